This design comes from an exercise in tuning for small area on the open sky130 flow, not from production work. Where RTL was checked, it was by simulation tests only, not by an equivalence proof against the original. Runs are listed by start time; runs that overlapped did not see each other's results, and the first one shown may already differ from the original design. Some runs may be left out. An edit can pass the tests and still lose a function that they never use. Function not checked in runs 2, 3, 6 to 8, 18 to 20, 22, 25 and 30: the RTL went through the layout flow alone. The clock cells of runs 15 to 30 come from the design's own scripts or RTL, not from TritonCTS. The clock input has no modelled driver; a real chip could not lean on it and would need a root buffer or a full tree. Power is estimated from default activity; no workload was simulated.

<file path="flow/design.v">
`timescale 1ns/1ps
module mtm_Alu_deserializer(
	input wire clk,
	input wire rst,	
	input wire sin,				
	output reg [9:0] packet,		
	output reg data_valid	
);
    reg state, next_state, data_valid_next;
    reg [3:0] bit_counter, next_bit_counter;
    reg [9:0] buffer, buffer_next, packet_next;
	parameter IDLE = 1'b0, ACQUIRE = 1'b1;
    always @ (posedge clk) begin
		if (!rst) begin
		state <= IDLE;
		data_valid <= 0;
		buffer <= 0;		
		bit_counter <= 0; 
        end	else begin
            state <= next_state;            
            bit_counter <= next_bit_counter;
            buffer <= buffer_next;
            packet <= packet_next;
            data_valid <= data_valid_next;
        end			
	end
    always @* begin
        next_bit_counter = 0;
        buffer_next = 0;
        packet_next = 10'b0000000000;
        data_valid_next = 1'b0;
        case (next_state)
            IDLE: begin
                buffer_next = 0;
                next_bit_counter = 0;
                packet_next = 10'b0000000000;
                data_valid_next = 1'b0;
                if (bit_counter == 10) begin
                    if (sin == 0) begin
                        packet_next = 10'b0000000000;
                        data_valid_next = 1'b0;
                    end else begin
                        packet_next = buffer;
                        data_valid_next = 1'b1;
                    end
                end else begin
                    packet_next = 10'b0000000000;
                    data_valid_next = 1'b0;
                end
            end
            ACQUIRE:
                begin
                    next_bit_counter = bit_counter + 1;  
                    buffer_next = {buffer[8:0], sin};                  
                end
        endcase
    end
	always @* begin
		case (state)
			IDLE: begin
		            if (sin == 0) begin
		                next_state = ACQUIRE;
		            end else begin
		                next_state = IDLE;
                    		end
                	end
            		ACQUIRE: begin
		            if (bit_counter < 10) begin
		                next_state = ACQUIRE;
		            end else begin
		                next_state = IDLE;
                    		end                    
                	end
			    default:
				next_state = IDLE;
		endcase
	end
endmodule  
`timescale 1ns/1ps
module mtm_Alu_core(
	input wire clk,
	input wire rst_n,
	input wire [9:0] frame,
	input wire input_ready,
	output reg [54:0] ALU_out,
	output reg data_ready
	);
	reg [2:0] OP;
	reg [2:0] OP_nxt;
	reg [31:0] A;
	reg [31:0] A_nxt;
	reg [31:0] B;
	reg [31:0] B_nxt;
	localparam 
	AND 	= 3'b000,
	OR 		= 3'b001,
	ADD 	= 3'b100,
	SUB 	= 3'b101;
	reg [2:0] state;
	reg [2:0] state_nxt;
	localparam
	IDLE			= 3'b000,
	CHECK_DATA		= 3'b001,
	BUFFER			= 3'b010,
	CHECK_OP_CRC	= 3'b011,
	CALCULATE		= 3'b100,
	SEND			= 3'b101,
	ERROR			= 3'b111;
	reg [3:0] packet_counter;
	reg [3:0] packet_counter_nxt;
	reg error;
	reg error_nxt;
	reg [9:0] frame_buff;
	reg [9:0] frame_buff_nxt;
	reg [54:0] ALU_out_nxt;
	reg data_ready_nxt;
	reg [31:0] C_buff;
	reg [31:0] C_buff_nxt;
	reg [7:0] CTL;
	reg [7:0] CTL_nxt;
	reg [3:0] CRC4;
	reg [2:0] CRC3;
	reg f_carry, f_overflow, f_zero, f_negative;
	always @(posedge clk) begin
		if (!rst_n) begin
			CTL			<= 0;
			C_buff			<= 0;
			data_ready		<= 0;
			OP			<= 0;
			error			<= 0;
			frame_buff		<= 0;
			A			<= 32'hFFFFFFFF;
			B			<= 32'hFFFFFFFF;
			ALU_out			<= 55'hFFFFFFFFFFFFFF;
			state			<= IDLE;
			packet_counter		<= 0;
		end
		else begin
			CTL		 		<= CTL_nxt;
			data_ready		<= data_ready_nxt;
			frame_buff		<= frame_buff_nxt;
			packet_counter	<= packet_counter_nxt;
			error			<= error_nxt;
			C_buff			<= C_buff_nxt;
			ALU_out 		<= ALU_out_nxt;
			A				<= A_nxt;
			B				<= B_nxt;
			OP				<= OP_nxt;
			state			<= state_nxt;
		end
	end
	always @* begin
		state_nxt = state;
		case(state) 
			IDLE: begin
				if(input_ready == 1) state_nxt = CHECK_DATA;
			end
			CHECK_DATA: begin
				if(error == 1) state_nxt = ERROR; 
				else state_nxt = BUFFER;
			end
			BUFFER: begin
				if(packet_counter == 9) state_nxt = CHECK_OP_CRC;
				else state_nxt = IDLE;
			end
			CHECK_OP_CRC: begin
				if(error == 1) state_nxt = ERROR;
				else state_nxt = CALCULATE;
			end
			CALCULATE: begin
				state_nxt = SEND;
			end
			SEND: begin
				state_nxt = IDLE;
			end
			ERROR: begin
				state_nxt = SEND;
			end
		endcase
	end
	always @* begin
		ALU_out_nxt = 0;
		A_nxt = 0;
		B_nxt = 0;
		CTL_nxt = 0;
		C_buff_nxt = 0;
		OP_nxt = 0;
		error_nxt = 0;
		data_ready_nxt = 0;
		frame_buff_nxt = 0;
		packet_counter_nxt = 0;
		f_carry = 0;
		f_overflow = 0;
		f_zero = 0;
		f_negative = 0;
		CRC4 = 0;
		CRC3 = 0;
		case(state_nxt) 
			IDLE: begin
				OP_nxt = 0;
				ALU_out_nxt = 55'hFFFFFFFFFFFFFF;
				error_nxt = 0;
				A_nxt = A;
				B_nxt = B;
				CTL_nxt = 8'hFF;
				C_buff_nxt = 0;
				data_ready_nxt = 0;
				packet_counter_nxt = packet_counter;
			end
			CHECK_DATA: begin
				OP_nxt = 0;
				ALU_out_nxt = ALU_out;
				error_nxt = 0;
				A_nxt = A;
				B_nxt = B;
				CTL_nxt = CTL;
				C_buff_nxt = C_buff;
				data_ready_nxt = 0;
				frame_buff_nxt = frame;
				packet_counter_nxt = packet_counter;
				if(packet_counter < 8) begin
					if(frame[8] == 1) begin
						error_nxt = 1;		 
						CTL_nxt = 8'b11001001;
					end
				end
				else if(packet_counter == 8) begin
					if(frame[8] == 0) begin
						error_nxt = 1;		 
						CTL_nxt = 8'b11001001;
					end
				end
				else if(frame[9] == 1) begin
					error_nxt = 1;			 
					CTL_nxt = 8'b11001001;
				end
			end
			BUFFER: begin
				OP_nxt = 0;
				ALU_out_nxt = ALU_out;
				error_nxt = 0;
				A_nxt = A;
				B_nxt = B;
				CTL_nxt = CTL;
				C_buff_nxt = C_buff;
				data_ready_nxt = 0;
				frame_buff_nxt = 0;
				packet_counter_nxt = packet_counter + 1;
				if(packet_counter < 4) B_nxt = {B, frame_buff[7:0]};		 
				else if(packet_counter < 8) A_nxt = {A, frame_buff[7:0]};		 
				else if(packet_counter == 8) CTL_nxt = {CTL, frame_buff[7:0]};	 
			end
			CHECK_OP_CRC: begin
				OP_nxt = CTL[6:4];
				ALU_out_nxt = ALU_out;
				error_nxt = 0;
				A_nxt = A;
				B_nxt = B;
				CTL_nxt = CTL;
				C_buff_nxt = C_buff;
				data_ready_nxt = 0;
				frame_buff_nxt = frame_buff;
				packet_counter_nxt = 0;
				CRC4_68({B, A, 1'b1, OP_nxt}, CRC4);
				if((OP_nxt != ADD) && (OP_nxt != OR) && (OP_nxt != SUB) && (OP_nxt != AND)) begin
					error_nxt = 1;				 
					CTL_nxt = 8'b10010011;
				end
				else if(CTL[3:0] != CRC4) begin															 
					error_nxt = 1;				 
					CTL_nxt = 8'b10100101;
				end
				else begin
					error_nxt = 0;				 
					CTL_nxt = 0;
				end
			end
			CALCULATE: begin
				OP_nxt = OP;
				ALU_out_nxt = ALU_out;
				error_nxt = 0;
				A_nxt = A;
				B_nxt = B;
				CTL_nxt = CTL;
				C_buff_nxt = C_buff;
				data_ready_nxt = 0;
				frame_buff_nxt = frame_buff;
				packet_counter_nxt = 0;
				f_carry 	= 0; 
				f_overflow 	= 0; 
				f_zero 		= 0; 
				f_negative 	= 0;
				case(OP)
					AND: begin
						C_buff_nxt = A & B;
					end
					OR: begin
						C_buff_nxt = A | B;
					end
					ADD: begin
						{f_carry, C_buff_nxt} = {1'b0, A} + {1'b0, B};
						f_overflow = ((B[31] ^ C_buff_nxt[31]) ^ A[31]) ^ f_carry;
					end
					SUB: begin
						{f_carry, C_buff_nxt} = {1'b0, A} - {1'b0, B};
						f_overflow = ((B[31] ^ C_buff_nxt[31]) ^ A[31]) ^ f_carry;
					end
				endcase
				if(C_buff_nxt[31] == 1) f_negative = 1;
				if(C_buff_nxt == 0) f_zero = 1;
				CRC3_37({C_buff_nxt, 1'b0, f_carry, f_overflow, f_zero, f_negative}, CRC3);
				CTL_nxt = {1'b0, f_carry, f_overflow, f_zero, f_negative, CRC3};
			end
			SEND: begin
				OP_nxt = OP;
				C_buff_nxt = C_buff;			
				error_nxt = 0;
				A_nxt = 32'hFFFFFFFF;
				B_nxt = 32'hFFFFFFFF;
				CTL_nxt = CTL;
				data_ready_nxt = 1;
				frame_buff_nxt = frame_buff;
				packet_counter_nxt = 0;
				ALU_out_nxt[54:44] = {2'b00, C_buff[31:24], 1'b1};
				ALU_out_nxt[43:33] = {2'b00, C_buff[23:16], 1'b1};
				ALU_out_nxt[32:22] = {2'b00, C_buff[15:8], 1'b1};
				ALU_out_nxt[21:11] = {2'b00, C_buff[7:0], 1'b1};
				ALU_out_nxt[10:0] = {2'b01, CTL, 1'b1};
			end
			ERROR: begin
				OP_nxt = OP;
				C_buff_nxt = 0;
				CTL_nxt = CTL;
				error_nxt = 0;
				A_nxt = 0;
				B_nxt = 0;
				data_ready_nxt = 0;
				frame_buff_nxt = frame_buff;
				packet_counter_nxt = 0;
			end
		endcase
	end
	task CRC3_37;
	  input reg [36:0] data;
	  output reg [2:0] CRC3_result;
	  reg [36:0] data_copy;
	  reg [2:0] Result;
	  begin
		 data_copy = data;
		 Result[0] = data_copy[35] ^ data_copy[32] ^ data_copy[31] ^ data_copy[30] ^ data_copy[28] ^ data_copy[25] ^ data_copy[24] ^ data_copy[23] ^ data_copy[21] ^ data_copy[18] ^ data_copy[17] ^ data_copy[16] ^ data_copy[14] ^ data_copy[11] ^ data_copy[10] ^ data_copy[9] ^ data_copy[7] ^ data_copy[4] ^ data_copy[3] ^ data_copy[2] ^ data_copy[0];
		 Result[1] = data_copy[36] ^ data_copy[35] ^ data_copy[33] ^ data_copy[30] ^ data_copy[29] ^ data_copy[28] ^ data_copy[26] ^ data_copy[23] ^ data_copy[22] ^ data_copy[21] ^ data_copy[19] ^ data_copy[16] ^ data_copy[15] ^ data_copy[14] ^ data_copy[12] ^ data_copy[9] ^ data_copy[8] ^ data_copy[7] ^ data_copy[5] ^ data_copy[2] ^ data_copy[1] ^ data_copy[0];
		 Result[2] = data_copy[36] ^ data_copy[34] ^ data_copy[31] ^ data_copy[30] ^ data_copy[29] ^ data_copy[27] ^ data_copy[24] ^ data_copy[23] ^ data_copy[22] ^ data_copy[20] ^ data_copy[17] ^ data_copy[16] ^ data_copy[15] ^ data_copy[13] ^ data_copy[10] ^ data_copy[9] ^ data_copy[8] ^ data_copy[6] ^ data_copy[3] ^ data_copy[2] ^ data_copy[1];
		 CRC3_result = Result;
	  end
	endtask
	task CRC4_68;
      input reg [67:0] data;
      output reg [3:0] CRC4_result;
      reg [67:0] data_copy;
      reg [3:0] Result;
      begin
         data_copy = data;
         Result[0] = data_copy[66] ^ data_copy[64] ^ data_copy[63] ^ data_copy[60] ^ data_copy[56] ^ data_copy[55] ^ data_copy[54] ^ data_copy[53] ^ data_copy[51] ^ data_copy[49] ^ data_copy[48] ^ data_copy[45] ^ data_copy[41] ^ data_copy[40] ^ data_copy[39] ^ data_copy[38] ^ data_copy[36] ^ data_copy[34] ^ data_copy[33] ^ data_copy[30] ^ data_copy[26] ^ data_copy[25] ^ data_copy[24] ^ data_copy[23] ^ data_copy[21] ^ data_copy[19] ^ data_copy[18] ^ data_copy[15] ^ data_copy[11] ^ data_copy[10] ^ data_copy[9] ^ data_copy[8] ^ data_copy[6] ^ data_copy[4] ^ data_copy[3] ^ data_copy[0];
         Result[1] = data_copy[67] ^ data_copy[66] ^ data_copy[65] ^ data_copy[63] ^ data_copy[61] ^ data_copy[60] ^ data_copy[57] ^ data_copy[53] ^ data_copy[52] ^ data_copy[51] ^ data_copy[50] ^ data_copy[48] ^ data_copy[46] ^ data_copy[45] ^ data_copy[42] ^ data_copy[38] ^ data_copy[37] ^ data_copy[36] ^ data_copy[35] ^ data_copy[33] ^ data_copy[31] ^ data_copy[30] ^ data_copy[27] ^ data_copy[23] ^ data_copy[22] ^ data_copy[21] ^ data_copy[20] ^ data_copy[18] ^ data_copy[16] ^ data_copy[15] ^ data_copy[12] ^ data_copy[8] ^ data_copy[7] ^ data_copy[6] ^ data_copy[5] ^ data_copy[3] ^ data_copy[1] ^ data_copy[0];
         Result[2] = data_copy[67] ^ data_copy[66] ^ data_copy[64] ^ data_copy[62] ^ data_copy[61] ^ data_copy[58] ^ data_copy[54] ^ data_copy[53] ^ data_copy[52] ^ data_copy[51] ^ data_copy[49] ^ data_copy[47] ^ data_copy[46] ^ data_copy[43] ^ data_copy[39] ^ data_copy[38] ^ data_copy[37] ^ data_copy[36] ^ data_copy[34] ^ data_copy[32] ^ data_copy[31] ^ data_copy[28] ^ data_copy[24] ^ data_copy[23] ^ data_copy[22] ^ data_copy[21] ^ data_copy[19] ^ data_copy[17] ^ data_copy[16] ^ data_copy[13] ^ data_copy[9] ^ data_copy[8] ^ data_copy[7] ^ data_copy[6] ^ data_copy[4] ^ data_copy[2] ^ data_copy[1];
         Result[3] = data_copy[67] ^ data_copy[65] ^ data_copy[63] ^ data_copy[62] ^ data_copy[59] ^ data_copy[55] ^ data_copy[54] ^ data_copy[53] ^ data_copy[52] ^ data_copy[50] ^ data_copy[48] ^ data_copy[47] ^ data_copy[44] ^ data_copy[40] ^ data_copy[39] ^ data_copy[38] ^ data_copy[37] ^ data_copy[35] ^ data_copy[33] ^ data_copy[32] ^ data_copy[29] ^ data_copy[25] ^ data_copy[24] ^ data_copy[23] ^ data_copy[22] ^ data_copy[20] ^ data_copy[18] ^ data_copy[17] ^ data_copy[14] ^ data_copy[10] ^ data_copy[9] ^ data_copy[8] ^ data_copy[7] ^ data_copy[5] ^ data_copy[3] ^ data_copy[2];
         CRC4_result = Result;
      end
   endtask
endmodule
`timescale 1ns/1ps
module mtm_Alu_serializer(
	input wire clk,
	input wire rst,	
	input wire [54:0] aluin,
	input wire dataready,				
	output reg sout
);
    reg [1:0] state, next_state;
	reg [54:0] buffer, buffer_next;
	reg[5:0] bit_counter, bit_counter_next;
	reg sout_next;
	parameter IDLE = 2'b00, SET_TYPE = 2'b01, FRAME = 2'b10;
    always @ (posedge clk) begin
		if (!rst) begin
			state <= IDLE;
            		sout <= 1'b1;
			buffer <= 0;
			bit_counter <= 0;
		end	else begin
            		state <= next_state;   
			buffer <= buffer_next;        
			sout <= sout_next;  
			bit_counter <= bit_counter_next;
			end			
		end
    always @* begin        
	sout_next = sout;
	bit_counter_next = bit_counter;
	buffer_next = buffer;
        case (next_state)
            IDLE: begin      
			sout_next = 1;
			bit_counter_next = 0;
			buffer_next = 0;
            end
            SET_TYPE: begin
			buffer_next = aluin;
			sout_next = 1'b1;
			if (aluin[8] == 1) begin
				bit_counter_next = 11;
			end else begin
				bit_counter_next = 55;
			end
        	end
	FRAME: begin
		sout_next = buffer[bit_counter - 1];
		bit_counter_next = bit_counter - 1;			
        	end
        endcase
    end
	always @* begin
		case (state)
			IDLE: begin              
				if (dataready == 1) begin
					next_state = SET_TYPE;
				end else begin
					next_state = IDLE;
				end
            end
            SET_TYPE: begin
				next_state = FRAME;
        	end
			FRAME: begin
				if (bit_counter == 0) begin
					next_state = IDLE;					
				end else begin
					next_state = FRAME;
				end				              
        	end
            default:
                next_state = IDLE;
		endcase
	end
endmodule  
`timescale 1ns/1ps
module mtm_Alu (
    input  wire clk,    
    input  wire rst_n,  
    input  wire sin,    
    output wire sout    
);
wire [31:0] A;
wire [31:0] B;
wire [31:0] C;
wire [7:0] CTL;
wire [7:0] CTL_out;
wire data_valid;
wire [9:0] packet;
wire [54:0] ALU_out;
wire data_ready;
mtm_Alu_deserializer u_mtm_Alu_deserializer(
  .clk(clk),
  .rst(rst_n),
  .sin(sin),
  .packet(packet),
  .data_valid(data_valid)
);
mtm_Alu_core u_mtm_Alu_core(
  .clk(clk),
  .rst_n(rst_n),
  .frame(packet),
  .input_ready(data_valid),
  .ALU_out(ALU_out),
  .data_ready(data_ready)
);
mtm_Alu_serializer u_mtm_Alu_serializer(
  .clk(clk),
  .rst(rst_n),
  .aluin(ALU_out),
  .dataready(data_ready),
  .sout(sout)
);
endmodule
</file>
<file path="flow/run.sh">
#!/bin/bash
# synth_recipe.tcl (not shown) runs the flow's synth.tcl, then flattens the netlist and writes it again
# the make line also repeats each setting of config.mk as NAME=value (left out here)
make -C /OpenROAD-flow-scripts/flow DESIGN_CONFIG=/design/flow/config.mk WORK_HOME=/design/flow/orfs CLKGATE_MAP_FILE= SYNTH_SCRIPT=/design/flow/synth_recipe.tcl finish
</file>
<file path="flow/config.mk">
export PLATFORM = sky130hd
export DESIGN_NAME = mtm_Alu
export DESIGN_NICKNAME = mtm_Alu
export VERILOG_FILES = /design/flow/design.v
export SDC_FILE = /design/flow/constraint.sdc
export NUM_CORES = 4
export LEC_CHECK = 0
export CAP_MARGIN = 20
export CORE_MARGIN = 2
export CORE_UTILIZATION = 40
export SLEW_MARGIN = 20
</file>
<file path="flow/constraint.sdc">
create_clock -name core_clock -period 8.0 [get_ports {clk}]
set_input_delay 1.6000 -clock core_clock [delete_from_list [all_inputs] [get_ports {clk}]]
set_output_delay 1.6000 -clock core_clock [all_outputs]
set_load 0.01 [all_outputs]
</file>
==> impl_metrics.sql, run 1 <==
INSERT INTO impl_metrics (metric_group, metric, value, unit) VALUES
('critical_path', 'worst_ep_arrival_time', '5.98', 'ns'),
('run_status', 'outcome', 'no timing/DRC/antenna violations', ''),
('hold_path', 'worst_case_hold_path_end_point', 'u_mtm_Alu_deserializer.buffer[6]', ''),
('detailed_routing', 'vias', '15300', ''),
('synthesis', 'synth_warn', '5', ''),
('timing', 'post_route_minimum_period', '5.54', 'ns'),
('cells_and_area', 'finalCoreUtilization', '44.1', '%'),
('cells_and_area', 'final.fill_count', '4118', ''),
('job', 'cap_viol_max_count', '0', ''),
('detailed_routing', 'drt_iter0_markers', '1516', ''),
('critical_path', 'type_of_element_launching_the_critical_path', 'flip-flop', ''),
('detailed_routing', 'drt_drc_violations_left', '0', ''),
('clocking', 'cts.repair.resized', '0', ''),
('detailed_routing', 'met3_wirelength', '2.94', 'mm'),
('clocking', 'cts_buffers', '29', ''),
('synthesis', 'yosysMostFrequentCell', 'sky130_fd_sc_hd__a21oi_1', ''),
('critical_path', 'r2r-end', 'u_mtm_Alu_core.CTL[2]', ''),
('die', 'die_area', '0.0434', 'mm^2'),
('timing', 'setup-tns-final', '0', 'ns'),
('cells_and_area', 'areaGrowthSynthToFinish', '8.20', '%'),
('grt', 'grt_pass1_wl', '87.9', 'mm'),
('timing', 'highest_clock_frequency_the_design_can_meet', '181', 'MHz'),
('clocking', 'tritoncts_num_sinks', '243', ''),
('critical_path', 'worstRegToRegCells', '21', ''),
('synthesis', 'netlist-cell-type-count', '96', ''),
('die', 'placementRows', '74', ''),
('synthesis', 'avg_cell_area_syn', '7.99', 'um^2'),
('clocking', 'ctsHtreeMaxLevel', '1', ''),
('timing', 'final-max-slew-violation-count', '0', ''),
('detailed_routing', 'highest-signal-layer', 'met4', ''),
('detailed_routing', 'drt_wl_total', '57.5', 'mm'),
('grt', 'maximum_number_of_pins_on_one_net_before_global_route_repair', '89', ''),
('detailed_routing', 'met2WireLength', '25.4', 'mm'),
('synthesis', 'synth_area_leader_cell', 'sky130_fd_sc_hd__dfxtp_1', ''),
('critical_path', 'worstSetupPathType', 'reg2reg', ''),
('timing', 'finClkSkew', '0.0123', 'ns'),
('synthesis', 'synth-seq-cells', '243', ''),
('hold_path', 'min-delay-start', 'u_mtm_Alu_deserializer.buffer[5]', ''),
('clocking', 'clk_root_buffer_cell', 'sky130_fd_sc_hd__clkbuf_16', ''),
('critical_path', 'timing.critical_path.required', '8.44', 'ns'),
('detailed_routing', 'route.antenna.remaining_nets', '0', ''),
('clocking', 'clk_path_buf_depth', '3', ''),
('synthesis', 'mappedNetlistNets', '2203', ''),
('timing', 'finalWorstSetupSlack', '2.46', 'ns'),
('synthesis', 'synthesis.instances', '2090', ''),
('placement', 'count_of_buffers_inserted_at_the_top_level_ports', '3', ''),
('detailed_routing', 'wire_per_inst', '22.5', 'um'),
('placement', 'gp_routability_congestion', '0.963', ''),
('critical_path', 'critPathCaptureType', 'flip-flop', ''),
('timing', 'layout_worst_path_cycle_share', '69.2', '%'),
('critical_path', 'reg_to_reg_critical_path_startpoint', 'u_mtm_Alu_core.B[12]', ''),
('critical_path', 'highest_net_fanout_along_the_worst_path', '13', ''),
('die', 'core-area', '0.0410', 'mm^2'),
('timing', 'setup_violations', '0', ''),
('clocking', 'post_cts_buffers', '0', ''),
('die', 'initial_utilization', '40.7', '%'),
('detailed_routing', 'wirelength_met1', '27.3', 'mm'),
('clocking', 'postCtsHoldBufs', '0', ''),
('die', 'die_h', '208', 'um'),
('timing', 'setup_repair_after_global_routing_missed_its_margin', 'false', ''),
('grt', 'groute.usage.overall', '25.9', '%'),
('synthesis', 'synthFlopType', 'sky130_fd_sc_hd__dfxtp_1', ''),
('synthesis', 'syn-cell-area', '0.0167', 'mm^2'),
('clocking', 'cts_tree', 'built', ''),
('die', 'chipWidth', '208', 'um'),
('timing', 'final_hold_viol_count', '0', ''),
('grt', 'antenna_violations_before_repair', '0', ''),
('placement', 'dp_worst_setup_slack', '2.74', 'ns'),
('detailed_routing', 'vias_per_cell', '5.99', ''),
('grt', 'vias_in_the_first_global_route', '14200', ''),
('synthesis', 'synth_edf_count', '10', '');
## cell families (layout without fill, tap and decap cells)
kind of cell / after synthesis / after routing / share of synthesized area, %
adders and majority gates: 110 / 110 / 8.33
muxes: 33 / 33 / 2.91
xor gates and xnor gates: 141 / 141 / 7.95
buffers and inverters: 272 / 205 / 6.30
AOI/OAI and AO/OA: 651 / 651 / 26.0
DFF: 243 / 243 / 29.7
and+or+nand+nor: 640 / 640 / 18.8
## sequential cells by signal, indices dropped and copies added, names as in the netlist, 3 cells and up
signal and flops:
u_mtm_Alu_core.ALU_out 42, u_mtm_Alu_serializer.buffer 42, u_mtm_Alu_core.A 32, u_mtm_Alu_core.B 32, u_mtm_Alu_core.C_buff 32, u_mtm_Alu_deserializer.buffer 10
u_mtm_Alu_deserializer.packet 10, u_mtm_Alu_core.CTL 8, u_mtm_Alu_core.frame_buff 8, u_mtm_Alu_serializer.bit_counter 6, u_mtm_Alu_core.packet_counter 4, u_mtm_Alu_deserializer.bit_counter 4
u_mtm_Alu_core.OP 3, u_mtm_Alu_core.state 3
## layout by cell type (no fill, tap or decap), types with 11 or more instances in the layout
cell type / count
sky130_fd_sc_hd__nand2b_1: 17
sky130_fd_sc_hd__nand2_1: 199
sky130_fd_sc_hd__a21o_1: 19
sky130_fd_sc_hd__nor2b_1: 52
sky130_fd_sc_hd__o21bai_1: 13
sky130_fd_sc_hd__or3_1: 12
sky130_fd_sc_hd__mux2i_1: 15
sky130_fd_sc_hd__xor2_1: 20
sky130_fd_sc_hd__o21ai_0: 61
sky130_fd_sc_hd__o21ai_1: 15
sky130_fd_sc_hd__nor2_1: 164
sky130_fd_sc_hd__nor3_1: 30
sky130_fd_sc_hd__a22oi_1: 33
sky130_fd_sc_hd__nor3b_1: 46
sky130_fd_sc_hd__buf_4: 27
sky130_fd_sc_hd__a21oi_1: 240
sky130_fd_sc_hd__and2_1: 27
sky130_fd_sc_hd__nand3_1: 28
sky130_fd_sc_hd__o211ai_1: 86
sky130_fd_sc_hd__clkbuf_16: 29
sky130_fd_sc_hd__nor4_1: 11
sky130_fd_sc_hd__inv_1: 122
sky130_fd_sc_hd__dfxtp_1: 233
sky130_fd_sc_hd__ha_1: 107
sky130_fd_sc_hd__mux4_2: 12
sky130_fd_sc_hd__xnor2_1: 113
sky130_fd_sc_hd__a211oi_1: 19
sky130_fd_sc_hd__o221ai_1: 50
## stage by stage
stage / area [um^2] / hold WS, ns / std cells
6_report: 18100 / 0.442 / 2555
5_1_grt: 18100 / 0.462 / 2555
4_1_cts: 18100 / 0.449 / 2555
3_5_place_dp: 17100 / 0.432 / 2503
3_3_place_gp: 17100 / 0.433 / 2503
2_1_floorplan: 16700 / 0.421 / 2090
## area by class of cell
type                            count  area, um^2  share of cell area [%]
Clock buffer                       34         774                    4.29
Sequential cell                   243        4960                    27.5
Timing Repair Buffer               29         223                    1.23
Clock inverter                     18         231                    1.28
Tap cell                          532         666                    3.68
Inverter                          124         465                    2.58
Multi-Input combinational cell   1575       10700                    59.5
## worst max-delay path: stages (launching register included)
cell and delay [ns]:
sky130_fd_sc_hd__dfxtp_1 0.46, sky130_fd_sc_hd__inv_1 0.10, sky130_fd_sc_hd__ha_1 0.62, sky130_fd_sc_hd__nand4_1 0.31
sky130_fd_sc_hd__a211oi_1 0.44, sky130_fd_sc_hd__nand2_1 0.22, sky130_fd_sc_hd__a21oi_1 0.35, sky130_fd_sc_hd__o2111ai_1 0.25
sky130_fd_sc_hd__o21a_1 0.22, sky130_fd_sc_hd__o311ai_1 0.37, sky130_fd_sc_hd__nor2_1 0.08, sky130_fd_sc_hd__o22a_1 0.30
sky130_fd_sc_hd__inv_1 0.09, sky130_fd_sc_hd__ha_1 0.19, sky130_fd_sc_hd__nand4_1 0.10, sky130_fd_sc_hd__nor3_1 0.16
sky130_fd_sc_hd__nand4_1 0.12, sky130_fd_sc_hd__nor4_1 0.31, sky130_fd_sc_hd__nand4_1 0.18, sky130_fd_sc_hd__o21ai_1 0.20
sky130_fd_sc_hd__xor2_1 0.25, sky130_fd_sc_hd__o22ai_1 0.10
## worst max-delay path by stage
stage	to	startpoint	cells past startpoint	slack, ns
floorplan	u_mtm_Alu_core.CTL[1]	u_mtm_Alu_core.B[0]	19	3.49
global placement	u_mtm_Alu_core.CTL[1]	u_mtm_Alu_core.B[0]	19	2.75
detailed placement	u_mtm_Alu_core.CTL[4]	u_mtm_Alu_core.B[12]	21	2.74
CTS	u_mtm_Alu_core.CTL[4]	u_mtm_Alu_core.B[12]	21	2.70
global route	u_mtm_Alu_core.CTL[2]	u_mtm_Alu_core.B[12]	21	1.98
finish	u_mtm_Alu_core.CTL[2]	u_mtm_Alu_core.B[12]	21	2.46
## routing by layer
metal,up-vias,global-route usage (%)
met2,486,40.9
met5,-,0
met1,7431,37.6
met4,0,7.84
met3,94,2.10
li1,7286,-
Power of run 1 is not shown: the default activity estimate is doubtful for this run.
==> run 2, diff against run 1 <==
==> flow/design.v (replaced) <==
`timescale 1ns/1ps
module mtm_Alu (
    input  wire clk,    
    input  wire rst_n,  
    input  wire sin,    
    output reg  sout    
);
localparam [1:0] RX = 2'd0, CP = 2'd1, TX = 2'd2;
reg  [1:0]  ph;      
reg  [3:0]  bc;      
reg  [3:0]  fc;      
reg  [64:0] r;       
reg         up;      
reg         sd;      
reg         dly;     
reg         t;       
reg  [3:0]  crc;     
reg         op2, op1, op0;
reg  [1:0]  kind;    
reg         cf;      
reg         ov, z, n;
wire rx = (ph == RX);
wire cp = (ph == CP);
wire tx = (ph == TX);
wire pay    = (bc >= 4'd2) && (bc <= 4'd9);    
wire push   = rx && !t && (((bc == 4'd2) && !up) || ((bc >= 4'd3) && (bc <= 4'd9)) ||
                           ((bc == 4'd10) && dly));
wire step   = cp && !up;
wire txsh   = tx && pay && (fc != 4'd4);
wire a   = r[0];
wire b   = r[32];
wire c   = op2 ? (a ^ b ^ cf) : (op0 ? (a | b) : (a & b));
wire cfn = op2 & (((a ^ op0) & b) | (((a ^ op0) | b) & cf));
wire [2:0] j = bc[2:0] - 3'd2;
reg  ebit, fbit;
always @* begin
    case (kind)
        2'd1:    ebit = 8'b11001001 >> (3'd7 - j);
        2'd2:    ebit = 8'b10010011 >> (3'd7 - j);
        default: ebit = 8'b10100101 >> (3'd7 - j);
    endcase
    case (j)
        3'd0:    fbit = 1'b0;
        3'd1:    fbit = cf;
        3'd2:    fbit = ov;
        3'd3:    fbit = z;
        3'd4:    fbit = n;
        default: fbit = crc[2];
    endcase
end
wire tbit = (fc != 4'd4) ? r[31] : ((kind == 2'd0) ? fbit : ebit);
wire cd  = tx ? tbit : ((t && bc == 4'd2) ? 1'b1 : sin);
wire cfb = cd ^ (tx ? crc[2] : crc[3]);
always @(posedge clk) begin
    sd <= sin;
    if (push || txsh || (!step && !up)) begin
        r  <= {r[63:0], dly ? sd : sin};
        up <= !(push || txsh);
    end else begin
        r  <= {1'b1, r[64:33], step ? c : r[32], r[31:1]};
        up <= 1'b0;
    end
    if (rx && pay) crc <= {crc[2:0], 1'b0} ^ {2'b00, cfb, cfb};
    if (tx && pay) crc <= {crc[2:0], 1'b0} ^ {2'b00, cfb, cfb};
    case (ph)
    RX: begin
        sout <= 1'b1;
        cf   <= 1'b0;
        z    <= 1'b1;
        dly  <= (bc == 4'd2) ? up : (dly && bc >= 4'd3);
        if (bc == 4'd1) t <= sin;
        if (t && bc == 4'd3) op2 <= sin;
        if (t && bc == 4'd4) op1 <= sin;
        if (t && bc == 4'd5) op0 <= sin;
        if (bc == 4'd0) begin
            if (!sin) bc <= 4'd1;
        end else if (bc != 4'd10) begin
            bc <= bc + 4'd1;
        end else begin
            bc <= 4'd0;
            if (!t && fc != 4'd8) begin
                fc <= fc + 4'd1;
            end else if (t && fc == 4'd8 && !op1 && crc == 4'd0) begin
                ph   <= CP;
                fc   <= 4'd0;
                kind <= 2'd0;
            end else begin
                ph   <= TX;
                fc   <= 4'd4;
                kind <= (!t || fc != 4'd8) ? 2'd1 : op1 ? 2'd2 : 2'd3;
            end
        end
    end
    CP: begin
        sout <= 1'b1;
        if (step) begin
            cf <= cfn;
            ov <= cf ^ cfn;
            z  <= z & !c;
            n  <= c;
            {fc[0], bc} <= {fc[0], bc} + 5'd1;
            if (fc[0] && bc == 4'd15) begin
                ph <= TX;
                fc <= 4'd0;
                bc <= 4'd0;
            end
        end
    end
    default: begin
        sout <= (bc == 4'd0) ? 1'b0 : (bc == 4'd1) ? (fc == 4'd4) : pay ? tbit : 1'b1;
        if (fc == 4'd4 && bc == 4'd10) begin
            ph  <= RX;
            bc  <= 4'd0;
            fc  <= 4'd0;
            crc <= 4'd0;
        end else if (bc == 4'd11) begin
            bc <= 4'd0;
            fc <= fc + 4'd1;
        end else begin
            bc <= bc + 4'd1;
        end
    end
    endcase
    if (!rst_n) begin
        ph   <= RX;
        bc   <= 4'd0;
        fc   <= 4'd0;
        up   <= 1'b0;
        crc  <= 4'd0;
        sout <= 1'b1;
    end
end
endmodule
==> impl_metrics.sql, run 2 <==
INSERT INTO impl_metrics (metric_group, metric, value, unit) VALUES
('clocking', 'cts_buffers', '9', ''),
('clocking', 'postCtsHoldBufs', '0', ''),
('placement', 'count_of_buffers_inserted_at_the_top_level_ports', '3', ''),
('detailed_routing', 'drt_wl_total', '7.27', 'mm'),
('grt', 'groute.usage.overall', '14.0', '%'),
('synthesis', 'netlist-cell-type-count', '56', ''),
('die', 'ports', '4', ''),
('die', 'die_area', '0.0110', 'mm^2'),
('detailed_routing', 'met3_wirelength', '333', 'um'),
('cells_and_area', 'largest-register', 'r', ''),
('timing', 'setup_violations', '0', ''),
('cells_and_area', 'mostFrequentLayoutCells', 'sky130_fd_sc_hd__dfxtp_1, sky130_fd_sc_hd__mux2_1, sky130_fd_sc_hd__nor2_1, sky130_fd_sc_hd__a21oi_1', ''),
('synthesis', 'synth.area.top_cells', 'sky130_fd_sc_hd__dfxtp_1, sky130_fd_sc_hd__mux2_1, sky130_fd_sc_hd__edfxtp_1, sky130_fd_sc_hd__ha_1, sky130_fd_sc_hd__mux2_2', ''),
('critical_path', 'reg_to_reg_critical_path_startpoint', 'bc[1]', ''),
('timing', 'highest_clock_frequency_the_design_can_meet', '319', 'MHz'),
('critical_path', 'setup.worst_path.start', 'bc[1]', ''),
('critical_path', 'type_of_element_launching_the_critical_path', 'flip-flop', ''),
('detailed_routing', 'route.antenna.remaining_nets', '0', ''),
('detailed_routing', 'vias', '2659', ''),
('cells_and_area', 'multi_input_comb_area', '0.00195', 'mm^2'),
('timing', 'hold_ws', '0.456', 'ns'),
('synthesis', 'syn-cell-area', '0.00407', 'mm^2'),
('cells_and_area', 'antenna_cells_inserted', '0', ''),
('placement', 'gp_routability_congestion', '0.822', ''),
('synthesis', 'yosysMostFrequentCell', 'sky130_fd_sc_hd__dfxtp_1', ''),
('synthesis', 'synth-seq-cells', '93', ''),
('die', 'core-area', '0.00982', 'mm^2'),
('synthesis', 'avg_cell_area_syn', '11.1', 'um^2'),
('synthesis', 'synthFlopType', 'sky130_fd_sc_hd__dfxtp_1', ''),
('synthesis', 'synth_simple_gate_area_share', '12.2', '%'),
('clocking', 'clk_root_buffer_cell', 'sky130_fd_sc_hd__clkbuf_8', ''),
('job', 'cap_viol_max_count', '0', ''),
('detailed_routing', 'wire_per_inst', '14.4', 'um'),
('clocking', 'clk_path_buf_depth', '2', ''),
('timing', 'final_hold_viol_count', '0', ''),
('detailed_routing', 'drt_iter0_markers', '171', ''),
('hold_path', 'min-delay-start', 'r[63]', ''),
('timing', 'setup-tns-final', '0', 'ns'),
('power_and_ir_drop', 'power.static_leakage', '1.81', 'nW'),
('clocking', 'insertion_delay', '0.37', 'ns'),
('timing', 'finClkSkew', '0.0186', 'ns'),
('critical_path', 'worstSetupPathType', 'reg2reg', ''),
('clocking', 'clkTransAtPathRegs', '0.11', 'ns'),
('synthesis', 'synth_xor_xnor_area_share', '1.51', '%'),
('synthesis', 'mappedNetlistNets', '385', ''),
('die', 'die_h', '105', 'um'),
('synthesis', 'synth_commonest_cells', 'sky130_fd_sc_hd__dfxtp_1, sky130_fd_sc_hd__mux2_1, sky130_fd_sc_hd__nor2_1', ''),
('timing', 'post_route_minimum_period', '3.13', 'ns'),
('timing', 'final-max-slew-violation-count', '0', ''),
('synthesis', 'post-synth-top-area-fraction', '40.4', '%'),
('detailed_routing', 'drt_first_pass_iters', '4', ''),
('timing', 'worst_slew_pin_slew', '0.776', 'ns'),
('placement', 'hpwlAfterDp', '5.01', 'mm'),
('synthesis', 'synthesis.instances', '367', ''),
('synthesis', 'synth-seq-area-share', '48.5', '%'),
('critical_path', 'r2r-end', 'r[44]', ''),
('detailed_routing', 'wirelength_met1', '3.56', 'mm'),
('critical_path', 'worstRegToRegCells', '9', ''),
('grt', 'maximum_number_of_pins_on_one_net_before_global_route_repair', '66', ''),
('hold_path', 'timing.hold.worst.class', 'reg2reg', ''),
('grt', 'grt_pass1_wl', '12.2', 'mm'),
('grt', 'gr-total-overflow', '0', ''),
('clocking', 'tritoncts_num_sinks', '93', ''),
('critical_path', 'highest_net_fanout_along_the_worst_path', '65', ''),
('synthesis', 'synth_area_leader_cell', 'sky130_fd_sc_hd__dfxtp_1', ''),
('timing', 'setup_repair_after_global_routing_missed_its_margin', 'false', ''),
('synthesis', 'synth_compound_gate_area_share', '10.0', '%'),
('cells_and_area', 'layout.cells.most_common', 'sky130_fd_sc_hd__dfxtp_1', ''),
('power_and_ir_drop', 'power.density', '249', 'mW/mm^2'),
('synthesis', 'synth_warn', '1', ''),
('critical_path', 'timing.critical_path.required', '8.25', 'ns'),
('power_and_ir_drop', 'ir_drop', '0.161', 'mV'),
('critical_path', 'worst_ep_arrival_time', '3.39', 'ns'),
('cells_and_area', 'final.fill_count', '968', ''),
('timing', 'layout_worst_path_cycle_share', '39.1', '%'),
('cells_and_area', 'ratio_of_cells_with_drive_above_1_in_the_final_layout', '9.14', '%'),
('clocking', 'cts.repair.resized', '0', ''),
('detailed_routing', 'vias_per_cell', '5.27', ''),
('die', 'initial_utilization', '41.4', '%'),
('clocking', 'cts_tree', 'built', ''),
('synthesis', 'combinational_family_with_the_most_area_after_synthesis', 'multiplexers', ''),
('timing', 'slew-limit-headroom', '48.3', '%'),
('grt', 'antenna_violations_before_repair', '0', ''),
('cells_and_area', 'final_nets', '385', ''),
('clocking', 'post_cts_buffers', '0', ''),
('detailed_routing', 'drt_drc_violations_left', '0', ''),
('clocking', 'ctsHtreeMaxLevel', '3', ''),
('synthesis', 'synth_edf_count', '11', ''),
('critical_path', 'crit_end', 'r[44]', ''),
('synthesis', 'synthMuxAreaShare', '19.2', '%'),
('detailed_routing', 'met2WireLength', '3.22', 'mm'),
('synthesis', 'synth-async-reset-ratio', '0', '%'),
('grt', 'vias_in_the_first_global_route', '2518', ''),
('critical_path', 'r2r_setup_slack', '4.87', 'ns'),
('synthesis', 'post_synth_fa_ha_maj_area_fraction', '4.86', '%'),
('cells_and_area', 'areaGrowthSynthToFinish', '7.69', '%'),
('die', 'chipWidth', '105', 'um'),
('detailed_routing', 'highest-signal-layer', 'met4', ''),
('cells_and_area', 'largest_register_ffs', '65', ''),
('die', 'placementRows', '36', ''),
('cells_and_area', 'seqCellArea', '0.00197', 'mm^2'),
('run_status', 'outcome', 'no timing/DRC/antenna violations', ''),
('critical_path', 'critPathCaptureType', 'flip-flop', '');
## run 2: cell types whose count changed in the layout (fill, tap and decap cells not counted), sizes merged, moves of 93 or more
| cell | previous run | this run |
|---|---|---|
| a21oi | 243 | 21 |
| nand2 | 199 | 16 |
| dfxtp | 233 | 82 |
| nor2 | 167 | 23 |
| xnor2 | 116 | 3 |
| inv | 125 | 18 |
| ha | 108 | 15 |
## run 2: layout make-up
cell class / count / share of cell area (%)
Inverter: 16 / 1.37
Tap cell: 133 / 3.80
Timing Repair Buffer: 4 / 0.857
Sequential cell: 93 / 45.0
Clock inverter: 7 / 1.60
Clock buffer: 9 / 2.83
Multi-Input combinational cell: 243 / 44.5
## run 2: worst min path at each step
stage	to	slack [ns]	depth (start not counted)
floorplan	r[64]	0.41	1
detailed placement	r[63]	0.43	1
finish	r[64]	0.46	1
global route	r[37]	0.48	1
CTS	r[64]	0.46	1
global placement	r[64]	0.42	1
## run 2: cell families (layout without fill, tap and decap cells)
logic type | count (synthesis) | in the layout
mux | 70 | 70
xor+xnor | 7 | 7
simple gates | 89 | 89
buf+inv | 31 | 36
compound gates | 61 | 61
fa+ha+maj | 16 | 16
flops | 93 | 93
## run 2: report_power, final
part           total [W]  internal, W  switching (W)
clock           0.000303     0.000120       0.000182
combinational   0.000179    0.0000934      0.0000857
sequential      0.000610     0.000561      0.0000484
## run 2: stage by stage
step	util [%]	instance area, um^2	total power [W]	worst slack, ns	std cells
final	44.6	4380	0.00109	4.87	505
after global routing	44.6	4380	0.00115	4.58	505
after CTS	44.6	4380	0.00111	4.84	505
after detailed placement	42.6	4190	0.000802	4.73	489
after global placement	42.6	4190	0.000791	4.78	489
after floorplan	-	4070	0.000758	5.40	367
## run 2: critical path: stages, from the launching register on
cell	delay, ns
sky130_fd_sc_hd__dfxtp_1	0.53
sky130_fd_sc_hd__inv_1	0.17
sky130_fd_sc_hd__ha_1	0.32
sky130_fd_sc_hd__o21bai_1	0.35
sky130_fd_sc_hd__a22oi_1	0.15
sky130_fd_sc_hd__o21ai_1	0.15
sky130_fd_sc_hd__a21oi_1	0.15
sky130_fd_sc_hd__nor2_4	0.14
sky130_fd_sc_hd__buf_4	0.61
sky130_fd_sc_hd__mux2_2	0.41
## run 2: routing by layer
metal / vias up / track usage [%]
li1: 1319 / -
met1: 1268 / 19.2
met2: 59 / 20.8
met3: 13 / 2.81
met4: 0 / 7.24
met5: - / 0
==> run 3, diff against run 2 <==
==> flow/design.v (replaced) <==
`timescale 1ns/1ps
module mtm_Alu (
    input  wire clk,    
    input  wire rst_n,  
    input  wire sin,    
    output reg  sout    
);
localparam [1:0] RX = 2'd0, CP = 2'd1, TX = 2'd2;
reg  [1:0]  ph;
reg  [3:0]  bc;
reg  [3:0]  fc;
reg  [64:0] q;       
reg         p;       
reg         ls, rs;  
reg         up;      
reg         sd;      
reg         dly;     
reg         t;       
reg  [3:0]  crc;     
reg         op2, op0;
reg         cf;      
reg         ov, z, n;
wire rx = (ph == RX);
wire cp = (ph == CP);
wire tx = !rx && !cp;
wire a   = q[0] ^ p;
wire b   = q[32] ^ p;
wire c   = op2 ? (a ^ b ^ cf) : (op0 ? (a | b) : (a & b));
wire cfn = op2 & (((a ^ op0) & b) | (((a ^ op0) | b) & cf));
reg  tbit;
always @* begin
    case (fc[1:0])
        2'd0:    case (bc[2:0])
                     3'd0:    tbit = 1'b0;
                     3'd1:    tbit = cf;
                     3'd2:    tbit = ov;
                     3'd3:    tbit = z;
                     3'd4:    tbit = n;
                     default: tbit = crc[2];
                 endcase
        2'd1:    tbit = 8'b10010011 >> bc[2:0];    
        2'd2:    tbit = 8'b11001001 >> bc[2:0];    
        default: tbit = 8'b10100101 >> bc[2:0];    
    endcase
    if (!fc[2]) tbit = q[31] ^ p;
end
wire cd  = tx ? tbit : ((t && bc == 4'd8) ? 1'b1 : sin);
wire cfb = cd ^ (tx ? crc[2] : crc[3]);
wire crc_ok = (crc[2:0] == 3'd0) && !cfb;
wire push = rx && !t && (((bc == 4'd8) && !up) || (bc[3] && bc != 4'd8) ||
                         ((bc == 4'd6) && dly));
wire txsh = tx && bc[3] && !fc[2];
wire step = cp && !up;
wire hold = !push && !txsh && !step;
reg  [1:0] ph_n;
reg  [3:0] bc_n, fc_n;
reg        t_n, dly_n, up_n;
always @* begin
    ph_n  = ph;
    bc_n  = bc;
    fc_n  = fc;
    t_n   = t;
    dly_n = dly;
    up_n  = hold && !up;
    case (ph)
    RX: begin
        if (bc == 4'd7) t_n = sin;
        if (bc == 4'd6) dly_n = 1'b0;
        if (bc == 4'd8 && !t) dly_n = up;
        if (bc == 4'd10 && t) dly_n = sin;
        if (bc == 4'd6) begin
            if (!sin) bc_n = 4'd7;
        end else if (bc != 4'd15) begin
            bc_n = bc + 4'd1;
        end else begin
            bc_n = 4'd6;
            if (!t && !fc[3]) begin
                fc_n = fc + 4'd1;
            end else if (t && fc[3] && !dly && crc_ok) begin
                ph_n = CP;
                fc_n = 4'd0;
                bc_n = 4'd0;
            end else begin
                ph_n = TX;
                fc_n = (!t || !fc[3]) ? 4'd5 : dly ? 4'd6 : 4'd7;
            end
        end
    end
    CP: begin
        if (step) begin
            {fc_n[0], bc_n} = {fc[0], bc} + 5'd1;
            if (fc[0] && bc == 4'd15) begin
                ph_n = TX;
                fc_n = 4'd0;
                bc_n = 4'd6;
            end
        end
    end
    default: begin
        if (bc == 4'd4 && fc[2]) begin
            ph_n = RX;
            bc_n = 4'd6;
            fc_n = 4'd0;
        end else begin
            bc_n = (bc == 4'd15) ? 4'd4 : bc + 4'd1;
            if (bc == 4'd5) fc_n = fc + 4'd1;
        end
    end
    endcase
    if (!rst_n) begin
        ph_n = RX;
        bc_n = 4'd6;
        fc_n = 4'd0;
        up_n = 1'b0;
    end
end
wire rx_n   = (ph_n == RX);
wire cp_n   = (ph_n == CP);
wire tx_n   = !rx_n && !cp_n;
wire push_n = rx_n && !t_n && (((bc_n == 4'd8) && !up_n) || (bc_n[3] && bc_n != 4'd8) ||
                               ((bc_n == 4'd6) && dly_n));
wire txsh_n = tx_n && bc_n[3] && !fc_n[2];
wire ls_n   = push_n || txsh_n || (!(cp_n && !up_n) && !up_n);
wire lo = (dly ? sd : sin) ^ p;
wire hi = 1'b0;
wire mid = step ? (c ^ p) : q[32];
integer i;
always @(posedge clk) begin
    sd  <= sin;
    p   <= !p;
    ls  <= ls_n;
    rs  <= !ls_n;
    ph  <= ph_n;
    bc  <= bc_n;
    fc  <= fc_n;
    t   <= t_n;
    dly <= dly_n;
    up  <= up_n;
    q[0]  <= !((lo | rs) & (q[1] | ls));
    for (i = 1; i < 64; i = i + 1)
        if (i != 31) q[i] <= !((q[i-1] | rs) & (q[i+1] | ls));
    q[31] <= !((q[30] | rs) & (mid | ls));
    q[64] <= !((q[63] | rs) & (hi | ls));
    if ((rx || tx) && bc[3]) crc <= {crc[2:0], 1'b0} ^ {2'b00, cfb, cfb};
    if (rx) begin
        cf <= 1'b0;
        z  <= 1'b1;
        if (t && bc == 4'd9)  op2 <= sin;
        if (t && bc == 4'd11) op0 <= sin;
    end
    if (step) begin
        cf <= cfn;
        ov <= cf ^ cfn;
        z  <= z & !c;
        n  <= c;
    end
    sout <= !tx || !(bc == 4'd6 || (bc == 4'd7 && !fc[2]) || (bc[3] && !tbit));
    if (tx && bc == 4'd4 && fc[2]) crc <= 4'd0;
    if (!rst_n) begin
        p    <= 1'b0;
        ls   <= 1'b1;
        rs   <= 1'b0;
        crc  <= 4'd0;
        sout <= 1'b1;
    end
end
endmodule
--- a/flow/config.mk
+++ b/flow/config.mk
@@ -5,6 +5,7 @@
 export SDC_FILE = /design/flow/constraint.sdc
 export NUM_CORES = 4
 export LEC_CHECK = 0
+export ABC_AREA = 1
 export CAP_MARGIN = 20
 export CORE_MARGIN = 2
 export CORE_UTILIZATION = 40
==> impl_metrics.sql, run 3 <==
INSERT INTO impl_metrics (metric_group, metric, value, unit) VALUES
('synthesis', 'synth-seq-cells', '93', ''),
('clocking', 'cts_buffers', '9', ''),
('detailed_routing', 'drt_iter0_markers', '228', ''),
('placement', 'count_of_buffers_inserted_at_the_top_level_ports', '3', ''),
('critical_path', 'type_of_element_launching_the_critical_path', 'input pin', ''),
('synthesis', 'netlist-cell-type-count', '38', ''),
('synthesis', 'synth-seq-area-share', '50.1', '%'),
('critical_path', 'crit_path_cell_trace', 'clkdlybuf4s50_1 > inv_1 > o211ai_1 > nand3_1 > nand2_2 > nand4_2 > nand2_1 > nand2_1 > nand2_1 > nand2_2 > o21bai_2 > nand2_1 > nand2_1 > a21oi_1', ''),
('synthesis', 'synth_warn', '1', ''),
('grt', 'vias_in_the_first_global_route', '2827', ''),
('synthesis', 'synthesis.instances', '448', ''),
('cells_and_area', 'largest-register', 'q', ''),
('timing', 'post_route_minimum_period', '3.23', 'ns'),
('timing', 'setup_repair_after_global_routing_missed_its_margin', 'false', ''),
('timing', 'finClkSkew', '0.0141', 'ns'),
('clocking', 'cts.repair.resized', '0', ''),
('clocking', 'ctsHtreeMaxLevel', '3', ''),
('synthesis', 'synth_xor_xnor_area_share', '1.83', '%'),
('power_and_ir_drop', 'ir_drop', '0.214', 'mV'),
('timing', 'worst_slew_pin_slew', '0.608', 'ns'),
('hold_path', 'worst_case_hold_path_end_point', 'q[63]', ''),
('job', 'cap_viol_max_count', '0', ''),
('critical_path', 'worstRegToRegCells', '17', ''),
('clocking', 'clkTransAtPathRegs', '0.09', 'ns'),
('critical_path', 'timing.critical_path.slowest_cell_delay', '0.62', 'ns'),
('synthesis', 'synth-async-reset-ratio', '0', '%'),
('grt', 'gr-total-overflow', '0', ''),
('timing', 'highest_clock_frequency_the_design_can_meet', '309', 'MHz'),
('die', 'die_h', '102', 'um'),
('synthesis', 'synthMuxAreaShare', '0', '%'),
('critical_path', 'r2r_setup_slack', '5.19', 'ns'),
('synthesis', 'post-synth-top-area-fraction', '45.4', '%'),
('critical_path', 'reg_to_reg_critical_path_startpoint', 'bc[0]', ''),
('detailed_routing', 'wire_per_inst', '14.0', 'um'),
('cells_and_area', 'layout.cells.most_common', 'sky130_fd_sc_hd__dfxtp_1', ''),
('detailed_routing', 'route.antenna.remaining_nets', '0', ''),
('critical_path', 'worstSetupPathType', 'in2reg', ''),
('clocking', 'clk_path_buf_depth', '2', ''),
('synthesis', 'synth_commonest_cells', 'sky130_fd_sc_hd__dfxtp_1, sky130_fd_sc_hd__o22ai_1, sky130_fd_sc_hd__nand2_1', ''),
('critical_path', 'crit_path_top_delay_cell', 'sky130_fd_sc_hd__clkdlybuf4s50_1', ''),
('power_and_ir_drop', 'power.static_leakage', '1.72', 'nW'),
('critical_path', 'critPathCaptureType', 'flip-flop', ''),
('clocking', 'cts_tree', 'built', ''),
('synthesis', 'combinational_family_with_the_most_area_after_synthesis', 'compound AO/OA/AOI/OAI gates', ''),
('clocking', 'post_cts_buffers', '0', ''),
('critical_path', 'critPathTopFamily', 'simple AND/OR/NAND/NOR gates', ''),
('synthesis', 'post_synth_fa_ha_maj_area_fraction', '3.91', '%'),
('cells_and_area', 'areaGrowthSynthToFinish', '7.99', '%'),
('cells_and_area', 'mostFrequentLayoutCells', 'sky130_fd_sc_hd__dfxtp_1, sky130_fd_sc_hd__o22ai_1, sky130_fd_sc_hd__nand2_1, sky130_fd_sc_hd__inv_1, sky130_fd_sc_hd__nor2_1', ''),
('cells_and_area', 'antenna_cells_inserted', '0', ''),
('placement', 'gp_routability_congestion', '0.984', ''),
('synthesis', 'avg_cell_area_syn', '8.56', 'um^2'),
('detailed_routing', 'drt_first_pass_iters', '4', ''),
('grt', 'antenna_violations_before_repair', '0', ''),
('timing', 'setup-tns-final', '0', 'ns'),
('synthesis', 'synth_edf_count', '6', ''),
('clocking', 'tritoncts_num_sinks', '93', ''),
('power_and_ir_drop', 'power.density', '414', 'mW/mm^2'),
('detailed_routing', 'vias_per_cell', '5.27', ''),
('synthesis', 'synth_compound_gate_area_share', '19.8', '%'),
('grt', 'groute.usage.overall', '17.0', '%'),
('detailed_routing', 'vias', '3047', ''),
('placement', 'hpwlAfterDp', '5.93', 'mm'),
('cells_and_area', 'ratio_of_cells_with_drive_above_1_in_the_final_layout', '10.5', '%'),
('timing', 'hold_ws', '0.411', 'ns'),
('grt', 'grt_pass1_wl', '13.8', 'mm'),
('detailed_routing', 'drt_wl_total', '8.11', 'mm'),
('critical_path', 'highest_net_fanout_along_the_worst_path', '7', ''),
('timing', 'slew-limit-headroom', '59.5', '%'),
('synthesis', 'yosysMostFrequentCell', 'sky130_fd_sc_hd__dfxtp_1', ''),
('critical_path', 'r2r-end', 'rs', ''),
('critical_path', 'cpMostUsedCell', 'sky130_fd_sc_hd__nand2_1', ''),
('hold_path', 'hold-path-cell-count', '1', ''),
('cells_and_area', 'largest_register_ffs', '65', ''),
('synthesis', 'syn-cell-area', '0.00384', 'mm^2'),
('grt', 'maximum_number_of_pins_on_one_net_before_global_route_repair', '66', ''),
('die', 'core-area', '0.00928', 'mm^2'),
('clocking', 'postCtsHoldBufs', '0', ''),
('synthesis', 'synth.area.top_cells', 'sky130_fd_sc_hd__dfxtp_1, sky130_fd_sc_hd__o22ai_1, sky130_fd_sc_hd__nand2_1, sky130_fd_sc_hd__edfxtp_1, sky130_fd_sc_hd__inv_1', ''),
('die', 'ports', '4', ''),
('detailed_routing', 'drt_drc_violations_left', '0', ''),
('timing', 'final-max-slew-violation-count', '0', ''),
('die', 'chipWidth', '102', 'um'),
('die', 'initial_utilization', '41.3', '%'),
('synthesis', 'synthFlopType', 'sky130_fd_sc_hd__dfxtp_1', ''),
('synthesis', 'synth_simple_gate_area_share', '16.4', '%'),
('synthesis', 'mappedNetlistNets', '463', ''),
('synthesis', 'synth_area_leader_cell', 'sky130_fd_sc_hd__dfxtp_1', ''),
('power_and_ir_drop', 'totalPowerFinal', '0.00171', 'W'),
('die', 'placementRows', '35', ''),
('critical_path', 'timing.critical_path.required', '8.22', 'ns'),
('timing', 'setup_violations', '0', ''),
('timing', 'layout_worst_path_cycle_share', '40.4', '%'),
('hold_path', 'min-delay-start', 'q[64]', ''),
('critical_path', 'worst_ep_arrival_time', '3.46', 'ns'),
('critical_path', 'timing.critical_path.buf_inv', '2', ''),
('clocking', 'clk_root_buffer_cell', 'sky130_fd_sc_hd__clkbuf_8', ''),
('die', 'die_area', '0.0104', 'mm^2'),
('timing', 'final_hold_viol_count', '0', ''),
('cells_and_area', 'final_nets', '460', ''),
('run_status', 'outcome', 'no timing/DRC/antenna violations', ''),
('hold_path', 'timing.hold.worst.class', 'reg2reg', ''),
('clocking', 'insertion_delay', '0.35', 'ns');
-- run 3: changes by cell type in the layout (fill, tap and decap cells not counted), sizes merged, moves of 9 or more --
cell	delta
nor2	+11
nand3	+13
mux2	-65
inv	+42
nand2	+51
o22ai	+65
o21ai	+9
-- run 3: power breakdown --
group / switching [W] / internal [W] / total [W]
registers: 0.000198 / 0.000684 / 0.000881
logic: 0.000296 / 0.000230 / 0.000526
clock network: 0.000161 / 0.000146 / 0.000307
total: 0.000655 / 0.00106 / 0.00171
-- run 3: worst max path at each step --
| stage | startpoint | to | slack [ns] | cells past startpoint |
|---|---|---|---|---|
| 3_5_place_dp | sin | ls | 4.42 | 14 |
| 3_3_place_gp | sin | ls | 4.43 | 14 |
| 5_1_grt | sin | rs | 4.54 | 15 |
| 6_report | sin | ls | 4.77 | 14 |
| 4_1_cts | sin | ls | 4.78 | 14 |
| 2_1_floorplan | sin | ls | 5.30 | 14 |
-- run 3: per-stage QoR --
| stage | cell area, um^2 | std cells | worst slack, ns | utilization (%) |
|---|---|---|---|---|
| detailed placement | 3940 | 563 | 4.42 | 42.5 |
| floorplan | 3840 | 448 | 5.30 | - |
| finish | 4140 | 578 | 4.77 | 44.6 |
| CTS | 4140 | 578 | 4.78 | 44.6 |
| global route | 4140 | 578 | 4.54 | 44.6 |
| global placement | 3940 | 563 | 4.43 | 42.5 |
-- run 3: metal layers --
| metal | global-route usage (%) | vias to the layer above | routed length, um | part of all wire, % |
|---|---|---|---|---|
| met5 | 0 | - | 0 | 0 |
| li1 | - | 1553 | - | - |
| met2 | 24.3 | 77 | 3530 | 44 |
| met4 | 5.74 | 0 | 130 | 1.6 |
| met1 | 24.7 | 1406 | 3970 | 49 |
| met3 | 4.86 | 11 | 483 | 6.0 |
-- run 3: area by class of cell --
class | count | area [um^2]
multi-input combinational | 281 | 1610
clock buffer | 9 | 124
sequential | 93 | 1930
clock inverter | 6 | 70.1
inverter | 57 | 216
tap | 129 | 161
timing repair buffer | 3 | 30.0
fill | 952 | 5140
-- run 3: cells by family after synthesis --
| group | count (synthesis) |
|---|---|
| AOI/OAI and AO/OA | 123 |
| buffers and inverters | 74 |
| xor gates and xnor gates | 8 |
| adders and majority gates | 12 |
| DFF | 93 |
| and+or+nand+nor | 138 |
==> run 4, diff against run 3 <==
--- a/flow/design.v
+++ b/flow/design.v
@@ -120,7 +120,9 @@
 wire push_n = rx_n && !t_n && (((bc_n == 4'd8) && !up_n) || (bc_n[3] && bc_n != 4'd8) ||
                                ((bc_n == 4'd6) && dly_n));
 wire txsh_n = tx_n && bc_n[3] && !fc_n[2];
-wire ls_n   = push_n || txsh_n || (!(cp_n && !up_n) && !up_n);
+wire b8_14  = bc[3] && (bc[2:0] != 3'd7);
+wire ls_n   = (rx && !t && (b8_14 || (bc == 4'd15 && dly && !fc[3]))) ||
+              (tx && !fc[2] && (b8_14 || bc == 4'd7)) || (!cp_n && !up_n);
 wire lo = (dly ? sd : sin) ^ p;
 wire hi = 1'b0;
 wire mid = step ? (c ^ p) : q[32];
==> impl_metrics.sql, run 4 <==
INSERT INTO impl_metrics (metric_group, metric, value, unit) VALUES
('detailed_routing', 'vias', '2987', ''),
('detailed_routing', 'vias_per_cell', '5.55', ''),
('synthesis', 'synth_xor_xnor_area_share', '1.64', '%'),
('synthesis', 'synth_warn', '1', ''),
('detailed_routing', 'wire_per_inst', '14.7', 'um'),
('critical_path', 'crit_path_cell_trace', 'clkdlybuf4s50_1 > inv_1 > o211ai_1 > nand3_1 > nand3_2 > nor2_2 > nand2_1 > nand2_1 > nand2_1 > nand3_2 > nand3_2 > nand2_1 > nand2_1', ''),
('cells_and_area', 'ratio_of_cells_with_drive_above_1_in_the_final_layout', '8.67', '%'),
('synthesis', 'synth_edf_count', '8', ''),
('placement', 'area_after_dpl', '0.00384', 'mm^2'),
('timing', 'highest_clock_frequency_the_design_can_meet', '324', 'MHz'),
('synthesis', 'synth.area.top_cells', 'sky130_fd_sc_hd__dfxtp_1, sky130_fd_sc_hd__o22ai_1, sky130_fd_sc_hd__edfxtp_1, sky130_fd_sc_hd__nand2_1, sky130_fd_sc_hd__inv_1', ''),
('power_and_ir_drop', 'switchingPower', '0.000747', 'W'),
('detailed_routing', 'route.antenna.remaining_nets', '0', ''),
('die', 'ports', '4', ''),
('synthesis', 'synth-seq-area-share', '51.9', '%'),
('placement', 'count_of_buffers_inserted_at_the_top_level_ports', '3', ''),
('timing', 'setup-tns-final', '0', 'ns'),
('synthesis', 'post-synth-top-area-fraction', '45.5', '%'),
('clocking', 'ctsHtreeMaxLevel', '3', ''),
('synthesis', 'yosysMostFrequentCell', 'sky130_fd_sc_hd__dfxtp_1', ''),
('cells_and_area', 'antenna_cells_inserted', '0', ''),
('timing', 'finClkSkew', '0.0137', 'ns'),
('critical_path', 'crit_path_top_delay_cell', 'sky130_fd_sc_hd__clkdlybuf4s50_1', ''),
('synthesis', 'syn-cell-area', '0.00374', 'mm^2'),
('cells_and_area', 'areaGrowthSynthToFinish', '8.10', '%'),
('grt', 'antenna_violations_before_repair', '0', ''),
('timing', 'setup_repair_after_global_routing_missed_its_margin', 'false', ''),
('timing', 'setup_violations', '0', ''),
('synthesis', 'combinational_family_with_the_most_area_after_synthesis', 'compound AO/OA/AOI/OAI gates', ''),
('clocking', 'tritoncts_num_sinks', '93', ''),
('power_and_ir_drop', 'cell_int_power', '0.00110', 'W'),
('clocking', 'insertion_delay', '0.36', 'ns'),
('placement', 'post-place-cells', '522', ''),
('power_and_ir_drop', 'switching_share', '40.5', '%'),
('cells_and_area', 'final_nets', '438', ''),
('synthesis', 'mappedNetlistNets', '441', ''),
('power_and_ir_drop', 'seq_power_share', '50.5', '%'),
('clocking', 'clk_root_buffer_cell', 'sky130_fd_sc_hd__clkbuf_8', ''),
('timing', 'layout_worst_path_cycle_share', '38.6', '%'),
('grt', 'grt_pass1_wl', '13.2', 'mm'),
('detailed_routing', 'drt_iter0_markers', '248', ''),
('run_status', 'outcome', 'no timing/DRC/antenna violations', ''),
('placement', 'gp_routability_congestion', '0.989', ''),
('critical_path', 'critPathCaptureType', 'flip-flop', ''),
('detailed_routing', 'drt_drc_violations_left', '0', ''),
('cells_and_area', 'largest-register', 'q', ''),
('synthesis', 'synthesis.instances', '425', ''),
('die', 'placementRows', '35', ''),
('synthesis', 'avg_cell_area_syn', '8.80', 'um^2'),
('job', 'cap_viol_max_count', '0', ''),
('grt', 'vias_in_the_first_global_route', '2783', ''),
('die', 'initial_utilization', '40.8', '%'),
('detailed_routing', 'drt_first_pass_iters', '5', ''),
('timing', 'worst_slew_pin_slew', '0.613', 'ns'),
('critical_path', 'timing.critical_path.required', '8.25', 'ns'),
('power_and_ir_drop', 'totalPowerFinal', '0.00184', 'W'),
('critical_path', 'highest_net_fanout_along_the_worst_path', '6', ''),
('power_and_ir_drop', 'power.static_leakage', '1.66', 'nW'),
('grt', 'groute.usage.overall', '16.7', '%'),
('clocking', 'postCtsHoldBufs', '0', ''),
('synthesis', 'synthMuxAreaShare', '0', '%'),
('synthesis', 'synth-seq-cells', '93', ''),
('synthesis', 'synth_simple_gate_area_share', '14.8', '%'),
('cells_and_area', 'mostFrequentLayoutCells', 'sky130_fd_sc_hd__dfxtp_1, sky130_fd_sc_hd__o22ai_1, sky130_fd_sc_hd__nand2_1, sky130_fd_sc_hd__inv_1, sky130_fd_sc_hd__nor2_1', ''),
('clocking', 'cts.repair.resized', '0', ''),
('die', 'chipWidth', '101', 'um'),
('synthesis', 'post_synth_fa_ha_maj_area_fraction', '4.35', '%'),
('power_and_ir_drop', 'ir_drop', '0.190', 'mV'),
('critical_path', 'timing.critical_path.slowest_cell_delay', '0.50', 'ns'),
('clocking', 'post_cts_buffers', '0', ''),
('cells_and_area', 'layout.cells.most_common', 'sky130_fd_sc_hd__dfxtp_1', ''),
('synthesis', 'synth_compound_gate_area_share', '20.6', '%'),
('power_and_ir_drop', 'power.density', '456', 'mW/mm^2'),
('grt', 'gr-total-overflow', '0', ''),
('cells_and_area', 'largest_register_ffs', '65', ''),
('clocking', 'clk_path_buf_depth', '2', ''),
('timing', 'post_route_minimum_period', '3.09', 'ns'),
('synthesis', 'synthFlopType', 'sky130_fd_sc_hd__dfxtp_1', ''),
('timing', 'final_hold_viol_count', '0', ''),
('cells_and_area', 'final-instance-count-excl-fill', '538', ''),
('timing', 'hold_ws', '0.412', 'ns'),
('critical_path', 'worstSetupPathType', 'in2reg', ''),
('synthesis', 'synth_area_leader_cell', 'sky130_fd_sc_hd__dfxtp_1', ''),
('die', 'die_area', '0.0101', 'mm^2'),
('critical_path', 'type_of_element_launching_the_critical_path', 'input pin', ''),
('detailed_routing', 'drt_wl_total', '7.92', 'mm'),
('synthesis', 'synth_commonest_cells', 'sky130_fd_sc_hd__dfxtp_1, sky130_fd_sc_hd__o22ai_1, sky130_fd_sc_hd__nand2_1', ''),
('placement', 'hpwlAfterDp', '5.58', 'mm'),
('clocking', 'cts_buffers', '9', ''),
('timing', 'slew-limit-headroom', '59.1', '%'),
('power_and_ir_drop', 'power.clock.fraction', '16.7', '%'),
('clocking', 'cts_tree', 'built', ''),
('cells_and_area', 'finalInstanceArea', '0.00404', 'mm^2'),
('grt', 'maximum_number_of_pins_on_one_net_before_global_route_repair', '66', ''),
('hold_path', 'timing.hold.worst.class', 'reg2reg', ''),
('clocking', 'clkTransAtPathRegs', '0.09', 'ns'),
('critical_path', 'cpMostUsedCell', 'sky130_fd_sc_hd__nand2_1', ''),
('critical_path', 'worst_ep_arrival_time', '3.34', 'ns'),
('die', 'die_h', '101', 'um'),
('synthesis', 'netlist-cell-type-count', '34', ''),
('synthesis', 'synth-async-reset-ratio', '0', '%'),
('timing', 'final-max-slew-violation-count', '0', ''),
('die', 'core-area', '0.00915', 'mm^2'),
('power_and_ir_drop', 'pwr-share-comb', '32.8', '%');
run 4: cell types whose count changed after synthesis, moves of 2 or more:
cell                       before  now
sky130_fd_sc_hd__nor3_1         7    3
sky130_fd_sc_hd__a221oi_1       1    4
sky130_fd_sc_hd__dfxtp_1       87   85
sky130_fd_sc_hd__nand2_1       63   56
sky130_fd_sc_hd__nor4_1         2    0
sky130_fd_sc_hd__edfxtp_1       6    8
sky130_fd_sc_hd__buf_6          3    0
sky130_fd_sc_hd__inv_2         10    3
run 4: layout make-up:
| class | instances | area [um^2] |
|---|---|---|
| clock buffer | 9 | 124 |
| clock inverter | 7 | 71.3 |
| sequential | 93 | 1950 |
| multi-input combinational | 267 | 1550 |
| timing repair buffer | 3 | 30.0 |
| fill | 870 | 5110 |
| tap | 111 | 139 |
| inverter | 48 | 180 |
run 4: kinds of logic (layout without fill, tap and decap cells):
logic type,Yosys count,count (layout)
AND/OR/NAND/NOR,122,122
adder cells (fa/ha/maj),13,13
XOR/XNOR,7,7
flip-flops,93,93
AO/OA/AOI/OAI,125,125
buffers and inverters,65,67
run 4: path summary, 6_finish.rpt:
| path | from | endpoint | slack (ns) | cells past startpoint |
|---|---|---|---|---|
| max reg2reg | bc[1] | ls | 5.53 | 18 |
| max | sin | ls | 4.91 | 13 |
| min | q[64] | q[63] | 0.41 | 1 |
| min reg2reg | q[64] | q[63] | 0.41 | 1 |
run 4: power groups by stage:
stage               clock, W  combinational (W)  sequential, W
floorplan                  0           0.000555       0.000811
global placement           0           0.000585       0.000933
detailed placement         0           0.000599       0.000937
CTS                 0.000319           0.000602       0.000928
global route        0.000336           0.000686       0.000968
finish              0.000308           0.000604       0.000931
run 4: per-layer routing:
layer	GRT usage (%)	routed length, um	up-vias
met5	0	0	-
li1	-	-	1496
met3	5.13	433	18
met2	25.0	3520	89
met1	22.5	3790	1384
met4	6.43	184	0
run 4: critical path: cells and delay by family:
family | cells | cell delay [ns]
AND/OR/NAND/NOR | 10 | 0.93
buffers and inverters | 2 | 0.66
AO/OA/AOI/OAI | 1 | 0.16
run 4: per-stage QoR:
step / utilization, % / worst slack, ns
2_1_floorplan: - / 5.36
3_3_place_gp: 42.0 / 4.64
3_5_place_dp: 42.0 / 4.55
4_1_cts: 44.1 / 4.94
5_1_grt: 44.2 / 4.70
6_report: 44.2 / 4.91
==> run 5, diff against run 4 <==
==> flow/design.v (replaced) <==
`timescale 1ns/1ps
module mtm_Alu (
    input  wire clk,    
    input  wire rst_n,  
    input  wire sin,    
    output wire sout    
);
localparam [1:0] RX = 2'd0, CP = 2'd1, TX = 2'd2;
reg  [1:0]  ph;
reg  [3:0]  bc;
reg  [3:0]  fc;
reg  [64:0] q;       
reg         p;       
reg         ls, rs;  
reg         up;      
reg         sd;      
reg         dly;     
reg         t;       
reg  [3:0]  crc;     
reg         op2, op0;
reg         cf;      
reg         ov, z, n;
wire rx = (ph == RX);
wire cp = (ph == CP);
wire tx = !rx && !cp;
wire pay   = !bc[3];                 
wire b7    = (bc == 4'd7);
wire b8    = (bc == 4'd8);
wire full  = (fc == 4'd6);           
wire tend  = tx && b8 && fc[2] && fc[0];
wire a   = q[0] ^ p;
wire b   = q[32] ^ p;
wire c   = op2 ? (a ^ b ^ cf) : (op0 ? (a | b) : (a & b));
wire cfn = op2 & (((a ^ op0) & b) | (((a ^ op0) | b) & cf));
wire step = cp && !up;
reg  tbit;
always @* begin
    case ({fc[3], fc[1]})
        2'b10:   tbit = (bc[2:0] == 3'd0) ? 1'b0 : (bc[2] && bc[1:0] != 2'd0) ? crc[2] : cf;
        2'b00:   tbit = 8'b10010011 >> bc[2:0];    
        2'b01:   tbit = 8'b11001001 >> bc[2:0];    
        default: tbit = 8'b10100101 >> bc[2:0];    
    endcase
    if (!fc[2]) tbit = q[31] ^ p;
end
wire cd  = tx ? tbit : (sin | (t && bc == 4'd0));
wire cfb = cd ^ (tx ? crc[2] : crc[3]);
wire crc_ok = (crc[2:0] == 3'd0) && !cfb;
wire push = rx && !t && (pay || (b8 && dly));
wire txsh = tx && pay && !fc[2];
wire up_n = ls && !push && !txsh;
reg  [1:0] ph_n;
reg  [3:0] bc_n, fc_n;
always @* begin
    ph_n = ph;
    fc_n = fc;
    if (rx && b8)
        bc_n = sin ? bc : 4'd15;
    else if (tend || (cp && !step))
        bc_n = bc;
    else
        bc_n = bc + 4'd1;
    if (b7 && (tx || step || (rx && !t && !full)))
        fc_n = fc + 4'd1;
    if (rx && b7) begin
        if (!t && !full) begin
        end else if (t && full && !dly && crc_ok) begin
            ph_n = CP;
        end else begin
            ph_n = TX;
            if (!full) fc_n = 4'd4;
            else if (t && !dly) fc_n = 4'd14;
            else if (!t) fc_n = 4'd4;
        end
    end
    if (step && b7 && fc[0])
        ph_n = TX;
    if (tend) begin
        ph_n = RX;
        fc_n = 4'd14;
    end
    if (!rst_n) begin
        ph_n = RX;
        bc_n = 4'd8;
        fc_n = 4'd14;
    end
end
wire cp_n   = (cp && !(step && b7 && fc[0])) || (rx && b7 && t && full && !dly && crc_ok);
wire push_n = rx && !t && ((!bc[3] && !b7) || (b7 && dly && !full));
wire txsh_n = tx && !fc[2] && ((!bc[3] && !b7) || (bc == 4'd15));
wire ls_n   = push_n || txsh_n || (!cp_n && !up_n);
wire lo  = (dly ? sd : sin) ^ p;
wire hi  = 1'b0;
wire mid = step ? (c ^ p) : q[32];
integer i;
always @(posedge clk) begin
    sd  <= sin;
    p   <= !p;
    ls  <= ls_n;
    rs  <= !ls_n;
    ph  <= ph_n;
    bc  <= bc_n;
    fc  <= fc_n;
    up  <= up_n;
    q[0]  <= !((lo | rs) & (q[1] | ls));
    for (i = 1; i < 64; i = i + 1)
        if (i != 31) q[i] <= !((q[i-1] | rs) & (q[i+1] | ls));
    q[31] <= !((q[30] | rs) & (mid | ls));
    q[64] <= !((q[63] | rs) & (hi | ls));
    if (!cp && pay) crc <= {crc[2:0], 1'b0} ^ {2'b00, cfb, cfb};
    if (tend) crc <= 4'd0;
    if (rx) begin
        if (bc == 4'd15) t <= sin;
        if (b8) dly <= 1'b0;
        if (!t && bc == 4'd0) dly <= up;
        if (t && bc == 4'd2) dly <= sin;
        if (t && bc == 4'd1) op2 <= sin;
        if (t && bc == 4'd3) op0 <= sin;
        cf <= 1'b0;
        z  <= 1'b1;
    end
    if (tx && fc == 4'd12 && pay && bc[2:0] != 3'd0) begin
        cf <= ov;
        ov <= z;
        z  <= n;
    end
    if (step) begin
        cf <= cfn;
        ov <= cf ^ cfn;
        z  <= z & !c;
        n  <= c;
    end
    if (!rst_n) begin
        p   <= 1'b0;
        ls  <= 1'b1;
        rs  <= 1'b0;
        up  <= 1'b0;
        crc <= 4'd0;
    end
end
assign sout = !tx || !((bc == 4'd14) || ((bc == 4'd15) && !fc[2]) || (pay && !tbit));
endmodule
==> impl_metrics.sql, run 5 <==
INSERT INTO impl_metrics (metric_group, metric, value, unit) VALUES
('clocking', 'tritoncts_num_sinks', '92', ''),
('critical_path', 'r2r-end', 'bc[3]', ''),
('power_and_ir_drop', 'switchingPower', '0.000459', 'W'),
('placement', 'count_of_buffers_inserted_at_the_top_level_ports', '3', ''),
('cells_and_area', 'final.fill_count', '866', ''),
('clocking', 'cts_tree', 'built', ''),
('clocking', 'clk_root_buffer_cell', 'sky130_fd_sc_hd__clkbuf_8', ''),
('cells_and_area', 'multi_input_comb_area', '0.00142', 'mm^2'),
('grt', 'maximum_number_of_pins_on_one_net_before_global_route_repair', '67', ''),
('synthesis', 'synth_area_leader_cell', 'sky130_fd_sc_hd__dfxtp_1', ''),
('critical_path', 'reg_to_reg_critical_path_startpoint', 'bc[0]', ''),
('synthesis', 'synth-seq-area-share', '53.5', '%'),
('placement', 'hpwlAfterDp', '4.66', 'mm'),
('hold_path', 'timing.hold.worst.class', 'reg2reg', ''),
('power_and_ir_drop', 'cell_int_power', '0.000943', 'W'),
('cells_and_area', 'layout.cells.most_common', 'sky130_fd_sc_hd__dfxtp_1', ''),
('die', 'placementRows', '34', ''),
('synthesis', 'syn-cell-area', '0.00359', 'mm^2'),
('synthesis', 'post-synth-top-area-fraction', '46.8', '%'),
('power_and_ir_drop', 'power.static_leakage', '1.58', 'nW'),
('grt', 'antenna_violations_before_repair', '0', ''),
('detailed_routing', 'wire_per_inst', '13.0', 'um'),
('detailed_routing', 'drt_drc_violations_left', '0', ''),
('detailed_routing', 'route.antenna.remaining_nets', '0', ''),
('timing', 'slew-limit-headroom', '30.2', '%'),
('clocking', 'postCtsHoldBufs', '0', ''),
('critical_path', 'highest_net_fanout_along_the_worst_path', '6', ''),
('critical_path', 'worstRegToRegCells', '13', ''),
('grt', 'grt_pass1_wl', '11.6', 'mm'),
('die', 'ports', '4', ''),
('clocking', 'ctsHtreeMaxLevel', '3', ''),
('power_and_ir_drop', 'seq_power_share', '58.7', '%'),
('critical_path', 'type_of_element_launching_the_critical_path', 'flip-flop', ''),
('critical_path', 'setup.worst_path.start', 'bc[0]', ''),
('cells_and_area', 'largest-register', 'q', ''),
('cells_and_area', 'largest_register_ffs', '65', ''),
('synthesis', 'synth_warn', '1', ''),
('placement', 'area_after_dpl', '0.00368', 'mm^2'),
('synthesis', 'mappedNetlistNets', '416', ''),
('clocking', 'cts_buffers', '9', ''),
('synthesis', 'synthesis.instances', '404', ''),
('detailed_routing', 'drt_iter0_markers', '142', ''),
('timing', 'final-max-slew-violation-count', '0', ''),
('cells_and_area', 'finalCoreUtilization', '44.5', '%'),
('synthesis', 'synth.area.top_cells', 'sky130_fd_sc_hd__dfxtp_1, sky130_fd_sc_hd__o22ai_1, sky130_fd_sc_hd__edfxtp_1, sky130_fd_sc_hd__nand2_1, sky130_fd_sc_hd__inv_1', ''),
('hold_path', 'hold-path-cell-count', '1', ''),
('clocking', 'insertion_delay', '0.34', 'ns'),
('timing', 'final_hold_viol_count', '0', ''),
('synthesis', 'netlist-cell-type-count', '36', ''),
('synthesis', 'synth-seq-cells', '92', ''),
('clocking', 'clk_path_buf_depth', '2', ''),
('cells_and_area', 'ratio_of_cells_with_drive_above_1_in_the_final_layout', '10.1', '%'),
('die', 'die_area', '0.00975', 'mm^2'),
('hold_path', 'worst_case_hold_path_end_point', 'q[63]', ''),
('die', 'initial_utilization', '41.2', '%'),
('synthesis', 'synth-async-reset-ratio', '0', '%'),
('detailed_routing', 'drt_first_pass_iters', '5', ''),
('critical_path', 'timing.critical_path.required', '6.40', 'ns'),
('cells_and_area', 'finalInstanceArea', '0.00388', 'mm^2'),
('clocking', 'post_cts_buffers', '0', ''),
('synthesis', 'synth_commonest_cells', 'sky130_fd_sc_hd__dfxtp_1, sky130_fd_sc_hd__o22ai_1, sky130_fd_sc_hd__nand2_1', ''),
('detailed_routing', 'wirelength_met1', '3.35', 'mm'),
('cells_and_area', 'final_nets', '412', ''),
('detailed_routing', 'vias_per_cell', '5.19', ''),
('detailed_routing', 'highest-signal-layer', 'met4', ''),
('clocking', 'clkTransAtPathRegs', '0.09', 'ns'),
('grt', 'gr-total-overflow', '0', ''),
('power_and_ir_drop', 'pwr-share-comb', '19.1', '%'),
('power_and_ir_drop', 'ir_drop', '0.116', 'mV'),
('placement', 'gp_routability_congestion', '0.866', ''),
('timing', 'layout_worst_path_cycle_share', '51.0', '%'),
('run_status', 'outcome', 'no timing/DRC/antenna violations', ''),
('critical_path', 'worstSetupPathType', 'reg2out', ''),
('grt', 'vias_in_the_first_global_route', '2571', ''),
('timing', 'highest_clock_frequency_the_design_can_meet', '245', 'MHz'),
('cells_and_area', 'seqCellArea', '0.00193', 'mm^2'),
('critical_path', 'r2r_setup_slack', '5.87', 'ns'),
('power_and_ir_drop', 'power.density', '361', 'mW/mm^2'),
('synthesis', 'avg_cell_area_syn', '8.89', 'um^2'),
('detailed_routing', 'met3_wirelength', '181', 'um'),
('critical_path', 'critPathCaptureType', 'output port', ''),
('timing', 'worst_slew_pin_slew', '1.05', 'ns'),
('power_and_ir_drop', 'power.clock.fraction', '22.2', '%'),
('grt', 'groute.usage.overall', '14.6', '%'),
('clocking', 'cts.repair.resized', '0', ''),
('detailed_routing', 'vias', '2662', ''),
('cells_and_area', 'antenna_cells_inserted', '0', ''),
('timing', 'setup_violations', '0', ''),
('die', 'die_h', '98.8', 'um'),
('detailed_routing', 'drt_wl_total', '6.68', 'mm'),
('job', 'cap_viol_max_count', '0', ''),
('cells_and_area', 'areaGrowthSynthToFinish', '8.01', '%'),
('cells_and_area', 'mostFrequentLayoutCells', 'sky130_fd_sc_hd__dfxtp_1, sky130_fd_sc_hd__o22ai_1, sky130_fd_sc_hd__nand2_1, sky130_fd_sc_hd__inv_1, sky130_fd_sc_hd__nor2_1', ''),
('timing', 'hold_ws', '0.425', 'ns'),
('timing', 'finClkSkew', '0.00633', 'ns'),
('timing', 'setup_repair_after_global_routing_missed_its_margin', 'false', ''),
('critical_path', 'worst_ep_arrival_time', '2.48', 'ns'),
('detailed_routing', 'met2WireLength', '3.05', 'mm'),
('die', 'core-area', '0.00872', 'mm^2'),
('power_and_ir_drop', 'totalPowerFinal', '0.00140', 'W'),
('synthesis', 'yosysMostFrequentCell', 'sky130_fd_sc_hd__dfxtp_1', ''),
('die', 'chipWidth', '98.8', 'um'),
('hold_path', 'min-delay-start', 'q[64]', ''),
('synthesis', 'synth_edf_count', '8', ''),
('timing', 'setup-tns-final', '0', 'ns'),
('synthesis', 'synthFlopType', 'sky130_fd_sc_hd__dfxtp_1', ''),
('timing', 'post_route_minimum_period', '4.08', 'ns'),
('power_and_ir_drop', 'switching_share', '32.7', '%');
==> run 5: cells by family after synthesis <==
| group | after synthesis | share of synthesized area, % |
|---|---|---|
| AOI/OAI and AO/OA | 105 | 17.9 |
| xor gates and xnor gates | 7 | 1.71 |
| adders and majority gates | 9 | 3.14 |
| buffers and inverters | 63 | 6.93 |
| DFF | 92 | 53.5 |
| and+or+nand+nor | 128 | 16.8 |
==> run 5: worst max-delay path: stages (launching register included) <==
cell,delay (ns)
sky130_fd_sc_hd__dfxtp_1,0.43
sky130_fd_sc_hd__inv_1,0.14
sky130_fd_sc_hd__ha_1,0.26
sky130_fd_sc_hd__inv_1,0.15
sky130_fd_sc_hd__nor2_2,0.06
sky130_fd_sc_hd__nor2_1,0.10
sky130_fd_sc_hd__nand3_1,0.08
sky130_fd_sc_hd__nand2_1,0.06
sky130_fd_sc_hd__inv_1,0.05
sky130_fd_sc_hd__nand2_2,0.06
sky130_fd_sc_hd__nand2_2,0.05
sky130_fd_sc_hd__a21oi_1,0.15
sky130_fd_sc_hd__clkdlybuf4s50_1,0.56
==> run 5: area by class of cell <==
type	instances	area share (%)
inverters	45	4.35
flip-flops and latches	92	49.7
clock inverters	6	1.81
repair buffers	3	0.774
clock buffers	10	3.29
well taps	108	3.48
multi-input cells	249	36.6
==> run 5: worst max-delay path by stage <==
stage	endpoint	slack [ns]
after floorplan	sout	4.96
after global placement	sout	4.37
after detailed placement	sout	4.28
after CTS	sout	3.89
after global routing	sout	3.72
final	sout	3.92
==> run 5: per-layer routing <==
metal	vias up	GRT usage, %
li1	1396	-
met3	5	2.77
met1	1231	19.7
met5	-	0
met2	30	23.0
met4	0	6.43
==> run 5: power groups by stage <==
stage	Combinational (W)	Sequential (W)	Clock, W
after floorplan	0.000273	0.000748	0
after global placement	0.000255	0.000828	0
final	0.000267	0.000824	0.000311
after detailed placement	0.000267	0.000832	0
after global routing	0.000309	0.000853	0.000342
after CTS	0.000270	0.000824	0.000323
==> run 5: per-stage QoR <==
stage,instances,worst slack [ns]
floorplan,404,4.96
finish,513,3.92
CTS,513,3.89
global route,513,3.72
global placement,497,4.37
detailed placement,497,4.28
==> run 6, diff against run 5 <==
--- a/flow/design.v
+++ b/flow/design.v
@@ -19,7 +19,7 @@
 reg  [3:0]  crc;     
 reg         op2, op0;
 reg         cf;      
-reg         ov, z, n;
+reg         ov, z;
 wire rx = (ph == RX);
 wire cp = (ph == CP);
 wire tx = !rx && !cp;
@@ -36,7 +36,8 @@
 reg  tbit;
 always @* begin
     case ({fc[3], fc[1]})
-        2'b10:   tbit = (bc[2:0] == 3'd0) ? 1'b0 : (bc[2] && bc[1:0] != 2'd0) ? crc[2] : cf;
+        2'b10:   tbit = (bc[2:0] == 3'd0) ? 1'b0 : (bc[2:0] == 3'd4) ? (q[63] ^ p) :
+                        bc[2] ? crc[2] : cf;    
         2'b00:   tbit = 8'b10010011 >> bc[2:0];    
         2'b01:   tbit = 8'b11001001 >> bc[2:0];    
         default: tbit = 8'b10100101 >> bc[2:0];    
@@ -122,13 +123,11 @@
     if (tx && fc == 4'd12 && pay && bc[2:0] != 3'd0) begin
         cf <= ov;
         ov <= z;
-        z  <= n;
     end
     if (step) begin
         cf <= cfn;
         ov <= cf ^ cfn;
         z  <= z & !c;
-        n  <= c;
     end
     if (!rst_n) begin
         p   <= 1'b0;
--- a/flow/config.mk
+++ b/flow/config.mk
@@ -9,4 +9,5 @@
 export CAP_MARGIN = 20
 export CORE_MARGIN = 2
 export CORE_UTILIZATION = 40
+export CTS_CLUSTER_SIZE = 24
 export SLEW_MARGIN = 20
==> impl_metrics.sql, run 6 <==
INSERT INTO impl_metrics (metric_group, metric, value, unit) VALUES
('grt', 'groute.usage.overall', '15.1', '%'),
('die', 'die_h', '98.4', 'um'),
('timing', 'highest_clock_frequency_the_design_can_meet', '253', 'MHz'),
('synthesis', 'avg_cell_area_syn', '8.77', 'um^2'),
('synthesis', 'synth_edf_count', '7', ''),
('placement', 'post-place-cells', '499', ''),
('placement', 'gp_routability_congestion', '0.907', ''),
('grt', 'antenna_violations_before_repair', '0', ''),
('clocking', 'ctsHtreeMaxLevel', '3', ''),
('detailed_routing', 'drt_drc_violations_left', '0', ''),
('synthesis', 'mappedNetlistNets', '418', ''),
('timing', 'post_route_minimum_period', '3.95', 'ns'),
('timing', 'hold_ws', '0.423', 'ns'),
('synthesis', 'synth-seq-cells', '91', ''),
('placement', 'count_of_buffers_inserted_at_the_top_level_ports', '3', ''),
('power_and_ir_drop', 'power.static_leakage', '1.55', 'nW'),
('detailed_routing', 'wire_per_inst', '13.5', 'um'),
('timing', 'setup_repair_after_global_routing_missed_its_margin', 'false', ''),
('cells_and_area', 'largest-register', 'q', ''),
('synthesis', 'synthFlopType', 'sky130_fd_sc_hd__dfxtp_1', ''),
('cells_and_area', 'mostFrequentLayoutCells', 'sky130_fd_sc_hd__dfxtp_1, sky130_fd_sc_hd__o22ai_1, sky130_fd_sc_hd__nand2_1, sky130_fd_sc_hd__inv_1, sky130_fd_sc_hd__nor2_1', ''),
('die', 'die_area', '0.00967', 'mm^2'),
('synthesis', 'yosysMostFrequentCell', 'sky130_fd_sc_hd__dfxtp_1', ''),
('clocking', 'cts.repair.resized', '0', ''),
('die', 'placementRows', '34', ''),
('clocking', 'cts_tree', 'built', ''),
('clocking', 'tritoncts_num_sinks', '91', ''),
('cells_and_area', 'antenna_cells_inserted', '0', ''),
('cells_and_area', 'areaGrowthSynthToFinish', '8.15', '%'),
('critical_path', 'highest_net_fanout_along_the_worst_path', '6', ''),
('power_and_ir_drop', 'ir_drop', '0.112', 'mV'),
('synthesis', 'syn-cell-area', '0.00356', 'mm^2'),
('synthesis', 'synth_warn', '1', ''),
('critical_path', 'crit_path_cell_trace', 'inv_1 > ha_1 > nand2_2 > nand2_1 > nor2_1 > a21oi_1 > nand2_1 > nand2_2 > a21oi_1 > clkdlybuf4s50_1', ''),
('clocking', 'insertion_delay', '0.35', 'ns'),
('clocking', 'post_cts_buffers', '0', ''),
('power_and_ir_drop', 'power.density', '364', 'mW/mm^2'),
('timing', 'slew-limit-headroom', '56.9', '%'),
('timing', 'setup_violations', '0', ''),
('run_status', 'outcome', 'no timing/DRC/antenna violations', ''),
('die', 'chipWidth', '98.4', 'um'),
('cells_and_area', 'ratio_of_cells_with_drive_above_1_in_the_final_layout', '9.09', '%'),
('cells_and_area', 'largest_register_ffs', '65', ''),
('clocking', 'postCtsHoldBufs', '0', ''),
('grt', 'vias_in_the_first_global_route', '2455', ''),
('timing', 'final-max-slew-violation-count', '0', ''),
('clocking', 'clk_path_buf_depth', '2', ''),
('timing', 'finClkSkew', '0.00774', 'ns'),
('critical_path', 'timing.critical_path.required', '6.40', 'ns'),
('synthesis', 'netlist-cell-type-count', '37', ''),
('cells_and_area', 'layout.cells.most_common', 'sky130_fd_sc_hd__dfxtp_1', ''),
('cells_and_area', 'final-instance-count-excl-fill', '515', ''),
('hold_path', 'timing.hold.worst.class', 'reg2reg', ''),
('detailed_routing', 'vias_per_cell', '5.20', ''),
('critical_path', 'timing.critical_path.slowest_cell_delay', '0.55', 'ns'),
('synthesis', 'synth_area_leader_cell', 'sky130_fd_sc_hd__dfxtp_1', ''),
('synthesis', 'synth_commonest_cells', 'sky130_fd_sc_hd__dfxtp_1, sky130_fd_sc_hd__o22ai_1, sky130_fd_sc_hd__nand2_1', ''),
('clocking', 'clkTransAtPathRegs', '0.09', 'ns'),
('die', 'initial_utilization', '41.0', '%'),
('die', 'core-area', '0.00868', 'mm^2'),
('synthesis', 'post-synth-top-area-fraction', '47.2', '%'),
('detailed_routing', 'drt_first_pass_iters', '4', ''),
('timing', 'setup-tns-final', '0', 'ns'),
('die', 'ports', '4', ''),
('grt', 'maximum_number_of_pins_on_one_net_before_global_route_repair', '67', ''),
('clocking', 'cts_buffers', '9', ''),
('job', 'cap_viol_max_count', '0', ''),
('synthesis', 'synthesis.instances', '406', ''),
('clocking', 'clk_root_buffer_cell', 'sky130_fd_sc_hd__clkbuf_8', ''),
('synthesis', 'synth-async-reset-ratio', '0', '%'),
('critical_path', 'worstSetupPathType', 'reg2out', ''),
('placement', 'hpwlAfterDp', '4.90', 'mm'),
('detailed_routing', 'drt_wl_total', '6.96', 'mm'),
('timing', 'worst_slew_pin_slew', '0.647', 'ns'),
('detailed_routing', 'vias', '2677', ''),
('critical_path', 'worst_ep_arrival_time', '2.35', 'ns'),
('grt', 'grt_pass1_wl', '11.8', 'mm'),
('synthesis', 'synth.area.top_cells', 'sky130_fd_sc_hd__dfxtp_1, sky130_fd_sc_hd__o22ai_1, sky130_fd_sc_hd__edfxtp_1, sky130_fd_sc_hd__nand2_1, sky130_fd_sc_hd__inv_1', ''),
('timing', 'final_hold_viol_count', '0', ''),
('detailed_routing', 'drt_iter0_markers', '105', ''),
('critical_path', 'crit_path_top_delay_cell', 'sky130_fd_sc_hd__clkdlybuf4s50_1', ''),
('grt', 'gr-total-overflow', '0', ''),
('detailed_routing', 'route.antenna.remaining_nets', '0', ''),
('timing', 'layout_worst_path_cycle_share', '49.3', '%'),
('synthesis', 'synth-seq-area-share', '53.1', '%'),
('critical_path', 'type_of_element_launching_the_critical_path', 'flip-flop', ''),
('critical_path', 'critPathCaptureType', 'output port', ''),
('cells_and_area', 'final_nets', '414', ''),
('cells_and_area', 'finalCoreUtilization', '44.4', '%');
run 6: cell count changes in the layout (fill, tap and decap cells not counted), moves of 2 or more:
| cell | delta |
|---|---|
| sky130_fd_sc_hd__nand4_1 | -2 |
| sky130_fd_sc_hd__a21oi_1 | +2 |
| sky130_fd_sc_hd__o21ai_1 | -2 |
| sky130_fd_sc_hd__nor2_2 | -4 |
| sky130_fd_sc_hd__nand2_2 | -2 |
| sky130_fd_sc_hd__nor2_1 | +8 |
run 6: layout make-up:
| class | count | area (um^2) |
|---|---|---|
| inverters | 46 | 174 |
| repair buffers | 3 | 30.0 |
| multi-input cells | 251 | 1420 |
| clock inverters | 6 | 70.1 |
| flip-flops and latches | 91 | 1900 |
| well taps | 108 | 135 |
| clock buffers | 10 | 128 |
| fillers | 883 | 4830 |
run 6: where the power goes:
part           internal, W  switching [W]  leakage [nW]  total, W
registers         0.000656       0.000161         0.771  0.000817
logic             0.000135       0.000141         0.683  0.000276
clock network     0.000148       0.000161        0.0997  0.000309
total             0.000939       0.000463          1.55   0.00140
run 6: worst paths after layout:
kind / from / endpoint / slack, ns / depth (start not counted)
setup reg to reg: bc[0] / ls / 5.91 / 15
hold / removal: q[64] / q[63] / 0.42 / 1
hold reg to reg: q[64] / q[63] / 0.42 / 1
setup / recovery: bc[0] / sout / 4.05 / 10
run 6: layer usage:
metal	vias to the layer above	GRT usage, %	share of wire (%)
met5	-	0	0
met2	26	21.4	44
met3	11	3.65	2.4
met4	0	5.69	1.7
li1	1396	-	-
met1	1244	22.3	52
run 6: worst max-delay path: cells and delay by family, from the launching register on:
family | cells | cell delay (ns)
and+or+nand+nor | 5 | 0.40
adders and majority gates | 1 | 0.29
buffers and inverters | 2 | 0.68
DFF | 1 | 0.41
AOI/OAI and AO/OA | 2 | 0.22
run 6: logic make-up after synthesis:
logic type	Yosys count	share of synthesized area, %
adder cells (fa/ha/maj)	9	3.16
XOR/XNOR	8	1.97
flip-flops	91	53.1
AO/OA/AOI/OAI	106	17.8
buffers and inverters	64	7.13
AND/OR/NAND/NOR	128	16.8
run 6: stage by stage:
step | power, W | instance area (um^2) | setup WS [ns]
finish | 0.00140 | 3850 | 4.05
global route | 0.00151 | 3850 | 3.89
CTS | 0.00142 | 3850 | 4.04
detailed placement | 0.00110 | 3650 | 4.44
global placement | 0.00109 | 3650 | 4.49
floorplan | 0.00102 | 3560 | 5.08
==> run 7, diff against run 6 <==
--- a/flow/config.mk
+++ b/flow/config.mk
@@ -9,5 +9,6 @@
 export CAP_MARGIN = 20
 export CORE_MARGIN = 2
 export CORE_UTILIZATION = 40
-export CTS_CLUSTER_SIZE = 24
+export CTS_CLUSTER_DIAMETER = 60
+export CTS_CLUSTER_SIZE = 32
 export SLEW_MARGIN = 20
==> impl_metrics.sql, run 7 <==
INSERT INTO impl_metrics (metric_group, metric, value, unit) VALUES
('synthesis', 'post-synth-top-area-fraction', '47.2', '%'),
('clocking', 'clkTransAtPathRegs', '0.09', 'ns'),
('timing', 'finClkSkew', '0.00774', 'ns'),
('power_and_ir_drop', 'power.clock.fraction', '22.1', '%'),
('clocking', 'cts_buffers', '9', ''),
('die', 'ports', '4', ''),
('power_and_ir_drop', 'cell_int_power', '0.000939', 'W'),
('timing', 'final-max-slew-violation-count', '0', ''),
('die', 'die_area', '0.00967', 'mm^2'),
('cells_and_area', 'antenna_cells_inserted', '0', ''),
('job', 'cap_viol_max_count', '0', ''),
('timing', 'layout_worst_path_cycle_share', '49.3', '%'),
('detailed_routing', 'drt_first_pass_iters', '4', ''),
('critical_path', 'critPathCaptureType', 'output port', ''),
('power_and_ir_drop', 'power.static_leakage', '1.55', 'nW'),
('timing', 'worst_slew_pin_slew', '0.647', 'ns'),
('critical_path', 'type_of_element_launching_the_critical_path', 'flip-flop', ''),
('synthesis', 'synth.area.top_cells', 'sky130_fd_sc_hd__dfxtp_1, sky130_fd_sc_hd__o22ai_1, sky130_fd_sc_hd__edfxtp_1, sky130_fd_sc_hd__nand2_1, sky130_fd_sc_hd__inv_1', ''),
('synthesis', 'avg_cell_area_syn', '8.77', 'um^2'),
('placement', 'gp_routability_congestion', '0.907', ''),
('cells_and_area', 'mostFrequentLayoutCells', 'sky130_fd_sc_hd__dfxtp_1, sky130_fd_sc_hd__o22ai_1, sky130_fd_sc_hd__nand2_1, sky130_fd_sc_hd__inv_1, sky130_fd_sc_hd__nor2_1', ''),
('grt', 'vias_in_the_first_global_route', '2455', ''),
('detailed_routing', 'drt_drc_violations_left', '0', ''),
('clocking', 'clk_path_buf_depth', '2', ''),
('synthesis', 'synth_area_leader_cell', 'sky130_fd_sc_hd__dfxtp_1', ''),
('detailed_routing', 'vias_per_cell', '5.20', ''),
('detailed_routing', 'drt_iter0_markers', '105', ''),
('detailed_routing', 'wire_per_inst', '13.5', 'um'),
('clocking', 'tritoncts_num_sinks', '91', ''),
('critical_path', 'highest_net_fanout_along_the_worst_path', '6', ''),
('die', 'die_h', '98.4', 'um'),
('critical_path', 'timing.critical_path.slowest_cell_delay', '0.55', 'ns'),
('cells_and_area', 'areaGrowthSynthToFinish', '8.15', '%'),
('power_and_ir_drop', 'switchingPower', '0.000463', 'W'),
('die', 'initial_utilization', '41.0', '%'),
('cells_and_area', 'final.fill_count', '883', ''),
('timing', 'slew-limit-headroom', '56.9', '%'),
('synthesis', 'synth_commonest_cells', 'sky130_fd_sc_hd__dfxtp_1, sky130_fd_sc_hd__o22ai_1, sky130_fd_sc_hd__nand2_1', ''),
('critical_path', 'timing.critical_path.required', '6.40', 'ns'),
('critical_path', 'crit_path_cell_trace', 'inv_1 > ha_1 > nand2_2 > nand2_1 > nor2_1 > a21oi_1 > nand2_1 > nand2_2 > a21oi_1 > clkdlybuf4s50_1', ''),
('die', 'chipWidth', '98.4', 'um'),
('clocking', 'cts.repair.resized', '0', ''),
('synthesis', 'synth-async-reset-ratio', '0', '%'),
('grt', 'grt_pass1_wl', '11.8', 'mm'),
('clocking', 'post_cts_buffers', '0', ''),
('synthesis', 'synth-seq-area-share', '53.1', '%'),
('timing', 'setup-tns-final', '0', 'ns'),
('timing', 'final_hold_viol_count', '0', ''),
('power_and_ir_drop', 'power.density', '364', 'mW/mm^2'),
('synthesis', 'synthFlopType', 'sky130_fd_sc_hd__dfxtp_1', ''),
('synthesis', 'mappedNetlistNets', '418', ''),
('clocking', 'cts_tree', 'built', ''),
('timing', 'hold_ws', '0.423', 'ns'),
('critical_path', 'crit_path_top_delay_cell', 'sky130_fd_sc_hd__clkdlybuf4s50_1', ''),
('clocking', 'insertion_delay', '0.35', 'ns'),
('timing', 'setup_repair_after_global_routing_missed_its_margin', 'false', ''),
('cells_and_area', 'layout.cells.most_common', 'sky130_fd_sc_hd__dfxtp_1', ''),
('timing', 'post_route_minimum_period', '3.95', 'ns'),
('critical_path', 'worst_ep_arrival_time', '2.35', 'ns'),
('hold_path', 'timing.hold.worst.class', 'reg2reg', ''),
('timing', 'highest_clock_frequency_the_design_can_meet', '253', 'MHz'),
('timing', 'setup_violations', '0', ''),
('synthesis', 'synth_edf_count', '7', ''),
('clocking', 'postCtsHoldBufs', '0', ''),
('placement', 'dp_worst_setup_slack', '4.44', 'ns'),
('power_and_ir_drop', 'pwr-share-comb', '19.7', '%'),
('detailed_routing', 'drt_wl_total', '6.96', 'mm'),
('detailed_routing', 'vias', '2677', ''),
('synthesis', 'yosysMostFrequentCell', 'sky130_fd_sc_hd__dfxtp_1', ''),
('cells_and_area', 'largest_register_ffs', '65', ''),
('clocking', 'ctsHtreeMaxLevel', '3', ''),
('run_status', 'outcome', 'no timing/DRC/antenna violations', ''),
('cells_and_area', 'final-instance-count-excl-fill', '515', ''),
('grt', 'maximum_number_of_pins_on_one_net_before_global_route_repair', '67', ''),
('cells_and_area', 'largest-register', 'q', ''),
('grt', 'gr-total-overflow', '0', ''),
('synthesis', 'syn-cell-area', '0.00356', 'mm^2'),
('synthesis', 'synth-seq-cells', '91', ''),
('critical_path', 'worstSetupPathType', 'reg2out', ''),
('timing', 'finalWorstSetupSlack', '4.05', 'ns'),
('power_and_ir_drop', 'seq_power_share', '58.2', '%'),
('detailed_routing', 'route.antenna.remaining_nets', '0', ''),
('synthesis', 'netlist-cell-type-count', '37', ''),
('placement', 'post-place-cells', '499', ''),
('synthesis', 'synth_warn', '1', ''),
('die', 'core-area', '0.00868', 'mm^2'),
('grt', 'antenna_violations_before_repair', '0', ''),
('die', 'placementRows', '34', ''),
('synthesis', 'synthesis.instances', '406', ''),
('placement', 'count_of_buffers_inserted_at_the_top_level_ports', '3', ''),
('placement', 'hpwlAfterDp', '4.90', 'mm'),
('power_and_ir_drop', 'ir_drop', '0.112', 'mV'),
('cells_and_area', 'final_nets', '414', ''),
('clocking', 'clk_root_buffer_cell', 'sky130_fd_sc_hd__clkbuf_8', ''),
('grt', 'groute.usage.overall', '15.1', '%'),
('power_and_ir_drop', 'switching_share', '33.0', '%'),
('cells_and_area', 'ratio_of_cells_with_drive_above_1_in_the_final_layout', '9.09', '%');
-- run 7: path summary, 6_finish.rpt --
kind	startpoint	endpoint	slack, ns	cells past startpoint
min reg2reg	q[64]	q[63]	0.42	1
max	bc[0]	sout	4.05	10
max reg2reg	bc[0]	ls	5.91	15
min	q[64]	q[63]	0.42	1
-- run 7: layout make-up --
cell class	instances	area (um^2)	area share (%)
clock buffer	10	128	3.31
multi-input combinational	251	1420	36.7
inverter	46	174	4.52
sequential	91	1900	49.3
clock inverter	6	70.1	1.82
timing repair buffer	3	30.0	0.780
tap	108	135	3.51
-- run 7: layer usage --
layer  global-route usage, %  wire length, um  share of wire (%)  vias up
met5                       0                0                  0        -
met4                    5.69              116                1.7        0
met3                    3.65              165                2.4       11
met2                    21.4             3040                 44       26
met1                    22.3             3640                 52     1244
li1                        -                -                  -     1396
-- run 7: kinds of logic after synthesis --
family	count (synthesis)	synth area share, %
and+or+nand+nor	128	16.8
buffers and inverters	64	7.13
adders and majority gates	9	3.16
DFF	91	53.1
xor gates and xnor gates	8	1.97
AOI/OAI and AO/OA	106	17.8
-- run 7: per-stage QoR --
step / instance area [um^2] / utilization [%] / total power, W
after floorplan: 3560 / - / 0.00102
after global placement: 3650 / 42.0 / 0.00109
after detailed placement: 3650 / 42.0 / 0.00110
after CTS: 3850 / 44.3 / 0.00142
after global routing: 3850 / 44.4 / 0.00151
final: 3850 / 44.4 / 0.00140
-- run 7: critical path: cells and delay by family, from the launching register on --
kind | cells | cell delay, ns
buffers and inverters | 2 | 0.68
AND/OR/NAND/NOR | 5 | 0.40
flip-flops | 1 | 0.41
AO/OA/AOI/OAI | 2 | 0.22
adder cells (fa/ha/maj) | 1 | 0.29
-- run 7: power groups by stage --
stage / combinational [W] / clock [W] / sequential, W
after floorplan: 0.000276 / 0 / 0.000741
after global placement: 0.000268 / 0 / 0.000820
after detailed placement: 0.000279 / 0 / 0.000825
after CTS: 0.000281 / 0.000321 / 0.000816
after global routing: 0.000318 / 0.000342 / 0.000845
final: 0.000276 / 0.000309 / 0.000817
==> run 8, diff against run 7 <==
--- a/flow/design.v
+++ b/flow/design.v
@@ -26,7 +26,7 @@
 wire pay   = !bc[3];                 
 wire b7    = (bc == 4'd7);
 wire b8    = (bc == 4'd8);
-wire full  = (fc == 4'd6);           
+wire full  = !fc[3] && fc[2] && fc[1];  
 wire tend  = tx && b8 && fc[2] && fc[0];
 wire a   = q[0] ^ p;
 wire b   = q[32] ^ p;
@@ -120,7 +120,7 @@
         cf <= 1'b0;
         z  <= 1'b1;
     end
-    if (tx && fc == 4'd12 && pay && bc[2:0] != 3'd0) begin
+    if (tx && fc[3] && fc[2] && !fc[1] && pay && bc[2:0] != 3'd0) begin
         cf <= ov;
         ov <= z;
     end
==> flow/flow/run.sh (new file) <==
#!/bin/bash
set -euo pipefail
export CTS_ARGS="-sink_clustering_enable -repair_clock_nets -dont_use_dummy_load"
bash standard.sh > standard.log 2>&1
==> flow/standard.sh (new file) <==
#!/bin/bash
# synth_recipe.tcl (not shown) runs the flow's synth.tcl, then flattens the netlist and writes it again
# the make line also repeats each setting of config.mk as NAME=value (left out here)
make -C /OpenROAD-flow-scripts/flow DESIGN_CONFIG=/design/flow/config.mk WORK_HOME=/design/flow/orfs CLKGATE_MAP_FILE= SYNTH_SCRIPT=/design/flow/synth_recipe.tcl "${@:-finish}"
--- a/flow/config.mk
+++ b/flow/config.mk
@@ -9,6 +9,4 @@
 export CAP_MARGIN = 20
 export CORE_MARGIN = 2
 export CORE_UTILIZATION = 40
-export CTS_CLUSTER_DIAMETER = 60
-export CTS_CLUSTER_SIZE = 32
 export SLEW_MARGIN = 20
removed: flow/run.sh
==> impl_metrics.sql, run 8 <==
INSERT INTO impl_metrics (metric_group, metric, value, unit) VALUES
('cells_and_area', 'multi_input_comb_area', '0.00140', 'mm^2'),
('synthesis', 'mappedNetlistNets', '414', ''),
('die', 'core-area', '0.00868', 'mm^2'),
('critical_path', 'crit_path_cell_trace', 'inv_1 > ha_1 > nand2_4 > nand2_2 > nor2_2 > a21oi_2 > nand2_1 > a21oi_1 > o21ai_0 > clkdlybuf4s50_1', ''),
('grt', 'vias_in_the_first_global_route', '2516', ''),
('clocking', 'clk_root_buffer_cell', 'sky130_fd_sc_hd__clkbuf_8', ''),
('power_and_ir_drop', 'power.static_leakage', '1.50', 'nW'),
('power_and_ir_drop', 'ir_drop', '0.122', 'mV'),
('detailed_routing', 'drt_wl_total', '6.56', 'mm'),
('detailed_routing', 'wire_per_inst', '13.0', 'um'),
('placement', 'dp_worst_setup_slack', '4.40', 'ns'),
('synthesis', 'synth-seq-area-share', '53.2', '%'),
('cells_and_area', 'antenna_cells_inserted', '0', ''),
('placement', 'hpwlAfterDp', '4.58', 'mm'),
('timing', 'final-max-slew-violation-count', '0', ''),
('synthesis', 'netlist-cell-type-count', '37', ''),
('cells_and_area', 'finalInstanceArea', '0.00376', 'mm^2'),
('synthesis', 'synthMuxAreaShare', '0', '%'),
('synthesis', 'post_synth_fa_ha_maj_area_fraction', '2.46', '%'),
('synthesis', 'synthesis.instances', '404', ''),
('synthesis', 'synth_xor_xnor_area_share', '1.72', '%'),
('synthesis', 'syn-cell-area', '0.00356', 'mm^2'),
('placement', 'gp_routability_congestion', '0.843', ''),
('cells_and_area', 'seqCellArea', '0.00190', 'mm^2'),
('timing', 'worst_slew_pin_slew', '0.637', 'ns'),
('job', 'cap_viol_max_count', '0', ''),
('critical_path', 'highest_net_fanout_along_the_worst_path', '6', ''),
('grt', 'grt_use_met1', '20.4', '%'),
('synthesis', 'avg_cell_area_syn', '8.80', 'um^2'),
('die', 'die_h', '98.3', 'um'),
('timing', 'finalWorstSetupSlack', '4.03', 'ns'),
('detailed_routing', 'drt_drc_violations_left', '0', ''),
('clocking', 'cts.repair.resized', '0', ''),
('power_and_ir_drop', 'totalPowerFinal', '0.00133', 'W'),
('grt', 'grt_use_met3', '2.58', '%'),
('timing', 'final_hold_viol_count', '0', ''),
('clocking', 'tritoncts_num_sinks', '91', ''),
('synthesis', 'synth_area_leader_cell', 'sky130_fd_sc_hd__dfxtp_1', ''),
('critical_path', 'timing.critical_path.required', '6.40', 'ns'),
('grt', 'busiest_layer', 'met2', ''),
('cells_and_area', 'mostFrequentLayoutCells', 'sky130_fd_sc_hd__dfxtp_1, sky130_fd_sc_hd__o22ai_1, sky130_fd_sc_hd__nand2_1, sky130_fd_sc_hd__inv_1, sky130_fd_sc_hd__nor2_1', ''),
('synthesis', 'synth_edf_count', '7', ''),
('synthesis', 'post-synth-top-area-fraction', '47.3', '%'),
('placement', 'area_after_dpl', '0.00363', 'mm^2'),
('timing', 'slew-limit-headroom', '57.6', '%'),
('detailed_routing', 'route.antenna.remaining_nets', '0', ''),
('clocking', 'clkTransAtPathRegs', '0.08', 'ns'),
('grt', 'groute.usage.overall', '14.3', '%'),
('die', 'chipWidth', '98.3', 'um'),
('grt', 'gr-total-overflow', '0', ''),
('timing', 'setup_repair_after_global_routing_missed_its_margin', 'false', ''),
('clocking', 'cts_tree', 'built', ''),
('critical_path', 'type_of_element_launching_the_critical_path', 'flip-flop', ''),
('critical_path', 'crit_path_top_delay_cell', 'sky130_fd_sc_hd__clkdlybuf4s50_1', ''),
('die', 'ports', '4', ''),
('clocking', 'cts_buffers', '9', ''),
('grt', 'met2_usage', '21.2', '%'),
('synthesis', 'combinational_family_with_the_most_area_after_synthesis', 'compound AO/OA/AOI/OAI gates', ''),
('detailed_routing', 'drt_first_pass_iters', '4', ''),
('clocking', 'ctsHtreeMaxLevel', '3', ''),
('synthesis', 'synthFlopType', 'sky130_fd_sc_hd__dfxtp_1', ''),
('synthesis', 'synth_simple_gate_area_share', '16.8', '%'),
('cells_and_area', 'layout.cells.most_common', 'sky130_fd_sc_hd__dfxtp_1', ''),
('synthesis', 'synth_compound_gate_area_share', '18.4', '%'),
('die', 'placementRows', '34', ''),
('timing', 'finClkSkew', '0.0274', 'ns'),
('clocking', 'postCtsHoldBufs', '0', ''),
('clocking', 'post_cts_buffers', '0', ''),
('die', 'initial_utilization', '41.0', '%'),
('die', 'die_area', '0.00966', 'mm^2'),
('clocking', 'clk_path_buf_depth', '2', ''),
('critical_path', 'worstSetupPathType', 'reg2out', ''),
('timing', 'post_route_minimum_period', '3.97', 'ns'),
('synthesis', 'synth_warn', '1', ''),
('cells_and_area', 'largest_register_ffs', '65', ''),
('cells_and_area', 'areaGrowthSynthToFinish', '5.77', '%'),
('cells_and_area', 'final.fill_count', '877', ''),
('cells_and_area', 'final_nets', '410', ''),
('detailed_routing', 'vias', '2657', ''),
('critical_path', 'critPathCaptureType', 'output port', ''),
('power_and_ir_drop', 'power.density', '353', 'mW/mm^2'),
('synthesis', 'synth.area.top_cells', 'sky130_fd_sc_hd__dfxtp_1, sky130_fd_sc_hd__o22ai_1, sky130_fd_sc_hd__edfxtp_1, sky130_fd_sc_hd__nand2_1, sky130_fd_sc_hd__inv_1', ''),
('placement', 'count_of_buffers_inserted_at_the_top_level_ports', '3', ''),
('critical_path', 'timing.critical_path.slowest_cell_delay', '0.56', 'ns'),
('grt', 'antenna_violations_before_repair', '0', ''),
('grt', 'grt_pass1_wl', '11.4', 'mm'),
('synthesis', 'synth-async-reset-ratio', '0', '%'),
('hold_path', 'timing.hold.worst.class', 'reg2reg', ''),
('synthesis', 'synth-seq-cells', '91', ''),
('detailed_routing', 'drt_iter0_markers', '151', ''),
('synthesis', 'synth_commonest_cells', 'sky130_fd_sc_hd__dfxtp_1, sky130_fd_sc_hd__o22ai_1, sky130_fd_sc_hd__nand2_1', ''),
('timing', 'highest_clock_frequency_the_design_can_meet', '252', 'MHz'),
('run_status', 'outcome', 'no timing/DRC/antenna violations', ''),
('cells_and_area', 'largest-register', 'q', ''),
('timing', 'layout_worst_path_cycle_share', '49.6', '%'),
('critical_path', 'worst_ep_arrival_time', '2.37', 'ns'),
('timing', 'setup-tns-final', '0', 'ns'),
('cells_and_area', 'ratio_of_cells_with_drive_above_1_in_the_final_layout', '9.55', '%'),
('clocking', 'insertion_delay', '0.35', 'ns'),
('timing', 'setup_violations', '0', ''),
('grt', 'maximum_number_of_pins_on_one_net_before_global_route_repair', '67', ''),
('synthesis', 'yosysMostFrequentCell', 'sky130_fd_sc_hd__dfxtp_1', ''),
('detailed_routing', 'vias_per_cell', '5.25', '');
## run 8: kinds of logic (layout without fill, tap and decap cells)
| group | count (synthesis) | after routing |
|---|---|---|
| buffers and inverters | 62 | 56 |
| XOR/XNOR | 7 | 7 |
| AND/OR/NAND/NOR | 132 | 132 |
| adder cells (fa/ha/maj) | 7 | 7 |
| flip-flops | 91 | 91 |
| AO/OA/AOI/OAI | 105 | 105 |
## run 8: per-layer routing
layer	vias up	part of all wire (%)
met2	41	43
li1	1387	-
met5	-	0
met1	1220	52
met3	9	2.6
met4	0	1.8
## run 8: cell type report
type / instances / area share, %
clock buffers: 9 / 3.29
flip-flops and latches: 91 / 50.5
inverters: 44 / 4.59
multi-input cells: 251 / 37.2
well taps: 108 / 3.59
repair buffers: 3 / 0.798
## run 8: worst max-delay path: cells and delay by family, from the launching register on
kind                     cells  cell delay (ns)
buffers and inverters        2             0.70
adder cells (fa/ha/maj)      1             0.29
AO/OA/AOI/OAI                3             0.28
AND/OR/NAND/NOR              4             0.37
flip-flops                   1             0.41
## run 8: where the power goes
part	internal [W]	switching [W]	leakage, nW
registers	0.000656	0.000162	0.771
clock network	0.000101	0.000131	0.0647
logic	0.000141	0.000139	0.669
total	0.000897	0.000432	1.50
## run 8: through the flow
step | cells | hold WS [ns] | utilization, %
after floorplan | 404 | 0.399 | -
after global placement | 497 | 0.405 | 41.9
after detailed placement | 497 | 0.422 | 41.9
after CTS | 506 | 0.428 | 43.3
after global routing | 506 | 0.437 | 43.3
final | 506 | 0.424 | 43.3
## run 8: final timing paths
kind,from,to,slack (ns),cells past startpoint
worst min-delay path,q[35],q[36],0.42,1
worst min register to register,q[35],q[36],0.42,1
worst max register to register,p,q[31],5.83,8
worst max-delay path,bc[0],sout,4.03,10
==> run 9, diff against run 8 <==
--- a/flow/design.v
+++ b/flow/design.v
@@ -32,7 +32,7 @@
 wire b   = q[32] ^ p;
 wire c   = op2 ? (a ^ b ^ cf) : (op0 ? (a | b) : (a & b));
 wire cfn = op2 & (((a ^ op0) & b) | (((a ^ op0) | b) & cf));
-wire step = cp && !up;
+wire step = cp && rs && !up;    
 reg  tbit;
 always @* begin
     case ({fc[3], fc[1]})
@@ -86,7 +86,7 @@
         fc_n = 4'd14;
     end
 end
-wire cp_n   = (cp && !(step && b7 && fc[0])) || (rx && b7 && t && full && !dly && crc_ok);
+wire cp_n   = cp && !(step && b7 && fc[0]);
 wire push_n = rx && !t && ((!bc[3] && !b7) || (b7 && dly && !full));
 wire txsh_n = tx && !fc[2] && ((!bc[3] && !b7) || (bc == 4'd15));
 wire ls_n   = push_n || txsh_n || (!cp_n && !up_n);
==> flow/flow/run.sh (replaced) <==
#!/bin/bash
# The standard layout (standard.sh, standard synthesis unchanged), with two changes:
# clock tree synthesis adds no dummy loads, and the port buffers are buf_1 cells.
# make's output goes to standard.log; each step's full log stays under orfs/logs.
set -euo pipefail
export CTS_ARGS="-sink_clustering_enable -repair_clock_nets -dont_use_dummy_load"
export BUFFER_PORTS_ARGS="-buffer_cell sky130_fd_sc_hd__buf_1"
bash standard.sh > standard.log 2>&1
==> impl_metrics.sql, run 9 <==
INSERT INTO impl_metrics (metric_group, metric, value, unit) VALUES
('run_status', 'outcome', 'no timing/DRC/antenna violations', ''),
('die', 'ports', '4', ''),
('synthesis', 'synth_area_leader_cell', 'sky130_fd_sc_hd__dfxtp_1', ''),
('cells_and_area', 'largest_register_ffs', '65', ''),
('cells_and_area', 'layout.cells.most_common', 'sky130_fd_sc_hd__dfxtp_1', ''),
('synthesis', 'mappedNetlistNets', '414', ''),
('synthesis', 'synth_edf_count', '7', ''),
('clocking', 'cts.repair.resized', '0', ''),
('die', 'placementRows', '34', ''),
('critical_path', 'highest_net_fanout_along_the_worst_path', '6', ''),
('critical_path', 'worst_ep_arrival_time', '1.90', 'ns'),
('synthesis', 'yosysMostFrequentCell', 'sky130_fd_sc_hd__dfxtp_1', ''),
('timing', 'finalWorstSetupSlack', '4.50', 'ns'),
('clocking', 'cts_buffers', '9', ''),
('clocking', 'clkTransAtPathRegs', '0.07', 'ns'),
('grt', 'grt_pass1_wl', '11.3', 'mm'),
('die', 'die_h', '98.2', 'um'),
('grt', 'vias_in_the_first_global_route', '2507', ''),
('detailed_routing', 'drt_drc_violations_left', '0', ''),
('synthesis', 'synth-async-reset-ratio', '0', '%'),
('power_and_ir_drop', 'ir_drop', '0.112', 'mV'),
('synthesis', 'netlist-cell-type-count', '35', ''),
('grt', 'antenna_violations_before_repair', '0', ''),
('cells_and_area', 'final_nets', '410', ''),
('timing', 'highest_clock_frequency_the_design_can_meet', '286', 'MHz'),
('clocking', 'clk_root_buffer_cell', 'sky130_fd_sc_hd__clkbuf_8', ''),
('synthesis', 'synth_commonest_cells', 'sky130_fd_sc_hd__dfxtp_1, sky130_fd_sc_hd__o22ai_1, sky130_fd_sc_hd__nand2_1', ''),
('timing', 'setup_violations', '0', ''),
('power_and_ir_drop', 'power.clock.fraction', '16.4', '%'),
('synthesis', 'synth.area.top_cells', 'sky130_fd_sc_hd__dfxtp_1, sky130_fd_sc_hd__o22ai_1, sky130_fd_sc_hd__edfxtp_1, sky130_fd_sc_hd__nand2_1, sky130_fd_sc_hd__inv_1', ''),
('synthesis', 'avg_cell_area_syn', '8.78', 'um^2'),
('synthesis', 'synthFlopType', 'sky130_fd_sc_hd__dfxtp_1', ''),
('detailed_routing', 'wire_per_inst', '13.2', 'um'),
('timing', 'setup-tns-final', '0', 'ns'),
('timing', 'hold_ws', '0.412', 'ns'),
('grt', 'maximum_number_of_pins_on_one_net_before_global_route_repair', '67', ''),
('grt', 'groute.usage.overall', '14.3', '%'),
('clocking', 'tritoncts_num_sinks', '91', ''),
('critical_path', 'timing.critical_path.required', '6.40', 'ns'),
('critical_path', 'critPathCaptureType', 'output port', ''),
('die', 'die_area', '0.00963', 'mm^2'),
('placement', 'count_of_buffers_inserted_at_the_top_level_ports', '3', ''),
('placement', 'dp_worst_setup_slack', '4.86', 'ns'),
('synthesis', 'post-synth-top-area-fraction', '47.4', '%'),
('power_and_ir_drop', 'seq_power_share', '59.2', '%'),
('detailed_routing', 'route.antenna.remaining_nets', '0', ''),
('clocking', 'post_cts_buffers', '0', ''),
('synthesis', 'synth-seq-cells', '91', ''),
('cells_and_area', 'mostFrequentLayoutCells', 'sky130_fd_sc_hd__dfxtp_1, sky130_fd_sc_hd__o22ai_1, sky130_fd_sc_hd__nand2_1, sky130_fd_sc_hd__inv_1, sky130_fd_sc_hd__nor2_1', ''),
('timing', 'layout_worst_path_cycle_share', '43.7', '%'),
('critical_path', 'worstSetupPathType', 'reg2out', ''),
('synthesis', 'synth_warn', '1', ''),
('die', 'chipWidth', '98.2', 'um'),
('detailed_routing', 'vias', '2641', ''),
('synthesis', 'syn-cell-area', '0.00355', 'mm^2'),
('power_and_ir_drop', 'cell_int_power', '0.000947', 'W'),
('synthesis', 'synthesis.instances', '404', ''),
('hold_path', 'timing.hold.worst.class', 'reg2reg', ''),
('synthesis', 'synth-seq-area-share', '53.4', '%'),
('cells_and_area', 'areaGrowthSynthToFinish', '5.43', '%'),
('placement', 'gp_routability_congestion', '0.925', ''),
('power_and_ir_drop', 'power.density', '386', 'mW/mm^2'),
('die', 'initial_utilization', '40.9', '%'),
('power_and_ir_drop', 'switchingPower', '0.000495', 'W'),
('detailed_routing', 'drt_first_pass_iters', '4', ''),
('timing', 'final_hold_viol_count', '0', ''),
('clocking', 'insertion_delay', '0.35', 'ns'),
('clocking', 'ctsHtreeMaxLevel', '3', ''),
('timing', 'setup_repair_after_global_routing_missed_its_margin', 'false', ''),
('critical_path', 'type_of_element_launching_the_critical_path', 'flip-flop', ''),
('power_and_ir_drop', 'pwr-share-comb', '24.4', '%'),
('detailed_routing', 'drt_wl_total', '6.66', 'mm'),
('power_and_ir_drop', 'totalPowerFinal', '0.00144', 'W'),
('power_and_ir_drop', 'switching_share', '34.4', '%'),
('timing', 'slew-limit-headroom', '57.5', '%'),
('cells_and_area', 'largest-register', 'q', ''),
('detailed_routing', 'drt_iter0_markers', '97', ''),
('cells_and_area', 'finalCoreUtilization', '43.1', '%'),
('clocking', 'cts_tree', 'built', ''),
('timing', 'finClkSkew', '0.0314', 'ns'),
('timing', 'final-max-slew-violation-count', '0', ''),
('die', 'core-area', '0.00868', 'mm^2'),
('timing', 'worst_slew_pin_slew', '0.637', 'ns'),
('timing', 'post_route_minimum_period', '3.50', 'ns'),
('clocking', 'clk_path_buf_depth', '2', ''),
('power_and_ir_drop', 'power.static_leakage', '1.48', 'nW'),
('grt', 'gr-total-overflow', '0', ''),
('placement', 'hpwlAfterDp', '4.70', 'mm'),
('clocking', 'postCtsHoldBufs', '0', ''),
('detailed_routing', 'vias_per_cell', '5.22', ''),
('cells_and_area', 'antenna_cells_inserted', '0', ''),
('cells_and_area', 'ratio_of_cells_with_drive_above_1_in_the_final_layout', '8.79', '%'),
('job', 'cap_viol_max_count', '0', '');
## run 9: cell types whose count changed after synthesis, sizes merged, moves of 2 or more
cell and change:
clkbuf +3, nor2 +2, buf -3, inv +2, a21oi -2, nand3 -3, nand2 -2, nor3 +2
## run 9: worst paths after layout
path         startpoint    end  slack [ns]  depth (start not counted)
max reg2reg           p  q[31]        5.79                          8
max               bc[0]   sout        4.50                         10
min reg2reg       q[64]  q[63]        0.41                          1
min               q[64]  q[63]        0.41                          1
## run 9: layout make-up
cell class | instances | area [um^2]
multi-input combinational | 249 | 1390
inverter | 46 | 180
timing repair buffer | 3 | 11.3
tap | 108 | 135
fill | 884 | 4940
sequential | 91 | 1900
clock buffer | 9 | 124
## run 9: kinds of logic (layout without fill, tap and decap cells)
group	count (synthesis)	in the layout	synth area share, %
compound gates	102	102	17.4
xor+xnor	8	8	1.98
fa+ha+maj	7	7	2.47
buf+inv	64	58	7.48
flops	91	91	53.4
simple gates	132	132	17.4
## run 9: worst max-delay path: stages, from the launching register on
cell	delay, ns
sky130_fd_sc_hd__dfxtp_1	0.40
sky130_fd_sc_hd__inv_1	0.13
sky130_fd_sc_hd__ha_1	0.29
sky130_fd_sc_hd__nand2_2	0.11
sky130_fd_sc_hd__nand2_1	0.07
sky130_fd_sc_hd__nor2_1	0.09
sky130_fd_sc_hd__a21oi_1	0.07
sky130_fd_sc_hd__nand2_1	0.06
sky130_fd_sc_hd__nand2_1	0.07
sky130_fd_sc_hd__a21oi_1	0.13
sky130_fd_sc_hd__buf_1	0.16
## run 9: stage by stage
step           instance area [um^2]  std cells
3_5_place_dp                   3610        497
4_1_cts                        3730        506
5_1_grt                        3740        506
2_1_floorplan                  3550        404
3_3_place_gp                   3610        497
6_report                       3740        506
## run 9: power groups by stage
| stage | combinational (W) | clock [W] | sequential (W) |
|---|---|---|---|
| finish | 0.000352 | 0.000237 | 0.000854 |
| global route | 0.000399 | 0.000262 | 0.000886 |
| CTS | 0.000355 | 0.000247 | 0.000856 |
| detailed placement | 0.000352 | 0 | 0.000865 |
| global placement | 0.000341 | 0 | 0.000858 |
| floorplan | 0.000365 | 0 | 0.000757 |
## run 9: metal layers
metal	routed length, um	track usage [%]	up-vias
met1	3260	18.4	1221
met2	3040	23.1	34
li1	-	-	1376
met4	152	6.11	0
met3	197	3.51	10
met5	0	0	-
==> run 10, diff against run 9 <==
==> flow/run.sh (new file) <==
#!/bin/bash
# synth_recipe.tcl (not shown) runs the flow's synth.tcl, then flattens the netlist and writes it again
# the make line also repeats each setting of config.mk as NAME=value (left out here)
make -C /OpenROAD-flow-scripts/flow DESIGN_CONFIG=/design/flow/config.mk WORK_HOME=/design/flow/orfs CLKGATE_MAP_FILE= SYNTH_SCRIPT=/design/flow/synth_recipe.tcl finish
removed: flow/flow/run.sh
removed: flow/standard.sh
==> impl_metrics.sql, run 10 <==
INSERT INTO impl_metrics (metric_group, metric, value, unit) VALUES
('timing', 'worst_slew_pin_slew', '0.648', 'ns'),
('power_and_ir_drop', 'power.density', '394', 'mW/mm^2'),
('synthesis', 'avg_cell_area_syn', '8.78', 'um^2'),
('clocking', 'cts_tree', 'built', ''),
('grt', 'vias_in_the_first_global_route', '2566', ''),
('synthesis', 'netlist-cell-type-count', '35', ''),
('placement', 'area_after_dpl', '0.00363', 'mm^2'),
('critical_path', 'type_of_element_launching_the_critical_path', 'flip-flop', ''),
('timing', 'slew-limit-headroom', '56.8', '%'),
('clocking', 'clkTransAtPathRegs', '0.10', 'ns'),
('cells_and_area', 'layout.cells.most_common', 'sky130_fd_sc_hd__dfxtp_1', ''),
('critical_path', 'critPathCaptureType', 'output port', ''),
('placement', 'count_of_buffers_inserted_at_the_top_level_ports', '3', ''),
('detailed_routing', 'drt_first_pass_iters', '4', ''),
('power_and_ir_drop', 'power.static_leakage', '1.52', 'nW'),
('clocking', 'tritoncts_num_sinks', '91', ''),
('cells_and_area', 'final_nets', '410', ''),
('cells_and_area', 'multi_input_comb_area', '0.00139', 'mm^2'),
('critical_path', 'highest_net_fanout_along_the_worst_path', '6', ''),
('synthesis', 'mappedNetlistNets', '414', ''),
('cells_and_area', 'final-instance-count-excl-fill', '513', ''),
('die', 'die_h', '98.2', 'um'),
('clocking', 'ctsHtreeMaxLevel', '3', ''),
('power_and_ir_drop', 'ir_drop', '0.120', 'mV'),
('synthesis', 'syn-cell-area', '0.00355', 'mm^2'),
('synthesis', 'post-synth-top-area-fraction', '47.4', '%'),
('grt', 'maximum_number_of_pins_on_one_net_before_global_route_repair', '67', ''),
('clocking', 'clk_path_buf_depth', '2', ''),
('detailed_routing', 'vias', '2648', ''),
('grt', 'antenna_violations_before_repair', '0', ''),
('synthesis', 'synthFlopType', 'sky130_fd_sc_hd__dfxtp_1', ''),
('synthesis', 'synth.area.top_cells', 'sky130_fd_sc_hd__dfxtp_1, sky130_fd_sc_hd__o22ai_1, sky130_fd_sc_hd__edfxtp_1, sky130_fd_sc_hd__nand2_1, sky130_fd_sc_hd__inv_1', ''),
('cells_and_area', 'largest_register_ffs', '65', ''),
('clocking', 'insertion_delay', '0.36', 'ns'),
('detailed_routing', 'drt_iter0_markers', '113', ''),
('timing', 'setup_repair_after_global_routing_missed_its_margin', 'false', ''),
('job', 'cap_viol_max_count', '0', ''),
('synthesis', 'yosysMostFrequentCell', 'sky130_fd_sc_hd__dfxtp_1', ''),
('grt', 'gr-total-overflow', '0', ''),
('die', 'placementRows', '34', ''),
('synthesis', 'synth-async-reset-ratio', '0', '%'),
('timing', 'setup_violations', '0', ''),
('run_status', 'outcome', 'no timing/DRC/antenna violations', ''),
('die', 'core-area', '0.00868', 'mm^2'),
('clocking', 'postCtsHoldBufs', '0', ''),
('placement', 'post-place-cells', '497', ''),
('synthesis', 'synth_commonest_cells', 'sky130_fd_sc_hd__dfxtp_1, sky130_fd_sc_hd__o22ai_1, sky130_fd_sc_hd__nand2_1', ''),
('detailed_routing', 'vias_per_cell', '5.16', ''),
('synthesis', 'synth-seq-cells', '91', ''),
('die', 'chipWidth', '98.2', 'um'),
('die', 'ports', '4', ''),
('timing', 'final-max-slew-violation-count', '0', ''),
('clocking', 'cts.repair.resized', '0', ''),
('clocking', 'clk_root_buffer_cell', 'sky130_fd_sc_hd__clkbuf_8', ''),
('grt', 'grt_pass1_wl', '11.8', 'mm'),
('cells_and_area', 'final.fill_count', '874', ''),
('detailed_routing', 'route.antenna.remaining_nets', '0', ''),
('cells_and_area', 'finalCoreUtilization', '44.1', '%'),
('grt', 'grt_use_met3', '3.44', '%'),
('placement', 'hpwlAfterDp', '4.77', 'mm'),
('die', 'initial_utilization', '40.9', '%'),
('power_and_ir_drop', 'totalPowerFinal', '0.00151', 'W'),
('cells_and_area', 'seqCellArea', '0.00190', 'mm^2'),
('clocking', 'cts_buffers', '9', ''),
('synthesis', 'synthesis.instances', '404', ''),
('timing', 'layout_worst_path_cycle_share', '49.2', '%'),
('critical_path', 'timing.critical_path.required', '6.40', 'ns'),
('cells_and_area', 'antenna_cells_inserted', '0', ''),
('timing', 'setup-tns-final', '0', 'ns'),
('timing', 'finClkSkew', '0.0197', 'ns'),
('timing', 'post_route_minimum_period', '3.94', 'ns'),
('cells_and_area', 'finalInstanceArea', '0.00383', 'mm^2'),
('grt', 'met2_usage', '23.8', '%'),
('critical_path', 'worstSetupPathType', 'reg2out', ''),
('cells_and_area', 'ratio_of_cells_with_drive_above_1_in_the_final_layout', '10.4', '%'),
('synthesis', 'synth_area_leader_cell', 'sky130_fd_sc_hd__dfxtp_1', ''),
('grt', 'groute.usage.overall', '14.9', '%'),
('cells_and_area', 'areaGrowthSynthToFinish', '7.94', '%'),
('clocking', 'post_cts_buffers', '0', ''),
('detailed_routing', 'drt_wl_total', '6.74', 'mm'),
('die', 'die_area', '0.00963', 'mm^2'),
('grt', 'busiest_layer', 'met2', ''),
('timing', 'final_hold_viol_count', '0', ''),
('cells_and_area', 'mostFrequentLayoutCells', 'sky130_fd_sc_hd__dfxtp_1, sky130_fd_sc_hd__o22ai_1, sky130_fd_sc_hd__nand2_1, sky130_fd_sc_hd__inv_1, sky130_fd_sc_hd__nor2_1', ''),
('grt', 'grt_use_met1', '19.4', '%'),
('critical_path', 'worst_ep_arrival_time', '2.34', 'ns'),
('synthesis', 'synth_edf_count', '7', ''),
('detailed_routing', 'drt_drc_violations_left', '0', ''),
('cells_and_area', 'largest-register', 'q', ''),
('synthesis', 'synth-seq-area-share', '53.4', '%'),
('timing', 'highest_clock_frequency_the_design_can_meet', '254', 'MHz'),
('detailed_routing', 'wire_per_inst', '13.1', 'um'),
('synthesis', 'synth_warn', '1', ''),
('placement', 'gp_routability_congestion', '0.943', ''),
('hold_path', 'timing.hold.worst.class', 'reg2reg', '');
[run 10: cell counts after synthesis]
No cell type changed its count.
[run 10: per-layer routing]
metal	vias to the layer above	wire, um
met5	-	0
met4	0	122
met3	10	145
li1	1390	-
met1	1221	3330
met2	27	3140
[run 10: cells by family after synthesis]
kind of cell,synth area share [%]
buffers and inverters,7.48
XOR/XNOR,1.98
AND/OR/NAND/NOR,17.4
AO/OA/AOI/OAI,17.4
adder cells (fa/ha/maj),2.47
flip-flops,53.4
[run 10: layout make-up]
cell class,instances,share of cell area [%]
clock buffer,9,3.24
clock inverter,7,1.83
inverter,46,4.71
multi-input combinational,249,36.3
sequential,91,49.6
tap,108,3.53
timing repair buffer,3,0.785
[run 10: final timing paths]
path | to | slack (ns) | cells after the start | startpoint
setup / recovery | sout | 4.06 | 10 | bc[0]
hold / removal | q[63] | 0.41 | 1 | q[64]
setup reg to reg | q[31] | 5.81 | 8 | p
hold reg to reg | q[63] | 0.41 | 1 | q[64]
[run 10: stage by stage]
step           hold slack [ns]  setup slack [ns]
2_1_floorplan            0.388              5.05
3_3_place_gp             0.400              4.52
3_5_place_dp             0.398              4.46
4_1_cts                  0.415              4.05
5_1_grt                  0.442              3.90
6_report                 0.413              4.06
[run 10: worst max-delay path, stage by stage (launching register included)]
cell	delay (ns)
sky130_fd_sc_hd__dfxtp_1	0.41
sky130_fd_sc_hd__inv_1	0.13
sky130_fd_sc_hd__ha_1	0.29
sky130_fd_sc_hd__nand2_2	0.11
sky130_fd_sc_hd__nand2_1	0.07
sky130_fd_sc_hd__nor2_1	0.08
sky130_fd_sc_hd__a21oi_1	0.07
sky130_fd_sc_hd__nand2_1	0.06
sky130_fd_sc_hd__nand2_1	0.07
sky130_fd_sc_hd__a21oi_1	0.13
sky130_fd_sc_hd__clkdlybuf4s50_1	0.54
[run 10: report_power, final]
part | internal (W) | total (W) | switching, W
clock | 0.000121 | 0.000295 | 0.000174
combinational | 0.000179 | 0.000356 | 0.000177
sequential | 0.000667 | 0.000856 | 0.000189
total | 0.000967 | 0.00151 | 0.000539
==> run 11, diff against run 10 <==
--- a/flow/design.v
+++ b/flow/design.v
@@ -5,7 +5,7 @@
     input  wire sin,    
     output wire sout    
 );
-localparam [1:0] RX = 2'd0, CP = 2'd1, TX = 2'd2;
+localparam [1:0] RX = 2'd0, CP = 2'd1, TX = 2'd2, TE = 2'd3;
 reg  [1:0]  ph;
 reg  [3:0]  bc;
 reg  [3:0]  fc;
@@ -19,15 +19,17 @@
 reg  [3:0]  crc;     
 reg         op2, op0;
 reg         cf;      
-reg         ov, z;
+reg         ov;      
 wire rx = (ph == RX);
 wire cp = (ph == CP);
-wire tx = !rx && !cp;
+wire tx = (ph == TX);
+wire te = (ph == TE);
 wire pay   = !bc[3];                 
 wire b7    = (bc == 4'd7);
 wire b8    = (bc == 4'd8);
 wire full  = !fc[3] && fc[2] && fc[1];  
 wire tend  = tx && b8 && fc[2] && fc[0];
+wire eend  = te && b8;
 wire a   = q[0] ^ p;
 wire b   = q[32] ^ p;
 wire c   = op2 ? (a ^ b ^ cf) : (op0 ? (a | b) : (a & b));
@@ -35,14 +37,17 @@
 wire step = cp && rs && !up;    
 reg  tbit;
 always @* begin
-    case ({fc[3], fc[1]})
-        2'b10:   tbit = (bc[2:0] == 3'd0) ? 1'b0 : (bc[2:0] == 3'd4) ? (q[63] ^ p) :
-                        bc[2] ? crc[2] : cf;    
-        2'b00:   tbit = 8'b10010011 >> bc[2:0];    
-        2'b01:   tbit = 8'b11001001 >> bc[2:0];    
-        default: tbit = 8'b10100101 >> bc[2:0];    
-    endcase
-    if (!fc[2]) tbit = q[31] ^ p;
+    if (te)
+        case ({t && full, dly})
+            2'b11:   tbit = 8'b11001001 >> bc[2:0];    
+            2'b10:   tbit = 8'b10100101 >> bc[2:0];    
+            default: tbit = 8'b10010011 >> bc[2:0];    
+        endcase
+    else if (fc[2])
+        tbit = (bc[2:0] == 3'd0) ? 1'b0 : (bc[2:0] == 3'd4) ? (q[63] ^ p) :
+               bc[2] ? crc[2] : cf;    
+    else
+        tbit = q[31] ^ p;
 end
 wire cd  = tx ? tbit : (sin | (t && bc == 4'd0));
 wire cfb = cd ^ (tx ? crc[2] : crc[3]);
@@ -57,26 +62,25 @@
     fc_n = fc;
     if (rx && b8)
         bc_n = sin ? bc : 4'd15;
-    else if (tend || (cp && !step))
+    else if (tend || eend || (cp && !step))
         bc_n = bc;
     else
         bc_n = bc + 4'd1;
-    if (b7 && (tx || step || (rx && !t && !full)))
+    if ((b7 && (tx || step || (rx && !t && !full))) || tend)
         fc_n = fc + 4'd1;
-    if (rx && b7) begin
-        if (!t && !full) begin
-        end else if (t && full && !dly && crc_ok) begin
+    if (rx && b7 && (t || full)) begin
+        if (t && full && !dly && crc_ok) begin
             ph_n = CP;
         end else begin
-            ph_n = TX;
-            if (!full) fc_n = 4'd4;
-            else if (t && !dly) fc_n = 4'd14;
-            else if (!t) fc_n = 4'd4;
+            ph_n = TE;
+            bc_n = 4'd9;
         end
     end
     if (step && b7 && fc[0])
         ph_n = TX;
-    if (tend) begin
+    if (tend)
+        ph_n = RX;
+    if (eend) begin
         ph_n = RX;
         fc_n = 4'd14;
     end
@@ -109,7 +113,7 @@
     q[31] <= !((q[30] | rs) & (mid | ls));
     q[64] <= !((q[63] | rs) & (hi | ls));
     if (!cp && pay) crc <= {crc[2:0], 1'b0} ^ {2'b00, cfb, cfb};
-    if (tend) crc <= 4'd0;
+    if (tend || eend) crc <= 4'd0;
     if (rx) begin
         if (bc == 4'd15) t <= sin;
         if (b8) dly <= 1'b0;
@@ -118,16 +122,15 @@
         if (t && bc == 4'd1) op2 <= sin;
         if (t && bc == 4'd3) op0 <= sin;
         cf <= 1'b0;
-        z  <= 1'b1;
     end
-    if (tx && fc[3] && fc[2] && !fc[1] && pay && bc[2:0] != 3'd0) begin
+    if (tx && fc[2] && pay && bc[2:0] != 3'd0) begin
         cf <= ov;
-        ov <= z;
+        ov <= t;
     end
     if (step) begin
         cf <= cfn;
         ov <= cf ^ cfn;
-        z  <= z & !c;
+        t  <= t & !c;
     end
     if (!rst_n) begin
         p   <= 1'b0;
@@ -137,5 +140,5 @@
         crc <= 4'd0;
     end
 end
-assign sout = !tx || !((bc == 4'd14) || ((bc == 4'd15) && !fc[2]) || (pay && !tbit));
+assign sout = (rx || cp) || !((bc == 4'd14) || ((bc == 4'd15) && tx && !fc[2]) || (pay && !tbit));
 endmodule
==> flow/flow/run.sh (new file) <==
#!/bin/bash
# The standard layout (standard.sh, standard synthesis unchanged), with two changes:
# clock tree synthesis adds no dummy loads, and the port buffers are buf_1 cells.
# make's output goes to standard.log; each step's full log stays under orfs/logs.
set -euo pipefail
export CTS_ARGS="-sink_clustering_enable -repair_clock_nets -dont_use_dummy_load"
export BUFFER_PORTS_ARGS="-buffer_cell sky130_fd_sc_hd__buf_1"
bash standard.sh > standard.log 2>&1
==> flow/standard.sh (new file) <==
#!/bin/bash
# synth_recipe.tcl (not shown) runs the flow's synth.tcl, then flattens the netlist and writes it again
# the make line also repeats each setting of config.mk as NAME=value (left out here)
make -C /OpenROAD-flow-scripts/flow DESIGN_CONFIG=/design/flow/config.mk WORK_HOME=/design/flow/orfs CLKGATE_MAP_FILE= SYNTH_SCRIPT=/design/flow/synth_recipe.tcl "${@:-finish}"
removed: flow/run.sh
==> impl_metrics.sql, run 11 <==
INSERT INTO impl_metrics (metric_group, metric, value, unit) VALUES
('run_status', 'outcome', 'no timing/DRC/antenna violations', ''),
('detailed_routing', 'drt_iter0_markers', '127', ''),
('timing', 'highest_clock_frequency_the_design_can_meet', '275', 'MHz'),
('power_and_ir_drop', 'power.density', '366', 'mW/mm^2'),
('critical_path', 'highest_net_fanout_along_the_worst_path', '6', ''),
('synthesis', 'synth-seq-area-share', '53.4', '%'),
('die', 'die_area', '0.00948', 'mm^2'),
('cells_and_area', 'areaGrowthSynthToFinish', '5.89', '%'),
('detailed_routing', 'drt_wl_total', '6.86', 'mm'),
('timing', 'post_route_minimum_period', '3.63', 'ns'),
('synthesis', 'netlist-cell-type-count', '36', ''),
('clocking', 'cts.repair.resized', '0', ''),
('grt', 'grt_pass1_wl', '11.8', 'mm'),
('synthesis', 'mappedNetlistNets', '405', ''),
('hold_path', 'timing.hold.worst.class', 'reg2reg', ''),
('cells_and_area', 'mostFrequentLayoutCells', 'sky130_fd_sc_hd__dfxtp_1, sky130_fd_sc_hd__o22ai_1, sky130_fd_sc_hd__nand2_1, sky130_fd_sc_hd__nand3_1, sky130_fd_sc_hd__inv_1', ''),
('timing', 'layout_worst_path_cycle_share', '45.4', '%'),
('detailed_routing', 'drt_first_pass_iters', '4', ''),
('die', 'ports', '4', ''),
('timing', 'hold_ws', '0.396', 'ns'),
('critical_path', 'reg_to_reg_critical_path_startpoint', 'p', ''),
('power_and_ir_drop', 'ir_drop', '0.103', 'mV'),
('grt', 'antenna_violations_before_repair', '0', ''),
('timing', 'final-max-slew-violation-count', '0', ''),
('detailed_routing', 'highest-signal-layer', 'met4', ''),
('cells_and_area', 'largest-register', 'q', ''),
('die', 'initial_utilization', '40.6', '%'),
('die', 'die_h', '97.4', 'um'),
('clocking', 'clkTransAtPathRegs', '0.09', 'ns'),
('timing', 'final_hold_viol_count', '0', ''),
('placement', 'hpwlAfterDp', '4.79', 'mm'),
('detailed_routing', 'wirelength_met1', '3.36', 'mm'),
('synthesis', 'synth.area.top_cells', 'sky130_fd_sc_hd__dfxtp_1, sky130_fd_sc_hd__o22ai_1, sky130_fd_sc_hd__nand2_1, sky130_fd_sc_hd__edfxtp_1, sky130_fd_sc_hd__nand3_1', ''),
('power_and_ir_drop', 'power.static_leakage', '1.48', 'nW'),
('clocking', 'insertion_delay', '0.35', 'ns'),
('placement', 'gp_routability_congestion', '0.918', ''),
('synthesis', 'synthesis.instances', '395', ''),
('detailed_routing', 'vias', '2723', ''),
('timing', 'setup_repair_after_global_routing_missed_its_margin', 'false', ''),
('die', 'core-area', '0.00859', 'mm^2'),
('die', 'chipWidth', '97.4', 'um'),
('job', 'cap_viol_max_count', '0', ''),
('power_and_ir_drop', 'totalPowerFinal', '0.00135', 'W'),
('timing', 'setup_violations', '0', ''),
('detailed_routing', 'route.antenna.remaining_nets', '0', ''),
('critical_path', 'worstRegToRegCells', '8', ''),
('timing', 'worst_slew_pin_slew', '0.620', 'ns'),
('detailed_routing', 'wire_per_inst', '13.8', 'um'),
('detailed_routing', 'met2WireLength', '3.03', 'mm'),
('critical_path', 'worst_ep_arrival_time', '2.03', 'ns'),
('synthesis', 'synth-seq-cells', '90', ''),
('clocking', 'cts_tree', 'built', ''),
('synthesis', 'post-synth-top-area-fraction', '48.2', '%'),
('clocking', 'cts_buffers', '9', ''),
('synthesis', 'avg_cell_area_syn', '8.82', 'um^2'),
('grt', 'vias_in_the_first_global_route', '2594', ''),
('grt', 'maximum_number_of_pins_on_one_net_before_global_route_repair', '67', ''),
('clocking', 'tritoncts_num_sinks', '90', ''),
('detailed_routing', 'drt_drc_violations_left', '0', ''),
('synthesis', 'synth_edf_count', '6', ''),
('critical_path', 'r2r-end', 'q[31]', ''),
('grt', 'gr-total-overflow', '0', ''),
('die', 'placementRows', '34', ''),
('critical_path', 'type_of_element_launching_the_critical_path', 'flip-flop', ''),
('synthesis', 'yosysMostFrequentCell', 'sky130_fd_sc_hd__dfxtp_1', ''),
('synthesis', 'synth_commonest_cells', 'sky130_fd_sc_hd__dfxtp_1, sky130_fd_sc_hd__o22ai_1, sky130_fd_sc_hd__nand2_1', ''),
('synthesis', 'synth-async-reset-ratio', '0', '%'),
('cells_and_area', 'largest_register_ffs', '65', ''),
('hold_path', 'min-delay-start', 'q[29]', ''),
('clocking', 'clk_root_buffer_cell', 'sky130_fd_sc_hd__clkbuf_8', ''),
('critical_path', 'worstSetupPathType', 'reg2out', ''),
('cells_and_area', 'layout.cells.most_common', 'sky130_fd_sc_hd__dfxtp_1', ''),
('critical_path', 'r2r_setup_slack', '5.89', 'ns'),
('synthesis', 'synthFlopType', 'sky130_fd_sc_hd__dfxtp_1', ''),
('critical_path', 'timing.critical_path.required', '6.40', 'ns'),
('cells_and_area', 'antenna_cells_inserted', '0', ''),
('clocking', 'ctsHtreeMaxLevel', '3', ''),
('critical_path', 'critPathCaptureType', 'output port', ''),
('detailed_routing', 'met3_wirelength', '353', 'um'),
('hold_path', 'hold-path-cell-count', '1', ''),
('timing', 'setup-tns-final', '0', 'ns'),
('cells_and_area', 'ratio_of_cells_with_drive_above_1_in_the_final_layout', '10.3', '%'),
('clocking', 'post_cts_buffers', '0', ''),
('grt', 'groute.usage.overall', '15.4', '%'),
('hold_path', 'worst_case_hold_path_end_point', 'q[28]', ''),
('synthesis', 'synth_area_leader_cell', 'sky130_fd_sc_hd__dfxtp_1', ''),
('clocking', 'postCtsHoldBufs', '0', ''),
('clocking', 'clk_path_buf_depth', '2', ''),
('timing', 'finClkSkew', '0.0315', 'ns'),
('cells_and_area', 'final_nets', '402', ''),
('timing', 'slew-limit-headroom', '58.7', '%'),
('placement', 'count_of_buffers_inserted_at_the_top_level_ports', '3', ''),
('detailed_routing', 'vias_per_cell', '5.47', ''),
('synthesis', 'syn-cell-area', '0.00349', 'mm^2'),
('synthesis', 'synth_warn', '1', '');
==> run 11: changes by cell type after synthesis, moves of 4 or more <==
cell and change:
sky130_fd_sc_hd__nor2_1 -12, sky130_fd_sc_hd__nand3_1 +11, sky130_fd_sc_hd__nand2_1 +6, sky130_fd_sc_hd__inv_2 +4, sky130_fd_sc_hd__inv_1 -14, sky130_fd_sc_hd__o21ai_1 +5
==> run 11: worst max path at each step <==
stage                     start    to  slack (ns)  cells after the start
after floorplan           bc[1]  sout        5.03                     11
after global placement    bc[0]  sout        4.79                     12
after detailed placement  bc[0]  sout        4.77                     12
after CTS                 bc[0]  sout        4.39                     12
after global routing      bc[1]  sout        4.18                     12
final                     bc[0]  sout        4.37                     12
==> run 11: per-layer routing <==
metal  global-route usage [%]  vias to the layer above
met5                        0                        -
met4                     6.20                        0
met3                     4.75                       11
met2                     23.6                       59
met1                     20.4                     1264
li1                         -                     1389
==> run 11: report_power, final <==
part | internal (W) | leakage, nW | switching [W]
logic | 0.000155 | 0.656 | 0.000154
clock network | 0.000101 | 0.0647 | 0.000132
registers | 0.000650 | 0.763 | 0.000158
==> run 11: final cells by class <==
class	instances	area [um^2]
clock buffer	9	124
fill	856	4900
inverter	34	128
multi-input combinational	254	1420
sequential	90	1870
tap	108	135
timing repair buffer	3	11.3
==> run 11: critical path: stages, from the launching register on <==
cell and delay [ns]:
sky130_fd_sc_hd__dfxtp_1 0.36, sky130_fd_sc_hd__inv_1 0.18, sky130_fd_sc_hd__ha_1 0.30, sky130_fd_sc_hd__inv_1 0.09, sky130_fd_sc_hd__a21oi_1 0.13, sky130_fd_sc_hd__nand2_1 0.06, sky130_fd_sc_hd__nand2_1 0.08, sky130_fd_sc_hd__nand2_1 0.05
sky130_fd_sc_hd__a21oi_1 0.13, sky130_fd_sc_hd__nand2_1 0.07, sky130_fd_sc_hd__nand2_1 0.05, sky130_fd_sc_hd__nand2_1 0.05, sky130_fd_sc_hd__buf_1 0.13
==> run 11: cells by family after synthesis <==
logic type | after synthesis | share of synthesized area (%)
compound gates | 106 | 18.3
xor+xnor | 4 | 1.22
fa+ha+maj | 7 | 2.51
buf+inv | 51 | 5.74
flops | 90 | 53.4
simple gates | 137 | 18.8
==> run 11: stage by stage <==
step	utilization, %	instances	setup WS [ns]	area [um^2]
after floorplan	-	395	5.03	3490
after global placement	41.5	489	4.79	3560
after detailed placement	41.5	489	4.77	3560
after CTS	42.9	498	4.39	3690
after global routing	43.0	498	4.18	3690
final	43.0	498	4.37	3690
==> run 12, diff against run 11 <==
==> flow/flow/run.sh (replaced) <==
#!/bin/bash
# The standard layout (standard.sh, standard synthesis unchanged), with two changes:
# clock tree synthesis adds no dummy loads, and the port buffers are buf_1 cells.
# make's output goes to standard.log; each step's full log stays under orfs/logs.
set -euo pipefail
export CTS_ARGS="-sink_clustering_enable -repair_clock_nets -dont_use_dummy_load -buf_list {sky130_fd_sc_hd__clkbuf_4 sky130_fd_sc_hd__clkbuf_8}"
export BUFFER_PORTS_ARGS="-buffer_cell sky130_fd_sc_hd__buf_1"
bash standard.sh > standard.log 2>&1
==> impl_metrics.sql, run 12 <==
INSERT INTO impl_metrics (metric_group, metric, value, unit) VALUES
('run_status', 'outcome', 'no timing/DRC/antenna violations', ''),
('synthesis', 'synthFlopType', 'sky130_fd_sc_hd__dfxtp_1', ''),
('die', 'chipWidth', '97.4', 'um'),
('detailed_routing', 'wire_per_inst', '13.8', 'um'),
('clocking', 'cts_buffers', '9', ''),
('synthesis', 'synth-async-reset-ratio', '0', '%'),
('timing', 'worst_slew_pin_slew', '0.620', 'ns'),
('synthesis', 'yosysMostFrequentCell', 'sky130_fd_sc_hd__dfxtp_1', ''),
('clocking', 'ctsHtreeMaxLevel', '3', ''),
('die', 'die_area', '0.00948', 'mm^2'),
('die', 'core-area', '0.00859', 'mm^2'),
('synthesis', 'synth_edf_count', '6', ''),
('detailed_routing', 'drt_first_pass_iters', '4', ''),
('cells_and_area', 'areaGrowthSynthToFinish', '5.89', '%'),
('critical_path', 'crit_path_top_delay_cell', 'sky130_fd_sc_hd__dfxtp_1', ''),
('critical_path', 'cpMostUsedCell', 'sky130_fd_sc_hd__nand2_1', ''),
('critical_path', 'critPathCaptureType', 'output port', ''),
('cells_and_area', 'final.fill_count', '856', ''),
('cells_and_area', 'seqCellArea', '0.00187', 'mm^2'),
('synthesis', 'synth-seq-area-share', '53.4', '%'),
('critical_path', 'highest_net_fanout_along_the_worst_path', '6', ''),
('placement', 'gp_routability_congestion', '0.918', ''),
('clocking', 'insertion_delay', '0.35', 'ns'),
('synthesis', 'synth-seq-cells', '90', ''),
('die', 'die_h', '97.4', 'um'),
('clocking', 'clk_root_buffer_cell', 'sky130_fd_sc_hd__clkbuf_8', ''),
('clocking', 'post_cts_buffers', '0', ''),
('critical_path', 'worstSetupPathType', 'reg2out', ''),
('clocking', 'postCtsHoldBufs', '0', ''),
('detailed_routing', 'route.antenna.remaining_nets', '0', ''),
('power_and_ir_drop', 'power.density', '366', 'mW/mm^2'),
('clocking', 'clkTransAtPathRegs', '0.09', 'ns'),
('die', 'ports', '4', ''),
('cells_and_area', 'final-instance-count-excl-fill', '498', ''),
('timing', 'highest_clock_frequency_the_design_can_meet', '275', 'MHz'),
('cells_and_area', 'mostFrequentLayoutCells', 'sky130_fd_sc_hd__dfxtp_1, sky130_fd_sc_hd__o22ai_1, sky130_fd_sc_hd__nand2_1, sky130_fd_sc_hd__nand3_1, sky130_fd_sc_hd__inv_1', ''),
('grt', 'antenna_violations_before_repair', '0', ''),
('clocking', 'clk_path_buf_depth', '2', ''),
('grt', 'gr-total-overflow', '0', ''),
('synthesis', 'synth_warn', '1', ''),
('placement', 'hpwlAfterDp', '4.79', 'mm'),
('synthesis', 'post-synth-top-area-fraction', '48.2', '%'),
('job', 'cap_viol_max_count', '0', ''),
('timing', 'final_hold_viol_count', '0', ''),
('synthesis', 'synth_area_leader_cell', 'sky130_fd_sc_hd__dfxtp_1', ''),
('critical_path', 'type_of_element_launching_the_critical_path', 'flip-flop', ''),
('synthesis', 'synth_commonest_cells', 'sky130_fd_sc_hd__dfxtp_1, sky130_fd_sc_hd__o22ai_1, sky130_fd_sc_hd__nand2_1', ''),
('cells_and_area', 'largest-register', 'q', ''),
('synthesis', 'netlist-cell-type-count', '36', ''),
('timing', 'setup_repair_after_global_routing_missed_its_margin', 'false', ''),
('clocking', 'tritoncts_num_sinks', '90', ''),
('timing', 'layout_worst_path_cycle_share', '45.4', '%'),
('cells_and_area', 'ratio_of_cells_with_drive_above_1_in_the_final_layout', '10.3', '%'),
('cells_and_area', 'layout.cells.most_common', 'sky130_fd_sc_hd__dfxtp_1', ''),
('cells_and_area', 'antenna_cells_inserted', '0', ''),
('die', 'placementRows', '34', ''),
('clocking', 'cts_tree', 'built', ''),
('timing', 'slew-limit-headroom', '58.7', '%'),
('grt', 'vias_in_the_first_global_route', '2594', ''),
('timing', 'post_route_minimum_period', '3.63', 'ns'),
('critical_path', 'crit_path_cell_trace', 'inv_1 > ha_1 > inv_1 > a21oi_1 > nand2_1 > nand2_1 > nand2_1 > a21oi_1 > nand2_1 > nand2_1 > nand2_1 > buf_1', ''),
('clocking', 'cts.repair.resized', '0', ''),
('synthesis', 'synthesis.instances', '395', ''),
('detailed_routing', 'drt_wl_total', '6.86', 'mm'),
('power_and_ir_drop', 'power.static_leakage', '1.48', 'nW'),
('cells_and_area', 'largest_register_ffs', '65', ''),
('critical_path', 'timing.critical_path.slowest_cell_delay', '0.36', 'ns'),
('detailed_routing', 'drt_iter0_markers', '127', ''),
('grt', 'maximum_number_of_pins_on_one_net_before_global_route_repair', '67', ''),
('detailed_routing', 'vias', '2723', ''),
('synthesis', 'synth.area.top_cells', 'sky130_fd_sc_hd__dfxtp_1, sky130_fd_sc_hd__o22ai_1, sky130_fd_sc_hd__nand2_1, sky130_fd_sc_hd__edfxtp_1, sky130_fd_sc_hd__nand3_1', ''),
('detailed_routing', 'vias_per_cell', '5.47', ''),
('hold_path', 'timing.hold.worst.class', 'reg2reg', ''),
('power_and_ir_drop', 'ir_drop', '0.103', 'mV'),
('placement', 'count_of_buffers_inserted_at_the_top_level_ports', '3', ''),
('timing', 'setup-tns-final', '0', 'ns'),
('synthesis', 'avg_cell_area_syn', '8.82', 'um^2'),
('critical_path', 'timing.critical_path.required', '6.40', 'ns'),
('synthesis', 'syn-cell-area', '0.00349', 'mm^2'),
('timing', 'finClkSkew', '0.0315', 'ns'),
('cells_and_area', 'final_nets', '402', ''),
('timing', 'final-max-slew-violation-count', '0', ''),
('detailed_routing', 'drt_drc_violations_left', '0', ''),
('die', 'initial_utilization', '40.6', '%'),
('critical_path', 'worst_ep_arrival_time', '2.03', 'ns'),
('cells_and_area', 'multi_input_comb_area', '0.00142', 'mm^2'),
('grt', 'grt_pass1_wl', '11.8', 'mm'),
('grt', 'groute.usage.overall', '15.4', '%'),
('timing', 'setup_violations', '0', ''),
('placement', 'post-place-cells', '489', ''),
('synthesis', 'mappedNetlistNets', '405', '');
run 12: where the power goes:
group	internal, W	leakage, nW	switching (W)
sequential	0.000650	0.763	0.000158
clock	0.000101	0.0647	0.000132
combinational	0.000155	0.656	0.000154
run 12: routing by layer:
| layer | share of wire, % | global-route usage [%] | vias up |
|---|---|---|---|
| li1 | - | - | 1389 |
| met1 | 49 | 20.4 | 1264 |
| met2 | 44 | 23.6 | 59 |
| met3 | 5.1 | 4.75 | 11 |
| met4 | 1.7 | 6.20 | 0 |
| met5 | 0 | 0 | - |
run 12: path summary, 6_finish.rpt:
check,start,end,slack (ns),depth (start not counted)
max,bc[0],sout,4.37,12
min,q[29],q[28],0.40,1
max reg2reg,p,q[31],5.89,8
min reg2reg,q[29],q[28],0.40,1
run 12: logic make-up after synthesis:
group / after synthesis / share of synthesized area [%]
DFF: 90 / 53.4
adders and majority gates: 7 / 2.51
and+or+nand+nor: 137 / 18.8
AOI/OAI and AO/OA: 106 / 18.3
buffers and inverters: 51 / 5.74
xor gates and xnor gates: 4 / 1.22
run 12: stage by stage:
stage | hold WS, ns | instance area (um^2) | worst slack, ns | power [W] | utilization [%]
2_1_floorplan | 0.388 | 3490 | 5.03 | 0.00104 | -
3_5_place_dp | 0.399 | 3560 | 4.77 | 0.00112 | 41.5
4_1_cts | 0.402 | 3690 | 4.39 | 0.00136 | 42.9
3_3_place_gp | 0.395 | 3560 | 4.79 | 0.00111 | 41.5
5_1_grt | 0.423 | 3690 | 4.18 | 0.00145 | 43.0
6_report | 0.396 | 3690 | 4.37 | 0.00135 | 43.0
run 12: worst max-delay path, delay by kind of cell, from the launching register on:
kind | cells | cell delay, ns
DFF | 1 | 0.36
and+or+nand+nor | 6 | 0.36
buffers and inverters | 3 | 0.40
adders and majority gates | 1 | 0.30
AOI/OAI and AO/OA | 2 | 0.26
run 12: final cells by class:
cell class	instances	area share, %
flip-flops and latches	90	50.6
multi-input cells	254	38.6
well taps	108	3.66
inverters	34	3.46
clock buffers	9	3.36
repair buffers	3	0.305
==> run 13, diff against run 12 <==
==> flow/flow/run.sh (replaced) <==
#!/bin/bash
# The standard layout (standard.sh, standard synthesis unchanged), with two changes:
# clock tree synthesis adds no dummy loads, and the port buffers are buf_1 cells.
# make's output goes to standard.log; each step's full log stays under orfs/logs.
set -euo pipefail
export CTS_ARGS="-sink_clustering_enable -repair_clock_nets -dont_use_dummy_load -buf_list sky130_fd_sc_hd__clkbuf_4 -root_buf sky130_fd_sc_hd__clkbuf_8"
export BUFFER_PORTS_ARGS="-buffer_cell sky130_fd_sc_hd__buf_1"
bash standard.sh > standard.log 2>&1
==> impl_metrics.sql, run 13 <==
INSERT INTO impl_metrics (metric_group, metric, value, unit) VALUES
('die', 'placementRows', '34', ''),
('grt', 'grt_pass1_wl', '11.8', 'mm'),
('cells_and_area', 'finalCoreUtilization', '43.0', '%'),
('synthesis', 'yosysMostFrequentCell', 'sky130_fd_sc_hd__dfxtp_1', ''),
('power_and_ir_drop', 'ir_drop', '0.103', 'mV'),
('synthesis', 'post-synth-top-area-fraction', '48.2', '%'),
('detailed_routing', 'route.antenna.remaining_nets', '0', ''),
('power_and_ir_drop', 'power.density', '366', 'mW/mm^2'),
('cells_and_area', 'ratio_of_cells_with_drive_above_1_in_the_final_layout', '10.3', '%'),
('critical_path', 'highest_net_fanout_along_the_worst_path', '6', ''),
('synthesis', 'mappedNetlistNets', '405', ''),
('cells_and_area', 'largest-register', 'q', ''),
('run_status', 'outcome', 'no timing/DRC/antenna violations', ''),
('grt', 'antenna_violations_before_repair', '0', ''),
('timing', 'finClkSkew', '0.0315', 'ns'),
('timing', 'final_hold_viol_count', '0', ''),
('cells_and_area', 'antenna_cells_inserted', '0', ''),
('timing', 'slew-limit-headroom', '58.7', '%'),
('critical_path', 'type_of_element_launching_the_critical_path', 'flip-flop', ''),
('synthesis', 'avg_cell_area_syn', '8.82', 'um^2'),
('synthesis', 'synth_commonest_cells', 'sky130_fd_sc_hd__dfxtp_1, sky130_fd_sc_hd__o22ai_1, sky130_fd_sc_hd__nand2_1', ''),
('synthesis', 'netlist-cell-type-count', '36', ''),
('critical_path', 'timing.critical_path.required', '6.40', 'ns'),
('detailed_routing', 'drt_drc_violations_left', '0', ''),
('timing', 'setup-tns-final', '0', 'ns'),
('die', 'ports', '4', ''),
('timing', 'highest_clock_frequency_the_design_can_meet', '275', 'MHz'),
('die', 'core-area', '0.00859', 'mm^2'),
('placement', 'gp_routability_congestion', '0.918', ''),
('detailed_routing', 'vias_per_cell', '5.47', ''),
('synthesis', 'synth-async-reset-ratio', '0', '%'),
('cells_and_area', 'seqCellArea', '0.00187', 'mm^2'),
('synthesis', 'synth-seq-cells', '90', ''),
('clocking', 'cts.repair.resized', '0', ''),
('detailed_routing', 'wire_per_inst', '13.8', 'um'),
('timing', 'final-max-slew-violation-count', '0', ''),
('critical_path', 'worst_ep_arrival_time', '2.03', 'ns'),
('critical_path', 'r2r-end', 'q[31]', ''),
('timing', 'worst_slew_pin_slew', '0.620', 'ns'),
('detailed_routing', 'drt_wl_total', '6.86', 'mm'),
('clocking', 'tritoncts_num_sinks', '90', ''),
('synthesis', 'synth-seq-area-share', '53.4', '%'),
('placement', 'count_of_buffers_inserted_at_the_top_level_ports', '3', ''),
('hold_path', 'timing.hold.worst.class', 'reg2reg', ''),
('critical_path', 'r2r_setup_slack', '5.89', 'ns'),
('synthesis', 'synth_area_leader_cell', 'sky130_fd_sc_hd__dfxtp_1', ''),
('cells_and_area', 'layout.cells.most_common', 'sky130_fd_sc_hd__dfxtp_1', ''),
('grt', 'groute.usage.overall', '15.4', '%'),
('cells_and_area', 'areaGrowthSynthToFinish', '5.89', '%'),
('synthesis', 'synthFlopType', 'sky130_fd_sc_hd__dfxtp_1', ''),
('critical_path', 'setup.worst_path.start', 'bc[0]', ''),
('job', 'cap_viol_max_count', '0', ''),
('critical_path', 'worstRegToRegCells', '8', ''),
('clocking', 'clk_path_buf_depth', '2', ''),
('clocking', 'insertion_delay', '0.35', 'ns'),
('die', 'initial_utilization', '40.6', '%'),
('synthesis', 'synthesis.instances', '395', ''),
('critical_path', 'critPathCaptureType', 'output port', ''),
('critical_path', 'crit_end', 'sout', ''),
('timing', 'layout_worst_path_cycle_share', '45.4', '%'),
('die', 'die_area', '0.00948', 'mm^2'),
('timing', 'setup_repair_after_global_routing_missed_its_margin', 'false', ''),
('detailed_routing', 'drt_iter0_markers', '127', ''),
('cells_and_area', 'multi_input_comb_area', '0.00142', 'mm^2'),
('clocking', 'post_cts_buffers', '0', ''),
('clocking', 'ctsHtreeMaxLevel', '3', ''),
('synthesis', 'synth_edf_count', '6', ''),
('grt', 'gr-total-overflow', '0', ''),
('critical_path', 'worstSetupPathType', 'reg2out', ''),
('synthesis', 'synth_warn', '1', ''),
('die', 'chipWidth', '97.4', 'um'),
('grt', 'vias_in_the_first_global_route', '2594', ''),
('cells_and_area', 'final_nets', '402', ''),
('die', 'die_h', '97.4', 'um'),
('synthesis', 'syn-cell-area', '0.00349', 'mm^2'),
('detailed_routing', 'drt_first_pass_iters', '4', ''),
('clocking', 'clk_root_buffer_cell', 'sky130_fd_sc_hd__clkbuf_8', ''),
('power_and_ir_drop', 'power.static_leakage', '1.48', 'nW'),
('detailed_routing', 'vias', '2723', ''),
('clocking', 'clkTransAtPathRegs', '0.09', 'ns'),
('cells_and_area', 'final.fill_count', '856', ''),
('clocking', 'cts_tree', 'built', ''),
('clocking', 'postCtsHoldBufs', '0', ''),
('cells_and_area', 'largest_register_ffs', '65', ''),
('cells_and_area', 'mostFrequentLayoutCells', 'sky130_fd_sc_hd__dfxtp_1, sky130_fd_sc_hd__o22ai_1, sky130_fd_sc_hd__nand2_1, sky130_fd_sc_hd__nand3_1, sky130_fd_sc_hd__inv_1', ''),
('grt', 'maximum_number_of_pins_on_one_net_before_global_route_repair', '67', ''),
('timing', 'post_route_minimum_period', '3.63', 'ns'),
('placement', 'hpwlAfterDp', '4.79', 'mm'),
('synthesis', 'synth.area.top_cells', 'sky130_fd_sc_hd__dfxtp_1, sky130_fd_sc_hd__o22ai_1, sky130_fd_sc_hd__nand2_1, sky130_fd_sc_hd__edfxtp_1, sky130_fd_sc_hd__nand3_1', ''),
('timing', 'setup_violations', '0', ''),
('clocking', 'cts_buffers', '9', ''),
('critical_path', 'reg_to_reg_critical_path_startpoint', 'p', '');
==> run 13: cell counts after synthesis <==
Identical to the previous run, type by type.
==> run 13: power breakdown <==
| part | leakage, nW | total, W | switching (W) | internal [W] |
|---|---|---|---|---|
| clock | 0.0647 | 0.000233 | 0.000132 | 0.000101 |
| sequential | 0.763 | 0.000808 | 0.000158 | 0.000650 |
| combinational | 0.656 | 0.000309 | 0.000154 | 0.000155 |
==> run 13: cell type report <==
class,count,area share (%)
Multi-Input combinational cell,254,38.6
Tap cell,108,3.66
Clock buffer,9,3.36
Sequential cell,90,50.6
Timing Repair Buffer,3,0.305
Inverter,34,3.46
==> run 13: kinds of logic after synthesis <==
family | synth area share [%]
adders and majority gates | 2.51
AOI/OAI and AO/OA | 18.3
DFF | 53.4
and+or+nand+nor | 18.8
buffers and inverters | 5.74
xor gates and xnor gates | 1.22
==> run 13: through the flow <==
| step | setup slack [ns] | std cells | area (um^2) | hold WS, ns | total power [W] |
|---|---|---|---|---|---|
| after detailed placement | 4.77 | 489 | 3560 | 0.399 | 0.00112 |
| after global routing | 4.18 | 498 | 3690 | 0.423 | 0.00145 |
| after CTS | 4.39 | 498 | 3690 | 0.402 | 0.00136 |
| after global placement | 4.79 | 489 | 3560 | 0.395 | 0.00111 |
| after floorplan | 5.03 | 395 | 3490 | 0.388 | 0.00104 |
| final | 4.37 | 498 | 3690 | 0.396 | 0.00135 |
==> run 13: routing by layer <==
layer | global-route usage, % | wire length [um]
met2 | 23.6 | 3030
met4 | 6.20 | 119
met3 | 4.75 | 353
met1 | 20.4 | 3360
met5 | 0 | 0
==> run 13: worst max-delay path: stages, from the launching register on <==
cell and delay, ns:
sky130_fd_sc_hd__dfxtp_1 0.36, sky130_fd_sc_hd__inv_1 0.18, sky130_fd_sc_hd__ha_1 0.30, sky130_fd_sc_hd__inv_1 0.09, sky130_fd_sc_hd__a21oi_1 0.13, sky130_fd_sc_hd__nand2_1 0.06
sky130_fd_sc_hd__nand2_1 0.08, sky130_fd_sc_hd__nand2_1 0.05, sky130_fd_sc_hd__a21oi_1 0.13, sky130_fd_sc_hd__nand2_1 0.07, sky130_fd_sc_hd__nand2_1 0.05, sky130_fd_sc_hd__nand2_1 0.05
sky130_fd_sc_hd__buf_1 0.13
==> run 13: how the worst min path moves through the flow <==
stage | from | endpoint | slack [ns] | cells past startpoint
after detailed placement | q[64] | q[63] | 0.40 | 1
after global placement | q[64] | q[63] | 0.39 | 1
after global routing | q[64] | q[63] | 0.42 | 1
after CTS | q[29] | q[28] | 0.40 | 1
after floorplan | q[64] | q[63] | 0.39 | 1
final | q[29] | q[28] | 0.40 | 1
==> run 14, diff against run 13 <==
==> flow/flow/run.sh (replaced) <==
#!/bin/bash
# The standard layout (standard.sh, standard synthesis unchanged), with two changes:
# clock tree synthesis adds no dummy loads, and the port buffers are buf_1 cells.
# make's output goes to standard.log; each step's full log stays under orfs/logs.
set -euo pipefail
export CTS_ARGS="-sink_clustering_enable -repair_clock_nets -dont_use_dummy_load"
export BUFFER_PORTS_ARGS="-buffer_cell sky130_fd_sc_hd__buf_1"
bash standard.sh > standard.log 2>&1
--- a/flow/config.mk
+++ b/flow/config.mk
@@ -5,7 +5,6 @@
 export SDC_FILE = /design/flow/constraint.sdc
 export NUM_CORES = 4
 export LEC_CHECK = 0
-export ABC_AREA = 1
 export CAP_MARGIN = 20
 export CORE_MARGIN = 2
 export CORE_UTILIZATION = 40
==> impl_metrics.sql, run 14 <==
INSERT INTO impl_metrics (metric_group, metric, value, unit) VALUES
('synthesis', 'synthFlopType', 'sky130_fd_sc_hd__dfxtp_1', ''),
('clocking', 'cts_tree', 'built', ''),
('detailed_routing', 'met3_wirelength', '262', 'um'),
('clocking', 'postCtsHoldBufs', '0', ''),
('timing', 'slew-limit-headroom', '58.3', '%'),
('synthesis', 'synth_commonest_cells', 'sky130_fd_sc_hd__dfxtp_1, sky130_fd_sc_hd__o22ai_1, sky130_fd_sc_hd__nor2_1', ''),
('power_and_ir_drop', 'ir_drop', '0.155', 'mV'),
('cells_and_area', 'ratio_of_cells_with_drive_above_1_in_the_final_layout', '7.04', '%'),
('clocking', 'clkTransAtPathRegs', '0.07', 'ns'),
('power_and_ir_drop', 'pwr-share-comb', '21.9', '%'),
('timing', 'setup-tns-final', '0', 'ns'),
('power_and_ir_drop', 'power.static_leakage', '1.38', 'nW'),
('die', 'chipWidth', '98.1', 'um'),
('clocking', 'clk_root_buffer_cell', 'sky130_fd_sc_hd__clkbuf_8', ''),
('detailed_routing', 'drt_iter0_markers', '157', ''),
('power_and_ir_drop', 'cell_int_power', '0.000907', 'W'),
('detailed_routing', 'vias', '2632', ''),
('cells_and_area', 'layout.cells.most_common', 'sky130_fd_sc_hd__dfxtp_1', ''),
('critical_path', 'setup.worst_path.start', 'bc[0]', ''),
('placement', 'count_of_buffers_inserted_at_the_top_level_ports', '3', ''),
('cells_and_area', 'areaGrowthSynthToFinish', '5.05', '%'),
('timing', 'layout_worst_path_cycle_share', '49.7', '%'),
('clocking', 'clk_path_buf_depth', '2', ''),
('die', 'die_area', '0.00962', 'mm^2'),
('timing', 'final_hold_viol_count', '0', ''),
('die', 'ports', '4', ''),
('power_and_ir_drop', 'switching_share', '31.4', '%'),
('critical_path', 'worstRegToRegCells', '5', ''),
('critical_path', 'crit_end', 'sout', ''),
('synthesis', 'synth-async-reset-ratio', '0', '%'),
('die', 'placementRows', '34', ''),
('detailed_routing', 'drt_drc_violations_left', '0', ''),
('synthesis', 'synth_area_leader_cell', 'sky130_fd_sc_hd__dfxtp_1', ''),
('power_and_ir_drop', 'power.clock.fraction', '17.7', '%'),
('cells_and_area', 'largest_register_ffs', '65', ''),
('critical_path', 'timing.critical_path.required', '6.40', 'ns'),
('detailed_routing', 'drt_first_pass_iters', '4', ''),
('die', 'initial_utilization', '41.0', '%'),
('hold_path', 'timing.hold.worst.class', 'reg2reg', ''),
('critical_path', 'reg_to_reg_critical_path_startpoint', 'rs', ''),
('timing', 'worst_slew_pin_slew', '0.625', 'ns'),
('detailed_routing', 'wirelength_met1', '3.48', 'mm'),
('power_and_ir_drop', 'totalPowerFinal', '0.00132', 'W'),
('clocking', 'cts_buffers', '9', ''),
('critical_path', 'worst_ep_arrival_time', '2.38', 'ns'),
('synthesis', 'netlist-cell-type-count', '66', ''),
('synthesis', 'synth_edf_count', '6', ''),
('synthesis', 'yosysMostFrequentCell', 'sky130_fd_sc_hd__dfxtp_1', ''),
('clocking', 'cts.repair.resized', '0', ''),
('hold_path', 'hold-path-cell-count', '1', ''),
('synthesis', 'synth-seq-cells', '90', ''),
('detailed_routing', 'wire_per_inst', '15.6', 'um'),
('critical_path', 'worstSetupPathType', 'reg2out', ''),
('detailed_routing', 'highest-signal-layer', 'met4', ''),
('detailed_routing', 'met2WireLength', '3.12', 'mm'),
('clocking', 'post_cts_buffers', '0', ''),
('timing', 'setup_violations', '0', ''),
('synthesis', 'post-synth-top-area-fraction', '47.5', '%'),
('grt', 'vias_in_the_first_global_route', '2455', ''),
('run_status', 'outcome', 'no timing/DRC/antenna violations', ''),
('power_and_ir_drop', 'seq_power_share', '60.4', '%'),
('cells_and_area', 'mostFrequentLayoutCells', 'sky130_fd_sc_hd__dfxtp_1, sky130_fd_sc_hd__o22ai_1, sky130_fd_sc_hd__nor2_1, sky130_fd_sc_hd__nand2_1, sky130_fd_sc_hd__nand3_1', ''),
('clocking', 'ctsHtreeMaxLevel', '3', ''),
('detailed_routing', 'drt_wl_total', '7.01', 'mm'),
('cells_and_area', 'final.fill_count', '866', ''),
('critical_path', 'r2r-end', 'fc[3]', ''),
('grt', 'grt_pass1_wl', '11.9', 'mm'),
('synthesis', 'mappedNetlistNets', '361', ''),
('critical_path', 'critPathCaptureType', 'output port', ''),
('job', 'cap_viol_max_count', '0', ''),
('power_and_ir_drop', 'switchingPower', '0.000415', 'W'),
('timing', 'highest_clock_frequency_the_design_can_meet', '252', 'MHz'),
('synthesis', 'avg_cell_area_syn', '10.1', 'um^2'),
('critical_path', 'type_of_element_launching_the_critical_path', 'flip-flop', ''),
('clocking', 'tritoncts_num_sinks', '90', ''),
('critical_path', 'highest_net_fanout_along_the_worst_path', '8', ''),
('die', 'core-area', '0.00864', 'mm^2'),
('timing', 'post_route_minimum_period', '3.98', 'ns'),
('placement', 'gp_routability_congestion', '0.870', ''),
('synthesis', 'synth-seq-area-share', '52.6', '%'),
('synthesis', 'synthesis.instances', '351', ''),
('grt', 'gr-total-overflow', '0', ''),
('cells_and_area', 'largest-register', 'q', ''),
('timing', 'final-max-slew-violation-count', '0', ''),
('critical_path', 'r2r_setup_slack', '5.74', 'ns'),
('synthesis', 'synth.area.top_cells', 'sky130_fd_sc_hd__dfxtp_1, sky130_fd_sc_hd__o22ai_1, sky130_fd_sc_hd__edfxtp_1, sky130_fd_sc_hd__ha_1, sky130_fd_sc_hd__nor2_1', ''),
('timing', 'finClkSkew', '0.0357', 'ns'),
('grt', 'maximum_number_of_pins_on_one_net_before_global_route_repair', '67', ''),
('cells_and_area', 'final_nets', '353', ''),
('synthesis', 'synth_warn', '1', ''),
('power_and_ir_drop', 'power.density', '356', 'mW/mm^2'),
('die', 'die_h', '98.1', 'um'),
('synthesis', 'syn-cell-area', '0.00354', 'mm^2'),
('timing', 'setup_repair_after_global_routing_missed_its_margin', 'false', ''),
('cells_and_area', 'antenna_cells_inserted', '0', ''),
('detailed_routing', 'vias_per_cell', '5.86', ''),
('detailed_routing', 'route.antenna.remaining_nets', '0', ''),
('grt', 'groute.usage.overall', '15.1', '%'),
('grt', 'antenna_violations_before_repair', '0', ''),
('clocking', 'insertion_delay', '0.35', 'ns'),
('placement', 'hpwlAfterDp', '4.60', 'mm');
[run 14: area by class of cell]
| type | instances | area [um^2] | area share (%) |
|---|---|---|---|
| sequential | 90 | 1870 | 50.3 |
| multi-input combinational | 229 | 1540 | 41.5 |
| tap | 108 | 135 | 3.63 |
| clock buffer | 9 | 124 | 3.33 |
| inverter | 10 | 37.5 | 1.01 |
| timing repair buffer | 3 | 11.3 | 0.303 |
[run 14: worst min path at each step]
stage	startpoint	endpoint
floorplan	q[64]	q[63]
global placement	q[64]	q[63]
detailed placement	q[64]	q[63]
CTS	q[64]	q[63]
global route	q[22]	q[21]
finish	q[64]	q[63]
[run 14: power by group through the flow]
stage / clock (W) / combinational (W) / sequential [W]
after global routing: 0.000263 / 0.000331 / 0.000825
after floorplan: 0 / 0.000282 / 0.000735
final: 0.000234 / 0.000290 / 0.000798
after CTS: 0.000244 / 0.000292 / 0.000798
after global placement: 0 / 0.000282 / 0.000802
after detailed placement: 0 / 0.000291 / 0.000806
[run 14: layer usage]
layer	vias up	GRT usage (%)
met3	14	3.01
met1	1259	21.0
met4	0	7.05
met2	56	22.5
met5	-	0
li1	1303	-
[run 14: worst max-delay path, cell delays in order, from the launching register on]
cell and delay, ns:
sky130_fd_sc_hd__dfxtp_1 0.45, sky130_fd_sc_hd__inv_1 0.13, sky130_fd_sc_hd__ha_1 0.31, sky130_fd_sc_hd__nand2b_1 0.18
sky130_fd_sc_hd__o32ai_1 0.37, sky130_fd_sc_hd__nor2_1 0.10, sky130_fd_sc_hd__o32ai_1 0.24, sky130_fd_sc_hd__o21ai_1 0.10
sky130_fd_sc_hd__buf_1 0.15
[run 14: cell families (layout without fill, tap and decap cells)]
logic type / Yosys count / count (layout) / share of synthesized area (%)
AO/OA/AOI/OAI: 117 / 117 / 22.4
flip-flops: 90 / 90 / 52.6
XOR/XNOR: 8 / 8 / 2.37
multiplexers: 6 / 6 / 1.77
adder cells (fa/ha/maj): 8 / 8 / 2.76
buffers and inverters: 32 / 22 / 3.85
AND/OR/NAND/NOR: 90 / 90 / 14.3
[run 14: stage by stage]
step                hold WS, ns  std cells  cell area (um^2)  utilization, %  setup WS (ns)
global placement          0.408        440              3590            41.6           4.45
global route              0.449        449              3720            43.1           3.78
CTS                       0.427        449              3710            43.0           4.02
detailed placement        0.414        440              3590            41.6           4.39
floorplan                 0.399        351              3540               -           4.75
finish                    0.428        449              3720            43.1           4.02
==> run 15, diff against run 14 <==
==> flow/flow/run.sh (replaced) <==
#!/bin/bash
# The standard layout (standard.sh, standard synthesis unchanged), with these changes:
#  - the port buffers are buf_1 cells;
#  - after clock tree synthesis, flow/clocktree.tcl replaces its tree by three clkbuf_16
#    buffers fed by the clock port, each driving the clock pins of a third of the
#    flip-flops (cut by position); the rest of the flow (routing, finish) is standard.
# Logs: standard_cts.log and standard.log (make's output), clocktree.log (OpenROAD's),
# and each ORFS step's full log under orfs/logs.
set -euo pipefail
export CTS_ARGS="-sink_clustering_enable -repair_clock_nets -dont_use_dummy_load"
export BUFFER_PORTS_ARGS="-buffer_cell sky130_fd_sc_hd__buf_1"
bash standard.sh cts > standard_cts.log 2>&1
R=orfs/results/${FLOW_PLATFORM}/mtm_Alu/base
LIB=$(ls ${FLOW_HOME}/platforms/${FLOW_PLATFORM}/lib/sky130_fd_sc_hd__tt_025C_1v80.lib) \
PLATFORM_DIR=${FLOW_HOME}/platforms/${FLOW_PLATFORM} \
IN_ODB=$R/4_cts.odb IN_SDC=$R/4_cts.sdc OUT_ODB=$R/4_cts_new.odb \
NBUF=3 BUFCELL=sky130_fd_sc_hd__clkbuf_16 \
  openroad -no_init -exit flow/clocktree.tcl > clocktree.log 2>&1
cp $R/4_cts_new.odb $R/4_1_cts.odb
sleep 1
cp $R/4_cts_new.odb $R/4_cts.odb
rm -f $R/4_cts_new.odb
bash standard.sh > standard.log 2>&1
==> flow/flow/clocktree.tcl (new file) <==
# Rebuild the clock tree that CTS made: drive the flip-flop clock pins from NBUF buffers of
# type BUFCELL, all fed by the clock port's net. Reads and writes the odb given in env vars.
set lib $::env(LIB)
read_db $::env(IN_ODB)
read_liberty $lib
read_sdc $::env(IN_SDC)
source $::env(PLATFORM_DIR)/setRC.tcl
set block [ord::get_db_block]
set nbuf $::env(NBUF)
set bufcell $::env(BUFCELL)
set db [ord::get_db]
set master [$db findMaster $bufcell]
# the clock port's net
set clkbterm [$block findBTerm clk]
set rootnet [$clkbterm getNet]
# collect sinks: flip-flop clock pins reached through the CTS buffers
set sinks {}
set todo [list $rootnet]
set cts_bufs {}
set cts_nets {}
while {[llength $todo] > 0} {
  set net [lindex $todo 0]
  set todo [lrange $todo 1 end]
  foreach it [$net getITerms] {
    if {[$it isOutputSignal]} { continue }
    set inst [$it getInst]
    set mname [[$inst getMaster] getName]
    if {[string match "*clkbuf*" $mname] || [string match "*clkinv*" $mname]} {
      lappend cts_bufs $inst
      foreach o [$inst getITerms] {
        if {[$o isOutputSignal] && [$o getNet] ne "NULL"} {
          lappend todo [$o getNet]
          lappend cts_nets [$o getNet]
        }
      }
    } else {
      lappend sinks $it
    }
  }
}
puts "sinks [llength $sinks], old clock buffers [llength $cts_bufs]"
foreach it $sinks { $it disconnect }
foreach inst $cts_bufs { odb::dbInst_destroy $inst }
foreach net $cts_nets { odb::dbNet_destroy $net }
# order the sinks by position and cut them into nbuf groups
set pts {}
foreach it $sinks {
  set inst [$it getInst]
  set loc [$inst getLocation]
  lappend pts [list [lindex $loc 0] [lindex $loc 1] $it]
}
set n [llength $pts]
if {$nbuf == 2} {
  set pts [lsort -integer -index 0 $pts]
  set groups [list [lrange $pts 0 [expr {$n/2-1}]] [lrange $pts [expr {$n/2}] end]]
} elseif {$nbuf == 4} {
  set pts [lsort -integer -index 0 $pts]
  set h [expr {$n/2}]
  set groups {}
  foreach half [list [lrange $pts 0 [expr {$h-1}]] [lrange $pts $h end]] {
    set half [lsort -integer -index 1 $half]
    set m [llength $half]
    lappend groups [lrange $half 0 [expr {$m/2-1}]] [lrange $half [expr {$m/2}] end]
  }
} else {
  set pts [lsort -integer -index 0 $pts]
  set groups {}
  for {set g 0} {$g < $nbuf} {incr g} {
    lappend groups [lrange $pts [expr {$g*$n/$nbuf}] [expr {($g+1)*$n/$nbuf-1}]]
  }
}
set g 0
foreach grp $groups {
  set sx 0; set sy 0
  foreach p $grp { incr sx [lindex $p 0]; incr sy [lindex $p 1] }
  set cx [expr {$sx / [llength $grp]}]
  set cy [expr {$sy / [llength $grp]}]
  set inst [odb::dbInst_create $block $master "clkbuf_leaf_$g"]
  $inst setLocation $cx $cy
  $inst setPlacementStatus PLACED
  set net [odb::dbNet_create $block "clknet_leaf_$g"]
  $net setSigType CLOCK
  foreach it [$inst getITerms] {
    set mt [[$it getMTerm] getName]
    if {$mt eq "A"} { $it connect $rootnet }
    if {$mt eq "X"} { $it connect $net }
  }
  foreach p $grp { [lindex $p 2] connect $net }
  puts "leaf $g: [llength $grp] sinks at $cx $cy"
  incr g
}
detailed_placement
check_placement -verbose
estimate_parasitics -placement
report_clock_skew
set worst 0
foreach pin [all_registers -clock_pins -edge_triggered] {
  foreach edge {rise fall} {
    foreach a {min max} {
      set s [expr {[sta::time_ui_sta [get_property $pin slew_${a}_$edge]] * 1e12}]
      if {$s > $worst} { set worst $s }
    }
  }
}
puts "worst flip-flop clock pin slew (placement estimate): $worst ps"
report_check_types -max_slew -max_capacitance
write_db $::env(OUT_ODB)
--- a/flow/config.mk
+++ b/flow/config.mk
@@ -5,6 +5,7 @@
 export SDC_FILE = /design/flow/constraint.sdc
 export NUM_CORES = 4
 export LEC_CHECK = 0
+export ABC_AREA = 1
 export CAP_MARGIN = 20
 export CORE_MARGIN = 2
 export CORE_UTILIZATION = 40
==> impl_metrics.sql, run 15 <==
INSERT INTO impl_metrics (metric_group, metric, value, unit) VALUES
('run_status', 'outcome', 'no timing/DRC/antenna violations', ''),
('cells_and_area', 'layout.cells.most_common', 'sky130_fd_sc_hd__dfxtp_1', ''),
('cells_and_area', 'largest_register_ffs', '65', ''),
('clocking', 'insertion_delay', '0.17', 'ns'),
('die', 'initial_utilization', '40.6', '%'),
('critical_path', 'highest_net_fanout_along_the_worst_path', '6', ''),
('synthesis', 'mappedNetlistNets', '405', ''),
('cells_and_area', 'ratio_of_cells_with_drive_above_1_in_the_final_layout', '8.85', '%'),
('critical_path', 'timing.critical_path.depth', '12', ''),
('clocking', 'cts.repair.resized', '0', ''),
('clocking', 'tritoncts_num_sinks', '90', ''),
('die', 'die_h', '97.4', 'um'),
('detailed_routing', 'vias', '2672', ''),
('critical_path', 'type_of_element_launching_the_critical_path', 'flip-flop', ''),
('cells_and_area', 'final-instance-count-excl-fill', '492', ''),
('timing', 'final-max-slew-violation-count', '0', ''),
('grt', 'maximum_number_of_pins_on_one_net_before_global_route_repair', '67', ''),
('power_and_ir_drop', 'power.static_leakage', '1.46', 'nW'),
('die', 'chipWidth', '97.4', 'um'),
('detailed_routing', 'vias_per_cell', '5.43', ''),
('critical_path', 'worstRegToRegCells', '8', ''),
('placement', 'post-place-cells', '489', ''),
('critical_path', 'cpMostUsedCell', 'sky130_fd_sc_hd__nand2_1', ''),
('detailed_routing', 'drt_iter0_markers', '138', ''),
('die', 'die_area', '0.00948', 'mm^2'),
('cells_and_area', 'mostFrequentLayoutCells', 'sky130_fd_sc_hd__dfxtp_1, sky130_fd_sc_hd__o22ai_1, sky130_fd_sc_hd__nand2_1, sky130_fd_sc_hd__nand3_1, sky130_fd_sc_hd__inv_1', ''),
('timing', 'post_route_minimum_period', '3.48', 'ns'),
('synthesis', 'synth-seq-area-share', '53.4', '%'),
('power_and_ir_drop', 'ir_drop', '0.170', 'mV'),
('placement', 'hpwlAfterDp', '4.79', 'mm'),
('critical_path', 'critPathTopFamily', 'buffers and inverters', ''),
('cells_and_area', 'seqCellArea', '0.00187', 'mm^2'),
('cells_and_area', 'largest-register', 'q', ''),
('synthesis', 'avg_cell_area_syn', '8.82', 'um^2'),
('critical_path', 'timing.critical_path.slowest_cell_delay', '0.38', 'ns'),
('cells_and_area', 'final.fill_count', '854', ''),
('die', 'core-area', '0.00859', 'mm^2'),
('synthesis', 'synth_area_leader_cell', 'sky130_fd_sc_hd__dfxtp_1', ''),
('die', 'ports', '4', ''),
('die', 'placementRows', '34', ''),
('detailed_routing', 'wire_per_inst', '13.6', 'um'),
('timing', 'finClkSkew', '0.0135', 'ns'),
('synthesis', 'syn-cell-area', '0.00349', 'mm^2'),
('grt', 'antenna_violations_before_repair', '0', ''),
('grt', 'grt_pass1_wl', '11.6', 'mm'),
('timing', 'layout_worst_path_cycle_share', '43.5', '%'),
('hold_path', 'hold-path-cell-count', '1', ''),
('clocking', 'post_cts_buffers', '0', ''),
('critical_path', 'timing.critical_path.buf_inv', '3', ''),
('grt', 'gr-total-overflow', '0', ''),
('critical_path', 'worst_ep_arrival_time', '1.88', 'ns'),
('synthesis', 'netlist-cell-type-count', '36', ''),
('critical_path', 'crit_path_top_delay_cell', 'sky130_fd_sc_hd__dfxtp_1', ''),
('grt', 'vias_in_the_first_global_route', '2541', ''),
('timing', 'highest_clock_frequency_the_design_can_meet', '288', 'MHz'),
('clocking', 'postCtsHoldBufs', '0', ''),
('timing', 'slew-limit-headroom', '58.5', '%'),
('synthesis', 'synth_commonest_cells', 'sky130_fd_sc_hd__dfxtp_1, sky130_fd_sc_hd__o22ai_1, sky130_fd_sc_hd__nand2_1', ''),
('timing', 'setup_violations', '0', ''),
('critical_path', 'timing.critical_path.required', '6.40', 'ns'),
('synthesis', 'synth_warn', '1', ''),
('critical_path', 'crit_path_cell_trace', 'inv_1 > ha_1 > inv_1 > a21oi_1 > nand2_1 > nand2_1 > nand2_1 > a21oi_1 > nand2_1 > nand2_1 > nand2_1 > buf_1', ''),
('synthesis', 'synth-seq-cells', '90', ''),
('detailed_routing', 'drt_wl_total', '6.67', 'mm'),
('synthesis', 'synth_edf_count', '6', ''),
('detailed_routing', 'drt_first_pass_iters', '5', ''),
('cells_and_area', 'multi_input_comb_area', '0.00142', 'mm^2'),
('placement', 'count_of_buffers_inserted_at_the_top_level_ports', '3', ''),
('timing', 'final_hold_viol_count', '0', ''),
('cells_and_area', 'final_nets', '396', ''),
('timing', 'worst_slew_pin_slew', '0.622', 'ns'),
('grt', 'groute.usage.overall', '14.5', '%'),
('synthesis', 'yosysMostFrequentCell', 'sky130_fd_sc_hd__dfxtp_1', ''),
('detailed_routing', 'drt_drc_violations_left', '0', ''),
('clocking', 'clkTransAtPathRegs', '0.11', 'ns'),
('synthesis', 'synth-async-reset-ratio', '0', '%'),
('hold_path', 'timing.hold.worst.class', 'reg2reg', ''),
('power_and_ir_drop', 'totalPowerFinal', '0.00129', 'W'),
('cells_and_area', 'antenna_cells_inserted', '0', ''),
('timing', 'setup_repair_after_global_routing_missed_its_margin', 'false', ''),
('synthesis', 'post-synth-top-area-fraction', '48.2', '%'),
('detailed_routing', 'route.antenna.remaining_nets', '0', ''),
('synthesis', 'synthesis.instances', '395', ''),
('cells_and_area', 'areaGrowthSynthToFinish', '4.49', '%'),
('synthesis', 'synthFlopType', 'sky130_fd_sc_hd__dfxtp_1', ''),
('critical_path', 'critPathCaptureType', 'output port', ''),
('placement', 'gp_routability_congestion', '0.918', ''),
('synthesis', 'synth.area.top_cells', 'sky130_fd_sc_hd__dfxtp_1, sky130_fd_sc_hd__o22ai_1, sky130_fd_sc_hd__nand2_1, sky130_fd_sc_hd__edfxtp_1, sky130_fd_sc_hd__nand3_1', ''),
('timing', 'setup-tns-final', '0', 'ns'),
('power_and_ir_drop', 'power.density', '355', 'mW/mm^2'),
('job', 'cap_viol_max_count', '0', ''),
('critical_path', 'worstSetupPathType', 'reg2out', '');
## run 15: changes by cell type after synthesis, moves of 5 or more
cell,delta
sky130_fd_sc_hd__inv_2,+6
sky130_fd_sc_hd__nand2_1,+46
sky130_fd_sc_hd__inv_1,+18
sky130_fd_sc_hd__nand2b_1,-7
sky130_fd_sc_hd__a21oi_1,+6
sky130_fd_sc_hd__nor2_1,+5
sky130_fd_sc_hd__nand3_1,+16
## run 15: routing by layer
| layer | GRT usage, % | routed length, um | vias to the layer above |
|---|---|---|---|
| li1 | - | - | 1371 |
| met1 | 20.2 | 3300 | 1249 |
| met2 | 23.7 | 3020 | 44 |
| met3 | 2.81 | 285 | 8 |
| met4 | 2.67 | 64 | 0 |
| met5 | 0 | 0 | - |
## run 15: final cells by class
cell class	instances	area share, %
Multi-Input combinational cell	254	39.1
Inverter	34	3.50
Sequential cell	90	51.3
Timing Repair Buffer	3	0.309
Tap cell	108	3.71
Buffer	3	2.06
## run 15: worst paths after layout
kind | from | to | slack (ns)
worst max register to register | p | q[31] | 5.84
worst min-delay path | q[64] | q[63] | 0.41
worst max-delay path | bc[0] | sout | 4.52
worst min register to register | q[64] | q[63] | 0.41
## run 15: cell families (layout without fill, tap and decap cells)
family                     count (synthesis)  in the layout  share of synthesized area [%]
AOI/OAI and AO/OA                        106            106                           18.3
adders and majority gates                  7              7                           2.51
xor gates and xnor gates                   4              4                           1.22
and+or+nand+nor                          137            137                           18.8
buffers and inverters                     51             40                           5.74
DFF                                       90             90                           53.4
## run 15: power breakdown
part / internal [W] / switching (W) / leakage (nW)
clock: 0.0000696 / 0.000106 / 0.0370
combinational: 0.000155 / 0.000154 / 0.656
sequential: 0.000649 / 0.000158 / 0.763
## run 15: stage by stage
| step | hold WS, ns | setup WS (ns) | instance area [um^2] | util [%] |
|---|---|---|---|---|
| after floorplan | 0.388 | 5.03 | 3490 | - |
| after global placement | 0.395 | 4.79 | 3560 | 41.5 |
| after detailed placement | 0.399 | 4.77 | 3560 | 41.5 |
| after CTS | 0.402 | 4.39 | 3690 | 42.9 |
| after global routing | 0.427 | 4.33 | 3640 | 42.4 |
| final | 0.412 | 4.52 | 3640 | 42.4 |
==> run 16, diff against run 15 <==
--- a/flow/design.v
+++ b/flow/design.v
@@ -28,8 +28,8 @@
 wire b7    = (bc == 4'd7);
 wire b8    = (bc == 4'd8);
 wire full  = !fc[3] && fc[2] && fc[1];  
-wire tend  = tx && b8 && fc[2] && fc[0];
-wire eend  = te && b8;
+wire tend  = tx && b7 && fc[2];
+wire eend  = te && b7;
 wire a   = q[0] ^ p;
 wire b   = q[32] ^ p;
 wire c   = op2 ? (a ^ b ^ cf) : (op0 ? (a | b) : (a & b));
@@ -62,25 +62,22 @@
     fc_n = fc;
     if (rx && b8)
         bc_n = sin ? bc : 4'd15;
-    else if (tend || eend || (cp && !step))
+    else if (cp && !step)
         bc_n = bc;
     else
         bc_n = bc + 4'd1;
-    if ((b7 && (tx || step || (rx && !t && !full))) || tend)
+    if (b7 && (tx || step || (rx && !t && !full)))
         fc_n = fc + 4'd1;
     if (rx && b7 && (t || full)) begin
         if (t && full && !dly && crc_ok) begin
             ph_n = CP;
         end else begin
             ph_n = TE;
-            bc_n = 4'd9;
         end
     end
     if (step && b7 && fc[0])
         ph_n = TX;
-    if (tend)
-        ph_n = RX;
-    if (eend) begin
+    if (tend || eend) begin
         ph_n = RX;
         fc_n = 4'd14;
     end
==> impl_metrics.sql, run 16 <==
INSERT INTO impl_metrics (metric_group, metric, value, unit) VALUES
('synthesis', 'mappedNetlistNets', '397', ''),
('synthesis', 'synth-seq-area-share', '53.9', '%'),
('placement', 'area_after_dpl', '0.00353', 'mm^2'),
('cells_and_area', 'final.fill_count', '822', ''),
('cells_and_area', 'finalCoreUtilization', '43.5', '%'),
('clocking', 'tritoncts_num_sinks', '90', ''),
('synthesis', 'post-synth-top-area-fraction', '48.7', '%'),
('clocking', 'clkTransAtPathRegs', '0.10', 'ns'),
('placement', 'gp_routability_congestion', '0.853', ''),
('die', 'die_h', '96.9', 'um'),
('synthesis', 'synth_edf_count', '6', ''),
('synthesis', 'synth_warn', '1', ''),
('die', 'core-area', '0.00830', 'mm^2'),
('die', 'placementRows', '33', ''),
('power_and_ir_drop', 'switching_share', '31.3', '%'),
('detailed_routing', 'drt_iter0_markers', '128', ''),
('synthesis', 'synth.area.top_cells', 'sky130_fd_sc_hd__dfxtp_1, sky130_fd_sc_hd__o22ai_1, sky130_fd_sc_hd__nand2_1, sky130_fd_sc_hd__edfxtp_1, sky130_fd_sc_hd__inv_1', ''),
('synthesis', 'synthesis.instances', '387', ''),
('hold_path', 'timing.hold.worst.class', 'reg2reg', ''),
('critical_path', 'crit_path_top_delay_cell', 'sky130_fd_sc_hd__dfxtp_1', ''),
('detailed_routing', 'drt_drc_violations_left', '0', ''),
('clocking', 'insertion_delay', '0.17', 'ns'),
('clocking', 'postCtsHoldBufs', '0', ''),
('synthesis', 'synth_commonest_cells', 'sky130_fd_sc_hd__dfxtp_1, sky130_fd_sc_hd__o22ai_1, sky130_fd_sc_hd__nand2_1', ''),
('critical_path', 'type_of_element_launching_the_critical_path', 'flip-flop', ''),
('critical_path', 'timing.critical_path.required', '6.40', 'ns'),
('power_and_ir_drop', 'cell_int_power', '0.000855', 'W'),
('critical_path', 'timing.critical_path.slowest_cell_delay', '0.46', 'ns'),
('critical_path', 'worst_ep_arrival_time', '1.79', 'ns'),
('timing', 'finClkSkew', '0.00977', 'ns'),
('cells_and_area', 'final_nets', '389', ''),
('grt', 'vias_in_the_first_global_route', '2388', ''),
('grt', 'gr-total-overflow', '0', ''),
('placement', 'count_of_buffers_inserted_at_the_top_level_ports', '3', ''),
('power_and_ir_drop', 'switchingPower', '0.000390', 'W'),
('power_and_ir_drop', 'power.clock.fraction', '14.0', '%'),
('timing', 'worst_slew_pin_slew', '0.635', 'ns'),
('detailed_routing', 'vias', '2569', ''),
('grt', 'grt_pass1_wl', '11.0', 'mm'),
('detailed_routing', 'drt_wl_total', '6.32', 'mm'),
('power_and_ir_drop', 'ir_drop', '0.138', 'mV'),
('clocking', 'cts.repair.resized', '0', ''),
('cells_and_area', 'largest-register', 'q', ''),
('die', 'chipWidth', '96.9', 'um'),
('timing', 'setup-tns-final', '0', 'ns'),
('detailed_routing', 'wire_per_inst', '13.1', 'um'),
('grt', 'antenna_violations_before_repair', '0', ''),
('cells_and_area', 'mostFrequentLayoutCells', 'sky130_fd_sc_hd__dfxtp_1, sky130_fd_sc_hd__o22ai_1, sky130_fd_sc_hd__nand2_1, sky130_fd_sc_hd__inv_1', ''),
('detailed_routing', 'drt_first_pass_iters', '4', ''),
('timing', 'slew-limit-headroom', '57.7', '%'),
('synthesis', 'synth-async-reset-ratio', '0', '%'),
('critical_path', 'crit_path_cell_trace', 'nand2_1 > nor2_2 > nand2_2 > nor2_2 > inv_1 > nand3_1 > nand3_1 > a21oi_1 > o21ai_1 > nand2_1 > buf_1', ''),
('critical_path', 'critPathTopFamily', 'simple AND/OR/NAND/NOR gates', ''),
('synthesis', 'synth-seq-cells', '90', ''),
('cells_and_area', 'areaGrowthSynthToFinish', '4.57', '%'),
('clocking', 'post_cts_buffers', '0', ''),
('detailed_routing', 'route.antenna.remaining_nets', '0', ''),
('power_and_ir_drop', 'power.static_leakage', '1.47', 'nW'),
('power_and_ir_drop', 'totalPowerFinal', '0.00124', 'W'),
('synthesis', 'netlist-cell-type-count', '39', ''),
('power_and_ir_drop', 'power.density', '345', 'mW/mm^2'),
('run_status', 'outcome', 'no timing/DRC/antenna violations', ''),
('synthesis', 'synth_area_leader_cell', 'sky130_fd_sc_hd__dfxtp_1', ''),
('timing', 'final-max-slew-violation-count', '0', ''),
('cells_and_area', 'antenna_cells_inserted', '0', ''),
('cells_and_area', 'multi_input_comb_area', '0.00137', 'mm^2'),
('synthesis', 'synthFlopType', 'sky130_fd_sc_hd__dfxtp_1', ''),
('timing', 'post_route_minimum_period', '3.39', 'ns'),
('die', 'initial_utilization', '41.6', '%'),
('job', 'cap_viol_max_count', '0', ''),
('grt', 'groute.usage.overall', '13.6', '%'),
('cells_and_area', 'layout.cells.most_common', 'sky130_fd_sc_hd__dfxtp_1', ''),
('critical_path', 'highest_net_fanout_along_the_worst_path', '8', ''),
('placement', 'dp_worst_setup_slack', '4.81', 'ns'),
('grt', 'maximum_number_of_pins_on_one_net_before_global_route_repair', '67', ''),
('timing', 'setup_repair_after_global_routing_missed_its_margin', 'false', ''),
('cells_and_area', 'ratio_of_cells_with_drive_above_1_in_the_final_layout', '8.22', '%'),
('cells_and_area', 'finalInstanceArea', '0.00361', 'mm^2'),
('power_and_ir_drop', 'seq_power_share', '64.5', '%'),
('timing', 'highest_clock_frequency_the_design_can_meet', '295', 'MHz'),
('timing', 'layout_worst_path_cycle_share', '42.4', '%'),
('power_and_ir_drop', 'pwr-share-comb', '21.5', '%'),
('synthesis', 'syn-cell-area', '0.00345', 'mm^2'),
('critical_path', 'worstSetupPathType', 'reg2out', ''),
('critical_path', 'timing.critical_path.buf_inv', '2', ''),
('critical_path', 'critPathCaptureType', 'output port', ''),
('synthesis', 'yosysMostFrequentCell', 'sky130_fd_sc_hd__dfxtp_1', ''),
('placement', 'hpwlAfterDp', '4.55', 'mm'),
('timing', 'final_hold_viol_count', '0', ''),
('cells_and_area', 'seqCellArea', '0.00187', 'mm^2'),
('timing', 'setup_violations', '0', ''),
('die', 'die_area', '0.00939', 'mm^2'),
('synthesis', 'avg_cell_area_syn', '8.92', 'um^2'),
('detailed_routing', 'vias_per_cell', '5.33', ''),
('timing', 'finalWorstSetupSlack', '4.61', 'ns'),
('die', 'ports', '4', ''),
('cells_and_area', 'largest_register_ffs', '65', '');
run 16: changes by cell type after synthesis, sizes merged, moves of 2 or more:
cell and change:
nor3 -3, nor2 +3, a21oi -6, nand4 -2, buf +2, inv +6
nand2 -6, nand3 -5, o21ai +2, o211ai +3, clkbuf -3
run 16: through the flow:
stage | hold slack, ns | instances
after floorplan | 0.388 | 387
after CTS | 0.414 | 488
after global routing | 0.450 | 482
after global placement | 0.393 | 479
final | 0.416 | 482
after detailed placement | 0.407 | 479
run 16: cell type report:
type	instances	area share (%)
well taps	105	3.64
repair buffers	3	0.312
inverters	41	4.30
multi-input cells	240	37.9
plain buffers	3	2.08
flip-flops and latches	90	51.8
run 16: path summary, 6_finish.rpt:
check | startpoint | to | slack [ns] | cells past startpoint
max | fc[2] | sout | 4.61 | 11
min | q[64] | q[63] | 0.42 | 1
max reg2reg | p | q[31] | 6.12 | 10
min reg2reg | q[64] | q[63] | 0.42 | 1
run 16: per-layer routing:
metal | up-vias | GRT usage (%) | share of wire [%]
li1 | 1333 | - | -
met5 | - | 0 | 0
met4 | 0 | 2.06 | 0.84
met3 | 4 | 2.17 | 1.9
met2 | 26 | 21.0 | 45
met1 | 1206 | 20.6 | 52
run 16: worst reg2reg max path, stage by stage, from the launching register on:
cell and delay (ns):
sky130_fd_sc_hd__dfxtp_1 0.41, sky130_fd_sc_hd__xnor2_1 0.33, sky130_fd_sc_hd__inv_1 0.08, sky130_fd_sc_hd__ha_1 0.31, sky130_fd_sc_hd__nand2_1 0.06, sky130_fd_sc_hd__nand2_1 0.05
sky130_fd_sc_hd__o21a_1 0.20, sky130_fd_sc_hd__xor2_1 0.13, sky130_fd_sc_hd__nand2_1 0.07, sky130_fd_sc_hd__nand2_1 0.05, sky130_fd_sc_hd__o21ai_0 0.07
run 16: power groups by stage:
stage                     combinational (W)  clock, W  sequential [W]
final                              0.000267  0.000174        0.000803
after floorplan                    0.000264         0        0.000735
after global placement             0.000256         0        0.000809
after detailed placement           0.000268         0        0.000813
after CTS                          0.000270  0.000244        0.000803
after global routing               0.000307  0.000197        0.000830
run 16: cell families after synthesis:
logic type	synth area share (%)
AOI/OAI and AO/OA	19.1
xor gates and xnor gates	1.01
and+or+nand+nor	17.0
adders and majority gates	2.54
buffers and inverters	6.45
DFF	53.9
==> run 17, diff against run 16 <==
--- a/flow/design.v
+++ b/flow/design.v
@@ -28,7 +28,7 @@
 wire b7    = (bc == 4'd7);
 wire b8    = (bc == 4'd8);
 wire full  = !fc[3] && fc[2] && fc[1];  
-wire tend  = tx && b7 && fc[2];
+wire tend  = tx && b8 && fc[2] && fc[0];
 wire eend  = te && b7;
 wire a   = q[0] ^ p;
 wire b   = q[32] ^ p;
@@ -62,11 +62,11 @@
     fc_n = fc;
     if (rx && b8)
         bc_n = sin ? bc : 4'd15;
-    else if (cp && !step)
+    else if (tend || (cp && !step))
         bc_n = bc;
     else
         bc_n = bc + 4'd1;
-    if (b7 && (tx || step || (rx && !t && !full)))
+    if ((b7 && (tx || step || (rx && !t && !full))) || tend)
         fc_n = fc + 4'd1;
     if (rx && b7 && (t || full)) begin
         if (t && full && !dly && crc_ok) begin
@@ -77,7 +77,9 @@
     end
     if (step && b7 && fc[0])
         ph_n = TX;
-    if (tend || eend) begin
+    if (tend)
+        ph_n = RX;
+    if (eend) begin
         ph_n = RX;
         fc_n = 4'd14;
     end
==> impl_metrics.sql, run 17 <==
INSERT INTO impl_metrics (metric_group, metric, value, unit) VALUES
('run_status', 'outcome', 'no timing/DRC/antenna violations', ''),
('grt', 'groute.usage.overall', '13.5', '%'),
('grt', 'gr-total-overflow', '0', ''),
('synthesis', 'synth_warn', '1', ''),
('critical_path', 'crit_path_cell_trace', 'nand2_2 > nor2_4 > nand2_2 > o21ai_2 > inv_1 > nand2_1 > nand3_1 > a21oi_1 > o21ai_1 > nand2_1 > buf_1', ''),
('critical_path', 'reg_to_reg_critical_path_startpoint', 'bc[0]', ''),
('timing', 'finalWorstSetupSlack', '4.61', 'ns'),
('critical_path', 'worstSetupPathType', 'reg2out', ''),
('cells_and_area', 'largest_register_ffs', '65', ''),
('detailed_routing', 'route.antenna.remaining_nets', '0', ''),
('clocking', 'tritoncts_num_sinks', '90', ''),
('synthesis', 'synth_area_leader_cell', 'sky130_fd_sc_hd__dfxtp_1', ''),
('critical_path', 'critPathCaptureType', 'output port', ''),
('cells_and_area', 'finalCoreUtilization', '43.7', '%'),
('synthesis', 'synth_commonest_cells', 'sky130_fd_sc_hd__dfxtp_1, sky130_fd_sc_hd__o22ai_1, sky130_fd_sc_hd__nand2_1', ''),
('die', 'chipWidth', '96.7', 'um'),
('synthesis', 'post-synth-top-area-fraction', '48.9', '%'),
('die', 'initial_utilization', '41.7', '%'),
('placement', 'dp_worst_setup_slack', '4.81', 'ns'),
('timing', 'setup_repair_after_global_routing_missed_its_margin', 'false', ''),
('hold_path', 'worst_case_hold_path_end_point', 'q[63]', ''),
('hold_path', 'min-delay-start', 'q[64]', ''),
('power_and_ir_drop', 'power.density', '346', 'mW/mm^2'),
('timing', 'final-max-slew-violation-count', '0', ''),
('cells_and_area', 'layout.cells.most_common', 'sky130_fd_sc_hd__dfxtp_1', ''),
('critical_path', 'critPathTopFamily', 'simple AND/OR/NAND/NOR gates', ''),
('placement', 'gp_routability_congestion', '0.885', ''),
('detailed_routing', 'vias_per_cell', '5.31', ''),
('cells_and_area', 'antenna_cells_inserted', '0', ''),
('placement', 'hpwlAfterDp', '4.45', 'mm'),
('detailed_routing', 'wirelength_met1', '3.24', 'mm'),
('critical_path', 'worst_ep_arrival_time', '1.79', 'ns'),
('synthesis', 'synth-seq-cells', '90', ''),
('critical_path', 'timing.critical_path.required', '6.40', 'ns'),
('cells_and_area', 'mostFrequentLayoutCells', 'sky130_fd_sc_hd__dfxtp_1, sky130_fd_sc_hd__o22ai_1, sky130_fd_sc_hd__nand2_1, sky130_fd_sc_hd__inv_1, sky130_fd_sc_hd__nand3_1', ''),
('critical_path', 'timing.critical_path.depth', '11', ''),
('timing', 'highest_clock_frequency_the_design_can_meet', '295', 'MHz'),
('detailed_routing', 'vias', '2574', ''),
('hold_path', 'hold-path-cell-count', '1', ''),
('timing', 'layout_worst_path_cycle_share', '42.4', '%'),
('cells_and_area', 'largest-register', 'q', ''),
('detailed_routing', 'highest-signal-layer', 'met4', ''),
('clocking', 'postCtsHoldBufs', '0', ''),
('die', 'placementRows', '33', ''),
('grt', 'vias_in_the_first_global_route', '2354', ''),
('critical_path', 'crit_path_top_delay_cell', 'sky130_fd_sc_hd__dfxtp_1', ''),
('timing', 'slew-limit-headroom', '59.0', '%'),
('timing', 'final_hold_viol_count', '0', ''),
('critical_path', 'timing.critical_path.slowest_cell_delay', '0.49', 'ns'),
('job', 'cap_viol_max_count', '0', ''),
('synthesis', 'synthFlopType', 'sky130_fd_sc_hd__dfxtp_1', ''),
('timing', 'setup-tns-final', '0', 'ns'),
('critical_path', 'type_of_element_launching_the_critical_path', 'flip-flop', ''),
('synthesis', 'syn-cell-area', '0.00344', 'mm^2'),
('cells_and_area', 'ratio_of_cells_with_drive_above_1_in_the_final_layout', '7.89', '%'),
('die', 'die_h', '96.7', 'um'),
('synthesis', 'yosysMostFrequentCell', 'sky130_fd_sc_hd__dfxtp_1', ''),
('timing', 'finClkSkew', '0.0102', 'ns'),
('grt', 'maximum_number_of_pins_on_one_net_before_global_route_repair', '67', ''),
('detailed_routing', 'drt_wl_total', '6.19', 'mm'),
('synthesis', 'synth.area.top_cells', 'sky130_fd_sc_hd__dfxtp_1, sky130_fd_sc_hd__o22ai_1, sky130_fd_sc_hd__nand2_1, sky130_fd_sc_hd__edfxtp_1, sky130_fd_sc_hd__nand3_1', ''),
('hold_path', 'timing.hold.worst.class', 'reg2reg', ''),
('critical_path', 'r2r_setup_slack', '6.02', 'ns'),
('synthesis', 'netlist-cell-type-count', '34', ''),
('grt', 'grt_pass1_wl', '10.9', 'mm'),
('synthesis', 'mappedNetlistNets', '400', ''),
('placement', 'count_of_buffers_inserted_at_the_top_level_ports', '3', ''),
('synthesis', 'synthesis.instances', '390', ''),
('critical_path', 'r2r-end', 'crc[1]', ''),
('detailed_routing', 'drt_drc_violations_left', '0', ''),
('die', 'ports', '4', ''),
('detailed_routing', 'wire_per_inst', '12.8', 'um'),
('critical_path', 'timing.critical_path.buf_inv', '2', ''),
('power_and_ir_drop', 'power.static_leakage', '1.45', 'nW'),
('synthesis', 'avg_cell_area_syn', '8.82', 'um^2'),
('clocking', 'insertion_delay', '0.17', 'ns'),
('synthesis', 'synth_edf_count', '6', ''),
('detailed_routing', 'met2WireLength', '2.73', 'mm'),
('clocking', 'clkTransAtPathRegs', '0.11', 'ns'),
('detailed_routing', 'met3_wirelength', '162', 'um'),
('timing', 'worst_slew_pin_slew', '0.615', 'ns'),
('clocking', 'cts.repair.resized', '0', ''),
('detailed_routing', 'drt_iter0_markers', '152', ''),
('die', 'core-area', '0.00826', 'mm^2'),
('detailed_routing', 'drt_first_pass_iters', '4', ''),
('timing', 'post_route_minimum_period', '3.39', 'ns'),
('cells_and_area', 'areaGrowthSynthToFinish', '4.84', '%'),
('synthesis', 'synth-seq-area-share', '54.1', '%'),
('critical_path', 'highest_net_fanout_along_the_worst_path', '7', ''),
('die', 'die_area', '0.00936', 'mm^2'),
('critical_path', 'setup.worst_path.start', 'fc[2]', ''),
('critical_path', 'worstRegToRegCells', '10', ''),
('grt', 'antenna_violations_before_repair', '0', ''),
('power_and_ir_drop', 'ir_drop', '0.141', 'mV'),
('cells_and_area', 'final_nets', '392', ''),
('synthesis', 'synth-async-reset-ratio', '0', '%'),
('clocking', 'post_cts_buffers', '0', ''),
('timing', 'setup_violations', '0', '');
run 17: cell types whose count changed in the layout (fill, tap and decap cells not counted), sizes merged, moves of 2 or more:
cell	previous run	this run
a31oi	3	1
o21ai	23	27
nand4	2	0
nand2	57	54
a21oi	8	10
nor2	32	28
nand3	25	34
run 17: cell type report:
type | instances | area [um^2]
Sequential cell | 90 | 1870
Tap cell | 105 | 131
Timing Repair Buffer | 4 | 31.3
Buffer | 3 | 75.1
Multi-Input combinational cell | 242 | 1350
Fill cell | 831 | 4650
Inverter | 41 | 154
run 17: kinds of logic after synthesis:
family                     after synthesis  share of synthesized area (%)
AOI/OAI and AO/OA                      109                           19.4
DFF                                     90                           54.1
and+or+nand+nor                        122                           16.2
buffers and inverters                   58                           6.69
adders and majority gates                7                           2.55
xor gates and xnor gates                 4                           1.02
run 17: power breakdown:
part | switching, W | internal, W | total [W]
combinational | 0.000144 | 0.000142 | 0.000286
clock | 0.000106 | 0.0000696 | 0.000176
sequential | 0.000139 | 0.000647 | 0.000785
run 17: worst register-to-register path: stages, from the launching register on:
cell and delay, ns:
sky130_fd_sc_hd__dfxtp_1 0.42, sky130_fd_sc_hd__inv_1 0.14, sky130_fd_sc_hd__ha_1 0.29, sky130_fd_sc_hd__nand2_1 0.15, sky130_fd_sc_hd__nor3_1 0.06, sky130_fd_sc_hd__o21ai_0 0.34
sky130_fd_sc_hd__nand3_1 0.20, sky130_fd_sc_hd__nand3_1 0.12, sky130_fd_sc_hd__nand3_1 0.07, sky130_fd_sc_hd__nand2_1 0.07, sky130_fd_sc_hd__inv_1 0.03
run 17: worst max path at each step:
stage / end
after floorplan: sout
after global placement: sout
after detailed placement: sout
after CTS: sout
after global routing: sout
final: sout
run 17: through the flow:
step / cell area [um^2] / power [W] / std cells / hold slack, ns
3_3_place_gp: 3510 / 0.00106 / 481 / 0.392
6_report: 3610 / 0.00125 / 485 / 0.423
3_5_place_dp: 3510 / 0.00108 / 481 / 0.406
2_1_floorplan: 3440 / 0.000999 / 390 / 0.388
5_1_grt: 3610 / 0.00134 / 485 / 0.444
4_1_cts: 3630 / 0.00131 / 490 / 0.417
run 17: routing by layer:
layer  GRT usage [%]  vias to the layer above
met1            19.5                     1192
li1                -                     1346
met5               0                        -
met2            21.3                       29
met4            2.38                        0
met3            2.60                        7
==> run 18, diff against run 17 <==
--- a/flow/design.v
+++ b/flow/design.v
@@ -49,11 +49,11 @@
     else
         tbit = q[31] ^ p;
 end
-wire cd  = tx ? tbit : (sin | (t && bc == 4'd0));
-wire cfb = cd ^ (tx ? crc[2] : crc[3]);
+wire cd  = ph[1] ? tbit : (sin | (t && bc == 4'd0));    
+wire cfb = cd ^ (ph[1] ? crc[2] : crc[3]);
 wire crc_ok = (crc[2:0] == 3'd0) && !cfb;
 wire push = rx && !t && (pay || (b8 && dly));
-wire txsh = tx && pay && !fc[2];
+wire txsh = ph[1] && pay && !fc[2];    
 wire up_n = ls && !push && !txsh;
 reg  [1:0] ph_n;
 reg  [3:0] bc_n, fc_n;
@@ -91,7 +91,7 @@
 end
 wire cp_n   = cp && !(step && b7 && fc[0]);
 wire push_n = rx && !t && ((!bc[3] && !b7) || (b7 && dly && !full));
-wire txsh_n = tx && !fc[2] && ((!bc[3] && !b7) || (bc == 4'd15));
+wire txsh_n = ph[1] && !fc[2] && ((!bc[3] && !b7) || (bc == 4'd15));
 wire ls_n   = push_n || txsh_n || (!cp_n && !up_n);
 wire lo  = (dly ? sd : sin) ^ p;
 wire hi  = 1'b0;
@@ -122,7 +122,7 @@
         if (t && bc == 4'd3) op0 <= sin;
         cf <= 1'b0;
     end
-    if (tx && fc[2] && pay && bc[2:0] != 3'd0) begin
+    if (ph[1] && fc[2] && pay && bc[2:0] != 3'd0) begin    
         cf <= ov;
         ov <= t;
     end
==> impl_metrics.sql, run 18 <==
INSERT INTO impl_metrics (metric_group, metric, value, unit) VALUES
('timing', 'final_hold_viol_count', '0', ''),
('grt', 'antenna_violations_before_repair', '0', ''),
('synthesis', 'syn-cell-area', '0.00348', 'mm^2'),
('placement', 'gp_routability_congestion', '0.981', ''),
('synthesis', 'synth-seq-area-share', '53.4', '%'),
('placement', 'count_of_buffers_inserted_at_the_top_level_ports', '3', ''),
('critical_path', 'timing.critical_path.slowest_cell_delay', '0.61', 'ns'),
('timing', 'finClkSkew', '0.00843', 'ns'),
('cells_and_area', 'areaGrowthSynthToFinish', '3.52', '%'),
('run_status', 'outcome', 'no timing/DRC/antenna violations', ''),
('clocking', 'postCtsHoldBufs', '0', ''),
('cells_and_area', 'largest-register', 'q', ''),
('critical_path', 'timing.critical_path.buf_inv', '1', ''),
('cells_and_area', 'largest_register_ffs', '65', ''),
('hold_path', 'timing.hold.worst.class', 'reg2reg', ''),
('die', 'ports', '4', ''),
('detailed_routing', 'vias_per_cell', '5.40', ''),
('critical_path', 'crit_path_cell_trace', 'nand4_2 > o21ai_0 > nand2_1 > nand3_2 > nand3_2 > a21oi_1 > o21ai_0 > buf_1', ''),
('timing', 'setup_violations', '0', ''),
('clocking', 'clkTransAtPathRegs', '0.11', 'ns'),
('critical_path', 'timing.critical_path.required', '6.40', 'ns'),
('cells_and_area', 'final_nets', '388', ''),
('cells_and_area', 'mostFrequentLayoutCells', 'sky130_fd_sc_hd__dfxtp_1, sky130_fd_sc_hd__o22ai_1, sky130_fd_sc_hd__nand2_1, sky130_fd_sc_hd__inv_1, sky130_fd_sc_hd__nor2_1', ''),
('grt', 'gr-total-overflow', '0', ''),
('clocking', 'tritoncts_num_sinks', '90', ''),
('detailed_routing', 'drt_wl_total', '6.52', 'mm'),
('detailed_routing', 'drt_drc_violations_left', '0', ''),
('synthesis', 'synth_commonest_cells', 'sky130_fd_sc_hd__dfxtp_1, sky130_fd_sc_hd__o22ai_1, sky130_fd_sc_hd__nand2_1', ''),
('timing', 'hold_ws', '0.420', 'ns'),
('synthesis', 'avg_cell_area_syn', '8.93', 'um^2'),
('timing', 'worst_slew_pin_slew', '0.628', 'ns'),
('power_and_ir_drop', 'ir_drop', '0.160', 'mV'),
('placement', 'hpwlAfterDp', '4.58', 'mm'),
('die', 'core-area', '0.00859', 'mm^2'),
('critical_path', 'highest_net_fanout_along_the_worst_path', '11', ''),
('die', 'placementRows', '34', ''),
('synthesis', 'synth-async-reset-ratio', '0', '%'),
('critical_path', 'critPathCaptureType', 'output port', ''),
('clocking', 'cts.repair.resized', '0', ''),
('die', 'chipWidth', '97.3', 'um'),
('job', 'cap_viol_max_count', '0', ''),
('power_and_ir_drop', 'power.density', '353', 'mW/mm^2'),
('detailed_routing', 'wire_per_inst', '13.5', 'um'),
('timing', 'highest_clock_frequency_the_design_can_meet', '285', 'MHz'),
('synthesis', 'synth_edf_count', '6', ''),
('detailed_routing', 'drt_first_pass_iters', '4', ''),
('synthesis', 'synth_warn', '1', ''),
('timing', 'setup-tns-final', '0', 'ns'),
('grt', 'maximum_number_of_pins_on_one_net_before_global_route_repair', '67', ''),
('timing', 'final-max-slew-violation-count', '0', ''),
('cells_and_area', 'final.fill_count', '884', ''),
('critical_path', 'type_of_element_launching_the_critical_path', 'flip-flop', ''),
('cells_and_area', 'seqCellArea', '0.00187', 'mm^2'),
('timing', 'slew-limit-headroom', '58.1', '%'),
('grt', 'vias_in_the_first_global_route', '2487', ''),
('synthesis', 'yosysMostFrequentCell', 'sky130_fd_sc_hd__dfxtp_1', ''),
('die', 'initial_utilization', '40.6', '%'),
('synthesis', 'synth_area_leader_cell', 'sky130_fd_sc_hd__dfxtp_1', ''),
('power_and_ir_drop', 'power.static_leakage', '1.41', 'nW'),
('timing', 'layout_worst_path_cycle_share', '43.9', '%'),
('clocking', 'insertion_delay', '0.17', 'ns'),
('critical_path', 'critPathTopFamily', 'flip-flops', ''),
('synthesis', 'synth.area.top_cells', 'sky130_fd_sc_hd__dfxtp_1, sky130_fd_sc_hd__o22ai_1, sky130_fd_sc_hd__edfxtp_1, sky130_fd_sc_hd__nand2_1, sky130_fd_sc_hd__inv_1', ''),
('timing', 'setup_repair_after_global_routing_missed_its_margin', 'false', ''),
('cells_and_area', 'multi_input_comb_area', '0.00136', 'mm^2'),
('cells_and_area', 'ratio_of_cells_with_drive_above_1_in_the_final_layout', '7.45', '%'),
('synthesis', 'netlist-cell-type-count', '36', ''),
('grt', 'grt_pass1_wl', '11.5', 'mm'),
('die', 'die_area', '0.00947', 'mm^2'),
('synthesis', 'post-synth-top-area-fraction', '48.3', '%'),
('grt', 'groute.usage.overall', '14.2', '%'),
('synthesis', 'synthesis.instances', '390', ''),
('clocking', 'post_cts_buffers', '0', ''),
('timing', 'post_route_minimum_period', '3.51', 'ns'),
('critical_path', 'worstSetupPathType', 'reg2out', ''),
('detailed_routing', 'drt_iter0_markers', '120', ''),
('synthesis', 'synthFlopType', 'sky130_fd_sc_hd__dfxtp_1', ''),
('cells_and_area', 'layout.cells.most_common', 'sky130_fd_sc_hd__dfxtp_1', ''),
('detailed_routing', 'vias', '2613', ''),
('detailed_routing', 'route.antenna.remaining_nets', '0', ''),
('synthesis', 'synth-seq-cells', '90', ''),
('die', 'die_h', '97.3', 'um'),
('cells_and_area', 'antenna_cells_inserted', '0', ''),
('critical_path', 'worst_ep_arrival_time', '1.91', 'ns'),
('critical_path', 'crit_path_top_delay_cell', 'sky130_fd_sc_hd__dfxtp_1', ''),
('synthesis', 'mappedNetlistNets', '400', '');
run 18: layout make-up:
class | instances | share of cell area (%)
Buffer | 3 | 2.08
Inverter | 42 | 4.37
Multi-Input combinational cell | 238 | 37.7
Sequential cell | 90 | 51.8
Tap cell | 108 | 3.75
Timing Repair Buffer | 3 | 0.312
run 18: cell families (layout without fill, tap and decap cells):
family | count (synthesis) | in the layout | share of synthesized area (%)
flip-flops | 90 | 90 | 53.4
XOR/XNOR | 4 | 4 | 1.01
buffers and inverters | 62 | 48 | 7.58
AND/OR/NAND/NOR | 114 | 114 | 16.0
adder cells (fa/ha/maj) | 7 | 7 | 2.51
AO/OA/AOI/OAI | 113 | 113 | 19.5
run 18: worst paths after layout:
| path | from | endpoint | slack (ns) | cells past startpoint |
|---|---|---|---|---|
| max | fc[2] | sout | 4.49 | 8 |
| min | q[64] | q[63] | 0.42 | 1 |
| max reg2reg | bc[1] | bc[3] | 5.86 | 13 |
| min reg2reg | q[64] | q[63] | 0.42 | 1 |
run 18: power by group:
part / leakage (nW) / switching, W / total (W) / internal (W)
Sequential: 0.763 / 0.000161 / 0.000811 / 0.000649
Clock: 0.0370 / 0.000105 / 0.000174 / 0.0000695
Combinational: 0.610 / 0.000142 / 0.000287 / 0.000145
Total: 1.41 / 0.000408 / 0.00127 / 0.000864
run 18: layer usage:
metal,part of all wire (%),routed length [um],vias up,track usage (%)
met2,44,2890,52,22.5
met3,3.3,218,12,2.52
met1,50,3230,1199,20.0
li1,-,-,1350,-
met5,0,0,-,0
met4,2.6,171,0,4.27
run 18: per-stage QoR:
step	cells	setup WS (ns)	util, %	power [W]	area [um^2]
detailed placement	481	4.71	41.0	0.00111	3530
global route	484	4.32	42.0	0.00137	3610
global placement	481	4.74	41.0	0.00109	3530
CTS	490	4.33	42.5	0.00134	3650
finish	484	4.49	42.0	0.00127	3610
floorplan	390	4.97	-	0.00102	3480
==> run 19, diff against run 18 <==
--- a/flow/design.v
+++ b/flow/design.v
@@ -53,7 +53,7 @@
 wire cfb = cd ^ (ph[1] ? crc[2] : crc[3]);
 wire crc_ok = (crc[2:0] == 3'd0) && !cfb;
 wire push = rx && !t && (pay || (b8 && dly));
-wire txsh = ph[1] && pay && !fc[2];    
+wire txsh = tx && pay && !fc[2];
 wire up_n = ls && !push && !txsh;
 reg  [1:0] ph_n;
 reg  [3:0] bc_n, fc_n;
@@ -91,7 +91,7 @@
 end
 wire cp_n   = cp && !(step && b7 && fc[0]);
 wire push_n = rx && !t && ((!bc[3] && !b7) || (b7 && dly && !full));
-wire txsh_n = ph[1] && !fc[2] && ((!bc[3] && !b7) || (bc == 4'd15));
+wire txsh_n = tx && !fc[2] && ((!bc[3] && !b7) || (bc == 4'd15));
 wire ls_n   = push_n || txsh_n || (!cp_n && !up_n);
 wire lo  = (dly ? sd : sin) ^ p;
 wire hi  = 1'b0;
==> impl_metrics.sql, run 19 <==
INSERT INTO impl_metrics (metric_group, metric, value, unit) VALUES
('run_status', 'outcome', 'no timing/DRC/antenna violations', ''),
('detailed_routing', 'vias_per_cell', '5.47', ''),
('cells_and_area', 'mostFrequentLayoutCells', 'sky130_fd_sc_hd__dfxtp_1, sky130_fd_sc_hd__o22ai_1, sky130_fd_sc_hd__nand2_1, sky130_fd_sc_hd__inv_1, sky130_fd_sc_hd__nor2_1', ''),
('power_and_ir_drop', 'cell_int_power', '0.000871', 'W'),
('die', 'ports', '4', ''),
('placement', 'count_of_buffers_inserted_at_the_top_level_ports', '3', ''),
('clocking', 'clkTransAtPathRegs', '0.11', 'ns'),
('clocking', 'cts.repair.resized', '0', ''),
('detailed_routing', 'route.antenna.remaining_nets', '0', ''),
('clocking', 'post_cts_buffers', '0', ''),
('cells_and_area', 'areaGrowthSynthToFinish', '3.91', '%'),
('power_and_ir_drop', 'power.density', '352', 'mW/mm^2'),
('clocking', 'tritoncts_num_sinks', '90', ''),
('grt', 'grt_pass1_wl', '11.0', 'mm'),
('die', 'chipWidth', '97.8', 'um'),
('timing', 'final-max-slew-violation-count', '0', ''),
('timing', 'final_hold_viol_count', '0', ''),
('synthesis', 'synth_compound_gate_area_share', '20.5', '%'),
('cells_and_area', 'final.fill_count', '828', ''),
('synthesis', 'synth_warn', '1', ''),
('cells_and_area', 'finalInstanceArea', '0.00366', 'mm^2'),
('synthesis', 'synth.area.top_cells', 'sky130_fd_sc_hd__dfxtp_1, sky130_fd_sc_hd__o22ai_1, sky130_fd_sc_hd__edfxtp_1, sky130_fd_sc_hd__nand2_1, sky130_fd_sc_hd__inv_1', ''),
('critical_path', 'critPathCaptureType', 'output port', ''),
('synthesis', 'post_synth_fa_ha_maj_area_fraction', '2.49', '%'),
('job', 'cap_viol_max_count', '0', ''),
('synthesis', 'netlist-cell-type-count', '41', ''),
('critical_path', 'crit_path_cell_trace', 'inv_1 > ha_1 > inv_1 > a21oi_1 > o21ai_1 > nand2_1 > nand2_1 > nand2_1 > nand2_1 > nand2_1 > nand2_1 > a21oi_1 > buf_1', ''),
('cells_and_area', 'finalCoreUtilization', '42.3', '%'),
('synthesis', 'synth_xor_xnor_area_share', '0.747', '%'),
('cells_and_area', 'layout.cells.most_common', 'sky130_fd_sc_hd__dfxtp_1', ''),
('die', 'core-area', '0.00864', 'mm^2'),
('power_and_ir_drop', 'totalPowerFinal', '0.00129', 'W'),
('critical_path', 'worst_ep_arrival_time', '1.95', 'ns'),
('timing', 'layout_worst_path_cycle_share', '44.4', '%'),
('critical_path', 'highest_net_fanout_along_the_worst_path', '6', ''),
('synthesis', 'mappedNetlistNets', '392', ''),
('power_and_ir_drop', 'power.static_leakage', '1.43', 'nW'),
('die', 'die_area', '0.00956', 'mm^2'),
('timing', 'slew-limit-headroom', '57.0', '%'),
('timing', 'highest_clock_frequency_the_design_can_meet', '281', 'MHz'),
('grt', 'antenna_violations_before_repair', '0', ''),
('synthesis', 'synth_area_leader_cell', 'sky130_fd_sc_hd__dfxtp_1', ''),
('cells_and_area', 'antenna_cells_inserted', '0', ''),
('critical_path', 'timing.critical_path.required', '6.40', 'ns'),
('detailed_routing', 'drt_drc_violations_left', '0', ''),
('synthesis', 'synthesis.instances', '382', ''),
('timing', 'setup_repair_after_global_routing_missed_its_margin', 'false', ''),
('placement', 'hpwlAfterDp', '4.54', 'mm'),
('power_and_ir_drop', 'pwr-share-comb', '23.2', '%'),
('critical_path', 'timing.critical_path.buf_inv', '3', ''),
('die', 'initial_utilization', '40.7', '%'),
('timing', 'finClkSkew', '0.00682', 'ns'),
('placement', 'post-place-cells', '475', ''),
('power_and_ir_drop', 'switchingPower', '0.000417', 'W'),
('timing', 'worst_slew_pin_slew', '0.645', 'ns'),
('power_and_ir_drop', 'seq_power_share', '63.2', '%'),
('detailed_routing', 'drt_first_pass_iters', '4', ''),
('synthesis', 'post-synth-top-area-fraction', '47.8', '%'),
('die', 'die_h', '97.8', 'um'),
('timing', 'post_route_minimum_period', '3.55', 'ns'),
('critical_path', 'type_of_element_launching_the_critical_path', 'flip-flop', ''),
('detailed_routing', 'drt_iter0_markers', '147', ''),
('die', 'placementRows', '34', ''),
('hold_path', 'timing.hold.worst.class', 'reg2reg', ''),
('synthesis', 'synth_edf_count', '6', ''),
('synthesis', 'synthMuxAreaShare', '0', '%'),
('synthesis', 'synth-seq-cells', '90', ''),
('synthesis', 'yosysMostFrequentCell', 'sky130_fd_sc_hd__dfxtp_1', ''),
('detailed_routing', 'wire_per_inst', '13.5', 'um'),
('power_and_ir_drop', 'switching_share', '32.4', '%'),
('synthesis', 'synthFlopType', 'sky130_fd_sc_hd__dfxtp_1', ''),
('synthesis', 'synth-async-reset-ratio', '0', '%'),
('cells_and_area', 'ratio_of_cells_with_drive_above_1_in_the_final_layout', '8.92', '%'),
('clocking', 'postCtsHoldBufs', '0', ''),
('critical_path', 'crit_path_top_delay_cell', 'sky130_fd_sc_hd__dfxtp_1', ''),
('critical_path', 'cpMostUsedCell', 'sky130_fd_sc_hd__nand2_1', ''),
('critical_path', 'critPathTopFamily', 'simple AND/OR/NAND/NOR gates', ''),
('detailed_routing', 'drt_wl_total', '6.45', 'mm'),
('cells_and_area', 'final-instance-count-excl-fill', '478', ''),
('grt', 'groute.usage.overall', '13.6', '%'),
('timing', 'setup_violations', '0', ''),
('cells_and_area', 'largest_register_ffs', '65', ''),
('synthesis', 'synth-seq-area-share', '52.9', '%'),
('power_and_ir_drop', 'ir_drop', '0.231', 'mV'),
('critical_path', 'timing.critical_path.slowest_cell_delay', '0.39', 'ns'),
('clocking', 'insertion_delay', '0.17', 'ns'),
('synthesis', 'combinational_family_with_the_most_area_after_synthesis', 'compound AO/OA/AOI/OAI gates', ''),
('grt', 'gr-total-overflow', '0', ''),
('critical_path', 'worstSetupPathType', 'reg2out', ''),
('timing', 'setup-tns-final', '0', 'ns'),
('placement', 'gp_routability_congestion', '0.925', ''),
('synthesis', 'syn-cell-area', '0.00352', 'mm^2'),
('grt', 'maximum_number_of_pins_on_one_net_before_global_route_repair', '67', ''),
('placement', 'area_after_dpl', '0.00358', 'mm^2'),
('synthesis', 'synth_commonest_cells', 'sky130_fd_sc_hd__dfxtp_1, sky130_fd_sc_hd__o22ai_1, sky130_fd_sc_hd__nand2_1', ''),
('cells_and_area', 'largest-register', 'q', ''),
('cells_and_area', 'final_nets', '382', ''),
('detailed_routing', 'vias', '2613', ''),
('power_and_ir_drop', 'power.clock.fraction', '13.7', '%'),
('grt', 'vias_in_the_first_global_route', '2331', ''),
('synthesis', 'synth_simple_gate_area_share', '17.0', '%'),
('synthesis', 'avg_cell_area_syn', '9.21', 'um^2');
[run 19: changes by cell type after synthesis, sizes merged, moves of 2 or more]
cell,delta
a21oi,+5
inv,-7
nand2,+10
nor3,-3
o21ai,-3
nand3,-6
o31ai,-2
buf,-3
nor2,-3
[run 19: layout make-up]
class	count	area (um^2)	share of cell area (%)
repair buffers	3	11.3	0.308
plain buffers	3	75.1	2.05
flip-flops and latches	90	1870	51.1
well taps	108	135	3.70
multi-input cells	239	1430	39.2
inverters	35	131	3.59
[run 19: path summary, 6_finish.rpt]
path | from | to | slack [ns] | cells past startpoint
max | bc[0] | sout | 4.45 | 13
min | q[64] | q[63] | 0.42 | 1
max reg2reg | bc[0] | crc[1] | 6.05 | 16
min reg2reg | q[64] | q[63] | 0.42 | 1
[run 19: kinds of logic after synthesis]
family | after synthesis
compound gates | 116
simple gates | 113
flops | 90
buf+inv | 53
fa+ha+maj | 7
xor+xnor | 3
[run 19: power groups by stage]
stage | Sequential (W) | Clock [W] | Combinational, W
after floorplan | 0.000738 | 0 | 0.000298
after global placement | 0.000816 | 0 | 0.000290
after detailed placement | 0.000823 | 0 | 0.000300
after CTS | 0.000813 | 0.000241 | 0.000301
after global routing | 0.000844 | 0.000200 | 0.000340
final | 0.000813 | 0.000176 | 0.000298
[run 19: metal layers]
metal | wire length (um) | vias to the layer above | track usage (%)
met5 | 0 | - | 0
met4 | 82 | 0 | 3.42
met3 | 199 | 6 | 2.43
met2 | 2940 | 46 | 21.0
met1 | 3230 | 1227 | 19.8
li1 | - | 1334 | -
[run 19: worst reg2reg max path, stage by stage, from the launching register on]
cell	delay, ns
sky130_fd_sc_hd__dfxtp_1	0.46
sky130_fd_sc_hd__inv_1	0.14
sky130_fd_sc_hd__ha_1	0.28
sky130_fd_sc_hd__inv_1	0.09
sky130_fd_sc_hd__a21oi_1	0.04
sky130_fd_sc_hd__o21ai_1	0.09
sky130_fd_sc_hd__nand2_1	0.06
sky130_fd_sc_hd__nand2_1	0.05
sky130_fd_sc_hd__nand2_1	0.04
sky130_fd_sc_hd__nand2_1	0.07
sky130_fd_sc_hd__nand2_1	0.11
sky130_fd_sc_hd__nand3_2	0.12
sky130_fd_sc_hd__nand2_1	0.05
sky130_fd_sc_hd__nand3_1	0.09
sky130_fd_sc_hd__nand3_1	0.08
sky130_fd_sc_hd__nand2_1	0.07
sky130_fd_sc_hd__inv_1	0.03
[run 19: per-stage QoR]
stage,setup WS (ns),hold slack [ns]
finish,4.45,0.418
global route,4.25,0.431
CTS,4.29,0.397
detailed placement,4.66,0.406
global placement,4.71,0.392
floorplan,4.93,0.388
==> run 20, diff against run 19 <==
--- a/flow/design.v
+++ b/flow/design.v
@@ -12,7 +12,6 @@
 reg  [64:0] q;       
 reg         p;       
 reg         ls, rs;  
-reg         up;      
 reg         sd;      
 reg         dly;     
 reg         t;       
@@ -34,7 +33,7 @@
 wire b   = q[32] ^ p;
 wire c   = op2 ? (a ^ b ^ cf) : (op0 ? (a | b) : (a & b));
 wire cfn = op2 & (((a ^ op0) & b) | (((a ^ op0) | b) & cf));
-wire step = cp && rs && !up;    
+wire step = cp && rs && !dly;    
 reg  tbit;
 always @* begin
     if (te)
@@ -105,7 +104,6 @@
     ph  <= ph_n;
     bc  <= bc_n;
     fc  <= fc_n;
-    up  <= up_n;
     q[0]  <= !((lo | rs) & (q[1] | ls));
     for (i = 1; i < 64; i = i + 1)
         if (i != 31) q[i] <= !((q[i-1] | rs) & (q[i+1] | ls));
@@ -116,12 +114,13 @@
     if (rx) begin
         if (bc == 4'd15) t <= sin;
         if (b8) dly <= 1'b0;
-        if (!t && bc == 4'd0) dly <= up;
+        if (!t && bc == 4'd0) dly <= rs;    
         if (t && bc == 4'd2) dly <= sin;
         if (t && bc == 4'd1) op2 <= sin;
         if (t && bc == 4'd3) op0 <= sin;
         cf <= 1'b0;
     end
+    if (ph_n == CP) dly <= up_n;
     if (ph[1] && fc[2] && pay && bc[2:0] != 3'd0) begin    
         cf <= ov;
         ov <= t;
@@ -135,7 +134,6 @@
         p   <= 1'b0;
         ls  <= 1'b1;
         rs  <= 1'b0;
-        up  <= 1'b0;
         crc <= 4'd0;
     end
 end
==> impl_metrics.sql, run 20 <==
INSERT INTO impl_metrics (metric_group, metric, value, unit) VALUES
('critical_path', 'worstSetupPathType', 'reg2out', ''),
('clocking', 'post_cts_buffers', '0', ''),
('grt', 'maximum_number_of_pins_on_one_net_before_global_route_repair', '67', ''),
('grt', 'groute.usage.overall', '14.2', '%'),
('cells_and_area', 'ratio_of_cells_with_drive_above_1_in_the_final_layout', '7.89', '%'),
('detailed_routing', 'drt_first_pass_iters', '4', ''),
('cells_and_area', 'areaGrowthSynthToFinish', '4.01', '%'),
('placement', 'dp_worst_setup_slack', '4.69', 'ns'),
('synthesis', 'yosysMostFrequentCell', 'sky130_fd_sc_hd__dfxtp_1', ''),
('timing', 'final-max-slew-violation-count', '0', ''),
('synthesis', 'synth_area_leader_cell', 'sky130_fd_sc_hd__dfxtp_1', ''),
('cells_and_area', 'largest_register_ffs', '65', ''),
('cells_and_area', 'final.fill_count', '869', ''),
('synthesis', 'syn-cell-area', '0.00349', 'mm^2'),
('synthesis', 'synth_warn', '1', ''),
('job', 'cap_viol_max_count', '0', ''),
('die', 'core-area', '0.00859', 'mm^2'),
('die', 'die_h', '97.4', 'um'),
('timing', 'setup_violations', '0', ''),
('synthesis', 'synthFlopType', 'sky130_fd_sc_hd__dfxtp_1', ''),
('power_and_ir_drop', 'power.density', '350', 'mW/mm^2'),
('synthesis', 'synth-seq-cells', '89', ''),
('critical_path', 'timing.critical_path.required', '6.40', 'ns'),
('detailed_routing', 'drt_drc_violations_left', '0', ''),
('timing', 'layout_worst_path_cycle_share', '43.8', '%'),
('cells_and_area', 'mostFrequentLayoutCells', 'sky130_fd_sc_hd__dfxtp_1, sky130_fd_sc_hd__o22ai_1, sky130_fd_sc_hd__nand2_1, sky130_fd_sc_hd__inv_1, sky130_fd_sc_hd__nand3_1', ''),
('timing', 'setup-tns-final', '0', 'ns'),
('critical_path', 'highest_net_fanout_along_the_worst_path', '6', ''),
('synthesis', 'synth-async-reset-ratio', '0', '%'),
('synthesis', 'synth_commonest_cells', 'sky130_fd_sc_hd__dfxtp_1, sky130_fd_sc_hd__o22ai_1, sky130_fd_sc_hd__nand2_1', ''),
('timing', 'hold_ws', '0.415', 'ns'),
('synthesis', 'synth.area.top_cells', 'sky130_fd_sc_hd__dfxtp_1, sky130_fd_sc_hd__o22ai_1, sky130_fd_sc_hd__nand2_1, sky130_fd_sc_hd__edfxtp_1, sky130_fd_sc_hd__inv_1', ''),
('timing', 'setup_repair_after_global_routing_missed_its_margin', 'false', ''),
('synthesis', 'netlist-cell-type-count', '37', ''),
('detailed_routing', 'vias_per_cell', '5.38', ''),
('synthesis', 'synth_edf_count', '6', ''),
('critical_path', 'worst_ep_arrival_time', '1.91', 'ns'),
('cells_and_area', 'antenna_cells_inserted', '0', ''),
('placement', 'hpwlAfterDp', '4.62', 'mm'),
('placement', 'count_of_buffers_inserted_at_the_top_level_ports', '3', ''),
('die', 'ports', '4', ''),
('die', 'chipWidth', '97.4', 'um'),
('critical_path', 'worstRegToRegCells', '11', ''),
('synthesis', 'avg_cell_area_syn', '8.89', 'um^2'),
('synthesis', 'synthesis.instances', '393', ''),
('detailed_routing', 'route.antenna.remaining_nets', '0', ''),
('clocking', 'postCtsHoldBufs', '0', ''),
('power_and_ir_drop', 'totalPowerFinal', '0.00127', 'W'),
('critical_path', 'type_of_element_launching_the_critical_path', 'flip-flop', ''),
('detailed_routing', 'wire_per_inst', '13.3', 'um'),
('grt', 'antenna_violations_before_repair', '0', ''),
('synthesis', 'post-synth-top-area-fraction', '47.6', '%'),
('hold_path', 'timing.hold.worst.class', 'reg2reg', ''),
('timing', 'finClkSkew', '0.00958', 'ns'),
('clocking', 'tritoncts_num_sinks', '89', ''),
('die', 'placementRows', '34', ''),
('placement', 'gp_routability_congestion', '0.909', ''),
('detailed_routing', 'drt_wl_total', '6.50', 'mm'),
('hold_path', 'hold-path-cell-count', '1', ''),
('timing', 'highest_clock_frequency_the_design_can_meet', '285', 'MHz'),
('cells_and_area', 'final_nets', '392', ''),
('grt', 'grt_pass1_wl', '11.5', 'mm'),
('power_and_ir_drop', 'ir_drop', '0.122', 'mV'),
('timing', 'final_hold_viol_count', '0', ''),
('die', 'die_area', '0.00949', 'mm^2'),
('synthesis', 'mappedNetlistNets', '403', ''),
('power_and_ir_drop', 'power.static_leakage', '1.43', 'nW'),
('timing', 'worst_slew_pin_slew', '0.615', 'ns'),
('clocking', 'cts.repair.resized', '0', ''),
('detailed_routing', 'vias', '2624', ''),
('grt', 'vias_in_the_first_global_route', '2442', ''),
('clocking', 'insertion_delay', '0.17', 'ns'),
('cells_and_area', 'layout.cells.most_common', 'sky130_fd_sc_hd__dfxtp_1', ''),
('run_status', 'outcome', 'no timing/DRC/antenna violations', ''),
('detailed_routing', 'drt_iter0_markers', '180', ''),
('synthesis', 'synth-seq-area-share', '52.7', '%'),
('timing', 'slew-limit-headroom', '59.0', '%'),
('timing', 'post_route_minimum_period', '3.51', 'ns'),
('critical_path', 'critPathCaptureType', 'output port', ''),
('grt', 'gr-total-overflow', '0', ''),
('die', 'initial_utilization', '40.6', '%'),
('clocking', 'clkTransAtPathRegs', '0.11', 'ns'),
('timing', 'finalWorstSetupSlack', '4.49', 'ns'),
('cells_and_area', 'largest-register', 'q', '');
## run 20: changes by cell type in the layout (fill, tap and decap cells not counted), sizes merged, moves of 3 or more
| cell | change |
|---|---|
| nor2 | -3 |
| inv | +10 |
| nand3 | +4 |
| a21oi | -5 |
| nand2 | +3 |
## run 20: final timing paths
| kind | from | end | slack (ns) |
|---|---|---|---|
| setup reg to reg | bc[0] | dly | 5.74 |
| hold reg to reg | q[64] | q[63] | 0.42 |
| setup / recovery | bc[0] | sout | 4.49 |
| hold / removal | q[64] | q[63] | 0.42 |
## run 20: logic make-up (layout without fill, tap and decap cells)
| logic type | Yosys count | count (layout) | synth area share (%) |
|---|---|---|---|
| flops | 89 | 89 | 52.7 |
| fa+ha+maj | 7 | 7 | 2.51 |
| simple gates | 114 | 114 | 15.5 |
| buf+inv | 65 | 52 | 7.49 |
| compound gates | 112 | 112 | 20.2 |
| xor+xnor | 6 | 6 | 1.50 |
## run 20: layout make-up
type                    instances  area, um^2  share of cell area (%)
flip-flops and latches         89        1850                    50.9
multi-input cells             239        1390                    38.2
inverters                      46         173                    4.75
well taps                     108         135                    3.72
plain buffers                   3        75.1                    2.07
repair buffers                  3        11.3                   0.310
## run 20: worst max-delay path, stage by stage, from the launching register on
cell and delay, ns:
sky130_fd_sc_hd__dfxtp_1 0.42, sky130_fd_sc_hd__inv_1 0.13, sky130_fd_sc_hd__ha_1 0.23, sky130_fd_sc_hd__inv_1 0.15, sky130_fd_sc_hd__nor2_1 0.07, sky130_fd_sc_hd__nor2_1 0.13, sky130_fd_sc_hd__nand3_1 0.09, sky130_fd_sc_hd__o21ai_0 0.08
sky130_fd_sc_hd__nand2_1 0.10, sky130_fd_sc_hd__nand3_1 0.09, sky130_fd_sc_hd__a21oi_1 0.06, sky130_fd_sc_hd__inv_1 0.05, sky130_fd_sc_hd__buf_1 0.14
## run 20: power breakdown
group,internal (W),total (W),switching [W]
combinational,0.000147,0.000288,0.000141
clock,0.0000697,0.000178,0.000108
sequential,0.000644,0.000805,0.000162
total,0.000860,0.00127,0.000411
## run 20: layer usage
metal,up-vias,GRT usage (%),routed length (um)
met5,-,0,0
met4,0,1.92,36
met3,3,2.23,289
met2,59,23.1,2890
met1,1222,20.4,3290
li1,1340,-,-
## run 20: per-stage QoR
stage / instances / utilization, % / instance area, um^2
after CTS: 494 / 42.8 / 3680
after detailed placement: 485 / 41.3 / 3550
final: 488 / 42.3 / 3630
after global placement: 485 / 41.3 / 3550
after floorplan: 393 / - / 3490
after global routing: 488 / 42.3 / 3630
==> run 21, diff against run 20 <==
--- a/flow/design.v
+++ b/flow/design.v
@@ -18,7 +18,6 @@
 reg  [3:0]  crc;     
 reg         op2, op0;
 reg         cf;      
-reg         ov;      
 wire rx = (ph == RX);
 wire cp = (ph == CP);
 wire tx = (ph == TX);
@@ -97,7 +96,6 @@
 wire mid = step ? (c ^ p) : q[32];
 integer i;
 always @(posedge clk) begin
-    sd  <= sin;
     p   <= !p;
     ls  <= ls_n;
     rs  <= !ls_n;
@@ -111,6 +109,7 @@
     q[64] <= !((q[63] | rs) & (hi | ls));
     if (!cp && pay) crc <= {crc[2:0], 1'b0} ^ {2'b00, cfb, cfb};
     if (tend || eend) crc <= 4'd0;
+    if (rx) sd <= sin;
     if (rx) begin
         if (bc == 4'd15) t <= sin;
         if (b8) dly <= 1'b0;
@@ -122,12 +121,12 @@
     end
     if (ph_n == CP) dly <= up_n;
     if (ph[1] && fc[2] && pay && bc[2:0] != 3'd0) begin    
-        cf <= ov;
-        ov <= t;
+        cf <= sd;
+        sd <= t;
     end
     if (step) begin
         cf <= cfn;
-        ov <= cf ^ cfn;
+        sd <= cf ^ cfn;
         t  <= t & !c;
     end
     if (!rst_n) begin
==> impl_metrics.sql, run 21 <==
INSERT INTO impl_metrics (metric_group, metric, value, unit) VALUES
('timing', 'finClkSkew', '0.00636', 'ns'),
('clocking', 'post_cts_buffers', '0', ''),
('timing', 'finalWorstSetupSlack', '4.53', 'ns'),
('power_and_ir_drop', 'totalPowerFinal', '0.00126', 'W'),
('synthesis', 'synth-seq-area-share', '53.1', '%'),
('timing', 'slew-limit-headroom', '58.4', '%'),
('placement', 'post-place-cells', '474', ''),
('synthesis', 'synthesis.instances', '385', ''),
('timing', 'setup_violations', '0', ''),
('cells_and_area', 'final_nets', '384', ''),
('job', 'cap_viol_max_count', '0', ''),
('critical_path', 'critPathCaptureType', 'output port', ''),
('synthesis', 'synthMuxAreaShare', '0', '%'),
('clocking', 'cts.repair.resized', '0', ''),
('critical_path', 'highest_net_fanout_along_the_worst_path', '6', ''),
('synthesis', 'post_synth_fa_ha_maj_area_fraction', '2.55', '%'),
('critical_path', 'timing.critical_path.buf_inv', '4', ''),
('synthesis', 'netlist-cell-type-count', '36', ''),
('detailed_routing', 'vias', '2547', ''),
('power_and_ir_drop', 'power.density', '353', 'mW/mm^2'),
('synthesis', 'yosysMostFrequentCell', 'sky130_fd_sc_hd__dfxtp_1', ''),
('placement', 'dp_worst_setup_slack', '4.74', 'ns'),
('synthesis', 'synth_compound_gate_area_share', '20.8', '%'),
('timing', 'setup_repair_after_global_routing_missed_its_margin', 'false', ''),
('grt', 'antenna_violations_before_repair', '0', ''),
('cells_and_area', 'finalCoreUtilization', '43.1', '%'),
('timing', 'final-max-slew-violation-count', '0', ''),
('cells_and_area', 'largest-register', 'q', ''),
('critical_path', 'timing.critical_path.required', '6.40', 'ns'),
('placement', 'gp_routability_congestion', '0.946', ''),
('detailed_routing', 'vias_per_cell', '5.34', ''),
('detailed_routing', 'drt_wl_total', '6.27', 'mm'),
('critical_path', 'type_of_element_launching_the_critical_path', 'flip-flop', ''),
('synthesis', 'syn-cell-area', '0.00343', 'mm^2'),
('power_and_ir_drop', 'switching_share', '32.1', '%'),
('synthesis', 'combinational_family_with_the_most_area_after_synthesis', 'compound AO/OA/AOI/OAI gates', ''),
('critical_path', 'crit_path_top_delay_cell', 'sky130_fd_sc_hd__dfxtp_1', ''),
('synthesis', 'synthFlopType', 'sky130_fd_sc_hd__dfxtp_1', ''),
('cells_and_area', 'layout.cells.most_common', 'sky130_fd_sc_hd__dfxtp_1', ''),
('power_and_ir_drop', 'ir_drop', '0.129', 'mV'),
('synthesis', 'mappedNetlistNets', '395', ''),
('detailed_routing', 'wire_per_inst', '13.1', 'um'),
('cells_and_area', 'antenna_cells_inserted', '0', ''),
('synthesis', 'synth-async-reset-ratio', '0', '%'),
('critical_path', 'crit_path_cell_trace', 'inv_1 > ha_1 > inv_1 > nor2_2 > nor2_1 > nand3_1 > o21ai_0 > nand2_1 > nand3_1 > a21oi_1 > inv_1 > buf_1', ''),
('cells_and_area', 'largest_register_ffs', '65', ''),
('synthesis', 'synth_commonest_cells', 'sky130_fd_sc_hd__dfxtp_1, sky130_fd_sc_hd__o22ai_1, sky130_fd_sc_hd__nand2_1', ''),
('detailed_routing', 'drt_drc_violations_left', '0', ''),
('timing', 'layout_worst_path_cycle_share', '43.4', '%'),
('synthesis', 'avg_cell_area_syn', '8.90', 'um^2'),
('synthesis', 'post-synth-top-area-fraction', '47.9', '%'),
('power_and_ir_drop', 'switchingPower', '0.000403', 'W'),
('synthesis', 'synth_area_leader_cell', 'sky130_fd_sc_hd__dfxtp_1', ''),
('timing', 'highest_clock_frequency_the_design_can_meet', '288', 'MHz'),
('synthesis', 'synth_simple_gate_area_share', '14.5', '%'),
('die', 'die_area', '0.00933', 'mm^2'),
('grt', 'grt_pass1_wl', '10.8', 'mm'),
('detailed_routing', 'route.antenna.remaining_nets', '0', ''),
('power_and_ir_drop', 'seq_power_share', '64.0', '%'),
('clocking', 'tritoncts_num_sinks', '88', ''),
('clocking', 'clkTransAtPathRegs', '0.11', 'ns'),
('timing', 'final_hold_viol_count', '0', ''),
('detailed_routing', 'drt_first_pass_iters', '5', ''),
('die', 'initial_utilization', '41.5', '%'),
('critical_path', 'cpMostUsedCell', 'sky130_fd_sc_hd__inv_1', ''),
('cells_and_area', 'final-instance-count-excl-fill', '477', ''),
('cells_and_area', 'mostFrequentLayoutCells', 'sky130_fd_sc_hd__dfxtp_1, sky130_fd_sc_hd__o22ai_1, sky130_fd_sc_hd__nand2_1, sky130_fd_sc_hd__inv_1, sky130_fd_sc_hd__o21ai_0', ''),
('die', 'placementRows', '33', ''),
('placement', 'hpwlAfterDp', '4.44', 'mm'),
('die', 'chipWidth', '96.6', 'um'),
('timing', 'worst_slew_pin_slew', '0.624', 'ns'),
('timing', 'setup-tns-final', '0', 'ns'),
('critical_path', 'worstSetupPathType', 'reg2out', ''),
('timing', 'post_route_minimum_period', '3.47', 'ns'),
('hold_path', 'timing.hold.worst.class', 'reg2reg', ''),
('die', 'die_h', '96.6', 'um'),
('grt', 'groute.usage.overall', '14.3', '%'),
('critical_path', 'critPathTopFamily', 'simple AND/OR/NAND/NOR gates', ''),
('cells_and_area', 'ratio_of_cells_with_drive_above_1_in_the_final_layout', '6.72', '%'),
('clocking', 'postCtsHoldBufs', '0', ''),
('cells_and_area', 'areaGrowthSynthToFinish', '3.87', '%'),
('placement', 'count_of_buffers_inserted_at_the_top_level_ports', '3', ''),
('synthesis', 'synth_xor_xnor_area_share', '1.79', '%'),
('clocking', 'insertion_delay', '0.17', 'ns'),
('power_and_ir_drop', 'power.static_leakage', '1.39', 'nW'),
('power_and_ir_drop', 'pwr-share-comb', '22.1', '%'),
('grt', 'gr-total-overflow', '0', ''),
('critical_path', 'timing.critical_path.slowest_cell_delay', '0.41', 'ns'),
('run_status', 'outcome', 'no timing/DRC/antenna violations', ''),
('grt', 'vias_in_the_first_global_route', '2382', ''),
('detailed_routing', 'drt_iter0_markers', '80', ''),
('power_and_ir_drop', 'cell_int_power', '0.000853', 'W'),
('grt', 'maximum_number_of_pins_on_one_net_before_global_route_repair', '67', ''),
('synthesis', 'synth_warn', '1', ''),
('synthesis', 'synth-seq-cells', '88', ''),
('die', 'ports', '4', ''),
('power_and_ir_drop', 'power.clock.fraction', '13.9', '%'),
('die', 'core-area', '0.00826', 'mm^2'),
('synthesis', 'synth.area.top_cells', 'sky130_fd_sc_hd__dfxtp_1, sky130_fd_sc_hd__o22ai_1, sky130_fd_sc_hd__edfxtp_1, sky130_fd_sc_hd__nand2_1, sky130_fd_sc_hd__inv_1', ''),
('critical_path', 'worst_ep_arrival_time', '1.87', 'ns'),
('synthesis', 'synth_edf_count', '6', '');
run 21: cell types whose count changed in the layout (fill, tap and decap cells not counted), sizes merged, moves of 2 or more:
| cell | change |
|---|---|
| o21ai | +4 |
| nand2 | -2 |
| inv | -4 |
| o21a | -2 |
| nand3 | -6 |
| o31ai | +2 |
| a21oi | +4 |
| nor2 | -3 |
run 21: worst paths after layout:
kind | from | end | slack, ns | cells after the start
setup / recovery | bc[0] | sout | 4.53 | 12
hold / removal | q[64] | q[63] | 0.42 | 1
setup reg to reg | rs | dly | 5.76 | 7
hold reg to reg | q[64] | q[63] | 0.42 | 1
run 21: power by group through the flow:
| stage | Combinational (W) | Sequential, W | Clock, W |
|---|---|---|---|
| 2_1_floorplan | 0.000287 | 0.000726 | 0 |
| 3_3_place_gp | 0.000271 | 0.000807 | 0 |
| 3_5_place_dp | 0.000279 | 0.000812 | 0 |
| 4_1_cts | 0.000281 | 0.000803 | 0.000237 |
| 5_1_grt | 0.000324 | 0.000831 | 0.000197 |
| 6_report | 0.000278 | 0.000803 | 0.000175 |
run 21: cell type report:
| class | count | area (um^2) |
|---|---|---|
| fill | 833 | 4700 |
| tap | 105 | 131 |
| inverter | 41 | 154 |
| multi-input combinational | 237 | 1360 |
| sequential | 88 | 1830 |
| timing repair buffer | 3 | 11.3 |
| buffer | 3 | 75.1 |
run 21: worst register-to-register path, stage by stage, from the launching register on:
cell,delay (ns)
sky130_fd_sc_hd__dfxtp_4,0.77
sky130_fd_sc_hd__inv_1,0.20
sky130_fd_sc_hd__nor3_4,0.33
sky130_fd_sc_hd__inv_2,0.13
sky130_fd_sc_hd__nor3_1,0.31
sky130_fd_sc_hd__a211oi_1,0.13
sky130_fd_sc_hd__nand2_1,0.11
sky130_fd_sc_hd__nand2_1,0.05
run 21: layer usage:
layer | up-vias | wire length, um | global-route usage, %
li1 | 1329 | - | -
met3 | 7 | 209 | 2.72
met5 | - | 0 | 0
met4 | 0 | 76 | 3.87
met1 | 1166 | 3140 | 19.4
met2 | 45 | 2850 | 23.4
run 21: cells by family (layout without fill, tap and decap cells):
family | Yosys count | count (layout)
AO/OA/AOI/OAI | 118 | 118
AND/OR/NAND/NOR | 105 | 105
flip-flops | 88 | 88
buffers and inverters | 60 | 47
adder cells (fa/ha/maj) | 7 | 7
XOR/XNOR | 7 | 7
run 21: through the flow:
step	cell area [um^2]	hold WS [ns]
after floorplan	3430	0.388
after detailed placement	3480	0.398
final	3560	0.420
after global placement	3480	0.399
after CTS	3600	0.413
after global routing	3560	0.436
==> run 22, diff against run 21 <==
--- a/flow/design.v
+++ b/flow/design.v
@@ -64,7 +64,7 @@
         bc_n = bc;
     else
         bc_n = bc + 4'd1;
-    if ((b7 && (tx || step || (rx && !t && !full))) || tend)
+    if ((b7 && (tx || step || (rx && !t))) || tend)    
         fc_n = fc + 4'd1;
     if (rx && b7 && (t || full)) begin
         if (t && full && !dly && crc_ok) begin
@@ -88,7 +88,7 @@
     end
 end
 wire cp_n   = cp && !(step && b7 && fc[0]);
-wire push_n = rx && !t && ((!bc[3] && !b7) || (b7 && dly && !full));
+wire push_n = rx && !t && ((!bc[3] && !b7) || (b7 && dly));
 wire txsh_n = tx && !fc[2] && ((!bc[3] && !b7) || (bc == 4'd15));
 wire ls_n   = push_n || txsh_n || (!cp_n && !up_n);
 wire lo  = (dly ? sd : sin) ^ p;
==> impl_metrics.sql, run 22 <==
INSERT INTO impl_metrics (metric_group, metric, value, unit) VALUES
('timing', 'setup-tns-final', '0', 'ns'),
('grt', 'grt_use_met3', '2.58', '%'),
('die', 'die_area', '0.00926', 'mm^2'),
('synthesis', 'synth-seq-cells', '88', ''),
('synthesis', 'synth_edf_count', '6', ''),
('synthesis', 'netlist-cell-type-count', '36', ''),
('synthesis', 'synth_commonest_cells', 'sky130_fd_sc_hd__dfxtp_1, sky130_fd_sc_hd__o22ai_1, sky130_fd_sc_hd__nand2_1', ''),
('cells_and_area', 'largest_register_ffs', '65', ''),
('synthesis', 'syn-cell-area', '0.00340', 'mm^2'),
('clocking', 'insertion_delay', '0.17', 'ns'),
('critical_path', 'timing.critical_path.depth', '11', ''),
('timing', 'post_route_minimum_period', '3.62', 'ns'),
('timing', 'finClkSkew', '0.00597', 'ns'),
('critical_path', 'worstRegToRegCells', '14', ''),
('synthesis', 'synth_warn', '1', ''),
('critical_path', 'timing.critical_path.slowest_cell_delay', '0.56', 'ns'),
('grt', 'gr-total-overflow', '0', ''),
('timing', 'setup_repair_after_global_routing_missed_its_margin', 'false', ''),
('critical_path', 'worst_ep_arrival_time', '2.02', 'ns'),
('clocking', 'cts.repair.resized', '0', ''),
('detailed_routing', 'vias', '2588', ''),
('grt', 'grt_use_met1', '19.7', '%'),
('placement', 'gp_routability_congestion', '0.886', ''),
('synthesis', 'avg_cell_area_syn', '8.93', 'um^2'),
('placement', 'count_of_buffers_inserted_at_the_top_level_ports', '3', ''),
('grt', 'grt_pass1_wl', '11.3', 'mm'),
('synthesis', 'synth_area_leader_cell', 'sky130_fd_sc_hd__dfxtp_1', ''),
('cells_and_area', 'finalInstanceArea', '0.00355', 'mm^2'),
('die', 'initial_utilization', '41.4', '%'),
('clocking', 'clkTransAtPathRegs', '0.11', 'ns'),
('synthesis', 'synth-async-reset-ratio', '0', '%'),
('hold_path', 'timing.hold.worst.class', 'reg2reg', ''),
('die', 'placementRows', '33', ''),
('critical_path', 'critPathCaptureType', 'output port', ''),
('critical_path', 'cpMostUsedCell', 'sky130_fd_sc_hd__nand2_1', ''),
('synthesis', 'post-synth-top-area-fraction', '48.3', '%'),
('critical_path', 'highest_net_fanout_along_the_worst_path', '9', ''),
('critical_path', 'worstSetupPathType', 'reg2out', ''),
('die', 'core-area', '0.00822', 'mm^2'),
('timing', 'setup_violations', '0', ''),
('power_and_ir_drop', 'ir_drop', '0.109', 'mV'),
('grt', 'maximum_number_of_pins_on_one_net_before_global_route_repair', '68', ''),
('timing', 'highest_clock_frequency_the_design_can_meet', '276', 'MHz'),
('critical_path', 'timing.critical_path.required', '6.40', 'ns'),
('synthesis', 'yosysMostFrequentCell', 'sky130_fd_sc_hd__dfxtp_1', ''),
('power_and_ir_drop', 'power.density', '352', 'mW/mm^2'),
('detailed_routing', 'drt_first_pass_iters', '4', ''),
('detailed_routing', 'drt_iter0_markers', '135', ''),
('critical_path', 'crit_path_top_delay_cell', 'sky130_fd_sc_hd__edfxtp_1', ''),
('grt', 'groute.usage.overall', '15.2', '%'),
('grt', 'met2_usage', '25.8', '%'),
('synthesis', 'synthFlopType', 'sky130_fd_sc_hd__dfxtp_1', ''),
('die', 'chipWidth', '96.2', 'um'),
('detailed_routing', 'wire_per_inst', '13.9', 'um'),
('timing', 'slew-limit-headroom', '57.8', '%'),
('grt', 'vias_in_the_first_global_route', '2464', ''),
('cells_and_area', 'ratio_of_cells_with_drive_above_1_in_the_final_layout', '7.86', '%'),
('clocking', 'postCtsHoldBufs', '0', ''),
('timing', 'final_hold_viol_count', '0', ''),
('detailed_routing', 'drt_drc_violations_left', '0', ''),
('grt', 'busiest_layer', 'met2', ''),
('cells_and_area', 'layout.cells.most_common', 'sky130_fd_sc_hd__dfxtp_1', ''),
('synthesis', 'synth.area.top_cells', 'sky130_fd_sc_hd__dfxtp_1, sky130_fd_sc_hd__o22ai_1, sky130_fd_sc_hd__nand2_1, sky130_fd_sc_hd__edfxtp_1, sky130_fd_sc_hd__inv_1', ''),
('detailed_routing', 'vias_per_cell', '5.46', ''),
('run_status', 'outcome', 'no timing/DRC/antenna violations', ''),
('timing', 'layout_worst_path_cycle_share', '45.2', '%'),
('timing', 'worst_slew_pin_slew', '0.632', 'ns'),
('power_and_ir_drop', 'power.static_leakage', '1.40', 'nW'),
('hold_path', 'hold-path-cell-count', '1', ''),
('critical_path', 'type_of_element_launching_the_critical_path', 'flip-flop', ''),
('critical_path', 'critPathTopFamily', 'simple AND/OR/NAND/NOR gates', ''),
('clocking', 'post_cts_buffers', '0', ''),
('placement', 'area_after_dpl', '0.00347', 'mm^2'),
('timing', 'final-max-slew-violation-count', '0', ''),
('synthesis', 'mappedNetlistNets', '391', ''),
('synthesis', 'synth-seq-area-share', '53.6', '%'),
('critical_path', 'timing.critical_path.buf_inv', '3', ''),
('cells_and_area', 'final_nets', '381', ''),
('cells_and_area', 'antenna_cells_inserted', '0', ''),
('power_and_ir_drop', 'totalPowerFinal', '0.00125', 'W'),
('cells_and_area', 'largest-register', 'q', ''),
('detailed_routing', 'route.antenna.remaining_nets', '0', ''),
('clocking', 'tritoncts_num_sinks', '88', ''),
('die', 'ports', '4', ''),
('synthesis', 'synthesis.instances', '381', ''),
('detailed_routing', 'drt_wl_total', '6.58', 'mm'),
('cells_and_area', 'areaGrowthSynthToFinish', '4.42', '%'),
('job', 'cap_viol_max_count', '0', ''),
('critical_path', 'crit_path_cell_trace', 'inv_1 > nor3_1 > nand2_1 > nand2_1 > nand2_1 > nand3_1 > nand2_1 > nand2_2 > o32ai_1 > inv_1 > buf_1', ''),
('placement', 'hpwlAfterDp', '4.67', 'mm'),
('grt', 'antenna_violations_before_repair', '0', ''),
('die', 'die_h', '96.2', 'um'),
('cells_and_area', 'mostFrequentLayoutCells', 'sky130_fd_sc_hd__dfxtp_1, sky130_fd_sc_hd__o22ai_1, sky130_fd_sc_hd__nand2_1, sky130_fd_sc_hd__inv_1, sky130_fd_sc_hd__o21ai_0', '');
run 22: cell count changes after synthesis, sizes merged, moves of 2 or more:
cell,delta
buf,+2
nand2,+4
nand3,-3
a21oi,+2
clkbuf,-2
nor2,-4
xnor2,-2
run 22: where the power goes:
group | total, W | leakage, nW | internal (W) | switching [W]
sequential | 0.000780 | 0.748 | 0.000637 | 0.000143
combinational | 0.000297 | 0.617 | 0.000140 | 0.000157
clock | 0.000174 | 0.0370 | 0.0000695 | 0.000105
total | 0.00125 | 1.40 | 0.000847 | 0.000405
run 22: path summary, 6_finish.rpt:
check | endpoint | slack (ns) | startpoint
max reg2reg | dly | 5.70 | t
min reg2reg | q[63] | 0.42 | q[64]
max | sout | 4.38 | t
min | q[63] | 0.42 | q[64]
run 22: cells by family after synthesis:
group                    Yosys count  synth area share, %
AO/OA/AOI/OAI                    119                 21.5
XOR/XNOR                           5                 1.29
adder cells (fa/ha/maj)            7                 2.58
buffers and inverters             59                 6.77
flip-flops                        88                 53.6
AND/OR/NAND/NOR                  103                 14.3
run 22: layout make-up:
type,instances,area [um^2]
sequential,88,1830
timing repair buffer,4,18.8
inverter,40,150
buffer,3,75.1
tap,105,131
fill,798,4670
multi-input combinational,234,1350
run 22: stage by stage:
stage / utilization [%] / hold WS [ns] / instances / setup slack (ns)
final: 43.2 / 0.418 / 474 / 4.38
after floorplan: - / 0.388 / 381 / 5.08
after CTS: 43.8 / 0.415 / 480 / 4.23
after detailed placement: 42.3 / 0.410 / 471 / 4.59
after global placement: 42.3 / 0.395 / 471 / 4.65
after global routing: 43.2 / 0.456 / 474 / 4.16
run 22: routing by layer:
metal,vias to the layer above,share of wire [%]
met5,-,0
met4,0,2.4
met3,10,4.0
met2,57,47
met1,1205,47
li1,1316,-
==> run 23, diff against run 22 <==
--- a/flow/design.v
+++ b/flow/design.v
@@ -26,8 +26,7 @@
 wire b7    = (bc == 4'd7);
 wire b8    = (bc == 4'd8);
 wire full  = !fc[3] && fc[2] && fc[1];  
-wire tend  = tx && b8 && fc[2] && fc[0];
-wire eend  = te && b7;
+wire rend  = ph[1] && b7 && (ph[0] || fc[2]);    
 wire a   = q[0] ^ p;
 wire b   = q[32] ^ p;
 wire c   = op2 ? (a ^ b ^ cf) : (op0 ? (a | b) : (a & b));
@@ -60,11 +59,11 @@
     fc_n = fc;
     if (rx && b8)
         bc_n = sin ? bc : 4'd15;
-    else if (tend || (cp && !step))
+    else if (cp && !step)
         bc_n = bc;
     else
         bc_n = bc + 4'd1;
-    if ((b7 && (tx || step || (rx && !t))) || tend)    
+    if (b7 && (tx || step || (rx && !t)))    
         fc_n = fc + 4'd1;
     if (rx && b7 && (t || full)) begin
         if (t && full && !dly && crc_ok) begin
@@ -75,9 +74,7 @@
     end
     if (step && b7 && fc[0])
         ph_n = TX;
-    if (tend)
-        ph_n = RX;
-    if (eend) begin
+    if (rend) begin
         ph_n = RX;
         fc_n = 4'd14;
     end
@@ -108,15 +105,15 @@
     q[31] <= !((q[30] | rs) & (mid | ls));
     q[64] <= !((q[63] | rs) & (hi | ls));
     if (!cp && pay) crc <= {crc[2:0], 1'b0} ^ {2'b00, cfb, cfb};
-    if (tend || eend) crc <= 4'd0;
+    if (rend) crc <= 4'd0;
     if (rx) sd <= sin;
     if (rx) begin
         if (bc == 4'd15) t <= sin;
         if (b8) dly <= 1'b0;
         if (!t && bc == 4'd0) dly <= rs;    
         if (t && bc == 4'd2) dly <= sin;
-        if (t && bc == 4'd1) op2 <= sin;
-        if (t && bc == 4'd3) op0 <= sin;
+        if (bc == 4'd1) op2 <= sin;    
+        if (bc == 4'd3) op0 <= sin;
         cf <= 1'b0;
     end
     if (ph_n == CP) dly <= up_n;
--- a/flow/config.mk
+++ b/flow/config.mk
@@ -8,5 +8,6 @@
 export ABC_AREA = 1
 export CAP_MARGIN = 20
 export CORE_MARGIN = 2
-export CORE_UTILIZATION = 40
+export CORE_UTILIZATION = 70
+export PLACE_DENSITY = 0.85
 export SLEW_MARGIN = 20
==> impl_metrics.sql, run 23 <==
INSERT INTO impl_metrics (metric_group, metric, value, unit) VALUES
('run_status', 'outcome', 'no timing/DRC/antenna violations', ''),
('cells_and_area', 'finalInstanceArea', '0.00349', 'mm^2'),
('synthesis', 'synthMuxAreaShare', '0', '%'),
('critical_path', 'type_of_element_launching_the_critical_path', 'flip-flop', ''),
('clocking', 'tritoncts_num_sinks', '88', ''),
('synthesis', 'mappedNetlistNets', '394', ''),
('timing', 'final_hold_viol_count', '0', ''),
('timing', 'setup_repair_after_global_routing_missed_its_margin', 'false', ''),
('detailed_routing', 'drt_wl_total', '6.47', 'mm'),
('power_and_ir_drop', 'pwr-share-comb', '24.8', '%'),
('placement', 'gp_routability_congestion', '0.970', ''),
('die', 'core-area', '0.00469', 'mm^2'),
('critical_path', 'worstSetupPathType', 'reg2out', ''),
('placement', 'count_of_buffers_inserted_at_the_top_level_ports', '3', ''),
('cells_and_area', 'antenna_cells_inserted', '0', ''),
('die', 'die_h', '73.6', 'um'),
('synthesis', 'synth.area.top_cells', 'sky130_fd_sc_hd__dfxtp_1, sky130_fd_sc_hd__o22ai_1, sky130_fd_sc_hd__edfxtp_1, sky130_fd_sc_hd__nand2_1, sky130_fd_sc_hd__inv_1', ''),
('synthesis', 'yosysMostFrequentCell', 'sky130_fd_sc_hd__dfxtp_1', ''),
('cells_and_area', 'layout.cells.most_common', 'sky130_fd_sc_hd__dfxtp_1', ''),
('detailed_routing', 'drt_first_pass_iters', '4', ''),
('critical_path', 'highest_net_fanout_along_the_worst_path', '6', ''),
('timing', 'post_route_minimum_period', '3.50', 'ns'),
('synthesis', 'synth_xor_xnor_area_share', '2.06', '%'),
('clocking', 'clkTransAtPathRegs', '0.10', 'ns'),
('clocking', 'post_cts_buffers', '0', ''),
('power_and_ir_drop', 'power.density', '355', 'mW/mm^2'),
('critical_path', 'critPathCaptureType', 'output port', ''),
('synthesis', 'synth_simple_gate_area_share', '14.0', '%'),
('power_and_ir_drop', 'switching_share', '31.7', '%'),
('synthesis', 'synthesis.instances', '384', ''),
('timing', 'worst_slew_pin_slew', '0.601', 'ns'),
('synthesis', 'post_synth_fa_ha_maj_area_fraction', '2.58', '%'),
('hold_path', 'timing.hold.worst.class', 'reg2reg', ''),
('timing', 'setup_violations', '0', ''),
('power_and_ir_drop', 'seq_power_share', '61.4', '%'),
('grt', 'maximum_number_of_pins_on_one_net_before_global_route_repair', '67', ''),
('critical_path', 'timing.critical_path.required', '6.40', 'ns'),
('synthesis', 'synth-async-reset-ratio', '0', '%'),
('detailed_routing', 'wire_per_inst', '15.1', 'um'),
('synthesis', 'post-synth-top-area-fraction', '48.4', '%'),
('detailed_routing', 'drt_drc_violations_left', '0', ''),
('grt', 'antenna_violations_before_repair', '0', ''),
('placement', 'hpwlAfterDp', '4.57', 'mm'),
('cells_and_area', 'ratio_of_cells_with_drive_above_1_in_the_final_layout', '5.60', '%'),
('grt', 'groute.usage.overall', '24.2', '%'),
('grt', 'grt_pass1_wl', '10.2', 'mm'),
('synthesis', 'synth-seq-area-share', '53.7', '%'),
('cells_and_area', 'largest_register_ffs', '65', ''),
('power_and_ir_drop', 'power.clock.fraction', '13.8', '%'),
('job', 'cap_viol_max_count', '0', ''),
('die', 'ports', '4', ''),
('synthesis', 'netlist-cell-type-count', '35', ''),
('cells_and_area', 'largest-register', 'q', ''),
('critical_path', 'worst_ep_arrival_time', '1.90', 'ns'),
('timing', 'final-max-slew-violation-count', '0', ''),
('clocking', 'postCtsHoldBufs', '0', ''),
('synthesis', 'avg_cell_area_syn', '8.84', 'um^2'),
('cells_and_area', 'final_nets', '387', ''),
('power_and_ir_drop', 'switchingPower', '0.000393', 'W'),
('detailed_routing', 'vias_per_cell', '6.00', ''),
('clocking', 'cts.repair.resized', '0', ''),
('timing', 'setup-tns-final', '0', 'ns'),
('synthesis', 'synth_compound_gate_area_share', '20.2', '%'),
('timing', 'highest_clock_frequency_the_design_can_meet', '286', 'MHz'),
('grt', 'vias_in_the_first_global_route', '2257', ''),
('grt', 'gr-total-overflow', '0', ''),
('clocking', 'insertion_delay', '0.17', 'ns'),
('detailed_routing', 'drt_iter0_markers', '210', ''),
('die', 'initial_utilization', '72.3', '%'),
('synthesis', 'synth_commonest_cells', 'sky130_fd_sc_hd__dfxtp_1, sky130_fd_sc_hd__o22ai_1, sky130_fd_sc_hd__nand2_1', ''),
('cells_and_area', 'areaGrowthSynthToFinish', '2.80', '%'),
('die', 'chipWidth', '73.6', 'um'),
('timing', 'finClkSkew', '0.0107', 'ns'),
('die', 'placementRows', '25', ''),
('synthesis', 'combinational_family_with_the_most_area_after_synthesis', 'compound AO/OA/AOI/OAI gates', ''),
('synthesis', 'synth_edf_count', '6', ''),
('synthesis', 'synth_area_leader_cell', 'sky130_fd_sc_hd__dfxtp_1', ''),
('die', 'die_area', '0.00542', 'mm^2'),
('detailed_routing', 'route.antenna.remaining_nets', '0', ''),
('timing', 'slew-limit-headroom', '59.9', '%'),
('placement', 'area_after_dpl', '0.00341', 'mm^2'),
('synthesis', 'syn-cell-area', '0.00339', 'mm^2'),
('timing', 'layout_worst_path_cycle_share', '43.7', '%'),
('cells_and_area', 'mostFrequentLayoutCells', 'sky130_fd_sc_hd__dfxtp_1, sky130_fd_sc_hd__o22ai_1, sky130_fd_sc_hd__nand2_1, sky130_fd_sc_hd__inv_1, sky130_fd_sc_hd__nor2_1', ''),
('power_and_ir_drop', 'ir_drop', '0.293', 'mV'),
('power_and_ir_drop', 'power.static_leakage', '1.40', 'nW'),
('synthesis', 'synth-seq-cells', '88', ''),
('detailed_routing', 'vias', '2575', ''),
('synthesis', 'synthFlopType', 'sky130_fd_sc_hd__dfxtp_1', ''),
('synthesis', 'synth_warn', '1', ''),
('power_and_ir_drop', 'cell_int_power', '0.000845', 'W');
## run 23: routing by layer
metal / vias to the layer above / global-route usage [%] / share of wire [%]
met4: 0 / 6.06 / 1.2
met5: - / 0 / 0
li1: 1325 / - / -
met1: 1177 / 33.1 / 48
met2: 65 / 40.1 / 47
met3: 8 / 3.84 / 3.7
## run 23: path summary, 6_finish.rpt
check / from / end / slack [ns] / cells past startpoint
worst max-delay path: bc[0] / sout / 4.50 / 12
worst min-delay path: q[64] / q[63] / 0.42 / 1
worst min register to register: q[64] / q[63] / 0.42 / 1
worst max register to register: bc[1] / dly / 5.77 / 11
## run 23: power by group through the flow
stage | Combinational (W) | Clock, W | Sequential, W
6_report | 0.000307 | 0.000171 | 0.000760
5_1_grt | 0.000344 | 0.000187 | 0.000778
4_1_cts | 0.000306 | 0.000233 | 0.000756
3_5_place_dp | 0.000304 | 0 | 0.000764
3_3_place_gp | 0.000290 | 0 | 0.000755
2_1_floorplan | 0.000256 | 0 | 0.000724
## run 23: worst max-delay path: stages, from the launching register on
cell and delay [ns]:
sky130_fd_sc_hd__dfxtp_1 0.36, sky130_fd_sc_hd__inv_1 0.16, sky130_fd_sc_hd__ha_1 0.19, sky130_fd_sc_hd__inv_1 0.08
sky130_fd_sc_hd__nor2_1 0.19, sky130_fd_sc_hd__inv_1 0.09, sky130_fd_sc_hd__nand4_1 0.10, sky130_fd_sc_hd__nand3_1 0.08
sky130_fd_sc_hd__nand2_1 0.09, sky130_fd_sc_hd__nand2_2 0.06, sky130_fd_sc_hd__o32ai_1 0.15, sky130_fd_sc_hd__inv_1 0.06
sky130_fd_sc_hd__buf_1 0.13
## run 23: layout make-up
type	count	area, um^2
fillers	365	1200
inverters	47	176
well taps	54	67.6
multi-input cells	232	1320
flip-flops and latches	88	1820
repair buffers	5	26.3
plain buffers	3	75.1
## run 23: cells by family after synthesis
group                    Yosys count
AO/OA/AOI/OAI                    113
AND/OR/NAND/NOR                  104
flip-flops                        88
buffers and inverters             64
XOR/XNOR                           8
adder cells (fa/ha/maj)            7
## run 23: per-stage QoR
step           worst slack, ns  hold WS, ns  std cells  utilization [%]  power [W]
2_1_floorplan             5.05        0.388        384                -   0.000980
4_1_cts                   4.38        0.413        435             75.4    0.00129
6_report                  4.50        0.416        429             74.4    0.00124
5_1_grt                   4.29        0.429        429             74.4    0.00131
3_5_place_dp              4.77        0.403        426             72.8    0.00107
3_3_place_gp              4.81        0.391        426             72.8    0.00105
==> run 24, diff against run 23 <==
--- a/flow/config.mk
+++ b/flow/config.mk
@@ -8,6 +8,5 @@
 export ABC_AREA = 1
 export CAP_MARGIN = 20
 export CORE_MARGIN = 2
-export CORE_UTILIZATION = 70
-export PLACE_DENSITY = 0.85
+export CORE_UTILIZATION = 40
 export SLEW_MARGIN = 20
==> impl_metrics.sql, run 24 <==
INSERT INTO impl_metrics (metric_group, metric, value, unit) VALUES
('critical_path', 'r2r-end', 'bc[2]', ''),
('synthesis', 'synth_simple_gate_area_share', '14.0', '%'),
('die', 'ports', '4', ''),
('critical_path', 'r2r_setup_slack', '5.74', 'ns'),
('timing', 'post_route_minimum_period', '3.48', 'ns'),
('placement', 'gp_routability_congestion', '0.962', ''),
('critical_path', 'highest_net_fanout_along_the_worst_path', '6', ''),
('cells_and_area', 'areaGrowthSynthToFinish', '4.53', '%'),
('cells_and_area', 'final.fill_count', '833', ''),
('synthesis', 'mappedNetlistNets', '394', ''),
('cells_and_area', 'largest-register', 'q', ''),
('grt', 'vias_in_the_first_global_route', '2365', ''),
('synthesis', 'synth.area.top_cells', 'sky130_fd_sc_hd__dfxtp_1, sky130_fd_sc_hd__o22ai_1, sky130_fd_sc_hd__edfxtp_1, sky130_fd_sc_hd__nand2_1, sky130_fd_sc_hd__inv_1', ''),
('run_status', 'outcome', 'no timing/DRC/antenna violations', ''),
('critical_path', 'type_of_element_launching_the_critical_path', 'flip-flop', ''),
('critical_path', 'timing.critical_path.required', '6.40', 'ns'),
('cells_and_area', 'final_nets', '386', ''),
('detailed_routing', 'drt_iter0_markers', '139', ''),
('clocking', 'postCtsHoldBufs', '0', ''),
('critical_path', 'crit_path_top_delay_cell', 'sky130_fd_sc_hd__dfxtp_1', ''),
('grt', 'grt_pass1_wl', '10.9', 'mm'),
('clocking', 'insertion_delay', '0.17', 'ns'),
('detailed_routing', 'drt_first_pass_iters', '5', ''),
('timing', 'setup_violations', '0', ''),
('timing', 'layout_worst_path_cycle_share', '43.5', '%'),
('synthesis', 'synth_compound_gate_area_share', '20.2', '%'),
('hold_path', 'timing.hold.worst.class', 'reg2reg', ''),
('timing', 'slew-limit-headroom', '57.8', '%'),
('critical_path', 'timing.critical_path.slowest_cell_delay', '0.37', 'ns'),
('synthesis', 'synth_edf_count', '6', ''),
('synthesis', 'post-synth-top-area-fraction', '48.4', '%'),
('cells_and_area', 'seqCellArea', '0.00183', 'mm^2'),
('power_and_ir_drop', 'power.static_leakage', '1.40', 'nW'),
('timing', 'setup-tns-final', '0', 'ns'),
('placement', 'hpwlAfterDp', '4.56', 'mm'),
('power_and_ir_drop', 'power.density', '348', 'mW/mm^2'),
('timing', 'final-max-slew-violation-count', '0', ''),
('hold_path', 'min-delay-start', 'q[64]', ''),
('critical_path', 'worst_ep_arrival_time', '1.88', 'ns'),
('cells_and_area', 'ratio_of_cells_with_drive_above_1_in_the_final_layout', '5.35', '%'),
('detailed_routing', 'vias', '2562', ''),
('job', 'cap_viol_max_count', '0', ''),
('synthesis', 'synthFlopType', 'sky130_fd_sc_hd__dfxtp_1', ''),
('synthesis', 'post_synth_fa_ha_maj_area_fraction', '2.58', '%'),
('timing', 'highest_clock_frequency_the_design_can_meet', '288', 'MHz'),
('clocking', 'clkTransAtPathRegs', '0.11', 'ns'),
('synthesis', 'combinational_family_with_the_most_area_after_synthesis', 'compound AO/OA/AOI/OAI gates', ''),
('detailed_routing', 'route.antenna.remaining_nets', '0', ''),
('synthesis', 'yosysMostFrequentCell', 'sky130_fd_sc_hd__dfxtp_1', ''),
('clocking', 'post_cts_buffers', '0', ''),
('placement', 'dp_worst_setup_slack', '4.77', 'ns'),
('cells_and_area', 'finalCoreUtilization', '43.2', '%'),
('grt', 'groute.usage.overall', '14.6', '%'),
('synthesis', 'synthesis.instances', '384', ''),
('cells_and_area', 'multi_input_comb_area', '0.00132', 'mm^2'),
('die', 'initial_utilization', '41.3', '%'),
('critical_path', 'critPathCaptureType', 'output port', ''),
('timing', 'finClkSkew', '0.00764', 'ns'),
('critical_path', 'setup.worst_path.start', 'bc[0]', ''),
('detailed_routing', 'wire_per_inst', '13.7', 'um'),
('placement', 'count_of_buffers_inserted_at_the_top_level_ports', '3', ''),
('synthesis', 'synth-seq-area-share', '53.7', '%'),
('timing', 'worst_slew_pin_slew', '0.633', 'ns'),
('synthesis', 'synth_area_leader_cell', 'sky130_fd_sc_hd__dfxtp_1', ''),
('cells_and_area', 'layout.cells.most_common', 'sky130_fd_sc_hd__dfxtp_1', ''),
('timing', 'setup_repair_after_global_routing_missed_its_margin', 'false', ''),
('critical_path', 'reg_to_reg_critical_path_startpoint', 'rs', ''),
('timing', 'final_hold_viol_count', '0', ''),
('synthesis', 'netlist-cell-type-count', '35', ''),
('synthesis', 'synth_warn', '1', ''),
('die', 'core-area', '0.00822', 'mm^2'),
('die', 'placementRows', '33', ''),
('cells_and_area', 'mostFrequentLayoutCells', 'sky130_fd_sc_hd__dfxtp_1, sky130_fd_sc_hd__o22ai_1, sky130_fd_sc_hd__nand2_1, sky130_fd_sc_hd__inv_1, sky130_fd_sc_hd__nor2_1', ''),
('detailed_routing', 'drt_wl_total', '6.54', 'mm'),
('synthesis', 'synth_commonest_cells', 'sky130_fd_sc_hd__dfxtp_1, sky130_fd_sc_hd__o22ai_1, sky130_fd_sc_hd__nand2_1', ''),
('cells_and_area', 'antenna_cells_inserted', '0', ''),
('critical_path', 'crit_end', 'sout', ''),
('critical_path', 'worstRegToRegCells', '9', ''),
('critical_path', 'cpMostUsedCell', 'sky130_fd_sc_hd__inv_1', ''),
('synthesis', 'avg_cell_area_syn', '8.84', 'um^2'),
('power_and_ir_drop', 'ir_drop', '0.215', 'mV'),
('clocking', 'cts.repair.resized', '0', ''),
('synthesis', 'synthMuxAreaShare', '0', '%'),
('detailed_routing', 'vias_per_cell', '5.35', ''),
('synthesis', 'synth-async-reset-ratio', '0', '%'),
('grt', 'antenna_violations_before_repair', '0', ''),
('clocking', 'tritoncts_num_sinks', '88', ''),
('synthesis', 'syn-cell-area', '0.00339', 'mm^2'),
('critical_path', 'worstSetupPathType', 'reg2out', ''),
('die', 'chipWidth', '96.1', 'um'),
('detailed_routing', 'drt_drc_violations_left', '0', ''),
('die', 'die_h', '96.1', 'um'),
('critical_path', 'crit_path_cell_trace', 'inv_1 > ha_1 > inv_1 > nor2_1 > inv_1 > nand4_1 > nand3_1 > nand2_1 > nand2_2 > o32ai_1 > inv_1 > buf_1', ''),
('cells_and_area', 'largest_register_ffs', '65', ''),
('die', 'die_area', '0.00924', 'mm^2'),
('synthesis', 'synth-seq-cells', '88', ''),
('synthesis', 'synth_xor_xnor_area_share', '2.06', '%'),
('grt', 'gr-total-overflow', '0', ''),
('timing', 'finalWorstSetupSlack', '4.52', 'ns'),
('grt', 'maximum_number_of_pins_on_one_net_before_global_route_repair', '68', '');
[run 24: worst min-delay path by stage]
stage | endpoint | slack, ns | cells past startpoint
6_report | q[63] | 0.42 | 1
4_1_cts | q[63] | 0.40 | 1
2_1_floorplan | q[63] | 0.39 | 1
3_3_place_gp | q[63] | 0.39 | 1
3_5_place_dp | q[63] | 0.39 | 1
5_1_grt | q[63] | 0.44 | 1
[run 24: where the power goes]
| group | switching (W) | internal (W) |
|---|---|---|
| logic | 0.000146 | 0.000139 |
| clock network | 0.000106 | 0.0000695 |
| registers | 0.000137 | 0.000636 |
| total | 0.000389 | 0.000844 |
[run 24: layout make-up]
type	count	area share, %
timing repair buffer	4	0.529
buffer	3	2.12
inverter	47	4.97
multi-input combinational	232	37.2
tap	105	3.70
sequential	88	51.5
[run 24: critical path, delay by kind of cell (launching register included)]
kind	cells	cell delay, ns
flops	1	0.37
simple gates	5	0.49
compound gates	1	0.13
buf+inv	5	0.54
fa+ha+maj	1	0.19
[run 24: logic make-up (layout without fill, tap and decap cells)]
logic type	after synthesis	in the layout
AOI/OAI and AO/OA	113	113
xor gates and xnor gates	8	8
adders and majority gates	7	7
buffers and inverters	64	54
DFF	88	88
and+or+nand+nor	104	104
[run 24: metal layers]
| layer | global-route usage [%] | vias to the layer above | wire length (um) |
|---|---|---|---|
| met2 | 22.9 | 55 | 2950 |
| li1 | - | 1318 | - |
| met5 | 0 | - | 0 |
| met4 | 2.14 | 0 | 0 |
| met3 | 2.43 | 0 | 256 |
| met1 | 21.7 | 1189 | 3330 |
[run 24: per-stage QoR]
stage	cells	hold slack, ns	instance area (um^2)	total power [W]
after global routing	479	0.436	3550	0.00131
after CTS	485	0.403	3590	0.00130
after global placement	476	0.393	3470	0.00105
after detailed placement	476	0.394	3470	0.00106
after floorplan	384	0.388	3390	0.000980
final	479	0.415	3550	0.00123
==> run 25, diff against run 24 <==
--- a/flow/design.v
+++ b/flow/design.v
@@ -63,7 +63,7 @@
         bc_n = bc;
     else
         bc_n = bc + 4'd1;
-    if (b7 && (tx || step || (rx && !t)))    
+    if (b7 && (ph[1] || step || (rx && !t)))    
         fc_n = fc + 4'd1;
     if (rx && b7 && (t || full)) begin
         if (t && full && !dly && crc_ok) begin
@@ -114,8 +114,8 @@
         if (t && bc == 4'd2) dly <= sin;
         if (bc == 4'd1) op2 <= sin;    
         if (bc == 4'd3) op0 <= sin;
-        cf <= 1'b0;
     end
+    if (cp && !step) cf <= 1'b0;    
     if (ph_n == CP) dly <= up_n;
     if (ph[1] && fc[2] && pay && bc[2:0] != 3'd0) begin    
         cf <= sd;
==> impl_metrics.sql, run 25 <==
INSERT INTO impl_metrics (metric_group, metric, value, unit) VALUES
('timing', 'post_route_minimum_period', '3.46', 'ns'),
('die', 'chipWidth', '96.4', 'um'),
('synthesis', 'combinational_family_with_the_most_area_after_synthesis', 'compound AO/OA/AOI/OAI gates', ''),
('cells_and_area', 'final-instance-count-excl-fill', '479', ''),
('detailed_routing', 'drt_drc_violations_left', '0', ''),
('power_and_ir_drop', 'cell_int_power', '0.000840', 'W'),
('placement', 'post-place-cells', '476', ''),
('critical_path', 'crit_path_top_delay_cell', 'sky130_fd_sc_hd__dfxtp_1', ''),
('timing', 'final_hold_viol_count', '0', ''),
('synthesis', 'synth_warn', '1', ''),
('synthesis', 'post_synth_fa_ha_maj_area_fraction', '2.57', '%'),
('timing', 'slew-limit-headroom', '57.9', '%'),
('clocking', 'postCtsHoldBufs', '0', ''),
('critical_path', 'reg_to_reg_critical_path_startpoint', 'bc[0]', ''),
('detailed_routing', 'vias', '2519', ''),
('power_and_ir_drop', 'power.static_leakage', '1.41', 'nW'),
('critical_path', 'setup.worst_path.start', 'bc[0]', ''),
('cells_and_area', 'layout.cells.most_common', 'sky130_fd_sc_hd__dfxtp_1', ''),
('power_and_ir_drop', 'switchingPower', '0.000385', 'W'),
('power_and_ir_drop', 'totalPowerFinal', '0.00123', 'W'),
('timing', 'final-max-slew-violation-count', '0', ''),
('cells_and_area', 'areaGrowthSynthToFinish', '4.77', '%'),
('synthesis', 'mappedNetlistNets', '394', ''),
('grt', 'gr-total-overflow', '0', ''),
('grt', 'grt_pass1_wl', '11.0', 'mm'),
('synthesis', 'synthMuxAreaShare', '0', '%'),
('cells_and_area', 'seqCellArea', '0.00183', 'mm^2'),
('grt', 'groute.usage.overall', '15.0', '%'),
('critical_path', 'crit_path_cell_trace', 'inv_1 > ha_1 > inv_1 > nor2_1 > inv_1 > nand4_1 > nand3_1 > nand2_1 > nand2_2 > o21ai_0 > inv_1 > buf_1', ''),
('synthesis', 'yosysMostFrequentCell', 'sky130_fd_sc_hd__dfxtp_1', ''),
('die', 'ports', '4', ''),
('synthesis', 'synth_edf_count', '6', ''),
('die', 'die_h', '96.4', 'um'),
('placement', 'count_of_buffers_inserted_at_the_top_level_ports', '3', ''),
('synthesis', 'synth_commonest_cells', 'sky130_fd_sc_hd__dfxtp_1, sky130_fd_sc_hd__o22ai_1, sky130_fd_sc_hd__nand2_1', ''),
('critical_path', 'r2r_setup_slack', '5.82', 'ns'),
('hold_path', 'timing.hold.worst.class', 'reg2reg', ''),
('timing', 'setup-tns-final', '0', 'ns'),
('clocking', 'clkTransAtPathRegs', '0.11', 'ns'),
('detailed_routing', 'drt_first_pass_iters', '4', ''),
('cells_and_area', 'antenna_cells_inserted', '0', ''),
('critical_path', 'critPathCaptureType', 'output port', ''),
('timing', 'layout_worst_path_cycle_share', '43.3', '%'),
('power_and_ir_drop', 'power.clock.fraction', '14.2', '%'),
('critical_path', 'cpMostUsedCell', 'sky130_fd_sc_hd__inv_1', ''),
('critical_path', 'worstSetupPathType', 'reg2out', ''),
('synthesis', 'synth_area_leader_cell', 'sky130_fd_sc_hd__dfxtp_1', ''),
('detailed_routing', 'route.antenna.remaining_nets', '0', ''),
('synthesis', 'synthesis.instances', '384', ''),
('timing', 'setup_violations', '0', ''),
('synthesis', 'synth-seq-cells', '88', ''),
('die', 'core-area', '0.00826', 'mm^2'),
('synthesis', 'synth_simple_gate_area_share', '14.2', '%'),
('power_and_ir_drop', 'power.density', '343', 'mW/mm^2'),
('placement', 'hpwlAfterDp', '4.66', 'mm'),
('job', 'cap_viol_max_count', '0', ''),
('grt', 'antenna_violations_before_repair', '0', ''),
('die', 'placementRows', '33', ''),
('detailed_routing', 'vias_per_cell', '5.26', ''),
('cells_and_area', 'ratio_of_cells_with_drive_above_1_in_the_final_layout', '6.95', '%'),
('critical_path', 'timing.critical_path.required', '6.40', 'ns'),
('clocking', 'cts.repair.resized', '0', ''),
('placement', 'dp_worst_setup_slack', '4.75', 'ns'),
('detailed_routing', 'drt_iter0_markers', '116', ''),
('synthesis', 'syn-cell-area', '0.00341', 'mm^2'),
('synthesis', 'synth.area.top_cells', 'sky130_fd_sc_hd__dfxtp_1, sky130_fd_sc_hd__o22ai_1, sky130_fd_sc_hd__nand2_1, sky130_fd_sc_hd__edfxtp_1, sky130_fd_sc_hd__inv_1', ''),
('timing', 'hold_ws', '0.435', 'ns'),
('critical_path', 'worstRegToRegCells', '9', ''),
('cells_and_area', 'largest-register', 'q', ''),
('die', 'die_area', '0.00929', 'mm^2'),
('power_and_ir_drop', 'ir_drop', '0.198', 'mV'),
('timing', 'finalWorstSetupSlack', '4.54', 'ns'),
('cells_and_area', 'largest_register_ffs', '65', ''),
('timing', 'worst_slew_pin_slew', '0.631', 'ns'),
('detailed_routing', 'drt_wl_total', '6.51', 'mm'),
('synthesis', 'synth_xor_xnor_area_share', '1.80', '%'),
('timing', 'finClkSkew', '0.00507', 'ns'),
('synthesis', 'synth_compound_gate_area_share', '20.8', '%'),
('critical_path', 'type_of_element_launching_the_critical_path', 'flip-flop', ''),
('grt', 'vias_in_the_first_global_route', '2370', ''),
('clocking', 'insertion_delay', '0.17', 'ns'),
('cells_and_area', 'mostFrequentLayoutCells', 'sky130_fd_sc_hd__dfxtp_1, sky130_fd_sc_hd__o22ai_1, sky130_fd_sc_hd__nand2_1, sky130_fd_sc_hd__inv_1, sky130_fd_sc_hd__a21oi_1', ''),
('clocking', 'tritoncts_num_sinks', '88', ''),
('clocking', 'post_cts_buffers', '0', ''),
('synthesis', 'post-synth-top-area-fraction', '48.1', '%'),
('power_and_ir_drop', 'switching_share', '31.4', '%'),
('die', 'initial_utilization', '41.3', '%'),
('synthesis', 'avg_cell_area_syn', '8.89', 'um^2'),
('placement', 'gp_routability_congestion', '0.916', ''),
('critical_path', 'r2r-end', 'dly', ''),
('cells_and_area', 'final_nets', '386', ''),
('critical_path', 'worst_ep_arrival_time', '1.86', 'ns'),
('cells_and_area', 'multi_input_comb_area', '0.00134', 'mm^2'),
('cells_and_area', 'final.fill_count', '855', ''),
('power_and_ir_drop', 'pwr-share-comb', '22.8', '%'),
('synthesis', 'synthFlopType', 'sky130_fd_sc_hd__dfxtp_1', ''),
('timing', 'highest_clock_frequency_the_design_can_meet', '289', 'MHz'),
('critical_path', 'crit_end', 'sout', ''),
('critical_path', 'highest_net_fanout_along_the_worst_path', '6', ''),
('power_and_ir_drop', 'seq_power_share', '63.0', '%'),
('timing', 'setup_repair_after_global_routing_missed_its_margin', 'false', ''),
('grt', 'maximum_number_of_pins_on_one_net_before_global_route_repair', '68', ''),
('detailed_routing', 'wire_per_inst', '13.6', 'um'),
('synthesis', 'synth-seq-area-share', '53.4', '%'),
('synthesis', 'netlist-cell-type-count', '34', ''),
('run_status', 'outcome', 'no timing/DRC/antenna violations', ''),
('synthesis', 'synth-async-reset-ratio', '0', '%'),
('critical_path', 'timing.critical_path.slowest_cell_delay', '0.36', 'ns');
## run 25: cell families (layout without fill, tap and decap cells)
kind of cell | count (synthesis) | count (layout)
compound gates | 115 | 115
flops | 88 | 88
fa+ha+maj | 7 | 7
xor+xnor | 7 | 7
simple gates | 102 | 102
buf+inv | 65 | 55
## run 25: worst min path at each step
stage | start | end | slack, ns | cells past startpoint
6_report | q[64] | q[63] | 0.43 | 1
4_1_cts | q[61] | q[60] | 0.43 | 1
3_5_place_dp | q[64] | q[63] | 0.42 | 1
3_3_place_gp | q[64] | q[63] | 0.39 | 1
5_1_grt | q[64] | q[63] | 0.44 | 1
2_1_floorplan | q[64] | q[63] | 0.39 | 1
## run 25: power by group through the flow
stage | clock [W] | combinational, W | sequential [W]
CTS | 0.000239 | 0.000282 | 0.000772
floorplan | 0 | 0.000252 | 0.000724
global placement | 0 | 0.000270 | 0.000776
finish | 0.000174 | 0.000280 | 0.000772
detailed placement | 0 | 0.000282 | 0.000781
global route | 0.000197 | 0.000319 | 0.000794
## run 25: metal layers
metal | share of wire, % | track usage (%) | up-vias
li1 | - | - | 1317
met1 | 50 | 20.7 | 1168
met2 | 47 | 24.8 | 29
met3 | 2.7 | 2.43 | 5
met4 | 0.95 | 3.05 | 0
met5 | 0 | 0 | -
## run 25: area by class of cell
class | count | area share [%]
Buffer | 3 | 2.10
Tap cell | 105 | 3.68
Inverter | 48 | 5.04
Multi-Input combinational cell | 231 | 37.6
Timing Repair Buffer | 4 | 0.525
Sequential cell | 88 | 51.1
## run 25: critical path, delay by kind of cell, from the launching register on
family | cells | cell delay (ns)
flip-flops | 1 | 0.36
AND/OR/NAND/NOR | 5 | 0.48
buffers and inverters | 5 | 0.51
adder cells (fa/ha/maj) | 1 | 0.19
AO/OA/AOI/OAI | 1 | 0.14
## run 25: metrics by stage
stage,utilization (%),cell area [um^2]
global placement,42.3,3500
global route,43.3,3570
CTS,43.8,3620
detailed placement,42.3,3500
floorplan,-,3410
finish,43.3,3570
==> run 26, diff against run 25 <==
--- a/flow/design.v
+++ b/flow/design.v
@@ -40,17 +40,16 @@
             2'b10:   tbit = 8'b10100101 >> bc[2:0];    
             default: tbit = 8'b10010011 >> bc[2:0];    
         endcase
-    else if (fc[2])
-        tbit = (bc[2:0] == 3'd0) ? 1'b0 : (bc[2:0] == 3'd4) ? (q[63] ^ p) :
-               bc[2] ? crc[2] : cf;    
+    else if (fc[2] && bc[2] && bc[1:0] != 2'd0)
+        tbit = crc[2];
     else
-        tbit = q[31] ^ p;
+        tbit = q[31] ^ p;    
 end
 wire cd  = ph[1] ? tbit : (sin | (t && bc == 4'd0));    
 wire cfb = cd ^ (ph[1] ? crc[2] : crc[3]);
 wire crc_ok = (crc[2:0] == 3'd0) && !cfb;
 wire push = rx && !t && (pay || (b8 && dly));
-wire txsh = tx && pay && !fc[2];
+wire txsh = tx && pay;
 wire up_n = ls && !push && !txsh;
 reg  [1:0] ph_n;
 reg  [3:0] bc_n, fc_n;
@@ -63,7 +62,7 @@
         bc_n = bc;
     else
         bc_n = bc + 4'd1;
-    if (b7 && (ph[1] || step || (rx && !t)))    
+    if (b7 && (tx || step || (rx && !t)))    
         fc_n = fc + 4'd1;
     if (rx && b7 && (t || full)) begin
         if (t && full && !dly && crc_ok) begin
@@ -86,9 +85,18 @@
 end
 wire cp_n   = cp && !(step && b7 && fc[0]);
 wire push_n = rx && !t && ((!bc[3] && !b7) || (b7 && dly));
-wire txsh_n = tx && !fc[2] && ((!bc[3] && !b7) || (bc == 4'd15));
+wire txsh_n = tx && ((!bc[3] && !b7) || (bc == 4'd15));
 wire ls_n   = push_n || txsh_n || (!cp_n && !up_n);
-wire lo  = (dly ? sd : sin) ^ p;
+reg  flagv;
+always @*
+    case (bc[2:0])
+        3'd1:    flagv = cf;
+        3'd2:    flagv = sd;
+        3'd3:    flagv = t;
+        3'd4:    flagv = q[35] ^ p;
+        default: flagv = 1'b0;
+    endcase
+wire lo  = (tx ? flagv : dly ? sd : sin) ^ p;
 wire hi  = 1'b0;
 wire mid = step ? (c ^ p) : q[32];
 integer i;
@@ -114,13 +122,9 @@
         if (t && bc == 4'd2) dly <= sin;
         if (bc == 4'd1) op2 <= sin;    
         if (bc == 4'd3) op0 <= sin;
+        cf <= 1'b0;
     end
-    if (cp && !step) cf <= 1'b0;    
     if (ph_n == CP) dly <= up_n;
-    if (ph[1] && fc[2] && pay && bc[2:0] != 3'd0) begin    
-        cf <= sd;
-        sd <= t;
-    end
     if (step) begin
         cf <= cfn;
         sd <= cf ^ cfn;
==> impl_metrics.sql, run 26 <==
INSERT INTO impl_metrics (metric_group, metric, value, unit) VALUES
('critical_path', 'crit_path_top_delay_cell', 'sky130_fd_sc_hd__dfxtp_1', ''),
('run_status', 'outcome', 'no timing/DRC/antenna violations', ''),
('detailed_routing', 'wire_per_inst', '13.2', 'um'),
('power_and_ir_drop', 'pwr-share-comb', '21.9', '%'),
('critical_path', 'timing.critical_path.required', '6.40', 'ns'),
('synthesis', 'synthesis.instances', '381', ''),
('synthesis', 'synth_commonest_cells', 'sky130_fd_sc_hd__dfxtp_1, sky130_fd_sc_hd__o22ai_1, sky130_fd_sc_hd__nand2_1', ''),
('critical_path', 'timing.critical_path.buf_inv', '4', ''),
('timing', 'post_route_minimum_period', '3.43', 'ns'),
('power_and_ir_drop', 'power.clock.fraction', '14.1', '%'),
('placement', 'count_of_buffers_inserted_at_the_top_level_ports', '3', ''),
('cells_and_area', 'final_nets', '383', ''),
('synthesis', 'synth_edf_count', '6', ''),
('synthesis', 'synth_area_leader_cell', 'sky130_fd_sc_hd__dfxtp_1', ''),
('timing', 'layout_worst_path_cycle_share', '42.9', '%'),
('cells_and_area', 'ratio_of_cells_with_drive_above_1_in_the_final_layout', '7.57', '%'),
('critical_path', 'worst_ep_arrival_time', '1.83', 'ns'),
('clocking', 'cts.repair.resized', '0', ''),
('die', 'die_area', '0.00931', 'mm^2'),
('grt', 'groute.usage.overall', '14.4', '%'),
('synthesis', 'combinational_family_with_the_most_area_after_synthesis', 'compound AO/OA/AOI/OAI gates', ''),
('clocking', 'postCtsHoldBufs', '0', ''),
('critical_path', 'worstRegToRegCells', '11', ''),
('die', 'placementRows', '33', ''),
('power_and_ir_drop', 'power.density', '348', 'mW/mm^2'),
('timing', 'final_hold_viol_count', '0', ''),
('power_and_ir_drop', 'cell_int_power', '0.000848', 'W'),
('timing', 'highest_clock_frequency_the_design_can_meet', '291', 'MHz'),
('synthesis', 'synth-seq-area-share', '53.2', '%'),
('critical_path', 'type_of_element_launching_the_critical_path', 'flip-flop', ''),
('power_and_ir_drop', 'ir_drop', '0.244', 'mV'),
('hold_path', 'timing.hold.worst.class', 'reg2reg', ''),
('synthesis', 'synth_simple_gate_area_share', '13.6', '%'),
('synthesis', 'mappedNetlistNets', '392', ''),
('synthesis', 'yosysMostFrequentCell', 'sky130_fd_sc_hd__dfxtp_1', ''),
('cells_and_area', 'finalCoreUtilization', '43.3', '%'),
('detailed_routing', 'drt_drc_violations_left', '0', ''),
('cells_and_area', 'mostFrequentLayoutCells', 'sky130_fd_sc_hd__dfxtp_1, sky130_fd_sc_hd__o22ai_1, sky130_fd_sc_hd__nand2_1, sky130_fd_sc_hd__inv_1, sky130_fd_sc_hd__o21ai_0', ''),
('detailed_routing', 'drt_first_pass_iters', '4', ''),
('timing', 'setup-tns-final', '0', 'ns'),
('power_and_ir_drop', 'power.static_leakage', '1.42', 'nW'),
('synthesis', 'synth_compound_gate_area_share', '21.9', '%'),
('synthesis', 'synth-async-reset-ratio', '0', '%'),
('synthesis', 'avg_cell_area_syn', '8.98', 'um^2'),
('synthesis', 'post-synth-top-area-fraction', '48.0', '%'),
('synthesis', 'synth.area.top_cells', 'sky130_fd_sc_hd__dfxtp_1, sky130_fd_sc_hd__o22ai_1, sky130_fd_sc_hd__nand2_1, sky130_fd_sc_hd__edfxtp_1, sky130_fd_sc_hd__inv_1', ''),
('timing', 'hold_ws', '0.419', 'ns'),
('grt', 'grt_pass1_wl', '10.7', 'mm'),
('synthesis', 'syn-cell-area', '0.00342', 'mm^2'),
('synthesis', 'post_synth_fa_ha_maj_area_fraction', '3.22', '%'),
('timing', 'finClkSkew', '0.0163', 'ns'),
('timing', 'slew-limit-headroom', '57.9', '%'),
('die', 'chipWidth', '96.5', 'um'),
('clocking', 'insertion_delay', '0.17', 'ns'),
('power_and_ir_drop', 'seq_power_share', '64.0', '%'),
('die', 'core-area', '0.00826', 'mm^2'),
('critical_path', 'critPathCaptureType', 'output port', ''),
('grt', 'maximum_number_of_pins_on_one_net_before_global_route_repair', '68', ''),
('critical_path', 'highest_net_fanout_along_the_worst_path', '5', ''),
('critical_path', 'r2r-end', 'dly', ''),
('critical_path', 'timing.critical_path.slowest_cell_delay', '0.43', 'ns'),
('timing', 'setup_violations', '0', ''),
('synthesis', 'synth_xor_xnor_area_share', '0.768', '%'),
('synthesis', 'netlist-cell-type-count', '37', ''),
('clocking', 'post_cts_buffers', '0', ''),
('detailed_routing', 'route.antenna.remaining_nets', '0', ''),
('grt', 'antenna_violations_before_repair', '0', ''),
('die', 'ports', '4', ''),
('clocking', 'clkTransAtPathRegs', '0.12', 'ns'),
('critical_path', 'timing.critical_path.depth', '11', ''),
('job', 'cap_viol_max_count', '0', ''),
('placement', 'gp_routability_congestion', '0.836', ''),
('synthesis', 'synthFlopType', 'sky130_fd_sc_hd__dfxtp_1', ''),
('placement', 'area_after_dpl', '0.00349', 'mm^2'),
('cells_and_area', 'finalInstanceArea', '0.00357', 'mm^2'),
('cells_and_area', 'largest-register', 'q', ''),
('cells_and_area', 'layout.cells.most_common', 'sky130_fd_sc_hd__dfxtp_1', ''),
('detailed_routing', 'vias', '2496', ''),
('power_and_ir_drop', 'switching_share', '31.8', '%'),
('power_and_ir_drop', 'switchingPower', '0.000396', 'W'),
('synthesis', 'synth_warn', '1', ''),
('critical_path', 'r2r_setup_slack', '5.78', 'ns'),
('critical_path', 'reg_to_reg_critical_path_startpoint', 'bc[1]', ''),
('power_and_ir_drop', 'totalPowerFinal', '0.00124', 'W'),
('synthesis', 'synth-seq-cells', '88', ''),
('grt', 'gr-total-overflow', '0', ''),
('die', 'die_h', '96.5', 'um'),
('cells_and_area', 'largest_register_ffs', '65', ''),
('detailed_routing', 'vias_per_cell', '5.25', ''),
('grt', 'vias_in_the_first_global_route', '2317', ''),
('detailed_routing', 'drt_iter0_markers', '101', ''),
('timing', 'setup_repair_after_global_routing_missed_its_margin', 'false', ''),
('timing', 'final-max-slew-violation-count', '0', ''),
('critical_path', 'critPathTopFamily', 'simple AND/OR/NAND/NOR gates', ''),
('critical_path', 'crit_end', 'sout', ''),
('critical_path', 'crit_path_cell_trace', 'inv_1 > ha_1 > nor4_1 > nor2_1 > nand2_1 > nand2_1 > inv_1 > nand2_2 > o22ai_1 > inv_1 > buf_1', ''),
('detailed_routing', 'drt_wl_total', '6.26', 'mm'),
('clocking', 'tritoncts_num_sinks', '88', ''),
('synthesis', 'synthMuxAreaShare', '0', '%'),
('timing', 'worst_slew_pin_slew', '0.632', 'ns'),
('critical_path', 'cpMostUsedCell', 'sky130_fd_sc_hd__inv_1', ''),
('die', 'initial_utilization', '41.4', '%'),
('cells_and_area', 'areaGrowthSynthToFinish', '4.39', '%'),
('cells_and_area', 'final.fill_count', '837', ''),
('critical_path', 'setup.worst_path.start', 'bc[1]', ''),
('cells_and_area', 'antenna_cells_inserted', '0', ''),
('placement', 'hpwlAfterDp', '4.43', 'mm'),
('critical_path', 'worstSetupPathType', 'reg2out', '');
-- run 26: power by group through the flow --
| stage | Combinational (W) | Clock [W] | Sequential [W] |
|---|---|---|---|
| final | 0.000273 | 0.000176 | 0.000796 |
| after global placement | 0.000267 | 0 | 0.000802 |
| after CTS | 0.000275 | 0.000243 | 0.000796 |
| after floorplan | 0.000275 | 0 | 0.000723 |
| after detailed placement | 0.000272 | 0 | 0.000806 |
| after global routing | 0.000314 | 0.000198 | 0.000824 |
-- run 26: worst reg2reg max path, cell delays in order (launching register included) --
cell	delay (ns)
sky130_fd_sc_hd__dfxtp_1	0.43
sky130_fd_sc_hd__ha_1	0.28
sky130_fd_sc_hd__nand2_1	0.09
sky130_fd_sc_hd__nor2_2	0.16
sky130_fd_sc_hd__inv_2	0.09
sky130_fd_sc_hd__a211oi_2	0.15
sky130_fd_sc_hd__inv_1	0.13
sky130_fd_sc_hd__nor4_1	0.25
sky130_fd_sc_hd__nand3_2	0.11
sky130_fd_sc_hd__nand2_2	0.11
sky130_fd_sc_hd__nand2_2	0.06
sky130_fd_sc_hd__o21ai_0	0.09
-- run 26: kinds of logic after synthesis --
group | count (synthesis)
simple gates | 101
flops | 88
compound gates | 117
fa+ha+maj | 9
xor+xnor | 3
buf+inv | 63
-- run 26: worst min path at each step --
| stage | startpoint | endpoint | slack, ns | cells after the start |
|---|---|---|---|---|
| after global routing | q[64] | q[63] | 0.44 | 1 |
| after global placement | q[64] | q[63] | 0.40 | 1 |
| after CTS | q[64] | q[63] | 0.42 | 1 |
| after detailed placement | q[64] | q[63] | 0.41 | 1 |
| final | q[64] | q[63] | 0.42 | 1 |
| after floorplan | q[64] | q[63] | 0.39 | 1 |
-- run 26: metal layers --
layer	track usage, %	wire length, um	vias up
li1	-	-	1326
met1	20.0	3240	1137
met2	23.3	2800	24
met3	2.40	139	9
met4	3.87	78	0
met5	0	0	-
-- run 26: cell type report --
cell class,count,area [um^2],area share [%]
multi-input combinational,230,1350,37.9
sequential,88,1830,51.2
timing repair buffer,3,11.3,0.315
buffer,3,75.1,2.10
inverter,46,173,4.83
tap,105,131,3.68
-- run 26: per-stage QoR --
step | cells | setup WS [ns]
finish | 475 | 4.57
global route | 475 | 4.29
CTS | 481 | 4.41
detailed placement | 472 | 4.78
global placement | 472 | 4.82
floorplan | 381 | 5.00
==> run 27, diff against run 26 <==
--- a/flow/design.v
+++ b/flow/design.v
@@ -40,16 +40,17 @@
             2'b10:   tbit = 8'b10100101 >> bc[2:0];    
             default: tbit = 8'b10010011 >> bc[2:0];    
         endcase
-    else if (fc[2] && bc[2] && bc[1:0] != 2'd0)
-        tbit = crc[2];
+    else if (fc[2])
+        tbit = (bc[2:0] == 3'd0) ? 1'b0 : (bc[2:0] == 3'd4) ? (q[63] ^ p) :
+               bc[2] ? crc[2] : cf;    
     else
-        tbit = q[31] ^ p;    
+        tbit = q[31] ^ p;
 end
 wire cd  = ph[1] ? tbit : (sin | (t && bc == 4'd0));    
 wire cfb = cd ^ (ph[1] ? crc[2] : crc[3]);
 wire crc_ok = (crc[2:0] == 3'd0) && !cfb;
 wire push = rx && !t && (pay || (b8 && dly));
-wire txsh = tx && pay;
+wire txsh = tx && pay && !fc[2];
 wire up_n = ls && !push && !txsh;
 reg  [1:0] ph_n;
 reg  [3:0] bc_n, fc_n;
@@ -85,18 +86,9 @@
 end
 wire cp_n   = cp && !(step && b7 && fc[0]);
 wire push_n = rx && !t && ((!bc[3] && !b7) || (b7 && dly));
-wire txsh_n = tx && ((!bc[3] && !b7) || (bc == 4'd15));
+wire txsh_n = tx && !fc[2] && ((!bc[3] && !b7) || (bc == 4'd15));
 wire ls_n   = push_n || txsh_n || (!cp_n && !up_n);
-reg  flagv;
-always @*
-    case (bc[2:0])
-        3'd1:    flagv = cf;
-        3'd2:    flagv = sd;
-        3'd3:    flagv = t;
-        3'd4:    flagv = q[35] ^ p;
-        default: flagv = 1'b0;
-    endcase
-wire lo  = (tx ? flagv : dly ? sd : sin) ^ p;
+wire lo  = (dly ? sd : sin) ^ p;
 wire hi  = 1'b0;
 wire mid = step ? (c ^ p) : q[32];
 integer i;
@@ -125,6 +117,10 @@
         cf <= 1'b0;
     end
     if (ph_n == CP) dly <= up_n;
+    if (ph[1] && fc[2] && pay && bc[2:0] != 3'd0) begin    
+        cf <= sd;
+        sd <= t;
+    end
     if (step) begin
         cf <= cfn;
         sd <= cf ^ cfn;
--- a/flow/config.mk
+++ b/flow/config.mk
@@ -6,7 +6,8 @@
 export NUM_CORES = 4
 export LEC_CHECK = 0
 export ABC_AREA = 1
-export CAP_MARGIN = 20
+export CAP_MARGIN = 0
 export CORE_MARGIN = 2
 export CORE_UTILIZATION = 40
-export SLEW_MARGIN = 20
+export GPL_TIMING_DRIVEN = 0
+export SLEW_MARGIN = 0
==> impl_metrics.sql, run 27 <==
INSERT INTO impl_metrics (metric_group, metric, value, unit) VALUES
('synthesis', 'synth-async-reset-ratio', '0', '%'),
('grt', 'vias_in_the_first_global_route', '2389', ''),
('synthesis', 'netlist-cell-type-count', '35', ''),
('cells_and_area', 'layout.cells.most_common', 'sky130_fd_sc_hd__dfxtp_1', ''),
('synthesis', 'synth.area.top_cells', 'sky130_fd_sc_hd__dfxtp_1, sky130_fd_sc_hd__o22ai_1, sky130_fd_sc_hd__edfxtp_1, sky130_fd_sc_hd__nand2_1, sky130_fd_sc_hd__inv_1', ''),
('timing', 'worst_slew_pin_slew', '0.586', 'ns'),
('synthesis', 'synthesis.instances', '384', ''),
('die', 'initial_utilization', '41.3', '%'),
('placement', 'area_after_dpl', '0.00354', 'mm^2'),
('critical_path', 'reg_to_reg_critical_path_startpoint', 'bc[0]', ''),
('critical_path', 'type_of_element_launching_the_critical_path', 'flip-flop', ''),
('hold_path', 'min-delay-start', 'q[64]', ''),
('die', 'die_h', '96.1', 'um'),
('die', 'placementRows', '33', ''),
('cells_and_area', 'largest-register', 'q', ''),
('detailed_routing', 'wire_per_inst', '12.8', 'um'),
('grt', 'maximum_number_of_pins_on_one_net_before_global_route_repair', '31', ''),
('clocking', 'insertion_delay', '0.17', 'ns'),
('timing', 'slew-limit-headroom', '60.5', '%'),
('run_status', 'outcome', 'no timing/DRC/antenna violations', ''),
('detailed_routing', 'drt_wl_total', '6.35', 'mm'),
('power_and_ir_drop', 'power.density', '342', 'mW/mm^2'),
('critical_path', 'highest_net_fanout_along_the_worst_path', '6', ''),
('die', 'chipWidth', '96.1', 'um'),
('synthesis', 'synth_area_leader_cell', 'sky130_fd_sc_hd__dfxtp_1', ''),
('placement', 'hpwlAfterDp', '4.76', 'mm'),
('critical_path', 'timing.critical_path.required', '6.40', 'ns'),
('synthesis', 'avg_cell_area_syn', '8.84', 'um^2'),
('critical_path', 'critPathTopFamily', 'buffers and inverters', ''),
('grt', 'gr-total-overflow', '0', ''),
('timing', 'setup_violations', '0', ''),
('synthesis', 'yosysMostFrequentCell', 'sky130_fd_sc_hd__dfxtp_1', ''),
('placement', 'gp_routability_congestion', '0.939', ''),
('synthesis', 'synth-seq-area-share', '53.7', '%'),
('detailed_routing', 'vias_per_cell', '5.17', ''),
('critical_path', 'crit_path_top_delay_cell', 'sky130_fd_sc_hd__dfxtp_1', ''),
('timing', 'finClkSkew', '0.0130', 'ns'),
('grt', 'groute.usage.overall', '14.9', '%'),
('clocking', 'cts.repair.resized', '0', ''),
('hold_path', 'timing.hold.worst.class', 'reg2reg', ''),
('job', 'cap_viol_max_count', '0', ''),
('cells_and_area', 'largest_register_ffs', '65', ''),
('timing', 'highest_clock_frequency_the_design_can_meet', '284', 'MHz'),
('timing', 'post_route_minimum_period', '3.52', 'ns'),
('critical_path', 'critPathCaptureType', 'output port', ''),
('critical_path', 'timing.critical_path.slowest_cell_delay', '0.36', 'ns'),
('detailed_routing', 'drt_iter0_markers', '146', ''),
('timing', 'final-max-slew-violation-count', '0', ''),
('critical_path', 'crit_path_cell_trace', 'inv_1 > ha_1 > inv_1 > nor2_1 > inv_1 > nand4_1 > nand3_1 > nand2_1 > nand2_2 > o32ai_1 > inv_1 > buf_1', ''),
('detailed_routing', 'drt_drc_violations_left', '0', ''),
('timing', 'setup_repair_after_global_routing_missed_its_margin', 'false', ''),
('clocking', 'post_cts_buffers', '0', ''),
('detailed_routing', 'vias', '2558', ''),
('die', 'die_area', '0.00924', 'mm^2'),
('timing', 'setup-tns-final', '0', 'ns'),
('critical_path', 'setup.worst_path.start', 'bc[0]', ''),
('synthesis', 'mappedNetlistNets', '394', ''),
('grt', 'grt_pass1_wl', '11.0', 'mm'),
('synthesis', 'synth_commonest_cells', 'sky130_fd_sc_hd__dfxtp_1, sky130_fd_sc_hd__o22ai_1, sky130_fd_sc_hd__nand2_1', ''),
('power_and_ir_drop', 'totalPowerFinal', '0.00123', 'W'),
('cells_and_area', 'areaGrowthSynthToFinish', '6.41', '%'),
('power_and_ir_drop', 'ir_drop', '0.239', 'mV'),
('timing', 'finalWorstSetupSlack', '4.48', 'ns'),
('cells_and_area', 'finalInstanceArea', '0.00361', 'mm^2'),
('detailed_routing', 'drt_first_pass_iters', '4', ''),
('clocking', 'tritoncts_num_sinks', '88', ''),
('cells_and_area', 'ratio_of_cells_with_drive_above_1_in_the_final_layout', '5.13', '%'),
('synthesis', 'synthFlopType', 'sky130_fd_sc_hd__dfxtp_1', ''),
('synthesis', 'synth-seq-cells', '88', ''),
('detailed_routing', 'route.antenna.remaining_nets', '0', ''),
('cells_and_area', 'antenna_cells_inserted', '0', ''),
('synthesis', 'synth_warn', '1', ''),
('placement', 'dp_worst_setup_slack', '4.67', 'ns'),
('timing', 'layout_worst_path_cycle_share', '44.0', '%'),
('grt', 'antenna_violations_before_repair', '0', ''),
('synthesis', 'synth_edf_count', '6', ''),
('die', 'core-area', '0.00822', 'mm^2'),
('placement', 'count_of_buffers_inserted_at_the_top_level_ports', '3', ''),
('synthesis', 'syn-cell-area', '0.00339', 'mm^2'),
('critical_path', 'timing.critical_path.buf_inv', '5', ''),
('timing', 'final_hold_viol_count', '0', ''),
('clocking', 'postCtsHoldBufs', '0', ''),
('timing', 'hold_ws', '0.417', 'ns'),
('critical_path', 'worst_ep_arrival_time', '1.92', 'ns'),
('cells_and_area', 'mostFrequentLayoutCells', 'sky130_fd_sc_hd__dfxtp_1, sky130_fd_sc_hd__o22ai_1, sky130_fd_sc_hd__nand2_1, sky130_fd_sc_hd__inv_1, sky130_fd_sc_hd__nor2_1', ''),
('synthesis', 'post-synth-top-area-fraction', '48.4', '%'),
('die', 'ports', '4', ''),
('critical_path', 'cpMostUsedCell', 'sky130_fd_sc_hd__inv_1', ''),
('power_and_ir_drop', 'power.static_leakage', '1.42', 'nW'),
('cells_and_area', 'final_nets', '402', ''),
('critical_path', 'worstSetupPathType', 'reg2out', ''),
('clocking', 'clkTransAtPathRegs', '0.10', 'ns');
==> run 27: changes by cell type after synthesis, moves of 4 or more <==
cell	delta
sky130_fd_sc_hd__o21ai_0	-4
sky130_fd_sc_hd__nor2_1	+5
sky130_fd_sc_hd__inv_2	-4
sky130_fd_sc_hd__inv_1	+5
sky130_fd_sc_hd__a21oi_1	+4
==> run 27: final cells by class <==
| type | count | area, um^2 |
|---|---|---|
| multi-input combinational | 232 | 1320 |
| tap | 105 | 131 |
| buffer | 20 | 151 |
| inverter | 47 | 176 |
| fill | 813 | 4600 |
| sequential | 88 | 1820 |
| timing repair buffer | 3 | 11.3 |
==> run 27: metal layers <==
layer	up-vias	part of all wire [%]	global-route usage [%]
li1	1346	-	-
met5	-	0	0
met1	1170	51	20.6
met3	7	2.9	2.82
met2	35	44	23.7
met4	0	1.3	3.93
==> run 27: through the flow <==
stage	std cells	util (%)
5_1_grt	495	44.0
3_3_place_gp	492	43.0
4_1_cts	501	44.6
2_1_floorplan	384	-
3_5_place_dp	492	43.0
6_report	495	44.0
==> run 27: cells by family after synthesis <==
logic type      after synthesis  share of synthesized area (%)
xor+xnor                      8                           2.06
fa+ha+maj                     7                           2.58
simple gates                104                           14.0
flops                        88                           53.7
compound gates              113                           20.2
buf+inv                      64                           7.45
==> run 27: final timing paths <==
kind,endpoint,slack (ns),cells past startpoint
hold / removal,q[63],0.42,1
setup / recovery,sout,4.48,12
setup reg to reg,dly,5.83,9
hold reg to reg,q[63],0.42,1
==> run 27: where the power goes <==
part / switching [W] / internal, W
clock network: 0.000106 / 0.0000696
registers: 0.000114 / 0.000635
logic: 0.000164 / 0.000144
total: 0.000385 / 0.000849
==> run 28, diff against run 27 <==
--- a/flow/config.mk
+++ b/flow/config.mk
@@ -9,5 +9,4 @@
 export CAP_MARGIN = 0
 export CORE_MARGIN = 2
 export CORE_UTILIZATION = 40
-export GPL_TIMING_DRIVEN = 0
 export SLEW_MARGIN = 0
==> impl_metrics.sql, run 28 <==
INSERT INTO impl_metrics (metric_group, metric, value, unit) VALUES
('cells_and_area', 'areaGrowthSynthToFinish', '4.46', '%'),
('synthesis', 'yosysMostFrequentCell', 'sky130_fd_sc_hd__dfxtp_1', ''),
('timing', 'setup_violations', '0', ''),
('clocking', 'insertion_delay', '0.17', 'ns'),
('critical_path', 'timing.critical_path.slowest_cell_delay', '0.37', 'ns'),
('grt', 'antenna_violations_before_repair', '0', ''),
('power_and_ir_drop', 'pwr-share-comb', '23.1', '%'),
('placement', 'count_of_buffers_inserted_at_the_top_level_ports', '3', ''),
('grt', 'gr-total-overflow', '0', ''),
('synthesis', 'mappedNetlistNets', '394', ''),
('critical_path', 'cpMostUsedCell', 'sky130_fd_sc_hd__inv_1', ''),
('detailed_routing', 'drt_first_pass_iters', '5', ''),
('critical_path', 'worst_ep_arrival_time', '1.88', 'ns'),
('clocking', 'post_cts_buffers', '0', ''),
('critical_path', 'worstRegToRegCells', '9', ''),
('synthesis', 'synth_area_leader_cell', 'sky130_fd_sc_hd__dfxtp_1', ''),
('synthesis', 'synth-async-reset-ratio', '0', '%'),
('timing', 'layout_worst_path_cycle_share', '43.5', '%'),
('critical_path', 'highest_net_fanout_along_the_worst_path', '6', ''),
('critical_path', 'r2r_setup_slack', '5.73', 'ns'),
('synthesis', 'synthesis.instances', '384', ''),
('die', 'placementRows', '33', ''),
('die', 'initial_utilization', '41.3', '%'),
('synthesis', 'post-synth-top-area-fraction', '48.4', '%'),
('grt', 'grt_use_met3', '2.43', '%'),
('hold_path', 'timing.hold.worst.class', 'reg2reg', ''),
('synthesis', 'post_synth_fa_ha_maj_area_fraction', '2.58', '%'),
('critical_path', 'r2r-end', 'bc[2]', ''),
('timing', 'final-max-slew-violation-count', '0', ''),
('synthesis', 'synth_warn', '1', ''),
('grt', 'maximum_number_of_pins_on_one_net_before_global_route_repair', '68', ''),
('grt', 'grt_use_met1', '21.7', '%'),
('detailed_routing', 'route.antenna.remaining_nets', '0', ''),
('power_and_ir_drop', 'switching_share', '31.6', '%'),
('detailed_routing', 'vias_per_cell', '5.34', ''),
('synthesis', 'syn-cell-area', '0.00339', 'mm^2'),
('placement', 'gp_routability_congestion', '0.962', ''),
('timing', 'post_route_minimum_period', '3.48', 'ns'),
('clocking', 'postCtsHoldBufs', '0', ''),
('die', 'die_area', '0.00924', 'mm^2'),
('power_and_ir_drop', 'totalPowerFinal', '0.00123', 'W'),
('critical_path', 'timing.critical_path.required', '6.40', 'ns'),
('timing', 'setup_repair_after_global_routing_missed_its_margin', 'false', ''),
('grt', 'grt_pass1_wl', '10.9', 'mm'),
('timing', 'setup-tns-final', '0', 'ns'),
('synthesis', 'synth-seq-cells', '88', ''),
('power_and_ir_drop', 'power.clock.fraction', '14.2', '%'),
('synthesis', 'netlist-cell-type-count', '35', ''),
('critical_path', 'worstSetupPathType', 'reg2out', ''),
('cells_and_area', 'multi_input_comb_area', '0.00132', 'mm^2'),
('cells_and_area', 'seqCellArea', '0.00182', 'mm^2'),
('critical_path', 'type_of_element_launching_the_critical_path', 'flip-flop', ''),
('synthesis', 'synth_edf_count', '6', ''),
('synthesis', 'synth_simple_gate_area_share', '14.0', '%'),
('detailed_routing', 'drt_drc_violations_left', '0', ''),
('timing', 'finalWorstSetupSlack', '4.52', 'ns'),
('timing', 'highest_clock_frequency_the_design_can_meet', '288', 'MHz'),
('critical_path', 'crit_path_top_delay_cell', 'sky130_fd_sc_hd__dfxtp_1', ''),
('grt', 'vias_in_the_first_global_route', '2365', ''),
('timing', 'slew-limit-headroom', '25.4', '%'),
('power_and_ir_drop', 'power.density', '348', 'mW/mm^2'),
('grt', 'groute.usage.overall', '14.6', '%'),
('placement', 'dp_worst_setup_slack', '4.77', 'ns'),
('die', 'ports', '4', ''),
('grt', 'met2_usage', '22.9', '%'),
('critical_path', 'critPathCaptureType', 'output port', ''),
('timing', 'hold_ws', '0.415', 'ns'),
('die', 'die_h', '96.1', 'um'),
('cells_and_area', 'finalCoreUtilization', '43.2', '%'),
('power_and_ir_drop', 'cell_int_power', '0.000844', 'W'),
('critical_path', 'reg_to_reg_critical_path_startpoint', 'rs', ''),
('critical_path', 'crit_path_cell_trace', 'inv_1 > ha_1 > inv_1 > nor2_1 > inv_1 > nand4_1 > nand3_1 > nand2_1 > nand2_2 > o32ai_1 > inv_1 > buf_1', ''),
('detailed_routing', 'wire_per_inst', '13.6', 'um'),
('run_status', 'outcome', 'no timing/DRC/antenna violations', ''),
('timing', 'worst_slew_pin_slew', '1.12', 'ns'),
('grt', 'busiest_layer', 'met2', ''),
('die', 'core-area', '0.00822', 'mm^2'),
('synthesis', 'synth_compound_gate_area_share', '20.2', '%'),
('cells_and_area', 'ratio_of_cells_with_drive_above_1_in_the_final_layout', '5.35', '%'),
('power_and_ir_drop', 'switchingPower', '0.000389', 'W'),
('critical_path', 'timing.critical_path.buf_inv', '5', ''),
('cells_and_area', 'largest_register_ffs', '65', ''),
('placement', 'hpwlAfterDp', '4.56', 'mm'),
('cells_and_area', 'largest-register', 'q', ''),
('cells_and_area', 'layout.cells.most_common', 'sky130_fd_sc_hd__dfxtp_1', ''),
('die', 'chipWidth', '96.1', 'um'),
('critical_path', 'setup.worst_path.start', 'bc[0]', ''),
('synthesis', 'synth_commonest_cells', 'sky130_fd_sc_hd__dfxtp_1, sky130_fd_sc_hd__o22ai_1, sky130_fd_sc_hd__nand2_1', ''),
('power_and_ir_drop', 'power.static_leakage', '1.40', 'nW'),
('clocking', 'tritoncts_num_sinks', '88', ''),
('synthesis', 'synthMuxAreaShare', '0', '%'),
('synthesis', 'synth_xor_xnor_area_share', '2.06', '%'),
('power_and_ir_drop', 'seq_power_share', '62.6', '%'),
('detailed_routing', 'drt_wl_total', '6.54', 'mm'),
('detailed_routing', 'vias', '2558', ''),
('detailed_routing', 'drt_iter0_markers', '139', ''),
('cells_and_area', 'final.fill_count', '834', ''),
('power_and_ir_drop', 'ir_drop', '0.215', 'mV'),
('hold_path', 'worst_case_hold_path_end_point', 'q[63]', ''),
('timing', 'final_hold_viol_count', '0', ''),
('synthesis', 'synth.area.top_cells', 'sky130_fd_sc_hd__dfxtp_1, sky130_fd_sc_hd__o22ai_1, sky130_fd_sc_hd__edfxtp_1, sky130_fd_sc_hd__nand2_1, sky130_fd_sc_hd__inv_1', ''),
('synthesis', 'combinational_family_with_the_most_area_after_synthesis', 'compound AO/OA/AOI/OAI gates', ''),
('timing', 'finClkSkew', '0.00765', 'ns'),
('synthesis', 'synth-seq-area-share', '53.7', '%'),
('cells_and_area', 'final_nets', '386', ''),
('clocking', 'clkTransAtPathRegs', '0.11', 'ns'),
('cells_and_area', 'mostFrequentLayoutCells', 'sky130_fd_sc_hd__dfxtp_1, sky130_fd_sc_hd__o22ai_1, sky130_fd_sc_hd__nand2_1, sky130_fd_sc_hd__inv_1, sky130_fd_sc_hd__nor2_1', ''),
('cells_and_area', 'antenna_cells_inserted', '0', ''),
('synthesis', 'avg_cell_area_syn', '8.84', 'um^2'),
('hold_path', 'min-delay-start', 'q[64]', ''),
('clocking', 'cts.repair.resized', '0', ''),
('synthesis', 'synthFlopType', 'sky130_fd_sc_hd__dfxtp_1', ''),
('job', 'cap_viol_max_count', '0', ''),
('hold_path', 'hold-path-cell-count', '1', ''),
('critical_path', 'critPathTopFamily', 'buffers and inverters', '');
==> run 28: cell counts after synthesis <==
Identical to the previous run, type by type.
==> run 28: worst max-delay path by stage <==
stage / slack (ns) / end / depth (start not counted)
after floorplan: 5.05 / sout / 11
after global placement: 4.79 / sout / 12
after detailed placement: 4.77 / sout / 12
after CTS: 4.38 / sout / 12
after global routing: 4.36 / sout / 12
final: 4.52 / sout / 12
==> run 28: cell type report <==
class                           count  share of cell area [%]
Timing Repair Buffer                4                   0.529
Sequential cell                    88                    51.4
Tap cell                          105                    3.71
Multi-Input combinational cell    232                    37.2
Inverter                           47                    4.98
Buffer                              3                    2.12
==> run 28: stage by stage <==
step / instance area [um^2] / cells
6_report: 3550 / 479
5_1_grt: 3550 / 479
4_1_cts: 3590 / 485
3_5_place_dp: 3470 / 476
3_3_place_gp: 3470 / 476
2_1_floorplan: 3390 / 384
==> run 28: layer usage <==
metal	up-vias	share of wire, %
met1	1186	51
li1	1317	-
met4	0	0
met2	55	45
met5	-	0
met3	0	3.9
==> run 28: cells by family after synthesis <==
logic type / after synthesis
adder cells (fa/ha/maj): 7
buffers and inverters: 64
AND/OR/NAND/NOR: 104
flip-flops: 88
AO/OA/AOI/OAI: 113
XOR/XNOR: 8
==> run 28: power by group through the flow <==
stage,registers [W],clock network [W],logic [W]
after floorplan,0.000724,0,0.000256
after global placement,0.000776,0,0.000277
after detailed placement,0.000779,0,0.000284
after CTS,0.000772,0.000238,0.000286
after global routing,0.000795,0.000196,0.000322
final,0.000773,0.000175,0.000285
==> run 29, diff against run 28 <==
--- a/flow/flow/run.sh
+++ b/flow/flow/run.sh
@@ -3,7 +3,9 @@
 #  - the port buffers are buf_1 cells;
 #  - after clock tree synthesis, flow/clocktree.tcl replaces its tree by three clkbuf_16
 #    buffers fed by the clock port, each driving the clock pins of a third of the
-#    flip-flops (cut by position); the rest of the flow (routing, finish) is standard.
+#    flip-flops (cut by position), and sets combinational gates to their smallest drive
+#    (repair_design then fixes any slew or capacitance limit); the rest of the flow
+#    (routing, finish) is standard.
 # Logs: standard_cts.log and standard.log (make's output), clocktree.log (OpenROAD's),
 # and each ORFS step's full log under orfs/logs.
 set -euo pipefail
--- a/flow/flow/clocktree.tcl
+++ b/flow/flow/clocktree.tcl
@@ -1,5 +1,6 @@
 # Rebuild the clock tree that CTS made: drive the flip-flop clock pins from NBUF buffers of
-# type BUFCELL, all fed by the clock port's net. Reads and writes the odb given in env vars.
+# type BUFCELL, all fed by the clock port's net; then size gates down (below).
+# Reads and writes the odb given in env vars.
 set lib $::env(LIB)
 read_db $::env(IN_ODB)
 read_liberty $lib
@@ -89,6 +90,27 @@
   puts "leaf $g: [llength $grp] sinks at $cx $cy"
   incr g
 }
+# Synthesis (ABC) leaves some gates of a low fanout at drive 2 or 4; put every
+# combinational gate at its smallest drive, then let repair_design fix any slew or
+# capacitance limit that this breaks. Flip-flops, buffers and clock cells stay as they are.
+set ndown 0
+foreach inst [$block getInsts] {
+  set mname [[$inst getMaster] getName]
+  if {![regexp {^(sky130_fd_sc_hd__[a-z0-9]+)_([0-9]+)$} $mname -> base drive]} { continue }
+  if {$drive <= 1} { continue }
+  if {[regexp {__(df|edf|sdf|clk|buf|tap|fill|decap|conb|dly)} $mname]} { continue }
+  set small ""
+  foreach d {0 1} {
+    if {$small eq "" && [$db findMaster ${base}_$d] ne "NULL"} { set small ${base}_$d }
+  }
+  if {$small eq ""} { continue }
+  puts "downsize [$inst getName] $mname -> $small"
+  replace_cell [$inst getName] $small
+  incr ndown
+}
+puts "downsized $ndown gates"
+estimate_parasitics -placement
+repair_design
 detailed_placement
 check_placement -verbose
 estimate_parasitics -placement
--- a/flow/config.mk
+++ b/flow/config.mk
@@ -6,7 +6,7 @@
 export NUM_CORES = 4
 export LEC_CHECK = 0
 export ABC_AREA = 1
-export CAP_MARGIN = 0
+export CAP_MARGIN = 20
 export CORE_MARGIN = 2
 export CORE_UTILIZATION = 40
-export SLEW_MARGIN = 0
+export SLEW_MARGIN = 20
==> impl_metrics.sql, run 29 <==
INSERT INTO impl_metrics (metric_group, metric, value, unit) VALUES
('timing', 'setup-tns-final', '0', 'ns'),
('grt', 'groute.usage.overall', '14.7', '%'),
('synthesis', 'synth_commonest_cells', 'sky130_fd_sc_hd__dfxtp_1, sky130_fd_sc_hd__o22ai_1, sky130_fd_sc_hd__nand2_1', ''),
('critical_path', 'worstSetupPathType', 'reg2out', ''),
('timing', 'final_hold_viol_count', '0', ''),
('timing', 'final-max-slew-violation-count', '0', ''),
('cells_and_area', 'ratio_of_cells_with_drive_above_1_in_the_final_layout', '1.60', '%'),
('die', 'die_h', '96.1', 'um'),
('power_and_ir_drop', 'totalPowerFinal', '0.00123', 'W'),
('die', 'initial_utilization', '41.3', '%'),
('synthesis', 'synth-seq-area-share', '53.7', '%'),
('synthesis', 'synth_warn', '1', ''),
('timing', 'worst_slew_pin_slew', '0.644', 'ns'),
('timing', 'post_route_minimum_period', '3.49', 'ns'),
('critical_path', 'highest_net_fanout_along_the_worst_path', '6', ''),
('run_status', 'outcome', 'no timing/DRC/antenna violations', ''),
('die', 'ports', '4', ''),
('critical_path', 'critPathCaptureType', 'output port', ''),
('synthesis', 'synthesis.instances', '384', ''),
('placement', 'gp_routability_congestion', '0.962', ''),
('synthesis', 'synth-seq-cells', '88', ''),
('critical_path', 'timing.critical_path.required', '6.40', 'ns'),
('power_and_ir_drop', 'ir_drop', '0.214', 'mV'),
('placement', 'count_of_buffers_inserted_at_the_top_level_ports', '3', ''),
('timing', 'slew-limit-headroom', '57.1', '%'),
('grt', 'antenna_violations_before_repair', '0', ''),
('synthesis', 'avg_cell_area_syn', '8.84', 'um^2'),
('die', 'chipWidth', '96.1', 'um'),
('clocking', 'clkTransAtPathRegs', '0.11', 'ns'),
('cells_and_area', 'areaGrowthSynthToFinish', '2.95', '%'),
('cells_and_area', 'final_nets', '386', ''),
('clocking', 'tritoncts_num_sinks', '88', ''),
('synthesis', 'synth.area.top_cells', 'sky130_fd_sc_hd__dfxtp_1, sky130_fd_sc_hd__o22ai_1, sky130_fd_sc_hd__edfxtp_1, sky130_fd_sc_hd__nand2_1, sky130_fd_sc_hd__inv_1', ''),
('detailed_routing', 'drt_drc_violations_left', '0', ''),
('synthesis', 'netlist-cell-type-count', '35', ''),
('cells_and_area', 'layout.cells.most_common', 'sky130_fd_sc_hd__dfxtp_1', ''),
('cells_and_area', 'largest_register_ffs', '65', ''),
('detailed_routing', 'drt_wl_total', '6.60', 'mm'),
('timing', 'setup_repair_after_global_routing_missed_its_margin', 'false', ''),
('clocking', 'insertion_delay', '0.17', 'ns'),
('detailed_routing', 'drt_first_pass_iters', '4', ''),
('critical_path', 'type_of_element_launching_the_critical_path', 'flip-flop', ''),
('detailed_routing', 'drt_iter0_markers', '130', ''),
('placement', 'post-place-cells', '476', ''),
('clocking', 'cts.repair.resized', '0', ''),
('placement', 'hpwlAfterDp', '4.56', 'mm'),
('grt', 'maximum_number_of_pins_on_one_net_before_global_route_repair', '68', ''),
('timing', 'finClkSkew', '0.00997', 'ns'),
('synthesis', 'post-synth-top-area-fraction', '48.4', '%'),
('hold_path', 'timing.hold.worst.class', 'reg2reg', ''),
('clocking', 'post_cts_buffers', '0', ''),
('synthesis', 'synthFlopType', 'sky130_fd_sc_hd__dfxtp_1', ''),
('cells_and_area', 'final-instance-count-excl-fill', '479', ''),
('clocking', 'postCtsHoldBufs', '0', ''),
('die', 'die_area', '0.00924', 'mm^2'),
('detailed_routing', 'vias_per_cell', '5.34', ''),
('job', 'cap_viol_max_count', '0', ''),
('timing', 'layout_worst_path_cycle_share', '43.7', '%'),
('detailed_routing', 'route.antenna.remaining_nets', '0', ''),
('detailed_routing', 'wire_per_inst', '13.8', 'um'),
('synthesis', 'synth_edf_count', '6', ''),
('synthesis', 'synth_area_leader_cell', 'sky130_fd_sc_hd__dfxtp_1', ''),
('placement', 'area_after_dpl', '0.00347', 'mm^2'),
('grt', 'grt_pass1_wl', '10.9', 'mm'),
('die', 'core-area', '0.00822', 'mm^2'),
('timing', 'highest_clock_frequency_the_design_can_meet', '286', 'MHz'),
('grt', 'gr-total-overflow', '0', ''),
('power_and_ir_drop', 'power.density', '353', 'mW/mm^2'),
('timing', 'setup_violations', '0', ''),
('synthesis', 'yosysMostFrequentCell', 'sky130_fd_sc_hd__dfxtp_1', ''),
('grt', 'vias_in_the_first_global_route', '2370', ''),
('critical_path', 'worst_ep_arrival_time', '1.89', 'ns'),
('power_and_ir_drop', 'power.static_leakage', '1.39', 'nW'),
('cells_and_area', 'finalInstanceArea', '0.00349', 'mm^2'),
('detailed_routing', 'vias', '2560', ''),
('cells_and_area', 'antenna_cells_inserted', '0', ''),
('cells_and_area', 'largest-register', 'q', ''),
('cells_and_area', 'mostFrequentLayoutCells', 'sky130_fd_sc_hd__dfxtp_1, sky130_fd_sc_hd__o22ai_1, sky130_fd_sc_hd__nand2_1, sky130_fd_sc_hd__inv_1, sky130_fd_sc_hd__nor2_1', ''),
('die', 'placementRows', '33', ''),
('synthesis', 'syn-cell-area', '0.00339', 'mm^2'),
('synthesis', 'mappedNetlistNets', '394', ''),
('synthesis', 'synth-async-reset-ratio', '0', '%');
run 29: cell counts after synthesis:
No cell type changed its count.
run 29: power breakdown:
| group | switching [W] | internal, W |
|---|---|---|
| combinational | 0.000145 | 0.000138 |
| sequential | 0.000137 | 0.000636 |
| clock | 0.000107 | 0.0000696 |
run 29: path summary, 6_finish.rpt:
check / endpoint / slack (ns) / startpoint / cells after the start
worst min register to register: q[63] / 0.42 / q[64] / 1
worst max register to register: bc[2] / 5.55 / rs / 9
worst min-delay path: q[63] / 0.42 / q[64] / 1
worst max-delay path: sout / 4.51 / bc[0] / 12
run 29: per-stage QoR:
step	worst slack (ns)	hold WS [ns]	util [%]
2_1_floorplan	5.05	0.388	-
3_3_place_gp	4.79	0.393	42.2
3_5_place_dp	4.77	0.394	42.2
4_1_cts	4.38	0.403	43.7
5_1_grt	4.31	0.436	42.5
6_report	4.51	0.416	42.5
run 29: worst max-delay path: stages (launching register included):
cell and delay, ns:
sky130_fd_sc_hd__dfxtp_1 0.42, sky130_fd_sc_hd__inv_1 0.13, sky130_fd_sc_hd__ha_1 0.23, sky130_fd_sc_hd__inv_1 0.11, sky130_fd_sc_hd__nor2_1 0.08, sky130_fd_sc_hd__inv_1 0.09
sky130_fd_sc_hd__nand4_1 0.09, sky130_fd_sc_hd__nand3_1 0.08, sky130_fd_sc_hd__nand2_1 0.05, sky130_fd_sc_hd__nand2_1 0.11, sky130_fd_sc_hd__o32ai_1 0.09, sky130_fd_sc_hd__inv_1 0.09
sky130_fd_sc_hd__buf_1 0.15
run 29: cells by family (layout without fill, tap and decap cells):
kind of cell / after synthesis / count (layout) / synth area share, %
and+or+nand+nor: 104 / 104 / 14.0
buffers and inverters: 64 / 54 / 7.45
adders and majority gates: 7 / 7 / 2.58
AOI/OAI and AO/OA: 113 / 113 / 20.2
DFF: 88 / 88 / 53.7
xor gates and xnor gates: 8 / 8 / 2.06
run 29: cell type report:
type / count / area, um^2
sequential: 88 / 1830
tap: 105 / 131
inverter: 47 / 176
buffer: 3 / 75.1
timing repair buffer: 4 / 18.8
multi-input combinational: 232 / 1270
fill: 839 / 4720
run 29: layer usage:
layer	vias to the layer above	track usage (%)	routed length [um]
met5	-	0	0
met4	0	2.14	29
met3	2	2.43	192
met2	38	22.9	2900
met1	1203	21.7	3470
li1	1317	-	-
==> run 30, diff against run 29 <==
--- a/flow/design.v
+++ b/flow/design.v
@@ -26,7 +26,8 @@
 wire b7    = (bc == 4'd7);
 wire b8    = (bc == 4'd8);
 wire full  = !fc[3] && fc[2] && fc[1];  
-wire rend  = ph[1] && b7 && (ph[0] || fc[2]);    
+wire tend  = tx && b8 && fc[2] && fc[0];
+wire eend  = te && b7;
 wire a   = q[0] ^ p;
 wire b   = q[32] ^ p;
 wire c   = op2 ? (a ^ b ^ cf) : (op0 ? (a | b) : (a & b));
@@ -59,11 +60,11 @@
     fc_n = fc;
     if (rx && b8)
         bc_n = sin ? bc : 4'd15;
-    else if (cp && !step)
+    else if (tend || (cp && !step))
         bc_n = bc;
     else
         bc_n = bc + 4'd1;
-    if (b7 && (tx || step || (rx && !t)))    
+    if ((b7 && (tx || step || (rx && !t))) || tend)    
         fc_n = fc + 4'd1;
     if (rx && b7 && (t || full)) begin
         if (t && full && !dly && crc_ok) begin
@@ -74,7 +75,9 @@
     end
     if (step && b7 && fc[0])
         ph_n = TX;
-    if (rend) begin
+    if (tend)
+        ph_n = RX;
+    if (eend) begin
         ph_n = RX;
         fc_n = 4'd14;
     end
@@ -105,15 +108,15 @@
     q[31] <= !((q[30] | rs) & (mid | ls));
     q[64] <= !((q[63] | rs) & (hi | ls));
     if (!cp && pay) crc <= {crc[2:0], 1'b0} ^ {2'b00, cfb, cfb};
-    if (rend) crc <= 4'd0;
+    if (tend || eend) crc <= 4'd0;
     if (rx) sd <= sin;
     if (rx) begin
         if (bc == 4'd15) t <= sin;
         if (b8) dly <= 1'b0;
         if (!t && bc == 4'd0) dly <= rs;    
         if (t && bc == 4'd2) dly <= sin;
-        if (bc == 4'd1) op2 <= sin;    
-        if (bc == 4'd3) op0 <= sin;
+        if (t && bc == 4'd1) op2 <= sin;
+        if (t && bc == 4'd3) op0 <= sin;
         cf <= 1'b0;
     end
     if (ph_n == CP) dly <= up_n;
==> impl_metrics.sql, run 30 <==
INSERT INTO impl_metrics (metric_group, metric, value, unit) VALUES
('die', 'placementRows', '33', ''),
('power_and_ir_drop', 'power.static_leakage', '1.39', 'nW'),
('critical_path', 'worstRegToRegCells', '8', ''),
('timing', 'final_hold_viol_count', '0', ''),
('clocking', 'insertion_delay', '0.17', 'ns'),
('placement', 'post-place-cells', '471', ''),
('synthesis', 'post-synth-top-area-fraction', '48.3', '%'),
('cells_and_area', 'largest_register_ffs', '65', ''),
('timing', 'setup_repair_after_global_routing_missed_its_margin', 'false', ''),
('cells_and_area', 'seqCellArea', '0.00183', 'mm^2'),
('synthesis', 'synth_commonest_cells', 'sky130_fd_sc_hd__dfxtp_1, sky130_fd_sc_hd__o22ai_1, sky130_fd_sc_hd__nand2_1', ''),
('detailed_routing', 'drt_first_pass_iters', '4', ''),
('synthesis', 'synthMuxAreaShare', '0', '%'),
('timing', 'hold_ws', '0.419', 'ns'),
('detailed_routing', 'drt_drc_violations_left', '0', ''),
('synthesis', 'synthesis.instances', '381', ''),
('synthesis', 'synthFlopType', 'sky130_fd_sc_hd__dfxtp_1', ''),
('synthesis', 'syn-cell-area', '0.00340', 'mm^2'),
('run_status', 'outcome', 'no timing/DRC/antenna violations', ''),
('critical_path', 'critPathCaptureType', 'output port', ''),
('synthesis', 'yosysMostFrequentCell', 'sky130_fd_sc_hd__dfxtp_1', ''),
('synthesis', 'synth-seq-area-share', '53.6', '%'),
('cells_and_area', 'largest-register', 'q', ''),
('critical_path', 'reg_to_reg_critical_path_startpoint', 'rs', ''),
('detailed_routing', 'drt_iter0_markers', '142', ''),
('synthesis', 'synth_edf_count', '6', ''),
('timing', 'slew-limit-headroom', '48.5', '%'),
('die', 'core-area', '0.00822', 'mm^2'),
('critical_path', 'r2r_setup_slack', '5.31', 'ns'),
('job', 'cap_viol_max_count', '0', ''),
('die', 'die_h', '96.2', 'um'),
('timing', 'setup_violations', '0', ''),
('cells_and_area', 'final_nets', '381', ''),
('die', 'chipWidth', '96.2', 'um'),
('synthesis', 'avg_cell_area_syn', '8.93', 'um^2'),
('power_and_ir_drop', 'ir_drop', '0.109', 'mV'),
('cells_and_area', 'multi_input_comb_area', '0.00127', 'mm^2'),
('timing', 'worst_slew_pin_slew', '0.767', 'ns'),
('critical_path', 'setup.worst_path.start', 't', ''),
('clocking', 'cts.repair.resized', '0', ''),
('cells_and_area', 'mostFrequentLayoutCells', 'sky130_fd_sc_hd__dfxtp_1, sky130_fd_sc_hd__o22ai_1, sky130_fd_sc_hd__nand2_1, sky130_fd_sc_hd__inv_1, sky130_fd_sc_hd__o21ai_0', ''),
('die', 'ports', '4', ''),
('detailed_routing', 'vias_per_cell', '5.51', ''),
('timing', 'post_route_minimum_period', '3.63', 'ns'),
('critical_path', 'worstSetupPathType', 'reg2out', ''),
('critical_path', 'timing.critical_path.depth', '11', ''),
('hold_path', 'min-delay-start', 'q[64]', ''),
('synthesis', 'synth_warn', '1', ''),
('placement', 'gp_routability_congestion', '0.886', ''),
('critical_path', 'highest_net_fanout_along_the_worst_path', '9', ''),
('die', 'initial_utilization', '41.4', '%'),
('synthesis', 'synth-async-reset-ratio', '0', '%'),
('timing', 'setup-tns-final', '0', 'ns'),
('synthesis', 'synth.area.top_cells', 'sky130_fd_sc_hd__dfxtp_1, sky130_fd_sc_hd__o22ai_1, sky130_fd_sc_hd__nand2_1, sky130_fd_sc_hd__edfxtp_1, sky130_fd_sc_hd__inv_1', ''),
('placement', 'count_of_buffers_inserted_at_the_top_level_ports', '3', ''),
('synthesis', 'netlist-cell-type-count', '36', ''),
('critical_path', 'crit_end', 'sout', ''),
('critical_path', 'worst_ep_arrival_time', '2.03', 'ns'),
('synthesis', 'synth-seq-cells', '88', ''),
('cells_and_area', 'layout.cells.most_common', 'sky130_fd_sc_hd__dfxtp_1', ''),
('detailed_routing', 'route.antenna.remaining_nets', '0', ''),
('synthesis', 'post_synth_fa_ha_maj_area_fraction', '2.58', '%'),
('clocking', 'post_cts_buffers', '0', ''),
('critical_path', 'timing.critical_path.buf_inv', '3', ''),
('cells_and_area', 'areaGrowthSynthToFinish', '2.10', '%'),
('power_and_ir_drop', 'totalPowerFinal', '0.00125', 'W'),
('cells_and_area', 'antenna_cells_inserted', '0', ''),
('timing', 'final-max-slew-violation-count', '0', ''),
('cells_and_area', 'finalInstanceArea', '0.00347', 'mm^2'),
('critical_path', 'critPathTopFamily', 'simple AND/OR/NAND/NOR gates', ''),
('placement', 'area_after_dpl', '0.00347', 'mm^2');
-- run 30: logic make-up after synthesis --
family,Yosys count
AO/OA/AOI/OAI,119
XOR/XNOR,5
adder cells (fa/ha/maj),7
buffers and inverters,59
flip-flops,88
AND/OR/NAND/NOR,103
-- run 30: area by class of cell --
type                    instances  area share [%]
flip-flops and latches         88            52.6
inverters                      40            4.32
plain buffers                   3            2.16
well taps                     105            3.78
repair buffers                  4           0.541
multi-input cells             234            36.6
-- run 30: how the worst min path moves through the flow --
stage / end / slack, ns / cells past startpoint
6_report: q[63] / 0.42 / 1
4_1_cts: q[63] / 0.42 / 1
2_1_floorplan: q[63] / 0.39 / 1
5_1_grt: q[47] / 0.46 / 1
3_3_place_gp: q[63] / 0.39 / 1
3_5_place_dp: q[63] / 0.41 / 1
-- run 30: per-stage QoR --
step,setup WS [ns],util (%)
floorplan,5.08,-
global placement,4.65,42.3
detailed placement,4.59,42.3
CTS,4.23,43.8
global route,4.12,42.3
finish,4.37,42.3
-- run 30: power breakdown --
group	leakage, nW	total [W]	internal (W)	switching [W]
registers	0.748	0.000779	0.000637	0.000142
logic	0.609	0.000293	0.000139	0.000154
clock network	0.0370	0.000175	0.0000695	0.000106
-- run 30: layer usage --
metal	wire [um]	track usage, %	part of all wire, %	up-vias
li1	-	-	-	1316
met1	3080	19.9	46	1222
met2	3140	25.8	47	61
met3	254	2.58	3.8	11
met4	158	5.00	2.4	0
met5	0	0	0	-

## static timing again, ports no longer ideal
In the flow no input, the clock included, has a driving cell. The finished layouts below were timed again as built, in two steps.
Step 1 sets driving cells, clkbuf_16 on the clock port and buf_2 on the other inputs (assumed; they add their load-dependent delay and slew).
Step 2 times the ports against the registers' clock, not the clock port: input delays grow and output delays shrink by t, the midpoint of the rising clock arrivals with the driver on.
Slacks: ideal ports / drivers / drivers and shift; pairs: ideal ports / drivers.
run | shift t [ns] | setup WS [ns] | worst slew at a driven data input, ns | cell pins on the clock port's net
run 1 | 0.616 | 2.465 / 2.465 / 2.465 | 0.07 | 1
run 2 | 0.398 | 4.869 / 4.869 / 4.709 | 0.04 | 1
run 3 | 0.374 | 4.766 / 4.770 / 4.396 | 0.03 | 1
run 4 | 0.387 | 4.912 / 4.924 / 4.537 | 0.03 | 1
run 5 | 0.374 | 3.922 / 3.888 / 4.262 | 0.03 | 1
run 6 | 0.377 | 4.053 / 4.023 / 4.400 | 0.03 | 1
run 7 | 0.377 | 4.053 / 4.023 / 4.400 | 0.03 | 1
run 8 | 0.368 | 4.032 / 4.001 / 4.369 | 0.03 | 1
run 9 | 0.368 | 4.501 / 4.471 / 4.839 | 0.03 | 1
run 10 | 0.379 | 4.065 / 4.035 / 4.414 | 0.03 | 1
run 11 | 0.373 | 4.369 / 4.334 / 4.707 | 0.04 | 1
run 12 | 0.373 | 4.369 / 4.334 / 4.707 | 0.04 | 1
run 13 | 0.373 | 4.369 / 4.334 / 4.707 | 0.04 | 1
run 14 | 0.365 | 4.024 / 3.994 / 4.359 | 0.03 | 1
run 15 | 0.224 | 4.524 / 4.464 / 4.688 | 0.04 | 3
run 16 | 0.222 | 4.610 / 4.552 / 4.774 | 0.03 | 3
run 17 | 0.222 | 4.605 / 4.547 / 4.769 | 0.03 | 3
run 18 | 0.222 | 4.488 / 4.429 / 4.651 | 0.03 | 3
run 19 | 0.220 | 4.447 / 4.391 / 4.611 | 0.03 | 3
run 20 | 0.223 | 4.493 / 4.434 / 4.657 | 0.03 | 3
run 21 | 0.225 | 4.531 / 4.470 / 4.695 | 0.03 | 3
run 22 | 0.225 | 4.381 / 4.318 / 4.543 | 0.03 | 3
run 23 | 0.217 | 4.502 / 4.445 / 4.662 | 0.03 | 3
run 24 | 0.219 | 4.524 / 4.469 / 4.688 | 0.03 | 3
run 25 | 0.223 | 4.536 / 4.477 / 4.700 | 0.03 | 3
run 26 | 0.223 | 4.568 / 4.511 / 4.734 | 0.03 | 3
run 27 | 0.227 | 4.480 / 4.419 / 4.646 | 0.03 | 3
run 28 | 0.219 | 4.524 / 4.469 / 4.688 | 0.03 | 3
run 29 | 0.220 | 4.507 / 4.450 / 4.670 | 0.03 | 3
run 30 | 0.225 | 4.372 / 4.311 / 4.536 | 0.03 | 3
After both steps every run listed still meets setup and hold. The setup slack of run 4, which loses most, moves by +0.012 ns with the drivers and by -0.375 ns with both steps.
